Context: an optimization exercise on an open-source flow, tuned for small area and a short achievable clock period. The choices shown serve that exercise and are no tape-out recipe.
Where RTL was checked, it was by simulation tests only, not by an equivalence proof against the original.
Order is by start time. A run may have started before the one above it ended, and the first run may already hold edits.
Some runs may be left out. An edit can pass the tests and still lose a function that they never use.
Only the layout flow was run in runs 3 to 9, 12 to 16, 18, 24 to 30, 34, 35, 37 to 42, 44 and 49; the RTL was not checked for function there.
The clock cells of runs 29 to 50 come from the design's own scripts or RTL, not from TritonCTS.
The flow treats the clock pin as an ideal source. Dropping or thinning the clock tree relies on that and would not hold on a real chip.
Power figures rest on the tool's default switching activity, not on a simulated workload.

[config.mk]
export PLATFORM = sky130hd
export DESIGN_NAME = M216A_TopModule
export DESIGN_NICKNAME = M216A_TopModule
export VERILOG_FILES = /design/flow/design.v
export SDC_FILE = /design/flow/constraint.sdc
export NUM_CORES = 4
export LEC_CHECK = 0
export CAP_MARGIN = 20
export CORE_MARGIN = 2
export CORE_UTILIZATION = 40
export SLEW_MARGIN = 20
[constraint.sdc]
create_clock -name core_clock -period 3.3 [get_ports {clk_i}]
set_input_delay 0.6600 -clock core_clock [delete_from_list [all_inputs] [get_ports {clk_i}]]
set_output_delay 0.6600 -clock core_clock [all_outputs]
set_load 0.01 [all_outputs]
[design.v]
`timescale 1ns / 100ps
module P1_Reg_4_bit_async (DataIn, DataOut, en, rst, clk);
    input [3:0] DataIn;
    output [3:0] DataOut;
    input en;
    input rst;
    input clk;
    reg [3:0] DataReg;
    always @(posedge clk or posedge rst)
        if(rst)
            DataReg <= 4'b0;
        else if (en)
            DataReg <= DataIn;
    assign DataOut = DataReg;
endmodule
`timescale 1ns / 100ps
module P1_Reg_5_bit_async (DataIn, DataOut, en, rst, clk);
    input [4:0] DataIn;
    output [4:0] DataOut;
    input en;
    input rst;
    input clk;
    reg [4:0] DataReg;
    always @(posedge clk or posedge rst)
        if(rst)
            DataReg <= 5'b0;
        else if (en)
            DataReg <= DataIn;
    assign DataOut = DataReg;
endmodule
`timescale 1ns / 100ps
module P1_Reg_8_bit_async (DataIn, DataOut, en, rst, clk);
    input [7:0] DataIn;
    output [7:0] DataOut;
    input en;
    input rst;
    input clk;
    reg [7:0] DataReg;
    always @(posedge clk or posedge rst)
  	    if(rst)
            DataReg <= 8'b0;
        else if (en)
            DataReg <= DataIn;
    assign DataOut = DataReg;
endmodule
`timescale 1ns / 100ps
module r_w_enable (
    input       clk,
    input       rst,
    output wire write_en,
    output wire read_en,
    output wire ph0_en,
    output wire ph1_en
);
    reg [1 : 0] counter;
    always @(posedge clk or posedge rst) begin
        if (rst) begin
            counter <= 2'b00;
        end
        else begin
            counter <= counter + 1;
        end
    end
    assign write_en = (counter == 2'b10);
    assign read_en  = (counter == 2'b11);
    assign ph0_en   = (counter == 2'b00);
    assign ph1_en   = (counter == 2'b01);
endmodule
`timescale 1ns / 100ps
module ram #(
    parameter ADDR_WIDTH = 4,   
    parameter DATA_WIDTH = 8   
)(
    input                               clk,     
    input                               rst, 
    input                               write_en,
    input                               read_en,     
    input  [ADDR_WIDTH - 1 : 0]         addr_write, 
    input  [DATA_WIDTH - 1 : 0]         data_in,    
    input  [ADDR_WIDTH - 1 : 0]         addr_read1,   
    input  [ADDR_WIDTH - 1 : 0]         addr_read2, 
    input  [ADDR_WIDTH - 1 : 0]         addr_read3, 
    output reg [DATA_WIDTH - 1 : 0]     data_out1,
    output reg [DATA_WIDTH - 1 : 0]     data_out2, 
    output reg [DATA_WIDTH - 1 : 0]     data_out3  
);
    reg [DATA_WIDTH - 1 : 0]    ram [0 : 13];
    always @(posedge clk or posedge rst) begin
        if (rst) begin
            ram[0]  <= 8'd128;
            ram[1]  <= 8'b0;
            ram[2]  <= 8'b0;
            ram[3]  <= 8'b0;
            ram[4]  <= 8'b0;
            ram[5]  <= 8'b0;
            ram[6]  <= 8'b0;
            ram[7]  <= 8'b0;
            ram[8]  <= 8'b0;
            ram[9]  <= 8'b0;
            ram[10] <= 8'b0;
            ram[11] <= 8'b0;
            ram[12] <= 8'b0;
            ram[13] <= 8'b0;
            data_out1 <= 8'b0;
            data_out2 <= 8'b0;
            data_out3 <= 8'b0;
        end
        else begin
            if (write_en && addr_write) begin
                ram[addr_write] <= data_in;
            end
            else if (read_en) begin
                data_out1 <= ram[addr_read1];
                data_out2 <= ram[addr_read2];
                data_out3 <= ram[addr_read3];
            end
        end
    end
endmodule
`timescale 1ns / 100ps
module Find_Row(height_in, width_in, str_id_1, str_id_2, str_id_3);
    input [4:0] height_in, width_in;
    output reg [3:0] str_id_1, str_id_2, str_id_3;
    always @(*)
    begin
        case (height_in)
            5'd4: {str_id_1, str_id_2, str_id_3}    = {4'd10, 4'd8,  4'd0};
            5'd5: {str_id_1, str_id_2, str_id_3}    = {4'd8,  4'd6,  4'd0};
            5'd6: {str_id_1, str_id_2, str_id_3}    = {4'd6,  4'd4,  4'd0};
            5'd7: {str_id_1, str_id_2, str_id_3}    = {4'd4,  4'd1,  4'd2};
            5'd8: {str_id_1, str_id_2, str_id_3}    = {4'd1,  4'd2,  4'd3};
            5'd9: {str_id_1, str_id_2, str_id_3}    = {4'd3,  4'd5,  4'd0};
            5'd10:{str_id_1, str_id_2, str_id_3}    = {4'd5,  4'd7,  4'd0};
            5'd11:{str_id_1, str_id_2, str_id_3}    = {4'd7,  4'd9,  4'd0};
            5'd12:{str_id_1, str_id_2, str_id_3}    = {4'd9,  4'd0,  4'd0};
            5'd13, 5'd14, 5'd15, 5'd16:  
                  {str_id_1, str_id_2, str_id_3}    = {4'd13, 4'd12, 4'd11};
            default: 
                  {str_id_1, str_id_2, str_id_3}    = {4'd0,  4'd0,  4'd0};
        endcase
    end
endmodule
`timescale 1ns / 100ps
module Min_Occupied_Width_No (
    occupied_width_1,
    occupied_width_2,
    occupied_width_3,
    min_occupied_width_no
);
    input [7:0] occupied_width_1;
    input [7:0] occupied_width_2;
    input [7:0] occupied_width_3;
    output [1:0] min_occupied_width_no; 
    reg [1:0] occupied_width_no;
    always @(*) begin
        if (occupied_width_1 > occupied_width_2) 
            occupied_width_no = (occupied_width_2 > occupied_width_3)? 2'd3 : 2'd2;
        else 
            occupied_width_no = (occupied_width_1 > occupied_width_3)? 2'd3 : 2'd1;
    end
    assign min_occupied_width_no = occupied_width_no;
endmodule
`timescale 1ns / 100ps
module Min_Occupied_Strip_Selector(
    strip_id_1,
    strip_id_2,
    strip_id_3,
    occupied_width_1,
    occupied_width_2,
    occupied_width_3,
    min_occupied_width_no,
    min_occupied_strip_id,
    min_occupied_strip_width
);
    input [3:0] strip_id_1;
    input [3:0] strip_id_2;
    input [3:0] strip_id_3;
    input [7:0] occupied_width_1;
    input [7:0] occupied_width_2;
    input [7:0] occupied_width_3;
    input [1:0] min_occupied_width_no;
    output reg [3:0] min_occupied_strip_id;
    output reg [7:0] min_occupied_strip_width;
    always @* begin
        case(min_occupied_width_no)
            2'd1: begin
                min_occupied_strip_id <= strip_id_1;
                min_occupied_strip_width <= occupied_width_1;
            end
            2'd2: begin
                min_occupied_strip_id <= strip_id_2;
                min_occupied_strip_width <= occupied_width_2;
            end
            2'd3: begin
                min_occupied_strip_id <= strip_id_3;
                min_occupied_strip_width <= occupied_width_3;
            end
            default:begin
                min_occupied_strip_id <= 0;
                min_occupied_strip_width <= 0;
            end
        endcase
    end
endmodule
`timescale 1ns / 100ps
module Strike_Detector(
    min_occupied_strip_width,
    width_in,
    strike_flag,
    new_occupied_strip_width
);
    input [7:0] min_occupied_strip_width;
    input [4:0] width_in;
    output reg strike_flag;
    output reg [7:0] new_occupied_strip_width;
    always @(*) begin
        new_occupied_strip_width = min_occupied_strip_width + {3'b000 , width_in};
        if (new_occupied_strip_width > 8'd128) 
            strike_flag = 1;
        else
            strike_flag = 0;
    end
endmodule
`timescale 1ns / 100ps
module Strike_Counter(
    strike_flag,
    en,
    clk,
    rst,
    strike_count
);
    input strike_flag;
    input en;
    input clk;
    input rst;  
    output reg [3:0] strike_count;
    always @(posedge clk or posedge rst) begin
        if (rst) begin 
            strike_count <= 0;
        end
        else if(en && strike_flag) begin
            strike_count <= strike_count + 1;
        end
    end
endmodule
`timescale 1ns / 100ps
module find_index (
    input [3 : 0]       strip_ID_in,
    input [7 : 0]       occupied_width_in,
    input               strike_flag_in,
    output reg [7 : 0]  x_out,
    output reg [7 : 0]  y_out
);
    always @(*) begin
        if(strike_flag_in) begin
            x_out <= 128;
            y_out <= 128;
        end
        else begin
            case(strip_ID_in)
                'd1:    y_out <= 0; 
                'd2:    y_out <= 8;
                'd3:    y_out <= 16;
                'd4:    y_out <= 25;
                'd5:    y_out <= 32;
                'd6:    y_out <= 42;
                'd7:    y_out <= 48;
                'd8:    y_out <= 59;
                'd9:    y_out <= 64;
                'd10:   y_out <= 76;
                'd11:   y_out <= 80;
                'd12:   y_out <= 96;
                'd13:   y_out <= 112;
                default: y_out <= 0;
            endcase
            if (strip_ID_in == 0)
                x_out <= 0;
            else
                x_out <= occupied_width_in;  
        end
    end
endmodule
`timescale 1ns / 100ps
module M216A_TopModule(
    input           clk_i,    
    input           rst_i,
    input  [4 : 0]  width_i,
    input  [4 : 0]  height_i,
    output [7 : 0]  index_x_o,
    output [7 : 0]  index_y_o,
    output [3 : 0]  strike_o
);
    wire            ph0_en;
    wire            ph1_en;
    wire [4 : 0]    height_input;
    wire [4 : 0]    width_input;
    wire [3 : 0]    internal_str_id_1;
    wire [3 : 0]    internal_str_id_2;
    wire [3 : 0]    internal_str_id_3;
    wire [7 : 0]    occ_width_1_reg;
    wire [7 : 0]    occ_width_2_reg;
    wire [7 : 0]    occ_width_3_reg;
    wire            write_en;
    wire            read_en;
    wire [1 : 0]    min_occupied_width_no_s4;
    wire [3 : 0]    min_occupied_strip_id_s4;   
    wire [7 : 0]    min_occupied_strip_width_s4;
    wire [7 : 0]    min_occupied_strip_width_s5;
    wire [3 : 0]    min_occupied_strip_id_s5; 
    wire [3 : 0]    min_occupied_strip_id;
    wire [7 : 0]    new_occupied_strip_width;
    wire [3 : 0]    strike_count;
    wire            strike_flag_s5;
    wire [7 : 0]    new_occupied_strip_width_s5;
    wire [4 : 0]    width_in_s5;
    wire [7 : 0]    x_index;
    wire [7 : 0]    y_index;
    P1_Reg_5_bit_async height_in_reg (
        .clk        (clk_i          ),
        .en         (ph1_en         ),
        .rst        (rst_i          ), 
        .DataIn     (height_i       ), 
        .DataOut    (height_input   )
    );
    P1_Reg_5_bit_async width_in_reg (
        .clk        (clk_i          ),
        .en         (ph1_en         ),
        .rst        (rst_i          ), 
        .DataIn     (width_i        ), 
        .DataOut    (width_input    )
    );
    Find_Row find_row_stage (
        .height_in  (height_input       ), 
        .width_in   (width_input        ), 
        .str_id_1   (internal_str_id_1  ), 
        .str_id_2   (internal_str_id_2  ), 
        .str_id_3   (internal_str_id_3  )
    );
    r_w_enable r_w_enable_inst (
        .clk        (clk_i                  ),
        .rst        (rst_i                  ),
        .write_en   (write_en               ),
        .read_en    (read_en                ),
        .ph0_en     (ph0_en                 ),
        .ph1_en     (ph1_en                 )
    );
    ram ram (
        .clk        (clk_i                  ),
        .rst        (rst_i                  ),
        .write_en   (write_en && !strike_flag_s5),
        .read_en    (read_en                ),
        .addr_write (min_occupied_strip_id  ),
        .data_in    (new_occupied_strip_width),
        .addr_read1 (internal_str_id_1      ),
        .addr_read2 (internal_str_id_2      ),
        .addr_read3 (internal_str_id_3      ),
        .data_out1  (occ_width_1_reg        ),
        .data_out2  (occ_width_2_reg        ),
        .data_out3  (occ_width_3_reg        )
    );
    Min_Occupied_Width_No  u_Min_Occupied_Width_No (
        .occupied_width_1           (occ_width_1_reg            ),
        .occupied_width_2           (occ_width_2_reg            ),
        .occupied_width_3           (occ_width_3_reg            ),
        .min_occupied_width_no      (min_occupied_width_no_s4   ) 
    );
    Min_Occupied_Strip_Selector  u_Min_Occupied_Strip_Selector (
        .strip_id_1                 (internal_str_id_1          ),
        .strip_id_2                 (internal_str_id_2          ),
        .strip_id_3                 (internal_str_id_3          ),
        .occupied_width_1           (occ_width_1_reg            ),
        .occupied_width_2           (occ_width_2_reg            ),
        .occupied_width_3           (occ_width_3_reg            ),
        .min_occupied_width_no      (min_occupied_width_no_s4   ),
        .min_occupied_strip_id      (min_occupied_strip_id_s4   ),
        .min_occupied_strip_width   (min_occupied_strip_width_s4)
    );
    P1_Reg_4_bit_async  u_min_occupied_strip_id_s4 (
        .clk        (clk_i                      ),
        .en         (ph0_en                     ),
        .rst        (rst_i                      ),
        .DataIn     (min_occupied_strip_id_s4   ),
        .DataOut    (min_occupied_strip_id_s5   )
    );
    P1_Reg_8_bit_async  u_min_occupied_strip_width_s4 (
        .clk        (clk_i                      ),
        .en         (ph0_en                     ),
        .rst        (rst_i                      ),
        .DataIn     (min_occupied_strip_width_s4),
        .DataOut    (min_occupied_strip_width_s5)
    );
    P1_Reg_5_bit_async  u_width_in_s4 (
        .clk        (clk_i                      ),
        .en         (ph0_en                     ),
        .rst        (rst_i                      ),
        .DataIn     (width_input                ),
        .DataOut    (width_in_s5                )
    );
    Strike_Detector  u_Strike_Detector (
        .min_occupied_strip_width   (min_occupied_strip_width_s5),
        .width_in                   (width_in_s5                ),
        .strike_flag                (strike_flag_s5             ),
        .new_occupied_strip_width   (new_occupied_strip_width_s5)
    );
    Strike_Counter  u_Strike_Counter (
        .clk            (clk_i              ),
        .en             (ph1_en             ),
        .rst            (rst_i              ),
        .strike_flag    (strike_flag_s5     ),
        .strike_count   (strike_count       )  
    );
    P1_Reg_4_bit_async  u_min_occupied_strip_id_s5 (
        .clk        (clk_i                      ),
        .en         (ph1_en                     ),
        .rst        (rst_i                      ),            
        .DataIn     (min_occupied_strip_id_s5   ),
        .DataOut    (min_occupied_strip_id      )
    );
    P1_Reg_8_bit_async  u_new_occupied_strip_width_s5 (
        .clk        (clk_i                      ),
        .en         (ph1_en                     ),
        .rst        (rst_i                      ),
        .DataIn     (new_occupied_strip_width_s5),
        .DataOut    (new_occupied_strip_width   )
    );
    find_index find_index_inst (
        .strip_ID_in            (min_occupied_strip_id_s5   ),
        .occupied_width_in      (min_occupied_strip_width_s5),
        .strike_flag_in         (strike_flag_s5             ),
        .x_out                  (x_index                    ),
        .y_out                  (y_index                    )
    );
    P1_Reg_4_bit_async P1_Reg_4_bit_inst4 (
        .clk        (clk_i                      ),
        .en         (ph0_en                     ),
        .rst        (rst_i                      ), 
        .DataIn     (strike_count               ),
        .DataOut    (strike_o                   )
    );
    P1_Reg_8_bit_async P1_Reg_8_bit_inst4 (
        .clk        (clk_i                      ),
        .en         (ph0_en                     ),
        .rst        (rst_i                      ), 
        .DataIn     (x_index                    ),
        .DataOut    (index_x_o                  )
    );
    P1_Reg_8_bit_async P1_Reg_8_bit_inst5 (
        .clk        (clk_i                      ),
        .en         (ph0_en                     ),
        .rst        (rst_i                      ), 
        .DataIn     (y_index                    ),
        .DataOut    (index_y_o                  )
    );
endmodule
[run.sh]
#!/bin/bash
# synth_recipe.tcl (not shown) runs the flow's synth.tcl, then flattens the netlist and writes it again
# the make line also repeats each setting of config.mk as NAME=value (left out here)
make -C /OpenROAD-flow-scripts/flow DESIGN_CONFIG=/design/flow/config.mk WORK_HOME=/design/flow/orfs CLKGATE_MAP_FILE= SYNTH_SCRIPT=/design/flow/synth_recipe.tcl finish
==> run_results.csv, run 1 <==
group,metric,value,unit
synthesis,synth_area,11200,µm²
floorplan,ios,32,
drt,first_iter_violations,850,
floorplan,die_h,171,µm
clock_network,clk_latency,530,ps
clock_network,htreeDepth,1,
timing,slew_violations,0,
clock_network,clock-sinks,201,
setup_path,slowest_delay,480,ps
timing,fin_skew,17.4,ps
timing,finalHoldViolCount,0,
setup_path,crit_path_start,"height_in_reg.DataReg[1]$_DFFE_PP0N_",
synthesis,synth.avg_cell_area,11.1,µm²
finish,areaGrowthSynthToFinish,15.1,%
floorplan,start_util,40.5,%
grt,grt_pass1_vias,8262,
placed_design,post-dp-hpwl,24800,µm
clock_network,cts_tree,"yes",
power_and_ir_drop,p_leak,5.71,nW
power_and_ir_drop,fin_total_pwr,8.86,mW
setup_path,worstReg2RegStart,"height_in_reg.DataReg[1]$_DFFE_PP0N_",
drt,detail_route.first_pass.iterations,6,
setup_path,crit_fanout,9,
clock_network,cts_hold_buf,0,
timing,setup_viol,0,
timing,max_slew_margin,31.2,%
clock_network,clk_pin_slew,60,ps
synthesis,synthCells,1012,
hold_path,whs_path_depth,0,
finish,fin_cells,1446,
placed_design,port_buffers,31,
synthesis,async_flop_share,100,%
grt,grt_pass1_wl,51500,µm
clock_network,cts_buffers,24,
setup_path,path_cells,"inv_1 -> ha_1 -> ha_1 -> mux2i_1 -> or2_0 -> and2_1 -> buf_4 -> a32oi_4 -> and2_1 -> o31ai_1 -> o31a_1",
synthesis,ys_warn_count,12,
synthesis,synth.largest_area_cell,"dfrtp_1",
setup_path,r2r-end,"ram.data_out2[5]$_DFFE_PP0P_",
clock_network,post-cts-setup-buffers,0,
setup_path,arrival,3480,ps
synthesis,yosysUniqueCellTypes,85,
floorplan,fp.dieW,171,µm
synthesis,synth_top_area_share,44.6,%
power_and_ir_drop,ir_drop,0.387,mV
finish,nets,1108,
placed_design,gp_congestion,1.01,
timing,rsz0062_at_grt,"false",
timing,tightestPinTransition,1030,ps
finish,drive_above_1_share,24.4,%
timing,fin_crit_sh,93.3,%
floorplan,fp-row-count,61,
clock_network,root_buffer,"clkbuf_16",
setup_path,startpoint_type,"register",
synthesis,yosysSeqAreaShare,44.9,%
hold_path,hold_end,"ram.ram[0][7]$_DFFE_PP1P_",
drt,antenna_left,0,
grt,overflow,0,
setup_path,critical_path_class,"reg2reg",
setup_path,reg2reg_slack,220,ps
placed_design,dp_cells,1402,
synthesis,ys_ff_latch,201,
grt,grt_start_max_net_pins,120,
synthesis,syn-num-nets,1070,
timing,max_freq,325,MHz
floorplan,dieArea,29400,µm²
grt,antenna_found_initial,0,
setup_path,worst_path_max_delay_cell,"dfrtp_1",
setup_path,cp-end-kind,"register",
grt,grt_use_total,23.1,%
setup_path,r2r_cells,11,
drt,route.detailed.drc,0,
synthesis,synthTopCellsByCount,"200 x dfrtp_1, 139 x mux2_2, 88 x nand2_1",
setup_path,cp.required,3710,ps
drt,vias_per_cell,5.84,
power_and_ir_drop,p_per_area,686,nW/µm²
synthesis,yosysMostFrequentCell,"dfrtp_1",
status,status,"finished clean",
synthesis,synth.area.top_cells,"dfrtp_1 45%, mux2_2 14%, ha_1 5.0%, mux2i_1 3.1%, nand2_1 2.9%",
synthesis,synth_edf_count,0,
finish,fillCellCount,2591,
clock_network,cts_resized,0,
clock_network,clockBufferDepth,3,
finish,n_antenna_cell,0,
job,maxCapViolCount,0,
hold_path,hp-start,"ram.ram[0][7]$_DFFE_PP1P_",
drt,vias,8439,
drt,post_drt_wl_per_cell,23.0,µm
timing,finalCriticalPeriod,3080,ps
floorplan,coreArea,27700,µm²
drt,wl,33200,µm
hold_path,hold_class,"reg2reg",
synthesis,synth_flop_cell,"dfrtp_1",
timing,tns,0,ps
[area by class of cell]
cell class | instances | area (µm²) | area share (%)
sequential | 201 | 5030 | 39.0
multi-input combinational | 711 | 5730 | 44.4
inverter | 42 | 161 | 1.25
tap | 378 | 473 | 3.66
clock inverter | 18 | 249 | 1.93
clock buffer | 26 | 618 | 4.79
timing repair buffer | 70 | 653 | 5.06
[flip-flops by register name, indices dropped and copies added (netlist names)]
register / count
u_min_occupied_strip_width_s4.DataReg: 8
width_in_reg.DataReg: 5
ram.data_out2: 8
P1_Reg_8_bit_inst5.DataReg: 8
u_min_occupied_strip_id_s5.DataReg: 4
ram.data_out1: 8
r_w_enable_inst.counter: 2
u_Strike_Counter.strike_count: 4
u_min_occupied_strip_id_s4.DataReg: 4
ram.ram: 112
height_in_reg.DataReg: 5
u_width_in_s4.DataReg: 5
P1_Reg_4_bit_inst4.DataReg: 4
u_new_occupied_strip_width_s5.DataReg: 8
P1_Reg_8_bit_inst4.DataReg: 8
ram.data_out3: 8
[layer usage]
metal	vias up	global-route usage [%]	part of all wire [%]
met5	-	0	0
met4	0	7.04	3.1
met3	69	4.07	5.9
met2	284	35.8	45
met1	4239	32.9	46
li1	3847	-	-
[how the worst max path moves through the flow]
stage | slack, ps | depth (start not counted) | endpoint
5_1_grt | 40 | 11 | ram.data_out2[7]$_DFFE_PP0P_
2_1_floorplan | 40 | 1 | P1_Reg_4_bit_inst4.DataReg[0]$_DFFE_PP0N_
6_report | 220 | 11 | ram.data_out2[5]$_DFFE_PP0P_
4_1_cts | 240 | 11 | ram.data_out2[5]$_DFFE_PP0P_
3_5_place_dp | 260 | 11 | ram.data_out2[5]$_DFFE_PP0P_
3_3_place_gp | 370 | 11 | ram.data_out2[5]$_DFFE_PP0P_
[placed cells by master (no fill, tap or decap), types with 4 or more instances in the layout]
| master | n |
|---|---|
| clkinvlp_4 | 4 |
| nand3_4 | 7 |
| nor2_1 | 32 |
| mux2_2 | 139 |
| buf_12 | 4 |
| o211ai_1 | 6 |
| nor3_1 | 12 |
| a22oi_1 | 31 |
| inv_1 | 39 |
| xor2_1 | 9 |
| nor2_2 | 4 |
| a311oi_1 | 5 |
| o2bb2ai_1 | 6 |
| nand3b_2 | 4 |
| buf_4 | 35 |
| a22o_1 | 22 |
| o21ai_0 | 39 |
| ha_1 | 45 |
| a31oi_1 | 12 |
| a221oi_1 | 9 |
| nand3_1 | 24 |
| and3_1 | 6 |
| a21oi_1 | 26 |
| nor2b_1 | 9 |
| clkbuf_16 | 24 |
| nand2b_1 | 16 |
| dfrtp_1 | 200 |
| clkdlybuf4s50_1 | 31 |
| bufinv_16 | 5 |
| o22ai_1 | 8 |
| o21a_1 | 11 |
| o221ai_1 | 6 |
| nand2_1 | 88 |
| nand4_1 | 16 |
| mux2i_1 | 35 |
| a221o_1 | 11 |
| a2111oi_0 | 4 |
| clkinv_2 | 5 |
[metrics by stage]
stage	area [µm²]	worst slack [ps]	hold WS, ps	util, %
after floorplan	11200	38.5	436	-
after global placement	12000	375	376	43.5
after detailed placement	12000	261	377	43.5
after CTS	12900	245	385	46.6
after global routing	12900	39.1	394	46.6
final	12900	222	386	46.6
[logic make-up after synthesis]
group | Yosys count | synth area share, %
simple gates | 245 | 12.1
fa+ha+maj | 46 | 5.20
flops | 201 | 44.9
mux | 174 | 17.1
xor+xnor | 10 | 0.781
compound gates | 236 | 15.9
buf+inv | 100 | 4.08
[critical path: cells and delay by family, from the launching register on]
family | cells | cell delay [ps]
compound gates | 3 | 600
flops | 1 | 480
simple gates | 3 | 940
fa+ha+maj | 2 | 520
mux | 1 | 80
buf+inv | 2 | 340
[power by group]
group | internal [mW] | leakage (nW) | total (mW) | switching [mW]
clock | 1.76 | 0.419 | 2.88 | 1.11
combinational | 1.05 | 2.64 | 1.97 | 0.920
sequential | 3.07 | 2.65 | 4.01 | 0.934
total | 5.89 | 5.71 | 8.86 | 2.97
==> run 2, diff against run 1 <==
==> design.v (replaced) <==
`timescale 1ns / 100ps
`timescale 1ns / 100ps
`timescale 1ns / 100ps
`timescale 1ns / 100ps
`timescale 1ns / 100ps
`timescale 1ns / 100ps
`timescale 1ns / 100ps
`timescale 1ns / 100ps
`timescale 1ns / 100ps
`timescale 1ns / 100ps
`timescale 1ns / 100ps
`timescale 1ns / 100ps
module M216A_TopModule(
    input           clk_i,
    input           rst_i,
    input  [4 : 0]  width_i,
    input  [4 : 0]  height_i,
    output [7 : 0]  index_x_o,
    output [7 : 0]  index_y_o,
    output [3 : 0]  strike_o
);
    reg  [1:0] ph;
    reg  [1:0] warm;           
    reg  [3:0] h_q;            
    reg  [3:0] w_q;            
    reg  [6:0] min_q;
    reg  [1:0] idx_q;
    reg  [6:0] x_q;
    reg  [6:0] y_q;
    reg        s_q;
    reg  [3:0] cnt_q;
    wire [6:0] occ [1:13];
    wire ph0 = (ph == 2'd0);
    wire live = ph0 && warm[1];
    function [3:0] cand;
        input [3:0] h;
        input [1:0] j;
        begin
            cand = 4'd0;
            case (h)
                4'd4:  cand = (j == 2'd0) ? 4'd10 : (j == 2'd1) ? 4'd8 : 4'd0;
                4'd5:  cand = (j == 2'd0) ? 4'd8  : (j == 2'd1) ? 4'd6 : 4'd0;
                4'd6:  cand = (j == 2'd0) ? 4'd6  : (j == 2'd1) ? 4'd4 : 4'd0;
                4'd7:  cand = (j == 2'd0) ? 4'd4  : (j == 2'd1) ? 4'd1 : 4'd2;
                4'd8:  cand = (j == 2'd0) ? 4'd1  : (j == 2'd1) ? 4'd2 : 4'd3;
                4'd9:  cand = (j == 2'd0) ? 4'd3  : (j == 2'd1) ? 4'd5 : 4'd0;
                4'd10: cand = (j == 2'd0) ? 4'd5  : (j == 2'd1) ? 4'd7 : 4'd0;
                4'd11: cand = (j == 2'd0) ? 4'd7  : (j == 2'd1) ? 4'd9 : 4'd0;
                4'd12: cand = (j == 2'd0) ? 4'd9  : 4'd0;
                default: cand = (j == 2'd0) ? 4'd13 : (j == 2'd1) ? 4'd12 : 4'd11;
            endcase
        end
    endfunction
    function [6:0] ystart;
        input [3:0] id;
        begin
            case (id)
                4'd2:  ystart = 7'd8;
                4'd3:  ystart = 7'd16;
                4'd4:  ystart = 7'd25;
                4'd5:  ystart = 7'd32;
                4'd6:  ystart = 7'd42;
                4'd7:  ystart = 7'd48;
                4'd8:  ystart = 7'd59;
                4'd9:  ystart = 7'd64;
                4'd10: ystart = 7'd76;
                4'd11: ystart = 7'd80;
                4'd12: ystart = 7'd96;
                4'd13: ystart = 7'd112;
                default: ystart = 7'd0;
            endcase
        end
    endfunction
    wire [1:0] rj = ph - 2'd1;
    wire [3:0] rid = cand(h_q, rj);
    reg  [6:0] rd;
    integer i;
    always @(*) begin
        rd = 7'd0;
        for (i = 1; i <= 13; i = i + 1)
            if (rid == i) rd = occ[i];
    end
    wire upd = (ph == 2'd1) || ((rid != 4'd0) && (rd < min_q));
    wire [3:0] win_id = cand(h_q, idx_q);
    wire [4:0] w5 = {(w_q == 4'd0), w_q};
    wire [7:0] sum = {1'b0, min_q} + {3'b000, w5};
    wire strike = (sum > 8'd128);
    wire [6:0] nocc = sum[6:0] | {7{sum[7]}};
    always @(posedge clk_i) begin
        if (rst_i) begin
            ph <= 2'd0;
            warm <= 2'd0;
            x_q <= 7'd0;
            y_q <= 7'd0;
            s_q <= 1'b0;
            cnt_q <= 4'd0;
        end else begin
            ph <= ph + 2'd1;
            if (ph0 && !warm[1]) warm <= warm + 2'd1;
            if (live) begin
                x_q <= strike ? 7'd0 : min_q;
                y_q <= strike ? 7'd0 : ystart(win_id);
                s_q <= strike;
                if (strike) cnt_q <= cnt_q + 4'd1;
            end
        end
    end
    always @(posedge clk_i) begin
        if (ph0) begin
            h_q <= height_i[3:0];
            w_q <= width_i[3:0];
        end
        if (ph != 2'd0 && upd) begin
            min_q <= rd;
            idx_q <= rj;
        end
    end
    genvar g;
    generate
        for (g = 1; g <= 13; g = g + 1) begin : strip
            reg [6:0] v;
            always @(posedge clk_i) begin
                if (rst_i)
                    v <= 7'd0;
                else if (live && !strike && win_id == g)
                    v <= nocc;
            end
            assign occ[g] = v;
        end
    endgenerate
    assign index_x_o = {s_q, x_q};
    assign index_y_o = {s_q, y_q};
    assign strike_o  = cnt_q;
endmodule
==> run 2 against run 1 <==
Against the previous run:
- now fails the layout checks on negative setup slack
- via count decreased by 29%
- synthesized cell count is 26% lower
- fmax shrank 22%
- non-clock buffer count is 71 higher
- synthesized area fell by 38%
- cell count shrank 25%
- sequential power fell by 55%
- clock skew decreased by 8.5 ps
- hold slack better by 64 ps
- global-route usage shrank 1.5 points
==> run_results.csv, run 2 <==
group,metric,value,unit
floorplan,start_util,40.6,%
synthesis,ys_warn_count,1,
placed_design,post-dp-hpwl,13500,µm
finish,largest_register_ffs,91,
synthesis,yosysUniqueCellTypes,77,
drt,wl,19400,µm
setup_path,cp-end-kind,"register",
clock_network,clockBufferDepth,2,
drt,vias,5987,
floorplan,die_h,136,µm
synthesis,synthMuxAreaShare,17.3,%
floorplan,fp-row-count,48,
synthesis,synth-compound-area-share,12.5,%
power_and_ir_drop,fin_total_pwr,5.69,mW
setup_path,arrival,4080,ps
hold_path,whs_path_depth,2,
drt,vias_per_cell,5.50,
synthesis,yosysMostFrequentCell,"nor2_1",
timing,fin_skew,8.89,ps
timing,max_freq,254,MHz
drt,route.met3.wl,1180,µm
status,so_faults,"negative setup slack",
synthesis,synth.largest_area_cell,"dfxtp_1",
synthesis,synth_top_area_share,32.9,%
placed_design,gp_congestion,0.901,
clock_network,root_buffer,"clkbuf_16",
grt,grt_start_max_net_pins,68,
timing,max_slew_margin,51.1,%
timing,finalHoldViolCount,0,
finish,drive_above_1_share,27.6,%
floorplan,ios,32,
drt,met1_length,8140,µm
grt,grt_pass1_vias,5793,
drt,post_drt_wl_per_cell,17.8,µm
clock_network,clk_pin_slew,60,ps
clock_network,cts_buffers,17,
drt,detail_route.first_pass.iterations,5,
power_and_ir_drop,ir_drop,0.408,mV
clock_network,cts_hold_buf,0,
finish,final_common_cell,"nor2_1",
finish,fin_util,53.4,%
synthesis,yosysSeqAreaShare,40.2,%
clock_network,clock-sinks,131,
finish,areaGrowthSynthToFinish,31.5,%
synthesis,synthTopCellsByCount,"129 x nor2_1, 114 x dfxtp_1, 98 x mux2i_1",
status,status,"finished with violations",
timing,slew_violations,0,
synthesis,synth-xor-area-share,0.883,%
placed_design,placed_area,7990,µm²
grt,grt_use_total,21.6,%
synthesis,ys_ff_latch,131,
synthesis,synthCells,744,
floorplan,dieArea,18400,µm²
synthesis,synth.area.top_cells,"dfxtp_1 33%, mux2i_1 14%, edfxtp_1 7.4%, nor2_1 7.0%, ha_1 3.6%",
clock_network,clk_latency,420,ps
floorplan,coreArea,17100,µm²
synthesis,yosys.area_share.simple,19.4,%
setup_path,crit_fanout,8,
finish,largest_register,"strip.v",
timing,setup_slack,-639,ps
clock_network,cts_tree,"yes",
synthesis,async_flop_share,0,%
setup_path,startpoint_type,"register",
synthesis,synth.avg_cell_area,9.34,µm²
timing,whs,450,ps
drt,first_iter_violations,422,
finish,n_antenna_cell,0,
timing,tightestPinTransition,734,ps
grt,overflow,0,
clock_network,htreeDepth,4,
timing,setup_viol,9,
setup_path,critical_path_class,"reg2reg",
floorplan,fp.dieW,136,µm
timing,finalCriticalPeriod,3940,ps
synthesis,syn-num-nets,777,
timing,fin_crit_sh,119,%
drt,antenna_left,0,
drt,dr_wl_met2,9440,µm
hold_path,hold_class,"reg2reg",
finish,nets,883,
drt,top_layer,"met4",
drt,route.detailed.drc,0,
synthesis,synth-adder-area-share,3.89,%
synthesis,synth_area,6950,µm²
grt,grt_pass1_wl,30500,µm
timing,rsz0062_at_grt,"true",
finish,fin_cells,1088,
placed_design,port_buffers,29,
synthesis,synth_flop_cell,"dfxtp_1",
synthesis,synth_top_family_by_area,"simple AND/OR/NAND/NOR gates",
job,maxCapViolCount,0,
power_and_ir_drop,p_per_area,623,nW/µm²
power_and_ir_drop,p_leak,4.07,nW
finish,layout_common_cells,"126 x nor2_1, 112 x dfxtp_1, 97 x mux2i_1, 90 x buf_4, 55 x nand2_1",
placed_design,dp_cells,1028,
synthesis,synth_edf_count,17,
setup_path,cp.required,3440,ps
setup_path,r2r_cells,20,
grt,antenna_found_initial,0,
finish,final_area,9130,µm²
run 2: kinds of logic (layout without fill, tap and decap cells):
| kind of cell | Yosys count | after routing |
|---|---|---|
| xor+xnor | 7 | 7 |
| fa+ha+maj | 21 | 21 |
| mux | 111 | 111 |
| compound gates | 123 | 123 |
| buf+inv | 79 | 198 |
| simple gates | 272 | 272 |
| flops | 131 | 131 |
run 2: power by group:
group | internal (mW) | total [mW] | leakage [nW] | switching (mW)
Clock | 1.14 | 1.86 | 0.294 | 0.723
Combinational | 0.852 | 2.02 | 2.69 | 1.17
Sequential | 1.71 | 1.80 | 1.09 | 0.0900
run 2: path summary, 6_finish.rpt:
| kind | from | to | slack (ps) |
|---|---|---|---|
| setup / recovery | h_q[0]$_DFFE_PN_ | min_q[4]$_DFFE_PP_ | -640 |
| hold / removal | x_q[4]$_SDFFE_PP0P_ | x_q[4]$_SDFFE_PP0P_ | 450 |
| setup reg to reg | h_q[0]$_DFFE_PN_ | min_q[4]$_DFFE_PP_ | -640 |
| hold reg to reg | x_q[4]$_SDFFE_PP0P_ | x_q[4]$_SDFFE_PP0P_ | 450 |
run 2: layout make-up:
type	count	area (µm²)
clock buffers	22	494
clock inverters	10	93.8
fillers	1527	7980
inverters	25	100
multi-input cells	534	4090
flip-flops and latches	131	2800
well taps	225	282
repair buffers	141	1280
run 2: worst max-delay path: stages, from the launching register on:
cell and delay (ps):
edfxtp_1 500, buf_6 170, nor4b_4 310, nor4_4 100, o221ai_4 240, buf_4 160
buf_12 130, buf_6 110, mux2i_1 70, a21oi_1 210, nor2_2 80, a21oi_2 220
ha_4 240, a21oi_2 150, o22ai_2 90, nor3_2 120, o31ai_2 110, nor3_2 160
nand2_1 130, o21ai_4 190, buf_6 140
run 2: metal layers:
metal / vias up / GRT usage, %
li1: 2845 / -
met1: 2906 / 27.0
met2: 191 / 36.1
met3: 45 / 4.08
met4: 0 / 9.78
met5: - / 0
run 2: what timing repair did:
action | CTS | global route
buffers inserted | 20 | 8
pin swaps | 8 | 7
gates resized for setup | 39 | 32
setup endpoints to repair | 20 | 53
run 2: per-stage QoR:
stage               setup WS (ps)  TNS (ps)
finish                       -639     -5690
CTS                          -553     -4890
floorplan                    -385     -3460
global placement             -671     -6040
global route                 -824     -7370
detailed placement           -832     -7720
==> run 3, diff against run 2 <==
==> design.v (replaced) <==
`timescale 1ns / 100ps
`timescale 1ns / 100ps
`timescale 1ns / 100ps
`timescale 1ns / 100ps
`timescale 1ns / 100ps
`timescale 1ns / 100ps
`timescale 1ns / 100ps
`timescale 1ns / 100ps
`timescale 1ns / 100ps
`timescale 1ns / 100ps
`timescale 1ns / 100ps
`timescale 1ns / 100ps
module M216A_TopModule(
    input           clk_i,
    input           rst_i,
    input  [4 : 0]  width_i,
    input  [4 : 0]  height_i,
    output [7 : 0]  index_x_o,
    output [7 : 0]  index_y_o,
    output [3 : 0]  strike_o
);
    reg  [1:0] ph;
    reg  [1:0] warm;           
    reg  [3:0] h_q;            
    reg  [3:0] w_q;            
    reg  [6:0] a_q, b_q, c_q;
    reg  [6:0] mn_q;
    reg  [1:0] idx_q;
    reg  [6:0] nocc_q;
    reg        strike_q;
    reg  [6:0] x_q;
    reg  [6:0] y_q;
    reg        s_q;
    reg  [3:0] cnt_q;
    wire [6:0] occ [1:13];
    wire [12:0] won;
    wire ph0  = (ph == 2'd0);
    wire live = ph0 & warm[1];
    wire nrst = ~rst_i;
    wire k4  = (h_q == 4'd4);
    wire k5  = (h_q == 4'd5);
    wire k6  = (h_q == 4'd6);
    wire k7  = (h_q == 4'd7);
    wire k8  = (h_q == 4'd8);
    wire k9  = (h_q == 4'd9);
    wire k10 = (h_q == 4'd10);
    wire k11 = (h_q == 4'd11);
    wire k12 = (h_q == 4'd12);
    wire k13 = ~(k4 | k5 | k6 | k7 | k8 | k9 | k10 | k11 | k12);
    wire [12:0] sel0 = {k13, 1'b0, 1'b0, k4, k12, k5, k11, k6, k10, k7, k9, 1'b0, k8};
    wire [12:0] sel1 = {1'b0, k13, 1'b0, 1'b0, k11, k4, k10, k5, k9, k6, 1'b0, k8, k7};
    wire [12:0] sel2 = {1'b0, 1'b0, k13, 1'b0, 1'b0, 1'b0, 1'b0, 1'b0, 1'b0, 1'b0, k8, k7, 1'b0};
    wire has1 = ~k12;
    wire has2 = k7 | k8 | k13;
    wire [6:0] ys [1:13];
    assign ys[1]  = 7'd0;
    assign ys[2]  = 7'd8;
    assign ys[3]  = 7'd16;
    assign ys[4]  = 7'd25;
    assign ys[5]  = 7'd32;
    assign ys[6]  = 7'd42;
    assign ys[7]  = 7'd48;
    assign ys[8]  = 7'd59;
    assign ys[9]  = 7'd64;
    assign ys[10] = 7'd76;
    assign ys[11] = 7'd80;
    assign ys[12] = 7'd96;
    assign ys[13] = 7'd112;
    reg  [6:0] rd0, rd1, rd2, ywin;
    integer i;
    always @(*) begin
        rd0 = 7'd0;
        rd1 = 7'd0;
        rd2 = 7'd0;
        ywin = 7'd0;
        for (i = 1; i <= 13; i = i + 1) begin
            rd0 = rd0 | (occ[i] & {7{sel0[i-1]}});
            rd1 = rd1 | (occ[i] & {7{sel1[i-1]}});
            rd2 = rd2 | (occ[i] & {7{sel2[i-1]}});
            ywin = ywin | (ys[i] & {7{won[i-1]}});
        end
    end
    function lt7;
        input [6:0] a;
        input [6:0] b;
        integer k;
        reg r;
        begin
            r = 1'b0;
            for (k = 0; k < 7; k = k + 1)
                r = (~a[k] & b[k]) | ((~a[k] | b[k]) & r);
            lt7 = r;
        end
    endfunction
    wire b_lt_a = lt7(b_q, a_q);
    wire c_lt_a = lt7(c_q, a_q);
    wire c_lt_b = lt7(c_q, b_q);
    wire pick_c = has2 & c_lt_a & c_lt_b;
    wire pick_b = has1 & b_lt_a & ~pick_c;
    wire [6:0] mn_d = pick_c ? c_q : pick_b ? b_q : a_q;
    wire [1:0] idx_d = {pick_c, pick_b};
    wire [4:0] w5  = {(w_q == 4'd0), w_q};
    wire [7:0] sum = {1'b0, mn_q} + {3'b000, w5};
    assign won = (sel0 & {13{idx_q == 2'd0}}) | (sel1 & {13{idx_q[0]}}) | (sel2 & {13{idx_q[1]}});
    wire       ld_out = rst_i | live;
    wire       keep   = nrst & ~strike_q;
    wire [6:0] nocc_r = nocc_q & {7{nrst}};
    always @(posedge clk_i) begin
        a_q <= rd0;
        b_q <= rd1;
        c_q <= rd2;
        mn_q <= mn_d;
        idx_q <= idx_d;
        nocc_q <= sum[6:0] | {7{sum[7]}};
        strike_q <= (sum > 8'd128);
        ph <= (ph + 2'd1) & {2{nrst}};
        if (rst_i | (ph0 & ~warm[1]))
            warm <= (warm + 2'd1) & {2{nrst}};
        if (ld_out) begin
            x_q <= mn_q & {7{keep}};
            y_q <= ywin & {7{keep}};
            s_q <= strike_q & nrst;
        end
        if (rst_i | (live & strike_q))
            cnt_q <= (cnt_q + 4'd1) & {4{nrst}};
        if (ph0) begin
            h_q <= height_i[3:0];
            w_q <= width_i[3:0];
        end
    end
    genvar g;
    generate
        for (g = 1; g <= 13; g = g + 1) begin : strip
            reg [6:0] v;
            always @(posedge clk_i)
                if (rst_i | (live & ~strike_q & won[g-1]))
                    v <= nocc_r;
            assign occ[g] = v;
        end
    endgenerate
    assign index_x_o = {s_q, x_q};
    assign index_y_o = {s_q, y_q};
    assign strike_o  = cnt_q;
endmodule
--- a/config.mk
+++ b/config.mk
@@ -5,6 +5,7 @@
 export SDC_FILE = /design/flow/constraint.sdc
 export NUM_CORES = 4
 export LEC_CHECK = 0
+export ABC_AREA = 1
 export CAP_MARGIN = 20
 export CORE_MARGIN = 2
 export CORE_UTILIZATION = 40
==> run 3 against run 2 <==
Against the previous run:
- now clean on timing, DRC and antenna
- register-to-register slack improved by 1400 ps
- flip-flop and latch count grew 29
- clock skew grew 12 ps
- clock power is 9% higher
- critical path depth is 14 lower
- sequential share of layout area increased by 23 points
- hold slack got worse by 40 ps
- count of clock-buffer cells in the layout is 3 higher
- largest power group is now registers
- die area shrank 0.28%
==> run_results.csv, run 3 <==
group,metric,value,unit
setup_path,worst_path_max_delay_cell,"edfxtp_1",
clock_network,cts_tree,"yes",
timing,setup_viol,0,
drt,dr_wl_met2,9000,µm
clock_network,cts_buffers,17,
synthesis,synth_flop_cell,"edfxtp_1",
synthesis,syn-num-nets,696,
placed_design,port_buffers,29,
setup_path,cp.required,3440,ps
synthesis,synth_area,6930,µm²
setup_path,critical_path_class,"reg2reg",
timing,whs,410,ps
setup_path,arrival,2630,ps
floorplan,ios,32,
grt,grt_start_max_net_pins,23,
clock_network,htreeDepth,4,
power_and_ir_drop,fin_total_pwr,6.48,mW
drt,vias_per_cell,5.17,
power_and_ir_drop,p_per_area,791,nW/µm²
synthesis,yosysUniqueCellTypes,42,
timing,tightestPinTransition,702,ps
synthesis,synth.area.top_cells,"edfxtp_1 52%, dfxtp_1 12%, inv_1 6.9%, nand2_1 6.6%, nor2_1 2.9%",
timing,tns,0,ps
finish,fin_cells,965,
finish,fin_util,47.8,%
drt,top_layer,"met4",
setup_path,startpoint_type,"register",
clock_network,clock-sinks,160,
grt,grt_pass1_vias,4688,
placed_design,gp_congestion,0.895,
clock_network,clk_pin_slew,60,ps
timing,rsz0062_at_grt,"false",
drt,route.met3.wl,994,µm
clock_network,post-cts-setup-buffers,0,
timing,max_freq,401,MHz
setup_path,slowest_delay,460,ps
placed_design,dp_cells,933,
floorplan,fp.dieW,136,µm
finish,n_antenna_cell,0,
setup_path,cp-end-kind,"register",
finish,drive_above_1_share,9.73,%
synthesis,synth.largest_area_cell,"edfxtp_1",
drt,met1_length,7960,µm
synthesis,synth.avg_cell_area,10.2,µm²
clock_network,clockBufferDepth,2,
synthesis,synthTopCellsByCount,"127 x inv_1, 122 x nand2_1, 120 x edfxtp_1",
grt,antenna_found_initial,0,
finish,areaGrowthSynthToFinish,18.2,%
timing,slew_violations,0,
finish,layout_common_cells,"127 x inv_1, 122 x nand2_1, 120 x edfxtp_1, 54 x nor2_1, 40 x dfxtp_1",
grt,grt_pass1_wl,27900,µm
placed_design,placed_area,7550,µm²
grt,grt_use_total,20.9,%
synthesis,synth_edf_count,120,
synthesis,yosysMostFrequentCell,"inv_1",
finish,largest_register_ffs,91,
job,maxCapViolCount,0,
synthesis,ys_ff_latch,160,
floorplan,dieArea,18400,µm²
finish,largest_register,"strip.v",
synthesis,synthCells,676,
clock_network,root_buffer,"clkbuf_16",
timing,finalHoldViolCount,0,
synthesis,synth_top_area_share,52.0,%
floorplan,fp-row-count,48,
timing,fin_crit_sh,75.6,%
status,status,"finished clean",
drt,post_drt_wl_per_cell,18.8,µm
power_and_ir_drop,ir_drop,0.414,mV
floorplan,die_h,136,µm
synthesis,ys_warn_count,1,
finish,final_area,8190,µm²
drt,first_iter_violations,415,
timing,setup_slack,807,ps
drt,vias,4989,
power_and_ir_drop,p_leak,3.41,nW
synthesis,yosysSeqAreaShare,63.6,%
placed_design,post-dp-hpwl,12900,µm
timing,fin_skew,20.9,ps
synthesis,async_flop_share,0,%
floorplan,coreArea,17100,µm²
finish,multi_input_area,1910,µm²
clock_network,cts_resized,0,
clock_network,cts_hold_buf,0,
finish,ff_latch_area,4400,µm²
floorplan,start_util,40.5,%
drt,route.detailed.drc,0,
placed_design,dp_worst_setup_slack,857,ps
setup_path,crit_fanout,15,
grt,overflow,0,
hold_path,hold_class,"reg2reg",
setup_path,path_cells,"nor2_4 -> nand2_1 -> o22ai_1 -> inv_1 -> o21ai_0 -> buf_4",
timing,finalCriticalPeriod,2490,ps
finish,fillCellCount,1582,
finish,nets,747,
drt,wl,18200,µm
drt,antenna_left,0,
finish,final_common_cell,"inv_1",
timing,max_slew_margin,52.7,%
drt,detail_route.first_pass.iterations,5,
clock_network,clk_latency,430,ps
-- run 3: changes by cell type after synthesis, sizes merged, moves of 14 or more --
cell	delta
a21oi	-21
mux2i	-99
nand3	+21
inv	+105
nand2	+68
clkbuf	-18
o21ai	+14
dfxtp	-74
edfxtp	+103
buf	-15
nor2	-72
o22ai	+28
-- run 3: path summary, 6_finish.rpt --
| path | start | slack (ps) | depth (start not counted) | end |
|---|---|---|---|---|
| worst max-delay path | h_q[3]$_DFFE_PN_ | 810 | 6 | strip[4].v[0]$_DFFE_PP_ |
| worst max register to register | h_q[3]$_DFFE_PN_ | 810 | 6 | strip[4].v[0]$_DFFE_PP_ |
| worst min register to register | ph[0]$_DFF_P_ | 410 | 1 | ph[0]$_DFF_P_ |
| worst min-delay path | ph[0]$_DFF_P_ | 410 | 1 | ph[0]$_DFF_P_ |
-- run 3: cell families (layout without fill, tap and decap cells) --
kind of cell    after synthesis  after routing  share of synthesized area, %
compound gates              115            115                          10.5
xor+xnor                      5              5                         0.632
fa+ha+maj                     8              8                          1.55
buf+inv                     151            215                          8.85
flops                       160            160                          63.6
simple gates                237            237                          14.8
-- run 3: area by class of cell --
class / instances / share of cell area, %
clock buffers: 25 / 7.09
well taps: 225 / 3.44
clock inverters: 7 / 0.657
repair buffers: 53 / 5.74
flip-flops and latches: 160 / 53.8
multi-input cells: 365 / 23.3
inverters: 130 / 5.99
-- run 3: layer usage --
layer | GRT usage [%] | up-vias
met5 | 0 | -
met4 | 6.77 | 0
met3 | 3.44 | 16
met2 | 34.3 | 152
met1 | 28.3 | 2427
li1 | - | 2394
-- run 3: critical path: cells and delay by family (launching register included) --
kind	cells	cell delay, ps
AO/OA/AOI/OAI	2	520
buffers and inverters	2	340
flip-flops	1	460
AND/OR/NAND/NOR	2	880
-- run 3: where the power goes --
group / switching, mW / leakage [nW] / total [mW] / internal, mW
sequential: 0.226 / 1.56 / 2.95 / 2.73
clock: 0.797 / 0.314 / 2.03 / 1.23
combinational: 0.986 / 1.54 / 1.50 / 0.512
==> run 4, diff against run 3 <==
--- a/config.mk
+++ b/config.mk
@@ -9,4 +9,7 @@
 export CAP_MARGIN = 20
 export CORE_MARGIN = 2
 export CORE_UTILIZATION = 40
+export CTS_BUF_LIST = sky130_fd_sc_hd__clkbuf_4 sky130_fd_sc_hd__clkbuf_8
+export CTS_CLUSTER_SIZE = 30
+export SETUP_SLACK_MARGIN = 1.6
 export SLEW_MARGIN = 20
==> run 4 against run 3 <==
Against the previous run:
- sequential power barely moved
- non-clock buffer count rose by 70
- power fell by 0.53%
- synthesized cell count did not move
- flip-flop and latch count did not move
- via count rose by 9.3%
- wire length rose by 11%
- global-route usage rose by 1.0 points
- clock power fell by 33%
- synthesized area did not move
- clock skew fell by 9.2 ps
- critical endpoint is now b_q[0]$_DFF_P_
- largest cell class unchanged
- highest routed layer unchanged
==> run_results.csv, run 4 <==
group,metric,value,unit
hold_path,hold_class,"reg2reg",
setup_path,worstReg2RegStart,"h_q[0]$_DFFE_PN_",
status,status,"finished clean",
synthesis,synth.area.top_cells,"edfxtp_1 52%, dfxtp_1 12%, inv_1 6.9%, nand2_1 6.6%, nor2_1 2.9%",
timing,rsz0062_at_grt,"true",
finish,ff_latch_area,4400,µm²
drt,vias,5452,
clock_network,clockBufferDepth,2,
synthesis,synthTopCellsByCount,"127 x inv_1, 122 x nand2_1, 120 x edfxtp_1",
drt,detail_route.first_pass.iterations,6,
placed_design,post-dp-hpwl,12700,µm
synthesis,syn-num-nets,696,
grt,grt_pass1_vias,5188,
finish,buffers_excl_clock,123,
finish,areaGrowthSynthToFinish,36.9,%
finish,drive_above_1_share,34.0,%
synthesis,yosysUniqueCellTypes,42,
synthesis,async_flop_share,0,%
finish,largest_register,"strip.v",
finish,n_antenna_cell,0,
floorplan,num_tap_cells,225,
drt,route.detailed.drc,0,
finish,layout_common_cells,"120 x edfxtp_1, 112 x inv_1, 100 x nand2_1, 55 x buf_4, 43 x nor2_1",
hold_path,hp-start,"ph[0]$_DFF_P_",
synthesis,yosysSeqAreaShare,63.6,%
finish,nClkBuffers,18,
setup_path,r2r-end,"b_q[0]$_DFF_P_",
timing,setup_viol,0,
synthesis,synth_top_area_share,52.0,%
setup_path,r2r_cells,9,
setup_path,crit_end,"b_q[0]$_DFF_P_",
setup_path,startpoint_type,"register",
setup_path,crit_fanout,6,
synthesis,synthCells,676,
power_and_ir_drop,fin_total_pwr,6.45,mW
timing,finalHoldViolCount,0,
grt,overflow,0,
grt,grt_start_max_net_pins,17,
job,maxCapViolCount,0,
synthesis,synth_flop_cell,"edfxtp_1",
timing,finalCriticalPeriod,1980,ps
synthesis,yosysMostFrequentCell,"inv_1",
timing,max_slew_margin,51.3,%
power_and_ir_drop,ir_drop,0.331,mV
drt,post_drt_wl_per_cell,19.3,µm
finish,nets,824,
finish,fin_util,55.4,%
drt,antenna_left,0,
setup_path,crit_path_start,"h_q[0]$_DFFE_PN_",
finish,sh_seq_area,46.5,%
finish,seq_cells,160,
grt,grt_pass1_wl,29700,µm
synthesis,synth.largest_area_cell,"edfxtp_1",
clock_network,htreeDepth,4,
timing,max_freq,506,MHz
setup_path,arrival,2260,ps
grt,grt_use_total,21.9,%
finish,fillCellCount,1417,
finish,clock_cell_area_share,3.89,%
timing,tns,0,ps
timing,setup_slack,1320,ps
finish,largestClassByArea,"flip-flops and latches",
timing,tightestPinTransition,730,ps
finish,multi_input_gates,370,
finish,nNonClkInverters,132,
synthesis,synth.avg_cell_area,10.2,µm²
finish,final_common_cell,"edfxtp_1",
grt,antenna_found_initial,0,
synthesis,synth_edf_count,120,
setup_path,critical_path_class,"reg2reg",
placed_design,port_buffers,29,
timing,slew_violations,0,
drt,wl,20100,µm
setup_path,cp.required,3580,ps
power_and_ir_drop,p_per_area,680,nW/µm²
floorplan,start_util,40.5,%
finish,multi_input_area,2690,µm²
setup_path,reg2reg_slack,1320,ps
floorplan,fp.dieW,136,µm
finish,buffer_area_share,12.6,%
synthesis,synth_area,6930,µm²
synthesis,ys_warn_count,1,
floorplan,dieArea,18400,µm²
clock_network,root_buffer,"clkbuf_8",
clock_network,cts_buffers,17,
floorplan,die_h,136,µm
timing,fin_skew,11.8,ps
timing,fin_crit_sh,59.9,%
floorplan,coreArea,17100,µm²
clock_network,clk_pin_slew,100,ps
drt,vias_per_cell,5.23,
clock_network,cts_tree,"yes",
placed_design,gp_congestion,0.895,
clock_network,clk_latency,470,ps
floorplan,fp-row-count,48,
power_and_ir_drop,p_leak,3.91,nW
clock_network,clock-sinks,160,
drt,first_iter_violations,472,
setup_path,cp-end-kind,"register",
finish,largest_register_ffs,91,
synthesis,ys_ff_latch,160,
clock_network,cts_hold_buf,0,
placed_design,dp_worst_setup_slack,870,ps
floorplan,ios,32,
finish,multi_input_area_share,28.3,%
[run 4: cell types whose count changed in the layout (fill, tap and decap cells not counted), moves of 11 or more]
cell             delta
buf_12             +17
buf_2              +20
buf_4              +31
buf_6              +21
clkbuf_16          -21
clkbuf_8           +13
clkdlybuf4s50_1    -20
inv_1              -15
nand2_1            -22
nand2_2            +11
nor2_1             -11
o21ai_0            -15
o21ai_4            +12
[run 4: worst min path at each step]
stage	end	slack [ps]	depth (start not counted)
after floorplan	ph[0]$_DFF_P_	390	1
final	ph[0]$_DFF_P_	430	1
after CTS	ph[0]$_DFF_P_	440	1
after global placement	ph[0]$_DFF_P_	390	1
after detailed placement	ph[0]$_DFF_P_	430	1
after global routing	ph[0]$_DFF_P_	450	1
[run 4: critical path: stages (launching register included)]
cell      delay [ps]
edfxtp_1         480
buf_6            180
inv_2             60
nor2_4            60
nand2_2          100
buf_6            130
buf_12           120
nor2_1            50
a311oi_2         380
nand4_1          240
[run 4: timing repair]
item / 4_1_cts / 5_1_grt
pin swaps: 35 / 47
buffers inserted: 53 / 29
gates cloned: 6 / 1
resized for setup: 165 / 83
setup endpoints to repair: 188 / 145
endpoints found under the hold margin: 0 / 0
[run 4: logic make-up after synthesis]
group	Yosys count	synth area share, %
AO/OA/AOI/OAI	115	10.5
buffers and inverters	151	8.85
flip-flops	160	63.6
adder cells (fa/ha/maj)	8	1.55
AND/OR/NAND/NOR	237	14.8
XOR/XNOR	5	0.632
[run 4: report_power, final]
part / internal (mW) / switching [mW] / total (mW)
clock: 0.554 / 0.797 / 1.35
combinational: 0.805 / 1.32 / 2.12
sequential: 2.72 / 0.248 / 2.97
total: 4.08 / 2.36 / 6.45
[run 4: routing by layer]
metal | share of wire, % | global-route usage, % | vias to the layer above | wire length [µm]
met1 | 43 | 28.7 | 2648 | 8680
li1 | - | - | 2558 | -
met4 | 2.1 | 7.81 | 0 | 426
met3 | 5.4 | 3.97 | 29 | 1080
met5 | 0 | 0 | - | 0
met2 | 49 | 36.6 | 217 | 9940
[run 4: per-stage QoR]
step | hold slack (ps) | cell area (µm²) | cells
final | 431 | 9480 | 1042
after global routing | 455 | 9480 | 1042
after global placement | 394 | 7620 | 921
after floorplan | 386 | 7100 | 676
after CTS | 441 | 8830 | 1012
after detailed placement | 427 | 7620 | 921
==> run 5, diff against run 4 <==
--- a/config.mk
+++ b/config.mk
@@ -9,7 +9,5 @@
 export CAP_MARGIN = 20
 export CORE_MARGIN = 2
 export CORE_UTILIZATION = 40
-export CTS_BUF_LIST = sky130_fd_sc_hd__clkbuf_4 sky130_fd_sc_hd__clkbuf_8
-export CTS_CLUSTER_SIZE = 30
 export SETUP_SLACK_MARGIN = 1.6
 export SLEW_MARGIN = 20
==> run 5 against run 4 <==
Against the previous run:
- still clean
- count of clock-buffer cells in the layout unchanged
- die area unchanged
- hold slack improved by 3.2 ps
- global-route usage about the same
- register-to-register slack got worse by 60 ps
- critical path depth decreased by 2
- critical endpoint is now strip[5].v[5]$_DFFE_PP_
- largest cell class unchanged
==> run_results.csv, run 5 <==
group,metric,value,unit
status,status,"finished clean",
finish,largest_register_ffs,91,
timing,max_slew_margin,46.1,%
synthesis,synth_top_area_share,52.0,%
grt,grt_use_total,21.9,%
finish,nets,839,
clock_network,clock-sinks,160,
grt,grt_pass1_vias,5281,
timing,fin_crit_sh,61.6,%
grt,antenna_found_initial,0,
drt,vias_per_cell,5.32,
drt,first_iter_violations,575,
finish,layout_common_cells,"120 x edfxtp_1, 107 x inv_1, 102 x nand2_1, 59 x buf_4, 40 x dfxtp_1",
finish,multi_input_area,2820,µm²
timing,slew_violations,0,
synthesis,synth.avg_cell_area,10.2,µm²
setup_path,cp.required,3400,ps
timing,setup_viol,0,
synthesis,synthCells,676,
placed_design,gp_congestion,0.895,
grt,grt_pass1_wl,29800,µm
floorplan,fp-row-count,48,
floorplan,ios,32,
placed_design,post-dp-hpwl,12700,µm
timing,finalCriticalPeriod,2030,ps
timing,max_freq,492,MHz
setup_path,reg2reg_slack,1270,ps
setup_path,startpoint_type,"register",
synthesis,synth.area.top_cells,"edfxtp_1 52%, dfxtp_1 12%, inv_1 6.9%, nand2_1 6.6%, nor2_1 2.9%",
finish,ff_latch_area,4400,µm²
synthesis,yosysSeqAreaShare,63.6,%
power_and_ir_drop,p_clk_share,26.2,%
timing,rsz0062_at_grt,"true",
synthesis,synthTopCellsByCount,"127 x inv_1, 122 x nand2_1, 120 x edfxtp_1",
setup_path,slowest_delay,520,ps
clock_network,clk_latency,430,ps
synthesis,syn-num-nets,696,
power_and_ir_drop,p_per_area,703,nW/µm²
timing,finalHoldViolCount,0,
power_and_ir_drop,ir_drop,0.455,mV
floorplan,coreArea,17100,µm²
synthesis,yosysMostFrequentCell,"inv_1",
synthesis,async_flop_share,0,%
drt,wl,21000,µm
setup_path,crit_buf_inv,3,
power_and_ir_drop,p_switching,2.50,mW
finish,fillCellCount,1331,
synthesis,synth_edf_count,120,
finish,drive_above_1_share,37.4,%
grt,grt_start_max_net_pins,17,
finish,largest_register,"strip.v",
finish,final_area,10000,µm²
floorplan,fp.dieW,136,µm
timing,fin_skew,12.0,ps
drt,post_drt_wl_per_cell,19.9,µm
clock_network,cts_buffers,17,
clock_network,root_buffer,"clkbuf_16",
placed_design,placed_area,7620,µm²
floorplan,die_h,136,µm
drt,route.detailed.drc,0,
timing,tightestPinTransition,808,ps
synthesis,ys_warn_count,1,
setup_path,crit_fanout,7,
clock_network,htreeDepth,4,
power_and_ir_drop,pwr-share-seq,42.3,%
synthesis,synth_area,6930,µm²
power_and_ir_drop,p_comb_share,31.5,%
setup_path,worst_path_max_delay_cell,"edfxtp_1",
power_and_ir_drop,p_leak,4.11,nW
drt,vias,5623,
clock_network,clk_pin_slew,70,ps
synthesis,yosysUniqueCellTypes,42,
job,maxCapViolCount,0,
setup_path,crit_family,"flip-flops",
floorplan,dieArea,18400,µm²
synthesis,synth.largest_area_cell,"edfxtp_1",
setup_path,critical_path_class,"reg2reg",
synthesis,ys_ff_latch,160,
floorplan,start_util,40.5,%
grt,overflow,0,
setup_path,cp-end-kind,"register",
drt,detail_route.first_pass.iterations,6,
finish,n_antenna_cell,0,
timing,tns,0,ps
power_and_ir_drop,p_sw_share,35.3,%
drt,antenna_left,0,
power_and_ir_drop,p_int,4.57,mW
setup_path,arrival,2140,ps
clock_network,cts_tree,"yes",
finish,areaGrowthSynthToFinish,45.0,%
clock_network,clockBufferDepth,2,
placed_design,port_buffers,29,
synthesis,synth_flop_cell,"edfxtp_1",
finish,final_common_cell,"edfxtp_1",
setup_path,path_cells,"inv_1 -> nor2_4 -> nand2_1 -> buf_6 -> o22ai_4 -> inv_2 -> o21ai_4",
hold_path,hold_class,"reg2reg",
[run 5: cell types whose count changed in the layout (fill, tap and decap cells not counted), moves of 6 or more]
cell / delta
buf_2: -6
buf_6: +9
clkbuf_16: +18
clkbuf_8: -17
inv_2: +6
o22ai_1: -7
[run 5: logic make-up after synthesis]
logic type	share of synthesized area [%]
AOI/OAI and AO/OA	10.5
xor gates and xnor gates	0.632
adders and majority gates	1.55
buffers and inverters	8.85
DFF	63.6
and+or+nand+nor	14.8
[run 5: metrics by stage]
step / cells / setup WS, ps / hold WS (ps) / util [%] / power [mW]
after detailed placement: 921 / 870 / 427 / 44.5 / 4.49
after CTS: 1025 / 1390 / 437 / 54.5 / 6.73
final: 1057 / 1270 / 434 / 58.7 / 7.06
after global placement: 921 / 893 / 394 / 44.5 / 4.45
after floorplan: 676 / 1540 / 386 / - / 3.95
after global routing: 1057 / 1230 / 449 / 58.7 / 7.40
[run 5: path summary, 6_finish.rpt]
check / startpoint / to / depth (start not counted)
worst max register to register: h_q[1]$_DFFE_PN_ / strip[5].v[5]$_DFFE_PP_ / 7
worst max-delay path: h_q[1]$_DFFE_PN_ / strip[5].v[5]$_DFFE_PP_ / 7
worst min-delay path: ph[0]$_DFF_P_ / ph[0]$_DFF_P_ / 1
worst min register to register: ph[0]$_DFF_P_ / ph[0]$_DFF_P_ / 1
[run 5: final cells by class]
cell class	instances	share of cell area, %
clock buffer	18	4.27
clock inverter	14	1.27
inverter	130	5.25
multi-input combinational	367	28.1
timing repair inverter	2	0.274
sequential	160	43.9
timing repair buffer	141	14.2
tap	225	2.80
[run 5: repair_timing]
action / in CTS / in global routing
endpoints found under the setup margin: 188 / 167
hold buffers: 0 / 0
pin swaps: 49 / 52
resized for setup: 188 / 103
setup buffers: 69 / 30
gates cloned: 3 / 2
[run 5: per-layer routing]
| layer | wire length, µm | GRT usage, % | share of wire, % |
|---|---|---|---|
| met1 | 8720 | 28.7 | 41 |
| met2 | 10500 | 36.6 | 50 |
| met3 | 1110 | 4.34 | 5.3 |
| met4 | 693 | 7.23 | 3.3 |
| met5 | 0 | 0 | 0 |
[run 5: power groups by stage]
stage	logic [mW]	registers [mW]	clock network, mW
floorplan	1.01	2.93	0
global placement	1.47	2.98	0
detailed placement	1.50	2.99	0
CTS	1.91	2.96	1.87
global route	2.42	3.03	1.95
finish	2.23	2.99	1.85
[run 5: worst register-to-register path, delay by kind of cell (launching register included)]
family	cells	cell delay (ps)
DFF	1	520
and+or+nand+nor	2	410
AOI/OAI and AO/OA	2	370
buffers and inverters	3	410
==> run 6, diff against run 5 <==
--- a/design.v
+++ b/design.v
@@ -25,7 +25,8 @@
     reg  [3:0] w_q;            
     reg  [6:0] a_q, b_q, c_q;
     reg  [6:0] mn_q;
-    reg  [1:0] idx_q;
+    reg  [3:0] id_q;           
+    reg        clr;            
     reg  [6:0] nocc_q;
     reg        strike_q;
     reg  [6:0] x_q;
@@ -52,6 +53,14 @@
     wire [12:0] sel2 = {1'b0, 1'b0, k13, 1'b0, 1'b0, 1'b0, 1'b0, 1'b0, 1'b0, 1'b0, k8, k7, 1'b0};
     wire has1 = ~k12;
     wire has2 = k7 | k8 | k13;
+    wire [3:0] id0 = ({4{k4}}  & 4'd10) | ({4{k5}}  & 4'd8) | ({4{k6}}  & 4'd6) |
+                     ({4{k7}}  & 4'd4)  | ({4{k8}}  & 4'd1) | ({4{k9}}  & 4'd3) |
+                     ({4{k10}} & 4'd5)  | ({4{k11}} & 4'd7) | ({4{k12}} & 4'd9) |
+                     ({4{k13}} & 4'd13);
+    wire [3:0] id1 = ({4{k4}}  & 4'd8)  | ({4{k5}}  & 4'd6) | ({4{k6}}  & 4'd4) |
+                     ({4{k7}}  & 4'd1)  | ({4{k8}}  & 4'd2) | ({4{k9}}  & 4'd5) |
+                     ({4{k10}} & 4'd7)  | ({4{k11}} & 4'd9) | ({4{k13}} & 4'd12);
+    wire [3:0] id2 = ({4{k7}}  & 4'd2)  | ({4{k8}}  & 4'd3) | ({4{k13}} & 4'd11);
     wire [6:0] ys [1:13];
     assign ys[1]  = 7'd0;
     assign ys[2]  = 7'd8;
@@ -98,24 +107,30 @@
     wire pick_c = has2 & c_lt_a & c_lt_b;
     wire pick_b = has1 & b_lt_a & ~pick_c;
     wire [6:0] mn_d = pick_c ? c_q : pick_b ? b_q : a_q;
-    wire [1:0] idx_d = {pick_c, pick_b};
+    wire [3:0] id_d = pick_c ? id2 : pick_b ? id1 : id0;
     wire [4:0] w5  = {(w_q == 4'd0), w_q};
     wire [7:0] sum = {1'b0, mn_q} + {3'b000, w5};
-    assign won = (sel0 & {13{idx_q == 2'd0}}) | (sel1 & {13{idx_q[0]}}) | (sel2 & {13{idx_q[1]}});
+    genvar g;
+    generate
+        for (g = 1; g <= 13; g = g + 1) begin : dec
+            assign won[g-1] = (id_q == g);
+        end
+    endgenerate
     wire       ld_out = rst_i | live;
     wire       keep   = nrst & ~strike_q;
-    wire [6:0] nocc_r = nocc_q & {7{nrst}};
+    wire [6:0] nocc_r = nocc_q & {7{~clr}};
     always @(posedge clk_i) begin
         a_q <= rd0;
         b_q <= rd1;
         c_q <= rd2;
         mn_q <= mn_d;
-        idx_q <= idx_d;
+        id_q <= id_d;
         nocc_q <= sum[6:0] | {7{sum[7]}};
         strike_q <= (sum > 8'd128);
         ph <= (ph + 2'd1) & {2{nrst}};
         if (rst_i | (ph0 & ~warm[1]))
             warm <= (warm + 2'd1) & {2{nrst}};
+        clr <= rst_i | ~warm[1];
         if (ld_out) begin
             x_q <= mn_q & {7{keep}};
             y_q <= ywin & {7{keep}};
@@ -128,12 +143,11 @@
             w_q <= width_i[3:0];
         end
     end
-    genvar g;
     generate
         for (g = 1; g <= 13; g = g + 1) begin : strip
             reg [6:0] v;
             always @(posedge clk_i)
-                if (rst_i | (live & ~strike_q & won[g-1]))
+                if (clr | (live & ~strike_q & won[g-1]))
                     v <= nocc_r;
             assign occ[g] = v;
         end
--- a/config.mk
+++ b/config.mk
@@ -9,5 +9,8 @@
 export CAP_MARGIN = 20
 export CORE_MARGIN = 2
 export CORE_UTILIZATION = 40
-export SETUP_SLACK_MARGIN = 1.6
+export CTS_BUF_LIST = sky130_fd_sc_hd__clkbuf_4 sky130_fd_sc_hd__clkbuf_8
+export CTS_CLUSTER_SIZE = 30
+export SETUP_SLACK_MARGIN = 1.7
 export SLEW_MARGIN = 20
+export TNS_END_PERCENT = 0
==> run 6 against run 5 <==
Against the previous run:
- die area shrank 0.51%
- largest power group unchanged
- synthesized area shrank 0.52%
- fmax grew 6.2%
- utilization shrank 8.1 points
- highest routed layer unchanged
- via count shrank 8.2%
- synthesized cell count shrank 3.8%
- still clean
==> run_results.csv, run 6 <==
group,metric,value,unit
status,status,"finished clean",
clock_network,clock-sinks,163,
hold_path,whs_path_depth,1,
drt,post_drt_wl_per_cell,19.5,µm
power_and_ir_drop,p_comb_share,30.0,%
synthesis,yosysUniqueCellTypes,39,
floorplan,die_h,135,µm
power_and_ir_drop,p_sw_share,36.3,%
hold_path,hold_class,"reg2reg",
setup_path,arrival,2170,ps
clock_network,clk_pin_slew,90,ps
finish,layout_common_cells,"120 x edfxtp_1, 119 x nand2_1, 99 x inv_1, 57 x nor2_1, 43 x dfxtp_1",
power_and_ir_drop,p_clk_share,20.8,%
floorplan,coreArea,16700,µm²
clock_network,cts_tree,"yes",
floorplan,fp-row-count,47,
timing,tightestPinTransition,1090,ps
grt,antenna_found_initial,0,
setup_path,r2r-end,"b_q[1]$_DFF_P_",
drt,detail_route.first_pass.iterations,6,
synthesis,synth_area,6890,µm²
synthesis,synth_flop_cell,"edfxtp_1",
drt,antenna_left,0,
synthesis,synth_top_area_share,52.3,%
synthesis,ys_ff_latch,163,
clock_network,root_buffer,"clkbuf_8",
synthesis,syn-num-nets,670,
timing,setup_viol,0,
finish,largest_register_ffs,91,
floorplan,dieArea,18300,µm²
floorplan,fp.dieW,135,µm
clock_network,htreeDepth,4,
placed_design,port_buffers,29,
setup_path,cp.required,3550,ps
setup_path,critical_path_class,"reg2reg",
setup_path,r2r_cells,7,
finish,fin_util,50.6,%
finish,multi_input_area,2290,µm²
grt,overflow,0,
finish,n_antenna_cell,0,
synthesis,yosysSeqAreaShare,64.8,%
finish,ff_latch_area,4460,µm²
drt,route.detailed.drc,0,
synthesis,async_flop_share,0,%
hold_path,hold_end,"ph[0]$_DFF_P_",
timing,slew_violations,0,
placed_design,post-dp-hpwl,12400,µm
placed_design,dp_cells,891,
timing,fin_skew,13.9,ps
power_and_ir_drop,p_switching,2.38,mW
setup_path,startpoint_type,"register",
clock_network,clk_latency,460,ps
clock_network,cts_buffers,17,
finish,largest_register,"strip.v",
synthesis,synth_edf_count,120,
setup_path,cp-end-kind,"register",
finish,fillCellCount,1492,
finish,nets,742,
grt,grt_pass1_wl,28600,µm
floorplan,ios,32,
timing,max_freq,523,MHz
timing,rsz0062_at_grt,"true",
synthesis,yosysMostFrequentCell,"nand2_1",
finish,drive_above_1_share,19.3,%
drt,first_iter_violations,497,
grt,grt_use_total,21.1,%
synthesis,synthCells,650,
hold_path,hp-start,"ph[0]$_DFF_P_",
floorplan,start_util,41.2,%
clock_network,clockBufferDepth,2,
synthesis,synth.largest_area_cell,"edfxtp_1",
finish,fin_cells,955,
synthesis,synth.avg_cell_area,10.6,µm²
grt,grt_pass1_vias,5098,
job,maxCapViolCount,0,
synthesis,ys_warn_count,1,
drt,vias,5161,
power_and_ir_drop,p_int,4.17,mW
timing,fin_crit_sh,58.0,%
timing,tns,0,ps
timing,finalCriticalPeriod,1910,ps
timing,whs,410,ps
finish,areaGrowthSynthToFinish,22.6,%
power_and_ir_drop,ir_drop,0.476,mV
setup_path,reg2reg_slack,1390,ps
power_and_ir_drop,p_leak,3.41,nW
drt,vias_per_cell,5.40,
synthesis,synth.area.top_cells,"edfxtp_1 52%, dfxtp_1 12%, nand2_1 6.9%, inv_1 5.9%, nor2_1 3.3%",
grt,grt_start_max_net_pins,23,
timing,finalHoldViolCount,0,
timing,max_slew_margin,27.0,%
finish,final_common_cell,"edfxtp_1",
setup_path,crit_fanout,8,
power_and_ir_drop,pwr-share-seq,49.3,%
placed_design,gp_congestion,0.892,
drt,wl,18700,µm
setup_path,worstReg2RegStart,"h_q[0]$_DFFE_PN_",
synthesis,synthTopCellsByCount,"127 x nand2_1, 120 x edfxtp_1, 108 x inv_1",
power_and_ir_drop,p_per_area,775,nW/µm²
clock_network,cts_hold_buf,0,
run 6: changes by cell type in the layout (fill, tap and decap cells not counted), sizes merged, moves of 4 or more:
cell / delta
a21oi: +7
clkdlybuf4s15: +14
a32o: +4
nand3: -20
buf: -86
clkbuf: -5
inv: -21
o21ai: -7
dlygate4sd2: +5
nor2: +6
o211ai: -5
a221oi: +21
o22ai: -13
run 6: routing by layer:
layer  global-route usage [%]  wire [µm]
met5                        0          0
met4                     9.14        592
met3                     4.41       1300
met2                     33.1       8630
met1                     28.6       8130
run 6: power by group through the flow:
stage	logic, mW	registers [mW]	clock network (mW)
5_1_grt	2.19	3.29	1.46
4_1_cts	1.91	3.21	1.38
3_3_place_gp	1.70	3.23	0
3_5_place_dp	1.73	3.24	0
6_report	1.96	3.23	1.36
2_1_floorplan	1.22	3.15	0
run 6: worst max-delay path by stage:
stage                startpoint                  endpoint  slack, ps  depth (start not counted)
2_1_floorplan     ph[0]$_DFF_P_  strip[12].v[0]$_DFFE_PP_       1680                          4
3_3_place_gp              rst_i          y_q[2]$_DFFE_PP_       1040                          4
3_5_place_dp              rst_i          x_q[5]$_DFFE_PP_       1010                          4
4_1_cts        h_q[0]$_DFFE_PN_            b_q[1]$_DFF_P_       1510                          7
5_1_grt        h_q[2]$_DFFE_PN_            a_q[3]$_DFF_P_       1400                          9
6_report       h_q[0]$_DFFE_PN_            b_q[1]$_DFF_P_       1390                          7
run 6: kinds of logic (layout without fill, tap and decap cells):
family,count (synthesis),in the layout,synth area share [%]
simple gates,224,226,13.7
compound gates,121,121,11.8
xor+xnor,5,5,0.636
flops,163,163,64.8
fa+ha+maj,8,8,1.56
buf+inv,129,212,7.41
run 6: what timing repair did:
item                       in CTS  in global routing
gates cloned                    2                  0
pin swaps                      16                  4
setup buffers                  27                  3
resized for setup              90                  6
setup endpoints to repair     195                222
run 6: final cells by class:
class	instances	share of cell area (%)
flip-flops and latches	163	52.8
multi-input cells	360	27.2
repair buffers	68	7.33
inverters	112	5.18
well taps	220	3.26
clock buffers	19	2.95
clock inverters	13	1.29
run 6: worst max-delay path: stages (launching register included):
cell and delay (ps):
edfxtp_1 490, inv_2 130, nor2_4 50, nand2_2 60, buf_6 120, clkinvlp_4 250
a221oi_2 340, nand4_1 270
run 6: stage by stage:
step                setup slack [ps]  cell area [µm²]  total power [mW]
floorplan                       1680             7030              4.37
global placement                1040             7550              4.93
detailed placement              1010             7560              4.97
CTS                             1510             8400              6.50
global route                    1400             8450              6.94
finish                          1390             8450              6.55
==> run 7, diff against run 6 <==
--- a/config.mk
+++ b/config.mk
@@ -13,4 +13,4 @@
 export CTS_CLUSTER_SIZE = 30
 export SETUP_SLACK_MARGIN = 1.7
 export SLEW_MARGIN = 20
-export TNS_END_PERCENT = 0
+export TNS_END_PERCENT = 5
==> run 7 against run 6 <==
Against the previous run:
- worst setup slack better by 61 ps
- utilization is 2.3 points higher
- sequential power hardly changed
- non-clock buffer count is 21 higher
- flip-flop and latch count stayed put
- clock skew is 0.60 ps lower
- wire length is 1.2% higher
- largest power group unchanged
- synthesized area stayed put
- register-to-register slack better by 60 ps
- fmax is 3.3% higher
- clock power is 4% higher
==> run_results.csv, run 7 <==
group,metric,value,unit
status,status,"finished clean",
finish,nets,762,
power_and_ir_drop,ir_drop,0.435,mV
job,maxCapViolCount,0,
synthesis,ys_ff_latch,163,
timing,slew_violations,0,
hold_path,hold_class,"reg2reg",
placed_design,port_buffers,29,
clock_network,clockBufferDepth,2,
floorplan,dieArea,18300,µm²
synthesis,syn-num-nets,670,
finish,fin_cells,975,
drt,route.detailed.drc,0,
timing,fin_crit_sh,56.1,%
drt,post_drt_wl_per_cell,19.4,µm
grt,overflow,0,
clock_network,clock-sinks,163,
drt,detail_route.first_pass.iterations,5,
setup_path,path_cells,"buf_6 -> buf_6 -> nand2_8 -> nor2_4 -> buf_2 -> a221oi_1 -> o2111ai_2",
synthesis,synth.area.top_cells,"edfxtp_1 52%, dfxtp_1 12%, nand2_1 6.9%, inv_1 5.9%, nor2_1 3.3%",
timing,finalCriticalPeriod,1850,ps
finish,largest_register,"strip.v",
placed_design,post-dp-hpwl,12100,µm
timing,max_freq,540,MHz
synthesis,synth_top_area_share,52.3,%
synthesis,synthCells,650,
setup_path,critical_path_class,"reg2reg",
finish,fin_util,52.9,%
finish,areaGrowthSynthToFinish,28.3,%
drt,vias_per_cell,5.34,
synthesis,yosysUniqueCellTypes,39,
grt,grt_use_total,20.8,%
finish,largest_register_ffs,91,
synthesis,ys_warn_count,1,
drt,vias,5206,
power_and_ir_drop,p_per_area,765,nW/µm²
clock_network,clk_pin_slew,90,ps
finish,drive_above_1_share,24.5,%
grt,grt_pass1_vias,5042,
floorplan,coreArea,16700,µm²
synthesis,synthTopCellsByCount,"127 x nand2_1, 120 x edfxtp_1, 108 x inv_1",
synthesis,yosysMostFrequentCell,"nand2_1",
clock_network,cts_buffers,17,
clock_network,clk_latency,460,ps
drt,first_iter_violations,395,
drt,wl,18900,µm
grt,grt_pass1_wl,27900,µm
synthesis,async_flop_share,0,%
grt,grt_start_max_net_pins,23,
setup_path,slowest_delay,500,ps
finish,n_antenna_cell,0,
timing,tightestPinTransition,1140,ps
drt,antenna_left,0,
placed_design,gp_congestion,0.880,
setup_path,crit_fanout,5,
finish,fillCellCount,1458,
synthesis,synth.avg_cell_area,10.6,µm²
floorplan,ios,32,
setup_path,crit_top_cell,"buf_6",
synthesis,synth_area,6890,µm²
synthesis,synth_flop_cell,"edfxtp_1",
clock_network,htreeDepth,4,
setup_path,arrival,2160,ps
timing,fin_skew,13.3,ps
synthesis,synth.largest_area_cell,"edfxtp_1",
setup_path,cp.required,3610,ps
floorplan,start_util,41.2,%
clock_network,cts_tree,"yes",
floorplan,die_h,135,µm
synthesis,yosysSeqAreaShare,64.8,%
synthesis,synth_edf_count,120,
setup_path,worst_path_max_delay_cell,"edfxtp_1",
floorplan,fp.dieW,135,µm
power_and_ir_drop,p_leak,3.53,nW
timing,max_slew_margin,23.8,%
placed_design,dp_cells,889,
timing,tns,0,ps
setup_path,cp-end-kind,"register",
floorplan,fp-row-count,47,
timing,rsz0062_at_grt,"true",
grt,antenna_found_initial,1,
timing,finalHoldViolCount,0,
finish,layout_common_cells,"120 x nand2_1, 120 x edfxtp_1, 97 x inv_1, 53 x nor2_1",
setup_path,startpoint_type,"register",
clock_network,root_buffer,"clkbuf_8",
timing,setup_viol,0,
-- run 7: cell families (layout without fill, tap and decap cells) --
logic type               count (synthesis)  count (layout)  synth area share (%)
AND/OR/NAND/NOR                        224             225                  13.7
adder cells (fa/ha/maj)                  8               8                  1.56
AO/OA/AOI/OAI                          121             121                  11.8
XOR/XNOR                                 5               5                 0.636
buffers and inverters                  129             233                  7.41
flip-flops                             163             163                  64.8
-- run 7: worst paths after layout --
path,slack [ps],cells after the start,from,end
worst max-delay path,1450,7,h_q[0]$_DFFE_PN_,a_q[4]$_DFF_P_
worst min-delay path,420,1,ph[0]$_DFF_P_,ph[0]$_DFF_P_
worst max register to register,1450,7,h_q[0]$_DFFE_PN_,a_q[4]$_DFF_P_
worst min register to register,420,1,ph[0]$_DFF_P_,ph[0]$_DFF_P_
-- run 7: final cells by class --
class,instances,area [µm²],area share [%]
Timing Repair Buffer,89,798,9.03
Multi-Input combinational cell,359,2460,27.8
Clock inverter,15,145,1.64
Inverter,112,460,5.21
Tap cell,220,275,3.11
Clock buffer,17,234,2.65
Sequential cell,163,4460,50.5
-- run 7: worst max-delay path, delay by kind of cell, from the launching register on --
kind                   cells  cell delay, ps
AO/OA/AOI/OAI              2             600
flip-flops                 1             500
AND/OR/NAND/NOR            2             130
buffers and inverters      3             480
-- run 7: power breakdown --
group | total [mW] | internal (mW) | leakage, nW | switching, mW
combinational | 2.12 | 0.771 | 1.66 | 1.35
clock | 1.41 | 0.613 | 0.183 | 0.797
sequential | 3.23 | 2.88 | 1.69 | 0.342
total | 6.76 | 4.27 | 3.53 | 2.49
-- run 7: through the flow --
step / hold WS (ps) / setup WS [ps] / instance area [µm²] / power (mW)
global placement: 395 / 1050 / 7550 / 4.98
finish: 422 / 1450 / 8840 / 6.76
CTS: 419 / 1530 / 8450 / 6.59
detailed placement: 405 / 1040 / 7550 / 5.00
floorplan: 386 / 1690 / 7040 / 4.37
global route: 431 / 1250 / 8840 / 7.15
-- run 7: routing by layer --
metal	part of all wire [%]	global-route usage, %
met5	0.042	0
met4	2.9	7.06
met3	7.1	5.01
met2	48	34.1
met1	42	27.2
-- run 7: what timing repair did --
item / CTS / global route
cloned: 1 / 3
pin swaps: 17 / 24
setup buffers: 32 / 18
endpoints found under the setup margin: 208 / 222
hold buffers: 0 / 0
resized for setup: 106 / 50
==> run 8, diff against run 7 <==
--- a/design.v
+++ b/design.v
@@ -21,20 +21,17 @@
 );
     reg  [1:0] ph;
     reg  [1:0] warm;           
+    reg        clr;            
     reg  [3:0] h_q;            
     reg  [3:0] w_q;            
     reg  [6:0] a_q, b_q, c_q;
-    reg  [6:0] mn_q;
-    reg  [3:0] id_q;           
-    reg        clr;            
-    reg  [6:0] nocc_q;
-    reg        strike_q;
+    reg        pb_q, pc_q;
+    reg  [7:0] sum_q;
     reg  [6:0] x_q;
     reg  [6:0] y_q;
     reg        s_q;
     reg  [3:0] cnt_q;
     wire [6:0] occ [1:13];
-    wire [12:0] won;
     wire ph0  = (ph == 2'd0);
     wire live = ph0 & warm[1];
     wire nrst = ~rst_i;
@@ -53,14 +50,7 @@
     wire [12:0] sel2 = {1'b0, 1'b0, k13, 1'b0, 1'b0, 1'b0, 1'b0, 1'b0, 1'b0, 1'b0, k8, k7, 1'b0};
     wire has1 = ~k12;
     wire has2 = k7 | k8 | k13;
-    wire [3:0] id0 = ({4{k4}}  & 4'd10) | ({4{k5}}  & 4'd8) | ({4{k6}}  & 4'd6) |
-                     ({4{k7}}  & 4'd4)  | ({4{k8}}  & 4'd1) | ({4{k9}}  & 4'd3) |
-                     ({4{k10}} & 4'd5)  | ({4{k11}} & 4'd7) | ({4{k12}} & 4'd9) |
-                     ({4{k13}} & 4'd13);
-    wire [3:0] id1 = ({4{k4}}  & 4'd8)  | ({4{k5}}  & 4'd6) | ({4{k6}}  & 4'd4) |
-                     ({4{k7}}  & 4'd1)  | ({4{k8}}  & 4'd2) | ({4{k9}}  & 4'd5) |
-                     ({4{k10}} & 4'd7)  | ({4{k11}} & 4'd9) | ({4{k13}} & 4'd12);
-    wire [3:0] id2 = ({4{k7}}  & 4'd2)  | ({4{k8}}  & 4'd3) | ({4{k13}} & 4'd11);
+    wire [12:0] won = (sel0 & {13{~pb_q & ~pc_q}}) | (sel1 & {13{pb_q}}) | (sel2 & {13{pc_q}});
     wire [6:0] ys [1:13];
     assign ys[1]  = 7'd0;
     assign ys[2]  = 7'd8;
@@ -101,53 +91,43 @@
             lt7 = r;
         end
     endfunction
-    wire b_lt_a = lt7(b_q, a_q);
-    wire c_lt_a = lt7(c_q, a_q);
-    wire c_lt_b = lt7(c_q, b_q);
-    wire pick_c = has2 & c_lt_a & c_lt_b;
-    wire pick_b = has1 & b_lt_a & ~pick_c;
-    wire [6:0] mn_d = pick_c ? c_q : pick_b ? b_q : a_q;
-    wire [3:0] id_d = pick_c ? id2 : pick_b ? id1 : id0;
-    wire [4:0] w5  = {(w_q == 4'd0), w_q};
-    wire [7:0] sum = {1'b0, mn_q} + {3'b000, w5};
-    genvar g;
-    generate
-        for (g = 1; g <= 13; g = g + 1) begin : dec
-            assign won[g-1] = (id_q == g);
-        end
-    endgenerate
-    wire       ld_out = rst_i | live;
-    wire       keep   = nrst & ~strike_q;
-    wire [6:0] nocc_r = nocc_q & {7{~clr}};
+    wire pc_d = has2 & lt7(c_q, a_q) & lt7(c_q, b_q);
+    wire pb_d = has1 & lt7(b_q, a_q) & ~pc_d;
+    wire [6:0] mn = pc_q ? c_q : pb_q ? b_q : a_q;
+    wire [4:0] w5 = {(w_q == 4'd0), w_q};
+    wire strike = sum_q[7] & (sum_q[6:0] != 7'd0);
+    wire [6:0] nocc_r = (sum_q[6:0] | {7{sum_q[7]}}) & {7{~clr}};
+    wire ld_out = rst_i | live;
+    wire keep   = nrst & ~strike;
     always @(posedge clk_i) begin
         a_q <= rd0;
         b_q <= rd1;
         c_q <= rd2;
-        mn_q <= mn_d;
-        id_q <= id_d;
-        nocc_q <= sum[6:0] | {7{sum[7]}};
-        strike_q <= (sum > 8'd128);
+        pb_q <= pb_d;
+        pc_q <= pc_d;
+        sum_q <= {1'b0, mn} + {3'b000, w5};
         ph <= (ph + 2'd1) & {2{nrst}};
         if (rst_i | (ph0 & ~warm[1]))
             warm <= (warm + 2'd1) & {2{nrst}};
         clr <= rst_i | ~warm[1];
         if (ld_out) begin
-            x_q <= mn_q & {7{keep}};
+            x_q <= mn & {7{keep}};
             y_q <= ywin & {7{keep}};
-            s_q <= strike_q & nrst;
+            s_q <= strike & nrst;
         end
-        if (rst_i | (live & strike_q))
+        if (rst_i | (live & strike))
             cnt_q <= (cnt_q + 4'd1) & {4{nrst}};
         if (ph0) begin
             h_q <= height_i[3:0];
             w_q <= width_i[3:0];
         end
     end
+    genvar g;
     generate
         for (g = 1; g <= 13; g = g + 1) begin : strip
             reg [6:0] v;
             always @(posedge clk_i)
-                if (clr | (live & ~strike_q & won[g-1]))
+                if (clr | (live & ~strike & won[g-1]))
                     v <= nocc_r;
             assign occ[g] = v;
         end
--- a/config.mk
+++ b/config.mk
@@ -13,4 +13,4 @@
 export CTS_CLUSTER_SIZE = 30
 export SETUP_SLACK_MARGIN = 1.7
 export SLEW_MARGIN = 20
-export TNS_END_PERCENT = 5
+export TNS_END_PERCENT = 0
==> run 8 against run 7 <==
Against the previous run:
- combinational power down 5%
- worst setup slack worse by 50 ps
- clock skew down 1.4 ps
- non-clock buffer count down 7
- register-to-register slack worse by 50 ps
- cell count down 1.2%
- via count down 3.0%
- sequential power down 6.8%
- fmax down 2.6%
- die area down 2.0%
- critical path depth down 1
- critical path type unchanged
- highest routed layer is now met4
==> run_results.csv, run 8 <==
group,metric,value,unit
clock_network,cts_hold_buf,0,
timing,rsz0062_at_grt,"true",
grt,overflow,0,
setup_path,crit_family,"simple AND/OR/NAND/NOR gates",
setup_path,arrival,2070,ps
timing,max_freq,526,MHz
synthesis,synth.largest_area_cell,"edfxtp_1",
setup_path,startpoint_type,"register",
placed_design,post-dp-hpwl,11900,µm
grt,grt_use_total,20.1,%
grt,antenna_found_initial,0,
drt,vias,5048,
timing,setup_viol,0,
timing,slew_violations,0,
placed_design,placed_area,7400,µm²
clock_network,clk_latency,450,ps
setup_path,worst_path_max_delay_cell,"edfxtp_1",
synthesis,synthCells,650,
finish,reg.largest.list,"strip.v (91), sum_q (8)",
setup_path,cp.required,3470,ps
power_and_ir_drop,p_switching,2.16,mW
finish,largest_register_ffs,91,
finish,n_antenna_cell,0,
power_and_ir_drop,ir_drop,0.429,mV
timing,max_slew_margin,26.6,%
synthesis,ys_warn_count,1,
hold_path,hold_class,"reg2reg",
grt,grt_pass1_wl,26700,µm
grt,grt_pass1_vias,4812,
drt,vias_per_cell,5.24,
clock_network,cts_tree,"yes",
floorplan,fp-row-count,47,
floorplan,die_h,134,µm
synthesis,syn-num-nets,670,
timing,tightestPinTransition,1100,ps
finish,nets,750,
synthesis,synth_top_area_share,53.4,%
timing,tns,0,ps
synthesis,yosysUniqueCellTypes,40,
setup_path,crit_buf_inv,2,
synthesis,synth_flop_cell,"edfxtp_1",
job,maxCapViolCount,0,
status,status,"finished clean",
power_and_ir_drop,pwr-share-seq,47.3,%
floorplan,start_util,40.8,%
clock_network,htreeDepth,4,
power_and_ir_drop,fin_total_pwr,6.37,mW
synthesis,synth.avg_cell_area,10.4,µm²
setup_path,cp-end-kind,"register",
finish,drive_above_1_share,21.3,%
timing,fin_skew,11.8,ps
synthesis,synth_area,6750,µm²
clock_network,clk_pin_slew,70,ps
floorplan,dieArea,17900,µm²
synthesis,async_flop_share,0,%
synthesis,synthTopCellsByCount,"120 x edfxtp_1, 119 x nand2_1, 107 x inv_1",
power_and_ir_drop,p_per_area,744,nW/µm²
timing,finalHoldViolCount,0,
drt,route.detailed.drc,0,
drt,detail_route.first_pass.iterations,5,
floorplan,fp.dieW,134,µm
synthesis,synth_edf_count,120,
setup_path,critical_path_class,"reg2reg",
synthesis,yosysMostFrequentCell,"edfxtp_1",
timing,fin_crit_sh,57.6,%
placed_design,port_buffers,29,
synthesis,synth.area.top_cells,"edfxtp_1 53%, dfxtp_1 10%, nand2_1 6.6%, inv_1 6.0%, o21ai_0 3.2%",
drt,antenna_left,0,
power_and_ir_drop,p_int,4.21,mW
setup_path,path_cells,"nor2_2 -> nand2_4 -> o22ai_2 -> inv_1 -> o21ai_4 -> buf_12",
clock_network,root_buffer,"clkbuf_8",
clock_network,clockBufferDepth,2,
timing,finalCriticalPeriod,1900,ps
clock_network,cts_buffers,17,
drt,wl,18000,µm
floorplan,coreArea,16500,µm²
drt,post_drt_wl_per_cell,18.7,µm
placed_design,gp_congestion,0.895,
setup_path,crit_fanout,9,
grt,grt_start_max_net_pins,22,
floorplan,ios,32,
setup_path,slowest_delay,480,ps
finish,largest_register,"strip.v",
power_and_ir_drop,p_comb_share,31.8,%
power_and_ir_drop,p_clk_share,20.9,%
synthesis,ys_ff_latch,154,
finish,final_common_cell,"edfxtp_1",
clock_network,clock-sinks,154,
power_and_ir_drop,p_sw_share,33.9,%
synthesis,yosysSeqAreaShare,63.5,%
finish,final_area,8560,µm²
power_and_ir_drop,p_leak,3.40,nW
finish,layout_common_cells,"120 x edfxtp_1, 112 x nand2_1, 101 x inv_1, 42 x nor2_1, 35 x buf_4",
finish,areaGrowthSynthToFinish,26.9,%
drt,first_iter_violations,443,
==> run 8: changes by cell type after synthesis, sizes merged, moves of 4 or more <==
| cell | delta |
|---|---|
| buf | +7 |
| nand2 | -7 |
| a32o | -4 |
| o221ai | -4 |
| o2111ai | -5 |
| o211ai | +12 |
| o22ai | +7 |
| nor2 | -17 |
| nand3 | +4 |
| a211oi | +5 |
| o21ai | +21 |
| dfxtp | -9 |
| a221oi | -19 |
==> run 8: power by group through the flow <==
stage / logic [mW] / clock network, mW / registers (mW)
floorplan: 1.12 / 0 / 2.97
global placement: 1.58 / 0 / 3.02
detailed placement: 1.60 / 0 / 3.04
CTS: 1.84 / 1.35 / 3.00
global route: 2.21 / 1.44 / 3.07
finish: 2.02 / 1.33 / 3.01
==> run 8: kinds of logic after synthesis <==
group / Yosys count / synth area share [%]
simple gates: 207 / 13.1
flops: 154 / 63.5
compound gates: 139 / 12.5
buf+inv: 135 / 8.35
fa+ha+maj: 8 / 1.60
xor+xnor: 7 / 0.909
==> run 8: timing repair <==
item	CTS	global route
endpoints found under the setup margin	187	201
resized for setup	65	34
buffers inserted	24	18
pin swaps	21	28
cloned	1	1
==> run 8: worst paths after layout <==
kind	start	endpoint	slack, ps	depth (start not counted)
setup / recovery	h_q[0]$_DFFE_PN_	strip[4].v[2]$_DFFE_PP_	1400	6
hold / removal	ph[0]$_DFF_P_	ph[0]$_DFF_P_	410	1
setup reg to reg	h_q[0]$_DFFE_PN_	strip[4].v[2]$_DFFE_PP_	1400	6
hold reg to reg	ph[0]$_DFF_P_	ph[0]$_DFF_P_	410	1
==> run 8: metrics by stage <==
| stage | util (%) | setup slack [ps] | hold WS (ps) | std cells |
|---|---|---|---|---|
| after global placement | 44.8 | 932 | 393 | 887 |
| after floorplan | - | 1460 | 386 | 650 |
| final | 51.8 | 1400 | 412 | 963 |
| after global routing | 51.8 | 1310 | 447 | 963 |
| after CTS | 49.8 | 1410 | 412 | 944 |
| after detailed placement | 44.8 | 913 | 400 | 887 |
==> run 8: cell type report <==
class,count,area (µm²)
repair inverters,1,5.00
well taps,220,275
multi-input cells,361,2320
clock inverters,4,43.8
clock buffers,28,323
repair buffers,82,838
fillers,1427,7970
flip-flops and latches,154,4290
inverters,113,459
==> run 8: metal layers <==
layer  track usage [%]  vias to the layer above  share of wire [%]
li1                  -                     2391                  -
met1              27.8                     2460                 44
met2              32.1                      176                 48
met3              4.42                       21                7.1
met4              5.79                        0                1.4
met5                 0                        -                  0
==> run 9, diff against run 8 <==
--- a/config.mk
+++ b/config.mk
@@ -9,8 +9,9 @@
 export CAP_MARGIN = 20
 export CORE_MARGIN = 2
 export CORE_UTILIZATION = 40
-export CTS_BUF_LIST = sky130_fd_sc_hd__clkbuf_4 sky130_fd_sc_hd__clkbuf_8
-export CTS_CLUSTER_SIZE = 30
+export CTS_BUF_LIST = sky130_fd_sc_hd__clkbuf_16
+export CTS_CLUSTER_DIAMETER = 200
+export CTS_CLUSTER_SIZE = 40
 export SETUP_SLACK_MARGIN = 1.7
 export SLEW_MARGIN = 20
 export TNS_END_PERCENT = 0
==> run 9 against run 8 <==
Against the previous run:
- via count grew 0.34%
- count of clock-buffer cells in the layout fell by 11
- clock skew down 2.8 ps
- critical path depth rose by 3
- non-clock buffer count up 5
- sequential share of layout area shrank 0.84 points
- still clean on timing, DRC and antenna
- highest routed layer unchanged
- largest cell class unchanged
==> run_results.csv, run 9 <==
group,metric,value,unit
finish,final_common_cell,"edfxtp_1",
synthesis,syn-num-nets,670,
finish,nets,755,
finish,fin_cells,968,
grt,grt_pass1_wl,26700,µm
setup_path,cp_num_cells,9,
grt,antenna_found_initial,0,
placed_design,post-dp-hpwl,11900,µm
clock_network,clk_latency,420,ps
power_and_ir_drop,p_switching,2.21,mW
power_and_ir_drop,p_int,4.51,mW
clock_network,clk_pin_slew,60,ps
clock_network,clockBufferDepth,2,
timing,tns,0,ps
finish,n_antenna_cell,0,
floorplan,die_h,134,µm
synthesis,synth_flop_cell,"edfxtp_1",
timing,setup_viol,0,
status,status,"finished clean",
grt,grt_start_max_net_pins,22,
synthesis,synth.area.top_cells,"edfxtp_1 53%, dfxtp_1 10%, nand2_1 6.6%, inv_1 6.0%, o21ai_0 3.2%",
synthesis,synth.avg_cell_area,10.4,µm²
drt,post_drt_wl_per_cell,18.4,µm
setup_path,startpoint_type,"register",
setup_path,crit_top_cell,"buf_4",
clock_network,root_buffer,"clkbuf_16",
setup_path,cp-end-kind,"register",
finish,fin_util,52.7,%
setup_path,critical_path_class,"reg2reg",
timing,rsz0062_at_grt,"true",
synthesis,synth_top_area_share,53.4,%
synthesis,synth.largest_area_cell,"edfxtp_1",
drt,antenna_left,0,
power_and_ir_drop,p_leak,3.48,nW
synthesis,yosysUniqueCellTypes,40,
power_and_ir_drop,p_sw_share,32.9,%
synthesis,synth_edf_count,120,
synthesis,ys_ff_latch,154,
finish,drive_above_1_share,19.9,%
timing,whs,410,ps
setup_path,arrival,2070,ps
placed_design,gp_congestion,0.895,
setup_path,path_cells,"buf_4 -> nor2_4 -> buf_4 -> nand2_8 -> buf_4 -> o22ai_4 -> inv_1 -> o21ai_4 -> buf_12",
timing,finalHoldViolCount,0,
clock_network,clock-sinks,154,
finish,layout_common_cells,"120 x edfxtp_1, 111 x inv_1, 110 x nand2_1, 43 x nor2_1, 43 x buf_4",
synthesis,yosysSeqAreaShare,63.5,%
setup_path,r2r_cells,9,
timing,fin_skew,9.05,ps
synthesis,async_flop_share,0,%
timing,tightestPinTransition,1050,ps
power_and_ir_drop,p_comb_share,30.0,%
placed_design,port_buffers,29,
setup_path,slowest_delay,400,ps
finish,largest_register_ffs,91,
floorplan,coreArea,16500,µm²
drt,detail_route.first_pass.iterations,5,
timing,slew_violations,0,
synthesis,synthCells,650,
floorplan,dieArea,17900,µm²
drt,wl,17900,µm
grt,grt_pass1_vias,4811,
setup_path,crit_family,"buffers and inverters",
power_and_ir_drop,pwr-share-seq,44.9,%
synthesis,yosysMostFrequentCell,"edfxtp_1",
placed_design,dp_cells,887,
timing,max_freq,518,MHz
grt,grt_use_total,20.1,%
timing,max_slew_margin,29.8,%
setup_path,crit_fanout,8,
finish,reg.largest.list,"strip.v (91), sum_q (8)",
floorplan,fp-row-count,47,
clock_network,cts_tree,"yes",
synthesis,synthTopCellsByCount,"120 x edfxtp_1, 119 x nand2_1, 107 x inv_1",
synthesis,ys_warn_count,1,
hold_path,hold_class,"reg2reg",
grt,overflow,0,
drt,route.detailed.drc,0,
floorplan,start_util,40.8,%
power_and_ir_drop,ir_drop,0.430,mV
synthesis,synth_area,6750,µm²
setup_path,cp.required,3440,ps
drt,vias_per_cell,5.23,
timing,fin_crit_sh,58.5,%
clock_network,cts_buffers,17,
job,maxCapViolCount,0,
setup_path,crit_buf_inv,5,
floorplan,fp.dieW,134,µm
hold_path,whs_path_depth,1,
finish,areaGrowthSynthToFinish,29.0,%
power_and_ir_drop,p_clk_share,25.2,%
finish,largest_register,"strip.v",
setup_path,worst_path_max_delay_cell,"edfxtp_1",
drt,vias,5065,
timing,finalCriticalPeriod,1930,ps
clock_network,htreeDepth,4,
drt,first_iter_violations,567,
floorplan,ios,32,
power_and_ir_drop,p_per_area,772,nW/µm²
[run 9: cell counts after synthesis]
No cell type changed its count.
[run 9: routing by layer]
metal | global-route usage (%) | up-vias | share of wire, %
li1 | - | 2397 | -
met1 | 27.7 | 2492 | 45
met2 | 32.1 | 158 | 49
met3 | 4.04 | 18 | 5.8
met4 | 6.91 | 0 | 0.97
met5 | 0 | - | 0
[run 9: layout make-up]
type                    instances  area, µm²
fillers                      1395       7820
clock inverters                15       85.1
inverters                     113        459
clock buffers                  17        425
repair buffers                 87        850
multi-input cells             361       2310
flip-flops and latches        154       4290
repair inverters                1       5.00
well taps                     220        275
[run 9: what timing repair did]
item	4_1_cts	5_1_grt
hold buffers	0	0
gates resized for setup	62	29
cloned	1	0
buffers inserted	23	25
pin swaps	16	27
setup endpoints to repair	187	202
[run 9: cells by family (layout without fill, tap and decap cells)]
logic type	after synthesis	count (layout)	share of synthesized area (%)
fa+ha+maj	8	8	1.60
buf+inv	135	233	8.35
simple gates	207	207	13.1
flops	154	154	63.5
xor+xnor	7	7	0.909
compound gates	139	139	12.5
[run 9: worst paths after layout]
kind,from,to,slack (ps)
max,h_q[3]$_DFFE_PN_,strip[4].v[2]$_DFFE_PP_,1370
min,ph[0]$_DFF_P_,ph[0]$_DFF_P_,410
max reg2reg,h_q[3]$_DFFE_PN_,strip[4].v[2]$_DFFE_PP_,1370
min reg2reg,ph[0]$_DFF_P_,ph[0]$_DFF_P_,410
[run 9: power by group through the flow]
stage               combinational, mW  clock [mW]  sequential [mW]
global route                     2.20        1.81             3.07
detailed placement               1.60           0             3.04
floorplan                        1.12           0             2.97
CTS                              1.83        1.72             3.00
finish                           2.01        1.69             3.01
global placement                 1.58           0             3.02
[run 9: through the flow]
stage / instance area, µm² / total power, mW / setup slack (ps)
after floorplan: 6910 / 4.08 / 1460
after global placement: 7400 / 4.60 / 932
after detailed placement: 7400 / 4.63 / 913
after CTS: 8350 / 6.56 / 1400
after global routing: 8700 / 7.08 / 1300
final: 8700 / 6.72 / 1370
==> run 10, diff against run 9 <==
--- a/design.v
+++ b/design.v
@@ -22,7 +22,7 @@
     reg  [1:0] ph;
     reg  [1:0] warm;           
     reg        clr;            
-    reg  [3:0] h_q;            
+    reg  [9:0] k_q;            
     reg  [3:0] w_q;            
     reg  [6:0] a_q, b_q, c_q;
     reg        pb_q, pc_q;
@@ -35,16 +35,28 @@
     wire ph0  = (ph == 2'd0);
     wire live = ph0 & warm[1];
     wire nrst = ~rst_i;
-    wire k4  = (h_q == 4'd4);
-    wire k5  = (h_q == 4'd5);
-    wire k6  = (h_q == 4'd6);
-    wire k7  = (h_q == 4'd7);
-    wire k8  = (h_q == 4'd8);
-    wire k9  = (h_q == 4'd9);
-    wire k10 = (h_q == 4'd10);
-    wire k11 = (h_q == 4'd11);
-    wire k12 = (h_q == 4'd12);
-    wire k13 = ~(k4 | k5 | k6 | k7 | k8 | k9 | k10 | k11 | k12);
+    wire [3:0] hi = height_i[3:0];
+    wire [9:0] k_d;
+    assign k_d[0] = (hi == 4'd4);
+    assign k_d[1] = (hi == 4'd5);
+    assign k_d[2] = (hi == 4'd6);
+    assign k_d[3] = (hi == 4'd7);
+    assign k_d[4] = (hi == 4'd8);
+    assign k_d[5] = (hi == 4'd9);
+    assign k_d[6] = (hi == 4'd10);
+    assign k_d[7] = (hi == 4'd11);
+    assign k_d[8] = (hi == 4'd12);
+    assign k_d[9] = ~|k_d[8:0];
+    wire k4  = k_q[0];
+    wire k5  = k_q[1];
+    wire k6  = k_q[2];
+    wire k7  = k_q[3];
+    wire k8  = k_q[4];
+    wire k9  = k_q[5];
+    wire k10 = k_q[6];
+    wire k11 = k_q[7];
+    wire k12 = k_q[8];
+    wire k13 = k_q[9];
     wire [12:0] sel0 = {k13, 1'b0, 1'b0, k4, k12, k5, k11, k6, k10, k7, k9, 1'b0, k8};
     wire [12:0] sel1 = {1'b0, k13, 1'b0, 1'b0, k11, k4, k10, k5, k9, k6, 1'b0, k8, k7};
     wire [12:0] sel2 = {1'b0, 1'b0, k13, 1'b0, 1'b0, 1'b0, 1'b0, 1'b0, 1'b0, 1'b0, k8, k7, 1'b0};
@@ -118,7 +130,7 @@
         if (rst_i | (live & strike))
             cnt_q <= (cnt_q + 4'd1) & {4{nrst}};
         if (ph0) begin
-            h_q <= height_i[3:0];
+            k_q <= k_d;
             w_q <= width_i[3:0];
         end
     end
--- a/config.mk
+++ b/config.mk
@@ -9,9 +9,8 @@
 export CAP_MARGIN = 20
 export CORE_MARGIN = 2
 export CORE_UTILIZATION = 40
-export CTS_BUF_LIST = sky130_fd_sc_hd__clkbuf_16
-export CTS_CLUSTER_DIAMETER = 200
-export CTS_CLUSTER_SIZE = 40
+export CTS_BUF_LIST = sky130_fd_sc_hd__clkbuf_4 sky130_fd_sc_hd__clkbuf_8
+export CTS_CLUSTER_SIZE = 30
 export SETUP_SLACK_MARGIN = 1.7
 export SLEW_MARGIN = 20
 export TNS_END_PERCENT = 0
==> run 10 against run 9 <==
Against the previous run:
- critical path type is now reg2out
- highest routed layer unchanged
- largest power group unchanged
- register-to-register slack better by 70 ps
- largest cell class unchanged
- cell count fell by 8.4%
- fmax increased by 2.8%
- synthesized cell count is 7.2% lower
- wire length decreased by 8.9%
- sequential power increased by 9.3%
==> run_results.csv, run 10 <==
group,metric,value,unit
clock_network,clk_pin_slew,80,ps
setup_path,worst_path_max_delay_cell,"edfxtp_1",
power_and_ir_drop,fin_total_pwr,7.01,mW
finish,layout_common_cells,"136 x nand2_1, 126 x edfxtp_1, 75 x inv_1, 32 x dfxtp_1",
timing,finalHoldViolCount,0,
clock_network,clk_latency,470,ps
setup_path,path_cells,"dlygate4sd2_1",
timing,fin_skew,11.3,ps
placed_design,port_buffers,29,
grt,grt_start_max_net_pins,23,
synthesis,synth_area,6830,µm²
synthesis,synth_top_area_share,55.4,%
placed_design,dp_worst_setup_slack,901,ps
finish,final_common_cell,"nand2_1",
grt,antenna_found_initial,0,
status,status,"finished clean",
drt,vias_per_cell,5.28,
synthesis,synth.avg_cell_area,11.3,µm²
drt,antenna_left,0,
synthesis,ys_ff_latch,160,
floorplan,fp.dieW,135,µm
floorplan,die_h,135,µm
setup_path,slowest_delay,440,ps
timing,finalCriticalPeriod,1880,ps
finish,n_antenna_cell,0,
drt,vias,4685,
finish,nets,674,
synthesis,yosysUniqueCellTypes,42,
setup_path,startpoint_type,"register",
job,maxCapViolCount,0,
clock_network,htreeDepth,4,
finish,drive_above_1_share,15.7,%
timing,max_slew_margin,31.8,%
timing,setup_viol,0,
setup_path,crit_family,"flip-flops",
setup_path,cp-end-kind,"output port",
synthesis,syn-num-nets,623,
timing,max_freq,533,MHz
grt,grt_pass1_vias,4551,
setup_path,crit_fanout,4,
synthesis,synth.largest_area_cell,"edfxtp_1",
floorplan,ios,32,
clock_network,cts_tree,"yes",
clock_network,root_buffer,"clkbuf_8",
setup_path,cp.required,2640,ps
setup_path,critical_path_class,"reg2out",
clock_network,cts_hold_buf,0,
synthesis,synth_edf_count,126,
power_and_ir_drop,p_leak,3.26,nW
timing,tightestPinTransition,1020,ps
finish,fin_util,48.3,%
finish,fillCellCount,1466,
floorplan,coreArea,16600,µm²
clock_network,clockBufferDepth,2,
finish,largest_register,"strip.v",
synthesis,synthTopCellsByCount,"138 x nand2_1, 126 x edfxtp_1, 76 x inv_1",
floorplan,dieArea,18100,µm²
drt,detail_route.first_pass.iterations,5,
placed_design,gp_congestion,0.844,
finish,fin_cells,887,
timing,setup_slack,1420,ps
drt,route.detailed.drc,0,
timing,tns,0,ps
grt,grt_use_total,18.8,%
floorplan,start_util,41.0,%
synthesis,ys_warn_count,1,
timing,rsz0062_at_grt,"true",
power_and_ir_drop,p_per_area,872,nW/µm²
grt,grt_pass1_wl,25200,µm
drt,wl,16300,µm
synthesis,synthCells,603,
finish,areaGrowthSynthToFinish,17.7,%
finish,largest_register_ffs,91,
synthesis,async_flop_share,0,%
clock_network,cts_buffers,17,
grt,overflow,0,
placed_design,dp_cells,832,
timing,slew_violations,0,
timing,fin_crit_sh,56.9,%
setup_path,arrival,1220,ps
clock_network,clock-sinks,160,
floorplan,fp-row-count,47,
synthesis,yosysMostFrequentCell,"nand2_1",
synthesis,synth.area.top_cells,"edfxtp_1 55%, dfxtp_1 10%, nand2_1 7.6%, inv_1 4.2%, a221oi_1 2.4%",
finish,reg.largest.list,"strip.v (91), k_q (10), sum_q (8)",
synthesis,yosysSeqAreaShare,65.4,%
setup_path,crit_buf_inv,1,
power_and_ir_drop,ir_drop,0.411,mV
hold_path,hold_class,"reg2reg",
drt,post_drt_wl_per_cell,18.3,µm
synthesis,synth_flop_cell,"edfxtp_1",
placed_design,post-dp-hpwl,10700,µm
drt,first_iter_violations,356,
[run 10: metrics by stage]
stage	hold slack, ps	area [µm²]
after floorplan	386	6850
after global placement	393	7290
after detailed placement	399	7290
after CTS	417	7970
after global routing	437	8030
final	414	8030
[run 10: power breakdown]
group,leakage [nW],internal [mW],switching [mW]
combinational,1.37,0.853,1.35
clock,0.208,0.757,0.752
sequential,1.68,2.93,0.359
[run 10: layout make-up]
type                       instances  area [µm²]  share of cell area [%]
sequential                       160        4470                    55.6
multi-input combinational        339        2060                    25.6
timing repair buffer              57         504                    6.28
inverter                          79         312                    3.88
tap                              220         275                    3.43
clock buffer                      17         234                    2.91
clock inverter                    15         180                    2.24
[run 10: per-layer routing]
metal / up-vias / GRT usage, % / share of wire (%)
met5: - / 0 / 0
met3: 27 / 4.73 / 6.5
met2: 149 / 30.8 / 48
li1: 2226 / - / -
met4: 0 / 6.55 / 1.8
met1: 2283 / 24.5 / 43
[run 10: repair_timing]
action / 4_1_cts / 5_1_grt
buffers inserted: 19 / 4
resized for setup: 40 / 5
pin swaps: 10 / 4
setup endpoints to repair: 214 / 214
[run 10: worst paths after layout]
kind                            from                to  slack [ps]  depth (start not counted)
setup / recovery  cnt_q[2]$_DFFE_PP_       strike_o[2]        1420                          1
hold / removal         ph[0]$_DFF_P_     ph[0]$_DFF_P_         410                          1
hold reg to reg        ph[0]$_DFF_P_     ph[0]$_DFF_P_         410                          1
setup reg to reg        pb_q$_DFF_P_  sum_q[6]$_DFF_P_        1440                         11
[run 10: logic make-up after synthesis]
| group | after synthesis | synth area share, % |
|---|---|---|
| AND/OR/NAND/NOR | 206 | 12.7 |
| flip-flops | 160 | 65.4 |
| AO/OA/AOI/OAI | 118 | 12.6 |
| buffers and inverters | 104 | 6.84 |
| adder cells (fa/ha/maj) | 8 | 1.58 |
| XOR/XNOR | 7 | 0.898 |
==> run 11, diff against run 10 <==
--- a/config.mk
+++ b/config.mk
@@ -5,7 +5,6 @@
 export SDC_FILE = /design/flow/constraint.sdc
 export NUM_CORES = 4
 export LEC_CHECK = 0
-export ABC_AREA = 1
 export CAP_MARGIN = 20
 export CORE_MARGIN = 2
 export CORE_UTILIZATION = 40
==> run 11 against run 10 <==
Against the previous run:
- still clean on timing, DRC and antenna
- worst setup slack got worse by 330 ps
- global-route usage decreased by 1.7 points
- critical path depth up 4
==> run_results.csv, run 11 <==
group,metric,value,unit
floorplan,fp.dieW,133,µm
drt,antenna_left,0,
setup_path,cp.required,3430,ps
placed_design,placed_area,7260,µm²
synthesis,yosysMostFrequentCell,"edfxtp_1",
synthesis,synth-compound-area-share,16.8,%
floorplan,die_h,133,µm
timing,tns,0,ps
setup_path,reg2reg_slack,1090,ps
synthesis,async_flop_share,0,%
grt,antenna_found_initial,0,
synthesis,yosysSeqAreaShare,66.8,%
synthesis,synth_flop_cell,"edfxtp_1",
setup_path,r2r-end,"strip[6].v[3]$_DFFE_PP_",
finish,drive_above_1_share,13.4,%
floorplan,dieArea,17800,µm²
finish,final_common_cell,"edfxtp_1",
placed_design,dp_worst_setup_slack,705,ps
grt,grt_use_met1,23.5,%
finish,largest_register,"strip.v",
finish,fillCellCount,1474,
synthesis,ys_warn_count,1,
synthesis,synth_edf_count,126,
timing,slew_violations,0,
drt,route.met3.wl,772,µm
drt,met1_length,6630,µm
hold_path,whs_path_depth,1,
grt,met2_usage,26.7,%
synthesis,synthCells,502,
synthesis,synth_area,6690,µm²
clock_network,clk_latency,450,ps
clock_network,clockBufferDepth,2,
setup_path,worst_path_max_delay_cell,"or4_4",
drt,vias_per_cell,5.66,
job,maxCapViolCount,0,
grt,grt_use_total,17.2,%
finish,nets,545,
floorplan,ios,32,
finish,layout_common_cells,"126 x edfxtp_1, 44 x nor2_1, 37 x a22oi_1, 32 x dfxtp_1, 29 x clkdlybuf4s50_1",
finish,largest_register_ffs,91,
synthesis,synth-xor-area-share,0.917,%
setup_path,cp-end-kind,"register",
grt,busiest_layer,"met2",
placed_design,gp_congestion,0.824,
synthesis,yosysUniqueCellTypes,54,
power_and_ir_drop,p_leak,2.83,nW
timing,tightestPinTransition,1040,ps
timing,finalCriticalPeriod,2210,ps
timing,setup_viol,0,
drt,top_layer,"met4",
synthesis,synthMuxAreaShare,1.05,%
setup_path,r2r_cells,5,
finish,n_antenna_cell,0,
timing,max_slew_margin,30.5,%
clock_network,cts_hold_buf,0,
setup_path,crit_fanout,10,
hold_path,hold_class,"reg2reg",
setup_path,startpoint_type,"register",
floorplan,fp-row-count,47,
clock_network,root_buffer,"clkbuf_8",
clock_network,htreeDepth,4,
grt,grt_pass1_wl,23200,µm
setup_path,slowest_delay,540,ps
hold_path,hold_end,"ph[0]$_DFF_P_",
placed_design,post-dp-hpwl,10100,µm
timing,max_freq,453,MHz
floorplan,start_util,40.6,%
drt,vias,4291,
grt,grtUsageMet3,3.27,%
clock_network,cts_buffers,17,
hold_path,hp-start,"ph[0]$_DFF_P_",
placed_design,port_buffers,29,
finish,final_area,7740,µm²
synthesis,synth_top_family_by_area,"compound AO/OA/AOI/OAI gates",
timing,fin_crit_sh,66.8,%
finish,areaGrowthSynthToFinish,15.8,%
power_and_ir_drop,p_per_area,826,nW/µm²
clock_network,clock-sinks,160,
grt,grt_start_max_net_pins,29,
timing,setup_slack,1090,ps
status,status,"finished clean",
synthesis,syn-num-nets,522,
grt,grt_pass1_vias,4215,
timing,finalHoldViolCount,0,
synthesis,synthTopCellsByCount,"126 x edfxtp_1, 45 x nor2_1, 37 x a22oi_1",
setup_path,critical_path_class,"reg2reg",
synthesis,synth.area.top_cells,"edfxtp_1 57%, dfxtp_1 10%, a22oi_1 4.2%, nor2_1 2.5%, a221oi_1 2.1%",
synthesis,synth_top_area_share,56.6,%
setup_path,arrival,2330,ps
drt,dr_wl_met2,6980,µm
power_and_ir_drop,ir_drop,0.439,mV
drt,first_iter_violations,622,
drt,detail_route.first_pass.iterations,6,
clock_network,cts_tree,"yes",
finish,reg.largest.list,"strip.v (91), k_q (10), sum_q (8)",
synthesis,synth.avg_cell_area,13.3,µm²
synthesis,synth.largest_area_cell,"edfxtp_1",
setup_path,path_cells,"or4_4 -> o41ai_4 -> nand3_4 -> buf_12 -> o21bai_4",
synthesis,yosys.area_share.simple,8.65,%
synthesis,ys_ff_latch,160,
drt,wl,14700,µm
synthesis,synth-adder-area-share,2.21,%
timing,rsz0062_at_grt,"true",
power_and_ir_drop,fin_total_pwr,6.39,mW
clock_network,clk_pin_slew,80,ps
drt,route.detailed.drc,0,
timing,fin_skew,11.1,ps
drt,post_drt_wl_per_cell,19.4,µm
grt,overflow,0,
setup_path,worstReg2RegStart,"sum_q[3]$_DFF_P_",
floorplan,coreArea,16500,µm²
[run 11: cell types whose count changed in the layout (fill, tap and decap cells not counted), moves of 9 or more]
cell / before / now
buf_4: 25 / 8
inv_1: 75 / 25
o21ai_4: 11 / 1
nor2_1: 25 / 44
o21bai_4: 0 / 10
nand2b_1: 0 / 10
nand2_1: 136 / 15
nand4_1: 18 / 7
nor2b_1: 0 / 9
dlygate4sd2_1: 20 / 0
a22oi_1: 2 / 37
a222oi_1: 0 / 14
clkdlybuf4s50_1: 9 / 29
[run 11: stage by stage]
| stage | std cells | utilization, % | hold slack, ps |
|---|---|---|---|
| floorplan | 502 | - | 386 |
| global placement | 721 | 44.1 | 393 |
| detailed placement | 721 | 44.1 | 395 |
| CTS | 754 | 46.7 | 408 |
| global route | 758 | 47.0 | 425 |
| finish | 758 | 47.0 | 411 |
[run 11: area by class of cell]
cell class | instances | area [µm²] | area share (%)
flip-flops and latches | 160 | 4470 | 57.8
multi-input cells | 282 | 2120 | 27.5
repair buffers | 39 | 382 | 4.93
well taps | 220 | 275 | 3.56
clock buffers | 17 | 234 | 3.02
clock inverters | 15 | 158 | 2.04
inverters | 25 | 93.8 | 1.21
[run 11: critical path, delay by kind of cell (launching register included)]
family	cells	cell delay [ps]
AND/OR/NAND/NOR	2	660
AO/OA/AOI/OAI	2	680
buffers and inverters	1	210
flip-flops	1	320
[run 11: cells by family (layout without fill, tap and decap cells)]
group	count (synthesis)	in the layout
flops	160	160
mux	7	7
buf+inv	60	96
simple gates	114	114
compound gates	142	142
xor+xnor	7	7
fa+ha+maj	12	12
[run 11: timing repair]
| item | CTS | global route |
|---|---|---|
| gates resized for setup | 7 | 7 |
| setup buffers | 1 | 3 |
| setup endpoints to repair | 219 | 259 |
| pin swaps | 3 | 1 |
| endpoints found under the hold margin | 0 | 0 |
[run 11: how the worst max path moves through the flow]
stage	start	to	cells after the start
finish	sum_q[3]$_DFF_P_	strip[6].v[3]$_DFFE_PP_	5
global route	sum_q[3]$_DFF_P_	strip[6].v[3]$_DFFE_PP_	5
CTS	sum_q[3]$_DFF_P_	strip[6].v[3]$_DFFE_PP_	5
detailed placement	pb_q$_DFF_P_	sum_q[6]$_DFF_P_	10
global placement	pb_q$_DFF_P_	sum_q[6]$_DFF_P_	10
floorplan	sum_q[3]$_DFF_P_	strip[10].v[0]$_DFFE_PP_	4
[run 11: power breakdown]
part	internal [mW]	total (mW)	leakage, nW	switching, mW
logic	0.757	1.66	0.953	0.904
registers	2.84	3.32	1.68	0.473
clock network	0.680	1.41	0.193	0.735
==> run 12, diff against run 11 <==
--- a/design.v
+++ b/design.v
@@ -27,6 +27,8 @@
     reg  [6:0] a_q, b_q, c_q;
     reg        pb_q, pc_q;
     reg  [7:0] sum_q;
+    reg        strike_q;
+    reg  [3:0] id_q;
     reg  [6:0] x_q;
     reg  [6:0] y_q;
     reg        s_q;
@@ -62,7 +64,21 @@
     wire [12:0] sel2 = {1'b0, 1'b0, k13, 1'b0, 1'b0, 1'b0, 1'b0, 1'b0, 1'b0, 1'b0, k8, k7, 1'b0};
     wire has1 = ~k12;
     wire has2 = k7 | k8 | k13;
-    wire [12:0] won = (sel0 & {13{~pb_q & ~pc_q}}) | (sel1 & {13{pb_q}}) | (sel2 & {13{pc_q}});
+    wire [3:0] id0 = ({4{k4}}  & 4'd10) | ({4{k5}}  & 4'd8) | ({4{k6}}  & 4'd6) |
+                     ({4{k7}}  & 4'd4)  | ({4{k8}}  & 4'd1) | ({4{k9}}  & 4'd3) |
+                     ({4{k10}} & 4'd5)  | ({4{k11}} & 4'd7) | ({4{k12}} & 4'd9) |
+                     ({4{k13}} & 4'd13);
+    wire [3:0] id1 = ({4{k4}}  & 4'd8)  | ({4{k5}}  & 4'd6) | ({4{k6}}  & 4'd4) |
+                     ({4{k7}}  & 4'd1)  | ({4{k8}}  & 4'd2) | ({4{k9}}  & 4'd5) |
+                     ({4{k10}} & 4'd7)  | ({4{k11}} & 4'd9) | ({4{k13}} & 4'd12);
+    wire [3:0] id2 = ({4{k7}}  & 4'd2)  | ({4{k8}}  & 4'd3) | ({4{k13}} & 4'd11);
+    wire [12:0] won;
+    genvar g;
+    generate
+        for (g = 1; g <= 13; g = g + 1) begin : dec
+            assign won[g-1] = (id_q == g);
+        end
+    endgenerate
     wire [6:0] ys [1:13];
     assign ys[1]  = 7'd0;
     assign ys[2]  = 7'd8;
@@ -107,7 +123,8 @@
     wire pb_d = has1 & lt7(b_q, a_q) & ~pc_d;
     wire [6:0] mn = pc_q ? c_q : pb_q ? b_q : a_q;
     wire [4:0] w5 = {(w_q == 4'd0), w_q};
-    wire strike = sum_q[7] & (sum_q[6:0] != 7'd0);
+    wire [6:0] thr = 7'd1 - {2'b00, w5};           
+    wire strike = strike_q;
     wire [6:0] nocc_r = (sum_q[6:0] | {7{sum_q[7]}}) & {7{~clr}};
     wire ld_out = rst_i | live;
     wire keep   = nrst & ~strike;
@@ -118,6 +135,8 @@
         pb_q <= pb_d;
         pc_q <= pc_d;
         sum_q <= {1'b0, mn} + {3'b000, w5};
+        strike_q <= ~lt7(mn, thr);                   
+        id_q <= pc_q ? id2 : pb_q ? id1 : id0;
         ph <= (ph + 2'd1) & {2{nrst}};
         if (rst_i | (ph0 & ~warm[1]))
             warm <= (warm + 2'd1) & {2{nrst}};
@@ -134,7 +153,6 @@
             w_q <= width_i[3:0];
         end
     end
-    genvar g;
     generate
         for (g = 1; g <= 13; g = g + 1) begin : strip
             reg [6:0] v;
--- a/config.mk
+++ b/config.mk
@@ -5,6 +5,7 @@
 export SDC_FILE = /design/flow/constraint.sdc
 export NUM_CORES = 4
 export LEC_CHECK = 0
+export ABC_AREA = 1
 export CAP_MARGIN = 20
 export CORE_MARGIN = 2
 export CORE_UTILIZATION = 40
==> run 12 against run 11 <==
Against the previous run:
- still clean
- design area increased by 7.4%
- sequential power increased by 5%
- clock skew increased by 1.8 ps
- via count increased by 17%
- global-route usage increased by 1.7 points
- non-clock buffer count increased by 10
- worst setup slack improved by 340 ps
- register-to-register slack improved by 340 ps
- flip-flop and latch count increased by 5
- fmax increased by 18%
- cell count increased by 26%
- largest cell class unchanged
==> run_results.csv, run 12 <==
group,metric,value,unit
status,status,"finished clean",
clock_network,cts_buffers,17,
synthesis,synth.largest_area_cell,"edfxtp_1",
finish,fillCellCount,1590,
synthesis,synth-adder-area-share,2.22,%
timing,finalCriticalPeriod,1870,ps
synthesis,synthCells,676,
synthesis,ys_warn_count,1,
timing,max_slew_margin,31.9,%
floorplan,start_util,41.0,%
finish,n_antenna_cell,0,
floorplan,fp-row-count,48,
drt,route.detailed.drc,0,
clock_network,clockBufferDepth,2,
setup_path,crit_buf_inv,2,
timing,whs,427,ps
finish,largest_register,"strip.v",
synthesis,synthMuxAreaShare,0,%
synthesis,yosysSeqAreaShare,64.4,%
timing,fin_crit_sh,56.5,%
floorplan,die_h,137,µm
clock_network,cts_tree,"yes",
job,maxCapViolCount,0,
setup_path,crit_family,"compound AO/OA/AOI/OAI gates",
power_and_ir_drop,p_leak,3.42,nW
timing,setup_viol,0,
grt,overflow,0,
timing,finalHoldViolCount,0,
finish,areaGrowthSynthToFinish,17.2,%
setup_path,cp.required,3400,ps
timing,tightestPinTransition,1020,ps
synthesis,synth_top_area_share,53.4,%
power_and_ir_drop,p_int,4.71,mW
grt,antenna_found_initial,0,
finish,layout_common_cells,"183 x nand2_1, 126 x edfxtp_1, 68 x inv_1, 51 x nor2_1, 35 x dfxtp_1",
timing,setup_slack,1430,ps
floorplan,fp.dieW,137,µm
power_and_ir_drop,pwr-share-seq,47.6,%
timing,tns,0,ps
grt,grt_use_total,18.9,%
finish,fin_cells,955,
synthesis,synth.avg_cell_area,10.5,µm²
hold_path,hold_class,"reg2reg",
synthesis,async_flop_share,0,%
synthesis,synth.area.top_cells,"edfxtp_1 53%, dfxtp_1 11%, nand2_1 9.8%, inv_1 3.7%, nor2_1 2.7%",
setup_path,critical_path_class,"reg2reg",
drt,post_drt_wl_per_cell,17.6,µm
grt,grt_pass1_vias,4806,
grt,grt_start_max_net_pins,26,
setup_path,slowest_delay,430,ps
synthesis,synthTopCellsByCount,"186 x nand2_1, 126 x edfxtp_1, 70 x inv_1",
synthesis,synth-xor-area-share,0.865,%
synthesis,synth_top_family_by_area,"simple AND/OR/NAND/NOR gates",
clock_network,clock-sinks,165,
grt,grt_pass1_wl,26200,µm
setup_path,startpoint_type,"register",
timing,rsz0062_at_grt,"true",
power_and_ir_drop,ir_drop,0.330,mV
setup_path,cp-end-kind,"register",
setup_path,path_cells,"inv_1 -> ha_4 -> nand3_1 -> buf_4 -> o21ai_4",
power_and_ir_drop,p_per_area,879,nW/µm²
setup_path,arrival,1970,ps
drt,antenna_left,0,
placed_design,dp_worst_setup_slack,901,ps
synthesis,yosysUniqueCellTypes,38,
placed_design,gp_congestion,0.897,
drt,first_iter_violations,583,
setup_path,crit_fanout,17,
synthesis,synth-compound-area-share,9.23,%
synthesis,yosysMostFrequentCell,"nand2_1",
floorplan,dieArea,18800,µm²
synthesis,synth_edf_count,126,
finish,reg.largest.list,"strip.v (91), k_q (10), sum_q (8)",
synthesis,syn-num-nets,700,
drt,detail_route.first_pass.iterations,5,
synthesis,synth_area,7090,µm²
setup_path,worst_path_max_delay_cell,"o21ai_4",
timing,slew_violations,0,
floorplan,coreArea,17300,µm²
power_and_ir_drop,p_sw_share,35.5,%
drt,wl,16800,µm
drt,vias_per_cell,5.24,
synthesis,ys_ff_latch,165,
finish,drive_above_1_share,13.6,%
clock_network,cts_hold_buf,0,
synthesis,synth_flop_cell,"edfxtp_1",
power_and_ir_drop,p_switching,2.60,mW
timing,max_freq,536,MHz
placed_design,port_buffers,29,
placed_design,post-dp-hpwl,11300,µm
clock_network,root_buffer,"clkbuf_8",
clock_network,htreeDepth,4,
finish,nets,742,
clock_network,clk_latency,450,ps
finish,largest_register_ffs,91,
power_and_ir_drop,p_comb_share,32.4,%
synthesis,yosys.area_share.simple,17.6,%
floorplan,ios,32,
finish,fin_util,48.1,%
timing,fin_skew,12.8,ps
finish,final_common_cell,"nand2_1",
power_and_ir_drop,p_clk_share,20.0,%
placed_design,dp_cells,908,
clock_network,clk_pin_slew,80,ps
drt,vias,5001,
[run 12: per-stage QoR]
step	instance area, µm²	power (mW)
6_report	8310	7.31
4_1_cts	8260	7.24
3_3_place_gp	7690	5.55
2_1_floorplan	7230	4.88
3_5_place_dp	7690	5.61
5_1_grt	8310	7.78
[run 12: cell families after synthesis]
group,count (synthesis)
fa+ha+maj,12
buf+inv,99
xor+xnor,7
flops,165
simple gates,297
compound gates,96
[run 12: worst paths after layout]
kind | from | endpoint | slack, ps | depth (start not counted)
worst max-delay path | ph[0]$_DFF_P_ | strip[10].v[6]$_DFFE_PP_ | 1430 | 5
worst min register to register | ph[0]$_DFF_P_ | ph[0]$_DFF_P_ | 430 | 1
worst max register to register | ph[0]$_DFF_P_ | strip[10].v[6]$_DFFE_PP_ | 1430 | 5
worst min-delay path | ph[0]$_DFF_P_ | ph[0]$_DFF_P_ | 430 | 1
[run 12: area by class of cell]
| class | instances | area [µm²] | area share [%] |
|---|---|---|---|
| Clock buffer | 18 | 241 | 2.91 |
| Clock inverter | 13 | 156 | 1.88 |
| Inverter | 73 | 287 | 3.45 |
| Multi-Input combinational cell | 412 | 2340 | 28.2 |
| Sequential cell | 165 | 4570 | 55.0 |
| Tap cell | 225 | 282 | 3.39 |
| Timing Repair Buffer | 49 | 428 | 5.15 |
[run 12: worst reg2reg max path, stage by stage (launching register included)]
cell and delay (ps):
dfxtp_1 320, inv_1 90, ha_4 300, nand3_1 110
buf_4 250, o21ai_4 430
[run 12: repair_timing]
action / CTS / global route
buffers inserted: 13 / 3
resized for setup: 39 / 9
pin swaps: 6 / 9
setup endpoints to repair: 167 / 213
[run 12: power by group through the flow]
stage                     clock (mW)  combinational [mW]  sequential (mW)
after floorplan                    0                1.53             3.35
after global placement             0                2.05             3.50
after detailed placement           0                2.09             3.52
after CTS                       1.50                2.27             3.47
after global routing            1.58                2.65             3.56
final                           1.46                2.37             3.48
[run 12: routing by layer]
metal	up-vias	track usage (%)	part of all wire, %
met5	-	0	0
met4	0	5.84	1.4
met3	21	4.85	6.8
met2	159	29.4	48
met1	2414	25.9	44
li1	2407	-	-
==> run 13, diff against run 12 <==
--- a/design.v
+++ b/design.v
@@ -26,7 +26,7 @@
     reg  [3:0] w_q;            
     reg  [6:0] a_q, b_q, c_q;
     reg        pb_q, pc_q;
-    reg  [7:0] sum_q;
+    reg  [6:0] mn_q;
     reg        strike_q;
     reg  [3:0] id_q;
     reg  [6:0] x_q;
@@ -125,7 +125,8 @@
     wire [4:0] w5 = {(w_q == 4'd0), w_q};
     wire [6:0] thr = 7'd1 - {2'b00, w5};           
     wire strike = strike_q;
-    wire [6:0] nocc_r = (sum_q[6:0] | {7{sum_q[7]}}) & {7{~clr}};
+    wire [7:0] sum = {1'b0, mn_q} + {3'b000, w5};
+    wire [6:0] nocc_r = (sum[6:0] | {7{sum[7]}}) & {7{~clr}};
     wire ld_out = rst_i | live;
     wire keep   = nrst & ~strike;
     always @(posedge clk_i) begin
@@ -134,7 +135,7 @@
         c_q <= rd2;
         pb_q <= pb_d;
         pc_q <= pc_d;
-        sum_q <= {1'b0, mn} + {3'b000, w5};
+        mn_q <= mn;
         strike_q <= ~lt7(mn, thr);                   
         id_q <= pc_q ? id2 : pb_q ? id1 : id0;
         ph <= (ph + 2'd1) & {2{nrst}};
@@ -142,7 +143,7 @@
             warm <= (warm + 2'd1) & {2{nrst}};
         clr <= rst_i | ~warm[1];
         if (ld_out) begin
-            x_q <= mn & {7{keep}};
+            x_q <= mn_q & {7{keep}};
             y_q <= ywin & {7{keep}};
             s_q <= strike & nrst;
         end
==> run 13 against run 12 <==
Against the previous run:
- cell count fell by 0.31%
- non-clock buffer count fell by 1
- critical path depth rose by 3
- count of clock-buffer cells in the layout rose by 2
- register-to-register slack got worse by 150 ps
- via count rose by 1.9%
- clock skew rose by 2.8 ps
- highest routed layer unchanged
- largest cell class unchanged
- synthesized area fell by 0.56%
- critical endpoint is now strip[5].v[5]$_DFFE_PP_
- wire length rose by 4.5%
- first-iteration DRC count fell by 26%
==> run_results.csv, run 13 <==
group,metric,value,unit
status,status,"finished clean",
synthesis,synth.area.top_cells,"edfxtp_1 54%, dfxtp_1 11%, nand2_1 9.8%, inv_1 4.3%, a221oi_1 2.6%",
timing,slew_violations,0,
setup_path,slowest_delay,490,ps
setup_path,cp.required,3530,ps
timing,tightestPinTransition,1040,ps
drt,route.met3.wl,1360,µm
clock_network,clk_latency,470,ps
clock_network,htreeDepth,4,
grt,overflow,0,
power_and_ir_drop,fin_total_pwr,7.24,mW
placed_design,gp_congestion,0.843,
drt,post_drt_wl_per_cell,18.4,µm
synthesis,ys_warn_count,1,
hold_path,hold_end,"ph[0]$_DFF_P_",
drt,wl,17500,µm
finish,areaGrowthSynthToFinish,18.4,%
synthesis,synth.avg_cell_area,10.5,µm²
drt,dr_wl_met2,8340,µm
setup_path,reg2reg_slack,1280,ps
hold_path,whs_path_depth,1,
synthesis,synth_flop_cell,"edfxtp_1",
placed_design,port_buffers,29,
drt,top_layer,"met4",
floorplan,die_h,137,µm
finish,drive_above_1_share,13.9,%
finish,largest_register_ffs,91,
setup_path,r2r_cells,8,
timing,rsz0062_at_grt,"true",
power_and_ir_drop,p_per_area,867,nW/µm²
setup_path,crit_buf_inv,1,
finish,fillCellCount,1522,
hold_path,hold_class,"reg2reg",
timing,finalCriticalPeriod,2020,ps
timing,finalHoldViolCount,0,
synthesis,synth_area,7050,µm²
setup_path,r2r-end,"strip[5].v[5]$_DFFE_PP_",
clock_network,root_buffer,"clkbuf_8",
synthesis,yosysUniqueCellTypes,33,
grt,grt_start_max_net_pins,25,
floorplan,fp-row-count,48,
setup_path,crit_family,"simple AND/OR/NAND/NOR gates",
drt,first_iter_violations,431,
clock_network,cts_tree,"yes",
grt,antenna_found_initial,0,
finish,nets,735,
synthesis,yosysSeqAreaShare,64.5,%
power_and_ir_drop,p_leak,3.46,nW
grt,grt_use_total,19.6,%
floorplan,start_util,40.9,%
grt,grt_pass1_vias,4876,
setup_path,path_cells,"ha_4 -> nand3_1 -> nand2_1 -> a21o_1 -> a21oi_2 -> nor3_1 -> nor2_4 -> buf_12",
synthesis,synth_top_area_share,53.7,%
synthesis,synthCells,674,
setup_path,worst_path_max_delay_cell,"edfxtp_1",
drt,antenna_left,0,
timing,max_slew_margin,30.5,%
finish,reg.largest.list,"strip.v (91), k_q (10)",
clock_network,clock-sinks,164,
power_and_ir_drop,pwr-share-seq,49.9,%
synthesis,syn-num-nets,695,
setup_path,crit_fanout,13,
floorplan,fp.dieW,137,µm
clock_network,cts_buffers,17,
power_and_ir_drop,p_int,4.52,mW
synthesis,yosysMostFrequentCell,"nand2_1",
drt,route.detailed.drc,0,
finish,final_common_cell,"nand2_1",
hold_path,hp-start,"ph[0]$_DFF_P_",
floorplan,ios,32,
floorplan,dieArea,18700,µm²
synthesis,ys_ff_latch,164,
power_and_ir_drop,p_comb_share,30.7,%
synthesis,synthTopCellsByCount,"184 x nand2_1, 126 x edfxtp_1, 80 x inv_1",
grt,grt_pass1_wl,26600,µm
floorplan,coreArea,17200,µm²
timing,setup_viol,0,
timing,tns,0,ps
setup_path,cp-end-kind,"register",
synthesis,async_flop_share,0,%
setup_path,worstReg2RegStart,"w_q[2]$_DFFE_PN_",
power_and_ir_drop,p_sw_share,37.5,%
timing,max_freq,495,MHz
clock_network,clk_pin_slew,90,ps
clock_network,clockBufferDepth,2,
setup_path,arrival,2250,ps
setup_path,startpoint_type,"register",
power_and_ir_drop,p_clk_share,19.4,%
finish,largest_register,"strip.v",
finish,layout_common_cells,"181 x nand2_1, 126 x edfxtp_1, 74 x inv_1, 37 x dfxtp_1, 34 x nor2_1",
synthesis,synth.largest_area_cell,"edfxtp_1",
drt,vias_per_cell,5.36,
placed_design,post-dp-hpwl,11400,µm
finish,n_antenna_cell,0,
setup_path,critical_path_class,"reg2reg",
power_and_ir_drop,p_switching,2.72,mW
drt,met1_length,7430,µm
drt,detail_route.first_pass.iterations,5,
drt,vias,5098,
timing,fin_crit_sh,61.2,%
power_and_ir_drop,ir_drop,0.322,mV
synthesis,synth_edf_count,126,
job,maxCapViolCount,0,
timing,fin_skew,15.6,ps
## run 13: final cells by class
type                            count  area [µm²]  area share [%]
Clock buffer                       20         269            3.22
Clock inverter                     12         113            1.35
Inverter                           81         317            3.79
Multi-Input combinational cell    402        2370            28.4
Sequential cell                   164        4550            54.5
Tap cell                          225         282            3.37
Timing Repair Buffer               48         445            5.34
## run 13: cell families (layout without fill, tap and decap cells)
kind of cell,after synthesis,after routing,synth area share (%)
fa+ha+maj,9,9,1.70
simple gates,272,272,15.8
buf+inv,108,161,6.32
flops,164,164,64.5
xor+xnor,6,6,0.745
compound gates,115,115,11.0
## run 13: what timing repair did
| action | 4_1_cts | 5_1_grt |
|---|---|---|
| hold buffers | 0 | 0 |
| setup buffers | 12 | 4 |
| setup endpoints to repair | 248 | 257 |
| resized for setup | 43 | 10 |
| pin swaps | 9 | 9 |
## run 13: power by group through the flow
stage | Combinational [mW] | Sequential, mW | Clock (mW)
3_3_place_gp | 1.98 | 3.61 | 0
3_5_place_dp | 2.03 | 3.64 | 0
5_1_grt | 2.46 | 3.69 | 1.50
2_1_floorplan | 1.51 | 3.42 | 0
4_1_cts | 2.14 | 3.59 | 1.43
6_report | 2.22 | 3.61 | 1.40
## run 13: through the flow
step	instances	worst slack [ps]	cell area [µm²]	hold slack (ps)	utilization (%)
after global placement	904	879	7700	402	44.7
after CTS	948	1320	8250	416	47.9
after global routing	952	1210	8340	428	48.4
after floorplan	674	1590	7250	386	-
final	952	1280	8340	412	48.4
after detailed placement	904	846	7700	403	44.7
## run 13: worst reg2reg max path: stages (launching register included)
cell and delay (ps):
edfxtp_1 490, ha_4 340, nand3_1 70, nand2_1 130, a21o_1 150, a21oi_2 60
nor3_1 320, nor2_4 60, buf_12 150
## run 13: how the worst max path moves through the flow
stage / from / endpoint / cells after the start
2_1_floorplan: w_q[3]$_DFFE_PN_ / strip[10].v[6]$_DFFE_PP_ / 9
3_3_place_gp: ph[0]$_DFF_P_ / strip[13].v[2]$_DFFE_PP_ / 4
3_5_place_dp: ph[0]$_DFF_P_ / strip[13].v[2]$_DFFE_PP_ / 4
4_1_cts: w_q[2]$_DFFE_PN_ / strip[2].v[1]$_DFFE_PP_ / 10
5_1_grt: w_q[2]$_DFFE_PN_ / strip[5].v[5]$_DFFE_PP_ / 8
6_report: w_q[2]$_DFFE_PN_ / strip[5].v[5]$_DFFE_PP_ / 8
## run 13: layer usage
metal	GRT usage (%)	vias up
li1	-	2411
met1	25.5	2465
met2	30.9	192
met3	5.63	30
met4	7.35	0
met5	0	-
==> run 14, diff against run 13 <==
--- a/design.v
+++ b/design.v
@@ -28,6 +28,8 @@
     reg        pb_q, pc_q;
     reg  [6:0] mn_q;
     reg        strike_q;
+    reg        live_q;         
+    reg        we_q;           
     reg  [3:0] id_q;
     reg  [6:0] x_q;
     reg  [6:0] y_q;
@@ -35,7 +37,8 @@
     reg  [3:0] cnt_q;
     wire [6:0] occ [1:13];
     wire ph0  = (ph == 2'd0);
-    wire live = ph0 & warm[1];
+    wire live = live_q;
+    wire live_d = nrst & (ph == 2'd3) & warm[1];
     wire nrst = ~rst_i;
     wire [3:0] hi = height_i[3:0];
     wire [9:0] k_d;
@@ -124,6 +127,7 @@
     wire [6:0] mn = pc_q ? c_q : pb_q ? b_q : a_q;
     wire [4:0] w5 = {(w_q == 4'd0), w_q};
     wire [6:0] thr = 7'd1 - {2'b00, w5};           
+    wire strike_d = ~lt7(mn, thr);                   
     wire strike = strike_q;
     wire [7:0] sum = {1'b0, mn_q} + {3'b000, w5};
     wire [6:0] nocc_r = (sum[6:0] | {7{sum[7]}}) & {7{~clr}};
@@ -136,7 +140,9 @@
         pb_q <= pb_d;
         pc_q <= pc_d;
         mn_q <= mn;
-        strike_q <= ~lt7(mn, thr);                   
+        strike_q <= strike_d;
+        live_q <= live_d;
+        we_q <= live_d & ~strike_d;
         id_q <= pc_q ? id2 : pb_q ? id1 : id0;
         ph <= (ph + 2'd1) & {2{nrst}};
         if (rst_i | (ph0 & ~warm[1]))
@@ -158,7 +164,7 @@
         for (g = 1; g <= 13; g = g + 1) begin : strip
             reg [6:0] v;
             always @(posedge clk_i)
-                if (clr | (live & ~strike & won[g-1]))
+                if (clr | (we_q & won[g-1]))
                     v <= nocc_r;
             assign occ[g] = v;
         end
==> run 14 against run 13 <==
Against the previous run:
- still clean on timing, DRC and antenna
- die area up 1.3%
- hold slack better by 35 ps
- critical path depth down 1
- design area down 1.1%
- first-iteration DRC count up 15%
- sequential power about the same
- wire length down 0.66%
- worst setup slack better by 21 ps
- combinational power down 8%
- utilization down 0.88 points
==> run_results.csv, run 14 <==
group,metric,value,unit
finish,largest_register_ffs,91,
synthesis,ys_ff_latch,166,
grt,met2_usage,32.2,%
synthesis,yosysSeqAreaShare,64.1,%
synthesis,synthTopCellsByCount,"173 x nand2_1, 126 x edfxtp_1, 75 x inv_1",
finish,nets,735,
timing,max_freq,500,MHz
clock_network,clk_latency,460,ps
setup_path,worstReg2RegStart,"w_q[3]$_DFFE_PN_",
hold_path,hp-start,"ph[0]$_DFF_P_",
clock_network,cts_buffers,17,
synthesis,async_flop_share,0,%
drt,wl,17400,µm
setup_path,r2r_cells,7,
setup_path,r2r-end,"strip[10].v[4]$_DFFE_PP_",
synthesis,synth_top_area_share,52.9,%
hold_path,hold_class,"reg2reg",
synthesis,synthCells,677,
drt,post_drt_wl_per_cell,18.3,µm
timing,slew_violations,0,
timing,whs,447,ps
synthesis,synth.avg_cell_area,10.6,µm²
floorplan,fp.dieW,138,µm
drt,antenna_left,0,
clock_network,clk_pin_slew,90,ps
synthesis,synth_area,7150,µm²
timing,setup_viol,0,
synthesis,synth_flop_cell,"edfxtp_1",
clock_network,root_buffer,"clkbuf_8",
hold_path,hold_end,"ph[0]$_DFF_P_",
status,status,"finished clean",
timing,tns,0,ps
timing,tightestPinTransition,1130,ps
grt,grt_use_total,19.3,%
timing,rsz0062_at_grt,"true",
clock_network,cts_tree,"yes",
finish,n_antenna_cell,0,
job,maxCapViolCount,0,
timing,fin_skew,12.4,ps
clock_network,clockBufferDepth,2,
floorplan,start_util,41.2,%
grt,grt_start_max_net_pins,26,
finish,areaGrowthSynthToFinish,15.4,%
floorplan,ios,32,
floorplan,coreArea,17400,µm²
clock_network,htreeDepth,4,
clock_network,clock-sinks,166,
grt,grt_pass1_wl,26700,µm
grt,grt_use_met1,24.6,%
timing,finalCriticalPeriod,2000,ps
placed_design,port_buffers,29,
power_and_ir_drop,p_leak,3.45,nW
synthesis,ys_warn_count,1,
synthesis,syn-num-nets,699,
hold_path,whs_path_depth,1,
synthesis,synth_edf_count,126,
synthesis,yosysMostFrequentCell,"nand2_1",
drt,route.detailed.drc,0,
setup_path,startpoint_type,"register",
synthesis,synth.largest_area_cell,"edfxtp_1",
finish,drive_above_1_share,11.7,%
setup_path,cp-end-kind,"register",
drt,vias_per_cell,5.39,
finish,final_common_cell,"nand2_1",
setup_path,critical_path_class,"reg2reg",
floorplan,dieArea,19000,µm²
synthesis,yosysUniqueCellTypes,43,
placed_design,post-dp-hpwl,11500,µm
grt,busiest_layer,"met2",
timing,fin_crit_sh,60.6,%
timing,max_slew_margin,25.0,%
grt,antenna_found_initial,0,
synthesis,synth.area.top_cells,"edfxtp_1 53%, dfxtp_1 11%, nand2_1 9.1%, inv_1 3.9%, a221oi_1 2.6%",
timing,finalHoldViolCount,0,
grt,overflow,0,
grt,grt_pass1_vias,5036,
finish,largest_register,"strip.v",
power_and_ir_drop,p_per_area,865,nW/µm²
setup_path,arrival,2200,ps
setup_path,cp.required,3500,ps
placed_design,gp_congestion,0.879,
floorplan,die_h,138,µm
floorplan,fp-row-count,48,
finish,fillCellCount,1548,
drt,first_iter_violations,495,
finish,reg.largest.list,"strip.v (91), k_q (10)",
power_and_ir_drop,ir_drop,0.306,mV
finish,layout_common_cells,"171 x nand2_1, 126 x edfxtp_1, 68 x inv_1, 40 x dfxtp_1, 39 x nor2_1",
setup_path,crit_fanout,13,
drt,detail_route.first_pass.iterations,5,
drt,vias,5127,
setup_path,reg2reg_slack,1300,ps
grt,grtUsageMet3,3.24,%
==> run 14: cell families (layout without fill, tap and decap cells) <==
kind of cell,count (synthesis),count (layout),synth area share [%]
fa+ha+maj,10,10,1.86
xor+xnor,6,6,0.735
buf+inv,107,156,6.28
compound gates,113,113,10.9
simple gates,275,275,16.1
flops,166,166,64.1
==> run 14: worst max path at each step <==
| stage | from | slack [ps] | to | cells after the start |
|---|---|---|---|---|
| 3_5_place_dp | rst_i | 950 | y_q[3]$_DFFE_PP_ | 4 |
| 5_1_grt | w_q[0]$_DFFE_PN_ | 1220 | strip[3].v[6]$_DFFE_PP_ | 9 |
| 3_3_place_gp | rst_i | 940 | y_q[3]$_DFFE_PP_ | 4 |
| 4_1_cts | w_q[1]$_DFFE_PN_ | 1310 | strip[1].v[6]$_DFFE_PP_ | 10 |
| 2_1_floorplan | w_q[3]$_DFFE_PN_ | 1570 | strip[10].v[6]$_DFFE_PP_ | 10 |
| 6_report | w_q[3]$_DFFE_PN_ | 1300 | strip[10].v[4]$_DFFE_PP_ | 7 |
==> run 14: metal layers <==
metal  wire length [µm]  up-vias
li1                   -     2417
met1               7320     2478
met2               8520      201
met3               1090       31
met4                492        0
met5                  0        -
==> run 14: report_power, final <==
group | leakage [nW] | internal [mW] | switching (mW)
logic | 1.52 | 0.797 | 1.25
clock network | 0.208 | 0.762 | 0.729
registers | 1.72 | 3.06 | 0.532
==> run 14: final cells by class <==
class                      count  area, µm²  share of cell area [%]
multi-input combinational    404       2230                    27.1
clock inverter                13        155                    1.88
timing repair buffer          46        443                    5.37
inverter                      78        303                    3.67
sequential                   166       4580                    55.6
clock buffer                  19        249                    3.02
tap                          225        282                    3.41
==> run 14: stage by stage <==
stage	util, %	total power, mW	cell area, µm²	worst slack [ps]	std cells
finish	47.5	7.14	8250	1300	951
global route	47.5	7.57	8250	1220	951
CTS	46.9	7.08	8140	1310	945
detailed placement	44.2	5.55	7670	948	907
global placement	44.2	5.49	7670	937	907
floorplan	-	4.87	7210	1570	677
==> run 14: what timing repair did <==
item	in CTS	in global routing
setup endpoints to repair	188	199
setup buffers	6	6
gates resized for setup	31	7
hold buffers	0	0
pin swaps	3	4
==> run 14: worst max-delay path, stage by stage, from the launching register on <==
cell,delay (ps)
edfxtp_1,450
buf_4,170
ha_4,230
a21oi_1,180
o21ai_2,110
xnor2_1,320
a21oi_4,100
buf_12,160
==> run 15, diff against run 14 <==
--- a/design.v
+++ b/design.v
@@ -22,24 +22,24 @@
     reg  [1:0] ph;
     reg  [1:0] warm;           
     reg        clr;            
+    reg        live_q;         
     reg  [9:0] k_q;            
-    reg  [3:0] w_q;            
+    reg  [4:0] w_q;
     reg  [6:0] a_q, b_q, c_q;
-    reg        pb_q, pc_q;
-    reg  [6:0] mn_q;
+    reg        pb_q;
+    reg  [6:0] m01_q;
+    reg        pc_q;
+    reg  [7:0] sum_q;
     reg        strike_q;
-    reg        live_q;         
-    reg        we_q;           
     reg  [3:0] id_q;
     reg  [6:0] x_q;
     reg  [6:0] y_q;
     reg        s_q;
     reg  [3:0] cnt_q;
     wire [6:0] occ [1:13];
-    wire ph0  = (ph == 2'd0);
-    wire live = live_q;
+    wire nrst   = ~rst_i;
+    wire ph0    = (ph == 2'd0);
     wire live_d = nrst & (ph == 2'd3) & warm[1];
-    wire nrst = ~rst_i;
     wire [3:0] hi = height_i[3:0];
     wire [9:0] k_d;
     assign k_d[0] = (hi == 4'd4);
@@ -75,39 +75,27 @@
                      ({4{k7}}  & 4'd1)  | ({4{k8}}  & 4'd2) | ({4{k9}}  & 4'd5) |
                      ({4{k10}} & 4'd7)  | ({4{k11}} & 4'd9) | ({4{k13}} & 4'd12);
     wire [3:0] id2 = ({4{k7}}  & 4'd2)  | ({4{k8}}  & 4'd3) | ({4{k13}} & 4'd11);
-    wire [12:0] won;
-    genvar g;
-    generate
-        for (g = 1; g <= 13; g = g + 1) begin : dec
-            assign won[g-1] = (id_q == g);
+    function [6:0] ystart;
+        input [3:0] id;
+        begin
+            ystart = ({7{id == 4'd2}}  & 7'd8)  | ({7{id == 4'd3}}  & 7'd16) |
+                     ({7{id == 4'd4}}  & 7'd25) | ({7{id == 4'd5}}  & 7'd32) |
+                     ({7{id == 4'd6}}  & 7'd42) | ({7{id == 4'd7}}  & 7'd48) |
+                     ({7{id == 4'd8}}  & 7'd59) | ({7{id == 4'd9}}  & 7'd64) |
+                     ({7{id == 4'd10}} & 7'd76) | ({7{id == 4'd11}} & 7'd80) |
+                     ({7{id == 4'd12}} & 7'd96) | ({7{id == 4'd13}} & 7'd112);
         end
-    endgenerate
-    wire [6:0] ys [1:13];
-    assign ys[1]  = 7'd0;
-    assign ys[2]  = 7'd8;
-    assign ys[3]  = 7'd16;
-    assign ys[4]  = 7'd25;
-    assign ys[5]  = 7'd32;
-    assign ys[6]  = 7'd42;
-    assign ys[7]  = 7'd48;
-    assign ys[8]  = 7'd59;
-    assign ys[9]  = 7'd64;
-    assign ys[10] = 7'd76;
-    assign ys[11] = 7'd80;
-    assign ys[12] = 7'd96;
-    assign ys[13] = 7'd112;
-    reg  [6:0] rd0, rd1, rd2, ywin;
+    endfunction
+    reg  [6:0] rd0, rd1, rd2;
     integer i;
     always @(*) begin
         rd0 = 7'd0;
         rd1 = 7'd0;
         rd2 = 7'd0;
-        ywin = 7'd0;
         for (i = 1; i <= 13; i = i + 1) begin
             rd0 = rd0 | (occ[i] & {7{sel0[i-1]}});
             rd1 = rd1 | (occ[i] & {7{sel1[i-1]}});
             rd2 = rd2 | (occ[i] & {7{sel2[i-1]}});
-            ywin = ywin | (ys[i] & {7{won[i-1]}});
         end
     end
     function lt7;
@@ -122,49 +110,57 @@
             lt7 = r;
         end
     endfunction
-    wire pc_d = has2 & lt7(c_q, a_q) & lt7(c_q, b_q);
-    wire pb_d = has1 & lt7(b_q, a_q) & ~pc_d;
-    wire [6:0] mn = pc_q ? c_q : pb_q ? b_q : a_q;
-    wire [4:0] w5 = {(w_q == 4'd0), w_q};
-    wire [6:0] thr = 7'd1 - {2'b00, w5};           
-    wire strike_d = ~lt7(mn, thr);                   
+    function [8:0] addw;
+        input [6:0] a;
+        input [4:0] w;
+        reg [7:0] s;
+        begin
+            s = {1'b0, a} + {3'b000, w};
+            addw = {s[7] & (s[6:0] != 7'd0), s};
+        end
+    endfunction
+    wire pb_d = has1 & lt7(b_q, a_q);
+    wire pc_d = has2 & lt7(c_q, m01_q);
+    wire [8:0] sc = addw(c_q, w_q);
+    wire [8:0] sm = addw(m01_q, w_q);
     wire strike = strike_q;
-    wire [7:0] sum = {1'b0, mn_q} + {3'b000, w5};
-    wire [6:0] nocc_r = (sum[6:0] | {7{sum[7]}}) & {7{~clr}};
-    wire ld_out = rst_i | live;
+    wire [6:0] nocc_r = (sum_q[6:0] | {7{sum_q[7]}}) & {7{~clr}};
+    wire [6:0] mn = pc_q ? c_q : m01_q;
+    wire ld_out = rst_i | live_q;
     wire keep   = nrst & ~strike;
     always @(posedge clk_i) begin
         a_q <= rd0;
         b_q <= rd1;
         c_q <= rd2;
         pb_q <= pb_d;
+        m01_q <= pb_d ? b_q : a_q;
         pc_q <= pc_d;
-        mn_q <= mn;
-        strike_q <= strike_d;
+        sum_q <= pc_d ? sc[7:0] : sm[7:0];
+        strike_q <= pc_d ? sc[8] : sm[8];
+        id_q <= pc_d ? id2 : pb_q ? id1 : id0;
         live_q <= live_d;
-        we_q <= live_d & ~strike_d;
-        id_q <= pc_q ? id2 : pb_q ? id1 : id0;
         ph <= (ph + 2'd1) & {2{nrst}};
         if (rst_i | (ph0 & ~warm[1]))
             warm <= (warm + 2'd1) & {2{nrst}};
         clr <= rst_i | ~warm[1];
         if (ld_out) begin
-            x_q <= mn_q & {7{keep}};
-            y_q <= ywin & {7{keep}};
+            x_q <= mn & {7{keep}};
+            y_q <= ystart(id_q) & {7{keep}};
             s_q <= strike & nrst;
         end
-        if (rst_i | (live & strike))
+        if (rst_i | (live_q & strike))
             cnt_q <= (cnt_q + 4'd1) & {4{nrst}};
         if (ph0) begin
             k_q <= k_d;
-            w_q <= width_i[3:0];
+            w_q <= width_i;
         end
     end
+    genvar g;
     generate
         for (g = 1; g <= 13; g = g + 1) begin : strip
             reg [6:0] v;
             always @(posedge clk_i)
-                if (clr | (we_q & won[g-1]))
+                if (clr | (live_q & ~strike & (id_q == g)))
                     v <= nocc_r;
             assign occ[g] = v;
         end
==> run 15 against run 14 <==
Against the previous run:
- clock power is essentially flat
- synthesized area grew 4.7%
- combinational power grew 4%
- clock skew shrank 1.1 ps
- critical path depth grew 1
- via count grew 5.6%
- non-clock buffer count grew 5
- wire length grew 1.9%
- fmax grew 9.7%
- flip-flop and latch count grew 8
- count of clock-buffer cells in the layout is the same
- global-route usage shrank 0.70 points
==> run_results.csv, run 15 <==
group,metric,value,unit
floorplan,coreArea,18500,µm²
timing,slew_violations,0,
synthesis,async_flop_share,0,%
clock_network,root_buffer,"clkbuf_8",
power_and_ir_drop,p_comb_share,29.6,%
setup_path,startpoint_type,"register",
finish,final_common_cell,"nand2_1",
placed_design,placed_area,8030,µm²
synthesis,yosysUniqueCellTypes,31,
synthesis,synth.largest_area_cell,"edfxtp_1",
placed_design,dp_worst_setup_slack,991,ps
finish,fin_cells,1010,
power_and_ir_drop,p_int,4.62,mW
placed_design,port_buffers,30,
power_and_ir_drop,p_switching,2.57,mW
finish,nets,790,
finish,largest_register,"strip.v",
hold_path,hold_end,"c_q[6]$_DFF_P_",
hold_path,hold_class,"reg2reg",
drt,route.detailed.drc,0,
timing,tightestPinTransition,920,ps
timing,finalCriticalPeriod,1820,ps
drt,antenna_left,0,
timing,max_slew_margin,38.4,%
synthesis,synth_edf_count,127,
hold_path,hp-start,"strip[11].v[6]$_DFFE_PP_",
floorplan,fp.dieW,141,µm
synthesis,synth.area.top_cells,"edfxtp_1 51%, dfxtp_1 13%, nand2_1 9.7%, inv_1 3.9%, a221oi_1 2.6%",
synthesis,synth_top_family_by_area,"simple AND/OR/NAND/NOR gates",
floorplan,ios,32,
clock_network,clk_latency,470,ps
finish,largest_register_ffs,91,
setup_path,crit_top_cell,"nand2_1",
grt,overflow,0,
timing,max_freq,549,MHz
synthesis,synth_area,7480,µm²
drt,vias,5413,
finish,multi_input_area,2360,µm²
clock_network,clock-sinks,174,
grt,grt_start_max_net_pins,25,
grt,grt_pass1_vias,5323,
finish,final_area,8510,µm²
synthesis,synth-compound-area-share,9.22,%
synthesis,synth-adder-area-share,2.71,%
synthesis,ys_warn_count,1,
finish,ff_latch_area,4760,µm²
synthesis,syn-num-nets,748,
synthesis,synth_top_area_share,51.0,%
synthesis,synth_flop_cell,"edfxtp_1",
grt,antenna_found_initial,0,
setup_path,worstReg2RegStart,"w_q[2]$_DFFE_PN_",
power_and_ir_drop,pwr-share-seq,49.9,%
finish,fillCellCount,1684,
timing,setup_slack,1480,ps
finish,drive_above_1_share,11.2,%
synthesis,synth.avg_cell_area,10.4,µm²
drt,first_iter_violations,438,
setup_path,critical_path_class,"reg2reg",
job,maxCapViolCount,0,
timing,whs,451,ps
synthesis,yosysMostFrequentCell,"nand2_1",
power_and_ir_drop,ir_drop,0.317,mV
hold_path,whs_path_depth,2,
setup_path,crit_fanout,5,
drt,vias_per_cell,5.36,
finish,fin_util,46.0,%
grt,grt_use_total,18.6,%
clock_network,cts_hold_buf,0,
synthesis,synth-xor-area-share,0.703,%
timing,tns,0,ps
timing,setup_viol,0,
placed_design,dp_cells,969,
drt,wl,17800,µm
power_and_ir_drop,p_sw_share,35.8,%
setup_path,slowest_delay,480,ps
clock_network,cts_buffers,17,
timing,fin_crit_sh,55.2,%
drt,post_drt_wl_per_cell,17.6,µm
synthesis,ys_ff_latch,174,
setup_path,r2r-end,"strike_q$_DFF_P_",
power_and_ir_drop,p_clk_share,20.4,%
placed_design,post-dp-hpwl,12300,µm
floorplan,dieArea,19800,µm²
setup_path,worst_path_max_delay_cell,"edfxtp_1",
finish,n_antenna_cell,0,
setup_path,cp-end-kind,"register",
power_and_ir_drop,p_per_area,845,nW/µm²
setup_path,arrival,2230,ps
power_and_ir_drop,fin_total_pwr,7.19,mW
clock_network,cts_tree,"yes",
setup_path,r2r_cells,8,
timing,rsz0062_at_grt,"true",
clock_network,clk_pin_slew,90,ps
synthesis,yosysSeqAreaShare,63.6,%
status,status,"finished clean",
floorplan,die_h,141,µm
setup_path,path_cells,"ha_1 -> a21oi_2 -> nand2_1 -> nand2_1 -> nand2_1 -> nand4_1 -> nand4_1 -> nand2_2",
synthesis,yosys.area_share.simple,18.1,%
clock_network,htreeDepth,4,
power_and_ir_drop,p_leak,3.60,nW
grt,grt_pass1_wl,28100,µm
finish,layout_common_cells,"190 x nand2_1, 127 x edfxtp_1, 75 x inv_1, 45 x dfxtp_1, 44 x nor2_1",
floorplan,fp-row-count,50,
drt,detail_route.first_pass.iterations,6,
finish,reg.largest.list,"strip.v (91), k_q (10), sum_q (8)",
timing,fin_skew,11.3,ps
synthesis,synthTopCellsByCount,"194 x nand2_1, 127 x edfxtp_1, 77 x inv_1",
setup_path,reg2reg_slack,1480,ps
placed_design,gp_congestion,0.852,
timing,finalHoldViolCount,0,
synthesis,synthCells,721,
finish,areaGrowthSynthToFinish,13.8,%
synthesis,synthMuxAreaShare,0,%
setup_path,cp.required,3710,ps
clock_network,clockBufferDepth,2,
floorplan,start_util,40.4,%
==> run 15: cell types whose count changed after synthesis, moves of 3 or more <==
cell	previous run	this run
dfxtp_1	40	47
nand2_1	173	194
buf_2	4	7
ha_1	9	13
nor2_1	40	46
nand3_1	27	38
nand4_1	16	21
nand3b_1	1	4
o21ai_0	29	26
==> run 15: worst max-delay path by stage <==
stage                                start                  endpoint  slack [ps]  cells past startpoint
after floorplan             live_q$_DFF_P_  strip[12].v[0]$_DFFE_PP_        1570                      4
after global placement               rst_i          y_q[4]$_DFFE_PP_        1050                      4
after detailed placement             rst_i          y_q[4]$_DFFE_PP_         990                      4
after CTS                 w_q[0]$_DFFE_PN_          strike_q$_DFF_P_        1530                     13
after global routing      w_q[0]$_DFFE_PN_          strike_q$_DFF_P_        1420                     13
final                     w_q[2]$_DFFE_PN_          strike_q$_DFF_P_        1480                      8
==> run 15: timing repair <==
action / 4_1_cts / 5_1_grt
buffers inserted: 8 / 1
resized for setup: 73 / 4
endpoints found under the setup margin: 93 / 240
pin swaps: 7 / 5
==> run 15: routing by layer <==
layer	GRT usage, %	vias to the layer above	share of wire (%)
met5	0	-	0
met1	24.8	2599	45
met3	3.40	21	5.6
li1	-	2579	-
met4	7.47	0	1.7
met2	30.3	214	48
==> run 15: cell type report <==
class,count,area share (%)
Clock buffer,19,2.93
Clock inverter,13,1.60
Inverter,77,3.40
Multi-Input combinational cell,442,27.8
Sequential cell,174,55.9
Tap cell,234,3.44
Timing Repair Buffer,51,5.00
==> run 15: critical path: cells and delay by family (launching register included) <==
kind | cells | cell delay (ps)
AND/OR/NAND/NOR | 6 | 630
flip-flops | 1 | 480
AO/OA/AOI/OAI | 1 | 210
adder cells (fa/ha/maj) | 1 | 430
==> run 15: power groups by stage <==
stage / Sequential (mW) / Combinational [mW] / Clock [mW]
final: 3.59 / 2.13 / 1.47
after CTS: 3.58 / 2.10 / 1.50
after floorplan: 3.43 / 1.49 / 0
after global placement: 3.61 / 1.97 / 0
after detailed placement: 3.63 / 2.01 / 0
after global routing: 3.66 / 2.42 / 1.60
==> run 15: cells by family after synthesis <==
| family | after synthesis |
|---|---|
| AO/OA/AOI/OAI | 102 |
| XOR/XNOR | 6 |
| adder cells (fa/ha/maj) | 15 |
| buffers and inverters | 105 |
| flip-flops | 174 |
| AND/OR/NAND/NOR | 319 |
==> run 16, diff against run 15 <==
==> flow/run.sh (new file) <==
#!/bin/bash
# Standard ORFS layout with three changes: sizing may change a cell's footprint,
# the port buffers are buf_2 cells, and CTS adds no dummy loads.
set -euo pipefail
bash standard.sh synth > synth.log 2>&1
bash standard.sh MATCH_CELL_FOOTPRINT=0 \
  "BUFFER_PORTS_ARGS=-buffer_cell sky130_fd_sc_hd__buf_2" \
  "CTS_ARGS=-sink_clustering_enable -repair_clock_nets -dont_use_dummy_load -sink_clustering_size 30 -buf_list {sky130_fd_sc_hd__clkbuf_4 sky130_fd_sc_hd__clkbuf_8}" \
  finish > layout.log 2>&1
==> standard.sh (new file) <==
#!/bin/bash
# synth_recipe.tcl (not shown) runs the flow's synth.tcl, then flattens the netlist and writes it again
# the make line also repeats each setting of config.mk as NAME=value (left out here)
make -C /OpenROAD-flow-scripts/flow DESIGN_CONFIG=/design/flow/config.mk WORK_HOME=/design/flow/orfs CLKGATE_MAP_FILE= SYNTH_SCRIPT=/design/flow/synth_recipe.tcl "${@:-finish}"
removed: run.sh
==> run 16 against run 15 <==
Against the previous run:
- sequential share of layout area rose by 1.8 points
- register-to-register slack improved by 50 ps
- fmax rose by 3.1%
- first-iteration DRC count rose by 5.9%
- critical endpoint unchanged
- largest cell class unchanged
- largest power group unchanged
- highest routed layer unchanged
==> run_results.csv, run 16 <==
group,metric,value,unit
status,status,"finished clean",
grt,overflow,0,
timing,fin_skew,40.0,ps
synthesis,synth_area,7480,µm²
synthesis,async_flop_share,0,%
grt,grt_use_met1,23.2,%
synthesis,yosysMostFrequentCell,"nand2_1",
timing,setup_viol,0,
finish,drive_above_1_share,12.8,%
floorplan,start_util,40.4,%
synthesis,synthTopCellsByCount,"194 x nand2_1, 127 x edfxtp_1, 77 x inv_1",
hold_path,hp-start,"width_i[3]",
clock_network,clk_latency,460,ps
placed_design,post-dp-hpwl,12100,µm
timing,max_freq,566,MHz
clock_network,clk_pin_slew,90,ps
finish,ff_latch_area,4760,µm²
synthesis,synthCells,721,
placed_design,port_buffers,30,
setup_path,cp-end-kind,"register",
drt,detail_route.first_pass.iterations,5,
power_and_ir_drop,p_per_area,822,nW/µm²
synthesis,yosysUniqueCellTypes,31,
clock_network,htreeDepth,4,
clock_network,cts_buffers,17,
finish,largest_register_ffs,91,
finish,largest_register,"strip.v",
hold_path,whs_path_depth,1,
clock_network,root_buffer,"clkbuf_8",
synthesis,yosysSeqAreaShare,63.6,%
setup_path,startpoint_type,"register",
timing,tns,0,ps
synthesis,synth_edf_count,127,
drt,vias_per_cell,5.39,
floorplan,ios,32,
clock_network,cts_tree,"yes",
power_and_ir_drop,fin_total_pwr,6.78,mW
floorplan,die_h,141,µm
job,maxCapViolCount,0,
setup_path,r2r_cells,13,
synthesis,synth_top_area_share,51.0,%
drt,wl,17200,µm
grt,met2_usage,28.9,%
setup_path,arrival,2120,ps
grt,antenna_found_initial,0,
grt,grt_use_total,17.7,%
grt,grt_start_max_net_pins,24,
setup_path,worstReg2RegStart,"w_q[0]$_DFFE_PN_",
clock_network,clock-sinks,174,
drt,antenna_left,0,
floorplan,coreArea,18500,µm²
synthesis,syn-num-nets,748,
setup_path,crit_fanout,2,
setup_path,cp.required,3650,ps
setup_path,critical_path_class,"reg2reg",
timing,whs,369,ps
clock_network,clockBufferDepth,2,
placed_design,placed_area,7870,µm²
floorplan,fp.dieW,141,µm
synthesis,ys_warn_count,1,
hold_path,hold_end,"w_q[3]$_DFFE_PN_",
grt,grt_pass1_vias,5035,
drt,first_iter_violations,464,
timing,max_slew_margin,34.0,%
finish,fillCellCount,1741,
power_and_ir_drop,ir_drop,0.354,mV
finish,final_area,8250,µm²
synthesis,synth.area.top_cells,"edfxtp_1 51%, dfxtp_1 13%, nand2_1 9.7%, inv_1 3.9%, a221oi_1 2.6%",
setup_path,r2r-end,"strike_q$_DFF_P_",
timing,fin_crit_sh,53.6,%
setup_path,reg2reg_slack,1530,ps
finish,areaGrowthSynthToFinish,10.3,%
finish,layout_common_cells,"186 x nand2_1, 127 x edfxtp_1, 73 x inv_1, 46 x dfxtp_1, 45 x nor2_1",
drt,post_drt_wl_per_cell,17.3,µm
synthesis,ys_ff_latch,174,
timing,finalCriticalPeriod,1770,ps
drt,vias,5346,
timing,finalHoldViolCount,0,
grt,busiest_layer,"met2",
finish,reg.largest.list,"strip.v (91), k_q (10), sum_q (8)",
power_and_ir_drop,p_leak,3.50,nW
timing,slew_violations,0,
timing,rsz0062_at_grt,"true",
grt,grtUsageMet3,3.91,%
timing,tightestPinTransition,987,ps
placed_design,gp_congestion,0.869,
finish,final_common_cell,"nand2_1",
synthesis,synth.largest_area_cell,"edfxtp_1",
finish,n_antenna_cell,0,
hold_path,hold_class,"in2reg",
synthesis,synth.avg_cell_area,10.4,µm²
finish,multi_input_area,2390,µm²
finish,nets,787,
drt,route.detailed.drc,0,
synthesis,synth_flop_cell,"edfxtp_1",
floorplan,dieArea,19800,µm²
floorplan,fp-row-count,50,
grt,grt_pass1_wl,26700,µm
run 16: changes by cell type in the layout (fill, tap and decap cells not counted), moves of 3 or more:
cell / delta
nand2_2: +4
buf_4: -3
inv_6: -4
buf_2: +23
clkdlybuf4s15_1: -11
nand2_1: -4
clkinv_2: -3
clkdlybuf4s50_1: -10
run 16: layer usage:
metal	vias to the layer above	routed length [µm]
met4	0	361
met3	31	812
li1	2553	-
met1	2580	7760
met5	-	0
met2	182	8270
run 16: area by class of cell:
cell class                      instances  share of cell area (%)
Timing Repair Buffer                   48                    3.46
Sequential cell                       174                    57.7
Inverter                               77                    3.50
Tap cell                              234                    3.55
Clock buffer                           17                    2.84
Multi-Input combinational cell        442                    29.0
run 16: cells by family after synthesis:
group	Yosys count	synth area share [%]
DFF	174	63.6
adders and majority gates	15	2.71
and+or+nand+nor	319	18.1
buffers and inverters	105	5.74
AOI/OAI and AO/OA	102	9.22
xor gates and xnor gates	6	0.703
run 16: power breakdown:
part           internal, mW  switching [mW]  leakage, nW
Clock                 0.454           0.630        0.122
Combinational         0.788            1.31         1.59
Sequential             3.12           0.471         1.79
Total                  4.36            2.42         3.50
run 16: how the worst max path moves through the flow:
| stage | slack [ps] | cells after the start | end | startpoint |
|---|---|---|---|---|
| 6_report | 1530 | 13 | strike_q$_DFF_P_ | w_q[0]$_DFFE_PN_ |
| 5_1_grt | 1470 | 13 | strike_q$_DFF_P_ | m01_q[0]$_DFF_P_ |
| 4_1_cts | 1560 | 13 | strike_q$_DFF_P_ | w_q[0]$_DFFE_PN_ |
| 3_5_place_dp | 1330 | 4 | strike_q$_DFF_P_ | k_q[3]$_DFFE_PN_ |
| 3_3_place_gp | 1350 | 4 | strike_q$_DFF_P_ | k_q[3]$_DFFE_PN_ |
| 2_1_floorplan | 1570 | 4 | strip[12].v[0]$_DFFE_PP_ | live_q$_DFF_P_ |
run 16: critical path, cell delays in order, from the launching register on:
cell and delay [ps]:
edfxtp_1 400, ha_2 210, inv_2 40, fa_2 350, inv_2 80, nand3_2 90
nand3_2 80, nand2_2 50, nand2_2 70, nand3_1 90, nand2_1 70, inv_1 40
nand2_1 60, nand2_2 70
run 16: timing repair:
action,4_1_cts,5_1_grt
pin swaps,9,3
hold endpoints to repair,0,0
endpoints found under the setup margin,107,196
resized for setup,17,10
hold buffers,0,0
setup buffers,5,2
run 16: metrics by stage:
stage	instances	utilization [%]	worst slack, ps
2_1_floorplan	721	-	1570
3_3_place_gp	968	42.5	1350
3_5_place_dp	968	42.5	1330
4_1_cts	990	44.2	1560
5_1_grt	992	44.5	1470
6_report	992	44.5	1530
==> run 17, diff against run 16 <==
==> design.v: back to that of run 10 <==
==> run 17 against run 16 <==
Against the previous run:
- still clean on timing, DRC and antenna
- global-route usage increased by 1.6 points
- register-to-register slack got worse by 100 ps
- fmax decreased by 5.4%
- non-clock buffer count increased by 13
- die area decreased by 8.5%
- hold slack improved by 25 ps
- wire length decreased by 5.5%
- clock power about the same
- power decreased by 2.3%
- clock skew decreased by 6.8 ps
- critical path type unchanged
- largest cell class unchanged
==> run_results.csv, run 17 <==
group,metric,value,unit
status,status,"finished clean",
drt,wl,16300,µm
setup_path,crit_family,"buffers and inverters",
setup_path,arrival,2010,ps
setup_path,crit_fanout,13,
setup_path,cp.required,3440,ps
setup_path,slowest_delay,300,ps
floorplan,start_util,41.0,%
finish,final_area,7770,µm²
synthesis,synth.avg_cell_area,11.3,µm²
floorplan,dieArea,18100,µm²
synthesis,ys_ff_latch,160,
synthesis,synth_top_area_share,55.4,%
synthesis,yosysUniqueCellTypes,42,
clock_network,cts_buffers,17,
drt,first_iter_violations,374,
clock_network,clockBufferDepth,2,
setup_path,startpoint_type,"register",
drt,detail_route.first_pass.iterations,4,
power_and_ir_drop,p_leak,3.16,nW
timing,tightestPinTransition,1030,ps
synthesis,synthCells,603,
clock_network,clk_latency,450,ps
synthesis,synth_area,6830,µm²
power_and_ir_drop,p_per_area,852,nW/µm²
grt,grt_pass1_vias,4721,
timing,setup_slack,1430,ps
synthesis,synth_flop_cell,"edfxtp_1",
timing,max_slew_margin,31.3,%
power_and_ir_drop,ir_drop,0.290,mV
setup_path,worst_path_max_delay_cell,"dfxtp_1",
synthesis,yosysMostFrequentCell,"nand2_1",
clock_network,cts_hold_buf,0,
finish,largest_register_ffs,91,
setup_path,path_cells,"inv_1 -> nand3_1 -> o21ai_4 -> nand3_4 -> buf_12 -> o31ai_2 -> buf_4",
finish,n_antenna_cell,0,
clock_network,htreeDepth,4,
drt,route.detailed.drc,0,
timing,max_freq,535,MHz
synthesis,async_flop_share,0,%
timing,finalCriticalPeriod,1870,ps
placed_design,post-dp-hpwl,10900,µm
clock_network,cts_tree,"yes",
finish,final_common_cell,"nand2_1",
job,maxCapViolCount,0,
synthesis,synth.largest_area_cell,"edfxtp_1",
timing,fin_skew,33.3,ps
placed_design,port_buffers,29,
clock_network,clk_pin_slew,70,ps
drt,post_drt_wl_per_cell,18.6,µm
timing,tns,0,ps
finish,nets,678,
grt,grt_pass1_wl,25800,µm
placed_design,gp_congestion,0.867,
drt,antenna_left,0,
setup_path,cp-end-kind,"register",
synthesis,synth.area.top_cells,"edfxtp_1 55%, dfxtp_1 10%, nand2_1 7.6%, inv_1 4.2%, a221oi_1 2.4%",
setup_path,crit_buf_inv,3,
timing,rsz0062_at_grt,"true",
floorplan,fp.dieW,135,µm
placed_design,placed_area,7160,µm²
finish,areaGrowthSynthToFinish,13.9,%
placed_design,dp_worst_setup_slack,809,ps
synthesis,synthTopCellsByCount,"138 x nand2_1, 126 x edfxtp_1, 76 x inv_1",
finish,ff_latch_area,4470,µm²
timing,finalHoldViolCount,0,
synthesis,synth_edf_count,126,
floorplan,fp-row-count,47,
finish,reg.largest.list,"strip.v (91), k_q (10), sum_q (8)",
timing,slew_violations,0,
power_and_ir_drop,fin_total_pwr,6.62,mW
hold_path,hold_class,"in2reg",
synthesis,syn-num-nets,623,
finish,drive_above_1_share,19.4,%
floorplan,coreArea,16600,µm²
clock_network,clock-sinks,160,
floorplan,ios,32,
drt,vias,4755,
grt,grt_start_max_net_pins,23,
finish,largest_register,"strip.v",
finish,multi_input_area,2070,µm²
timing,setup_viol,0,
finish,layout_common_cells,"136 x nand2_1, 126 x edfxtp_1, 73 x inv_1, 32 x dfxtp_1, 30 x buf_4",
finish,fillCellCount,1488,
timing,fin_crit_sh,56.7,%
drt,vias_per_cell,5.43,
grt,antenna_found_initial,0,
floorplan,die_h,135,µm
setup_path,critical_path_class,"reg2reg",
clock_network,root_buffer,"clkbuf_8",
synthesis,ys_warn_count,1,
grt,overflow,0,
synthesis,yosysSeqAreaShare,65.4,%
grt,grt_use_total,19.2,%
==> run 17: changes by cell type in the layout (fill, tap and decap cells not counted), sizes merged, moves of 4 or more <==
cell,before,now
nand3b,4,0
nand3,38,13
nor2,46,26
nand2,198,140
o22ai,2,11
buf,48,61
dfxtp,47,34
o21ai,26,33
a21oi,25,21
o211ai,2,6
ha,13,7
==> run 17: routing by layer <==
metal | GRT usage [%] | vias up | share of wire, %
met2 | 30.5 | 187 | 48
met5 | 0 | - | 0
li1 | - | 2219 | -
met3 | 4.69 | 42 | 6.2
met4 | 9.12 | 0 | 3.4
met1 | 24.9 | 2307 | 42
==> run 17: worst register-to-register path: cells and delay by family (launching register included) <==
| family | cells | cell delay, ps |
|---|---|---|
| AO/OA/AOI/OAI | 2 | 520 |
| buffers and inverters | 3 | 520 |
| flip-flops | 1 | 300 |
| AND/OR/NAND/NOR | 2 | 250 |
==> run 17: stage by stage <==
step	cells	util, %	hold WS [ps]
global route	876	46.7	353
global placement	834	43.0	395
finish	876	46.7	394
floorplan	603	-	386
CTS	875	46.6	363
detailed placement	834	43.0	406
==> run 17: final cells by class <==
cell class	count	area share (%)
multi-input combinational	339	26.7
sequential	160	57.5
clock buffer	17	3.01
timing repair buffer	61	5.17
inverter	79	4.04
tap	220	3.54
==> run 17: kinds of logic after synthesis <==
kind of cell             after synthesis  synth area share [%]
AO/OA/AOI/OAI                        118                  12.6
adder cells (fa/ha/maj)                8                  1.58
AND/OR/NAND/NOR                      206                  12.7
XOR/XNOR                               7                 0.898
flip-flops                           160                  65.4
buffers and inverters                104                  6.84
==> run 17: worst paths after layout <==
| check | start | endpoint | slack (ps) | cells past startpoint |
|---|---|---|---|---|
| max reg2reg | sum_q[5]$_DFF_P_ | strip[13].v[3]$_DFFE_PP_ | 1430 | 7 |
| max | sum_q[5]$_DFF_P_ | strip[13].v[3]$_DFFE_PP_ | 1430 | 7 |
| min reg2reg | ph[0]$_DFF_P_ | ph[0]$_DFF_P_ | 410 | 1 |
| min | width_i[3] | w_q[3]$_DFFE_PN_ | 390 | 1 |
==> run 17: where the power goes <==
group / total, mW / switching [mW] / leakage, nW / internal (mW)
clock network: 1.05 / 0.592 / 0.122 / 0.454
logic: 2.28 / 1.38 / 1.36 / 0.891
registers: 3.30 / 0.360 / 1.68 / 2.94
total: 6.62 / 2.34 / 3.16 / 4.29
==> run 17: timing repair <==
| action | in CTS | in global routing |
|---|---|---|
| pin swaps | 14 | 7 |
| setup endpoints to repair | 189 | 209 |
| gates resized for setup | 32 | 2 |
| buffers inserted | 24 | 1 |
| endpoints found under the hold margin | 0 | 0 |
==> run 18, diff against run 17 <==
==> design.v (replaced) <==
`timescale 1ns / 100ps
`timescale 1ns / 100ps
`timescale 1ns / 100ps
`timescale 1ns / 100ps
`timescale 1ns / 100ps
`timescale 1ns / 100ps
`timescale 1ns / 100ps
`timescale 1ns / 100ps
`timescale 1ns / 100ps
`timescale 1ns / 100ps
`timescale 1ns / 100ps
`timescale 1ns / 100ps
module M216A_TopModule(
    input           clk_i,
    input           rst_i,
    input  [4 : 0]  width_i,
    input  [4 : 0]  height_i,
    output [7 : 0]  index_x_o,
    output [7 : 0]  index_y_o,
    output [3 : 0]  strike_o
);
    reg  [1:0] ph;
    reg  [1:0] warm;           
    reg        clr;            
    reg        live_q;         
    reg  [3:0] h_q;            
    reg  [4:0] w_q;
    reg  [6:0] a_q, b_q, c_q;
    reg        pb_q;
    reg  [6:0] m01_q;
    reg        pc_q;
    reg  [7:0] sum_q;
    reg        strike_q;
    reg  [3:0] id_q;
    reg  [6:0] x_q;
    reg  [6:0] y_q;
    reg        s_q;
    reg  [3:0] cnt_q;
    wire [6:0] occ [1:13];
    wire nrst   = ~rst_i;
    wire ph0    = (ph == 2'd0);
    wire live_d = nrst & (ph == 2'd3) & warm[1];
    wire k4  = (h_q == 4'd4);
    wire k5  = (h_q == 4'd5);
    wire k6  = (h_q == 4'd6);
    wire k7  = (h_q == 4'd7);
    wire k8  = (h_q == 4'd8);
    wire k9  = (h_q == 4'd9);
    wire k10 = (h_q == 4'd10);
    wire k11 = (h_q == 4'd11);
    wire k12 = (h_q == 4'd12);
    wire k13 = ~(k4 | k5 | k6 | k7 | k8 | k9 | k10 | k11 | k12);
    wire [12:0] sel0 = {k13, 1'b0, 1'b0, k4, k12, k5, k11, k6, k10, k7, k9, 1'b0, k8};
    wire [12:0] sel1 = {1'b0, k13, 1'b0, 1'b0, k11, k4, k10, k5, k9, k6, 1'b0, k8, k7};
    wire [12:0] sel2 = {1'b0, 1'b0, k13, 1'b0, 1'b0, 1'b0, 1'b0, 1'b0, 1'b0, 1'b0, k8, k7, 1'b0};
    wire has1 = ~k12;
    wire has2 = k7 | k8 | k13;
    wire [3:0] id0 = ({4{k4}}  & 4'd10) | ({4{k5}}  & 4'd8) | ({4{k6}}  & 4'd6) |
                     ({4{k7}}  & 4'd4)  | ({4{k8}}  & 4'd1) | ({4{k9}}  & 4'd3) |
                     ({4{k10}} & 4'd5)  | ({4{k11}} & 4'd7) | ({4{k12}} & 4'd9) |
                     ({4{k13}} & 4'd13);
    wire [3:0] id1 = ({4{k4}}  & 4'd8)  | ({4{k5}}  & 4'd6) | ({4{k6}}  & 4'd4) |
                     ({4{k7}}  & 4'd1)  | ({4{k8}}  & 4'd2) | ({4{k9}}  & 4'd5) |
                     ({4{k10}} & 4'd7)  | ({4{k11}} & 4'd9) | ({4{k13}} & 4'd12);
    wire [3:0] id2 = ({4{k7}}  & 4'd2)  | ({4{k8}}  & 4'd3) | ({4{k13}} & 4'd11);
    function [6:0] ystart;
        input [3:0] id;
        begin
            ystart = ({7{id == 4'd2}}  & 7'd8)  | ({7{id == 4'd3}}  & 7'd16) |
                     ({7{id == 4'd4}}  & 7'd25) | ({7{id == 4'd5}}  & 7'd32) |
                     ({7{id == 4'd6}}  & 7'd42) | ({7{id == 4'd7}}  & 7'd48) |
                     ({7{id == 4'd8}}  & 7'd59) | ({7{id == 4'd9}}  & 7'd64) |
                     ({7{id == 4'd10}} & 7'd76) | ({7{id == 4'd11}} & 7'd80) |
                     ({7{id == 4'd12}} & 7'd96) | ({7{id == 4'd13}} & 7'd112);
        end
    endfunction
    reg  [6:0] rd0, rd1, rd2;
    integer i;
    always @(*) begin
        rd0 = 7'd0;
        rd1 = 7'd0;
        rd2 = 7'd0;
        for (i = 1; i <= 13; i = i + 1) begin
            rd0 = rd0 | (occ[i] & {7{sel0[i-1]}});
            rd1 = rd1 | (occ[i] & {7{sel1[i-1]}});
            rd2 = rd2 | (occ[i] & {7{sel2[i-1]}});
        end
    end
    function lt7;
        input [6:0] a;
        input [6:0] b;
        integer k;
        reg r;
        begin
            r = 1'b0;
            for (k = 0; k < 7; k = k + 1)
                r = (~a[k] & b[k]) | ((~a[k] | b[k]) & r);
            lt7 = r;
        end
    endfunction
    function [8:0] addw;
        input [6:0] a;
        input [4:0] w;
        reg [7:0] s;
        begin
            s = {1'b0, a} + {3'b000, w};
            addw = {s[7] & (s[6:0] != 7'd0), s};
        end
    endfunction
    wire pb_d = has1 & lt7(b_q, a_q);
    wire pc_d = has2 & lt7(c_q, m01_q);
    wire [8:0] sc = addw(c_q, w_q);
    wire [8:0] sm = addw(m01_q, w_q);
    wire strike = strike_q;
    wire [6:0] nocc_r = (sum_q[6:0] | {7{sum_q[7]}}) & {7{~clr}};
    wire [6:0] mn = pc_q ? c_q : m01_q;
    wire ld_out = rst_i | live_q;
    wire keep   = nrst & ~strike;
    always @(posedge clk_i) begin
        a_q <= rd0;
        b_q <= rd1;
        c_q <= rd2;
        pb_q <= pb_d;
        m01_q <= pb_d ? b_q : a_q;
        pc_q <= pc_d;
        sum_q <= pc_d ? sc[7:0] : sm[7:0];
        strike_q <= pc_d ? sc[8] : sm[8];
        id_q <= pc_d ? id2 : pb_q ? id1 : id0;
        live_q <= live_d;
        ph <= (ph + 2'd1) & {2{nrst}};
        if (rst_i | (ph0 & ~warm[1]))
            warm <= (warm + 2'd1) & {2{nrst}};
        clr <= rst_i | ~warm[1];
        if (ld_out) begin
            x_q <= mn & {7{keep}};
            y_q <= ystart(id_q) & {7{keep}};
            s_q <= strike & nrst;
        end
        if (rst_i | (live_q & strike))
            cnt_q <= (cnt_q + 4'd1) & {4{nrst}};
        if (ph0) begin
            h_q <= height_i[3:0];
            w_q <= width_i;
        end
    end
    genvar g;
    generate
        for (g = 1; g <= 13; g = g + 1) begin : strip
            reg [6:0] v;
            always @(posedge clk_i)
                if (clr | (live_q & ~strike & (id_q == g)))
                    v <= nocc_r;
            assign occ[g] = v;
        end
    endgenerate
    assign index_x_o = {s_q, x_q};
    assign index_y_o = {s_q, y_q};
    assign strike_o  = cnt_q;
endmodule
==> run 18 against run 17 <==
Against the previous run:
- flip-flop and latch count rose by 8
- clock power increased by 4%
- synthesized area up 8.4%
- design area rose by 5.9%
- sequential power down 3%
- critical endpoint is now a_q[3]$_DFF_P_
- non-clock buffer count fell by 9
==> run_results.csv, run 18 <==
group,metric,value,unit
status,status,"finished clean",
finish,final_area,8230,µm²
floorplan,start_util,41.0,%
setup_path,cp.required,3590,ps
synthesis,synth.area.top_cells,"edfxtp_1 49%, dfxtp_1 13%, nand2_1 8.7%, inv_1 5.6%, nand3_1 3.2%",
placed_design,gp_congestion,0.896,
grt,grt_start_max_net_pins,24,
setup_path,startpoint_type,"register",
finish,reg.largest.list,"strip.v (91), sum_q (8)",
timing,rsz0062_at_grt,"true",
drt,post_drt_wl_per_cell,17.4,µm
grt,grt_use_total,18.7,%
synthesis,yosys.area_share.simple,17.7,%
synthesis,yosysUniqueCellTypes,36,
synthesis,synth-compound-area-share,9.88,%
clock_network,root_buffer,"clkbuf_8",
timing,finalCriticalPeriod,1910,ps
placed_design,post-dp-hpwl,12800,µm
power_and_ir_drop,p_per_area,711,nW/µm²
synthesis,async_flop_share,0,%
drt,detail_route.first_pass.iterations,5,
finish,drive_above_1_share,12.6,%
synthesis,synth_top_family_by_area,"simple AND/OR/NAND/NOR gates",
synthesis,synth_edf_count,121,
synthesis,yosysMostFrequentCell,"nand2_1",
drt,wl,17900,µm
synthesis,ys_ff_latch,168,
grt,grt_pass1_wl,27800,µm
synthesis,synth.largest_area_cell,"edfxtp_1",
finish,nets,828,
synthesis,synth-adder-area-share,2.74,%
job,maxCapViolCount,0,
clock_network,clk_latency,460,ps
grt,grt_pass1_vias,5041,
setup_path,critical_path_class,"reg2reg",
synthesis,synth.avg_cell_area,9.86,µm²
synthesis,ys_warn_count,1,
floorplan,fp.dieW,140,µm
synthesis,yosysSeqAreaShare,61.8,%
finish,multi_input_area,2360,µm²
synthesis,synthCells,750,
setup_path,crit_fanout,15,
timing,whs,384,ps
clock_network,clock-sinks,168,
timing,slew_violations,0,
timing,setup_viol,0,
synthesis,synthTopCellsByCount,"172 x nand2_1, 121 x edfxtp_1, 110 x inv_1",
timing,fin_skew,30.8,ps
timing,finalHoldViolCount,0,
grt,overflow,0,
clock_network,clk_pin_slew,80,ps
grt,antenna_found_initial,1,
synthesis,synth_flop_cell,"edfxtp_1",
clock_network,cts_buffers,17,
drt,vias,5308,
floorplan,dieArea,19600,µm²
finish,n_antenna_cell,0,
drt,antenna_left,0,
timing,tns,0,ps
clock_network,cts_hold_buf,0,
synthesis,synth_top_area_share,49.1,%
floorplan,fp-row-count,49,
timing,max_freq,524,MHz
drt,vias_per_cell,5.16,
power_and_ir_drop,ir_drop,0.249,mV
placed_design,port_buffers,30,
timing,tightestPinTransition,1120,ps
clock_network,htreeDepth,4,
synthesis,synth-xor-area-share,0.829,%
finish,fillCellCount,1767,
synthesis,synthMuxAreaShare,0,%
timing,fin_crit_sh,57.8,%
drt,route.detailed.drc,0,
clock_network,clockBufferDepth,2,
placed_design,placed_area,7810,µm²
finish,layout_common_cells,"167 x nand2_1, 121 x edfxtp_1, 107 x inv_1, 58 x nor2_1, 46 x nand3_1",
finish,final_common_cell,"nand2_1",
timing,max_slew_margin,25.4,%
floorplan,ios,32,
clock_network,cts_tree,"yes",
setup_path,cp-end-kind,"register",
power_and_ir_drop,p_leak,3.44,nW
setup_path,arrival,2200,ps
finish,areaGrowthSynthToFinish,11.2,%
synthesis,synth_area,7400,µm²
drt,first_iter_violations,514,
floorplan,coreArea,18000,µm²
finish,largest_register_ffs,91,
floorplan,die_h,140,µm
finish,ff_latch_area,4580,µm²
finish,largest_register,"strip.v",
synthesis,syn-num-nets,777,
hold_path,hold_class,"in2reg",
-- run 18: cell types whose count changed in the layout (fill, tap and decap cells not counted), sizes merged, moves of 9 or more --
cell	before	now
a211oi	0	17
a221oi	21	4
a22o	17	0
buf	61	52
dfxtp	34	47
inv	79	112
nand2	140	174
nand3	13	48
nand4	18	8
nor2	26	63
o22ai	11	21
-- run 18: kinds of logic after synthesis --
group	Yosys count
AO/OA/AOI/OAI	119
adder cells (fa/ha/maj)	15
flip-flops	168
AND/OR/NAND/NOR	308
buffers and inverters	133
XOR/XNOR	7
-- run 18: what timing repair did --
action | 4_1_cts | 5_1_grt
gates resized for setup | 16 | 7
pin swaps | 3 | 2
setup endpoints to repair | 144 | 240
setup buffers | 12 | 1
-- run 18: area by class of cell --
type,count,area share [%]
Multi-Input combinational cell,449,28.7
Tap cell,229,3.48
Sequential cell,168,55.7
Timing Repair Buffer,52,4.03
Inverter,113,5.23
Clock buffer,17,2.84
-- run 18: final timing paths --
kind | start | end | slack (ps) | cells past startpoint
setup reg to reg | h_q[0]$_DFFE_PN_ | a_q[3]$_DFF_P_ | 1390 | 9
hold / removal | height_i[1] | h_q[1]$_DFFE_PN_ | 380 | 1
setup / recovery | h_q[0]$_DFFE_PN_ | a_q[3]$_DFF_P_ | 1390 | 9
hold reg to reg | b_q[2]$_DFF_P_ | m01_q[2]$_DFF_P_ | 440 | 2
-- run 18: power by group --
group	internal (mW)	switching [mW]	total [mW]
sequential	2.90	0.287	3.19
combinational	0.504	1.07	1.57
clock	0.455	0.634	1.09
total	3.86	1.99	5.85
-- run 18: critical path, stage by stage, from the launching register on --
cell      delay (ps)
edfxtp_1         480
buf_4            200
inv_1             50
nor2_1            60
nand2_2          240
inv_1            100
nand2_1          100
nand3_1           80
nor3_1           310
nand4_1          130
-- run 18: through the flow --
step	utilization, %	power (mW)	std cells	setup slack (ps)
after detailed placement	43.3	4.75	998	1100
final	45.6	5.85	1028	1390
after global placement	43.3	4.73	998	1070
after CTS	45.5	5.86	1027	1410
after floorplan	-	4.22	750	1530
after global routing	45.6	6.21	1028	1290
-- run 18: layer usage --
| layer | track usage (%) | share of wire [%] |
|---|---|---|
| met1 | 27.6 | 47 |
| met2 | 28.5 | 45 |
| met3 | 2.91 | 6.1 |
| met4 | 6.16 | 1.6 |
| met5 | 0 | 0 |
==> run 19, diff against run 18 <==
--- a/design.v
+++ b/design.v
@@ -23,13 +23,13 @@
     reg  [1:0] warm;           
     reg        clr;            
     reg        live_q;         
-    reg  [3:0] h_q;            
+    reg  [9:0] k_q;            
     reg  [4:0] w_q;
     reg  [6:0] a_q, b_q, c_q;
-    reg        pb_q;
-    reg  [6:0] m01_q;
-    reg        pc_q;
+    reg  [6:0] thr_q;          
+    reg  [6:0] mn_q;
     reg  [7:0] sum_q;
+    reg        we_q;           
     reg        strike_q;
     reg  [3:0] id_q;
     reg  [6:0] x_q;
@@ -40,16 +40,28 @@
     wire nrst   = ~rst_i;
     wire ph0    = (ph == 2'd0);
     wire live_d = nrst & (ph == 2'd3) & warm[1];
-    wire k4  = (h_q == 4'd4);
-    wire k5  = (h_q == 4'd5);
-    wire k6  = (h_q == 4'd6);
-    wire k7  = (h_q == 4'd7);
-    wire k8  = (h_q == 4'd8);
-    wire k9  = (h_q == 4'd9);
-    wire k10 = (h_q == 4'd10);
-    wire k11 = (h_q == 4'd11);
-    wire k12 = (h_q == 4'd12);
-    wire k13 = ~(k4 | k5 | k6 | k7 | k8 | k9 | k10 | k11 | k12);
+    wire [3:0] hi = height_i[3:0];
+    wire [9:0] k_d;
+    assign k_d[0] = (hi == 4'd4);
+    assign k_d[1] = (hi == 4'd5);
+    assign k_d[2] = (hi == 4'd6);
+    assign k_d[3] = (hi == 4'd7);
+    assign k_d[4] = (hi == 4'd8);
+    assign k_d[5] = (hi == 4'd9);
+    assign k_d[6] = (hi == 4'd10);
+    assign k_d[7] = (hi == 4'd11);
+    assign k_d[8] = (hi == 4'd12);
+    assign k_d[9] = ~|k_d[8:0];
+    wire k4  = k_q[0];
+    wire k5  = k_q[1];
+    wire k6  = k_q[2];
+    wire k7  = k_q[3];
+    wire k8  = k_q[4];
+    wire k9  = k_q[5];
+    wire k10 = k_q[6];
+    wire k11 = k_q[7];
+    wire k12 = k_q[8];
+    wire k13 = k_q[9];
     wire [12:0] sel0 = {k13, 1'b0, 1'b0, k4, k12, k5, k11, k6, k10, k7, k9, 1'b0, k8};
     wire [12:0] sel1 = {1'b0, k13, 1'b0, 1'b0, k11, k4, k10, k5, k9, k6, 1'b0, k8, k7};
     wire [12:0] sel2 = {1'b0, 1'b0, k13, 1'b0, 1'b0, 1'b0, 1'b0, 1'b0, 1'b0, 1'b0, k8, k7, 1'b0};
@@ -98,49 +110,45 @@
             lt7 = r;
         end
     endfunction
-    function [8:0] addw;
-        input [6:0] a;
-        input [4:0] w;
-        reg [7:0] s;
-        begin
-            s = {1'b0, a} + {3'b000, w};
-            addw = {s[7] & (s[6:0] != 7'd0), s};
-        end
-    endfunction
-    wire pb_d = has1 & lt7(b_q, a_q);
-    wire pc_d = has2 & lt7(c_q, m01_q);
-    wire [8:0] sc = addw(c_q, w_q);
-    wire [8:0] sm = addw(m01_q, w_q);
+    wire b_lt_a = lt7(b_q, a_q);
+    wire c_lt_a = lt7(c_q, a_q);
+    wire c_lt_b = lt7(c_q, b_q);
+    wire pc = has2 & c_lt_a & c_lt_b;
+    wire pb = has1 & b_lt_a & ~pc;
+    wire strike_d = ~lt7(mn_q, thr_q);
     wire strike = strike_q;
     wire [6:0] nocc_r = (sum_q[6:0] | {7{sum_q[7]}}) & {7{~clr}};
-    wire [6:0] mn = pc_q ? c_q : m01_q;
-    wire ld_out = rst_i | live_q;
-    wire keep   = nrst & ~strike;
     always @(posedge clk_i) begin
         a_q <= rd0;
         b_q <= rd1;
         c_q <= rd2;
-        pb_q <= pb_d;
-        m01_q <= pb_d ? b_q : a_q;
-        pc_q <= pc_d;
-        sum_q <= pc_d ? sc[7:0] : sm[7:0];
-        strike_q <= pc_d ? sc[8] : sm[8];
-        id_q <= pc_d ? id2 : pb_q ? id1 : id0;
+        thr_q <= 7'd1 - {2'b00, w_q};
+        mn_q <= pc ? c_q : pb ? b_q : a_q;
+        id_q <= pc ? id2 : pb ? id1 : id0;
+        sum_q <= {1'b0, mn_q} + {3'b000, w_q};
+        strike_q <= strike_d;
+        we_q <= live_d & ~strike_d;
         live_q <= live_d;
         ph <= (ph + 2'd1) & {2{nrst}};
         if (rst_i | (ph0 & ~warm[1]))
             warm <= (warm + 2'd1) & {2{nrst}};
         clr <= rst_i | ~warm[1];
-        if (ld_out) begin
-            x_q <= mn & {7{keep}};
-            y_q <= ystart(id_q) & {7{keep}};
-            s_q <= strike & nrst;
+        if (ph0) begin
+            k_q <= k_d;
+            w_q <= width_i;
         end
-        if (rst_i | (live_q & strike))
-            cnt_q <= (cnt_q + 4'd1) & {4{nrst}};
-        if (ph0) begin
-            h_q <= height_i[3:0];
-            w_q <= width_i;
+    end
+    always @(posedge clk_i) begin
+        if (rst_i) begin
+            x_q <= 7'd0;
+            y_q <= 7'd0;
+            s_q <= 1'b0;
+            cnt_q <= 4'd0;
+        end else if (live_q) begin
+            x_q <= strike ? 7'd0 : mn_q;
+            y_q <= strike ? 7'd0 : ystart(id_q);
+            s_q <= strike;
+            if (strike) cnt_q <= cnt_q + 4'd1;
         end
     end
     genvar g;
@@ -148,7 +156,7 @@
         for (g = 1; g <= 13; g = g + 1) begin : strip
             reg [6:0] v;
             always @(posedge clk_i)
-                if (clr | (live_q & ~strike & (id_q == g)))
+                if (clr | (we_q & (id_q == g)))
                     v <= nocc_r;
             assign occ[g] = v;
         end
==> flow/run.sh (replaced) <==
#!/bin/bash
# Standard ORFS layout with these changes: sizing may change a cell's footprint,
# the port buffers are buf_2 cells, and CTS builds a shallow tree of clkbuf_16
# cells without dummy loads.
set -euo pipefail
bash standard.sh synth > synth.log 2>&1
bash standard.sh MATCH_CELL_FOOTPRINT=0 \
  "BUFFER_PORTS_ARGS=-buffer_cell sky130_fd_sc_hd__buf_2" \
  "CTS_ARGS=-sink_clustering_enable -repair_clock_nets -dont_use_dummy_load -sink_clustering_size 45 -sink_clustering_max_diameter 500 -buf_list {sky130_fd_sc_hd__clkbuf_16} -root_buf sky130_fd_sc_hd__clkbuf_16" \
  finish > layout.log 2>&1
==> run 19 against run 18 <==
Against the previous run:
- count of clock-buffer cells in the layout unchanged
- via count shrank 1.6%
- synthesized cell count fell by 1.7%
- die area down 0.58%
- cell count decreased by 2.2%
- fmax up 13%
- critical endpoint is now strip[5].v[1]$_DFFE_PP_
- largest cell class unchanged
==> run_results.csv, run 19 <==
group,metric,value,unit
drt,first_iter_violations,531,
drt,vias_per_cell,5.20,
floorplan,fp-row-count,49,
finish,n_antenna_cell,0,
drt,detail_route.first_pass.iterations,5,
synthesis,ys_ff_latch,179,
status,status,"finished clean",
drt,vias,5224,
clock_network,cts_buffers,17,
job,maxCapViolCount,0,
synthesis,synth_area,7350,µm²
finish,largest_register_ffs,91,
clock_network,root_buffer,"clkbuf_16",
synthesis,synth_top_area_share,44.1,%
placed_design,post-dp-hpwl,11500,µm
grt,antenna_found_initial,0,
finish,drive_above_1_share,11.7,%
power_and_ir_drop,p_clk_share,22.5,%
grt,grt_use_met1,24.1,%
synthesis,synth.area.top_cells,"edfxtp_1 44%, dfxtp_1 19%, nand2_1 11%, inv_1 3.7%, a21oi_1 2.3%",
timing,max_slew_margin,35.7,%
finish,areaGrowthSynthToFinish,13.3,%
finish,ff_latch_area,4660,µm²
drt,post_drt_wl_per_cell,16.9,µm
grt,grt_pass1_wl,26500,µm
clock_network,clk_pin_slew,70,ps
synthesis,synth-compound-area-share,9.10,%
synthesis,async_flop_share,0,%
synthesis,synth_top_family_by_area,"simple AND/OR/NAND/NOR gates",
floorplan,die_h,140,µm
synthesis,synthCells,737,
floorplan,fp.dieW,140,µm
power_and_ir_drop,p_switching,2.42,mW
placed_design,dp_cells,976,
placed_design,port_buffers,30,
finish,final_common_cell,"nand2_1",
timing,finalHoldViolCount,0,
finish,reg.largest.list,"strip.v (91), k_q (10), sum_q (8)",
synthesis,synth-adder-area-share,1.80,%
grt,busiest_layer,"met2",
setup_path,crit_fanout,7,
timing,max_freq,593,MHz
synthesis,synth_flop_cell,"edfxtp_1",
timing,tightestPinTransition,962,ps
timing,rsz0062_at_grt,"true",
floorplan,dieArea,19500,µm²
setup_path,startpoint_type,"register",
clock_network,cts_tree,"yes",
power_and_ir_drop,pwr-share-seq,49.4,%
synthesis,synthMuxAreaShare,0,%
power_and_ir_drop,p_int,4.74,mW
setup_path,cp-end-kind,"register",
hold_path,hold_class,"in2reg",
finish,fin_cells,1005,
finish,largest_register,"strip.v",
setup_path,cp.required,3370,ps
synthesis,yosysUniqueCellTypes,40,
drt,antenna_left,0,
power_and_ir_drop,p_per_area,859,nW/µm²
power_and_ir_drop,p_sw_share,33.8,%
setup_path,critical_path_class,"reg2reg",
grt,met2_usage,29.4,%
floorplan,coreArea,18000,µm²
clock_network,htreeDepth,4,
grt,grtUsageMet3,3.82,%
clock_network,cts_hold_buf,0,
floorplan,start_util,40.8,%
clock_network,clk_latency,440,ps
synthesis,yosysMostFrequentCell,"nand2_1",
synthesis,synthTopCellsByCount,"214 x nand2_1, 108 x edfxtp_1, 73 x inv_1",
power_and_ir_drop,fin_total_pwr,7.16,mW
timing,setup_viol,0,
synthesis,yosysSeqAreaShare,63.4,%
timing,slew_violations,0,
grt,grt_start_max_net_pins,23,
power_and_ir_drop,p_leak,3.54,nW
synthesis,synth_edf_count,108,
drt,wl,17000,µm
grt,grt_pass1_vias,4861,
power_and_ir_drop,p_comb_share,28.1,%
synthesis,synth-xor-area-share,0.953,%
synthesis,synth.largest_area_cell,"edfxtp_1",
clock_network,clock-sinks,179,
placed_design,gp_congestion,0.857,
synthesis,yosys.area_share.simple,18.8,%
floorplan,ios,32,
timing,tns,0,ps
setup_path,arrival,1750,ps
clock_network,clockBufferDepth,2,
timing,finalCriticalPeriod,1690,ps
power_and_ir_drop,ir_drop,0.428,mV
timing,fin_crit_sh,51.1,%
grt,grt_use_total,17.9,%
drt,route.detailed.drc,0,
finish,fillCellCount,1734,
synthesis,ys_warn_count,1,
synthesis,synth.avg_cell_area,9.98,µm²
finish,layout_common_cells,"213 x nand2_1, 108 x edfxtp_1, 73 x inv_1, 71 x dfxtp_1, 42 x nor2_1",
finish,multi_input_area,2340,µm²
synthesis,syn-num-nets,759,
grt,overflow,0,
timing,fin_skew,19.9,ps
finish,nets,800,
run 19: power groups by stage:
stage | Combinational, mW | Clock (mW) | Sequential (mW)
after detailed placement | 1.84 | 0 | 3.58
after floorplan | 1.45 | 0 | 3.40
after global routing | 2.27 | 1.73 | 3.61
after global placement | 1.82 | 0 | 3.58
after CTS | 1.87 | 1.64 | 3.54
final | 2.01 | 1.61 | 3.53
run 19: logic make-up after synthesis:
| group | count (synthesis) |
|---|---|
| flops | 179 |
| xor+xnor | 8 |
| fa+ha+maj | 10 |
| buf+inv | 106 |
| simple gates | 330 |
| compound gates | 104 |
run 19: critical path, stage by stage, from the launching register on:
cell     delay (ps)
dfxtp_1         400
inv_1            70
nor2_1          130
inv_1           160
o21ai_2         560
run 19: path summary, 6_finish.rpt:
kind | from | end | slack [ps] | cells past startpoint
hold reg to reg | strip[13].v[3]$_DFFE_PP_ | a_q[3]$_DFF_P_ | 430 | 2
hold / removal | width_i[3] | w_q[3]$_DFFE_PN_ | 400 | 1
setup / recovery | id_q[2]$_SDFF_PP0_ | strip[5].v[1]$_DFFE_PP_ | 1610 | 4
setup reg to reg | id_q[2]$_SDFF_PP0_ | strip[5].v[1]$_DFFE_PP_ | 1610 | 4
run 19: area by class of cell:
class                   instances  area share, %
repair buffers                 51           3.84
flip-flops and latches        179           56.0
clock buffers                  17           5.11
well taps                     229           3.44
multi-input cells             452           28.1
inverters                      77           3.53
run 19: metal layers:
layer	wire length [µm]	up-vias
met5	0	-
met4	186	0
met3	857	20
met2	8150	129
met1	7770	2513
li1	-	2562
run 19: metrics by stage:
| stage | utilization, % | hold WS (ps) | area, µm² | worst slack [ps] |
|---|---|---|---|---|
| 4_1_cts | 45.4 | 386 | 8190 | 1460 |
| 3_3_place_gp | 42.9 | 415 | 7730 | 1320 |
| 2_1_floorplan | - | 399 | 7360 | 1690 |
| 3_5_place_dp | 42.9 | 421 | 7730 | 1320 |
| 5_1_grt | 46.2 | 381 | 8330 | 1500 |
| 6_report | 46.2 | 397 | 8330 | 1610 |
run 19: timing repair:
action / 4_1_cts / 5_1_grt
setup endpoints to repair: 113 / 206
gates resized for setup: 6 / 9
buffers inserted: 0 / 12
==> run 20, diff against run 19 <==
==> flow/run.sh (replaced) <==
#!/bin/bash
# Standard ORFS layout with three changes: sizing may change a cell's footprint,
# the port buffers are buf_2 cells, and CTS adds no dummy loads.
set -euo pipefail
bash standard.sh synth > synth.log 2>&1
bash standard.sh MATCH_CELL_FOOTPRINT=0 \
  "BUFFER_PORTS_ARGS=-buffer_cell sky130_fd_sc_hd__buf_2" \
  "CTS_ARGS=-sink_clustering_enable -repair_clock_nets -dont_use_dummy_load -sink_clustering_size 30 -buf_list {sky130_fd_sc_hd__clkbuf_4 sky130_fd_sc_hd__clkbuf_8}" \
  finish > layout.log 2>&1
--- a/config.mk
+++ b/config.mk
@@ -13,4 +13,4 @@
 export CTS_CLUSTER_SIZE = 30
 export SETUP_SLACK_MARGIN = 1.7
 export SLEW_MARGIN = 20
-export TNS_END_PERCENT = 0
+export TNS_END_PERCENT = 100
==> run 20 against run 19 <==
Against the previous run:
- still clean
- power increased by 4.2%
- combinational power increased by 38%
- die area did not move
- synthesized area did not move
- critical path depth decreased by 2
- register-to-register slack improved by 30 ps
- design area is 8.6% higher
- critical path type unchanged
- largest cell class unchanged
==> run_results.csv, run 20 <==
group,metric,value,unit
drt,vias,5550,
timing,finalHoldViolCount,0,
finish,n_antenna_cell,0,
hold_path,hold_class,"in2reg",
job,maxCapViolCount,0,
clock_network,clockBufferDepth,2,
synthesis,ys_ff_latch,179,
synthesis,synthTopCellsByCount,"214 x nand2_1, 108 x edfxtp_1, 73 x inv_1",
grt,antenna_found_initial,0,
synthesis,async_flop_share,0,%
synthesis,syn-num-nets,759,
finish,largest_register,"strip.v",
grt,overflow,0,
setup_path,crit_buf_inv,0,
finish,nets,848,
floorplan,fp.dieW,140,µm
power_and_ir_drop,p_leak,3.79,nW
drt,detail_route.first_pass.iterations,5,
drt,wl,18400,µm
drt,vias_per_cell,5.27,
status,status,"finished clean",
placed_design,gp_congestion,0.857,
drt,antenna_left,0,
hold_path,whs_path_depth,1,
drt,post_drt_wl_per_cell,17.5,µm
placed_design,dp_cells,976,
timing,fin_skew,28.5,ps
timing,max_slew_margin,35.8,%
power_and_ir_drop,ir_drop,0.352,mV
timing,tightestPinTransition,959,ps
timing,slew_violations,0,
clock_network,cts_hold_buf,0,
drt,route.detailed.drc,0,
floorplan,die_h,140,µm
finish,fin_cells,1053,
setup_path,crit_family,"simple AND/OR/NAND/NOR gates",
synthesis,synth_area,7350,µm²
finish,largest_register_ffs,91,
synthesis,synth.avg_cell_area,9.98,µm²
setup_path,slowest_delay,740,ps
timing,tns,0,ps
drt,first_iter_violations,598,
setup_path,cp-end-kind,"register",
floorplan,dieArea,19500,µm²
grt,grt_start_max_net_pins,23,
setup_path,critical_path_class,"reg2reg",
synthesis,yosysUniqueCellTypes,40,
timing,setup_slack,1640,ps
timing,finalCriticalPeriod,1660,ps
grt,grt_pass1_vias,5041,
finish,final_common_cell,"nand2_1",
setup_path,r2r_cells,2,
setup_path,cp.required,3420,ps
setup_path,worst_path_max_delay_cell,"nor2_1",
clock_network,clk_pin_slew,90,ps
synthesis,yosysSeqAreaShare,63.4,%
synthesis,synth_top_area_share,44.1,%
clock_network,htreeDepth,4,
timing,rsz0062_at_grt,"true",
finish,drive_above_1_share,28.4,%
synthesis,synth.area.top_cells,"edfxtp_1 44%, dfxtp_1 19%, nand2_1 11%, inv_1 3.7%, a21oi_1 2.3%",
setup_path,crit_top_cell,"nor2_1",
timing,setup_viol,0,
placed_design,port_buffers,30,
setup_path,crit_fanout,13,
placed_design,post-dp-hpwl,11500,µm
setup_path,arrival,1780,ps
timing,fin_crit_sh,50.3,%
clock_network,cts_tree,"yes",
clock_network,clk_latency,470,ps
clock_network,cts_buffers,17,
finish,areaGrowthSynthToFinish,23.0,%
clock_network,root_buffer,"clkbuf_8",
grt,grt_pass1_wl,27200,µm
floorplan,start_util,40.8,%
finish,layout_common_cells,"195 x nand2_1, 108 x edfxtp_1, 65 x inv_1, 46 x buf_4, 40 x dfxtp_1",
finish,reg.largest.list,"strip.v (91), k_q (10), sum_q (8)",
floorplan,ios,32,
power_and_ir_drop,p_per_area,825,nW/µm²
setup_path,cp_num_cells,2,
placed_design,dp_worst_setup_slack,1320,ps
synthesis,yosysMostFrequentCell,"nand2_1",
timing,whs,358,ps
synthesis,synth.largest_area_cell,"edfxtp_1",
synthesis,ys_warn_count,1,
floorplan,fp-row-count,49,
synthesis,synthCells,737,
setup_path,startpoint_type,"register",
synthesis,synth_edf_count,108,
setup_path,path_cells,"nor2_1 -> nor2_1",
grt,grt_use_total,18.3,%
synthesis,synth_flop_cell,"edfxtp_1",
floorplan,coreArea,18000,µm²
timing,max_freq,602,MHz
clock_network,clock-sinks,179,
-- run 20: cell counts after synthesis --
Identical to the previous run, type by type.
-- run 20: final timing paths --
kind	startpoint	end	slack, ps
setup / recovery	sum_q[7]$_DFF_P_	strip[13].v[2]$_DFFE_PP_	1640
hold / removal	width_i[3]	w_q[3]$_DFFE_PN_	360
setup reg to reg	sum_q[7]$_DFF_P_	strip[13].v[2]$_DFFE_PP_	1640
hold reg to reg	strip[13].v[3]$_DFFE_PP_	a_q[3]$_DFF_P_	430
-- run 20: repair_timing --
item / in CTS / in global routing
setup endpoints to repair: 127 / 201
cloned: 1 / 3
pin swaps: 4 / 39
buffers inserted: 22 / 34
gates resized for setup: 53 / 114
-- run 20: power breakdown --
group          leakage [nW]  total, mW  switching (mW)  internal, mW
clock network         0.122       1.11           0.660         0.455
registers              1.80       3.58           0.455          3.12
logic                  1.87       2.77            1.63          1.14
-- run 20: kinds of logic after synthesis --
kind of cell / synth area share, %
xor+xnor: 0.953
flops: 63.4
buf+inv: 5.91
simple gates: 18.8
compound gates: 9.10
fa+ha+maj: 1.80
-- run 20: stage by stage --
step / util [%] / total power, mW / instance area [µm²]
CTS: 46.5 / 6.72 / 8380
floorplan: - / 4.85 / 7360
global placement: 42.9 / 5.40 / 7730
global route: 50.2 / 7.91 / 9050
detailed placement: 42.9 / 5.43 / 7730
finish: 50.2 / 7.46 / 9050
-- run 20: metal layers --
metal  routed length (µm)  vias to the layer above  global-route usage (%)
met5                    0                        -                       0
met4                  314                        0                    5.58
met1                 8110                     2703                    24.5
met2                 9060                      160                    30.1
met3                  933                       25                    4.03
li1                     -                     2662                       -
-- run 20: cell type report --
cell class | count | area (µm²)
Timing Repair Buffer | 96 | 858
Clock buffer | 17 | 234
Sequential cell | 179 | 4710
Fill cell | 1655 | 8980
Multi-Input combinational cell | 453 | 2640
Timing Repair inverter | 2 | 13.8
Tap cell | 229 | 287
Inverter | 77 | 308
-- run 20: worst reg2reg max path: stages (launching register included) --
cell and delay, ps:
dfxtp_1 450, nor2_1 120, nor2_1 740
==> run 21, diff against run 20 <==
--- a/config.mk
+++ b/config.mk
@@ -11,6 +11,6 @@
 export CORE_UTILIZATION = 40
 export CTS_BUF_LIST = sky130_fd_sc_hd__clkbuf_4 sky130_fd_sc_hd__clkbuf_8
 export CTS_CLUSTER_SIZE = 30
-export SETUP_SLACK_MARGIN = 1.7
+export SETUP_SLACK_MARGIN = 1.85
 export SLEW_MARGIN = 20
-export TNS_END_PERCENT = 100
+export TNS_END_PERCENT = 10
==> run 21 against run 20 <==
Against the previous run:
- critical path type unchanged
- sequential share of layout area grew 0.68 points
- largest cell class unchanged
- power down 0.45%
- clock skew grew 6.3 ps
- critical endpoint is now mn_q[1]$_DFF_P_
- design area shrank 1.9%
- still clean
==> run_results.csv, run 21 <==
group,metric,value,unit
placed_design,gp_congestion,0.846,
finish,reg.largest.list,"strip.v (91), k_q (10), sum_q (8)",
placed_design,dp_worst_setup_slack,1360,ps
floorplan,coreArea,18000,µm²
clock_network,clk_pin_slew,100,ps
synthesis,ys_warn_count,1,
timing,finalCriticalPeriod,1740,ps
synthesis,synth_top_area_share,44.1,%
floorplan,ios,32,
drt,vias,5545,
finish,fin_util,49.2,%
timing,tns,0,ps
clock_network,htreeDepth,4,
timing,tightestPinTransition,919,ps
grt,antenna_found_initial,0,
setup_path,reg2reg_slack,1560,ps
synthesis,synth_edf_count,108,
floorplan,fp-row-count,49,
synthesis,synth.largest_area_cell,"edfxtp_1",
clock_network,cts_tree,"yes",
clock_network,clockBufferDepth,2,
timing,slew_violations,0,
drt,detail_route.first_pass.iterations,5,
synthesis,ys_ff_latch,179,
drt,wl,18500,µm
finish,n_antenna_cell,0,
synthesis,yosysMostFrequentCell,"nand2_1",
synthesis,synth.avg_cell_area,9.98,µm²
synthesis,synth_flop_cell,"edfxtp_1",
placed_design,port_buffers,30,
timing,finalHoldViolCount,0,
finish,drive_above_1_share,24.7,%
timing,fin_skew,34.9,ps
finish,final_common_cell,"nand2_1",
placed_design,placed_area,7730,µm²
synthesis,synthCells,737,
clock_network,clk_latency,470,ps
setup_path,worstReg2RegStart,"b_q[4]$_DFF_P_",
synthesis,synth.area.top_cells,"edfxtp_1 44%, dfxtp_1 19%, nand2_1 11%, inv_1 3.7%, a21oi_1 2.3%",
grt,grt_start_max_net_pins,23,
setup_path,cp-end-kind,"register",
synthesis,yosysUniqueCellTypes,40,
power_and_ir_drop,fin_total_pwr,7.43,mW
synthesis,synthTopCellsByCount,"214 x nand2_1, 108 x edfxtp_1, 73 x inv_1",
clock_network,root_buffer,"clkbuf_8",
timing,max_slew_margin,38.5,%
grt,overflow,0,
drt,vias_per_cell,5.28,
synthesis,yosysSeqAreaShare,63.4,%
clock_network,clock-sinks,179,
floorplan,dieArea,19500,µm²
power_and_ir_drop,ir_drop,0.386,mV
floorplan,start_util,40.8,%
finish,largest_register_ffs,91,
hold_path,whs_path_depth,1,
setup_path,startpoint_type,"register",
hold_path,hold_class,"in2reg",
setup_path,crit_fanout,7,
floorplan,die_h,140,µm
power_and_ir_drop,p_per_area,837,nW/µm²
finish,fin_cells,1050,
timing,rsz0062_at_grt,"true",
finish,layout_common_cells,"196 x nand2_1, 108 x edfxtp_1, 63 x inv_1, 59 x dfxtp_1, 45 x buf_4",
placed_design,dp_cells,976,
finish,nets,845,
drt,first_iter_violations,499,
placed_design,post-dp-hpwl,11500,µm
timing,setup_slack,1560,ps
drt,post_drt_wl_per_cell,17.6,µm
synthesis,synth_area,7350,µm²
setup_path,r2r_cells,11,
synthesis,async_flop_share,0,%
timing,setup_viol,0,
job,maxCapViolCount,0,
finish,areaGrowthSynthToFinish,20.7,%
status,status,"finished clean",
finish,final_area,8870,µm²
setup_path,r2r-end,"mn_q[1]$_DFF_P_",
hold_path,hold_end,"w_q[1]$_DFFE_PN_",
setup_path,arrival,2080,ps
power_and_ir_drop,p_leak,3.77,nW
floorplan,fp.dieW,140,µm
timing,max_freq,576,MHz
timing,fin_crit_sh,52.6,%
synthesis,syn-num-nets,759,
hold_path,hp-start,"width_i[1]",
grt,grt_use_total,18.7,%
setup_path,critical_path_class,"reg2reg",
grt,grt_pass1_vias,5154,
finish,largest_register,"strip.v",
setup_path,cp.required,3650,ps
clock_network,cts_buffers,17,
drt,route.detailed.drc,0,
timing,whs,353,ps
grt,grt_pass1_wl,27800,µm
drt,antenna_left,0,
run 21: cell counts after synthesis:
No cell type changed its count.
run 21: cells by family after synthesis:
family | Yosys count | synth area share, %
AO/OA/AOI/OAI | 104 | 9.10
XOR/XNOR | 8 | 0.953
adder cells (fa/ha/maj) | 10 | 1.80
buffers and inverters | 106 | 5.91
flip-flops | 179 | 63.4
AND/OR/NAND/NOR | 330 | 18.8
run 21: worst max-delay path by stage:
| stage | from | endpoint | slack (ps) | cells past startpoint |
|---|---|---|---|---|
| final | b_q[4]$_DFF_P_ | mn_q[1]$_DFF_P_ | 1560 | 11 |
| after global routing | b_q[4]$_DFF_P_ | mn_q[1]$_DFF_P_ | 1530 | 11 |
| after CTS | cnt_q[0]$_SDFFE_PP0P_ | strike_o[0] | 1620 | 1 |
| after detailed placement | id_q[1]$_DFF_P_ | strip[3].v[1]$_DFFE_PP_ | 1360 | 2 |
| after global placement | id_q[1]$_DFF_P_ | strip[12].v[2]$_DFFE_PP_ | 1400 | 3 |
| after floorplan | id_q[3]$_DFF_P_ | strip[11].v[0]$_DFFE_PP_ | 1710 | 4 |
run 21: repair_timing:
| action | CTS | global route |
|---|---|---|
| gates cloned | 0 | 4 |
| buffers inserted | 24 | 29 |
| setup endpoints to repair | 231 | 251 |
| pin swaps | 4 | 38 |
| hold buffers | 0 | 0 |
| resized for setup | 19 | 97 |
run 21: area by class of cell:
| cell class | count | area [µm²] |
|---|---|---|
| repair inverters | 1 | 8.76 |
| flip-flops and latches | 179 | 4680 |
| multi-input cells | 454 | 2610 |
| repair buffers | 93 | 743 |
| clock buffers | 17 | 234 |
| fillers | 1682 | 9150 |
| well taps | 229 | 287 |
| inverters | 77 | 310 |
run 21: metal layers:
layer | share of wire, % | track usage (%) | wire [µm] | vias up
met2 | 48 | 29.6 | 8810 | 164
met4 | 2.2 | 6.58 | 399 | 0
met3 | 5.1 | 4.23 | 941 | 32
met5 | 0 | 0 | 0 | -
met1 | 45 | 25.4 | 8330 | 2695
li1 | - | - | - | 2654
run 21: worst max-delay path: stages (launching register included):
cell and delay [ps]:
dfxtp_1 380, inv_1 90, o21ai_0 220, inv_1 80, nand2_1 80, nand2_1 60
nand2_2 140, nand3_4 190, inv_6 160, nand2_1 80, nand3_1 100, inv_1 40
run 21: power breakdown:
part	internal, mW	switching, mW
combinational	1.09	1.67
sequential	3.12	0.441
clock	0.455	0.656
==> run 22, diff against run 21 <==
--- a/config.mk
+++ b/config.mk
@@ -11,6 +11,6 @@
 export CORE_UTILIZATION = 40
 export CTS_BUF_LIST = sky130_fd_sc_hd__clkbuf_4 sky130_fd_sc_hd__clkbuf_8
 export CTS_CLUSTER_SIZE = 30
-export SETUP_SLACK_MARGIN = 1.85
+export SETUP_SLACK_MARGIN = 1.7
 export SLEW_MARGIN = 20
-export TNS_END_PERCENT = 10
+export TNS_END_PERCENT = 0
==> run 22 against run 21 <==
Against the previous run:
- count of clock-buffer cells in the layout is the same
- largest power group unchanged
- utilization shrank 4.0 points
- still clean
- via count shrank 5.1%
- critical path type unchanged
- power shrank 11%
- non-clock buffer count shrank 40
- worst setup slack gained 32 ps
==> run_results.csv, run 22 <==
group,metric,value,unit
timing,finalCriticalPeriod,1700,ps
synthesis,synth.largest_area_cell,"edfxtp_1",
placed_design,post-dp-hpwl,11500,µm
setup_path,cp.required,3410,ps
drt,detail_route.first_pass.iterations,7,
hold_path,hold_class,"in2reg",
setup_path,path_cells,"nor2_1 -> nor2_1",
synthesis,yosysSeqAreaShare,63.4,%
finish,fillCellCount,1766,
clock_network,clock-sinks,179,
finish,nets,802,
setup_path,cp-end-kind,"register",
synthesis,synth_edf_count,108,
synthesis,synthTopCellsByCount,"214 x nand2_1, 108 x edfxtp_1, 73 x inv_1",
finish,areaGrowthSynthToFinish,10.8,%
setup_path,slowest_delay,770,ps
power_and_ir_drop,ir_drop,0.378,mV
job,maxCapViolCount,0,
drt,post_drt_wl_per_cell,16.8,µm
finish,ff_latch_area,4660,µm²
drt,wl,16900,µm
synthesis,synth_area,7350,µm²
placed_design,port_buffers,30,
finish,reg.largest.list,"strip.v (91), k_q (10), sum_q (8)",
grt,grt_pass1_wl,26200,µm
grt,grt_pass1_vias,4812,
finish,final_area,8150,µm²
synthesis,ys_warn_count,1,
clock_network,cts_buffers,17,
power_and_ir_drop,fin_total_pwr,6.63,mW
synthesis,synth.area.top_cells,"edfxtp_1 44%, dfxtp_1 19%, nand2_1 11%, inv_1 3.7%, a21oi_1 2.3%",
setup_path,crit_path_start,"sum_q[7]$_DFF_P_",
drt,vias_per_cell,5.22,
timing,fin_skew,27.0,ps
drt,top_layer,"met4",
synthesis,ys_ff_latch,179,
clock_network,clk_latency,470,ps
clock_network,cts_tree,"yes",
timing,tightestPinTransition,1000,ps
setup_path,critical_path_class,"reg2reg",
drt,route.detailed.drc,0,
timing,setup_viol,0,
setup_path,crit_buf_inv,0,
setup_path,crit_top_cell,"nor2_1",
setup_path,arrival,1810,ps
hold_path,hp-start,"width_i[3]",
finish,final_common_cell,"nand2_1",
finish,n_antenna_cell,0,
drt,first_iter_violations,522,
placed_design,dp_worst_setup_slack,1320,ps
synthesis,synth_flop_cell,"edfxtp_1",
setup_path,worstReg2RegStart,"sum_q[7]$_DFF_P_",
finish,largest_register_ffs,91,
floorplan,fp.dieW,140,µm
placed_design,gp_congestion,0.857,
clock_network,clockBufferDepth,2,
synthesis,async_flop_share,0,%
drt,antenna_left,0,
synthesis,synthCells,737,
setup_path,crit_family,"simple AND/OR/NAND/NOR gates",
finish,largest_register,"strip.v",
floorplan,coreArea,18000,µm²
floorplan,dieArea,19500,µm²
timing,max_freq,587,MHz
floorplan,ios,32,
setup_path,worst_path_max_delay_cell,"nor2_1",
synthesis,yosysMostFrequentCell,"nand2_1",
grt,grt_use_total,17.8,%
synthesis,synth.avg_cell_area,9.98,µm²
power_and_ir_drop,p_leak,3.46,nW
timing,finalHoldViolCount,0,
grt,grt_start_max_net_pins,23,
clock_network,clk_pin_slew,90,ps
finish,drive_above_1_share,11.7,%
drt,route.met3.wl,875,µm
grt,overflow,0,
floorplan,fp-row-count,49,
synthesis,yosysUniqueCellTypes,40,
setup_path,startpoint_type,"register",
power_and_ir_drop,p_per_area,814,nW/µm²
floorplan,die_h,140,µm
floorplan,start_util,40.8,%
timing,tns,0,ps
synthesis,syn-num-nets,759,
clock_network,root_buffer,"clkbuf_8",
grt,antenna_found_initial,0,
timing,max_slew_margin,33.0,%
finish,multi_input_area,2330,µm²
drt,dr_wl_met2,8010,µm
placed_design,placed_area,7730,µm²
drt,met1_length,7830,µm
clock_network,htreeDepth,4,
timing,fin_crit_sh,51.6,%
finish,fin_util,45.2,%
status,status,"finished clean",
timing,setup_slack,1600,ps
drt,vias,5260,
synthesis,synth_top_area_share,44.1,%
timing,rsz0062_at_grt,"true",
setup_path,crit_fanout,13,
timing,slew_violations,0,
finish,layout_common_cells,"214 x nand2_1, 108 x edfxtp_1, 73 x inv_1, 71 x dfxtp_1, 42 x nor2_1",
run 22: cell counts after synthesis:
Identical to the previous run, type by type.
run 22: per-layer routing:
metal	vias up	global-route usage, %
li1	2568	-
met1	2508	24.2
met2	165	28.9
met3	19	4.06
met4	0	5.00
met5	-	0
run 22: what timing repair did:
item / CTS / global route
setup endpoints to repair: 127 / 220
hold buffers: 0 / 0
buffers inserted: 0 / 14
gates resized for setup: 6 / 7
gates cloned: 0 / 0
pin swaps: 0 / 0
run 22: logic make-up (layout without fill, tap and decap cells):
logic type	count (synthesis)	count (layout)	synth area share, %
simple gates	330	330	18.8
flops	179	179	63.4
fa+ha+maj	10	10	1.80
xor+xnor	8	8	0.953
compound gates	104	104	9.10
buf+inv	106	147	5.91
run 22: cell type report:
cell class | count | area share (%)
well taps | 229 | 3.52
inverters | 77 | 3.61
flip-flops and latches | 179 | 57.3
repair buffers | 53 | 4.12
clock buffers | 17 | 2.87
multi-input cells | 452 | 28.6
run 22: through the flow:
step | cells | hold WS (ps)
after CTS | 993 | 338
after floorplan | 737 | 399
after detailed placement | 976 | 421
after global routing | 1007 | 328
final | 1007 | 360
after global placement | 976 | 415
run 22: power by group:
| part | switching (mW) | internal [mW] |
|---|---|---|
| logic | 1.27 | 0.722 |
| registers | 0.424 | 3.10 |
| clock network | 0.654 | 0.455 |
| total | 2.35 | 4.28 |
run 22: path summary, 6_finish.rpt:
check | endpoint | slack, ps | cells after the start
worst max-delay path | strip[13].v[2]$_DFFE_PP_ | 1600 | 2
worst max register to register | strip[13].v[2]$_DFFE_PP_ | 1600 | 2
worst min register to register | a_q[0]$_DFF_P_ | 430 | 2
worst min-delay path | w_q[3]$_DFFE_PN_ | 360 | 1
==> run 23, diff against run 22 <==
--- a/config.mk
+++ b/config.mk
@@ -11,6 +11,6 @@
 export CORE_UTILIZATION = 40
 export CTS_BUF_LIST = sky130_fd_sc_hd__clkbuf_4 sky130_fd_sc_hd__clkbuf_8
 export CTS_CLUSTER_SIZE = 30
-export SETUP_SLACK_MARGIN = 1.7
+export SETUP_SLACK_MARGIN = 1.55
 export SLEW_MARGIN = 20
 export TNS_END_PERCENT = 0
==> run 23 against run 22 <==
Against the previous run:
- worst setup slack got worse by 30 ps
- critical endpoint is now sum_q[6]$_DFF_P_
- largest cell class unchanged
- largest power group unchanged
- count of clock-buffer cells in the layout did not move
- sequential share of layout area rose by 0.43 points
- highest routed layer unchanged
- clock power barely moved
- still clean
- critical path depth rose by 5
- sequential power barely moved
- cell count fell by 0.20%
- power fell by 1.7%
- synthesized cell count did not move
- fmax fell by 1.7%
==> run_results.csv, run 23 <==
group,metric,value,unit
status,status,"finished clean",
finish,areaGrowthSynthToFinish,9.96,%
placed_design,port_buffers,30,
setup_path,critical_path_class,"reg2reg",
setup_path,path_cells,"ha_1 -> inv_1 -> fa_1 -> o21ai_1 -> a21oi_1 -> nor2_1 -> xor2_1",
clock_network,root_buffer,"clkbuf_8",
synthesis,synth.largest_area_cell,"edfxtp_1",
drt,post_drt_wl_per_cell,16.8,µm
synthesis,yosysMostFrequentCell,"nand2_1",
finish,fillCellCount,1705,
drt,detail_route.first_pass.iterations,5,
drt,antenna_left,0,
synthesis,synth_area,7350,µm²
synthesis,yosysUniqueCellTypes,40,
placed_design,dp_cells,979,
finish,final_common_cell,"nand2_1",
setup_path,cp-end-kind,"register",
hold_path,whs_path_depth,1,
finish,fin_cells,1005,
hold_path,hp-start,"width_i[2]",
drt,wl,16900,µm
finish,nets,800,
timing,whs,374,ps
setup_path,crit_family,"adder cells",
drt,route.detailed.drc,0,
drt,first_iter_violations,448,
synthesis,ys_warn_count,1,
timing,tns,0,ps
grt,grt_start_max_net_pins,23,
floorplan,fp.dieW,140,µm
placed_design,dp_worst_setup_slack,1400,ps
clock_network,clockBufferDepth,2,
timing,fin_skew,22.8,ps
timing,max_slew_margin,34.1,%
setup_path,r2r-end,"sum_q[6]$_DFF_P_",
setup_path,cp.required,3660,ps
timing,setup_viol,0,
synthesis,synth_top_area_share,44.1,%
setup_path,crit_buf_inv,1,
finish,n_antenna_cell,0,
finish,fin_util,44.8,%
floorplan,dieArea,19500,µm²
clock_network,cts_hold_buf,0,
clock_network,clk_latency,450,ps
finish,largest_register,"strip.v",
timing,finalCriticalPeriod,1730,ps
synthesis,synthCells,737,
floorplan,start_util,40.8,%
setup_path,worstReg2RegStart,"mn_q[0]$_DFF_P_",
grt,grt_pass1_wl,26800,µm
clock_network,clk_pin_slew,90,ps
setup_path,worst_path_max_delay_cell,"dfxtp_1",
finish,drive_above_1_share,10.6,%
clock_network,cts_buffers,17,
job,maxCapViolCount,0,
floorplan,die_h,140,µm
drt,vias_per_cell,5.14,
power_and_ir_drop,p_leak,3.44,nW
grt,overflow,0,
power_and_ir_drop,p_per_area,806,nW/µm²
setup_path,reg2reg_slack,1570,ps
clock_network,htreeDepth,4,
timing,rsz0062_at_grt,"true",
setup_path,arrival,2100,ps
synthesis,async_flop_share,0,%
power_and_ir_drop,ir_drop,0.381,mV
synthesis,synth.avg_cell_area,9.98,µm²
grt,antenna_found_initial,0,
setup_path,r2r_cells,7,
synthesis,synthTopCellsByCount,"214 x nand2_1, 108 x edfxtp_1, 73 x inv_1",
placed_design,gp_congestion,0.855,
synthesis,yosysSeqAreaShare,63.4,%
timing,tightestPinTransition,984,ps
setup_path,crit_fanout,3,
floorplan,fp-row-count,49,
grt,grt_use_total,18.0,%
timing,finalHoldViolCount,0,
grt,grt_pass1_vias,4911,
synthesis,synth_flop_cell,"edfxtp_1",
finish,layout_common_cells,"214 x nand2_1, 108 x edfxtp_1, 73 x inv_1, 71 x dfxtp_1, 43 x nor2_1",
setup_path,slowest_delay,410,ps
hold_path,hold_class,"in2reg",
placed_design,post-dp-hpwl,11700,µm
synthesis,synth_edf_count,108,
finish,largest_register_ffs,91,
floorplan,ios,32,
timing,setup_slack,1570,ps
timing,slew_violations,0,
floorplan,coreArea,18000,µm²
setup_path,startpoint_type,"register",
synthesis,synth.area.top_cells,"edfxtp_1 44%, dfxtp_1 19%, nand2_1 11%, inv_1 3.7%, a21oi_1 2.3%",
clock_network,clock-sinks,179,
clock_network,cts_tree,"yes",
drt,vias,5164,
synthesis,syn-num-nets,759,
synthesis,ys_ff_latch,179,
timing,max_freq,577,MHz
timing,fin_crit_sh,52.5,%
hold_path,hold_end,"w_q[2]$_DFFE_PN_",
finish,reg.largest.list,"strip.v (91), k_q (10), sum_q (8)",
==> run 23: worst max-delay path by stage <==
stage                          start                       end  slack (ps)  depth (start not counted)
floorplan            id_q[1]$_DFF_P_   strip[4].v[0]$_DFFE_PP_        1670                          3
global placement     id_q[1]$_DFF_P_  strip[12].v[2]$_DFFE_PP_        1360                          3
detailed placement   id_q[1]$_DFF_P_  strip[12].v[2]$_DFFE_PP_        1400                          3
CTS                  id_q[1]$_DFF_P_   strip[6].v[4]$_DFFE_PP_        1370                          4
global route        w_q[2]$_DFFE_PN_          sum_q[5]$_DFF_P_        1420                          7
finish               mn_q[0]$_DFF_P_          sum_q[6]$_DFF_P_        1570                          7
==> run 23: cell type report <==
cell class / count / area [µm²] / share of cell area, %
sequential: 179 / 4660 / 57.7
clock buffer: 17 / 234 / 2.89
multi-input combinational: 452 / 2290 / 28.3
timing repair buffer: 51 / 320 / 3.96
tap: 229 / 287 / 3.54
inverter: 77 / 292 / 3.61
==> run 23: layer usage <==
layer	up-vias	global-route usage (%)	wire, µm
li1	2563	-	-
met1	2441	25.2	7700
met2	139	28.4	7940
met3	21	3.44	931
met4	0	6.05	305
met5	-	0	0
==> run 23: where the power goes <==
part / switching (mW) / internal, mW
Combinational: 1.22 / 0.667
Clock: 0.641 / 0.455
Sequential: 0.434 / 3.10
Total: 2.29 / 4.22
==> run 23: per-stage QoR <==
step | instance area [µm²] | power (mW)
after floorplan | 7350 | 4.85
after global placement | 7750 | 5.41
after detailed placement | 7750 | 5.42
after CTS | 7990 | 6.53
after global routing | 8080 | 6.98
final | 8080 | 6.52
==> run 23: what timing repair did <==
action                     4_1_cts  5_1_grt
resized for setup                1        4
setup endpoints to repair       28       90
setup buffers                    0        9
==> run 23: cell families after synthesis <==
family	after synthesis	share of synthesized area, %
AND/OR/NAND/NOR	330	18.8
flip-flops	179	63.4
buffers and inverters	106	5.91
AO/OA/AOI/OAI	104	9.10
adder cells (fa/ha/maj)	10	1.80
XOR/XNOR	8	0.953
==> run 23: worst reg2reg max path, stage by stage, from the launching register on <==
cell     delay, ps
dfxtp_1        410
ha_1           200
inv_1           50
fa_1           410
o21ai_1        220
a21oi_1         90
nor2_1         120
xor2_1         150
==> run 24, diff against run 23 <==
--- a/design.v
+++ b/design.v
@@ -110,6 +110,26 @@
             lt7 = r;
         end
     endfunction
+    function [7:0] addw;
+        input [6:0] a;
+        input [4:0] w;
+        reg [6:0] b;
+        reg [7:0] c;
+        reg t;
+        integer i, j, k;
+        begin
+            b = {2'b00, w};
+            c = 8'd0;
+            for (i = 0; i < 7; i = i + 1)
+                for (j = 0; j <= i; j = j + 1) begin
+                    t = a[j] & b[j];
+                    for (k = j + 1; k <= i; k = k + 1)
+                        t = t & (a[k] | b[k]);
+                    c[i+1] = c[i+1] | t;
+                end
+            addw = {c[7], (a ^ c[6:0]) ^ b};
+        end
+    endfunction
     wire b_lt_a = lt7(b_q, a_q);
     wire c_lt_a = lt7(c_q, a_q);
     wire c_lt_b = lt7(c_q, b_q);
@@ -125,7 +145,7 @@
         thr_q <= 7'd1 - {2'b00, w_q};
         mn_q <= pc ? c_q : pb ? b_q : a_q;
         id_q <= pc ? id2 : pb ? id1 : id0;
-        sum_q <= {1'b0, mn_q} + {3'b000, w_q};
+        sum_q <= addw(mn_q, w_q);
         strike_q <= strike_d;
         we_q <= live_d & ~strike_d;
         live_q <= live_d;
--- a/config.mk
+++ b/config.mk
@@ -11,6 +11,6 @@
 export CORE_UTILIZATION = 40
 export CTS_BUF_LIST = sky130_fd_sc_hd__clkbuf_4 sky130_fd_sc_hd__clkbuf_8
 export CTS_CLUSTER_SIZE = 30
-export SETUP_SLACK_MARGIN = 1.55
+export SETUP_SLACK_MARGIN = 1.7
 export SLEW_MARGIN = 20
 export TNS_END_PERCENT = 0
==> run 24 against run 23 <==
Against the previous run:
- worst setup slack better by 31 ps
- register-to-register slack better by 30 ps
- design area up 1.2%
- critical path type unchanged
- critical endpoint is now a_q[5]$_DFF_P_
- largest cell class unchanged
- highest routed layer unchanged
==> run_results.csv, run 24 <==
group,metric,value,unit
grt,antenna_found_initial,0,
status,status,"finished clean",
drt,vias,5352,
finish,nets,816,
finish,drive_above_1_share,11.3,%
setup_path,critical_path_class,"reg2reg",
synthesis,synth.area.top_cells,"edfxtp_1 44%, dfxtp_1 19%, nand2_1 11%, inv_1 4.1%, nand3_1 2.7%",
timing,finalCriticalPeriod,1700,ps
synthesis,synth.avg_cell_area,9.76,µm²
synthesis,async_flop_share,0,%
grt,grt_use_total,18.5,%
finish,reg.largest.list,"strip.v (91), k_q (10), sum_q (8)",
drt,post_drt_wl_per_cell,17.2,µm
synthesis,synth_edf_count,108,
placed_design,gp_congestion,0.823,
synthesis,yosysMostFrequentCell,"nand2_1",
power_and_ir_drop,ir_drop,0.331,mV
grt,overflow,0,
timing,max_freq,588,MHz
setup_path,worstReg2RegStart,"k_q[2]$_DFFE_PN_",
synthesis,synth_top_area_share,43.9,%
grt,grt_pass1_wl,27400,µm
floorplan,ios,32,
drt,antenna_left,0,
synthesis,yosysUniqueCellTypes,36,
floorplan,die_h,140,µm
floorplan,coreArea,18000,µm²
floorplan,fp.dieW,140,µm
synthesis,syn-num-nets,775,
setup_path,cp-end-kind,"register",
hold_path,hold_end,"w_q[3]$_DFFE_PN_",
timing,slew_violations,0,
synthesis,ys_ff_latch,179,
synthesis,yosysSeqAreaShare,63.2,%
timing,tightestPinTransition,1030,ps
setup_path,r2r-end,"a_q[5]$_DFF_P_",
power_and_ir_drop,p_per_area,814,nW/µm²
drt,detail_route.first_pass.iterations,5,
clock_network,cts_buffers,17,
clock_network,htreeDepth,4,
floorplan,dieArea,19600,µm²
clock_network,clock-sinks,179,
clock_network,clk_latency,460,ps
timing,fin_skew,29.2,ps
setup_path,arrival,2040,ps
finish,final_common_cell,"nand2_1",
drt,route.detailed.drc,0,
timing,rsz0062_at_grt,"true",
drt,vias_per_cell,5.22,
drt,first_iter_violations,502,
clock_network,cts_tree,"yes",
drt,wl,17700,µm
clock_network,root_buffer,"clkbuf_8",
timing,setup_viol,0,
placed_design,post-dp-hpwl,11700,µm
setup_path,startpoint_type,"register",
timing,fin_crit_sh,51.6,%
clock_network,clockBufferDepth,2,
synthesis,synthCells,757,
setup_path,cp.required,3640,ps
synthesis,synth.largest_area_cell,"edfxtp_1",
setup_path,r2r_cells,4,
placed_design,port_buffers,30,
floorplan,start_util,41.0,%
setup_path,reg2reg_slack,1600,ps
job,maxCapViolCount,0,
finish,largest_register_ffs,91,
timing,tns,0,ps
power_and_ir_drop,fin_total_pwr,6.66,mW
finish,layout_common_cells,"221 x nand2_1, 108 x edfxtp_1, 79 x inv_1, 71 x dfxtp_1, 49 x nor2_1",
floorplan,fp-row-count,49,
synthesis,synth_area,7390,µm²
synthesis,synthTopCellsByCount,"222 x nand2_1, 108 x edfxtp_1, 80 x inv_1",
timing,max_slew_margin,31.1,%
timing,finalHoldViolCount,0,
grt,grt_start_max_net_pins,23,
grt,grt_pass1_vias,5047,
finish,areaGrowthSynthToFinish,10.8,%
finish,fin_util,45.4,%
hold_path,hold_class,"in2reg",
hold_path,hp-start,"width_i[3]",
power_and_ir_drop,p_leak,3.49,nW
finish,largest_register,"strip.v",
synthesis,ys_warn_count,1,
finish,n_antenna_cell,0,
hold_path,whs_path_depth,1,
clock_network,clk_pin_slew,90,ps
setup_path,crit_fanout,16,
synthesis,synth_flop_cell,"edfxtp_1",
==> run 24: changes by cell type in the layout (fill, tap and decap cells not counted), sizes merged, moves of 5 or more <==
cell and delta:
nand3 +5, nand2 +10, nand4 +8, inv +5, nor2 +6
==> run 24: critical path: stages (launching register included) <==
cell and delay (ps):
edfxtp_1 710, a221oi_1 430, nand3_1 140, a21oi_1 220
nand2_1 70
==> run 24: cell families (layout without fill, tap and decap cells) <==
kind of cell / after synthesis / after routing / synth area share [%]
simple gates: 355 / 355 / 20.4
buf+inv: 111 / 150 / 5.96
flops: 179 / 179 / 63.2
fa+ha+maj: 6 / 6 / 1.12
compound gates: 98 / 98 / 8.42
xor+xnor: 8 / 8 / 0.949
==> run 24: worst max-delay path by stage <==
stage	endpoint	depth (start not counted)	slack (ps)	from
final	a_q[5]$_DFF_P_	4	1600	k_q[2]$_DFFE_PN_
after detailed placement	id_q[0]$_DFF_P_	7	1230	k_q[4]$_DFFE_PN_
after global routing	strip[4].v[3]$_DFFE_PP_	4	1510	id_q[2]$_SDFF_PP0_
after floorplan	strip[11].v[0]$_DFFE_PP_	4	1710	id_q[3]$_DFF_P_
after CTS	strip[8].v[1]$_DFFE_PP_	4	1390	id_q[3]$_DFF_P_
after global placement	id_q[0]$_DFF_P_	7	1270	k_q[4]$_DFFE_PN_
==> run 24: repair_timing <==
item                                    in CTS  in global routing
hold buffers                                 0                  0
buffers inserted                             2                 14
gates resized for setup                      4                 10
endpoints found under the setup margin     140                204
pin swaps                                    0                  2
==> run 24: layer usage <==
metal / vias up / share of wire [%] / global-route usage, %
met1: 2572 / 45 / 25.3
li1: 2613 / - / -
met3: 19 / 6.1 / 3.85
met5: - / 0 / 0
met2: 148 / 48 / 29.4
met4: 0 / 1.6 / 6.47
==> run 24: area by class of cell <==
type	instances	area, µm²
well taps	229	287
repair buffers	50	313
clock buffers	17	234
flip-flops and latches	179	4660
fillers	1791	9840
inverters	83	312
multi-input cells	467	2370
==> run 24: report_power, final <==
group / switching [mW] / internal [mW]
sequential: 0.467 / 3.12
combinational: 1.29 / 0.687
clock: 0.640 / 0.455
==> run 24: per-stage QoR <==
stage | area, µm² | setup WS (ps) | std cells | hold slack (ps)
6_report | 8180 | 1600 | 1025 | 367
5_1_grt | 8180 | 1510 | 1025 | 340
4_1_cts | 8030 | 1390 | 1011 | 347
3_5_place_dp | 7740 | 1230 | 992 | 389
3_3_place_gp | 7740 | 1270 | 992 | 387
2_1_floorplan | 7390 | 1710 | 757 | 371
==> run 25, diff against run 24 <==
--- a/config.mk
+++ b/config.mk
@@ -8,9 +8,10 @@
 export ABC_AREA = 1
 export CAP_MARGIN = 20
 export CORE_MARGIN = 2
-export CORE_UTILIZATION = 40
+export CORE_UTILIZATION = 65
 export CTS_BUF_LIST = sky130_fd_sc_hd__clkbuf_4 sky130_fd_sc_hd__clkbuf_8
 export CTS_CLUSTER_SIZE = 30
+export PLACE_DENSITY = 0.75
 export SETUP_SLACK_MARGIN = 1.7
 export SLEW_MARGIN = 20
 export TNS_END_PERCENT = 0
==> run 25 against run 24 <==
Against the previous run:
- utilization up 28 points
- critical path depth unchanged
- worst setup slack worse by 41 ps
- non-clock buffer count down 1
- die area down 37%
- clock skew up 0.87 ps
- highest routed layer unchanged
- first-iteration DRC count up 67%
- synthesized cell count unchanged
==> run_results.csv, run 25 <==
group,metric,value,unit
setup_path,cp-end-kind,"register",
drt,route.detailed.drc,0,
timing,fin_skew,30.0,ps
floorplan,coreArea,11000,µm²
floorplan,fp.dieW,111,µm
finish,fillCellCount,808,
synthesis,ys_ff_latch,179,
setup_path,r2r-end,"a_q[4]$_DFF_P_",
synthesis,yosysMostFrequentCell,"nand2_1",
placed_design,post-dp-hpwl,11800,µm
setup_path,cp.required,3640,ps
hold_path,hold_class,"in2reg",
finish,drive_above_1_share,10.4,%
finish,fin_util,73.0,%
synthesis,synthCells,757,
placed_design,gp_congestion,0.905,
synthesis,syn-num-nets,775,
timing,setup_slack,1560,ps
setup_path,critical_path_class,"reg2reg",
grt,antenna_found_initial,0,
finish,areaGrowthSynthToFinish,8.61,%
floorplan,fp-row-count,38,
finish,layout_common_cells,"222 x nand2_1, 108 x edfxtp_1, 79 x inv_1, 71 x dfxtp_1, 48 x nor2_1",
setup_path,reg2reg_slack,1560,ps
timing,finalCriticalPeriod,1740,ps
finish,largest_register,"strip.v",
placed_design,port_buffers,30,
synthesis,synth_area,7390,µm²
status,status,"finished clean",
timing,rsz0062_at_grt,"true",
finish,largest_register_ffs,91,
timing,max_slew_margin,31.1,%
power_and_ir_drop,p_leak,3.47,nW
hold_path,whs_path_depth,1,
synthesis,ys_warn_count,1,
timing,slew_violations,0,
synthesis,synth_flop_cell,"edfxtp_1",
synthesis,synthTopCellsByCount,"222 x nand2_1, 108 x edfxtp_1, 80 x inv_1",
placed_design,placed_area,7680,µm²
finish,final_common_cell,"nand2_1",
clock_network,cts_buffers,17,
synthesis,async_flop_share,0,%
timing,tightestPinTransition,1030,ps
drt,antenna_left,0,
power_and_ir_drop,p_per_area,832,nW/µm²
finish,fin_cells,935,
floorplan,start_util,67.2,%
drt,post_drt_wl_per_cell,18.6,µm
drt,wl,17400,µm
job,maxCapViolCount,0,
grt,grt_start_max_net_pins,24,
timing,tns,0,ps
power_and_ir_drop,ir_drop,0.581,mV
grt,grt_use_total,29.4,%
drt,vias,5623,
grt,grt_pass1_vias,5338,
hold_path,hold_end,"w_q[1]$_DFFE_PN_",
floorplan,dieArea,12200,µm²
finish,reg.largest.list,"strip.v (91), k_q (10), sum_q (8)",
timing,max_freq,574,MHz
setup_path,startpoint_type,"register",
setup_path,worstReg2RegStart,"k_q[2]$_DFFE_PN_",
synthesis,synth.avg_cell_area,9.76,µm²
synthesis,synth_top_area_share,43.9,%
clock_network,root_buffer,"clkbuf_8",
clock_network,clk_latency,460,ps
synthesis,yosysSeqAreaShare,63.2,%
clock_network,htreeDepth,4,
power_and_ir_drop,fin_total_pwr,6.68,mW
floorplan,ios,32,
placed_design,dp_cells,910,
timing,fin_crit_sh,52.8,%
synthesis,synth.area.top_cells,"edfxtp_1 44%, dfxtp_1 19%, nand2_1 11%, inv_1 4.1%, nand3_1 2.7%",
timing,setup_viol,0,
timing,finalHoldViolCount,0,
synthesis,yosysUniqueCellTypes,36,
grt,grt_pass1_wl,27700,µm
synthesis,synth_edf_count,108,
clock_network,clock-sinks,179,
floorplan,die_h,111,µm
setup_path,r2r_cells,4,
finish,nets,815,
clock_network,clk_pin_slew,70,ps
finish,n_antenna_cell,0,
drt,vias_per_cell,6.01,
timing,whs,383,ps
finish,final_area,8020,µm²
grt,overflow,0,
drt,first_iter_violations,839,
drt,detail_route.first_pass.iterations,6,
synthesis,synth.largest_area_cell,"edfxtp_1",
placed_design,dp_worst_setup_slack,1360,ps
setup_path,arrival,2080,ps
clock_network,cts_tree,"yes",
hold_path,hp-start,"width_i[1]",
clock_network,clockBufferDepth,2,
setup_path,crit_fanout,16,
run 25: what timing repair did:
| action | CTS | global route |
|---|---|---|
| buffers inserted | 1 | 7 |
| resized for setup | 3 | 7 |
| hold buffers | 0 | 0 |
| setup endpoints to repair | 91 | 174 |
| endpoints found under the hold margin | 0 | 0 |
run 25: kinds of logic (layout without fill, tap and decap cells):
| logic type | count (synthesis) | after routing | share of synthesized area, % |
|---|---|---|---|
| DFF | 179 | 179 | 63.2 |
| and+or+nand+nor | 355 | 355 | 20.4 |
| AOI/OAI and AO/OA | 98 | 98 | 8.42 |
| buffers and inverters | 111 | 149 | 5.96 |
| xor gates and xnor gates | 8 | 8 | 0.949 |
| adders and majority gates | 6 | 6 | 1.12 |
run 25: final cells by class:
type | count | area (µm²) | area share (%)
Clock buffer | 17 | 234 | 2.92
Tap cell | 140 | 175 | 2.18
Multi-Input combinational cell | 467 | 2340 | 29.2
Timing Repair Buffer | 49 | 293 | 3.65
Inverter | 83 | 312 | 3.88
Sequential cell | 179 | 4660 | 58.2
run 25: worst max path at each step:
| stage | cells after the start | endpoint | slack [ps] | from |
|---|---|---|---|---|
| 2_1_floorplan | 4 | strip[11].v[0]$_DFFE_PP_ | 1710 | id_q[3]$_DFF_P_ |
| 3_5_place_dp | 7 | id_q[0]$_DFF_P_ | 1360 | k_q[4]$_DFFE_PN_ |
| 3_3_place_gp | 7 | id_q[0]$_DFF_P_ | 1410 | k_q[4]$_DFFE_PN_ |
| 4_1_cts | 3 | strip[12].v[1]$_DFFE_PP_ | 1460 | id_q[1]$_DFF_P_ |
| 6_report | 4 | a_q[4]$_DFF_P_ | 1560 | k_q[2]$_DFFE_PN_ |
| 5_1_grt | 7 | a_q[0]$_DFF_P_ | 1500 | k_q[3]$_DFFE_PN_ |
run 25: report_power, final:
part           total, mW  internal [mW]  switching (mW)  leakage [nW]
sequential          3.60           3.12           0.479          1.79
clock               1.10          0.455           0.644         0.122
combinational       1.98          0.678            1.30          1.56
total               6.68           4.25            2.43          3.47
run 25: critical path, cell delays in order (launching register included):
cell and delay, ps:
edfxtp_1 720, a221oi_1 460, nand3_1 180, a21oi_1 200, nand2_1 70
run 25: metal layers:
| layer | global-route usage, % | share of wire, % | wire (µm) | up-vias |
|---|---|---|---|---|
| li1 | - | - | - | 2619 |
| met1 | 42.5 | 42 | 7320 | 2666 |
| met2 | 44.0 | 46 | 7950 | 296 |
| met3 | 7.14 | 9.7 | 1680 | 42 |
| met4 | 10.2 | 2.4 | 423 | 0 |
| met5 | 0 | 0 | 0 | - |
==> run 26, diff against run 25 <==
--- a/config.mk
+++ b/config.mk
@@ -8,10 +8,9 @@
 export ABC_AREA = 1
 export CAP_MARGIN = 20
 export CORE_MARGIN = 2
-export CORE_UTILIZATION = 65
+export CORE_UTILIZATION = 40
 export CTS_BUF_LIST = sky130_fd_sc_hd__clkbuf_4 sky130_fd_sc_hd__clkbuf_8
 export CTS_CLUSTER_SIZE = 30
-export PLACE_DENSITY = 0.75
-export SETUP_SLACK_MARGIN = 1.7
+export SETUP_SLACK_MARGIN = 1.65
 export SLEW_MARGIN = 20
-export TNS_END_PERCENT = 0
+export TNS_END_PERCENT = 100
==> run 26 against run 25 <==
Against the previous run:
- first-iteration DRC count is 51% lower
- design area is 6.5% higher
- worst setup slack better by 61 ps
- die area is 60% higher
- critical path type unchanged
==> run_results.csv, run 26 <==
group,metric,value,unit
timing,setup_viol,0,
placed_design,gp_congestion,0.908,
timing,rsz0062_at_grt,"true",
clock_network,htreeDepth,4,
clock_network,clk_latency,460,ps
drt,vias,5484,
timing,fin_skew,30.1,ps
clock_network,clockBufferDepth,2,
setup_path,crit_end,"strip[6].v[3]$_DFFE_PP_",
finish,fin_cells,1056,
grt,grt_use_total,18.5,%
clock_network,clock-sinks,179,
power_and_ir_drop,ir_drop,0.338,mV
synthesis,synthMuxAreaShare,0,%
setup_path,r2r_cells,4,
setup_path,cp-end-kind,"register",
clock_network,clk_pin_slew,90,ps
setup_path,slowest_delay,520,ps
grt,grt_pass1_vias,5039,
setup_path,critical_path_class,"reg2reg",
finish,drive_above_1_share,18.1,%
status,status,"finished clean",
synthesis,synth_top_family_by_area,"simple AND/OR/NAND/NOR gates",
synthesis,synth_flop_cell,"edfxtp_1",
synthesis,yosysMostFrequentCell,"nand2_1",
setup_path,worstReg2RegStart,"id_q[1]$_DFF_P_",
synthesis,async_flop_share,0,%
synthesis,synthTopCellsByCount,"222 x nand2_1, 108 x edfxtp_1, 80 x inv_1",
timing,tns,0,ps
finish,reg.largest.list,"strip.v (91), k_q (10), sum_q (8)",
floorplan,die_h,140,µm
synthesis,ys_ff_latch,179,
synthesis,syn-num-nets,775,
finish,largest_register,"strip.v",
timing,finalHoldViolCount,0,
drt,post_drt_wl_per_cell,16.9,µm
grt,antenna_found_initial,0,
synthesis,synth-adder-area-share,1.12,%
synthesis,synthCells,757,
drt,route.detailed.drc,0,
setup_path,cp.required,3370,ps
synthesis,synth_area,7390,µm²
drt,vias_per_cell,5.19,
setup_path,worst_path_max_delay_cell,"o21ai_2",
job,maxCapViolCount,0,
floorplan,ios,32,
timing,fin_crit_sh,51.0,%
floorplan,coreArea,18000,µm²
timing,slew_violations,0,
setup_path,crit_fanout,7,
synthesis,synth.largest_area_cell,"edfxtp_1",
setup_path,startpoint_type,"register",
synthesis,synth_top_area_share,43.9,%
finish,final_common_cell,"nand2_1",
placed_design,dp_cells,996,
finish,areaGrowthSynthToFinish,15.7,%
floorplan,fp.dieW,140,µm
grt,grt_start_max_net_pins,24,
timing,max_slew_margin,36.3,%
grt,grt_pass1_wl,27200,µm
setup_path,arrival,1760,ps
synthesis,synth-compound-area-share,8.42,%
clock_network,cts_tree,"yes",
synthesis,yosysUniqueCellTypes,36,
synthesis,synth_edf_count,108,
power_and_ir_drop,p_leak,3.66,nW
drt,wl,17900,µm
synthesis,yosysSeqAreaShare,63.2,%
grt,overflow,0,
setup_path,r2r-end,"strip[6].v[3]$_DFFE_PP_",
synthesis,ys_warn_count,1,
drt,antenna_left,0,
setup_path,path_cells,"inv_1 -> nor2_1 -> nand2_1 -> o21ai_2",
setup_path,reg2reg_slack,1620,ps
finish,layout_common_cells,"220 x nand2_1, 108 x edfxtp_1, 75 x inv_1, 60 x dfxtp_1, 45 x buf_4",
placed_design,port_buffers,30,
synthesis,yosys.area_share.simple,20.4,%
hold_path,hold_class,"in2reg",
timing,finalCriticalPeriod,1680,ps
floorplan,fp-row-count,49,
setup_path,crit_path_start,"id_q[1]$_DFF_P_",
clock_network,root_buffer,"clkbuf_8",
finish,n_antenna_cell,0,
floorplan,dieArea,19600,µm²
synthesis,synth-xor-area-share,0.949,%
synthesis,synth.avg_cell_area,9.76,µm²
drt,first_iter_violations,410,
placed_design,post-dp-hpwl,11800,µm
finish,largest_register_ffs,91,
power_and_ir_drop,p_per_area,815,nW/µm²
clock_network,cts_buffers,17,
synthesis,synth.area.top_cells,"edfxtp_1 44%, dfxtp_1 19%, nand2_1 11%, inv_1 4.1%, nand3_1 2.7%",
floorplan,start_util,41.0,%
drt,detail_route.first_pass.iterations,5,
timing,tightestPinTransition,952,ps
finish,nets,847,
timing,max_freq,595,MHz
run 26: metrics by stage:
stage | hold WS (ps) | utilization (%) | instance area, µm² | setup slack, ps | power (mW)
floorplan | 371 | - | 7390 | 1700 | 4.92
global placement | 387 | 43.1 | 7770 | 1360 | 5.49
detailed placement | 386 | 43.1 | 7770 | 1380 | 5.52
CTS | 338 | 45.3 | 8160 | 1410 | 6.67
global route | 348 | 47.4 | 8540 | 1560 | 7.39
finish | 367 | 47.4 | 8540 | 1620 | 6.97
run 26: worst min path at each step:
stage,from,end,slack [ps],cells past startpoint
after CTS,width_i[0],w_q[0]$_DFFE_PN_,340,1
final,width_i[0],w_q[0]$_DFFE_PN_,370,1
after global placement,w_q[1]$_DFFE_PN_,thr_q[1]$_DFF_P_,390,0
after detailed placement,w_q[1]$_DFFE_PN_,thr_q[1]$_DFF_P_,390,0
after floorplan,w_q[1]$_DFFE_PN_,thr_q[1]$_DFF_P_,370,0
after global routing,width_i[3],w_q[3]$_DFFE_PN_,350,1
run 26: cells by family (layout without fill, tap and decap cells):
family                     count (synthesis)  in the layout
AOI/OAI and AO/OA                         98             98
buffers and inverters                    111            180
adders and majority gates                  6              6
xor gates and xnor gates                   8              8
and+or+nand+nor                          355            356
DFF                                      179            179
run 26: critical path, delay by kind of cell, from the launching register on:
family | cells | cell delay (ps)
flops | 1 | 410
buf+inv | 1 | 80
compound gates | 1 | 520
simple gates | 2 | 300
run 26: power breakdown:
group	leakage, nW	switching, mW	internal [mW]
clock	0.122	0.637	0.455
sequential	1.79	0.477	3.13
combinational	1.74	1.40	0.867
run 26: final cells by class:
type / instances / area [µm²]
clock buffers: 17 / 234
flip-flops and latches: 179 / 4680
repair buffers: 80 / 581
well taps: 229 / 287
multi-input cells: 468 / 2450
inverters: 83 / 315
fillers: 1730 / 9480
run 26: what timing repair did:
item                                    4_1_cts  5_1_grt
pin swaps                                     1       12
endpoints found under the setup margin       76      136
resized for setup                            16       37
setup buffers                                13       29
hold buffers                                  0        0
cloned                                        0        1
run 26: metal layers:
metal	GRT usage (%)	part of all wire [%]	vias up
met5	0	0	-
li1	-	-	2684
met3	3.58	5.4	23
met4	7.58	2.2	0
met1	25.3	46	2628
met2	29.0	47	149
==> run 27, diff against run 26 <==
--- a/config.mk
+++ b/config.mk
@@ -5,12 +5,11 @@
 export SDC_FILE = /design/flow/constraint.sdc
 export NUM_CORES = 4
 export LEC_CHECK = 0
-export ABC_AREA = 1
 export CAP_MARGIN = 20
 export CORE_MARGIN = 2
 export CORE_UTILIZATION = 40
 export CTS_BUF_LIST = sky130_fd_sc_hd__clkbuf_4 sky130_fd_sc_hd__clkbuf_8
 export CTS_CLUSTER_SIZE = 30
-export SETUP_SLACK_MARGIN = 1.65
+export SETUP_SLACK_MARGIN = 1.7
 export SLEW_MARGIN = 20
-export TNS_END_PERCENT = 100
+export TNS_END_PERCENT = 0
==> run 27 against run 26 <==
Against the previous run:
- synthesized cell count decreased by 20%
- clock skew up 4.8 ps
- worst setup slack worse by 350 ps
- combinational power down 15%
- die area down 1.1%
- utilization decreased by 2.7 points
- global-route usage down 0.64 points
- non-clock buffer count shrank 28
- cell count fell by 18%
- count of clock-buffer cells in the layout is the same
- critical path depth is 3 higher
- critical endpoint is now sum_q[7]$_DFF_P_
==> run_results.csv, run 27 <==
group,metric,value,unit
setup_path,startpoint_type,"register",
clock_network,clk_pin_slew,90,ps
grt,grt_pass1_vias,4909,
timing,max_freq,493,MHz
grt,grt_use_met1,24.2,%
setup_path,path_cells,"ha_2 -> a21oi_2 -> a21oi_1 -> maj3_2 -> maj3_2 -> maj3_2 -> and3_1",
drt,wl,17300,µm
power_and_ir_drop,ir_drop,0.314,mV
setup_path,critical_path_class,"reg2reg",
finish,fillCellCount,1639,
clock_network,clk_latency,470,ps
setup_path,r2r_cells,7,
setup_path,crit_path_start,"w_q[0]$_DFFE_PN_",
floorplan,fp.dieW,139,µm
drt,antenna_left,0,
drt,vias_per_cell,5.86,
synthesis,syn-num-nets,625,
synthesis,synth.avg_cell_area,12.0,µm²
synthesis,synthCells,607,
floorplan,dieArea,19300,µm²
setup_path,cp-end-kind,"register",
drt,first_iter_violations,710,
clock_network,clockBufferDepth,2,
placed_design,gp_congestion,0.891,
finish,n_antenna_cell,0,
drt,route.detailed.drc,0,
synthesis,synthTopCellsByCount,"108 x edfxtp_1, 71 x dfxtp_1, 47 x nor2_1",
job,maxCapViolCount,0,
setup_path,worst_path_max_delay_cell,"edfxtp_1",
floorplan,start_util,40.6,%
finish,final_common_cell,"edfxtp_1",
drt,top_layer,"met4",
drt,post_drt_wl_per_cell,19.9,µm
grt,grtUsageMet3,3.83,%
clock_network,htreeDepth,4,
synthesis,synth_top_area_share,44.4,%
power_and_ir_drop,p_leak,3.10,nW
placed_design,port_buffers,30,
setup_path,slowest_delay,410,ps
synthesis,async_flop_share,0,%
clock_network,cts_hold_buf,0,
grt,overflow,0,
drt,met1_length,7630,µm
timing,setup_viol,0,
setup_path,worstReg2RegStart,"w_q[0]$_DFFE_PN_",
timing,tightestPinTransition,901,ps
timing,fin_skew,34.9,ps
synthesis,ys_warn_count,1,
hold_path,hold_class,"in2reg",
setup_path,crit_end,"sum_q[7]$_DFF_P_",
setup_path,arrival,2380,ps
synthesis,yosysUniqueCellTypes,54,
placed_design,dp_worst_setup_slack,1130,ps
synthesis,synth_flop_cell,"edfxtp_1",
grt,grt_use_total,17.8,%
finish,largest_register_ffs,91,
finish,nets,660,
grt,antenna_found_initial,0,
clock_network,cts_tree,"yes",
grt,grt_pass1_wl,26800,µm
timing,finalHoldViolCount,0,
finish,largest_register,"strip.v",
setup_path,cp.required,3650,ps
setup_path,r2r-end,"sum_q[7]$_DFF_P_",
setup_path,crit_fanout,3,
synthesis,yosysMostFrequentCell,"edfxtp_1",
drt,detail_route.first_pass.iterations,8,
floorplan,ios,32,
floorplan,coreArea,18000,µm²
status,status,"finished clean",
setup_path,reg2reg_slack,1270,ps
power_and_ir_drop,p_per_area,822,nW/µm²
clock_network,clock-sinks,179,
timing,max_slew_margin,39.7,%
finish,layout_common_cells,"108 x edfxtp_1, 70 x dfxtp_1, 47 x nor2_1, 37 x inv_1, 30 x buf_2",
placed_design,post-dp-hpwl,11600,µm
synthesis,synth.area.top_cells,"edfxtp_1 44%, dfxtp_1 19%, a22oi_1 2.9%, nor2_1 2.4%, a222oi_1 2.1%",
timing,fin_crit_sh,61.4,%
finish,areaGrowthSynthToFinish,9.89,%
drt,vias,5093,
timing,finalCriticalPeriod,2030,ps
timing,setup_slack,1270,ps
timing,rsz0062_at_grt,"true",
floorplan,fp-row-count,49,
clock_network,cts_buffers,17,
timing,tns,0,ps
synthesis,yosysSeqAreaShare,63.9,%
drt,route.met3.wl,1160,µm
floorplan,die_h,139,µm
grt,met2_usage,28.2,%
setup_path,crit_top_cell,"maj3_2",
grt,grt_start_max_net_pins,27,
timing,slew_violations,0,
clock_network,root_buffer,"clkbuf_8",
synthesis,ys_ff_latch,179,
drt,dr_wl_met2,8090,µm
synthesis,synth_area,7300,µm²
finish,drive_above_1_share,14.5,%
synthesis,synth_edf_count,108,
synthesis,synth.largest_area_cell,"edfxtp_1",
grt,busiest_layer,"met2",
finish,reg.largest.list,"strip.v (91), k_q (10), sum_q (8)",
## run 27: changes by cell type in the layout (fill, tap and decap cells not counted), moves of 15 or more
cell / delta
buf_4: -23
a22oi_1: +28
inv_1: -38
nand2b_1: +16
a222oi_1: +15
nand3_1: -24
nor2b_1: +15
nand2_1: -197
## run 27: worst max-delay path: cells and delay by family, from the launching register on
family,cells,cell delay (ps)
and+or+nand+nor,1,170
DFF,1,410
AOI/OAI and AO/OA,2,160
adders and majority gates,4,1170
## run 27: cell families (layout without fill, tap and decap cells)
kind of cell,after synthesis,in the layout,synth area share [%]
flops,179,179,63.9
simple gates,160,160,10.8
compound gates,155,155,15.7
buf+inv,74,107,3.94
fa+ha+maj,15,15,2.52
xor+xnor,14,14,1.68
mux,10,10,1.42
## run 27: timing repair
item	in CTS	in global routing
setup endpoints to repair	83	206
buffers inserted	5	1
gates resized for setup	2	5
pin swaps	4	1
gates cloned	0	0
## run 27: cell type report
cell class              count  area [µm²]  area share, %
multi-input cells         354        2380           29.6
clock buffers              17         234           2.92
inverters                  38         143           1.78
flip-flops and latches    179        4670           58.2
well taps                 229         287           3.57
repair buffers             52         315           3.93
## run 27: metrics by stage
| step | std cells | total power [mW] | hold slack, ps | utilization, % | instance area (µm²) |
|---|---|---|---|---|---|
| floorplan | 607 | 4.76 | 402 | - | 7310 |
| global placement | 846 | 5.31 | 416 | 43.0 | 7720 |
| detailed placement | 846 | 5.36 | 425 | 43.0 | 7720 |
| CTS | 868 | 6.52 | 357 | 44.5 | 7990 |
| global route | 869 | 6.95 | 348 | 44.7 | 8020 |
| finish | 869 | 6.59 | 375 | 44.7 | 8020 |
## run 27: report_power, final
| group | leakage [nW] | total, mW | internal (mW) | switching, mW |
|---|---|---|---|---|
| Clock | 0.122 | 1.11 | 0.455 | 0.654 |
| Combinational | 1.18 | 1.94 | 0.849 | 1.09 |
| Sequential | 1.79 | 3.54 | 3.02 | 0.517 |
## run 27: worst min path at each step
stage | start | end | slack [ps] | depth (start not counted)
floorplan | ph[0]$_DFF_P_ | ph[0]$_DFF_P_ | 400 | 1
global placement | ph[0]$_DFF_P_ | ph[0]$_DFF_P_ | 420 | 1
detailed placement | ph[0]$_DFF_P_ | ph[0]$_DFF_P_ | 430 | 1
CTS | width_i[4] | w_q[4]$_DFFE_PN_ | 360 | 1
global route | width_i[3] | w_q[3]$_DFFE_PN_ | 350 | 1
finish | width_i[3] | w_q[3]$_DFFE_PN_ | 370 | 1
==> run 28, diff against run 27 <==
==> flow/run.sh (replaced) <==
#!/bin/bash
# Standard ORFS layout with these changes: sizing may change a cell's footprint,
# the port buffers are buf_2 cells, and the clock tree is the two-level tree
# that flow/cts_tree.tcl builds (see there).
set -euo pipefail
bash standard.sh synth > synth.log 2>&1
bash standard.sh MATCH_CELL_FOOTPRINT=0 \
  "BUFFER_PORTS_ARGS=-buffer_cell sky130_fd_sc_hd__buf_2" \
  "PRE_CTS_TCL=$PWD/flow/cts_tree.tcl" \
  finish > layout.log 2>&1
==> flow/cts_tree.tcl (new file) <==
# Hook run by ORFS's cts.tcl before clock_tree_synthesis (PRE_CTS_TCL).
# Builds a two-level clock tree instead: the registers are split into two
# halves by median x and each half into four groups by y quartiles; each
# group's clock pins are driven by a clkbuf_16 at the group's centre, and
# the four leaf buffers of a half by a clkbuf_16 at their centre, which the
# clock port drives.  clock_tree_synthesis is then replaced by a no-op; the
# rest of cts.tcl (legalisation, timing repair, writing the results) runs as
# usual.

set db [ord::get_db]
set block [ord::get_db_block]
set master [$db findMaster sky130_fd_sc_hd__clkbuf_16]
set clk_net [[$block findBTerm clk_i] getNet]

proc sink_xy { it } {
  set bb [[$it getInst] getBBox]
  return [list [expr {([$bb xMin] + [$bb xMax]) / 2}] [expr {([$bb yMin] + [$bb yMax]) / 2}]]
}

# split items (lists whose elements idx is a coordinate) into n parts of
# nearly equal size along that coordinate
proc split_by { items idx n } {
  set s [lsort -integer -index $idx $items]
  set len [llength $s]
  set parts {}
  for { set i 0 } { $i < $n } { incr i } {
    set a [expr {($i * $len) / $n}]
    set b [expr {(($i + 1) * $len) / $n - 1}]
    lappend parts [lrange $s $a $b]
  }
  return $parts
}

proc centre { items } {
  set sx 0
  set sy 0
  foreach s $items {
    incr sx [lindex $s 1]
    incr sy [lindex $s 2]
  }
  set n [llength $items]
  return [list [expr {$sx / $n}] [expr {$sy / $n}]]
}

proc add_buffer { name x y in_net out_name } {
  global block master
  set inst [odb::dbInst_create $block $master $name]
  $inst setLocation $x $y
  $inst setPlacementStatus PLACED
  set net [odb::dbNet_create $block $out_name]
  $net setSigType CLOCK
  [$inst findITerm A] connect $in_net
  [$inst findITerm X] connect $net
  return $net
}

set sinks {}
foreach it [$clk_net getITerms] {
  lappend sinks [concat [list $it] [sink_xy $it]]
}
puts "cts_tree: [llength $sinks] clock sinks"

set h 0
foreach half [split_by $sinks 1 2] {
  set leaves [split_by $half 2 4]
  set cs {}
  foreach grp $leaves {
    lappend cs [concat [list {}] [centre $grp]]
  }
  lassign [centre $cs] hx hy
  set hnet [add_buffer "clkbuf_tree_$h" $hx $hy $clk_net "clknet_tree_$h"]
  puts "cts_tree: clkbuf_tree_$h at ($hx, $hy)"
  set l 0
  foreach grp $leaves {
    lassign [centre $grp] cx cy
    set lnet [add_buffer "clkbuf_tree_${h}_$l" $cx $cy $hnet "clknet_tree_${h}_$l"]
    foreach s $grp {
      set it [lindex $s 0]
      $it disconnect
      $it connect $lnet
    }
    puts "cts_tree: clkbuf_tree_${h}_$l drives [llength $grp] sinks at ($cx, $cy)"
    incr l
  }
  incr h
}
$clk_net setSigType CLOCK
global_connect
set_propagated_clock [all_clocks]

rename clock_tree_synthesis cts_tree_unused_clock_tree_synthesis
proc clock_tree_synthesis { args } {
  puts "cts_tree: clock tree already built, clock_tree_synthesis skipped"
}
--- a/config.mk
+++ b/config.mk
@@ -5,6 +5,7 @@
 export SDC_FILE = /design/flow/constraint.sdc
 export NUM_CORES = 4
 export LEC_CHECK = 0
+export ABC_AREA = 1
 export CAP_MARGIN = 20
 export CORE_MARGIN = 2
 export CORE_UTILIZATION = 40
==> run 28 against run 27 <==
Against the previous run:
- the run now fails in 4_1_cts
- synthesized cell count increased by 25%
- synthesized area up 1.2%
==> run_results.csv, run 28 <==
group,metric,value,unit
synthesis,syn-num-nets,775,
status,error,"Error: cts.tcl, 6 can't read \"block\": no such variable",
floorplan,fp.dieW,140,µm
synthesis,synth_edf_count,108,
placed_design,placed_area,7740,µm²
placed_design,gp_congestion,0.823,
synthesis,yosysSeqAreaShare,63.2,%
placed_design,port_buffers,30,
synthesis,synth_area,7390,µm²
synthesis,yosysUniqueCellTypes,36,
synthesis,synthCells,757,
synthesis,ys_ff_latch,179,
status,stop_stage,"4_1_cts",
synthesis,synth_top_area_share,43.9,%
floorplan,fp-row-count,49,
placed_design,dp_worst_setup_slack,1230,ps
synthesis,synth.area.top_cells,"edfxtp_1 44%, dfxtp_1 19%, nand2_1 11%, inv_1 4.1%, nand3_1 2.7%",
synthesis,yosysMostFrequentCell,"nand2_1",
synthesis,synth.largest_area_cell,"edfxtp_1",
synthesis,ys_warn_count,1,
synthesis,synth_flop_cell,"edfxtp_1",
placed_design,post-dp-hpwl,11700,µm
synthesis,async_flop_share,0,%
floorplan,start_util,41.0,%
floorplan,die_h,140,µm
status,status,"stopped before the end",
floorplan,ios,32,
synthesis,synth.avg_cell_area,9.76,µm²
synthesis,synthTopCellsByCount,"222 x nand2_1, 108 x edfxtp_1, 80 x inv_1",
==> run 28: cell count changes after synthesis, moves of 10 or more <==
cell	previous run	this run
nand2_1	26	222
inv_1	37	80
a22oi_1	28	0
nand3_1	16	40
nand2b_1	16	0
nor2b_1	16	0
a222oi_1	15	0
nand4_1	9	23
clkbuf_1	32	22
==> run 28: worst max path at each step <==
stage,slack (ps),from,cells after the start,endpoint
after global placement,1270,k_q[4]$_DFFE_PN_,7,id_q[0]$_DFF_P_
after detailed placement,1230,k_q[4]$_DFFE_PN_,7,id_q[0]$_DFF_P_
after floorplan,1710,id_q[3]$_DFF_P_,4,strip[11].v[0]$_DFFE_PP_
==> run 28: cells by family after synthesis <==
kind of cell	share of synthesized area, %
AOI/OAI and AO/OA	8.42
xor gates and xnor gates	0.949
adders and majority gates	1.12
buffers and inverters	5.96
DFF	63.2
and+or+nand+nor	20.4
==> run 28: power by group through the flow <==
stage | Combinational (mW) | Clock, mW | Sequential, mW
2_1_floorplan | 1.49 | 0 | 3.43
3_3_place_gp | 1.83 | 0 | 3.66
3_5_place_dp | 1.85 | 0 | 3.65
==> run 28: per-stage QoR <==
| stage | util, % | std cells |
|---|---|---|
| 2_1_floorplan | - | 757 |
| 3_3_place_gp | 43.0 | 992 |
| 3_5_place_dp | 43.0 | 992 |
==> run 29, diff against run 28 <==
--- a/flow/cts_tree.tcl
+++ b/flow/cts_tree.tcl
@@ -7,10 +7,9 @@
 # rest of cts.tcl (legalisation, timing repair, writing the results) runs as
 # usual.
 
-set db [ord::get_db]
-set block [ord::get_db_block]
-set master [$db findMaster sky130_fd_sc_hd__clkbuf_16]
-set clk_net [[$block findBTerm clk_i] getNet]
+set ::cts_tree_block [ord::get_db_block]
+set ::cts_tree_master [[ord::get_db] findMaster sky130_fd_sc_hd__clkbuf_16]
+set clk_net [[$::cts_tree_block findBTerm clk_i] getNet]
 
 proc sink_xy { it } {
   set bb [[$it getInst] getBBox]
@@ -43,11 +42,10 @@
 }
 
 proc add_buffer { name x y in_net out_name } {
-  global block master
-  set inst [odb::dbInst_create $block $master $name]
+  set inst [odb::dbInst_create $::cts_tree_block $::cts_tree_master $name]
   $inst setLocation $x $y
   $inst setPlacementStatus PLACED
-  set net [odb::dbNet_create $block $out_name]
+  set net [odb::dbNet_create $::cts_tree_block $out_name]
   $net setSigType CLOCK
   [$inst findITerm A] connect $in_net
   [$inst findITerm X] connect $net
==> run 29 against run 28 <==
Against the previous run:
- now clean on timing, DRC and antenna
- synthesized area did not move
- synthesized cell count did not move
==> run_results.csv, run 29 <==
group,metric,value,unit
status,status,"finished clean",
hold_path,hold_class,"reg2reg",
timing,rsz0062_at_grt,"true",
finish,fin_cells,1018,
drt,vias,5342,
floorplan,die_h,140,µm
placed_design,post-dp-hpwl,11700,µm
synthesis,synth_top_area_share,43.9,%
finish,final_common_cell,"nand2_1",
synthesis,synth_flop_cell,"edfxtp_1",
timing,setup_slack,1630,ps
drt,vias_per_cell,5.25,
drt,antenna_left,0,
power_and_ir_drop,p_per_area,822,nW/µm²
synthesis,synthTopCellsByCount,"222 x nand2_1, 108 x edfxtp_1, 80 x inv_1",
synthesis,synth_top_family_by_area,"simple AND/OR/NAND/NOR gates",
synthesis,syn-num-nets,775,
finish,n_antenna_cell,0,
power_and_ir_drop,p_leak,3.49,nW
timing,max_slew_margin,33.8,%
clock_network,cts_hold_buf,0,
synthesis,synth-adder-area-share,1.12,%
finish,fillCellCount,1764,
synthesis,synth.avg_cell_area,9.76,µm²
drt,first_iter_violations,407,
setup_path,reg2reg_slack,1630,ps
drt,post_drt_wl_per_cell,17.2,µm
hold_path,hold_end,"thr_q[1]$_DFF_P_",
finish,layout_common_cells,"221 x nand2_1, 108 x edfxtp_1, 79 x inv_1, 71 x dfxtp_1, 49 x nor2_1",
floorplan,fp-row-count,49,
setup_path,startpoint_type,"register",
setup_path,crit_fanout,7,
synthesis,synthMuxAreaShare,0,%
synthesis,yosys.area_share.simple,20.4,%
synthesis,synth-compound-area-share,8.42,%
drt,wl,17500,µm
grt,grt_use_total,17.4,%
floorplan,fp.dieW,140,µm
synthesis,synth-xor-area-share,0.949,%
timing,finalCriticalPeriod,1670,ps
grt,antenna_found_initial,0,
timing,setup_viol,0,
setup_path,critical_path_class,"reg2reg",
synthesis,synth.area.top_cells,"edfxtp_1 44%, dfxtp_1 19%, nand2_1 11%, inv_1 4.1%, nand3_1 2.7%",
setup_path,worstReg2RegStart,"id_q[0]$_DFF_P_",
finish,ff_latch_area,4660,µm²
timing,finalHoldViolCount,0,
clock_network,clk_pin_slew,90,ps
timing,tns,0,ps
synthesis,ys_warn_count,1,
setup_path,arrival,1630,ps
finish,multi_input_area,2370,µm²
power_and_ir_drop,fin_total_pwr,6.74,mW
drt,detail_route.first_pass.iterations,5,
placed_design,gp_congestion,0.823,
placed_design,dp_worst_setup_slack,1230,ps
grt,overflow,0,
timing,tightestPinTransition,989,ps
synthesis,synth_area,7390,µm²
floorplan,coreArea,18000,µm²
placed_design,port_buffers,30,
placed_design,dp_cells,992,
setup_path,r2r-end,"strip[4].v[3]$_DFFE_PP_",
synthesis,synthCells,757,
hold_path,whs_path_depth,0,
floorplan,start_util,41.0,%
synthesis,yosysMostFrequentCell,"nand2_1",
grt,grt_pass1_wl,27000,µm
job,maxCapViolCount,0,
setup_path,r2r_cells,3,
timing,slew_violations,0,
drt,route.detailed.drc,0,
finish,drive_above_1_share,10.5,%
hold_path,hp-start,"w_q[1]$_DFFE_PN_",
floorplan,dieArea,19600,µm²
setup_path,cp.required,3250,ps
timing,fin_crit_sh,50.7,%
floorplan,ios,32,
timing,max_freq,598,MHz
grt,grt_pass1_vias,4988,
synthesis,yosysUniqueCellTypes,36,
synthesis,ys_ff_latch,179,
synthesis,async_flop_share,0,%
finish,largest_register,"strip.v",
synthesis,yosysSeqAreaShare,63.2,%
finish,nets,809,
power_and_ir_drop,ir_drop,0.336,mV
finish,areaGrowthSynthToFinish,11.0,%
setup_path,cp-end-kind,"register",
timing,fin_skew,12.6,ps
clock_network,clk_latency,320,ps
finish,largest_register_ffs,91,
grt,grt_start_max_net_pins,24,
synthesis,synth_edf_count,108,
finish,reg.largest.list,"strip.v (91), k_q (10), sum_q (8)",
timing,whs,407,ps
synthesis,synth.largest_area_cell,"edfxtp_1",
==> run 29: layout make-up <==
type	instances	area share, %
Multi-Input combinational cell	467	28.9
Buffer	10	3.05
Tap cell	229	3.50
Sequential cell	179	56.9
Timing Repair Buffer	50	3.82
Inverter	83	3.80
==> run 29: per-stage QoR <==
| stage | utilization [%] | area, µm² |
|---|---|---|
| floorplan | - | 7390 |
| global placement | 43.0 | 7740 |
| detailed placement | 43.0 | 7740 |
| CTS | 44.6 | 8040 |
| global route | 45.5 | 8200 |
| finish | 45.5 | 8200 |
==> run 29: cell families after synthesis <==
kind of cell	Yosys count
AO/OA/AOI/OAI	98
XOR/XNOR	8
buffers and inverters	111
flip-flops	179
adder cells (fa/ha/maj)	6
AND/OR/NAND/NOR	355
==> run 29: timing repair <==
action	CTS	global route
pin swaps	0	2
resized for setup	4	10
cloned	0	0
setup buffers	2	14
endpoints found under the setup margin	127	192
==> run 29: how the worst max path moves through the flow <==
stage / start / endpoint / slack (ps) / cells past startpoint
global placement: k_q[4]$_DFFE_PN_ / id_q[0]$_DFF_P_ / 1270 / 7
finish: id_q[0]$_DFF_P_ / strip[4].v[3]$_DFFE_PP_ / 1630 / 3
floorplan: id_q[3]$_DFF_P_ / strip[11].v[0]$_DFFE_PP_ / 1710 / 4
CTS: id_q[2]$_SDFF_PP0_ / strip[7].v[6]$_DFFE_PP_ / 1390 / 4
detailed placement: k_q[4]$_DFFE_PN_ / id_q[0]$_DFF_P_ / 1230 / 7
global route: id_q[2]$_SDFF_PP0_ / strip[4].v[3]$_DFFE_PP_ / 1510 / 4
==> run 29: where the power goes <==
part | switching (mW) | internal, mW | total (mW)
clock network | 0.638 | 0.546 | 1.18
logic | 1.29 | 0.686 | 1.98
registers | 0.462 | 3.12 | 3.58
total | 2.39 | 4.35 | 6.74
==> run 29: per-layer routing <==
layer / track usage (%) / wire length, µm / vias to the layer above
met3: 1.86 / 933 / 29
met1: 24.9 / 7910 / 2560
met2: 28.7 / 8230 / 153
met4: 4.00 / 423 / 0
met5: 0 / 0 / -
li1: - / - / 2600
==> run 29: worst max-delay path, stage by stage (launching register included) <==
cell and delay [ps]:
dfxtp_1 360, nor2_1 180, inv_1 160, o31ai_4 600
==> run 30, diff against run 29 <==
--- a/design.v
+++ b/design.v
@@ -19,7 +19,7 @@
     output [7 : 0]  index_y_o,
     output [3 : 0]  strike_o
 );
-    reg  [1:0] ph;
+    reg  [3:0] ph;             
     reg  [1:0] warm;           
     reg        clr;            
     reg        live_q;         
@@ -28,7 +28,7 @@
     reg  [6:0] a_q, b_q, c_q;
     reg  [6:0] thr_q;          
     reg  [6:0] mn_q;
-    reg  [7:0] sum_q;
+    reg  [6:0] sum_q;          
     reg        we_q;           
     reg        strike_q;
     reg  [3:0] id_q;
@@ -38,8 +38,8 @@
     reg  [3:0] cnt_q;
     wire [6:0] occ [1:13];
     wire nrst   = ~rst_i;
-    wire ph0    = (ph == 2'd0);
-    wire live_d = nrst & (ph == 2'd3) & warm[1];
+    wire ph0    = ph[0];
+    wire live_d = nrst & ph[3] & warm[1];
     wire [3:0] hi = height_i[3:0];
     wire [9:0] k_d;
     assign k_d[0] = (hi == 4'd4);
@@ -130,6 +130,7 @@
             addw = {c[7], (a ^ c[6:0]) ^ b};
         end
     endfunction
+    wire [7:0] sum = addw(mn_q, w_q);
     wire b_lt_a = lt7(b_q, a_q);
     wire c_lt_a = lt7(c_q, a_q);
     wire c_lt_b = lt7(c_q, b_q);
@@ -137,7 +138,7 @@
     wire pb = has1 & b_lt_a & ~pc;
     wire strike_d = ~lt7(mn_q, thr_q);
     wire strike = strike_q;
-    wire [6:0] nocc_r = (sum_q[6:0] | {7{sum_q[7]}}) & {7{~clr}};
+    wire [6:0] nocc_r = sum_q & {7{~clr}};
     always @(posedge clk_i) begin
         a_q <= rd0;
         b_q <= rd1;
@@ -145,14 +146,16 @@
         thr_q <= 7'd1 - {2'b00, w_q};
         mn_q <= pc ? c_q : pb ? b_q : a_q;
         id_q <= pc ? id2 : pb ? id1 : id0;
-        sum_q <= addw(mn_q, w_q);
+        sum_q <= sum[6:0] | {7{sum[7]}};
         strike_q <= strike_d;
         we_q <= live_d & ~strike_d;
         live_q <= live_d;
-        ph <= (ph + 2'd1) & {2{nrst}};
+        ph <= rst_i ? 4'b0001 : {ph[2:0], ph[3]};
         if (rst_i | (ph0 & ~warm[1]))
             warm <= (warm + 2'd1) & {2{nrst}};
         clr <= rst_i | ~warm[1];
+    end
+    always @(posedge clk_i) begin
         if (ph0) begin
             k_q <= k_d;
             w_q <= width_i;
==> run 30 against run 29 <==
Against the previous run:
- clock skew is 1.2 ps lower
- combinational power fell by 16%
- flip-flop and latch count increased by 1
- critical path type unchanged
- critical endpoint is now a_q[1]$_DFF_P_
- largest power group unchanged
==> run_results.csv, run 30 <==
group,metric,value,unit
status,status,"finished clean",
timing,fin_skew,11.3,ps
setup_path,cp.required,3510,ps
synthesis,synthTopCellsByCount,"241 x nand2_1, 108 x edfxtp_1, 78 x inv_1",
power_and_ir_drop,pwr-share-seq,53.7,%
drt,vias,5162,
finish,largest_register_ffs,91,
hold_path,hold_class,"reg2reg",
synthesis,syn-num-nets,780,
finish,areaGrowthSynthToFinish,11.7,%
placed_design,post-dp-hpwl,11500,µm
synthesis,ys_ff_latch,180,
power_and_ir_drop,p_comb_share,27.1,%
synthesis,async_flop_share,0,%
placed_design,gp_congestion,0.877,
power_and_ir_drop,p_switching,2.04,mW
floorplan,ios,32,
drt,route.detailed.drc,0,
grt,overflow,0,
setup_path,startpoint_type,"register",
setup_path,path_cells,"buf_4 -> nand2_1 -> nand4_1 -> a221oi_1 -> nand3_1 -> a21oi_1 -> nand2_1",
placed_design,dp_worst_setup_slack,1340,ps
synthesis,synth_edf_count,108,
grt,antenna_found_initial,0,
finish,largest_register,"strip.v",
setup_path,crit_buf_inv,1,
timing,fin_crit_sh,51.3,%
timing,slew_violations,0,
timing,setup_viol,0,
finish,reg.largest.list,"strip.v (91), k_q (10)",
floorplan,dieArea,19600,µm²
floorplan,start_util,40.9,%
setup_path,cp-end-kind,"register",
floorplan,coreArea,18100,µm²
finish,n_antenna_cell,0,
finish,fin_cells,1034,
drt,post_drt_wl_per_cell,15.8,µm
clock_network,cts_hold_buf,0,
timing,max_slew_margin,35.7,%
finish,fin_util,45.7,%
power_and_ir_drop,p_clk_share,19.2,%
timing,tightestPinTransition,960,ps
finish,drive_above_1_share,12.9,%
job,maxCapViolCount,0,
synthesis,synth.area.top_cells,"edfxtp_1 44%, dfxtp_1 19%, nand2_1 12%, inv_1 4.0%, nor2_1 2.2%",
floorplan,fp-row-count,49,
floorplan,fp.dieW,140,µm
synthesis,synth_top_area_share,43.8,%
grt,grt_use_total,16.5,%
setup_path,crit_top_cell,"nand2_1",
drt,first_iter_violations,263,
finish,final_common_cell,"nand2_1",
drt,antenna_left,0,
synthesis,synth.largest_area_cell,"edfxtp_1",
synthesis,synth_area,7400,µm²
placed_design,dp_cells,1006,
finish,nets,823,
grt,grt_start_max_net_pins,24,
setup_path,slowest_delay,530,ps
timing,max_freq,590,MHz
grt,grt_pass1_wl,26000,µm
timing,setup_slack,1610,ps
clock_network,clk_pin_slew,90,ps
timing,tns,0,ps
synthesis,yosysSeqAreaShare,63.3,%
timing,rsz0062_at_grt,"true",
finish,layout_common_cells,"240 x nand2_1, 108 x edfxtp_1, 78 x inv_1, 71 x dfxtp_1, 42 x nor2_1",
timing,whs,408,ps
synthesis,ys_warn_count,1,
setup_path,arrival,1900,ps
drt,wl,16300,µm
finish,fillCellCount,1671,
power_and_ir_drop,p_int,4.11,mW
power_and_ir_drop,p_leak,3.55,nW
setup_path,crit_fanout,12,
synthesis,synthCells,764,
placed_design,port_buffers,30,
synthesis,yosysUniqueCellTypes,38,
power_and_ir_drop,ir_drop,0.406,mV
synthesis,synth.avg_cell_area,9.69,µm²
synthesis,synth_flop_cell,"edfxtp_1",
floorplan,die_h,140,µm
setup_path,worst_path_max_delay_cell,"edfxtp_1",
drt,detail_route.first_pass.iterations,5,
power_and_ir_drop,p_per_area,743,nW/µm²
setup_path,critical_path_class,"reg2reg",
grt,grt_pass1_vias,4967,
timing,finalCriticalPeriod,1690,ps
drt,vias_per_cell,4.99,
timing,finalHoldViolCount,0,
setup_path,crit_family,"flip-flops",
synthesis,yosysMostFrequentCell,"nand2_1",
power_and_ir_drop,p_sw_share,33.1,%
clock_network,clk_latency,310,ps
-- run 30: cell count changes after synthesis, sizes merged, moves of 4 or more --
cell and delta:
nand2 +18, nand4 -5, nor2 -7, o21ai +6, nand3 -4, inv +6
-- run 30: metal layers --
| metal | track usage (%) | share of wire [%] |
|---|---|---|
| met5 | 0 | 0 |
| met4 | 4.36 | 2.9 |
| met3 | 0.650 | 2.8 |
| met2 | 27.6 | 46 |
| met1 | 23.8 | 48 |
-- run 30: area by class of cell --
| class | instances | area (µm²) | share of cell area, % |
|---|---|---|---|
| multi-input combinational | 468 | 2320 | 28.1 |
| inverter | 88 | 337 | 4.07 |
| buffer | 10 | 250 | 3.03 |
| tap | 229 | 287 | 3.47 |
| timing repair buffer | 59 | 384 | 4.65 |
| sequential | 180 | 4690 | 56.7 |
-- run 30: logic make-up after synthesis --
family                   synth area share [%]
AO/OA/AOI/OAI                            8.59
XOR/XNOR                                0.710
adder cells (fa/ha/maj)                 0.778
buffers and inverters                    6.14
flip-flops                               63.3
AND/OR/NAND/NOR                          20.5
-- run 30: worst paths after layout --
check,slack [ps],depth (start not counted),from,endpoint
max,1610,7,k_q[3]$_DFFE_PP_,a_q[1]$_DFF_P_
min,410,2,ph[2]$_SDFF_PP0_,ph[3]$_SDFF_PP0_
max reg2reg,1610,7,k_q[3]$_DFFE_PP_,a_q[1]$_DFF_P_
min reg2reg,410,2,ph[2]$_SDFF_PP0_,ph[3]$_SDFF_PP0_
-- run 30: power by group through the flow --
stage | sequential, mW | combinational [mW] | clock [mW]
after floorplan | 3.22 | 1.20 | 0
after global placement | 3.35 | 1.52 | 0
after detailed placement | 3.36 | 1.54 | 0
after CTS | 3.31 | 1.56 | 1.21
after global routing | 3.37 | 1.92 | 1.28
final | 3.30 | 1.67 | 1.18
-- run 30: stage by stage --
step / cell area (µm²) / total power, mW
2_1_floorplan: 7410 / 4.42
3_3_place_gp: 7810 / 4.88
3_5_place_dp: 7810 / 4.89
4_1_cts: 8080 / 6.07
5_1_grt: 8270 / 6.57
6_report: 8270 / 6.14
-- run 30: worst min-delay path: stages, from the launching register on --
cell	delay, ps
dfxtp_1	310
inv_1	40
nor2_1	30
-- run 30: repair_timing --
action / 4_1_cts / 5_1_grt
buffers inserted: 0 / 18
gates resized for setup: 4 / 10
endpoints found under the setup margin: 73 / 145
pin swaps: 0 / 2
==> run 31, diff against run 30 <==
--- a/design.v
+++ b/design.v
@@ -28,7 +28,7 @@
     reg  [6:0] a_q, b_q, c_q;
     reg  [6:0] thr_q;          
     reg  [6:0] mn_q;
-    reg  [6:0] sum_q;          
+    reg  [7:0] sum_q;
     reg        we_q;           
     reg        strike_q;
     reg  [3:0] id_q;
@@ -130,7 +130,6 @@
             addw = {c[7], (a ^ c[6:0]) ^ b};
         end
     endfunction
-    wire [7:0] sum = addw(mn_q, w_q);
     wire b_lt_a = lt7(b_q, a_q);
     wire c_lt_a = lt7(c_q, a_q);
     wire c_lt_b = lt7(c_q, b_q);
@@ -138,7 +137,7 @@
     wire pb = has1 & b_lt_a & ~pc;
     wire strike_d = ~lt7(mn_q, thr_q);
     wire strike = strike_q;
-    wire [6:0] nocc_r = sum_q & {7{~clr}};
+    wire [6:0] nocc_r = (sum_q[6:0] | {7{sum_q[7]}}) & {7{~clr}};
     always @(posedge clk_i) begin
         a_q <= rd0;
         b_q <= rd1;
@@ -146,7 +145,7 @@
         thr_q <= 7'd1 - {2'b00, w_q};
         mn_q <= pc ? c_q : pb ? b_q : a_q;
         id_q <= pc ? id2 : pb ? id1 : id0;
-        sum_q <= sum[6:0] | {7{sum[7]}};
+        sum_q <= addw(mn_q, w_q);
         strike_q <= strike_d;
         we_q <= live_d & ~strike_d;
         live_q <= live_d;
@@ -156,7 +155,10 @@
         clr <= rst_i | ~warm[1];
     end
     always @(posedge clk_i) begin
-        if (ph0) begin
+        if (rst_i) begin
+            k_q <= 10'd0;
+            w_q <= 5'd0;
+        end else if (ph0) begin
             k_q <= k_d;
             w_q <= width_i;
         end
==> run 31 against run 30 <==
Against the previous run:
- clock power is essentially flat
- sequential share of layout area down 0.65 points
- sequential power down 8.8%
- global-route usage is 0.45 points higher
- register-to-register slack improved by 20 ps
- design area fell by 1.6%
- first-iteration DRC count is 62% higher
- fmax rose by 1.4%
- wire length up 4.0%
- synthesized area fell by 0.98%
- synthesized cell count rose by 0.13%
- hold slack worse by 1.3 ps
- highest routed layer unchanged
==> run_results.csv, run 31 <==
group,metric,value,unit
setup_path,worst_path_max_delay_cell,"nor2_1",
setup_path,crit_fanout,13,
drt,detail_route.first_pass.iterations,5,
floorplan,fp.dieW,139,µm
finish,final_common_cell,"nand2_1",
setup_path,path_cells,"nor2_1 -> nor2_1",
setup_path,crit_top_cell,"nor2_1",
setup_path,arrival,1650,ps
setup_path,cp-end-kind,"register",
finish,fin_util,45.3,%
grt,overflow,0,
finish,layout_common_cells,"217 x nand2_1, 93 x edfxtp_1, 86 x dfxtp_1, 75 x inv_1, 47 x nor2_1",
grt,grt_pass1_vias,4988,
timing,max_freq,598,MHz
power_and_ir_drop,p_leak,3.31,nW
drt,route.detailed.drc,0,
status,status,"finished clean",
timing,rsz0062_at_grt,"true",
finish,largest_register,"strip.v",
power_and_ir_drop,p_per_area,624,nW/µm²
grt,antenna_found_initial,0,
synthesis,synth_flop_cell,"edfxtp_1",
finish,final_area,8130,µm²
placed_design,placed_area,7720,µm²
timing,finalHoldViolCount,0,
synthesis,async_flop_share,0,%
power_and_ir_drop,fin_total_pwr,5.08,mW
synthesis,syn-num-nets,781,
timing,finalCriticalPeriod,1670,ps
grt,grt_pass1_wl,26800,µm
setup_path,cp.required,3280,ps
finish,fillCellCount,1733,
drt,first_iter_violations,426,
setup_path,slowest_delay,740,ps
finish,largest_register_ffs,91,
floorplan,ios,32,
finish,n_antenna_cell,0,
timing,fin_crit_sh,50.6,%
power_and_ir_drop,ir_drop,0.287,mV
job,maxCapViolCount,0,
timing,fin_skew,12.9,ps
setup_path,critical_path_class,"reg2reg",
synthesis,synthCells,765,
synthesis,synth_top_area_share,38.1,%
drt,antenna_left,0,
placed_design,post-dp-hpwl,11600,µm
finish,nets,816,
drt,wl,16900,µm
floorplan,start_util,40.8,%
setup_path,startpoint_type,"register",
synthesis,yosysUniqueCellTypes,37,
synthesis,yosysSeqAreaShare,62.1,%
finish,reg.largest.list,"strip.v (91), k_q (10), sum_q (8)",
clock_network,cts_hold_buf,0,
drt,vias,5312,
drt,post_drt_wl_per_cell,16.5,µm
timing,setup_viol,0,
hold_path,hold_class,"reg2reg",
synthesis,synthTopCellsByCount,"220 x nand2_1, 93 x edfxtp_1, 88 x dfxtp_1",
timing,max_slew_margin,35.0,%
placed_design,port_buffers,30,
finish,areaGrowthSynthToFinish,11.0,%
timing,slew_violations,0,
synthesis,synth.avg_cell_area,9.58,µm²
timing,tns,0,ps
synthesis,yosysMostFrequentCell,"nand2_1",
grt,grt_use_total,16.9,%
synthesis,ys_ff_latch,181,
floorplan,coreArea,18000,µm²
synthesis,synth.largest_area_cell,"edfxtp_1",
clock_network,clk_pin_slew,100,ps
synthesis,ys_warn_count,1,
synthesis,synth.area.top_cells,"edfxtp_1 38%, dfxtp_1 24%, nand2_1 11%, inv_1 3.9%, a221oi_1 2.5%",
floorplan,die_h,139,µm
synthesis,synth_area,7330,µm²
drt,vias_per_cell,5.17,
timing,tightestPinTransition,972,ps
clock_network,clk_latency,320,ps
floorplan,fp-row-count,49,
grt,grt_start_max_net_pins,25,
synthesis,synth_edf_count,93,
floorplan,dieArea,19400,µm²
finish,drive_above_1_share,11.7,%
placed_design,gp_congestion,0.852,
==> run 31: metal layers <==
layer	routed length [µm]	part of all wire [%]	up-vias	track usage, %
li1	-	-	2646	-
met1	8450	50	2529	25.5
met2	7410	44	114	27.3
met3	731	4.3	23	1.45
met4	342	2.0	0	2.55
met5	0	0	-	0
==> run 31: power breakdown <==
part / total, mW / internal, mW / switching, mW
registers: 3.01 / 2.77 / 0.231
logic: 0.866 / 0.301 / 0.565
clock network: 1.21 / 0.547 / 0.659
==> run 31: path summary, 6_finish.rpt <==
check	startpoint	to	slack, ps	cells after the start
max reg2reg	sum_q[7]$_DFF_P_	strip[12].v[6]$_DFFE_PP_	1630	2
max	sum_q[7]$_DFF_P_	strip[12].v[6]$_DFFE_PP_	1630	2
min	ph[1]$_SDFF_PP0_	ph[2]$_SDFF_PP0_	410	2
min reg2reg	ph[1]$_SDFF_PP0_	ph[2]$_SDFF_PP0_	410	2
==> run 31: cells by family after synthesis <==
logic type               synth area share [%]
XOR/XNOR                                0.956
flip-flops                               62.1
adder cells (fa/ha/maj)                 0.785
AND/OR/NAND/NOR                          19.0
buffers and inverters                    6.28
AO/OA/AOI/OAI                            10.9
==> run 31: cell type report <==
type / instances / area, µm² / share of cell area (%)
Buffer: 10 / 250 / 3.08
Inverter: 84 / 322 / 3.95
Multi-Input combinational cell: 472 / 2390 / 29.4
Sequential cell: 181 / 4560 / 56.0
Tap cell: 229 / 287 / 3.52
Timing Repair Buffer: 51 / 324 / 3.98
==> run 31: through the flow <==
stage,std cells,setup slack [ps],hold slack (ps)
2_1_floorplan,765,1650,364
3_3_place_gp,1006,1220,389
3_5_place_dp,1006,1200,386
4_1_cts,1017,1530,411
5_1_grt,1027,1540,422
6_report,1027,1630,406
==> run 31: what timing repair did <==
item | 4_1_cts | 5_1_grt
buffers inserted | 1 | 8
gates cloned | 0 | 2
pin swaps | 1 | 2
endpoints found under the setup margin | 93 | 232
resized for setup | 2 | 14
==> run 31: critical path, delay by kind of cell (launching register included) <==
family	cells	cell delay [ps]
flops	1	470
simple gates	2	850
==> run 32, diff against run 31 <==
--- a/design.v
+++ b/design.v
@@ -24,11 +24,10 @@
     reg        clr;            
     reg        live_q;         
     reg  [9:0] k_q;            
-    reg  [4:0] w_q;
+    reg  [3:0] wm1_q;          
     reg  [6:0] a_q, b_q, c_q;
-    reg  [6:0] thr_q;          
     reg  [6:0] mn_q;
-    reg  [7:0] sum_q;
+    reg  [6:0] sum_q;          
     reg        we_q;           
     reg        strike_q;
     reg  [3:0] id_q;
@@ -110,42 +109,49 @@
             lt7 = r;
         end
     endfunction
-    function [7:0] addw;
+    function [8:0] addm1;
         input [6:0] a;
-        input [4:0] w;
+        input [3:0] m;
         reg [6:0] b;
-        reg [7:0] c;
+        reg [7:0] c0;              
+        reg [7:0] c1;              
         reg t;
         integer i, j, k;
         begin
-            b = {2'b00, w};
-            c = 8'd0;
-            for (i = 0; i < 7; i = i + 1)
+            b = {3'b000, m};
+            c0 = 8'd0;
+            c1 = 8'd1;
+            for (i = 0; i < 7; i = i + 1) begin
                 for (j = 0; j <= i; j = j + 1) begin
                     t = a[j] & b[j];
                     for (k = j + 1; k <= i; k = k + 1)
                         t = t & (a[k] | b[k]);
-                    c[i+1] = c[i+1] | t;
+                    c0[i+1] = c0[i+1] | t;
                 end
-            addw = {c[7], (a ^ c[6:0]) ^ b};
+                t = 1'b1;
+                for (k = 0; k <= i; k = k + 1)
+                    t = t & (a[k] | b[k]);
+                c1[i+1] = c0[i+1] | t;
+            end
+            addm1 = {c0[7], c1[7], (a ^ c1[6:0]) ^ b};
         end
     endfunction
+    wire [8:0] sum = addm1(mn_q, wm1_q);      
     wire b_lt_a = lt7(b_q, a_q);
     wire c_lt_a = lt7(c_q, a_q);
     wire c_lt_b = lt7(c_q, b_q);
     wire pc = has2 & c_lt_a & c_lt_b;
     wire pb = has1 & b_lt_a & ~pc;
-    wire strike_d = ~lt7(mn_q, thr_q);
+    wire strike_d = sum[8];
     wire strike = strike_q;
-    wire [6:0] nocc_r = (sum_q[6:0] | {7{sum_q[7]}}) & {7{~clr}};
+    wire [6:0] nocc_r = sum_q & {7{~clr}};
     always @(posedge clk_i) begin
         a_q <= rd0;
         b_q <= rd1;
         c_q <= rd2;
-        thr_q <= 7'd1 - {2'b00, w_q};
         mn_q <= pc ? c_q : pb ? b_q : a_q;
         id_q <= pc ? id2 : pb ? id1 : id0;
-        sum_q <= addw(mn_q, w_q);
+        sum_q <= sum[6:0] | {7{sum[7]}};
         strike_q <= strike_d;
         we_q <= live_d & ~strike_d;
         live_q <= live_d;
@@ -157,10 +163,10 @@
     always @(posedge clk_i) begin
         if (rst_i) begin
             k_q <= 10'd0;
-            w_q <= 5'd0;
+            wm1_q <= 4'd0;
         end else if (ph0) begin
             k_q <= k_d;
-            w_q <= width_i;
+            wm1_q <= width_i[3:0] - 4'd1;
         end
     end
     always @(posedge clk_i) begin
==> run 32 against run 31 <==
Against the previous run:
- still clean
- cell count fell by 1.5%
- synthesized cell count shrank 0.52%
- utilization up 0.20 points
- worst setup slack better by 39 ps
- critical path depth rose by 1
- highest routed layer unchanged
==> run_results.csv, run 32 <==
group,metric,value,unit
timing,fin_crit_sh,49.5,%
timing,max_freq,613,MHz
finish,areaGrowthSynthToFinish,10.4,%
setup_path,cp_num_cells,3,
drt,post_drt_wl_per_cell,16.7,µm
hold_path,hold_class,"reg2reg",
drt,vias,5248,
power_and_ir_drop,ir_drop,0.299,mV
finish,largest_register_ffs,91,
synthesis,synth_flop_cell,"edfxtp_1",
setup_path,r2r-end,"strip[4].v[3]$_DFFE_PP_",
timing,whs,408,ps
finish,final_common_cell,"nand2_1",
grt,grt_use_total,18.2,%
timing,tightestPinTransition,930,ps
setup_path,worst_path_max_delay_cell,"o31ai_4",
timing,finalHoldViolCount,0,
synthesis,async_flop_share,0,%
clock_network,cts_hold_buf,0,
synthesis,synth_area,7170,µm²
finish,nets,805,
synthesis,synth.largest_area_cell,"edfxtp_1",
drt,met1_length,7990,µm
timing,rsz0062_at_grt,"true",
finish,fin_util,45.5,%
finish,fillCellCount,1710,
power_and_ir_drop,p_int,3.46,mW
finish,drive_above_1_share,10.7,%
synthesis,ys_warn_count,1,
finish,layout_common_cells,"201 x nand2_1, 93 x edfxtp_1, 85 x inv_1, 79 x dfxtp_1, 52 x nand3_1",
finish,n_antenna_cell,0,
power_and_ir_drop,p_sw_share,28.1,%
grt,overflow,0,
job,maxCapViolCount,0,
drt,wl,16900,µm
finish,largest_register,"strip.v",
power_and_ir_drop,p_comb_share,16.3,%
placed_design,post-dp-hpwl,11700,µm
synthesis,synth.avg_cell_area,9.43,µm²
setup_path,critical_path_class,"reg2reg",
grt,grt_pass1_vias,4864,
placed_design,dp_worst_setup_slack,1400,ps
finish,reg.largest.list,"strip.v (91), k_q (10)",
synthesis,synthCells,761,
setup_path,path_cells,"nor2_1 -> inv_1 -> o31ai_4",
timing,max_slew_margin,37.8,%
hold_path,hp-start,"ph[2]$_SDFF_PP0_",
power_and_ir_drop,p_per_area,607,nW/µm²
synthesis,yosysMostFrequentCell,"nand2_1",
setup_path,crit_end,"strip[4].v[3]$_DFFE_PP_",
clock_network,clk_pin_slew,90,ps
setup_path,startpoint_type,"register",
placed_design,gp_congestion,0.830,
setup_path,crit_fanout,7,
synthesis,synthTopCellsByCount,"202 x nand2_1, 93 x edfxtp_1, 86 x inv_1",
floorplan,fp.dieW,138,µm
floorplan,dieArea,19000,µm²
synthesis,yosysSeqAreaShare,61.3,%
power_and_ir_drop,fin_total_pwr,4.81,mW
drt,first_iter_violations,368,
floorplan,start_util,41.2,%
synthesis,yosysUniqueCellTypes,38,
drt,route.detailed.drc,0,
synthesis,synth.area.top_cells,"edfxtp_1 39%, dfxtp_1 22%, nand2_1 11%, inv_1 4.5%, nand3_1 3.6%",
floorplan,fp-row-count,48,
setup_path,crit_buf_inv,1,
setup_path,arrival,1590,ps
synthesis,synth_edf_count,93,
drt,detail_route.first_pass.iterations,5,
timing,setup_viol,0,
clock_network,clk_latency,320,ps
timing,tns,0,ps
power_and_ir_drop,p_leak,3.25,nW
drt,vias_per_cell,5.19,
setup_path,cp.required,3250,ps
timing,finalCriticalPeriod,1630,ps
drt,top_layer,"met4",
grt,grt_start_max_net_pins,25,
setup_path,reg2reg_slack,1670,ps
grt,grt_pass1_wl,26800,µm
placed_design,port_buffers,29,
floorplan,die_h,138,µm
drt,dr_wl_met2,7970,µm
floorplan,coreArea,17400,µm²
setup_path,r2r_cells,3,
setup_path,worstReg2RegStart,"id_q[1]$_DFF_P_",
status,status,"finished clean",
timing,slew_violations,0,
timing,fin_skew,8.12,ps
setup_path,crit_path_start,"id_q[1]$_DFF_P_",
drt,antenna_left,0,
setup_path,slowest_delay,500,ps
synthesis,syn-num-nets,777,
power_and_ir_drop,p_clk_share,24.3,%
timing,setup_slack,1670,ps
drt,route.met3.wl,608,µm
setup_path,crit_family,"compound AO/OA/AOI/OAI gates",
grt,antenna_found_initial,0,
power_and_ir_drop,pwr-share-seq,59.3,%
setup_path,cp-end-kind,"register",
synthesis,ys_ff_latch,173,
synthesis,synth_top_area_share,38.9,%
floorplan,ios,32,
power_and_ir_drop,p_switching,1.35,mW
==> run 32: cell count changes after synthesis, sizes merged, moves of 3 or more <==
cell    delta
nand3     +22
inv        +8
buf        -3
nor2       -5
clkbuf     +3
nand4      -4
o211ai     -4
a22o       +3
a221oi     -7
xor2       -4
o21ai      -6
a21oi     +12
dfxtp      -8
nand2     -16
==> run 32: logic make-up after synthesis <==
group | share of synthesized area, %
AOI/OAI and AO/OA | 10.8
xor gates and xnor gates | 0.366
adders and majority gates | 0.698
buffers and inverters | 6.80
DFF | 61.3
and+or+nand+nor | 20.1
==> run 32: area by class of cell <==
type | count | area [µm²] | share of cell area (%)
sequential | 173 | 4400 | 55.5
multi-input combinational | 465 | 2340 | 29.5
inverter | 93 | 355 | 4.49
timing repair buffer | 45 | 294 | 3.71
tap | 225 | 282 | 3.55
buffer | 10 | 250 | 3.16
timing repair inverter | 1 | 7.51 | 0.0948
==> run 32: how the worst min path moves through the flow <==
stage | end | slack, ps | depth (start not counted)
floorplan | ph[2]$_SDFF_PP0_ | 390 | 2
global placement | ph[3]$_SDFF_PP0_ | 390 | 2
detailed placement | ph[3]$_SDFF_PP0_ | 400 | 2
CTS | ph[3]$_SDFF_PP0_ | 410 | 2
global route | ph[3]$_SDFF_PP0_ | 420 | 2
finish | ph[3]$_SDFF_PP0_ | 410 | 2
==> run 32: what timing repair did <==
item,4_1_cts,5_1_grt
buffers inserted,0,4
gates cloned,0,1
setup endpoints to repair,57,199
resized for setup,3,9
pin swaps,0,3
==> run 32: power groups by stage <==
stage / registers (mW) / logic (mW) / clock network (mW)
4_1_cts: 2.85 / 0.742 / 1.19
6_report: 2.85 / 0.784 / 1.17
3_5_place_dp: 2.90 / 0.728 / 0
3_3_place_gp: 2.89 / 0.726 / 0
2_1_floorplan: 2.82 / 0.540 / 0
5_1_grt: 2.89 / 0.886 / 1.26
==> run 32: worst min-delay path, delay by kind of cell, from the launching register on <==
family | cells | cell delay, ps
buffers and inverters | 1 | 40
DFF | 1 | 310
and+or+nand+nor | 1 | 30
==> run 32: through the flow <==
stage / cell area, µm² / std cells
6_report: 7920 / 1012
5_1_grt: 7920 / 1012
4_1_cts: 7830 / 1007
3_5_place_dp: 7560 / 997
3_3_place_gp: 7560 / 997
2_1_floorplan: 7180 / 761
==> run 32: routing by layer <==
metal / up-vias / global-route usage [%]
li1: 2614 / -
met1: 2503 / 26.9
met2: 113 / 30.3
met3: 18 / 0.731
met4: 0 / 2.78
met5: - / 0
==> run 33, diff against run 32 <==
--- a/config.mk
+++ b/config.mk
@@ -8,7 +8,7 @@
 export ABC_AREA = 1
 export CAP_MARGIN = 20
 export CORE_MARGIN = 2
-export CORE_UTILIZATION = 40
+export CORE_UTILIZATION = 70
 export CTS_BUF_LIST = sky130_fd_sc_hd__clkbuf_4 sky130_fd_sc_hd__clkbuf_8
 export CTS_CLUSTER_SIZE = 30
 export SETUP_SLACK_MARGIN = 1.7
==> run 33 against run 32 <==
Against the previous run:
- worst setup slack got worse by 50 ps
- fmax down 3.0%
- synthesized cell count is the same
- sequential power is essentially flat
- largest power group unchanged
- register-to-register slack got worse by 50 ps
- flip-flop and latch count did not move
- first-iteration DRC count grew 53%
- utilization rose by 34 points
- synthesized area stayed put
- critical path depth is 2 lower
- design area decreased by 1.2%
- critical path type unchanged
- hold slack improved by 9.8 ps
==> run_results.csv, run 33 <==
group,metric,value,unit
timing,finalHoldViolCount,0,
grt,grt_pass1_vias,5097,
timing,setup_viol,0,
synthesis,synth_top_area_share,38.9,%
timing,setup_slack,1620,ps
synthesis,synthMuxAreaShare,0,%
drt,antenna_left,0,
setup_path,cp.required,3250,ps
synthesis,synthCells,761,
synthesis,synth-adder-area-share,0.698,%
synthesis,yosysSeqAreaShare,61.3,%
finish,fillCellCount,615,
setup_path,crit_buf_inv,0,
synthesis,yosysMostFrequentCell,"nand2_1",
synthesis,yosys.area_share.simple,20.1,%
synthesis,synth-compound-area-share,10.8,%
setup_path,worst_path_max_delay_cell,"nor2_1",
floorplan,start_util,72.7,%
grt,antenna_found_initial,0,
setup_path,slowest_delay,890,ps
synthesis,synth-xor-area-share,0.366,%
setup_path,startpoint_type,"register",
synthesis,ys_ff_latch,173,
placed_design,dp_cells,902,
timing,slew_violations,0,
setup_path,arrival,1630,ps
placed_design,dp_worst_setup_slack,1090,ps
synthesis,synth.largest_area_cell,"edfxtp_1",
synthesis,synth.area.top_cells,"edfxtp_1 39%, dfxtp_1 22%, nand2_1 11%, inv_1 4.5%, nand3_1 3.6%",
power_and_ir_drop,p_per_area,612,nW/µm²
setup_path,reg2reg_slack,1620,ps
placed_design,gp_congestion,0.884,
floorplan,ios,32,
synthesis,yosysUniqueCellTypes,38,
setup_path,r2r-end,"strip[3].v[1]$_DFFE_PP_",
synthesis,synth_edf_count,93,
finish,drive_above_1_share,11.3,%
setup_path,crit_family,"simple AND/OR/NAND/NOR gates",
floorplan,dieArea,11100,µm²
synthesis,synthTopCellsByCount,"202 x nand2_1, 93 x edfxtp_1, 86 x inv_1",
timing,tns,0,ps
power_and_ir_drop,ir_drop,0.454,mV
finish,areaGrowthSynthToFinish,9.14,%
finish,reg.largest.list,"strip.v (91), k_q (10)",
drt,wl,16300,µm
synthesis,ys_warn_count,1,
clock_network,cts_hold_buf,0,
timing,fin_crit_sh,51.0,%
synthesis,synth_flop_cell,"edfxtp_1",
setup_path,path_cells,"nor2_1",
drt,vias,5482,
grt,grt_start_max_net_pins,25,
setup_path,worstReg2RegStart,"clr$_DFF_P_",
finish,layout_common_cells,"201 x nand2_1, 93 x edfxtp_1, 86 x inv_1, 77 x dfxtp_1, 52 x nand3_1",
drt,route.detailed.drc,0,
timing,rsz0062_at_grt,"true",
floorplan,fp-row-count,36,
clock_network,clk_latency,310,ps
synthesis,synth_area,7170,µm²
timing,tightestPinTransition,1130,ps
drt,post_drt_wl_per_cell,17.7,µm
finish,largest_register,"strip.v",
floorplan,die_h,105,µm
power_and_ir_drop,fin_total_pwr,4.79,mW
setup_path,crit_path_start,"clr$_DFF_P_",
floorplan,fp.dieW,105,µm
finish,nets,808,
finish,n_antenna_cell,0,
status,status,"finished clean",
grt,grt_pass1_wl,25800,µm
hold_path,hold_class,"reg2reg",
drt,vias_per_cell,5.94,
grt,grt_use_total,29.1,%
setup_path,critical_path_class,"reg2reg",
setup_path,crit_end,"strip[3].v[1]$_DFFE_PP_",
timing,max_freq,595,MHz
placed_design,post-dp-hpwl,11700,µm
drt,detail_route.first_pass.iterations,6,
power_and_ir_drop,p_leak,3.28,nW
setup_path,r2r_cells,1,
timing,fin_skew,9.53,ps
grt,overflow,0,
placed_design,port_buffers,29,
synthesis,syn-num-nets,777,
timing,max_slew_margin,24.2,%
clock_network,clk_pin_slew,90,ps
setup_path,crit_fanout,13,
drt,first_iter_violations,564,
setup_path,cp_num_cells,1,
finish,final_common_cell,"nand2_1",
synthesis,async_flop_share,0,%
floorplan,coreArea,9860,µm²
setup_path,cp-end-kind,"register",
timing,finalCriticalPeriod,1680,ps
synthesis,synth.avg_cell_area,9.43,µm²
finish,largest_register_ffs,91,
job,maxCapViolCount,0,
synthesis,synth_top_family_by_area,"simple AND/OR/NAND/NOR gates",
finish,fin_cells,923,
run 33: final cells by class:
type	instances	area (µm²)	share of cell area (%)
sequential	173	4400	56.2
inverter	93	355	4.54
tap	133	166	2.13
multi-input combinational	465	2330	29.8
timing repair buffer	49	324	4.14
buffer	10	250	3.20
run 33: how the worst min path moves through the flow:
stage / startpoint / endpoint / slack (ps) / cells after the start
after floorplan: ph[1]$_SDFF_PP0_ / ph[2]$_SDFF_PP0_ / 390 / 2
after global placement: ph[1]$_SDFF_PP0_ / ph[2]$_SDFF_PP0_ / 400 / 2
after detailed placement: ph[2]$_SDFF_PP0_ / ph[3]$_SDFF_PP0_ / 400 / 2
after CTS: ph[2]$_SDFF_PP0_ / ph[3]$_SDFF_PP0_ / 410 / 2
after global routing: ph[1]$_SDFF_PP0_ / ph[2]$_SDFF_PP0_ / 440 / 2
final: ph[2]$_SDFF_PP0_ / ph[3]$_SDFF_PP0_ / 420 / 2
run 33: per-layer routing:
layer / vias to the layer above / share of wire [%] / track usage, %
met5: - / 0 / 0
met3: 29 / 8.4 / 4.76
met4: 0 / 2.3 / 5.62
met1: 2597 / 41 / 41.1
met2: 234 / 48 / 48.3
li1: 2622 / - / -
run 33: logic make-up (layout without fill, tap and decap cells):
group | after synthesis | in the layout
AND/OR/NAND/NOR | 336 | 336
adder cells (fa/ha/maj) | 4 | 4
XOR/XNOR | 3 | 3
buffers and inverters | 123 | 152
flip-flops | 173 | 173
AO/OA/AOI/OAI | 122 | 122
run 33: stage by stage:
stage	hold WS, ps	utilization [%]	instance area (µm²)
after floorplan	388	-	7180
after global placement	400	75.2	7420
after detailed placement	398	75.2	7420
after CTS	414	77.9	7680
after global routing	442	79.4	7830
final	418	79.4	7830
run 33: what timing repair did:
action,4_1_cts,5_1_grt
setup endpoints to repair,98,129
setup buffers,0,11
resized for setup,7,10
pin swaps,0,2
run 33: tightest hold or removal path, stage by stage (launching register included):
cell and delay (ps):
dfxtp_1 300, inv_1 40, nor2_1 30
run 33: power by group:
group | internal (mW) | switching (mW)
clock network | 0.544 | 0.592
logic | 0.258 | 0.531
registers | 2.65 | 0.210
total | 3.46 | 1.33
==> run 34, diff against run 33 <==
--- a/design.v
+++ b/design.v
@@ -21,7 +21,6 @@
 );
     reg  [3:0] ph;             
     reg  [1:0] warm;           
-    reg        clr;            
     reg        live_q;         
     reg  [9:0] k_q;            
     reg  [3:0] wm1_q;          
@@ -144,7 +143,8 @@
     wire pb = has1 & b_lt_a & ~pc;
     wire strike_d = sum[8];
     wire strike = strike_q;
-    wire [6:0] nocc_r = sum_q & {7{~clr}};
+    wire       clr    = ~warm[1];             
+    wire [6:0] nocc_r = sum_q & {7{warm[1]}};
     always @(posedge clk_i) begin
         a_q <= rd0;
         b_q <= rd1;
@@ -158,7 +158,6 @@
         ph <= rst_i ? 4'b0001 : {ph[2:0], ph[3]};
         if (rst_i | (ph0 & ~warm[1]))
             warm <= (warm + 2'd1) & {2{nrst}};
-        clr <= rst_i | ~warm[1];
     end
     always @(posedge clk_i) begin
         if (rst_i) begin
--- a/config.mk
+++ b/config.mk
@@ -8,7 +8,7 @@
 export ABC_AREA = 1
 export CAP_MARGIN = 20
 export CORE_MARGIN = 2
-export CORE_UTILIZATION = 70
+export CORE_UTILIZATION = 55
 export CTS_BUF_LIST = sky130_fd_sc_hd__clkbuf_4 sky130_fd_sc_hd__clkbuf_8
 export CTS_CLUSTER_SIZE = 30
 export SETUP_SLACK_MARGIN = 1.7
==> run 34 against run 33 <==
Against the previous run:
- cell count rose by 5.1%
- fmax decreased by 2.3%
- hold slack lost 6.2 ps
- highest routed layer unchanged
- combinational power grew 37%
- clock power is essentially flat
==> run_results.csv, run 34 <==
group,metric,value,unit
floorplan,fp.dieW,118,µm
floorplan,ios,32,
placed_design,dp_cells,953,
floorplan,dieArea,14000,µm²
synthesis,yosysMostFrequentCell,"nand2_1",
timing,fin_skew,14.1,ps
setup_path,arrival,1920,ps
setup_path,startpoint_type,"register",
grt,grt_pass1_vias,5187,
finish,nets,816,
synthesis,synth.area.top_cells,"edfxtp_1 39%, dfxtp_1 22%, nand2_1 12%, inv_1 4.3%, a21oi_1 2.7%",
power_and_ir_drop,p_leak,3.30,nW
timing,setup_viol,0,
synthesis,synth_area,7170,µm²
drt,top_layer,"met4",
drt,detail_route.first_pass.iterations,5,
clock_network,cts_hold_buf,0,
placed_design,port_buffers,29,
drt,antenna_left,0,
drt,first_iter_violations,448,
finish,areaGrowthSynthToFinish,9.30,%
finish,largest_register_ffs,91,
synthesis,synth.avg_cell_area,9.27,µm²
clock_network,clk_pin_slew,90,ps
setup_path,r2r_cells,6,
timing,fin_crit_sh,52.2,%
finish,fin_cells,970,
timing,finalHoldViolCount,0,
finish,largest_register,"strip.v",
grt,antenna_found_initial,0,
synthesis,syn-num-nets,789,
grt,grt_pass1_wl,26700,µm
drt,post_drt_wl_per_cell,17.5,µm
finish,fillCellCount,1102,
synthesis,synth_flop_cell,"edfxtp_1",
hold_path,whs_path_depth,2,
timing,max_slew_margin,37.3,%
drt,wl,17000,µm
floorplan,fp-row-count,41,
grt,overflow,0,
finish,fin_util,61.8,%
finish,layout_common_cells,"232 x nand2_1, 93 x edfxtp_1, 82 x inv_1, 74 x dfxtp_1, 46 x nor2_1",
placed_design,post-dp-hpwl,11500,µm
timing,max_freq,581,MHz
drt,met1_length,8000,µm
power_and_ir_drop,ir_drop,0.350,mV
synthesis,synthCells,773,
finish,final_common_cell,"nand2_1",
synthesis,ys_ff_latch,172,
hold_path,hold_class,"reg2reg",
timing,rsz0062_at_grt,"true",
synthesis,synth.largest_area_cell,"edfxtp_1",
drt,dr_wl_met2,7600,µm
hold_path,hp-start,"ph[2]$_SDFF_PP0_",
job,maxCapViolCount,0,
clock_network,clk_latency,310,ps
setup_path,critical_path_class,"reg2reg",
status,status,"finished clean",
synthesis,async_flop_share,0,%
synthesis,synthTopCellsByCount,"233 x nand2_1, 93 x edfxtp_1, 82 x inv_1",
setup_path,cp.required,3500,ps
finish,drive_above_1_share,10.3,%
timing,slew_violations,0,
synthesis,synth_edf_count,93,
drt,route.met3.wl,972,µm
finish,n_antenna_cell,0,
timing,tightestPinTransition,939,ps
floorplan,coreArea,12700,µm²
grt,grt_use_total,23.9,%
grt,grt_start_max_net_pins,34,
setup_path,worstReg2RegStart,"k_q[5]$_SDFFE_PP0P_",
drt,vias,5434,
synthesis,synth_top_area_share,39.0,%
setup_path,crit_fanout,19,
synthesis,yosysSeqAreaShare,61.0,%
setup_path,cp-end-kind,"register",
setup_path,crit_path_start,"k_q[5]$_SDFFE_PP0P_",
finish,reg.largest.list,"strip.v (91), k_q (10)",
placed_design,gp_congestion,0.867,
synthesis,ys_warn_count,1,
power_and_ir_drop,p_per_area,688,nW/µm²
synthesis,yosysUniqueCellTypes,43,
timing,finalCriticalPeriod,1720,ps
timing,tns,0,ps
floorplan,die_h,118,µm
drt,route.detailed.drc,0,
drt,vias_per_cell,5.60,
floorplan,start_util,56.6,%
## run 34: cell count changes in the layout (fill, tap and decap cells not counted), moves of 4 or more
cell / before / now
nand2_1: 201 / 232
a21oi_1: 34 / 38
nand2_2: 6 / 2
o21ai_1: 7 / 3
nand3_1: 52 / 36
inv_1: 86 / 82
## run 34: worst paths after layout
check                          end  slack [ps]
setup / recovery    a_q[0]$_DFF_P_        1580
hold / removal    ph[3]$_SDFF_PP0_         410
setup reg to reg    a_q[0]$_DFF_P_        1580
hold reg to reg   ph[3]$_SDFF_PP0_         410
## run 34: cell type report
| type | instances | area, µm² | area share [%] |
|---|---|---|---|
| timing repair buffer | 48 | 304 | 3.88 |
| multi-input combinational | 480 | 2350 | 30.0 |
| tap | 172 | 215 | 2.75 |
| buffer | 10 | 250 | 3.19 |
| sequential | 172 | 4380 | 55.9 |
| inverter | 88 | 335 | 4.28 |
## run 34: routing by layer
layer / track usage, % / vias up
li1: - / 2644
met4: 5.50 / 0
met5: 0 / -
met2: 38.3 / 184
met3: 1.45 / 33
met1: 35.8 / 2573
## run 34: per-stage QoR
step | setup slack, ps | hold WS [ps] | power (mW) | cell area (µm²)
3_3_place_gp | 1400 | 391 | 4.18 | 7480
2_1_floorplan | 1650 | 388 | 3.83 | 7170
3_5_place_dp | 1360 | 400 | 4.20 | 7480
4_1_cts | 1490 | 415 | 5.35 | 7740
6_report | 1580 | 412 | 5.39 | 7840
5_1_grt | 1480 | 447 | 5.67 | 7840
## run 34: logic make-up after synthesis
kind of cell | after synthesis | share of synthesized area, %
AND/OR/NAND/NOR | 352 | 20.5
adder cells (fa/ha/maj) | 4 | 0.698
AO/OA/AOI/OAI | 120 | 10.7
flip-flops | 172 | 61.0
buffers and inverters | 122 | 6.79
XOR/XNOR | 3 | 0.367
## run 34: worst max-delay path, cell delays in order, from the launching register on
cell and delay [ps]:
dfxtp_1 630, nand2_1 170, nand4_1 110, a221oi_1 260
nand3_1 210, a21oi_1 150, nand2_1 60
## run 34: what timing repair did
item / CTS / global route
pin swaps: 0 / 1
endpoints found under the setup margin: 86 / 208
setup buffers: 0 / 6
gates cloned: 0 / 1
gates resized for setup: 2 / 9
## run 34: power breakdown
part           switching, mW  leakage, nW  internal [mW]
Clock                  0.614        0.123          0.545
Sequential             0.291         1.64           2.86
Combinational          0.750         1.53          0.330
==> run 35, diff against run 34 <==
--- a/design.v
+++ b/design.v
@@ -99,12 +99,16 @@
     function lt7;
         input [6:0] a;
         input [6:0] b;
-        integer k;
-        reg r;
+        integer j, k;
+        reg r, t;
         begin
             r = 1'b0;
-            for (k = 0; k < 7; k = k + 1)
-                r = (~a[k] & b[k]) | ((~a[k] | b[k]) & r);
+            for (k = 0; k < 7; k = k + 1) begin
+                t = ~a[k] & b[k];
+                for (j = k + 1; j < 7; j = j + 1)
+                    t = t & (~a[j] | b[j]);
+                r = r | t;
+            end
             lt7 = r;
         end
     endfunction
==> run 35 against run 34 <==
Against the previous run:
- design area down 0.57%
- critical path depth is 4 lower
- flip-flop and latch count is the same
- sequential share of layout area up 0.26 points
- sequential power is 4% lower
- synthesized cell count decreased by 0.39%
- synthesized area is 0.12% higher
- via count up 0.63%
- clock power barely moved
- cell count down 0.52%
- critical endpoint is now warm[1]$_DFFE_PP_
- highest routed layer unchanged
==> run_results.csv, run 35 <==
group,metric,value,unit
hold_path,hold_class,"reg2reg",
grt,grt_pass1_wl,26500,µm
drt,detail_route.first_pass.iterations,6,
synthesis,synth_area,7180,µm²
synthesis,syn-num-nets,786,
timing,tightestPinTransition,726,ps
finish,fillCellCount,1090,
timing,fin_skew,10.8,ps
finish,largest_register_ffs,91,
power_and_ir_drop,ir_drop,0.317,mV
finish,fin_util,61.5,%
finish,n_antenna_cell,0,
timing,rsz0062_at_grt,"true",
synthesis,synth_edf_count,93,
clock_network,cts_hold_buf,0,
grt,grt_pass1_vias,5051,
finish,largest_register,"strip.v",
finish,areaGrowthSynthToFinish,8.54,%
timing,max_freq,579,MHz
grt,overflow,0,
synthesis,synth.area.top_cells,"edfxtp_1 39%, dfxtp_1 22%, nand2_1 13%, inv_1 4.0%, nand3_1 2.9%",
power_and_ir_drop,p_sw_share,29.2,%
timing,tns,0,ps
synthesis,yosysSeqAreaShare,60.9,%
floorplan,ios,32,
finish,layout_common_cells,"240 x nand2_1, 93 x edfxtp_1, 78 x dfxtp_1, 77 x inv_1, 47 x nor2_1",
placed_design,port_buffers,29,
setup_path,crit_fanout,16,
timing,setup_viol,0,
setup_path,cp-end-kind,"register",
job,maxCapViolCount,0,
synthesis,synthCells,770,
placed_design,gp_congestion,0.880,
grt,antenna_found_initial,0,
timing,fin_crit_sh,52.4,%
drt,antenna_left,0,
synthesis,yosysMostFrequentCell,"nand2_1",
synthesis,synth_top_area_share,38.9,%
power_and_ir_drop,p_leak,3.28,nW
synthesis,ys_warn_count,1,
floorplan,fp.dieW,118,µm
timing,slew_violations,0,
floorplan,coreArea,12700,µm²
status,status,"finished clean",
floorplan,start_util,56.7,%
setup_path,arrival,1720,ps
drt,vias,5468,
timing,finalCriticalPeriod,1730,ps
synthesis,async_flop_share,0,%
drt,route.detailed.drc,0,
timing,whs,410,ps
placed_design,dp_worst_setup_slack,1370,ps
power_and_ir_drop,p_per_area,643,nW/µm²
finish,drive_above_1_share,8.83,%
setup_path,critical_path_class,"reg2reg",
synthesis,synthTopCellsByCount,"240 x nand2_1, 93 x edfxtp_1, 79 x dfxtp_1",
clock_network,clk_pin_slew,90,ps
power_and_ir_drop,p_comb_share,16.8,%
timing,setup_slack,1570,ps
floorplan,fp-row-count,41,
power_and_ir_drop,p_int,3.55,mW
drt,first_iter_violations,495,
power_and_ir_drop,pwr-share-seq,60.2,%
drt,vias_per_cell,5.67,
setup_path,cp.required,3300,ps
timing,max_slew_margin,51.5,%
setup_path,startpoint_type,"register",
synthesis,ys_ff_latch,172,
placed_design,dp_cells,954,
drt,post_drt_wl_per_cell,17.2,µm
placed_design,post-dp-hpwl,12000,µm
synthesis,yosysUniqueCellTypes,36,
grt,grt_use_total,23.4,%
floorplan,dieArea,14000,µm²
power_and_ir_drop,p_switching,1.46,mW
finish,final_common_cell,"nand2_1",
drt,wl,16600,µm
floorplan,die_h,118,µm
timing,finalHoldViolCount,0,
finish,reg.largest.list,"strip.v (91), k_q (10)",
power_and_ir_drop,p_clk_share,23.0,%
synthesis,synth_flop_cell,"edfxtp_1",
finish,nets,811,
grt,grt_start_max_net_pins,32,
synthesis,synth.avg_cell_area,9.32,µm²
clock_network,clk_latency,310,ps
finish,fin_cells,965,
synthesis,synth.largest_area_cell,"edfxtp_1",
[run 35: cell count changes after synthesis, moves of 5 or more]
cell and change:
nand2_1 +7, a221oi_1 +7, buf_2 +5, nand3_1 +5, inv_1 -5, o21ai_0 -5, clkbuf_1 -10
[run 35: layer usage]
| metal | vias to the layer above | global-route usage, % | wire length (µm) |
|---|---|---|---|
| met3 | 26 | 1.98 | 1210 |
| met1 | 2576 | 35.8 | 7570 |
| met2 | 215 | 36.8 | 7500 |
| met5 | - | 0 | 0 |
| li1 | 2651 | - | - |
| met4 | 0 | 4.44 | 306 |
[run 35: final cells by class]
type                            count  area, µm²  area share (%)
Tap cell                          172        215            2.76
Multi-Input combinational cell    487       2380            30.6
Buffer                             10        250            3.21
Inverter                           80        304            3.90
Timing Repair Buffer               44        264            3.39
Sequential cell                   172       4380            56.2
[run 35: per-stage QoR]
stage | cell area [µm²] | power (mW)
after detailed placement | 7500 | 3.87
after floorplan | 7180 | 3.54
final | 7790 | 5.01
after global placement | 7500 | 3.85
after CTS | 7760 | 5.00
after global routing | 7790 | 5.26
[run 35: worst paths after layout]
kind | start | endpoint | slack, ps | cells past startpoint
setup / recovery | ph[0]$_SDFF_PP1_ | warm[1]$_DFFE_PP_ | 1570 | 2
hold / removal | ph[1]$_SDFF_PP0_ | ph[2]$_SDFF_PP0_ | 410 | 2
setup reg to reg | ph[0]$_SDFF_PP1_ | warm[1]$_DFFE_PP_ | 1570 | 2
hold reg to reg | ph[1]$_SDFF_PP0_ | ph[2]$_SDFF_PP0_ | 410 | 2
[run 35: timing repair]
action / CTS / global route
endpoints found under the setup margin: 66 / 219
hold endpoints to repair: 0 / 0
resized for setup: 2 / 3
buffers inserted: 0 / 1
gates cloned: 0 / 0
[run 35: power by group through the flow]
stage	combinational, mW	sequential (mW)	clock [mW]
CTS	0.822	3.01	1.17
finish	0.845	3.02	1.15
floorplan	0.589	2.95	0
global placement	0.799	3.05	0
global route	0.955	3.06	1.25
detailed placement	0.816	3.06	0
[run 35: cells by family (layout without fill, tap and decap cells)]
group                    count (synthesis)  count (layout)  synth area share [%]
buffers and inverters                  111             134                  6.21
AND/OR/NAND/NOR                        366             366                  21.3
AO/OA/AOI/OAI                          114             114                  10.5
adder cells (fa/ha/maj)                  4               4                 0.697
flip-flops                             172             172                  60.9
XOR/XNOR                                 3               3                 0.366
[run 35: critical path, cell delays in order (launching register included)]
cell	delay (ps)
dfxtp_1	700
clkinvlp_4	380
o21ai_0	330
==> run 36, diff against run 35 <==
--- a/design.v
+++ b/design.v
@@ -21,6 +21,7 @@
 );
     reg  [3:0] ph;             
     reg  [1:0] warm;           
+    reg        clr;            
     reg        live_q;         
     reg  [9:0] k_q;            
     reg  [3:0] wm1_q;          
@@ -99,16 +100,12 @@
     function lt7;
         input [6:0] a;
         input [6:0] b;
-        integer j, k;
-        reg r, t;
+        integer k;
+        reg r;
         begin
             r = 1'b0;
-            for (k = 0; k < 7; k = k + 1) begin
-                t = ~a[k] & b[k];
-                for (j = k + 1; j < 7; j = j + 1)
-                    t = t & (~a[j] | b[j]);
-                r = r | t;
-            end
+            for (k = 0; k < 7; k = k + 1)
+                r = (~a[k] & b[k]) | ((~a[k] | b[k]) & r);
             lt7 = r;
         end
     endfunction
@@ -147,8 +144,7 @@
     wire pb = has1 & b_lt_a & ~pc;
     wire strike_d = sum[8];
     wire strike = strike_q;
-    wire       clr    = ~warm[1];             
-    wire [6:0] nocc_r = sum_q & {7{warm[1]}};
+    wire [6:0] nocc_r = sum_q & {7{~clr}};
     always @(posedge clk_i) begin
         a_q <= rd0;
         b_q <= rd1;
@@ -162,6 +158,7 @@
         ph <= rst_i ? 4'b0001 : {ph[2:0], ph[3]};
         if (rst_i | (ph0 & ~warm[1]))
             warm <= (warm + 2'd1) & {2{nrst}};
+        clr <= rst_i | ~warm[1];
     end
     always @(posedge clk_i) begin
         if (rst_i) begin
==> run 36 against run 35 <==
Against the previous run:
- wire length fell by 3.8%
- combinational power shrank 8.4%
- first-iteration DRC count decreased by 29%
- die area about the same
- fmax increased by 9.0%
- largest power group unchanged
- global-route usage shrank 0.86 points
- register-to-register slack better by 140 ps
- design area is 1.0% higher
- power fell by 4.5%
- flip-flop and latch count is 1 higher
- highest routed layer unchanged
- clock power hardly changed
==> run_results.csv, run 36 <==
group,metric,value,unit
drt,first_iter_violations,351,
floorplan,dieArea,14000,µm²
drt,route.detailed.drc,0,
synthesis,yosysUniqueCellTypes,38,
drt,detail_route.first_pass.iterations,5,
synthesis,synth.avg_cell_area,9.43,µm²
setup_path,slowest_delay,320,ps
floorplan,coreArea,12700,µm²
hold_path,hold_class,"reg2reg",
power_and_ir_drop,ir_drop,0.291,mV
setup_path,crit_buf_inv,5,
finish,reg.largest.list,"strip.v (91), k_q (10)",
setup_path,critical_path_class,"reg2reg",
status,status,"finished clean",
power_and_ir_drop,p_int,3.46,mW
drt,antenna_left,0,
power_and_ir_drop,p_sw_share,27.7,%
grt,grt_use_total,22.5,%
setup_path,crit_top_cell,"inv_1",
finish,nets,808,
grt,antenna_found_initial,2,
finish,multi_input_area,2330,µm²
setup_path,cp.required,3510,ps
placed_design,post-dp-hpwl,11700,µm
synthesis,synth.area.top_cells,"edfxtp_1 39%, dfxtp_1 22%, nand2_1 11%, inv_1 4.5%, nand3_1 3.6%",
power_and_ir_drop,p_clk_share,24.2,%
synthesis,yosysSeqAreaShare,61.3,%
timing,tightestPinTransition,1020,ps
grt,grt_start_max_net_pins,25,
power_and_ir_drop,p_comb_share,16.2,%
placed_design,port_buffers,29,
synthesis,synth_top_area_share,38.9,%
job,maxCapViolCount,0,
setup_path,crit_fanout,24,
drt,wl,16000,µm
timing,finalCriticalPeriod,1590,ps
power_and_ir_drop,p_leak,3.27,nW
synthesis,synth_edf_count,93,
timing,tns,0,ps
timing,finalHoldViolCount,0,
clock_network,clk_latency,310,ps
synthesis,synthCells,761,
drt,vias_per_cell,5.43,
power_and_ir_drop,p_per_area,608,nW/µm²
synthesis,ys_ff_latch,173,
power_and_ir_drop,pwr-share-seq,59.6,%
finish,final_common_cell,"nand2_1",
clock_network,cts_hold_buf,0,
placed_design,dp_worst_setup_slack,1090,ps
grt,grt_pass1_wl,25600,µm
setup_path,startpoint_type,"register",
placed_design,gp_congestion,0.847,
finish,n_antenna_cell,0,
timing,rsz0062_at_grt,"true",
drt,post_drt_wl_per_cell,16.6,µm
finish,ff_latch_area,4400,µm²
timing,setup_slack,1710,ps
synthesis,yosysMostFrequentCell,"nand2_1",
placed_design,placed_area,7480,µm²
setup_path,crit_family,"buffers and inverters",
finish,largest_register_ffs,91,
setup_path,arrival,1800,ps
synthesis,async_flop_share,0,%
power_and_ir_drop,p_switching,1.33,mW
synthesis,synth.largest_area_cell,"edfxtp_1",
setup_path,path_cells,"buf_6 -> nor2_1 -> inv_1 -> o21ai_1 -> inv_1 -> nand3_4 -> buf_4 -> nand3_1 -> nand3_1 -> inv_1",
floorplan,start_util,56.6,%
finish,drive_above_1_share,11.3,%
finish,areaGrowthSynthToFinish,9.75,%
timing,fin_crit_sh,48.1,%
floorplan,ios,32,
timing,setup_viol,0,
finish,fillCellCount,1106,
floorplan,fp-row-count,41,
grt,overflow,0,
clock_network,clk_pin_slew,90,ps
finish,final_area,7870,µm²
synthesis,synth_area,7170,µm²
synthesis,syn-num-nets,777,
timing,fin_skew,12.5,ps
setup_path,worst_path_max_delay_cell,"dfxtp_1",
finish,layout_common_cells,"200 x nand2_1, 93 x edfxtp_1, 86 x inv_1, 76 x dfxtp_1, 52 x nand3_1",
synthesis,synthTopCellsByCount,"202 x nand2_1, 93 x edfxtp_1, 86 x inv_1",
setup_path,cp-end-kind,"register",
timing,slew_violations,0,
synthesis,ys_warn_count,1,
timing,max_slew_margin,31.7,%
timing,max_freq,631,MHz
drt,vias,5223,
synthesis,synth_flop_cell,"edfxtp_1",
grt,grt_pass1_vias,4940,
finish,largest_register,"strip.v",
floorplan,fp.dieW,118,µm
timing,whs,422,ps
floorplan,die_h,118,µm
==> run 36: layout make-up <==
cell class	count	area share (%)
Sequential cell	173	55.9
Multi-Input combinational cell	465	29.5
Inverter	93	4.51
Timing Repair Buffer	49	4.12
Buffer	10	3.18
Tap cell	172	2.73
==> run 36: power by group through the flow <==
stage,logic [mW],registers [mW],clock network [mW]
after floorplan,0.540,2.82,0
after global placement,0.699,2.89,0
after detailed placement,0.716,2.90,0
after CTS,0.719,2.85,1.18
after global routing,0.878,2.90,1.25
final,0.774,2.86,1.16
==> run 36: per-stage QoR <==
stage | instances | power [mW] | utilization, %
3_5_place_dp | 943 | 3.62 | 59.1
5_1_grt | 962 | 5.02 | 62.1
3_3_place_gp | 943 | 3.59 | 59.1
4_1_cts | 953 | 4.76 | 61.1
2_1_floorplan | 761 | 3.36 | -
6_report | 962 | 4.79 | 62.1
==> run 36: worst paths after layout <==
check	start	to	slack, ps	cells after the start
max reg2reg	k_q[9]$_SDFFE_PP0P_	mn_q[2]$_DFF_P_	1710	10
min	ph[2]$_SDFF_PP0_	ph[3]$_SDFF_PP0_	420	2
max	k_q[9]$_SDFFE_PP0P_	mn_q[2]$_DFF_P_	1710	10
min reg2reg	ph[2]$_SDFF_PP0_	ph[3]$_SDFF_PP0_	420	2
==> run 36: cells by family after synthesis <==
family | share of synthesized area [%]
buffers and inverters | 6.80
flip-flops | 61.3
AND/OR/NAND/NOR | 20.1
AO/OA/AOI/OAI | 10.8
adder cells (fa/ha/maj) | 0.698
XOR/XNOR | 0.366
==> run 36: per-layer routing <==
metal	share of wire [%]	wire (µm)	vias up	track usage, %
met3	6.1	970	14	1.93
met1	47	7490	2455	34.5
met2	45	7210	136	35.8
met5	0	0	-	0
met4	1.8	280	0	3.61
li1	-	-	2618	-
==> run 36: what timing repair did <==
action | CTS | global route
pin swaps | 0 | 1
endpoints found under the setup margin | 79 | 102
setup buffers | 0 | 9
resized for setup | 7 | 10
==> run 36: worst register-to-register path: stages (launching register included) <==
cell	delay [ps]
dfxtp_1	320
buf_6	180
nor2_1	160
inv_1	70
o21ai_1	160
inv_1	100
nand3_4	160
buf_4	160
nand3_1	70
nand3_1	80
inv_1	40
==> run 37, diff against run 36 <==
--- a/design.v
+++ b/design.v
@@ -100,12 +100,16 @@
     function lt7;
         input [6:0] a;
         input [6:0] b;
-        integer k;
-        reg r;
+        integer j, k;
+        reg r, t;
         begin
             r = 1'b0;
-            for (k = 0; k < 7; k = k + 1)
-                r = (~a[k] & b[k]) | ((~a[k] | b[k]) & r);
+            for (k = 0; k < 7; k = k + 1) begin
+                t = ~a[k] & b[k];
+                for (j = k + 1; j < 7; j = j + 1)
+                    t = t & (~a[j] | b[j]);
+                r = r | t;
+            end
             lt7 = r;
         end
     endfunction
@@ -156,8 +160,10 @@
         we_q <= live_d & ~strike_d;
         live_q <= live_d;
         ph <= rst_i ? 4'b0001 : {ph[2:0], ph[3]};
-        if (rst_i | (ph0 & ~warm[1]))
-            warm <= (warm + 2'd1) & {2{nrst}};
+        if (rst_i)
+            warm <= 2'd0;
+        else if (ph0 & ~warm[1])
+            warm <= warm + 2'd1;
         clr <= rst_i | ~warm[1];
     end
     always @(posedge clk_i) begin
==> run 37 against run 36 <==
Against the previous run:
- still clean
- die area is 0.29% higher
- combinational power is 24% lower
- synthesized area is 0.30% higher
- sequential share of layout area is 0.31 points higher
- flip-flop and latch count stayed put
- design area is 1.1% lower
- via count is 2.9% higher
- clock skew is 2.7 ps higher
- critical path depth is 7 lower
- critical endpoint is now strip[4].v[3]$_DFFE_PP_
- largest cell class unchanged
==> run_results.csv, run 37 <==
group,metric,value,unit
floorplan,start_util,56.8,%
timing,finalCriticalPeriod,1650,ps
synthesis,synthCells,784,
synthesis,async_flop_share,0,%
power_and_ir_drop,fin_total_pwr,4.37,mW
finish,largest_register,"strip.v",
setup_path,cp.required,3250,ps
placed_design,port_buffers,29,
setup_path,r2r_cells,3,
grt,overflow,0,
synthesis,synth.area.top_cells,"edfxtp_1 38%, dfxtp_1 23%, nand2_1 13%, inv_1 3.9%, nor2_1 3.2%",
synthesis,yosys.area_share.simple,22.5,%
synthesis,synth_top_family_by_area,"simple AND/OR/NAND/NOR gates",
setup_path,crit_fanout,7,
synthesis,synth.largest_area_cell,"edfxtp_1",
synthesis,synth-xor-area-share,0.365,%
finish,final_common_cell,"nand2_1",
setup_path,critical_path_class,"reg2reg",
power_and_ir_drop,p_leak,3.32,nW
finish,fin_util,61.5,%
synthesis,synth-compound-area-share,8.99,%
finish,nets,820,
timing,setup_slack,1650,ps
drt,vias_per_cell,5.52,
clock_network,cts_hold_buf,0,
grt,grt_pass1_vias,5137,
floorplan,coreArea,12700,µm²
synthesis,ys_ff_latch,173,
hold_path,whs_path_depth,2,
power_and_ir_drop,p_sw_share,26.0,%
timing,setup_viol,0,
finish,areaGrowthSynthToFinish,8.24,%
timing,finalHoldViolCount,0,
finish,reg.largest.list,"strip.v (91), k_q (10)",
finish,drive_above_1_share,9.23,%
drt,detail_route.first_pass.iterations,5,
drt,vias,5372,
grt,antenna_found_initial,0,
clock_network,clk_latency,310,ps
synthesis,synthMuxAreaShare,0,%
setup_path,startpoint_type,"register",
drt,first_iter_violations,359,
power_and_ir_drop,p_int,3.24,mW
timing,fin_crit_sh,50.0,%
synthesis,synthTopCellsByCount,"243 x nand2_1, 91 x edfxtp_1, 82 x dfxtp_1",
timing,slew_violations,0,
grt,grt_pass1_wl,26700,µm
timing,fin_skew,15.1,ps
synthesis,synth.avg_cell_area,9.18,µm²
power_and_ir_drop,p_clk_share,26.1,%
grt,grt_use_total,23.7,%
setup_path,cp-end-kind,"register",
floorplan,die_h,118,µm
finish,largest_register_ffs,91,
clock_network,clk_pin_slew,90,ps
placed_design,post-dp-hpwl,11800,µm
power_and_ir_drop,pwr-share-seq,60.5,%
synthesis,synth_flop_cell,"edfxtp_1",
synthesis,yosysUniqueCellTypes,38,
power_and_ir_drop,p_comb_share,13.4,%
timing,rsz0062_at_grt,"true",
timing,tns,0,ps
drt,wl,16500,µm
floorplan,fp-row-count,41,
synthesis,syn-num-nets,800,
placed_design,dp_worst_setup_slack,1410,ps
timing,tightestPinTransition,1020,ps
timing,max_slew_margin,31.4,%
synthesis,synth_top_area_share,38.0,%
synthesis,synth_edf_count,91,
floorplan,fp.dieW,118,µm
placed_design,gp_congestion,0.918,
synthesis,yosysMostFrequentCell,"nand2_1",
finish,layout_common_cells,"242 x nand2_1, 91 x edfxtp_1, 79 x dfxtp_1, 75 x inv_1, 59 x nor2_1",
power_and_ir_drop,ir_drop,0.282,mV
synthesis,synth-adder-area-share,0.696,%
power_and_ir_drop,p_switching,1.14,mW
grt,grt_start_max_net_pins,29,
hold_path,hold_class,"reg2reg",
timing,max_freq,607,MHz
drt,route.detailed.drc,0,
synthesis,yosysSeqAreaShare,60.8,%
synthesis,ys_warn_count,1,
drt,antenna_left,0,
drt,post_drt_wl_per_cell,16.9,µm
status,status,"finished clean",
job,maxCapViolCount,0,
power_and_ir_drop,p_per_area,562,nW/µm²
finish,n_antenna_cell,0,
floorplan,dieArea,14000,µm²
setup_path,arrival,1590,ps
synthesis,synth_area,7190,µm²
floorplan,ios,32,
-- run 37: cell count changes after synthesis, moves of 5 or more --
cell and change:
nand2_1 +41, o21ai_0 -9, a22o_1 -5, buf_2 +9
nand3_1 -7, inv_1 -11, nor2_1 +17
-- run 37: through the flow --
step | std cells | hold WS (ps) | area (µm²)
final | 974 | 414 | 7790
after global routing | 974 | 444 | 7790
after CTS | 972 | 417 | 7740
after detailed placement | 962 | 404 | 7470
after global placement | 962 | 397 | 7470
after floorplan | 784 | 388 | 7200
-- run 37: repair_timing --
| item | in CTS | in global routing |
|---|---|---|
| buffers inserted | 0 | 2 |
| pin swaps | 0 | 1 |
| resized for setup | 3 | 9 |
| endpoints found under the hold margin | 0 | 0 |
| endpoints found under the setup margin | 69 | 100 |
-- run 37: final cells by class --
type | count | area [µm²]
Tap cell | 172 | 215
Multi-Input combinational cell | 497 | 2390
Fill cell | 1099 | 4880
Timing Repair Buffer | 45 | 265
Inverter | 77 | 292
Buffer | 10 | 250
Sequential cell | 173 | 4380
-- run 37: kinds of logic (layout without fill, tap and decap cells) --
| group | count (synthesis) | after routing |
|---|---|---|
| adders and majority gates | 4 | 4 |
| buffers and inverters | 114 | 132 |
| and+or+nand+nor | 388 | 388 |
| xor gates and xnor gates | 3 | 3 |
| DFF | 173 | 173 |
| AOI/OAI and AO/OA | 102 | 102 |
-- run 37: metal layers --
| metal | track usage (%) | wire [µm] |
|---|---|---|
| met5 | 0 | 0 |
| met4 | 4.84 | 361 |
| met3 | 1.01 | 722 |
| met2 | 41.4 | 7960 |
| met1 | 33.2 | 7460 |
-- run 37: power groups by stage --
stage / clock [mW] / sequential (mW) / combinational [mW]
4_1_cts: 1.16 / 2.65 / 0.552
2_1_floorplan: 0 / 2.63 / 0.418
3_5_place_dp: 0 / 2.69 / 0.544
3_3_place_gp: 0 / 2.69 / 0.536
6_report: 1.14 / 2.65 / 0.587
5_1_grt: 1.23 / 2.67 / 0.665
-- run 37: critical path: stages, from the launching register on --
cell	delay [ps]
dfxtp_1	360
nor2_1	230
inv_1	160
o31ai_4	530
-- run 37: final timing paths --
kind | from | to | slack [ps]
min reg2reg | ph[2]$_SDFF_PP0_ | ph[3]$_SDFF_PP0_ | 410
max | id_q[1]$_DFF_P_ | strip[4].v[3]$_DFFE_PP_ | 1650
min | ph[2]$_SDFF_PP0_ | ph[3]$_SDFF_PP0_ | 410
max reg2reg | id_q[1]$_DFF_P_ | strip[4].v[3]$_DFFE_PP_ | 1650
==> run 38, diff against run 37 <==
--- a/config.mk
+++ b/config.mk
@@ -8,7 +8,7 @@
 export ABC_AREA = 1
 export CAP_MARGIN = 20
 export CORE_MARGIN = 2
-export CORE_UTILIZATION = 55
+export CORE_UTILIZATION = 40
 export CTS_BUF_LIST = sky130_fd_sc_hd__clkbuf_4 sky130_fd_sc_hd__clkbuf_8
 export CTS_CLUSTER_SIZE = 30
 export SETUP_SLACK_MARGIN = 1.7
==> run 38 against run 37 <==
Against the previous run:
- still clean on timing, DRC and antenna
- power down 0.51%
- fmax up 0.41%
- first-iteration DRC count down 13%
- synthesized area unchanged
- via count down 1.6%
- flip-flop and latch count unchanged
- hold slack worse by 7.7 ps
- wire length up 1.2%
- combinational power down 4.3%
- largest power group unchanged
- highest routed layer unchanged
==> run_results.csv, run 38 <==
group,metric,value,unit
status,status,"finished clean",
finish,areaGrowthSynthToFinish,8.97,%
synthesis,synthCells,784,
setup_path,path_cells,"nor2_1 -> inv_1 -> o31ai_4",
power_and_ir_drop,p_per_area,555,nW/µm²
setup_path,worst_path_max_delay_cell,"o31ai_4",
setup_path,cp-end-kind,"register",
timing,tns,0,ps
floorplan,coreArea,17800,µm²
setup_path,crit_buf_inv,1,
placed_design,port_buffers,29,
grt,antenna_found_initial,0,
grt,grt_pass1_vias,4850,
floorplan,fp-row-count,49,
synthesis,synth_area,7190,µm²
drt,route.detailed.drc,0,
setup_path,critical_path_class,"reg2reg",
finish,drive_above_1_share,9.24,%
floorplan,die_h,138,µm
synthesis,syn-num-nets,800,
drt,post_drt_wl_per_cell,16.2,µm
setup_path,cp.required,3250,ps
finish,reg.largest.list,"strip.v (91), k_q (10)",
finish,layout_common_cells,"243 x nand2_1, 91 x edfxtp_1, 78 x dfxtp_1, 75 x inv_1, 60 x nor2_1",
drt,detail_route.first_pass.iterations,5,
synthesis,synth_flop_cell,"edfxtp_1",
grt,grt_pass1_wl,26600,µm
hold_path,hold_class,"reg2reg",
synthesis,yosysSeqAreaShare,60.8,%
synthesis,yosysMostFrequentCell,"nand2_1",
timing,finalHoldViolCount,0,
synthesis,yosysUniqueCellTypes,38,
synthesis,ys_warn_count,1,
setup_path,crit_family,"compound AO/OA/AOI/OAI gates",
synthesis,synth.avg_cell_area,9.18,µm²
floorplan,dieArea,19100,µm²
grt,grt_start_max_net_pins,29,
synthesis,synth.largest_area_cell,"edfxtp_1",
clock_network,clk_latency,310,ps
drt,wl,16700,µm
setup_path,crit_fanout,7,
synthesis,synth_top_area_share,38.0,%
drt,first_iter_violations,311,
finish,largest_register,"strip.v",
placed_design,post-dp-hpwl,11600,µm
grt,overflow,0,
setup_path,arrival,1590,ps
power_and_ir_drop,fin_total_pwr,4.35,mW
finish,n_antenna_cell,0,
floorplan,start_util,40.5,%
finish,nets,819,
finish,fillCellCount,1722,
clock_network,post-cts-setup-buffers,0,
placed_design,gp_congestion,0.858,
synthesis,async_flop_share,0,%
timing,tightestPinTransition,974,ps
synthesis,synth.area.top_cells,"edfxtp_1 38%, dfxtp_1 23%, nand2_1 13%, inv_1 3.9%, nor2_1 3.2%",
floorplan,fp.dieW,138,µm
floorplan,ios,32,
drt,vias_per_cell,5.13,
drt,vias,5286,
synthesis,synth_edf_count,91,
setup_path,startpoint_type,"register",
clock_network,cts_hold_buf,0,
timing,max_freq,609,MHz
timing,setup_viol,0,
timing,fin_crit_sh,49.8,%
timing,finalCriticalPeriod,1640,ps
grt,grt_use_total,17.1,%
finish,largest_register_ffs,91,
power_and_ir_drop,p_leak,3.32,nW
synthesis,synthTopCellsByCount,"243 x nand2_1, 91 x edfxtp_1, 82 x dfxtp_1",
timing,rsz0062_at_grt,"true",
job,maxCapViolCount,0,
setup_path,slowest_delay,540,ps
power_and_ir_drop,ir_drop,0.249,mV
synthesis,ys_ff_latch,173,
drt,antenna_left,0,
finish,final_common_cell,"nand2_1",
timing,max_slew_margin,34.8,%
timing,slew_violations,0,
clock_network,clk_pin_slew,80,ps
timing,fin_skew,11.9,ps
run 38: cell counts after synthesis:
No cell type changed its count.
run 38: metal layers:
layer  vias up  wire length (µm)  GRT usage [%]
li1       2643                 -              -
met2       120              7520           27.5
met3        18               760          0.762
met4         0               282           2.42
met1      2505              8120           26.5
met5         -                 0              0
run 38: repair_timing:
action	CTS	global route
gates resized for setup	2	7
pin swaps	0	0
setup endpoints to repair	42	76
run 38: tightest hold or removal path: cells and delay by family, from the launching register on:
kind	cells	cell delay (ps)
buf+inv	1	40
flops	1	300
simple gates	1	30
run 38: logic make-up after synthesis:
logic type | Yosys count | synth area share [%]
buffers and inverters | 114 | 6.68
DFF | 173 | 60.8
AOI/OAI and AO/OA | 102 | 8.99
xor gates and xnor gates | 3 | 0.365
and+or+nand+nor | 388 | 22.5
adders and majority gates | 4 | 0.696
run 38: cell type report:
| class | count | area, µm² | share of cell area [%] |
|---|---|---|---|
| Buffer | 10 | 250 | 3.19 |
| Sequential cell | 173 | 4380 | 55.9 |
| Tap cell | 229 | 287 | 3.65 |
| Inverter | 77 | 289 | 3.69 |
| Timing Repair Buffer | 44 | 258 | 3.29 |
| Multi-Input combinational cell | 497 | 2380 | 30.3 |
run 38: stage by stage:
stage / util, % / area, µm² / worst slack (ps) / instances / hold slack, ps
after global placement: 42.5 / 7560 / 1410 / 1020 / 391
after global routing: 44.1 / 7840 / 1540 / 1030 / 429
after detailed placement: 42.5 / 7560 / 1420 / 1020 / 396
after floorplan: - / 7200 / 1650 / 784 / 388
after CTS: 44.0 / 7820 / 1510 / 1030 / 408
final: 44.1 / 7840 / 1660 / 1030 / 406
run 38: power breakdown:
group          internal, mW  switching [mW]  total (mW)
sequential             2.50           0.141        2.64
clock                 0.545           0.605        1.15
combinational         0.177           0.385       0.562
run 38: final timing paths:
kind / startpoint / end / slack (ps) / depth (start not counted)
worst max-delay path: id_q[1]$_DFF_P_ / strip[4].v[5]$_DFFE_PP_ / 1660 / 3
worst max register to register: id_q[1]$_DFF_P_ / strip[4].v[5]$_DFFE_PP_ / 1660 / 3
worst min-delay path: ph[1]$_SDFF_PP0_ / ph[2]$_SDFF_PP0_ / 410 / 2
worst min register to register: ph[1]$_SDFF_PP0_ / ph[2]$_SDFF_PP0_ / 410 / 2
==> run 39, diff against run 38 <==
--- a/design.v
+++ b/design.v
@@ -30,7 +30,7 @@
     reg  [6:0] sum_q;          
     reg        we_q;           
     reg        strike_q;
-    reg  [3:0] id_q;
+    reg  [7:0] id_q;           
     reg  [6:0] x_q;
     reg  [6:0] y_q;
     reg        s_q;
@@ -74,17 +74,27 @@
                      ({4{k7}}  & 4'd1)  | ({4{k8}}  & 4'd2) | ({4{k9}}  & 4'd5) |
                      ({4{k10}} & 4'd7)  | ({4{k11}} & 4'd9) | ({4{k13}} & 4'd12);
     wire [3:0] id2 = ({4{k7}}  & 4'd2)  | ({4{k8}}  & 4'd3) | ({4{k13}} & 4'd11);
-    function [6:0] ystart;
+    function [7:0] rowcol;
         input [3:0] id;
+        reg [3:0] n;
         begin
-            ystart = ({7{id == 4'd2}}  & 7'd8)  | ({7{id == 4'd3}}  & 7'd16) |
-                     ({7{id == 4'd4}}  & 7'd25) | ({7{id == 4'd5}}  & 7'd32) |
-                     ({7{id == 4'd6}}  & 7'd42) | ({7{id == 4'd7}}  & 7'd48) |
-                     ({7{id == 4'd8}}  & 7'd59) | ({7{id == 4'd9}}  & 7'd64) |
-                     ({7{id == 4'd10}} & 7'd76) | ({7{id == 4'd11}} & 7'd80) |
-                     ({7{id == 4'd12}} & 7'd96) | ({7{id == 4'd13}} & 7'd112);
+            n = id - 4'd1;
+            rowcol = {4'b0001 << n[3:2], 4'b0001 << n[1:0]};
         end
     endfunction
+    wire [12:0] won;
+    genvar g;
+    generate
+        for (g = 1; g <= 13; g = g + 1) begin : dec
+            assign won[g-1] = id_q[4 + (g-1)/4] & id_q[(g-1)%4];
+        end
+    endgenerate
+    wire [6:0] ywin = ({7{won[1]}}  & 7'd8)  | ({7{won[2]}}  & 7'd16) |
+                      ({7{won[3]}}  & 7'd25) | ({7{won[4]}}  & 7'd32) |
+                      ({7{won[5]}}  & 7'd42) | ({7{won[6]}}  & 7'd48) |
+                      ({7{won[7]}}  & 7'd59) | ({7{won[8]}}  & 7'd64) |
+                      ({7{won[9]}}  & 7'd76) | ({7{won[10]}} & 7'd80) |
+                      ({7{won[11]}} & 7'd96) | ({7{won[12]}} & 7'd112);
     reg  [6:0] rd0, rd1, rd2;
     integer i;
     always @(*) begin
@@ -154,7 +164,7 @@
         b_q <= rd1;
         c_q <= rd2;
         mn_q <= pc ? c_q : pb ? b_q : a_q;
-        id_q <= pc ? id2 : pb ? id1 : id0;
+        id_q <= rowcol(pc ? id2 : pb ? id1 : id0);
         sum_q <= sum[6:0] | {7{sum[7]}};
         strike_q <= strike_d;
         we_q <= live_d & ~strike_d;
@@ -183,17 +193,16 @@
             cnt_q <= 4'd0;
         end else if (live_q) begin
             x_q <= strike ? 7'd0 : mn_q;
-            y_q <= strike ? 7'd0 : ystart(id_q);
+            y_q <= strike ? 7'd0 : ywin;
             s_q <= strike;
             if (strike) cnt_q <= cnt_q + 4'd1;
         end
     end
-    genvar g;
     generate
         for (g = 1; g <= 13; g = g + 1) begin : strip
             reg [6:0] v;
             always @(posedge clk_i)
-                if (clr | (we_q & (id_q == g)))
+                if (clr | (we_q & won[g-1]))
                     v <= nocc_r;
             assign occ[g] = v;
         end
--- a/config.mk
+++ b/config.mk
@@ -8,7 +8,7 @@
 export ABC_AREA = 1
 export CAP_MARGIN = 20
 export CORE_MARGIN = 2
-export CORE_UTILIZATION = 40
+export CORE_UTILIZATION = 55
 export CTS_BUF_LIST = sky130_fd_sc_hd__clkbuf_4 sky130_fd_sc_hd__clkbuf_8
 export CTS_CLUSTER_SIZE = 30
 export SETUP_SLACK_MARGIN = 1.7
==> run 39 against run 38 <==
Against the previous run:
- still clean
- global-route usage is 6.2 points higher
- clock skew down 1.8 ps
- sequential share of layout area fell by 0.32 points
- critical path type unchanged
==> run_results.csv, run 39 <==
group,metric,value,unit
status,status,"finished clean",
timing,max_freq,531,MHz
timing,slew_violations,0,
synthesis,yosysSeqAreaShare,60.9,%
synthesis,synth.area.top_cells,"edfxtp_1 37%, dfxtp_1 24%, nand2_1 11%, inv_1 3.2%, nor2_1 3.2%",
synthesis,synth_area,7310,µm²
finish,layout_common_cells,"199 x nand2_1, 91 x edfxtp_1, 67 x dfxtp_1, 60 x nor2_1, 59 x inv_1",
drt,first_iter_violations,420,
timing,setup_slack,1420,ps
setup_path,slowest_delay,350,ps
timing,tns,0,ps
placed_design,port_buffers,29,
finish,areaGrowthSynthToFinish,10.6,%
synthesis,ys_ff_latch,177,
drt,route.detailed.drc,0,
hold_path,hold_class,"reg2reg",
setup_path,cp-end-kind,"register",
floorplan,fp.dieW,119,µm
grt,overflow,0,
grt,grt_start_max_net_pins,31,
synthesis,synth_flop_cell,"edfxtp_1",
drt,detail_route.first_pass.iterations,5,
power_and_ir_drop,pwr-share-seq,59.5,%
power_and_ir_drop,fin_total_pwr,4.66,mW
synthesis,synth_top_area_share,37.4,%
timing,finalCriticalPeriod,1880,ps
setup_path,path_cells,"buf_4 -> nand2_2 -> nand2_1 -> nand3b_1 -> nand3_1 -> nand2_1 -> nand2_2 -> nand3_4 -> clkinv_4 -> nand2_4 -> nand2_4 -> inv_6 -> ha_4 -> xor2_2 -> nor2_1",
drt,post_drt_wl_per_cell,17.3,µm
placed_design,dp_worst_setup_slack,1190,ps
finish,fin_cells,971,
placed_design,dp_cells,953,
setup_path,cp.required,3520,ps
synthesis,synth.largest_area_cell,"edfxtp_1",
synthesis,synthTopCellsByCount,"205 x nand2_1, 91 x edfxtp_1, 86 x dfxtp_1",
setup_path,crit_fanout,6,
grt,grt_pass1_wl,26300,µm
finish,nets,814,
clock_network,clk_latency,320,ps
timing,rsz0062_at_grt,"true",
finish,drive_above_1_share,16.0,%
timing,max_slew_margin,38.1,%
floorplan,fp-row-count,42,
floorplan,die_h,119,µm
setup_path,startpoint_type,"register",
synthesis,synthCells,772,
finish,reg.largest.list,"strip.v (91), k_q (10), id_q (8)",
power_and_ir_drop,p_per_area,576,nW/µm²
setup_path,arrival,2100,ps
clock_network,clk_pin_slew,90,ps
timing,tightestPinTransition,925,ps
finish,fin_util,61.8,%
power_and_ir_drop,p_int,3.40,mW
finish,fillCellCount,1097,
timing,whs,406,ps
floorplan,coreArea,13100,µm²
synthesis,yosysMostFrequentCell,"nand2_1",
synthesis,synth_edf_count,91,
timing,setup_viol,0,
synthesis,async_flop_share,0,%
setup_path,critical_path_class,"reg2reg",
synthesis,yosysUniqueCellTypes,43,
grt,grt_pass1_vias,5064,
finish,n_antenna_cell,0,
power_and_ir_drop,ir_drop,0.337,mV
drt,vias,5475,
power_and_ir_drop,p_comb_share,15.3,%
floorplan,start_util,55.9,%
power_and_ir_drop,p_sw_share,27.0,%
grt,grt_use_total,23.3,%
floorplan,ios,32,
timing,finalHoldViolCount,0,
finish,largest_register,"strip.v",
placed_design,placed_area,7640,µm²
job,maxCapViolCount,0,
finish,final_common_cell,"nand2_1",
power_and_ir_drop,p_switching,1.26,mW
placed_design,gp_congestion,0.881,
timing,fin_skew,10.2,ps
synthesis,syn-num-nets,789,
timing,fin_crit_sh,57.1,%
floorplan,dieArea,14200,µm²
power_and_ir_drop,p_leak,3.42,nW
drt,antenna_left,0,
power_and_ir_drop,p_clk_share,25.2,%
synthesis,ys_warn_count,1,
clock_network,cts_hold_buf,0,
grt,antenna_found_initial,0,
drt,wl,16800,µm
drt,vias_per_cell,5.64,
synthesis,synth.avg_cell_area,9.47,µm²
placed_design,post-dp-hpwl,11500,µm
finish,largest_register_ffs,91,
setup_path,worst_path_max_delay_cell,"dfxtp_2",
finish,final_area,8080,µm²
-- run 39: layer usage --
metal  wire length (µm)  vias to the layer above  track usage (%)
li1                   -                     2669                -
met1               7300                     2612             32.9
met2               8160                      160             39.3
met3                819                       34            0.958
met4                505                        0             7.37
met5                  0                        -                0
-- run 39: worst max-delay path, delay by kind of cell (launching register included) --
family                   cells  cell delay, ps
buffers and inverters        3             280
AND/OR/NAND/NOR             10             840
XOR/XNOR                     1             160
adder cells (fa/ha/maj)      1             170
flip-flops                   1             350
-- run 39: layout make-up --
cell class	instances	area (µm²)	share of cell area, %
repair buffers	45	273	3.38
inverters	72	283	3.50
multi-input cells	491	2570	31.8
flip-flops and latches	177	4490	55.5
well taps	176	220	2.72
plain buffers	10	250	3.10
-- run 39: power groups by stage --
stage	Clock [mW]	Combinational [mW]	Sequential, mW
final	1.17	0.714	2.77
after global routing	1.28	0.807	2.80
after CTS	1.19	0.662	2.77
after detailed placement	0	0.645	2.81
after global placement	0	0.628	2.80
after floorplan	0	0.513	2.75
-- run 39: kinds of logic (layout without fill, tap and decap cells) --
kind of cell | count (synthesis) | after routing | share of synthesized area [%]
and+or+nand+nor | 364 | 364 | 21.8
DFF | 177 | 177 | 60.9
AOI/OAI and AO/OA | 117 | 117 | 10.3
buffers and inverters | 104 | 127 | 5.51
adders and majority gates | 5 | 5 | 0.856
xor gates and xnor gates | 5 | 5 | 0.599
-- run 39: worst paths after layout --
check / start / end / depth (start not counted) / slack (ps)
worst min register to register: ph[2]$_SDFF_PP0_ / ph[3]$_SDFF_PP0_ / 2 / 410
worst min-delay path: ph[2]$_SDFF_PP0_ / ph[3]$_SDFF_PP0_ / 2 / 410
worst max register to register: c_q[3]$_DFF_P_ / id_q[5]$_SDFF_PP0_ / 15 / 1420
worst max-delay path: c_q[3]$_DFF_P_ / id_q[5]$_SDFF_PP0_ / 15 / 1420
-- run 39: timing repair --
action,CTS,global route
setup endpoints to repair,56,101
buffers inserted,1,7
pin swaps,0,17
gates resized for setup,13,36
==> run 40, diff against run 39 <==
--- a/config.mk
+++ b/config.mk
@@ -8,7 +8,7 @@
 export ABC_AREA = 1
 export CAP_MARGIN = 20
 export CORE_MARGIN = 2
-export CORE_UTILIZATION = 55
+export CORE_UTILIZATION = 40
 export CTS_BUF_LIST = sky130_fd_sc_hd__clkbuf_4 sky130_fd_sc_hd__clkbuf_8
 export CTS_CLUSTER_SIZE = 30
 export SETUP_SLACK_MARGIN = 1.7
==> run 40 against run 39 <==
Against the previous run:
- sequential power hardly changed
- synthesized area unchanged
- clock power about the same
- hold slack gained 1.2 ps
- register-to-register slack better by 70 ps
- power about the same
- global-route usage shrank 5.8 points
- fmax rose by 3.8%
- still clean on timing, DRC and antenna
- first-iteration DRC count down 8.3%
- synthesized cell count unchanged
- clock skew up 8.5 ps
==> run_results.csv, run 40 <==
group,metric,value,unit
status,status,"finished clean",
floorplan,coreArea,18000,µm²
synthesis,ys_warn_count,1,
finish,largest_register_ffs,91,
placed_design,port_buffers,29,
power_and_ir_drop,p_int,3.40,mW
timing,max_freq,551,MHz
finish,layout_common_cells,"197 x nand2_1, 91 x edfxtp_1, 72 x dfxtp_1, 60 x nor2_1, 59 x inv_1",
drt,wl,17200,µm
setup_path,cp-end-kind,"register",
floorplan,dieArea,19400,µm²
placed_design,gp_congestion,0.903,
finish,drive_above_1_share,15.9,%
timing,finalCriticalPeriod,1820,ps
grt,grt_pass1_vias,4958,
clock_network,clk_latency,320,ps
synthesis,synth.largest_area_cell,"edfxtp_1",
synthesis,synthTopCellsByCount,"205 x nand2_1, 91 x edfxtp_1, 86 x dfxtp_1",
synthesis,synth.area.top_cells,"edfxtp_1 37%, dfxtp_1 24%, nand2_1 11%, inv_1 3.2%, nor2_1 3.2%",
power_and_ir_drop,p_sw_share,27.0,%
finish,final_common_cell,"nand2_1",
grt,grt_start_max_net_pins,31,
synthesis,yosysUniqueCellTypes,43,
timing,slew_violations,0,
synthesis,synth_top_area_share,37.4,%
setup_path,arrival,2030,ps
drt,vias_per_cell,5.13,
drt,post_drt_wl_per_cell,16.7,µm
grt,busiest_layer,"met2",
setup_path,startpoint_type,"register",
floorplan,ios,32,
setup_path,slowest_delay,380,ps
finish,final_area,8150,µm²
synthesis,synth_edf_count,91,
timing,max_slew_margin,33.1,%
timing,fin_crit_sh,55.0,%
setup_path,crit_fanout,6,
setup_path,worst_path_max_delay_cell,"dfxtp_4",
grt,met2_usage,29.8,%
placed_design,placed_area,7740,µm²
timing,tns,0,ps
synthesis,synth.avg_cell_area,9.47,µm²
timing,fin_skew,18.7,ps
drt,route.detailed.drc,0,
timing,setup_viol,0,
clock_network,clk_pin_slew,90,ps
synthesis,syn-num-nets,789,
floorplan,die_h,139,µm
grt,grt_pass1_wl,27200,µm
drt,detail_route.first_pass.iterations,5,
synthesis,synth_area,7310,µm²
grt,grt_use_total,17.5,%
power_and_ir_drop,ir_drop,0.273,mV
grt,overflow,0,
finish,nets,818,
drt,route.met3.wl,714,µm
finish,reg.largest.list,"strip.v (91), k_q (10), id_q (8)",
grt,grtUsageMet3,1.21,%
job,maxCapViolCount,0,
setup_path,critical_path_class,"reg2reg",
synthesis,synth_flop_cell,"edfxtp_1",
drt,antenna_left,0,
hold_path,hold_class,"reg2reg",
synthesis,async_flop_share,0,%
placed_design,post-dp-hpwl,11700,µm
setup_path,cp.required,3520,ps
finish,fin_util,45.4,%
drt,vias,5272,
finish,n_antenna_cell,0,
drt,top_layer,"met4",
synthesis,synthCells,772,
synthesis,ys_ff_latch,177,
timing,rsz0062_at_grt,"true",
timing,tightestPinTransition,1000,ps
finish,areaGrowthSynthToFinish,11.5,%
power_and_ir_drop,p_comb_share,15.3,%
finish,largest_register,"strip.v",
synthesis,yosysMostFrequentCell,"nand2_1",
power_and_ir_drop,p_leak,3.42,nW
floorplan,fp.dieW,139,µm
floorplan,fp-row-count,49,
setup_path,path_cells,"inv_1 -> nand2_1 -> o21ai_0 -> a21oi_1 -> nand3_1 -> nand2_1 -> nand2_2 -> nand3_4 -> clkinv_4 -> nand2_2 -> nand2_4 -> inv_6 -> ha_4 -> xor2_1 -> nor2_1",
power_and_ir_drop,p_clk_share,25.4,%
synthesis,yosysSeqAreaShare,60.9,%
power_and_ir_drop,pwr-share-seq,59.3,%
drt,met1_length,8160,µm
power_and_ir_drop,p_per_area,571,nW/µm²
timing,finalHoldViolCount,0,
drt,first_iter_violations,385,
drt,dr_wl_met2,7990,µm
power_and_ir_drop,p_switching,1.26,mW
grt,antenna_found_initial,0,
floorplan,start_util,40.7,%
grt,grt_use_met1,25.1,%
run 40: cell types whose count changed in the layout (fill, tap and decap cells not counted), moves of 2 or more:
cell / change
buf_4: +5
dfxtp_1: +5
dfxtp_2: -3
nand2_2: +3
o21ai_0: -3
dfxtp_4: -2
nand2_1: -2
o21ai_1: +2
run 40: timing repair:
action | in CTS | in global routing
setup endpoints to repair | 60 | 137
pin swaps | 5 | 8
buffers inserted | 6 | 2
gates cloned | 0 | 0
hold buffers | 0 | 0
resized for setup | 31 | 9
run 40: stage by stage:
| step | hold WS [ps] | power [mW] | cells | worst slack (ps) |
|---|---|---|---|---|
| floorplan | 388 | 3.26 | 772 | 1630 |
| global placement | 391 | 3.45 | 1010 | 1230 |
| detailed placement | 396 | 3.46 | 1010 | 1250 |
| CTS | 411 | 4.66 | 1026 | 1510 |
| global route | 424 | 4.90 | 1028 | 1350 |
| finish | 408 | 4.66 | 1028 | 1480 |
run 40: cell families after synthesis:
| family | Yosys count | share of synthesized area (%) |
|---|---|---|
| and+or+nand+nor | 364 | 21.8 |
| buffers and inverters | 104 | 5.51 |
| AOI/OAI and AO/OA | 117 | 10.3 |
| DFF | 177 | 60.9 |
| adders and majority gates | 5 | 0.856 |
| xor gates and xnor gates | 5 | 0.599 |
run 40: power groups by stage:
stage	registers [mW]	logic (mW)	clock network [mW]
after global routing	2.80	0.816	1.29
after CTS	2.76	0.701	1.20
after detailed placement	2.81	0.653	0
final	2.76	0.714	1.18
after global placement	2.80	0.648	0
after floorplan	2.75	0.513	0
run 40: final timing paths:
check / startpoint / endpoint / slack [ps] / cells after the start
worst max register to register: c_q[3]$_DFF_P_ / id_q[7]$_SDFF_PN0_ / 1480 / 15
worst max-delay path: c_q[3]$_DFF_P_ / id_q[7]$_SDFF_PN0_ / 1480 / 15
worst min-delay path: ph[1]$_SDFF_PP0_ / ph[2]$_SDFF_PP0_ / 410 / 2
worst min register to register: ph[1]$_SDFF_PP0_ / ph[2]$_SDFF_PP0_ / 410 / 2
run 40: area by class of cell:
| class | instances | area, µm² |
|---|---|---|
| flip-flops and latches | 177 | 4480 |
| plain buffers | 10 | 250 |
| well taps | 229 | 287 |
| repair buffers | 49 | 299 |
| multi-input cells | 491 | 2560 |
| inverters | 72 | 280 |
| fillers | 1717 | 9810 |
run 40: worst max-delay path, delay by kind of cell, from the launching register on:
family,cells,cell delay (ps)
and+or+nand+nor,8,610
DFF,1,380
buffers and inverters,3,200
AOI/OAI and AO/OA,2,200
xor gates and xnor gates,1,170
adders and majority gates,1,150
==> run 41, diff against run 40 <==
--- a/design.v
+++ b/design.v
@@ -66,22 +66,14 @@
     wire [12:0] sel2 = {1'b0, 1'b0, k13, 1'b0, 1'b0, 1'b0, 1'b0, 1'b0, 1'b0, 1'b0, k8, k7, 1'b0};
     wire has1 = ~k12;
     wire has2 = k7 | k8 | k13;
-    wire [3:0] id0 = ({4{k4}}  & 4'd10) | ({4{k5}}  & 4'd8) | ({4{k6}}  & 4'd6) |
-                     ({4{k7}}  & 4'd4)  | ({4{k8}}  & 4'd1) | ({4{k9}}  & 4'd3) |
-                     ({4{k10}} & 4'd5)  | ({4{k11}} & 4'd7) | ({4{k12}} & 4'd9) |
-                     ({4{k13}} & 4'd13);
-    wire [3:0] id1 = ({4{k4}}  & 4'd8)  | ({4{k5}}  & 4'd6) | ({4{k6}}  & 4'd4) |
-                     ({4{k7}}  & 4'd1)  | ({4{k8}}  & 4'd2) | ({4{k9}}  & 4'd5) |
-                     ({4{k10}} & 4'd7)  | ({4{k11}} & 4'd9) | ({4{k13}} & 4'd12);
-    wire [3:0] id2 = ({4{k7}}  & 4'd2)  | ({4{k8}}  & 4'd3) | ({4{k13}} & 4'd11);
-    function [7:0] rowcol;
-        input [3:0] id;
-        reg [3:0] n;
-        begin
-            n = id - 4'd1;
-            rowcol = {4'b0001 << n[3:2], 4'b0001 << n[1:0]};
-        end
-    endfunction
+    wire [7:0] id0 = ({8{k4}} & 8'h42) | ({8{k5}} & 8'h28) | ({8{k6}} & 8'h22) |
+                     ({8{k7}} & 8'h18)  | ({8{k8}} & 8'h11) | ({8{k9}} & 8'h14) |
+                     ({8{k10}} & 8'h21)  | ({8{k11}} & 8'h24) | ({8{k12}} & 8'h41) |
+                     ({8{k13}} & 8'h81);
+    wire [7:0] id1 = ({8{k4}} & 8'h28)  | ({8{k5}} & 8'h22) | ({8{k6}} & 8'h18) |
+                     ({8{k7}} & 8'h11)  | ({8{k8}} & 8'h12) | ({8{k9}} & 8'h21) |
+                     ({8{k10}} & 8'h24)  | ({8{k11}} & 8'h41) | ({8{k13}} & 8'h48);
+    wire [7:0] id2 = ({8{k7}} & 8'h12)  | ({8{k8}} & 8'h14) | ({8{k13}} & 8'h44);
     wire [12:0] won;
     genvar g;
     generate
@@ -164,7 +156,7 @@
         b_q <= rd1;
         c_q <= rd2;
         mn_q <= pc ? c_q : pb ? b_q : a_q;
-        id_q <= rowcol(pc ? id2 : pb ? id1 : id0);
+        id_q <= pc ? id2 : pb ? id1 : id0;
         sum_q <= sum[6:0] | {7{sum[7]}};
         strike_q <= strike_d;
         we_q <= live_d & ~strike_d;
--- a/config.mk
+++ b/config.mk
@@ -8,7 +8,7 @@
 export ABC_AREA = 1
 export CAP_MARGIN = 20
 export CORE_MARGIN = 2
-export CORE_UTILIZATION = 40
+export CORE_UTILIZATION = 55
 export CTS_BUF_LIST = sky130_fd_sc_hd__clkbuf_4 sky130_fd_sc_hd__clkbuf_8
 export CTS_CLUSTER_SIZE = 30
 export SETUP_SLACK_MARGIN = 1.7
==> run 41 against run 40 <==
Against the previous run:
- still clean on timing, DRC and antenna
- via count grew 4.6%
- combinational power down about 50%
- utilization increased by 14 points
- design area shrank 4.2%
- synthesized area is 0.41% lower
- critical path depth down 13
- wire length is 7.7% higher
- largest power group unchanged
==> run_results.csv, run 41 <==
group,metric,value,unit
status,status,"finished clean",
clock_network,post-cts-setup-buffers,0,
synthesis,yosysSeqAreaShare,61.2,%
floorplan,coreArea,13100,µm²
synthesis,ys_warn_count,1,
timing,whs,411,ps
hold_path,hold_class,"reg2reg",
floorplan,fp-row-count,42,
synthesis,async_flop_share,0,%
timing,max_freq,596,MHz
setup_path,crit_fanout,13,
setup_path,critical_path_class,"reg2reg",
placed_design,dp_cells,936,
timing,max_slew_margin,36.7,%
grt,grt_use_total,26.0,%
power_and_ir_drop,p_per_area,525,nW/µm²
setup_path,cp.required,3240,ps
timing,setup_viol,0,
timing,finalHoldViolCount,0,
synthesis,synth.area.top_cells,"edfxtp_1 38%, dfxtp_1 24%, nand2_1 9.9%, nand3_1 5.0%, inv_1 3.7%",
finish,areaGrowthSynthToFinish,7.29,%
grt,grt_pass1_vias,5122,
synthesis,ys_ff_latch,177,
synthesis,synth_edf_count,91,
finish,drive_above_1_share,8.69,%
clock_network,clk_pin_slew,90,ps
floorplan,ios,32,
synthesis,synthTopCellsByCount,"192 x nand2_1, 91 x edfxtp_1, 86 x dfxtp_1",
job,maxCapViolCount,0,
drt,vias_per_cell,5.82,
synthesis,yosysUniqueCellTypes,39,
drt,wl,18500,µm
drt,first_iter_violations,548,
timing,tns,0,ps
setup_path,arrival,1620,ps
drt,post_drt_wl_per_cell,19.6,µm
floorplan,start_util,55.6,%
finish,fin_util,59.7,%
grt,antenna_found_initial,0,
setup_path,reg2reg_slack,1620,ps
finish,largest_register_ffs,91,
timing,fin_skew,16.7,ps
finish,nets,789,
synthesis,synthCells,762,
synthesis,synth_flop_cell,"edfxtp_1",
drt,vias,5515,
synthesis,synth_area,7280,µm²
clock_network,cts_hold_buf,0,
drt,antenna_left,0,
setup_path,r2r-end,"strip[9].v[4]$_DFFE_PP_",
finish,fin_cells,947,
synthesis,synth_top_area_share,37.5,%
setup_path,r2r_cells,2,
timing,tightestPinTransition,946,ps
placed_design,port_buffers,29,
setup_path,startpoint_type,"register",
setup_path,crit_end,"strip[9].v[4]$_DFFE_PP_",
setup_path,cp-end-kind,"register",
timing,slew_violations,0,
finish,largest_register,"strip.v",
timing,finalCriticalPeriod,1680,ps
floorplan,dieArea,14200,µm²
finish,n_antenna_cell,0,
clock_network,clk_latency,310,ps
grt,grt_pass1_wl,28700,µm
synthesis,synth.largest_area_cell,"edfxtp_1",
drt,detail_route.first_pass.iterations,5,
placed_design,post-dp-hpwl,12500,µm
finish,reg.largest.list,"strip.v (91), k_q (10), id_q (8)",
timing,fin_crit_sh,50.8,%
grt,grt_start_max_net_pins,30,
power_and_ir_drop,ir_drop,0.283,mV
drt,route.detailed.drc,0,
grt,overflow,0,
setup_path,worstReg2RegStart,"clr$_DFF_P_",
floorplan,die_h,119,µm
power_and_ir_drop,p_leak,3.24,nW
timing,rsz0062_at_grt,"true",
floorplan,fp.dieW,119,µm
synthesis,yosysMostFrequentCell,"nand2_1",
placed_design,gp_congestion,0.940,
synthesis,syn-num-nets,778,
finish,final_common_cell,"nand2_1",
synthesis,synth.avg_cell_area,9.55,µm²
finish,layout_common_cells,"191 x nand2_1, 91 x edfxtp_1, 85 x dfxtp_1, 73 x nand3_1, 71 x inv_1",
setup_path,crit_path_start,"clr$_DFF_P_",
[run 41: how the worst min path moves through the flow]
stage / startpoint / end / slack (ps) / cells past startpoint
2_1_floorplan: ph[1]$_SDFF_PP0_ / ph[2]$_SDFF_PP0_ / 390 / 2
3_3_place_gp: ph[1]$_SDFF_PP0_ / ph[2]$_SDFF_PP0_ / 400 / 2
3_5_place_dp: ph[1]$_SDFF_PP0_ / ph[2]$_SDFF_PP0_ / 400 / 2
4_1_cts: ph[1]$_SDFF_PP0_ / ph[2]$_SDFF_PP0_ / 410 / 2
5_1_grt: ph[1]$_SDFF_PP0_ / ph[2]$_SDFF_PP0_ / 470 / 2
6_report: ph[1]$_SDFF_PP0_ / ph[2]$_SDFF_PP0_ / 410 / 2
[run 41: metal layers]
metal | GRT usage, % | up-vias | share of wire, %
li1 | - | 2621 | -
met1 | 40.3 | 2636 | 46
met2 | 40.9 | 228 | 45
met3 | 1.48 | 30 | 7.0
met4 | 4.99 | 0 | 2.2
met5 | 0 | - | 0
[run 41: power breakdown]
part	total (mW)	switching (mW)	internal (mW)	leakage (nW)
logic	0.354	0.254	0.100	1.33
clock network	1.16	0.619	0.546	0.123
registers	2.58	0.116	2.47	1.79
[run 41: timing repair]
action                     in CTS  in global routing
pin swaps                       0                  1
setup endpoints to repair      63                137
cloned                          0                  1
gates resized for setup         0                 11
[run 41: cell families after synthesis]
group | synth area share [%]
AND/OR/NAND/NOR | 20.9
flip-flops | 61.2
AO/OA/AOI/OAI | 10.6
buffers and inverters | 6.29
adder cells (fa/ha/maj) | 0.688
XOR/XNOR | 0.361
[run 41: layout make-up]
cell class | count | area [µm²]
timing repair buffer | 35 | 190
buffer | 10 | 250
inverter | 73 | 274
tap | 176 | 220
multi-input combinational | 476 | 2420
fill | 1165 | 5280
sequential | 177 | 4460
[run 41: stage by stage]
stage / power [mW] / worst slack [ps] / instance area, µm²
floorplan: 2.83 / 1710 / 7280
finish: 4.10 / 1620 / 7810
CTS: 4.10 / 1400 / 7760
global route: 4.25 / 1530 / 7810
detailed placement: 2.96 / 1390 / 7510
global placement: 2.95 / 1410 / 7510
[run 41: worst max-delay path, stage by stage, from the launching register on]
cell and delay, ps:
dfxtp_1 510, inv_1 280, nand2_1 520
==> run 42, diff against run 41 <==
--- a/config.mk
+++ b/config.mk
@@ -8,7 +8,7 @@
 export ABC_AREA = 1
 export CAP_MARGIN = 20
 export CORE_MARGIN = 2
-export CORE_UTILIZATION = 55
+export CORE_UTILIZATION = 40
 export CTS_BUF_LIST = sky130_fd_sc_hd__clkbuf_4 sky130_fd_sc_hd__clkbuf_8
 export CTS_CLUSTER_SIZE = 30
 export SETUP_SLACK_MARGIN = 1.7
==> run 42 against run 41 <==
Against the previous run:
- hold slack got worse by 10 ps
- clock power about the same
- worst setup slack got worse by 78 ps
- die area increased by 36%
- design area increased by 0.75%
- flip-flop and latch count unchanged
- synthesized area unchanged
- critical endpoint is now strip[6].v[0]$_DFFE_PP_
==> run_results.csv, run 42 <==
group,metric,value,unit
timing,finalCriticalPeriod,1760,ps
floorplan,dieArea,19300,µm²
setup_path,crit_family,"flip-flops",
synthesis,yosysUniqueCellTypes,39,
finish,final_area,7870,µm²
setup_path,crit_buf_inv,2,
clock_network,clk_pin_slew,90,ps
timing,slew_violations,0,
timing,fin_crit_sh,53.2,%
timing,fin_skew,10.8,ps
drt,wl,18000,µm
floorplan,ios,32,
floorplan,fp-row-count,49,
clock_network,clk_latency,320,ps
hold_path,hold_class,"reg2reg",
drt,vias,5357,
timing,max_freq,569,MHz
drt,detail_route.first_pass.iterations,5,
timing,max_slew_margin,34.2,%
synthesis,synth.largest_area_cell,"edfxtp_1",
synthesis,ys_warn_count,1,
setup_path,arrival,1710,ps
placed_design,placed_area,7570,µm²
finish,largest_register,"strip.v",
clock_network,cts_hold_buf,0,
synthesis,synthCells,762,
finish,drive_above_1_share,8.95,%
setup_path,startpoint_type,"register",
placed_design,post-dp-hpwl,11800,µm
power_and_ir_drop,p_leak,3.22,nW
power_and_ir_drop,p_per_area,520,nW/µm²
synthesis,synth_flop_cell,"edfxtp_1",
setup_path,cp.required,3250,ps
timing,rsz0062_at_grt,"true",
drt,first_iter_violations,464,
job,maxCapViolCount,0,
floorplan,coreArea,17900,µm²
synthesis,yosysMostFrequentCell,"nand2_1",
finish,final_common_cell,"nand2_1",
grt,grt_pass1_vias,5028,
setup_path,slowest_delay,570,ps
finish,n_antenna_cell,0,
finish,layout_common_cells,"191 x nand2_1, 91 x edfxtp_1, 85 x dfxtp_1, 73 x nand3_1, 70 x inv_1",
floorplan,start_util,40.7,%
timing,finalHoldViolCount,0,
setup_path,path_cells,"clkinvlp_4 -> buf_4 -> nand2_1",
synthesis,synth_edf_count,91,
synthesis,synth_area,7280,µm²
grt,grt_pass1_wl,28100,µm
synthesis,syn-num-nets,778,
setup_path,critical_path_class,"reg2reg",
floorplan,fp.dieW,139,µm
drt,route.detailed.drc,0,
drt,post_drt_wl_per_cell,18.0,µm
grt,grt_use_total,18.3,%
placed_design,gp_congestion,0.860,
synthesis,synth_top_area_share,37.5,%
finish,nets,789,
finish,areaGrowthSynthToFinish,8.10,%
finish,reg.largest.list,"strip.v (91), k_q (10), id_q (8)",
synthesis,ys_ff_latch,177,
drt,antenna_left,0,
setup_path,cp-end-kind,"register",
timing,tns,0,ps
floorplan,die_h,139,µm
synthesis,synth.avg_cell_area,9.55,µm²
setup_path,worst_path_max_delay_cell,"dfxtp_1",
grt,grt_start_max_net_pins,30,
drt,vias_per_cell,5.36,
status,status,"finished clean",
synthesis,async_flop_share,0,%
setup_path,crit_fanout,13,
timing,tightestPinTransition,986,ps
synthesis,synthTopCellsByCount,"192 x nand2_1, 91 x edfxtp_1, 86 x dfxtp_1",
synthesis,yosysSeqAreaShare,61.2,%
finish,largest_register_ffs,91,
placed_design,port_buffers,29,
synthesis,synth.area.top_cells,"edfxtp_1 38%, dfxtp_1 24%, nand2_1 9.9%, nand3_1 5.0%, inv_1 3.7%",
power_and_ir_drop,ir_drop,0.238,mV
grt,overflow,0,
timing,setup_viol,0,
grt,antenna_found_initial,0,
[run 42: cell counts after synthesis]
No cell type changed its count.
[run 42: logic make-up (layout without fill, tap and decap cells)]
kind of cell               Yosys count  count (layout)  share of synthesized area, %
xor gates and xnor gates             3               3                         0.361
and+or+nand+nor                    355             356                          20.9
DFF                                177             177                          61.2
AOI/OAI and AO/OA                  113             113                          10.6
adders and majority gates            4               4                         0.688
buffers and inverters              110             118                          6.29
[run 42: stage by stage]
| step | setup WS (ps) | std cells | utilization [%] | power (mW) | hold slack [ps] |
|---|---|---|---|---|---|
| 5_1_grt | 1500 | 1000 | 44.0 | 4.27 | 420 |
| 3_3_place_gp | 1370 | 988 | 42.3 | 2.95 | 400 |
| 3_5_place_dp | 1350 | 988 | 42.3 | 2.96 | 396 |
| 6_report | 1540 | 1000 | 44.0 | 4.10 | 401 |
| 2_1_floorplan | 1710 | 762 | - | 2.83 | 388 |
| 4_1_cts | 1580 | 998 | 43.8 | 4.11 | 407 |
[run 42: metal layers]
metal	global-route usage, %	routed length [µm]	vias up
met5	0	0	-
met2	30.0	8230	160
li1	-	-	2619
met3	2.49	1240	30
met4	3.93	480	0
met1	26.1	8100	2548
[run 42: what timing repair did]
action / CTS / global route
endpoints found under the setup margin: 92 / 153
hold endpoints to repair: 0 / 0
buffers inserted: 0 / 1
cloned: 0 / 1
gates resized for setup: 5 / 5
[run 42: final timing paths]
kind,from,endpoint,slack [ps],cells past startpoint
worst max-delay path,clr$_DFF_P_,strip[6].v[0]$_DFFE_PP_,1540,3
worst max register to register,clr$_DFF_P_,strip[6].v[0]$_DFFE_PP_,1540,3
worst min-delay path,ph[1]$_SDFF_PP0_,ph[2]$_SDFF_PP0_,400,2
worst min register to register,ph[1]$_SDFF_PP0_,ph[2]$_SDFF_PP0_,400,2
[run 42: where the power goes]
part	internal (mW)	switching, mW	total (mW)
Sequential	2.47	0.112	2.58
Clock	0.546	0.631	1.18
Combinational	0.0997	0.241	0.341
[run 42: cell type report]
type | count | area (µm²)
repair buffers | 35 | 190
plain buffers | 10 | 250
inverters | 73 | 278
fillers | 1751 | 10000
flip-flops and latches | 177 | 4460
multi-input cells | 476 | 2410
well taps | 229 | 287
[run 42: worst reg2reg max path: cells and delay by family, from the launching register on]
| family | cells | cell delay, ps |
|---|---|---|
| AND/OR/NAND/NOR | 1 | 470 |
| flip-flops | 1 | 570 |
| buffers and inverters | 2 | 360 |
==> run 43, diff against run 42 <==
==> design.v: back to that of run 32 <==
==> flow/run.sh (replaced) <==
#!/bin/bash
# Standard ORFS layout with these changes: sizing may change a cell's footprint,
# the port buffers are buf_2 cells, and the clock tree is the two-level tree
# that flow/cts_tree.tcl builds (see there); flow/post_cts.tcl adds a
# resize-only timing repair after CTS.
set -euo pipefail
bash standard.sh synth > synth.log 2>&1
bash standard.sh MATCH_CELL_FOOTPRINT=0 \
  "BUFFER_PORTS_ARGS=-buffer_cell sky130_fd_sc_hd__buf_2" \
  "PRE_CTS_TCL=$PWD/flow/cts_tree.tcl" "POST_CTS_TCL=$PWD/flow/post_cts.tcl" \
  finish > layout.log 2>&1
==> flow/post_cts.tcl (new file) <==
# Hook run at the end of ORFS's cts.tcl (POST_CTS_TCL): a second setup
# repair that only resizes cells (and swaps pins), over every endpoint below
# the setup slack margin, then legalises the placement again.
log_cmd repair_timing -setup -setup_margin $::env(SETUP_SLACK_MARGIN) -repair_tns 100 \
  -sequence "sizeup,swap" -skip_last_gasp -verbose
detailed_placement
check_placement -verbose
--- a/config.mk
+++ b/config.mk
@@ -8,7 +8,7 @@
 export ABC_AREA = 1
 export CAP_MARGIN = 20
 export CORE_MARGIN = 2
-export CORE_UTILIZATION = 40
+export CORE_UTILIZATION = 55
 export CTS_BUF_LIST = sky130_fd_sc_hd__clkbuf_4 sky130_fd_sc_hd__clkbuf_8
 export CTS_CLUSTER_SIZE = 30
 export SETUP_SLACK_MARGIN = 1.7
==> run 43 against run 42 <==
Against the previous run:
- register-to-register slack improved by 160 ps
- design area rose by 0.56%
- critical path depth rose by 7
- combinational power rose by 130%
- highest routed layer unchanged
==> run_results.csv, run 43 <==
group,metric,value,unit
floorplan,ios,32,
placed_design,gp_congestion,0.847,
grt,grt_start_max_net_pins,25,
placed_design,post-dp-hpwl,11700,µm
synthesis,synth.avg_cell_area,9.43,µm²
power_and_ir_drop,p_per_area,608,nW/µm²
timing,setup_slack,1700,ps
grt,grt_use_met1,34.5,%
floorplan,fp.dieW,118,µm
drt,wl,16100,µm
finish,n_antenna_cell,0,
drt,antenna_left,0,
synthesis,synth-adder-area-share,0.698,%
synthesis,synth-compound-area-share,10.8,%
finish,layout_common_cells,"193 x nand2_1, 93 x edfxtp_1, 82 x inv_1, 68 x dfxtp_1, 50 x nand3_1",
job,maxCapViolCount,0,
finish,drive_above_1_share,14.1,%
synthesis,ys_ff_latch,173,
drt,first_iter_violations,387,
setup_path,crit_family,"buffers and inverters",
setup_path,arrival,1810,ps
grt,grt_pass1_vias,4927,
synthesis,synth_edf_count,93,
synthesis,ys_warn_count,1,
drt,post_drt_wl_per_cell,16.8,µm
floorplan,fp-row-count,41,
finish,areaGrowthSynthToFinish,10.3,%
setup_path,worst_path_max_delay_cell,"dfxtp_1",
status,status,"finished clean",
synthesis,synthCells,761,
setup_path,path_cells,"buf_12 -> nor2_1 -> inv_1 -> o21ai_1 -> inv_1 -> nand3_4 -> buf_4 -> nand3_1 -> nand3_1 -> inv_1",
setup_path,crit_fanout,24,
setup_path,cp.required,3510,ps
grt,busiest_layer,"met2",
setup_path,r2r-end,"mn_q[2]$_DFF_P_",
setup_path,reg2reg_slack,1700,ps
synthesis,yosysSeqAreaShare,61.3,%
grt,antenna_found_initial,2,
setup_path,cp-end-kind,"register",
setup_path,worstReg2RegStart,"k_q[9]$_SDFFE_PP0P_",
synthesis,synth_area,7170,µm²
finish,largest_register,"strip.v",
timing,tightestPinTransition,1020,ps
setup_path,crit_end,"mn_q[2]$_DFF_P_",
timing,fin_skew,14.6,ps
drt,vias_per_cell,5.47,
timing,max_slew_margin,32.0,%
synthesis,synth_flop_cell,"edfxtp_1",
power_and_ir_drop,ir_drop,0.288,mV
finish,ff_latch_area,4410,µm²
grt,overflow,0,
hold_path,hp-start,"ph[2]$_SDFF_PP0_",
synthesis,synth-xor-area-share,0.366,%
synthesis,synthTopCellsByCount,"202 x nand2_1, 93 x edfxtp_1, 86 x inv_1",
synthesis,synth_top_area_share,38.9,%
grt,met2_usage,36.1,%
synthesis,syn-num-nets,777,
grt,grt_use_total,22.6,%
drt,route.detailed.drc,0,
timing,max_freq,625,MHz
setup_path,slowest_delay,330,ps
clock_network,clk_pin_slew,90,ps
synthesis,synth.area.top_cells,"edfxtp_1 39%, dfxtp_1 22%, nand2_1 11%, inv_1 4.5%, nand3_1 3.6%",
synthesis,async_flop_share,0,%
grt,grt_pass1_wl,25700,µm
floorplan,dieArea,14000,µm²
grt,grtUsageMet3,1.93,%
synthesis,yosysMostFrequentCell,"nand2_1",
floorplan,die_h,118,µm
synthesis,yosysUniqueCellTypes,38,
floorplan,coreArea,12700,µm²
setup_path,critical_path_class,"reg2reg",
timing,setup_viol,0,
setup_path,crit_buf_inv,5,
finish,multi_input_area,2380,µm²
clock_network,clk_latency,310,ps
setup_path,cp_num_cells,10,
finish,largest_register_ffs,91,
timing,slew_violations,0,
setup_path,crit_path_start,"k_q[9]$_SDFFE_PP0P_",
setup_path,r2r_cells,10,
placed_design,dp_worst_setup_slack,1090,ps
finish,final_common_cell,"nand2_1",
setup_path,crit_top_cell,"inv_1",
finish,reg.largest.list,"strip.v (91), k_q (10)",
timing,fin_crit_sh,48.5,%
synthesis,synth_top_family_by_area,"simple AND/OR/NAND/NOR gates",
timing,finalHoldViolCount,0,
synthesis,synthMuxAreaShare,0,%
timing,tns,0,ps
placed_design,port_buffers,29,
hold_path,hold_class,"reg2reg",
finish,nets,807,
timing,finalCriticalPeriod,1600,ps
power_and_ir_drop,p_leak,3.27,nW
finish,fillCellCount,1121,
drt,detail_route.first_pass.iterations,5,
setup_path,startpoint_type,"register",
drt,vias,5255,
timing,rsz0062_at_grt,"true",
synthesis,yosys.area_share.simple,20.1,%
synthesis,synth.largest_area_cell,"edfxtp_1",
floorplan,start_util,56.6,%
run 43: cell count changes in the layout (fill, tap and decap cells not counted), moves of 9 or more:
| cell | previous run | this run |
|---|---|---|
| inv_1 | 70 | 82 |
| dfxtp_2 | 1 | 10 |
| nand3_1 | 73 | 50 |
| dfxtp_1 | 85 | 68 |
| buf_4 | 6 | 17 |
| o21ai_0 | 18 | 27 |
| nor2_1 | 52 | 42 |
run 43: cell families after synthesis:
family          Yosys count
simple gates            336
buf+inv                 123
fa+ha+maj                 4
compound gates          122
xor+xnor                  3
flops                   173
run 43: worst min-delay path by stage:
stage	end	slack [ps]	cells past startpoint
final	ph[3]$_SDFF_PP0_	420	2
after global routing	ph[3]$_SDFF_PP0_	450	2
after detailed placement	ph[2]$_SDFF_PP0_	400	2
after global placement	ph[2]$_SDFF_PP0_	400	2
after floorplan	ph[2]$_SDFF_PP0_	390	2
run 43: report_power, final:
part,switching [mW],total [mW],internal (mW)
sequential,0.206,2.86,2.65
combinational,0.535,0.799,0.263
clock,0.611,1.16,0.545
total,1.35,4.81,3.46
run 43: metrics by stage:
stage | util (%) | cells | area [µm²] | power, mW | hold slack, ps
6_report | 62.4 | 961 | 7910 | 4.81 | 418
5_1_grt | 62.4 | 961 | 7910 | 5.04 | 454
3_5_place_dp | 59.1 | 943 | 7480 | 3.62 | 400
3_3_place_gp | 59.1 | 943 | 7480 | 3.59 | 404
2_1_floorplan | - | 761 | 7180 | 3.36 | 388
run 43: area by class of cell:
type	instances	area share, %
Timing Repair Buffer	47	3.73
Inverter	93	4.55
Multi-Input combinational cell	466	30.0
Sequential cell	173	55.8
Tap cell	172	2.72
Buffer	10	3.16
run 43: metal layers:
layer / up-vias / part of all wire, %
li1: 2614 / -
met1: 2454 / 47
met2: 167 / 45
met3: 20 / 6.2
met4: 0 / 1.9
met5: - / 0
run 43: tightest hold or removal path, stage by stage, from the launching register on:
cell	delay [ps]
dfxtp_1	310
inv_1	40
nor2_1	30
==> run 44, diff against run 43 <==
==> design.v: back to that of run 41 <==
==> run 44 against run 43 <==
Against the previous run:
- still clean
- worst setup slack got worse by 84 ps
- synthesized area grew 1.5%
- cell count fell by 1.5%
- synthesized cell count is 0.13% higher
- wire length increased by 16%
- critical path type unchanged
- largest cell class unchanged
- largest power group unchanged
==> run_results.csv, run 44 <==
group,metric,value,unit
setup_path,startpoint_type,"register",
placed_design,gp_congestion,0.940,
timing,max_slew_margin,36.4,%
drt,route.detailed.drc,0,
synthesis,synthTopCellsByCount,"192 x nand2_1, 91 x edfxtp_1, 86 x dfxtp_1",
floorplan,dieArea,14200,µm²
power_and_ir_drop,pwr-share-seq,62.9,%
grt,antenna_found_initial,0,
timing,setup_viol,0,
synthesis,yosysUniqueCellTypes,39,
synthesis,async_flop_share,0,%
timing,rsz0062_at_grt,"true",
synthesis,synth_edf_count,91,
floorplan,coreArea,13100,µm²
floorplan,fp.dieW,119,µm
synthesis,synth.avg_cell_area,9.55,µm²
placed_design,post-dp-hpwl,12500,µm
grt,grt_pass1_wl,28800,µm
drt,detail_route.first_pass.iterations,7,
synthesis,yosysMostFrequentCell,"nand2_1",
clock_network,clk_latency,310,ps
timing,whs,411,ps
grt,grt_use_total,26.1,%
synthesis,syn-num-nets,778,
floorplan,start_util,55.6,%
finish,largest_register,"strip.v",
timing,tns,0,ps
finish,fin_cells,947,
timing,max_freq,594,MHz
clock_network,clk_pin_slew,90,ps
synthesis,synth.largest_area_cell,"edfxtp_1",
grt,grt_pass1_vias,5173,
grt,grt_start_max_net_pins,30,
timing,finalHoldViolCount,0,
hold_path,hold_class,"reg2reg",
finish,areaGrowthSynthToFinish,7.96,%
finish,layout_common_cells,"189 x nand2_1, 91 x edfxtp_1, 82 x dfxtp_1, 69 x inv_1, 67 x nand3_1",
placed_design,dp_cells,936,
synthesis,synth_top_area_share,37.5,%
finish,nets,789,
finish,drive_above_1_share,10.5,%
setup_path,r2r-end,"strip[9].v[4]$_DFFE_PP_",
setup_path,crit_fanout,13,
timing,slew_violations,0,
status,status,"finished clean",
drt,vias_per_cell,5.92,
setup_path,reg2reg_slack,1620,ps
drt,wl,18700,µm
finish,fillCellCount,1157,
hold_path,whs_path_depth,2,
floorplan,die_h,119,µm
finish,largest_register_ffs,91,
finish,reg.largest.list,"strip.v (91), k_q (10), id_q (8)",
finish,ff_latch_area,4460,µm²
drt,post_drt_wl_per_cell,19.7,µm
power_and_ir_drop,p_per_area,522,nW/µm²
drt,first_iter_violations,553,
drt,antenna_left,0,
power_and_ir_drop,p_clk_share,28.3,%
setup_path,crit_path_start,"clr$_DFF_P_",
placed_design,port_buffers,29,
timing,fin_skew,11.7,ps
power_and_ir_drop,ir_drop,0.283,mV
grt,overflow,0,
drt,vias,5607,
finish,n_antenna_cell,0,
synthesis,ys_ff_latch,177,
floorplan,ios,32,
synthesis,synth.area.top_cells,"edfxtp_1 38%, dfxtp_1 24%, nand2_1 9.9%, nand3_1 5.0%, inv_1 3.7%",
power_and_ir_drop,p_leak,3.24,nW
timing,tightestPinTransition,950,ps
job,maxCapViolCount,0,
hold_path,hold_end,"ph[2]$_SDFF_PP0_",
synthesis,ys_warn_count,1,
power_and_ir_drop,p_sw_share,24.2,%
setup_path,worstReg2RegStart,"clr$_DFF_P_",
setup_path,arrival,1630,ps
finish,multi_input_area,2450,µm²
setup_path,cp-end-kind,"register",
synthesis,synth_flop_cell,"edfxtp_1",
finish,final_common_cell,"nand2_1",
hold_path,hp-start,"ph[1]$_SDFF_PP0_",
power_and_ir_drop,p_comb_share,8.8,%
synthesis,synthCells,762,
timing,finalCriticalPeriod,1680,ps
floorplan,fp-row-count,42,
power_and_ir_drop,p_switching,0.993,mW
setup_path,critical_path_class,"reg2reg",
timing,fin_crit_sh,51.0,%
synthesis,synth_area,7280,µm²
synthesis,yosysSeqAreaShare,61.2,%
setup_path,r2r_cells,2,
power_and_ir_drop,p_int,3.11,mW
setup_path,cp.required,3240,ps
-- run 44: cell types whose count changed after synthesis, sizes merged, moves of 8 or more --
cell and delta:
nand2 -10, buf +8, inv -18, nand3 +19, o21ai -11, nor2 +8
-- run 44: worst max path at each step --
stage | cells after the start | endpoint | slack [ps]
finish | 2 | strip[9].v[4]$_DFFE_PP_ | 1620
global route | 12 | id_q[5]$_SDFF_PP0_ | 1550
detailed placement | 4 | warm[1]$_SDFFE_PP0P_ | 1390
global placement | 4 | we_q$_DFF_P_ | 1410
floorplan | 3 | strip[10].v[0]$_DFFE_PP_ | 1710
-- run 44: metal layers --
metal / wire length, µm / vias to the layer above / global-route usage, % / part of all wire, %
met3: 1310 / 35 / 1.82 / 7.0
met1: 8440 / 2723 / 40.2 / 45
met5: 0 / - / 0 / 0
met2: 8490 / 227 / 41.0 / 45
met4: 437 / 0 / 5.51 / 2.3
li1: - / 2622 / - / -
-- run 44: power groups by stage --
| stage | sequential (mW) | combinational (mW) | clock (mW) |
|---|---|---|---|
| final | 2.58 | 0.361 | 1.16 |
| after detailed placement | 2.63 | 0.335 | 0 |
| after global routing | 2.60 | 0.402 | 1.25 |
| after floorplan | 2.58 | 0.256 | 0 |
| after global placement | 2.62 | 0.330 | 0 |
-- run 44: per-stage QoR --
stage                     instance area (µm²)  total power [mW]  worst slack, ps  utilization [%]
final                                    7860              4.11             1620             60.1
after global routing                     7860              4.26             1550             60.1
after detailed placement                 7510              2.96             1390             57.4
after global placement                   7510              2.95             1410             57.4
after floorplan                          7280              2.83             1710                -
-- run 44: kinds of logic (layout without fill, tap and decap cells) --
kind of cell    after synthesis  in the layout  synth area share, %
buf+inv                     110            118                 6.29
simple gates                355            356                 20.9
compound gates              113            113                 10.6
xor+xnor                      3              3                0.361
flops                       177            177                 61.2
fa+ha+maj                     4              4                0.688
-- run 44: area by class of cell --
cell class                      count  share of cell area, %
Timing Repair Buffer               35                   2.58
Sequential cell                   177                   56.8
Buffer                             10                   3.18
Tap cell                          176                   2.80
Inverter                           73                   3.49
Multi-Input combinational cell    476                   31.1
-- run 44: worst max-delay path: stages (launching register included) --
cell and delay, ps:
dfxtp_1 520, inv_1 290, nand2_1 510
==> run 45, diff against run 44 <==
==> design.v: back to that of run 32 <==
==> flow/run.sh (replaced) <==
#!/bin/bash
# Standard ORFS layout with these changes: sizing may change a cell's footprint,
# the port buffers are buf_2 cells, and the clock tree is the two-level tree
# that flow/cts_tree.tcl builds (see there).
set -euo pipefail
bash standard.sh synth > synth.log 2>&1
bash standard.sh MATCH_CELL_FOOTPRINT=0 \
  "BUFFER_PORTS_ARGS=-buffer_cell sky130_fd_sc_hd__buf_2" \
  "PRE_CTS_TCL=$PWD/flow/cts_tree.tcl" \
  finish > layout.log 2>&1
--- a/config.mk
+++ b/config.mk
@@ -11,6 +11,6 @@
 export CORE_UTILIZATION = 55
 export CTS_BUF_LIST = sky130_fd_sc_hd__clkbuf_4 sky130_fd_sc_hd__clkbuf_8
 export CTS_CLUSTER_SIZE = 30
-export SETUP_SLACK_MARGIN = 1.7
+export SETUP_SLACK_MARGIN = 1.6
 export SLEW_MARGIN = 20
 export TNS_END_PERCENT = 0
removed: flow/post_cts.tcl
==> run 45 against run 44 <==
Against the previous run:
- still clean
- sequential power is about 10% higher
- synthesized cell count is 0.13% lower
- fmax is 7.9% lower
==> run_results.csv, run 45 <==
group,metric,value,unit
finish,areaGrowthSynthToFinish,8.34,%
grt,overflow,0,
status,status,"finished clean",
grt,grt_start_max_net_pins,25,
finish,fillCellCount,1119,
synthesis,synthCells,761,
synthesis,synth_top_area_share,38.9,%
setup_path,r2r-end,"id_q[0]$_DFF_P_",
timing,slew_violations,0,
floorplan,ios,32,
power_and_ir_drop,p_switching,1.31,mW
timing,tightestPinTransition,964,ps
finish,layout_common_cells,"202 x nand2_1, 93 x edfxtp_1, 86 x inv_1, 79 x dfxtp_1, 52 x nand3_1",
timing,max_freq,547,MHz
timing,finalCriticalPeriod,1830,ps
synthesis,synth.area.top_cells,"edfxtp_1 39%, dfxtp_1 22%, nand2_1 11%, inv_1 4.5%, nand3_1 3.6%",
setup_path,reg2reg_slack,1470,ps
finish,largest_register,"strip.v",
timing,setup_viol,0,
synthesis,synth_flop_cell,"edfxtp_1",
setup_path,crit_buf_inv,3,
floorplan,coreArea,12700,µm²
synthesis,yosysUniqueCellTypes,38,
synthesis,syn-num-nets,777,
clock_network,clk_pin_slew,90,ps
power_and_ir_drop,p_clk_share,24.4,%
drt,first_iter_violations,362,
placed_design,post-dp-hpwl,11700,µm
job,maxCapViolCount,0,
synthesis,ys_ff_latch,173,
drt,detail_route.first_pass.iterations,5,
drt,wl,15900,µm
grt,antenna_found_initial,1,
synthesis,synth_area,7170,µm²
timing,fin_crit_sh,55.4,%
timing,fin_skew,17.2,ps
power_and_ir_drop,p_sw_share,27.7,%
drt,antenna_left,0,
timing,finalHoldViolCount,0,
power_and_ir_drop,pwr-share-seq,60.1,%
finish,reg.largest.list,"strip.v (91), k_q (10)",
floorplan,start_util,56.6,%
synthesis,yosysSeqAreaShare,61.3,%
power_and_ir_drop,p_int,3.43,mW
setup_path,cp_num_cells,8,
floorplan,die_h,118,µm
floorplan,fp.dieW,118,µm
setup_path,critical_path_class,"reg2reg",
setup_path,r2r_cells,8,
setup_path,crit_end,"id_q[0]$_DFF_P_",
synthesis,ys_warn_count,1,
synthesis,yosysMostFrequentCell,"nand2_1",
drt,route.detailed.drc,0,
timing,max_slew_margin,35.5,%
synthesis,synth.avg_cell_area,9.43,µm²
timing,rsz0062_at_grt,"true",
power_and_ir_drop,p_leak,3.23,nW
drt,vias_per_cell,5.46,
hold_path,whs_path_depth,2,
setup_path,crit_family,"compound AO/OA/AOI/OAI gates",
finish,n_antenna_cell,0,
synthesis,synthTopCellsByCount,"202 x nand2_1, 93 x edfxtp_1, 86 x inv_1",
synthesis,async_flop_share,0,%
finish,nets,803,
synthesis,synth.largest_area_cell,"edfxtp_1",
placed_design,placed_area,7490,µm²
setup_path,arrival,2010,ps
finish,multi_input_area,2290,µm²
grt,grt_pass1_wl,26000,µm
synthesis,synth_edf_count,93,
setup_path,worst_path_max_delay_cell,"dfxtp_1",
floorplan,fp-row-count,41,
finish,final_area,7770,µm²
setup_path,cp-end-kind,"register",
hold_path,hold_class,"reg2reg",
grt,grt_use_total,22.9,%
clock_network,clk_latency,320,ps
finish,fin_util,61.3,%
drt,vias,5229,
setup_path,slowest_delay,320,ps
placed_design,port_buffers,29,
drt,post_drt_wl_per_cell,16.7,µm
finish,drive_above_1_share,9.81,%
timing,tns,0,ps
floorplan,dieArea,14000,µm²
power_and_ir_drop,p_per_area,610,nW/µm²
power_and_ir_drop,ir_drop,0.298,mV
placed_design,gp_congestion,0.831,
grt,grt_pass1_vias,5095,
setup_path,crit_fanout,24,
setup_path,cp.required,3490,ps
setup_path,crit_path_start,"k_q[9]$_SDFFE_PP0P_",
setup_path,path_cells,"buf_6 -> nor2_1 -> inv_1 -> o21ai_0 -> inv_1 -> nand3_4 -> nor2_1 -> a21oi_1",
setup_path,startpoint_type,"register",
power_and_ir_drop,p_comb_share,15.5,%
finish,largest_register_ffs,91,
finish,ff_latch_area,4400,µm²
setup_path,worstReg2RegStart,"k_q[9]$_SDFFE_PP0P_",
finish,final_common_cell,"nand2_1",
-- run 45: worst min-delay path by stage --
stage	start	to	slack [ps]
after CTS	ph[1]$_SDFF_PP0_	ph[2]$_SDFF_PP0_	420
after detailed placement	ph[2]$_SDFF_PP0_	ph[3]$_SDFF_PP0_	400
after global routing	ph[1]$_SDFF_PP0_	ph[2]$_SDFF_PP0_	420
final	ph[1]$_SDFF_PP0_	ph[2]$_SDFF_PP0_	410
after floorplan	ph[1]$_SDFF_PP0_	ph[2]$_SDFF_PP0_	390
after global placement	ph[1]$_SDFF_PP0_	ph[2]$_SDFF_PP0_	400
-- run 45: layout make-up --
type / count / share of cell area (%)
repair buffers: 44 / 3.37
flip-flops and latches: 173 / 56.6
well taps: 172 / 2.77
inverters: 93 / 4.57
plain buffers: 10 / 3.22
multi-input cells: 465 / 29.5
-- run 45: cell families (layout without fill, tap and decap cells) --
logic type | count (synthesis) | after routing | synth area share [%]
flip-flops | 173 | 173 | 61.3
AO/OA/AOI/OAI | 122 | 122 | 10.8
adder cells (fa/ha/maj) | 4 | 4 | 0.698
buffers and inverters | 123 | 147 | 6.80
AND/OR/NAND/NOR | 336 | 336 | 20.1
XOR/XNOR | 3 | 3 | 0.366
-- run 45: worst min-delay path: stages (launching register included) --
cell	delay, ps
dfxtp_1	310
inv_1	40
nor2_1	30
-- run 45: through the flow --
step                      instances  hold slack, ps  power [mW]  worst slack [ps]
after detailed placement        945             402        3.62              1130
after floorplan                 761             388        3.36              1630
after global routing            957             422        4.98              1370
after CTS                       955             415        4.75              1460
after global placement          945             400        3.59              1170
final                           957             412        4.74              1470
-- run 45: timing repair --
| action | CTS | global route |
|---|---|---|
| pin swaps | 0 | 0 |
| hold endpoints to repair | 0 | 0 |
| hold buffers | 0 | 0 |
| gates cloned | 0 | 0 |
| endpoints found under the setup margin | 42 | 55 |
| gates resized for setup | 2 | 4 |
| buffers inserted | 0 | 2 |
-- run 45: power by group through the flow --
stage / clock [mW] / sequential, mW / combinational (mW)
floorplan: 0 / 2.82 / 0.537
global placement: 0 / 2.88 / 0.707
detailed placement: 0 / 2.89 / 0.726
CTS: 1.18 / 2.85 / 0.727
global route: 1.25 / 2.89 / 0.836
finish: 1.16 / 2.85 / 0.734
-- run 45: per-layer routing --
metal	up-vias	part of all wire, %	GRT usage (%)
met1	2456	48	34.4
met3	16	5.1	1.83
met4	0	1.5	3.54
li1	2604	-	-
met5	-	0	0
met2	153	45	37.4
==> run 46, diff against run 45 <==
--- a/config.mk
+++ b/config.mk
@@ -11,6 +11,6 @@
 export CORE_UTILIZATION = 55
 export CTS_BUF_LIST = sky130_fd_sc_hd__clkbuf_4 sky130_fd_sc_hd__clkbuf_8
 export CTS_CLUSTER_SIZE = 30
-export SETUP_SLACK_MARGIN = 1.6
+export SETUP_SLACK_MARGIN = 1.8
 export SLEW_MARGIN = 20
 export TNS_END_PERCENT = 0
==> run 46 against run 45 <==
Against the previous run:
- register-to-register slack better by 240 ps
- critical path type unchanged
- largest power group unchanged
- power is 0.96% higher
- highest routed layer unchanged
- synthesized area stayed put
- largest cell class unchanged
- die area stayed put
- via count is 0.71% higher
==> run_results.csv, run 46 <==
group,metric,value,unit
floorplan,die_h,118,µm
hold_path,whs_path_depth,2,
synthesis,synth.avg_cell_area,9.43,µm²
grt,grt_pass1_wl,26000,µm
timing,fin_crit_sh,48.1,%
hold_path,hp-start,"ph[2]$_SDFF_PP0_",
finish,nets,808,
timing,fin_skew,14.6,ps
setup_path,path_cells,"inv_1 -> nor2_1 -> inv_1 -> nor2_1 -> nand2_1 -> nand2_2",
timing,finalHoldViolCount,0,
finish,reg.largest.list,"strip.v (91), k_q (10)",
synthesis,synth.largest_area_cell,"edfxtp_1",
timing,finalCriticalPeriod,1590,ps
drt,top_layer,"met4",
floorplan,ios,32,
floorplan,fp-row-count,41,
synthesis,yosysUniqueCellTypes,38,
drt,met1_length,7520,µm
setup_path,r2r-end,"strip[10].v[1]$_DFFE_PP_",
grt,grt_pass1_vias,5005,
setup_path,crit_end,"strip[10].v[1]$_DFFE_PP_",
setup_path,slowest_delay,450,ps
drt,post_drt_wl_per_cell,16.6,µm
grt,overflow,0,
setup_path,cp.required,3300,ps
finish,largest_register,"strip.v",
grt,grt_start_max_net_pins,25,
setup_path,crit_fanout,7,
setup_path,startpoint_type,"register",
timing,max_slew_margin,32.9,%
placed_design,gp_congestion,0.847,
drt,first_iter_violations,340,
timing,slew_violations,0,
placed_design,port_buffers,29,
hold_path,hold_class,"reg2reg",
synthesis,synth_edf_count,93,
timing,setup_viol,0,
power_and_ir_drop,p_leak,3.28,nW
synthesis,yosysSeqAreaShare,61.3,%
floorplan,coreArea,12700,µm²
hold_path,hold_end,"ph[3]$_SDFF_PP0_",
grt,grt_use_total,22.8,%
finish,layout_common_cells,"200 x nand2_1, 93 x edfxtp_1, 85 x inv_1, 73 x dfxtp_1, 52 x nand3_1",
setup_path,worstReg2RegStart,"id_q[1]$_DFF_P_",
drt,antenna_left,0,
finish,areaGrowthSynthToFinish,9.84,%
synthesis,synthCells,761,
synthesis,synth_flop_cell,"edfxtp_1",
drt,detail_route.first_pass.iterations,5,
timing,rsz0062_at_grt,"true",
setup_path,crit_path_start,"id_q[1]$_DFF_P_",
setup_path,worst_path_max_delay_cell,"dfxtp_1",
setup_path,arrival,1580,ps
finish,final_area,7880,µm²
setup_path,reg2reg_slack,1710,ps
grt,antenna_found_initial,2,
drt,vias,5266,
floorplan,start_util,56.6,%
timing,tns,0,ps
power_and_ir_drop,p_per_area,607,nW/µm²
status,status,"finished clean",
synthesis,synthTopCellsByCount,"202 x nand2_1, 93 x edfxtp_1, 86 x inv_1",
synthesis,synth_area,7170,µm²
synthesis,synth_top_area_share,38.9,%
power_and_ir_drop,ir_drop,0.291,mV
drt,route.met3.wl,1000,µm
finish,n_antenna_cell,0,
setup_path,r2r_cells,6,
drt,vias_per_cell,5.47,
clock_network,cts_hold_buf,0,
setup_path,cp-end-kind,"register",
floorplan,dieArea,14000,µm²
drt,wl,16000,µm
clock_network,clk_pin_slew,90,ps
synthesis,synth.area.top_cells,"edfxtp_1 39%, dfxtp_1 22%, nand2_1 11%, inv_1 4.5%, nand3_1 3.6%",
timing,max_freq,630,MHz
synthesis,async_flop_share,0,%
synthesis,syn-num-nets,777,
drt,route.detailed.drc,0,
synthesis,ys_ff_latch,173,
drt,dr_wl_met2,7190,µm
setup_path,critical_path_class,"reg2reg",
finish,final_common_cell,"nand2_1",
clock_network,clk_latency,310,ps
finish,drive_above_1_share,11.8,%
job,maxCapViolCount,0,
placed_design,placed_area,7480,µm²
floorplan,fp.dieW,118,µm
finish,largest_register_ffs,91,
synthesis,yosysMostFrequentCell,"nand2_1",
synthesis,ys_warn_count,1,
placed_design,post-dp-hpwl,11700,µm
timing,tightestPinTransition,1000,ps
[run 46: cell counts after synthesis]
Identical to the previous run, type by type.
[run 46: layer usage]
metal / track usage (%) / up-vias
li1: - / 2620
met1: 34.9 / 2474
met2: 36.4 / 155
met3: 1.88 / 17
met4: 3.69 / 0
met5: 0 / -
[run 46: timing repair]
action / 4_1_cts / 5_1_grt
endpoints found under the setup margin: 119 / 210
buffers inserted: 8 / 1
hold endpoints to repair: 0 / 0
resized for setup: 13 / 10
pin swaps: 2 / 1
[run 46: per-stage QoR]
| step | utilization [%] | setup slack, ps | total power, mW | std cells | hold slack (ps) |
|---|---|---|---|---|---|
| floorplan | - | 1650 | 3.36 | 761 | 388 |
| CTS | 62.0 | 1670 | 4.80 | 961 | 418 |
| global placement | 59.1 | 1160 | 3.59 | 943 | 404 |
| finish | 62.2 | 1710 | 4.78 | 962 | 420 |
| detailed placement | 59.1 | 1090 | 3.62 | 943 | 400 |
| global route | 62.2 | 1560 | 5.02 | 962 | 455 |
[run 46: power by group]
| group | total [mW] | internal, mW | switching (mW) |
|---|---|---|---|
| clock network | 1.16 | 0.545 | 0.615 |
| logic | 0.768 | 0.258 | 0.510 |
| registers | 2.86 | 2.65 | 0.205 |
| total | 4.78 | 3.45 | 1.33 |
[run 46: final cells by class]
| class | count | area, µm² |
|---|---|---|
| inverter | 93 | 355 |
| tap | 172 | 215 |
| multi-input combinational | 465 | 2330 |
| buffer | 10 | 250 |
| timing repair buffer | 49 | 324 |
| sequential | 173 | 4410 |
| fill | 1107 | 4790 |
[run 46: worst max-delay path: cells and delay by family, from the launching register on]
| family | cells | cell delay (ps) |
|---|---|---|
| simple gates | 4 | 680 |
| flops | 1 | 450 |
| buf+inv | 2 | 140 |
[run 46: cell families (layout without fill, tap and decap cells)]
| group | count (synthesis) | in the layout | share of synthesized area [%] |
|---|---|---|---|
| AOI/OAI and AO/OA | 122 | 122 | 10.8 |
| xor gates and xnor gates | 3 | 3 | 0.366 |
| adders and majority gates | 4 | 4 | 0.698 |
| buffers and inverters | 123 | 152 | 6.80 |
| DFF | 173 | 173 | 61.3 |
| and+or+nand+nor | 336 | 336 | 20.1 |
==> run 47, diff against run 46 <==
--- a/config.mk
+++ b/config.mk
@@ -8,9 +8,9 @@
 export ABC_AREA = 1
 export CAP_MARGIN = 20
 export CORE_MARGIN = 2
-export CORE_UTILIZATION = 55
+export CORE_UTILIZATION = 50
 export CTS_BUF_LIST = sky130_fd_sc_hd__clkbuf_4 sky130_fd_sc_hd__clkbuf_8
 export CTS_CLUSTER_SIZE = 30
-export SETUP_SLACK_MARGIN = 1.8
+export SETUP_SLACK_MARGIN = 1.7
 export SLEW_MARGIN = 20
 export TNS_END_PERCENT = 0
==> run 47 against run 46 <==
Against the previous run:
- cell count grew 1.0%
- critical path type unchanged
- design area decreased by 0.13%
- die area rose by 9.7%
- flip-flop and latch count did not move
- synthesized cell count is the same
- largest power group unchanged
- sequential power is essentially flat
- clock power barely moved
- clock skew fell by 0.96 ps
- synthesized area did not move
- critical path depth unchanged
- fmax is 7.1% lower
- global-route usage shrank 1.6 points
==> run_results.csv, run 47 <==
group,metric,value,unit
status,status,"finished clean",
synthesis,synth.area.top_cells,"edfxtp_1 39%, dfxtp_1 22%, nand2_1 11%, inv_1 4.5%, nand3_1 3.6%",
synthesis,synth.avg_cell_area,9.43,µm²
drt,antenna_left,0,
finish,reg.largest.list,"strip.v (91), k_q (10)",
floorplan,ios,32,
grt,grt_pass1_vias,5010,
finish,largest_register,"strip.v",
synthesis,synth_area,7170,µm²
timing,tns,0,ps
setup_path,crit_fanout,7,
synthesis,yosysUniqueCellTypes,38,
timing,tightestPinTransition,922,ps
floorplan,fp-row-count,43,
grt,antenna_found_initial,0,
setup_path,arrival,1680,ps
clock_network,clk_latency,310,ps
power_and_ir_drop,p_sw_share,28.0,%
power_and_ir_drop,p_switching,1.34,mW
power_and_ir_drop,p_clk_share,24.2,%
synthesis,async_flop_share,0,%
power_and_ir_drop,p_per_area,609,nW/µm²
timing,slew_violations,0,
timing,rsz0062_at_grt,"true",
synthesis,synthTopCellsByCount,"202 x nand2_1, 93 x edfxtp_1, 86 x inv_1",
setup_path,r2r_cells,6,
synthesis,yosysMostFrequentCell,"nand2_1",
timing,whs,428,ps
drt,wl,16200,µm
synthesis,synth_flop_cell,"edfxtp_1",
placed_design,post-dp-hpwl,11800,µm
grt,grt_use_total,21.2,%
hold_path,hold_class,"reg2reg",
power_and_ir_drop,p_leak,3.27,nW
floorplan,fp.dieW,124,µm
drt,vias,5278,
timing,finalCriticalPeriod,1710,ps
finish,n_antenna_cell,0,
synthesis,ys_ff_latch,173,
finish,nets,810,
setup_path,startpoint_type,"register",
drt,vias_per_cell,5.43,
setup_path,critical_path_class,"reg2reg",
drt,route.detailed.drc,0,
finish,layout_common_cells,"202 x nand2_1, 93 x edfxtp_1, 86 x inv_1, 79 x dfxtp_1, 52 x nand3_1",
floorplan,die_h,124,µm
finish,areaGrowthSynthToFinish,9.70,%
power_and_ir_drop,p_int,3.45,mW
grt,grt_start_max_net_pins,25,
power_and_ir_drop,pwr-share-seq,59.5,%
finish,largest_register_ffs,91,
synthesis,yosysSeqAreaShare,61.3,%
drt,detail_route.first_pass.iterations,5,
finish,final_common_cell,"nand2_1",
placed_design,port_buffers,29,
floorplan,start_util,51.5,%
timing,fin_crit_sh,51.8,%
timing,max_slew_margin,38.3,%
floorplan,coreArea,13900,µm²
power_and_ir_drop,p_comb_share,16.3,%
timing,finalHoldViolCount,0,
synthesis,synth.largest_area_cell,"edfxtp_1",
finish,drive_above_1_share,10.9,%
job,maxCapViolCount,0,
setup_path,cp.required,3270,ps
synthesis,synthCells,761,
synthesis,ys_warn_count,1,
setup_path,cp-end-kind,"register",
timing,setup_viol,0,
drt,first_iter_violations,378,
timing,max_freq,585,MHz
synthesis,synth_top_area_share,38.9,%
drt,post_drt_wl_per_cell,16.6,µm
power_and_ir_drop,fin_total_pwr,4.79,mW
synthesis,syn-num-nets,777,
grt,overflow,0,
timing,fin_skew,13.7,ps
clock_network,clk_pin_slew,100,ps
hold_path,whs_path_depth,2,
floorplan,dieArea,15300,µm²
grt,grt_pass1_wl,25500,µm
synthesis,synth_edf_count,93,
placed_design,gp_congestion,0.873,
power_and_ir_drop,ir_drop,0.402,mV
-- run 47: power by group through the flow --
stage | logic, mW | registers (mW) | clock network [mW]
after global placement | 0.718 | 2.89 | 0
after detailed placement | 0.731 | 2.90 | 0
after floorplan | 0.540 | 2.82 | 0
final | 0.783 | 2.85 | 1.16
after global routing | 0.882 | 2.89 | 1.24
after CTS | 0.742 | 2.85 | 1.18
-- run 47: what timing repair did --
action                     4_1_cts  5_1_grt
buffers inserted                 3        6
hold buffers                     0        0
resized for setup                5        3
cloned                           0        0
pin swaps                        0        1
setup endpoints to repair       64       84
-- run 47: per-layer routing --
layer | vias to the layer above | track usage [%] | share of wire [%]
met5 | - | 0 | 0
met4 | 0 | 3.41 | 1.6
met3 | 18 | 1.47 | 5.1
met2 | 149 | 33.4 | 45
met1 | 2489 | 33.0 | 48
li1 | 2622 | - | -
-- run 47: cells by family (layout without fill, tap and decap cells) --
family                   count (synthesis)  after routing  synth area share, %
AND/OR/NAND/NOR                        336            336                 20.1
flip-flops                             173            173                 61.3
buffers and inverters                  123            154                 6.80
AO/OA/AOI/OAI                          122            122                 10.8
adder cells (fa/ha/maj)                  4              4                0.698
XOR/XNOR                                 3              3                0.366
-- run 47: layout make-up --
| cell class | instances | area, µm² |
|---|---|---|
| multi-input cells | 465 | 2320 |
| flip-flops and latches | 173 | 4400 |
| fillers | 1223 | 6070 |
| repair buffers | 51 | 327 |
| plain buffers | 10 | 250 |
| inverters | 93 | 355 |
| well taps | 180 | 225 |
-- run 47: worst max-delay path, cell delays in order (launching register included) --
cell and delay (ps):
dfxtp_1 430, inv_1 100, nor2_1 150, inv_1 110
nor2_1 180, nand2_1 90, nand2_1 300
-- run 47: path summary, 6_finish.rpt --
kind                                                  to  slack, ps        startpoint
worst max-delay path            strip[10].v[1]$_DFFE_PP_       1590   id_q[3]$_DFF_P_
worst min-delay path                    ph[2]$_SDFF_PP0_        430  ph[1]$_SDFF_PP0_
worst max register to register  strip[10].v[1]$_DFFE_PP_       1590   id_q[3]$_DFF_P_
worst min register to register          ph[2]$_SDFF_PP0_        430  ph[1]$_SDFF_PP0_
-- run 47: stage by stage --
step | instance area (µm²) | worst slack (ps) | std cells | util, %
2_1_floorplan | 7180 | 1650 | 761 | -
3_3_place_gp | 7510 | 1180 | 953 | 53.9
3_5_place_dp | 7510 | 1070 | 953 | 53.9
4_1_cts | 7800 | 1590 | 966 | 56.0
5_1_grt | 7870 | 1490 | 972 | 56.5
6_report | 7870 | 1590 | 972 | 56.5
==> run 48, diff against run 47 <==
--- a/config.mk
+++ b/config.mk
@@ -8,7 +8,7 @@
 export ABC_AREA = 1
 export CAP_MARGIN = 20
 export CORE_MARGIN = 2
-export CORE_UTILIZATION = 50
+export CORE_UTILIZATION = 60
 export CTS_BUF_LIST = sky130_fd_sc_hd__clkbuf_4 sky130_fd_sc_hd__clkbuf_8
 export CTS_CLUSTER_SIZE = 30
 export SETUP_SLACK_MARGIN = 1.7
==> run 48 against run 47 <==
Against the previous run:
- critical path depth did not move
- highest routed layer unchanged
- flip-flop and latch count did not move
- fmax rose by 2.9%
- largest cell class unchanged
- power fell by 0.44%
- critical endpoint is now a_q[2]$_DFF_P_
- worst setup slack improved by 49 ps
- first-iteration DRC count rose by 5.0%
==> run_results.csv, run 48 <==
group,metric,value,unit
floorplan,fp-row-count,39,
timing,fin_skew,11.1,ps
synthesis,synth-adder-area-share,0.698,%
synthesis,yosysUniqueCellTypes,38,
placed_design,port_buffers,29,
placed_design,post-dp-hpwl,11400,µm
synthesis,synth_area,7170,µm²
grt,grt_pass1_wl,25200,µm
finish,fin_util,67.8,%
synthesis,syn-num-nets,777,
grt,overflow,0,
timing,tightestPinTransition,1040,ps
clock_network,cts_hold_buf,0,
timing,setup_viol,0,
setup_path,arrival,1860,ps
timing,finalHoldViolCount,0,
grt,grt_use_total,24.3,%
grt,grt_start_max_net_pins,25,
drt,vias_per_cell,5.68,
drt,detail_route.first_pass.iterations,5,
floorplan,die_h,113,µm
synthesis,ys_warn_count,1,
synthesis,synth-xor-area-share,0.366,%
clock_network,clk_pin_slew,90,ps
finish,layout_common_cells,"202 x nand2_1, 93 x edfxtp_1, 86 x inv_1, 78 x dfxtp_1, 52 x nand3_1",
power_and_ir_drop,p_per_area,609,nW/µm²
synthesis,synth_edf_count,93,
grt,grt_pass1_vias,4946,
finish,final_common_cell,"nand2_1",
job,maxCapViolCount,0,
synthesis,yosysSeqAreaShare,61.3,%
synthesis,async_flop_share,0,%
power_and_ir_drop,p_leak,3.28,nW
floorplan,coreArea,11600,µm²
drt,post_drt_wl_per_cell,16.7,µm
status,status,"finished clean",
setup_path,crit_fanout,18,
synthesis,synth_top_family_by_area,"simple AND/OR/NAND/NOR gates",
grt,antenna_found_initial,0,
finish,n_antenna_cell,0,
synthesis,synthTopCellsByCount,"202 x nand2_1, 93 x edfxtp_1, 86 x inv_1",
drt,wl,15600,µm
drt,first_iter_violations,397,
finish,reg.largest.list,"strip.v (91), k_q (10)",
synthesis,synth-compound-area-share,10.8,%
floorplan,dieArea,12800,µm²
drt,antenna_left,0,
finish,areaGrowthSynthToFinish,9.31,%
floorplan,start_util,62.0,%
floorplan,fp.dieW,113,µm
timing,rsz0062_at_grt,"true",
drt,route.detailed.drc,0,
drt,vias,5322,
synthesis,ys_ff_latch,173,
synthesis,yosysMostFrequentCell,"nand2_1",
setup_path,startpoint_type,"register",
power_and_ir_drop,ir_drop,0.322,mV
timing,max_freq,602,MHz
finish,fillCellCount,926,
setup_path,cp-end-kind,"register",
synthesis,yosys.area_share.simple,20.1,%
synthesis,synth_top_area_share,38.9,%
synthesis,synth.avg_cell_area,9.43,µm²
synthesis,synthCells,761,
setup_path,critical_path_class,"reg2reg",
finish,drive_above_1_share,11.2,%
finish,largest_register,"strip.v",
finish,largest_register_ffs,91,
timing,slew_violations,0,
timing,fin_crit_sh,50.3,%
placed_design,gp_congestion,0.865,
synthesis,synth.area.top_cells,"edfxtp_1 39%, dfxtp_1 22%, nand2_1 11%, inv_1 4.5%, nand3_1 3.6%",
timing,finalCriticalPeriod,1660,ps
hold_path,hold_class,"reg2reg",
finish,nets,812,
clock_network,clk_latency,310,ps
timing,max_slew_margin,30.4,%
synthesis,synth_flop_cell,"edfxtp_1",
synthesis,synth.largest_area_cell,"edfxtp_1",
setup_path,cp.required,3500,ps
timing,tns,0,ps
floorplan,ios,32,
synthesis,synthMuxAreaShare,0,%
==> run 48: changes by cell type in the layout (fill, tap and decap cells not counted) <==
cell and change:
nand2_2 -1, dfxtp_4 +1, nand2_4 +1, nor2_4 -1
dfxtp_1 -1, nor2_2 +1, buf_4 +2
==> run 48: path summary, 6_finish.rpt <==
| kind | startpoint | end | slack (ps) | depth (start not counted) |
|---|---|---|---|---|
| setup / recovery | k_q[5]$_SDFFE_PP0P_ | a_q[2]$_DFF_P_ | 1640 | 6 |
| hold / removal | ph[1]$_SDFF_PP0_ | ph[2]$_SDFF_PP0_ | 420 | 2 |
| setup reg to reg | k_q[5]$_SDFFE_PP0P_ | a_q[2]$_DFF_P_ | 1640 | 6 |
| hold reg to reg | ph[1]$_SDFF_PP0_ | ph[2]$_SDFF_PP0_ | 420 | 2 |
==> run 48: layer usage <==
metal | up-vias | GRT usage, % | part of all wire (%)
met4 | 0 | 2.68 | 1.3
met2 | 189 | 39.6 | 46
met1 | 2485 | 36.4 | 46
li1 | 2629 | - | -
met5 | - | 0 | 0
met3 | 19 | 3.27 | 6.7
==> run 48: logic make-up (layout without fill, tap and decap cells) <==
kind of cell / count (synthesis) / after routing
flops: 173 / 173
simple gates: 336 / 336
fa+ha+maj: 4 / 4
compound gates: 122 / 122
xor+xnor: 3 / 3
buf+inv: 123 / 156
==> run 48: what timing repair did <==
action,in CTS,in global routing
setup endpoints to repair,69,115
buffers inserted,0,12
gates resized for setup,3,7
cloned,0,0
pin swaps,0,2
==> run 48: power by group <==
part	total, mW	internal [mW]	leakage [nW]	switching [mW]
clock network	1.16	0.545	0.123	0.611
logic	0.768	0.259	1.45	0.509
registers	2.85	2.65	1.71	0.198
==> run 48: layout make-up <==
type,instances,area (µm²),share of cell area (%)
plain buffers,10,250,3.19
multi-input cells,465,2320,29.5
inverters,93,355,4.53
well taps,143,179,2.28
flip-flops and latches,173,4400,56.1
repair buffers,53,342,4.36
==> run 48: stage by stage <==
stage | cells | setup WS (ps) | cell area, µm² | hold WS, ps | total power [mW]
CTS | 925 | 1460 | 7710 | 420 | 4.74
global route | 937 | 1480 | 7840 | 445 | 5.01
floorplan | 761 | 1650 | 7180 | 388 | 3.36
detailed placement | 915 | 1140 | 7450 | 402 | 3.61
global placement | 915 | 1180 | 7450 | 401 | 3.58
finish | 937 | 1640 | 7840 | 415 | 4.77
==> run 48: worst max-delay path, stage by stage, from the launching register on <==
cell and delay (ps):
dfxtp_1 560, nand2_1 160, nand4_1 130, a221oi_1 350, nand3_1 140, a21oi_1 160
nand2_1 60
==> run 49, diff against run 48 <==
--- a/design.v
+++ b/design.v
@@ -100,12 +100,16 @@
     function lt7;
         input [6:0] a;
         input [6:0] b;
-        integer k;
-        reg r;
+        integer j, k;
+        reg r, t;
         begin
             r = 1'b0;
-            for (k = 0; k < 7; k = k + 1)
-                r = (~a[k] & b[k]) | ((~a[k] | b[k]) & r);
+            for (k = 0; k < 7; k = k + 1) begin
+                t = ~a[k] & b[k];
+                for (j = k + 1; j < 7; j = j + 1)
+                    t = t & (~a[j] | b[j]);
+                r = r | t;
+            end
             lt7 = r;
         end
     endfunction
@@ -156,8 +160,10 @@
         we_q <= live_d & ~strike_d;
         live_q <= live_d;
         ph <= rst_i ? 4'b0001 : {ph[2:0], ph[3]};
-        if (rst_i | (ph0 & ~warm[1]))
-            warm <= (warm + 2'd1) & {2{nrst}};
+        if (rst_i)
+            warm <= 2'd0;
+        else if (ph0 & ~warm[1])
+            warm <= warm + 2'd1;
         clr <= rst_i | ~warm[1];
     end
     always @(posedge clk_i) begin
--- a/config.mk
+++ b/config.mk
@@ -8,9 +8,9 @@
 export ABC_AREA = 1
 export CAP_MARGIN = 20
 export CORE_MARGIN = 2
-export CORE_UTILIZATION = 60
+export CORE_UTILIZATION = 55
 export CTS_BUF_LIST = sky130_fd_sc_hd__clkbuf_4 sky130_fd_sc_hd__clkbuf_8
 export CTS_CLUSTER_SIZE = 30
-export SETUP_SLACK_MARGIN = 1.7
+export SETUP_SLACK_MARGIN = 1.8
 export SLEW_MARGIN = 20
 export TNS_END_PERCENT = 0
==> run 49 against run 48 <==
Against the previous run:
- first-iteration DRC count down 9.6%
- sequential power shrank 7.0%
- via count rose by 0.94%
- cell count grew 3.9%
- still clean
- wire length grew 5.5%
- utilization down 6.3 points
==> run_results.csv, run 49 <==
group,metric,value,unit
grt,grt_pass1_wl,26700,µm
grt,grt_pass1_vias,5137,
grt,overflow,0,
finish,largest_register_ffs,91,
placed_design,port_buffers,29,
setup_path,cp.required,3250,ps
synthesis,synthTopCellsByCount,"243 x nand2_1, 91 x edfxtp_1, 82 x dfxtp_1",
setup_path,critical_path_class,"reg2reg",
power_and_ir_drop,p_per_area,562,nW/µm²
floorplan,start_util,56.8,%
setup_path,crit_fanout,7,
synthesis,synth_edf_count,91,
timing,setup_viol,0,
synthesis,yosysSeqAreaShare,60.8,%
timing,max_slew_margin,31.4,%
synthesis,yosysUniqueCellTypes,38,
finish,drive_above_1_share,9.23,%
setup_path,arrival,1590,ps
drt,route.detailed.drc,0,
finish,reg.largest.list,"strip.v (91), k_q (10)",
finish,nets,820,
synthesis,synth.area.top_cells,"edfxtp_1 38%, dfxtp_1 23%, nand2_1 13%, inv_1 3.9%, nor2_1 3.2%",
floorplan,fp.dieW,118,µm
setup_path,worstReg2RegStart,"id_q[1]$_DFF_P_",
synthesis,yosysMostFrequentCell,"nand2_1",
setup_path,cp-end-kind,"register",
finish,final_area,7790,µm²
drt,vias,5372,
hold_path,hp-start,"ph[2]$_SDFF_PP0_",
grt,grt_use_total,23.7,%
finish,final_common_cell,"nand2_1",
drt,antenna_left,0,
drt,detail_route.first_pass.iterations,5,
drt,post_drt_wl_per_cell,16.9,µm
setup_path,startpoint_type,"register",
job,maxCapViolCount,0,
floorplan,fp-row-count,41,
timing,rsz0062_at_grt,"true",
clock_network,clk_pin_slew,90,ps
power_and_ir_drop,p_leak,3.32,nW
timing,max_freq,607,MHz
synthesis,synth_flop_cell,"edfxtp_1",
synthesis,async_flop_share,0,%
finish,largest_register,"strip.v",
timing,tns,0,ps
finish,areaGrowthSynthToFinish,8.24,%
grt,antenna_found_initial,0,
timing,finalHoldViolCount,0,
finish,n_antenna_cell,0,
placed_design,post-dp-hpwl,11800,µm
floorplan,ios,32,
placed_design,placed_area,7470,µm²
timing,tightestPinTransition,1020,ps
clock_network,cts_hold_buf,0,
floorplan,die_h,118,µm
drt,vias_per_cell,5.52,
grt,grt_start_max_net_pins,29,
setup_path,crit_path_start,"id_q[1]$_DFF_P_",
timing,fin_crit_sh,50.0,%
synthesis,synth_area,7190,µm²
synthesis,synth.avg_cell_area,9.18,µm²
setup_path,worst_path_max_delay_cell,"o31ai_4",
finish,layout_common_cells,"242 x nand2_1, 91 x edfxtp_1, 79 x dfxtp_1, 75 x inv_1, 59 x nor2_1",
setup_path,path_cells,"nor2_1 -> inv_1 -> o31ai_4",
clock_network,clk_latency,310,ps
synthesis,synth.largest_area_cell,"edfxtp_1",
synthesis,syn-num-nets,800,
drt,first_iter_violations,359,
synthesis,ys_ff_latch,173,
floorplan,dieArea,14000,µm²
floorplan,coreArea,12700,µm²
synthesis,synth_top_area_share,38.0,%
power_and_ir_drop,ir_drop,0.282,mV
hold_path,hold_class,"reg2reg",
finish,fin_util,61.5,%
timing,slew_violations,0,
setup_path,slowest_delay,530,ps
status,status,"finished clean",
drt,wl,16500,µm
timing,fin_skew,15.1,ps
placed_design,gp_congestion,0.918,
timing,finalCriticalPeriod,1650,ps
synthesis,ys_warn_count,1,
timing,whs,414,ps
synthesis,synthCells,784,
[run 49: stage by stage]
| stage | setup slack, ps | power (mW) | cells |
|---|---|---|---|
| finish | 1650 | 4.37 | 974 |
| floorplan | 1650 | 3.05 | 784 |
| CTS | 1560 | 4.36 | 972 |
| detailed placement | 1410 | 3.24 | 962 |
| global route | 1560 | 4.56 | 974 |
| global placement | 1420 | 3.22 | 962 |
[run 49: layout make-up]
class	count	area (µm²)
Buffer	10	250
Timing Repair Buffer	45	265
Fill cell	1099	4880
Sequential cell	173	4380
Multi-Input combinational cell	497	2390
Inverter	77	292
Tap cell	172	215
[run 49: routing by layer]
| metal | wire length (µm) | global-route usage, % | vias up |
|---|---|---|---|
| met5 | 0 | 0 | - |
| met4 | 361 | 4.84 | 0 |
| met3 | 722 | 1.01 | 22 |
| met2 | 7960 | 41.4 | 136 |
| met1 | 7460 | 33.2 | 2562 |
| li1 | - | - | 2652 |
[run 49: logic make-up after synthesis]
family | count (synthesis) | synth area share, %
DFF | 173 | 60.8
AOI/OAI and AO/OA | 102 | 8.99
adders and majority gates | 4 | 0.696
buffers and inverters | 114 | 6.68
and+or+nand+nor | 388 | 22.5
xor gates and xnor gates | 3 | 0.365
[run 49: path summary, 6_finish.rpt]
kind	end	slack (ps)	cells past startpoint
setup / recovery	strip[4].v[3]$_DFFE_PP_	1650	3
hold / removal	ph[3]$_SDFF_PP0_	410	2
setup reg to reg	strip[4].v[3]$_DFFE_PP_	1650	3
hold reg to reg	ph[3]$_SDFF_PP0_	410	2
[run 49: repair_timing]
action | in CTS | in global routing
endpoints found under the setup margin | 107 | 224
pin swaps | 0 | 1
gates cloned | 0 | 0
buffers inserted | 0 | 2
gates resized for setup | 3 | 9
[run 49: critical path: cells and delay by family (launching register included)]
kind                   cells  cell delay (ps)
buffers and inverters      1              160
AND/OR/NAND/NOR            1              230
flip-flops                 1              360
AO/OA/AOI/OAI              1              530
[run 49: where the power goes]
part           internal, mW  switching, mW  leakage, nW  total (mW)
clock network         0.544          0.595        0.123        1.14
registers              2.50          0.149         1.76        2.65
logic                 0.194          0.394         1.44       0.587
total                  3.24           1.14         3.32        4.37
==> run 50, diff against run 49 <==
--- a/design.v
+++ b/design.v
@@ -100,16 +100,12 @@
     function lt7;
         input [6:0] a;
         input [6:0] b;
-        integer j, k;
-        reg r, t;
+        integer k;
+        reg r;
         begin
             r = 1'b0;
-            for (k = 0; k < 7; k = k + 1) begin
-                t = ~a[k] & b[k];
-                for (j = k + 1; j < 7; j = j + 1)
-                    t = t & (~a[j] | b[j]);
-                r = r | t;
-            end
+            for (k = 0; k < 7; k = k + 1)
+                r = (~a[k] & b[k]) | ((~a[k] | b[k]) & r);
             lt7 = r;
         end
     endfunction
@@ -160,10 +156,8 @@
         we_q <= live_d & ~strike_d;
         live_q <= live_d;
         ph <= rst_i ? 4'b0001 : {ph[2:0], ph[3]};
-        if (rst_i)
-            warm <= 2'd0;
-        else if (ph0 & ~warm[1])
-            warm <= warm + 2'd1;
+        if (rst_i | (ph0 & ~warm[1]))
+            warm <= (warm + 2'd1) & {2{nrst}};
         clr <= rst_i | ~warm[1];
     end
     always @(posedge clk_i) begin
==> flow/run.sh (replaced) <==
#!/bin/bash
# Standard ORFS layout with these changes: sizing may change a cell's footprint,
# the port buffers are buf_2 cells, and the clock tree is the two-level tree
# that flow/cts_tree.tcl builds (see there); flow/post_cts.tcl adds a
# resize-only timing repair after CTS.
set -euo pipefail
bash standard.sh synth > synth.log 2>&1
bash standard.sh MATCH_CELL_FOOTPRINT=0 \
  "BUFFER_PORTS_ARGS=-buffer_cell sky130_fd_sc_hd__buf_2" \
  "PRE_CTS_TCL=$PWD/flow/cts_tree.tcl" "POST_CTS_TCL=$PWD/flow/post_cts.tcl" \
  finish > layout.log 2>&1
==> flow/post_cts.tcl (new file) <==
# Hook run at the end of ORFS's cts.tcl (POST_CTS_TCL): a second setup
# repair that only resizes cells (and swaps pins), over every endpoint below
# the setup slack margin, then legalises the placement again.
log_cmd repair_timing -setup -setup_margin $::env(SETUP_SLACK_MARGIN) -repair_tns 100 \
  -sequence "sizeup,swap" -skip_last_gasp -verbose
detailed_placement
check_placement -verbose
==> run 50 against run 49 <==
Against the previous run:
- sequential share of layout area is 0.83 points lower
- power rose by 11%
- utilization rose by 1.6 points
- largest power group unchanged
- sequential power up 8.3%
- hold slack gained 3.5 ps
- flip-flop and latch count did not move
- wire length shrank 1.7%
- still clean on timing, DRC and antenna
- critical path type unchanged
==> run_results.csv, run 50 <==
group,metric,value,unit
power_and_ir_drop,p_per_area,606,nW/µm²
timing,finalHoldViolCount,0,
synthesis,syn-num-nets,777,
hold_path,hp-start,"ph[2]$_SDFF_PP0_",
synthesis,synth_edf_count,93,
power_and_ir_drop,p_leak,3.31,nW
drt,route.detailed.drc,0,
timing,max_slew_margin,34.1,%
clock_network,clk_latency,310,ps
setup_path,cp.required,3270,ps
setup_path,crit_fanout,13,
grt,antenna_found_initial,2,
finish,layout_common_cells,"198 x nand2_1, 93 x edfxtp_1, 80 x inv_1, 61 x dfxtp_1, 52 x nand3_1",
floorplan,coreArea,12700,µm²
grt,grt_use_total,23.2,%
timing,max_freq,646,MHz
floorplan,fp.dieW,118,µm
synthesis,yosysMostFrequentCell,"nand2_1",
finish,final_common_cell,"nand2_1",
timing,tightestPinTransition,985,ps
finish,largest_register_ffs,91,
drt,antenna_left,0,
grt,grt_pass1_vias,5088,
hold_path,hold_class,"reg2reg",
hold_path,whs_path_depth,2,
timing,tns,0,ps
finish,drive_above_1_share,15.7,%
placed_design,port_buffers,29,
setup_path,worstReg2RegStart,"clr$_DFF_P_",
timing,slew_violations,0,
finish,fillCellCount,1101,
setup_path,startpoint_type,"register",
synthesis,async_flop_share,0,%
power_and_ir_drop,ir_drop,0.292,mV
synthesis,synth_top_area_share,38.9,%
synthesis,synthCells,761,
synthesis,synth.avg_cell_area,9.43,µm²
setup_path,worst_path_max_delay_cell,"nor2_1",
timing,rsz0062_at_grt,"true",
synthesis,ys_ff_latch,173,
setup_path,critical_path_class,"reg2reg",
synthesis,synth.area.top_cells,"edfxtp_1 39%, dfxtp_1 22%, nand2_1 11%, inv_1 4.5%, nand3_1 3.6%",
status,status,"finished clean",
hold_path,hold_end,"ph[3]$_SDFF_PP0_",
clock_network,clk_pin_slew,90,ps
grt,grt_start_max_net_pins,25,
timing,finalCriticalPeriod,1550,ps
setup_path,path_cells,"nor2_1",
finish,n_antenna_cell,0,
setup_path,crit_buf_inv,0,
synthesis,yosysUniqueCellTypes,38,
synthesis,synth_area,7170,µm²
finish,largest_register,"strip.v",
placed_design,dp_cells,943,
synthesis,ys_warn_count,1,
placed_design,post-dp-hpwl,11700,µm
floorplan,ios,32,
setup_path,arrival,1520,ps
timing,fin_skew,14.5,ps
placed_design,gp_congestion,0.847,
synthesis,synth_flop_cell,"edfxtp_1",
synthesis,synth.largest_area_cell,"edfxtp_1",
finish,areaGrowthSynthToFinish,11.5,%
finish,nets,808,
drt,vias,5276,
drt,post_drt_wl_per_cell,16.9,µm
setup_path,cp-end-kind,"register",
setup_path,crit_family,"simple AND/OR/NAND/NOR gates",
setup_path,r2r_cells,1,
setup_path,slowest_delay,790,ps
timing,fin_crit_sh,46.9,%
drt,detail_route.first_pass.iterations,5,
job,maxCapViolCount,0,
timing,setup_viol,0,
finish,reg.largest.list,"strip.v (91), k_q (10)",
floorplan,fp-row-count,41,
setup_path,r2r-end,"strip[12].v[2]$_DFFE_PP_",
synthesis,yosysSeqAreaShare,61.3,%
floorplan,start_util,56.6,%
setup_path,reg2reg_slack,1750,ps
floorplan,dieArea,14000,µm²
synthesis,synthTopCellsByCount,"202 x nand2_1, 93 x edfxtp_1, 86 x inv_1",
finish,fin_cells,962,
grt,overflow,0,
grt,grt_pass1_wl,26300,µm
floorplan,die_h,118,µm
drt,wl,16200,µm
drt,first_iter_violations,340,
drt,vias_per_cell,5.48,
==> run 50: changes by cell type in the layout (fill, tap and decap cells not counted), sizes merged, moves of 3 or more <==
cell and change:
nor2 -17, nand2 -38, buf +3, nand3 +8, a22o +5, nand4 -3
o21ai +12, inv +14
==> run 50: logic make-up (layout without fill, tap and decap cells) <==
kind of cell	after synthesis	after routing	synth area share, %
AOI/OAI and AO/OA	122	122	10.8
xor gates and xnor gates	3	3	0.366
adders and majority gates	4	4	0.698
buffers and inverters	123	152	6.80
DFF	173	173	61.3
and+or+nand+nor	336	336	20.1
==> run 50: metrics by stage <==
| step | power (mW) | hold WS [ps] | setup WS, ps | util (%) | area, µm² |
|---|---|---|---|---|---|
| after floorplan | 3.36 | 388 | 1650 | - | 7180 |
| after global placement | 3.59 | 404 | 1160 | 59.1 | 7480 |
| after detailed placement | 3.62 | 400 | 1090 | 59.1 | 7480 |
| after global routing | 5.08 | 456 | 1550 | 63.1 | 8000 |
| final | 4.84 | 417 | 1750 | 63.1 | 8000 |
==> run 50: cell type report <==
cell class / instances / area, µm² / share of cell area (%)
tap: 172 / 215 / 2.69
sequential: 173 / 4430 / 55.4
inverter: 93 / 358 / 4.48
buffer: 10 / 250 / 3.13
timing repair buffer: 49 / 339 / 4.24
multi-input combinational: 465 / 2400 / 30.1
==> run 50: how the worst max path moves through the flow <==
stage | slack, ps | startpoint | cells past startpoint | end
global placement | 1160 | rst_i | 4 | k_q[9]$_SDFFE_PP0P_
global route | 1550 | b_q[2]$_DFF_P_ | 15 | id_q[2]$_SDFF_PP0_
floorplan | 1650 | id_q[1]$_DFF_P_ | 3 | strip[12].v[0]$_DFFE_PP_
finish | 1750 | clr$_DFF_P_ | 1 | strip[12].v[2]$_DFFE_PP_
detailed placement | 1090 | rst_i | 4 | k_q[9]$_SDFFE_PP0P_
==> run 50: routing by layer <==
| layer | GRT usage, % | wire length (µm) | up-vias |
|---|---|---|---|
| met4 | 4.22 | 331 | 0 |
| met5 | 0 | 0 | - |
| met3 | 1.98 | 807 | 16 |
| met1 | 34.8 | 7710 | 2527 |
| met2 | 37.5 | 7370 | 115 |
| li1 | - | - | 2618 |
==> run 50: power breakdown <==
group	internal [mW]	switching, mW	total (mW)
Combinational	0.282	0.531	0.813
Sequential	2.66	0.214	2.87
Clock	0.545	0.613	1.16

[port drivers added, routing unchanged]
In the flow no input, the clock included, has a driving cell. The finished layouts below were timed again as built, in two steps.
Step 1 (the two cells are an assumption about what drives the block):
set clk [get_ports {clk_i}]
set_driving_cell -lib_cell sky130_fd_sc_hd__clkbuf_16 $clk
set_driving_cell -lib_cell sky130_fd_sc_hd__buf_2 [delete_from_list [all_inputs] $clk]
Step 2, shift: input delay + t, output delay - t, t = (earliest + latest rising clock arrival at the registers) / 2. This alone moves slack from input paths to output paths.
Slacks: ideal / step 1 / step 2; pairs: ideal / step 1.
run	shift t [ns]	setup slack, ns	worst hold slack (ns)	worst data-port slew with drivers (ns)	pins driven straight from the clock port
run 1	0.573	0.222 / 0.222 / 0.222	0.386 / 0.386 / 0.386	0.03	1
run 2	0.459	-0.639 / -0.639 / -0.639	0.450 / 0.450 / 0.450	0.03	1
run 3	0.467	0.807 / 0.807 / 0.807	0.410 / 0.410 / 0.410	0.04	1
run 4	0.503	1.324 / 1.324 / 0.950	0.431 / 0.431 / 0.431	0.03	1
run 5	0.473	1.268 / 1.268 / 1.048	0.434 / 0.434 / 0.434	0.03	1
run 6	0.489	1.386 / 1.386 / 1.090	0.410 / 0.410 / 0.410	0.04	1
run 7	0.494	1.448 / 1.448 / 1.088	0.422 / 0.422 / 0.422	0.03	1
run 8	0.485	1.398 / 1.398 / 0.980	0.412 / 0.412 / 0.412	0.05	1
run 9	0.463	1.370 / 1.370 / 1.105	0.410 / 0.410 / 0.410	0.05	1
run 10	0.494	1.423 / 1.389 / 0.989	0.414 / 0.414 / 0.414	0.03	1
run 11	0.484	1.095 / 1.095 / 0.956	0.411 / 0.411 / 0.411	0.04	1
run 12	0.487	1.435 / 1.403 / 1.064	0.427 / 0.427 / 0.427	0.03	1
run 13	0.502	1.280 / 1.280 / 1.090	0.412 / 0.412 / 0.412	0.03	1
run 14	0.486	1.302 / 1.302 / 0.968	0.447 / 0.447 / 0.447	0.03	1
run 15	0.499	1.478 / 1.478 / 1.102	0.451 / 0.451 / 0.451	0.03	1
run 16	0.480	1.532 / 1.532 / 1.503	0.369 / 0.358 / 0.447	0.03	1
run 17	0.474	1.431 / 1.431 / 1.377	0.394 / 0.377 / 0.411	0.03	1
run 18	0.479	1.392 / 1.392 / 1.343	0.384 / 0.373 / 0.443	0.03	1
run 19	0.467	1.613 / 1.613 / 1.488	0.397 / 0.382 / 0.430	0.03	1
run 20	0.491	1.640 / 1.640 / 1.509	0.358 / 0.347 / 0.425	0.03	1
run 21	0.497	1.564 / 1.564 / 1.505	0.353 / 0.333 / 0.428	0.03	1
run 22	0.490	1.597 / 1.597 / 1.494	0.360 / 0.350 / 0.432	0.03	1
run 23	0.479	1.567 / 1.567 / 1.526	0.374 / 0.361 / 0.433	0.03	1
run 24	0.485	1.599 / 1.587 / 1.521	0.367 / 0.350 / 0.406	0.03	1
run 25	0.481	1.558 / 1.558 / 1.558	0.383 / 0.375 / 0.429	0.04	1
run 26	0.492	1.618 / 1.618 / 1.526	0.367 / 0.346 / 0.411	0.03	1
run 27	0.490	1.272 / 1.272 / 1.272	0.375 / 0.357 / 0.433	0.03	1
run 29	0.366	1.627 / 1.627 / 1.534	0.407 / 0.407 / 0.407	0.03	2
run 30	0.363	1.606 / 1.606 / 1.592	0.408 / 0.408 / 0.408	0.03	2
run 31	0.374	1.629 / 1.629 / 1.389	0.406 / 0.406 / 0.406	0.03	2
run 32	0.369	1.668 / 1.668 / 1.480	0.408 / 0.408 / 0.408	0.03	2
run 33	0.359	1.618 / 1.618 / 1.396	0.418 / 0.418 / 0.418	0.03	2
run 34	0.358	1.578 / 1.578 / 1.446	0.412 / 0.412 / 0.412	0.03	2
run 35	0.359	1.572 / 1.572 / 1.430	0.410 / 0.410 / 0.410	0.03	2
run 36	0.362	1.714 / 1.714 / 1.425	0.422 / 0.422 / 0.422	0.03	2
run 37	0.356	1.652 / 1.652 / 1.483	0.414 / 0.414 / 0.414	0.03	2
run 38	0.362	1.658 / 1.658 / 1.420	0.406 / 0.406 / 0.406	0.03	2
run 39	0.363	1.415 / 1.415 / 1.415	0.406 / 0.406 / 0.406	0.03	2
run 40	0.367	1.484 / 1.484 / 1.484	0.408 / 0.408 / 0.408	0.03	2
run 41	0.355	1.622 / 1.622 / 1.395	0.411 / 0.411 / 0.411	0.03	2
run 42	0.363	1.544 / 1.544 / 1.497	0.401 / 0.401 / 0.401	0.03	2
run 43	0.361	1.700 / 1.700 / 1.400	0.418 / 0.418 / 0.418	0.03	2
run 44	0.359	1.616 / 1.616 / 1.388	0.411 / 0.411 / 0.411	0.03	2
run 45	0.361	1.472 / 1.472 / 1.251	0.412 / 0.412 / 0.412	0.03	2
run 46	0.362	1.712 / 1.712 / 1.409	0.420 / 0.420 / 0.420	0.03	2
run 47	0.362	1.591 / 1.591 / 1.484	0.428 / 0.428 / 0.428	0.03	2
run 48	0.361	1.640 / 1.640 / 1.456	0.415 / 0.415 / 0.415	0.04	2
run 49	0.356	1.652 / 1.652 / 1.483	0.414 / 0.414 / 0.414	0.03	2
run 50	0.362	1.751 / 1.751 / 1.564	0.417 / 0.417 / 0.417	0.03	2
The setup slack of run 10, which loses most, moves by -0.034 ns with the drivers and by -0.434 ns with both steps.
